What follows belongs to an exercise in optimizing a design on an open flow for a short achievable clock period; a production flow would make more cautious choices. RTL that was checked went through simulation tests only; none was proved equivalent to the original. The runs stand in the order in which they began. Some may have run side by side, so a run need not build on the results above it, and the first need not be the original design. Some runs may be left out. An edit can pass the tests and still lose a function that they never use. Only the layout flow was run in runs 3, 5 to 9, 11 and 12; the RTL was not checked for function there. Power and IR drop assume default switching activity.

===== design/flow/config.mk =====
export PLATFORM = sky130hd
export DESIGN_NAME = ALU_TOP
export DESIGN_NICKNAME = ALU_TOP
export VERILOG_FILES = /design/flow/design.v
export SDC_FILE = /design/flow/constraint.sdc
export NUM_CORES = 4
export LEC_CHECK = 0
export CAP_MARGIN = 20
export CORE_MARGIN = 2
export CORE_UTILIZATION = 40
export SLEW_MARGIN = 20

===== design/flow/constraint.sdc =====
create_clock -name core_clock -period 34.0 [get_ports {CLK}]
set_input_delay 6.8000 -clock core_clock [delete_from_list [all_inputs] [get_ports {CLK}]]
set_output_delay 6.8000 -clock core_clock [all_outputs]
set_load 0.01 [all_outputs]

===== design/flow/design.v =====
module decoder (
input       wire      [1:0]   alu_fun_d,
output      reg       [3:0]   EN_Signals
);
always @(*) begin
 case (alu_fun_d)
    2'b00:  EN_Signals = 4'b1000;
    2'b01:  EN_Signals = 4'b0100;
    2'b10:  EN_Signals = 4'b0010;
    2'b11:  EN_Signals = 4'b0001;
endcase
end
endmodule
module arithmetic_u # (
    parameter   WIDTH =16)
(
  input    wire                  CLK,
  input    wire                  A_EN,
  input    wire   [1:0]          ALU_fun_AU,
  input    wire   [WIDTH-1 :0]   IN1, 
  input    wire   [WIDTH-1 :0]   IN2, 
  output   reg    [WIDTH-1 :0]   Arith_Out, 
  output   reg                   Carry_Out,                 
  output   reg                   Arith_flag
);
always @(*) 
begin
    if (A_EN)
      begin
        Arith_flag = 1 ;
        Carry_Out  = 0 ;
        case (ALU_fun_AU)
          2'b00: {Carry_Out,Arith_Out}  = IN1 + IN2 ;
          2'b01:  Arith_Out             = IN1 - IN2 ;
          2'b10:  Arith_Out             = IN1 * IN2 ;
          2'b11:  Arith_Out             = (IN2 == 0) ? {WIDTH{1'b1}} : IN1 / IN2 ;
        endcase  
      end
    else
      begin
      Arith_Out  = 0; 
      Carry_Out  = 0;
      Arith_flag = 0;
      end
end
endmodule
module logic_u # (
    parameter WIDTH=16)
(
  input    wire                  CLK,
  input    wire                  L_EN,
  input    wire   [1:0]          ALU_fun_LU,
  input    wire   [WIDTH-1 :0]   IN1, 
  input    wire   [WIDTH-1 :0]   IN2, 
  output   reg    [WIDTH-1 :0]   Logic_Out,                 
  output   reg                   Logic_flag
);
always @(*) 
begin
    if (L_EN)
      begin
        Logic_flag = 1 ;
        case (ALU_fun_LU)
          2'b00:  Logic_Out             =   IN1 & IN2;
          2'b01:  Logic_Out             =   IN1 | IN2;
          2'b10:  Logic_Out             = ~(IN1 & IN2);
          2'b11:  Logic_Out             = ~(IN1 | IN2);
        endcase  
      end
    else
      begin
      Logic_Out  = 0; 
      Logic_flag = 0;
      end
end
endmodule
module cmp_u # (
    parameter   WIDTH =16)
(
  input    wire                  CLK,
  input    wire                  C_EN,
  input    wire   [1:0]          ALU_fun_CU,
  input    wire   [WIDTH-1 :0]   IN1, 
  input    wire   [WIDTH-1 :0]   IN2, 
  output   reg    [WIDTH-1 :0]   CMP_Out,                  
  output   reg                   CMP_flag
);
always @(*) 
begin
    if (C_EN)
      begin
     CMP_flag = 1 ;
        case (ALU_fun_CU)
          2'b00:  CMP_Out       = 0;
          2'b01:  CMP_Out       =(IN1==IN2)? 'd1:0;
          2'b10:  CMP_Out       =(IN1>IN2)?  'd2:0;
          2'b11:  CMP_Out       =(IN1<IN2)?  'd3:0;
        endcase  
      end
    else
      begin
     CMP_Out  = 0; 
     CMP_flag = 0;
      end
end
endmodule
module shift_u# (
    parameter   WIDTH =16)
(
  input    wire                  CLK,
  input    wire                  S_EN,
  input    wire   [1:0]          ALU_fun_SU,
  input    wire   [WIDTH-1 :0]   IN1, 
  input    wire   [WIDTH-1 :0]   IN2, 
  output   reg    [WIDTH-1 :0]   SHIFT_Out,                  
  output   reg                   SHIFT_Flag
);
always @(*) 
begin
    if (S_EN)
      begin
     SHIFT_Flag = 1 ;
        case (ALU_fun_SU)
          2'b00:  SHIFT_Out       = IN1 >>1;
          2'b01:  SHIFT_Out       = IN1 <<1;
          2'b10:  SHIFT_Out       = IN2 >>1;
          2'b11:  SHIFT_Out       = IN2 <<1;
        endcase  
      end
    else
      begin
     SHIFT_Out   = 0; 
     SHIFT_Flag = 0;
      end
end
endmodule
module ALU_TOP #(
parameter WIDTH =16)
(
  input    wire                       CLK,RST,
  input    wire       [3:0]           ALU_FUN,
  input    wire       [WIDTH-1:0]     A,B,      
  output   reg        [WIDTH-1:0]     Arith_Out,
  output   reg        [WIDTH-1:0]     Logic_Out,
  output   reg        [WIDTH-1:0]     CMP_Out,
  output   reg        [WIDTH-1:0]     SHIFT_Out,
  output   reg                        Carry_Out,
  output   reg        [3:0]           flags_reg
);
wire    [3:0] EN_D_out ;   
wire   [WIDTH-1:0]  Arith_Out_c,Logic_Out_c;
wire   [WIDTH-1:0]  CMP_Out_c,SHIFT_Out_c;
wire                Arith_F_c,Logic_F_c,Carry_Out_c;
wire                CMP_F_c,SHIFT_F_c; 
wire   [3:0]        flags_c;
assign  flags_c = {SHIFT_F_c,CMP_F_c,Logic_F_c,Arith_F_c} ;
always @(posedge CLK or negedge RST ) 
begin
    if (!RST) 
     begin
        Arith_Out <= 0;
        Carry_Out <= 0; 
        Logic_Out <= 0;
        CMP_Out   <= 0;
        SHIFT_Out <= 0;
        flags_reg <= 0;
     end
    else
     begin
        Arith_Out <= Arith_Out_c;
        Carry_Out <= Carry_Out_c; 
        Logic_Out <= Logic_Out_c;
        CMP_Out   <= CMP_Out_c;
        SHIFT_Out <= SHIFT_Out_c;
        flags_reg <= flags_c;
     end
end
decoder d_U (
.alu_fun_d(ALU_FUN[3:2]),
.EN_Signals(EN_D_out)
);
arithmetic_u A_U (
.IN1(A),
.IN2(B),
.CLK(CLK),
.A_EN(EN_D_out[3]),
.ALU_fun_AU(ALU_FUN[1:0]),
.Arith_Out(Arith_Out_c),
.Carry_Out(Carry_Out_c),
.Arith_flag(Arith_F_c)
);
logic_u L_U (
.IN1(A),
.IN2(B),
.CLK(CLK),
.L_EN(EN_D_out[2]),
.ALU_fun_LU(ALU_FUN[1:0]),
.Logic_Out(Logic_Out_c),
.Logic_flag(Logic_F_c)
);
cmp_u C_U (
.IN1(A),
.IN2(B),
.CLK(CLK),
.C_EN(EN_D_out[1]),
.ALU_fun_CU(ALU_FUN[1:0]),
.CMP_Out(CMP_Out_c),
.CMP_flag(CMP_F_c)
);
shift_u S_U (
.IN1(A),
.IN2(B),
.CLK(CLK),
.S_EN(EN_D_out[0]),
.ALU_fun_SU(ALU_FUN[1:0]),
.SHIFT_Out(SHIFT_Out_c),
.SHIFT_Flag(SHIFT_F_c)
);
endmodule

===== design/flow/run.sh =====
#!/bin/bash
# synth_recipe.tcl (not shown) runs the flow's synth.tcl, then flattens the netlist and writes it again
# the make line also repeats each setting of config.mk as NAME=value (left out here)
make -C /OpenROAD-flow-scripts/flow DESIGN_CONFIG=/design/flow/config.mk WORK_HOME=/design/flow/orfs CLKGATE_MAP_FILE= SYNTH_SCRIPT=/design/flow/synth_recipe.tcl finish

==> metrics.cfg, run 1 <==
[outcome]
status = timing/DRC/antenna clean

[sta]
layout_min_cycle_time_ns = 32.49
hold_viol = 0
finalCritPeriodShare = 0.956
fin_setup_tns_ns = 0
worst_pin_slew_ns = 1.00
finalSetupViolCount = 0
whs_ns = 6.62
layout_setup_ws_ns = 1.51
slew_headroom = 0.330
slew_violations = 0
fmax_ghz = 0.0308

[yosys]
yosysWarningCount = 6
synth-compound-area-share = 0.222
ys_seq_area_frac = 0.0915
synth_xor_area_frac = 0.0804
netlist_area_mm2 = 0.0150
synth_area_per_cell_um2 = 7.83
ys_async_sr_fraction = 1.00
synth_edf_count = 0
synth_cells = 1921
synth_flop_cell = dfrtp_1
synth_fa_ha_area_frac = 0.305
synth.distinct_cells = 90
synth_top_family_by_area = adder cells
synthSimpleGateAreaFrac = 0.181
muxShareOfSynthArea = 0.0449
ys_ff_latch = 55

[global_route]
grt_usage = 0.281
grt_pass1_wl_mm = 84.0
grt_max_degree = 79
busiest_layer = met2
antenna_found_initial = 1
grt_pass1_vias = 14400
grtUsageMet2 = 0.464
globalRouteMet1Util = 0.368
grt-ovfl-total = 0
grt_util_met3 = 0.0390

[detailed_routing]
wl_per_cell_um = 21.9
drc_errors = 0
drtIter0Drc = 1302
drtAntennaViolNets = 0
dr.pass1.iters = 6
wl_mm = 54.9
vias_per_cell = 5.87
detailroute.via_count = 14700

[cts]
cts_buffer_depth = 2
tritoncts = done
cts-hold-fix-buffers = 0
root_buffer = clkbuf_16
clk_pin_slew_worst_paths_ns = 0.08
cts_buffers = 5
htreeDepth = 2
cts.sinks = 55

[finish]
final_cell_mix = 235 x ha_1, 187 x nor2_1, 180 x inv_1
fin_util = 0.463
reg_top3 = Arith_Out: 16 flops, Logic_Out: 16 flops, SHIFT_Out: 16 flops
antenna-diode-count = 0
areaGrowthSynthToFinish_pct = 14.8
final_common_cell = ha_1
stdcell_count = 2510
drive_gt1_frac = 0.115
finalNetCount = 2391

[floorplan]
die_area_mm2 = 0.0392
core_area_mm2 = 0.0373
fp-row-count = 71
io_pins = 107
start_util = 0.403
die_h_um = 198
fp.dieW_um = 198

[critical_path]
required_ns = 34.14
slowest_stage = or4b_4
crit_fanout = 11
cp_slowest_stage_delay_ns = 0.53
arrival_ns = 32.64
start_kind = input port
cpMostUsedCell = ha_1
end_kind = flip-flop
path_class = in -> reg
crit_buf_inv = 14
cp_top_family = compound AO/OA/AOI/OAI gates

[power_and_ir_drop]
vdd_drop_max_uv = 50.3
p_per_area_mw_per_mm2 = 40.3
cellLeakagePower_nw = 8.08

[place]
dp_cells = 2496
post-place-ws_ns = -0.424
gp_congestion = 0.956
hpwl_mm = 43.3
port_buffers = 92

[hold_path]
hold_class = in -> async

[run]
cap_violations = 0

-- cells by family (layout without fill, tap and decap cells) --
group	Yosys count	count (layout)
compound gates	492	492
xor+xnor	138	138
fa+ha+maj	318	318
buf+inv	282	384
flops	55	55
mux	50	50
other cells	1	14
simple gates	585	585
-- where the power goes --
part           total (mW)  switching, mW  internal, mW
logic               0.569          0.326         0.243
registers          0.0725        0.00180        0.0707
clock network      0.0547         0.0263        0.0284
-- synthesized netlist by cell type (15+ instances only) --
master    instances  area [um2]
mux2i_1          17         170
nor2_1          188         706
or3_1            19         119
nand2b_1         15        93.8
and2_1           20         125
dfrtp_1          55        1380
ha_1            236        2950
a21oi_1         135         676
and3_1           15        93.8
nand3_1          28         140
nand2_1         175         657
clkbuf_1         67         251
a31oi_1          18         113
or2_2            16         100
xor2_1           42         368
fa_1             82        1640
o21ai_0          70         350
nor3_1           55         275
xnor2_1          96         841
o21a_1           44         330
nand4_1          15        93.8
mux2_2           19         214
a211oi_1         24         180
a21o_1           35         263
inv_1           180         676
buf_4            15         113
o211ai_1         19         143
-- stage by stage --
stage | power [mW] | cell area [um2]
after floorplan | 0.478 | 15100
after global placement | 0.622 | 16900
after detailed placement | 0.627 | 16900
after CTS | 0.687 | 17000
after global routing | 0.759 | 17300
final | 0.696 | 17300
-- final timing paths --
| path | start | to | slack [ns] | depth (start not counted) |
|---|---|---|---|---|
| worst max-delay path | B[13] | Arith_Out[0] | 1.51 | 122 |
| worst min-delay path | RST | Arith_Out[0] | 6.62 | 2 |
| max in group asynchronous | RST | Arith_Out[13] | 26.90 | 2 |
| min in group core_clock | ALU_FUN[0] | Arith_Out[15] | 7.07 | 3 |
-- cell type report --
cell class,instances,area (um2)
clock buffer,5,125
sequential,55,1380
inverter,187,702
fill,3718,20000
clock inverter,3,33.8
timing repair buffer,189,1640
tap,474,593
multi-input combinational,1597,12800
-- timing repair --
action                                  4_1_cts  5_1_grt
setup buffers                                 0        6
endpoints found under the setup margin        1        2
pin swaps                                     0        6
resized for setup                             1       54
cloned                                        0        0
-- metal layers --
metal,vias up,wire length [um]
met1,7022,23400
met5,-,16
met4,2,2660
met3,136,4260
met2,652,24600
li1,6927,-
==> inputs of run 2 (changes only) <==
--- a/design/flow/design.v
+++ b/design/flow/design.v
@@ -11,38 +11,542 @@
 endcase
 end
 endmodule
-module arithmetic_u # (
-    parameter   WIDTH =16)
+module arithmetic_u #(
+    parameter WIDTH = 16)
 (
-  input    wire                  CLK,
-  input    wire                  A_EN,
-  input    wire   [1:0]          ALU_fun_AU,
-  input    wire   [WIDTH-1 :0]   IN1, 
-  input    wire   [WIDTH-1 :0]   IN2, 
-  output   reg    [WIDTH-1 :0]   Arith_Out, 
-  output   reg                   Carry_Out,                 
-  output   reg                   Arith_flag
+  input  wire               A_EN,
+  input  wire [1:0]         ALU_fun_AU,
+  input  wire [WIDTH-1:0]   IN1,
+  input  wire [WIDTH-1:0]   IN2,
+  output reg  [WIDTH-1:0]   Arith_Out,    
+  output reg                Carry_Out,
+  output wire               Arith_flag,
+  output wire               Div_sel
 );
-always @(*) 
+assign Arith_flag = A_EN;
+assign Div_sel    = A_EN & (ALU_fun_AU == 2'b11);
+always @(*)
 begin
+    Arith_Out = 0;
+    Carry_Out = 0;
     if (A_EN)
+      case (ALU_fun_AU)
+        2'b00: {Carry_Out, Arith_Out} = IN1 + IN2;
+        2'b01: Arith_Out = IN1 - IN2;
+        2'b10: Arith_Out = IN1 * IN2;
+        default: Arith_Out = 0;
+      endcase
+end
+endmodule
+module div_u (
+  input  wire          CLK,
+  input  wire          RST,
+  input  wire          EN,
+  input  wire [15:0]   A,
+  input  wire [15:0]   B,
+  output wire [15:0]   Q
+);
+wire [19:0] M0 = 20'd0;
+wire [19:0] M1 = {{4{1'b0}}, B};
+wire [19:0] M2 = {M1[18:0], 1'b0};
+wire [19:0] M3 = (M1 << 2) - M1;
+wire [19:0] M4 = {M2[18:0], 1'b0};
+wire [19:0] M5 = (M1 << 2) + M1;
+wire [19:0] M6 = {M3[18:0], 1'b0};
+wire [19:0] M7 = (M1 << 3) - M1;
+wire [19:0] M8 = {M4[18:0], 1'b0};
+wire [19:0] M9 = (M1 << 3) + M1;
+wire [19:0] M10 = {M5[18:0], 1'b0};
+wire [19:0] M11 = (M1 << 3) + M3;
+wire [19:0] M12 = {M6[18:0], 1'b0};
+wire [19:0] M13 = (M1 << 3) + M5;
+wire [19:0] M14 = {M7[18:0], 1'b0};
+wire [19:0] M15 = (M1 << 4) - M1;
+wire [3:0] A_s0;
+wire [3:0] A_s1;
+wire [3:0] A_s2;
+wire [3:0] A_s3;
+wire H0_1_c = (B <= 16'd15);
+wire H0_2_c = (B <= 16'd7);
+wire H0_3_c = (B <= 16'd5);
+wire H0_4_c = (B <= 16'd3);
+wire H0_5_c = (B <= 16'd3);
+wire H0_6_c = (B <= 16'd2);
+wire H0_7_c = (B <= 16'd2);
+wire H0_8_c = (B <= 16'd1);
+wire H0_9_c = (B <= 16'd1);
+wire H0_10_c = (B <= 16'd1);
+wire H0_11_c = (B <= 16'd1);
+wire H0_12_c = (B <= 16'd1);
+wire H0_13_c = (B <= 16'd1);
+wire H0_14_c = (B <= 16'd1);
+wire H0_15_c = (B <= 16'd1);
+wire H1_1_c = (B <= 16'd255);
+wire H1_2_c = (B <= 16'd127);
+wire H1_3_c = (B <= 16'd85);
+wire H1_4_c = (B <= 16'd63);
+wire H1_5_c = (B <= 16'd51);
+wire H1_6_c = (B <= 16'd42);
+wire H1_7_c = (B <= 16'd36);
+wire H1_8_c = (B <= 16'd31);
+wire H1_9_c = (B <= 16'd28);
+wire H1_10_c = (B <= 16'd25);
+wire H1_11_c = (B <= 16'd23);
+wire H1_12_c = (B <= 16'd21);
+wire H1_13_c = (B <= 16'd19);
+wire H1_14_c = (B <= 16'd18);
+wire H1_15_c = (B <= 16'd17);
+wire H2_1_c = (B <= 16'd4095);
+wire H2_2_c = (B <= 16'd2047);
+wire H2_3_c = (B <= 16'd1365);
+wire H2_4_c = (B <= 16'd1023);
+wire H2_5_c = (B <= 16'd819);
+wire H2_6_c = (B <= 16'd682);
+wire H2_7_c = (B <= 16'd585);
+wire H2_8_c = (B <= 16'd511);
+wire H2_9_c = (B <= 16'd455);
+wire H2_10_c = (B <= 16'd409);
+wire H2_11_c = (B <= 16'd372);
+wire H2_12_c = (B <= 16'd341);
+wire H2_13_c = (B <= 16'd315);
+wire H2_14_c = (B <= 16'd292);
+wire H2_15_c = (B <= 16'd273);
+wire H3_2_c = (B <= 16'd32767);
+wire H3_3_c = (B <= 16'd21845);
+wire H3_4_c = (B <= 16'd16383);
+wire H3_5_c = (B <= 16'd13107);
+wire H3_6_c = (B <= 16'd10922);
+wire H3_7_c = (B <= 16'd9362);
+wire H3_8_c = (B <= 16'd8191);
+wire H3_9_c = (B <= 16'd7281);
+wire H3_10_c = (B <= 16'd6553);
+wire H3_11_c = (B <= 16'd5957);
+wire H3_12_c = (B <= 16'd5461);
+wire H3_13_c = (B <= 16'd5041);
+wire H3_14_c = (B <= 16'd4681);
+wire H3_15_c = (B <= 16'd4369);
+assign A_s0 = A[15:12];
+assign A_s1 = A[11:8];
+wire [3:0] X0 = A_s0;
+wire [4:0] D0_1 = {1'b0, X0} - {1'b0, M1[3:0]};
+wire T0_1 = H0_1_c & ~D0_1[4];
+wire [4:0] D0_2 = {1'b0, X0} - {1'b0, M2[3:0]};
+wire T0_2 = H0_2_c & ~D0_2[4];
+wire [4:0] D0_3 = {1'b0, X0} - {1'b0, M3[3:0]};
+wire T0_3 = H0_3_c & ~D0_3[4];
+wire [4:0] D0_4 = {1'b0, X0} - {1'b0, M4[3:0]};
+wire T0_4 = H0_4_c & ~D0_4[4];
+wire [4:0] D0_5 = {1'b0, X0} - {1'b0, M5[3:0]};
+wire T0_5 = H0_5_c & ~D0_5[4];
+wire [4:0] D0_6 = {1'b0, X0} - {1'b0, M6[3:0]};
+wire T0_6 = H0_6_c & ~D0_6[4];
+wire [4:0] D0_7 = {1'b0, X0} - {1'b0, M7[3:0]};
+wire T0_7 = H0_7_c & ~D0_7[4];
+wire [4:0] D0_8 = {1'b0, X0} - {1'b0, M8[3:0]};
+wire T0_8 = H0_8_c & ~D0_8[4];
+wire [4:0] D0_9 = {1'b0, X0} - {1'b0, M9[3:0]};
+wire T0_9 = H0_9_c & ~D0_9[4];
+wire [4:0] D0_10 = {1'b0, X0} - {1'b0, M10[3:0]};
+wire T0_10 = H0_10_c & ~D0_10[4];
+wire [4:0] D0_11 = {1'b0, X0} - {1'b0, M11[3:0]};
+wire T0_11 = H0_11_c & ~D0_11[4];
+wire [4:0] D0_12 = {1'b0, X0} - {1'b0, M12[3:0]};
+wire T0_12 = H0_12_c & ~D0_12[4];
+wire [4:0] D0_13 = {1'b0, X0} - {1'b0, M13[3:0]};
+wire T0_13 = H0_13_c & ~D0_13[4];
+wire [4:0] D0_14 = {1'b0, X0} - {1'b0, M14[3:0]};
+wire T0_14 = H0_14_c & ~D0_14[4];
+wire [4:0] D0_15 = {1'b0, X0} - {1'b0, M15[3:0]};
+wire T0_15 = H0_15_c & ~D0_15[4];
+wire T0_0 = 1'b1;
+wire T0_16 = 1'b0;
+wire S0_0 = T0_0 & ~T0_1;
+wire S0_1 = T0_1 & ~T0_2;
+wire S0_2 = T0_2 & ~T0_3;
+wire S0_3 = T0_3 & ~T0_4;
+wire S0_4 = T0_4 & ~T0_5;
+wire S0_5 = T0_5 & ~T0_6;
+wire S0_6 = T0_6 & ~T0_7;
+wire S0_7 = T0_7 & ~T0_8;
+wire S0_8 = T0_8 & ~T0_9;
+wire S0_9 = T0_9 & ~T0_10;
+wire S0_10 = T0_10 & ~T0_11;
+wire S0_11 = T0_11 & ~T0_12;
+wire S0_12 = T0_12 & ~T0_13;
+wire S0_13 = T0_13 & ~T0_14;
+wire S0_14 = T0_14 & ~T0_15;
+wire S0_15 = T0_15 & ~T0_16;
+wire Qd0_0 = S0_1 | S0_3 | S0_5 | S0_7 | S0_9 | S0_11 | S0_13 | S0_15;
+wire Qd0_1 = S0_2 | S0_3 | S0_6 | S0_7 | S0_10 | S0_11 | S0_14 | S0_15;
+wire Qd0_2 = S0_4 | S0_5 | S0_6 | S0_7 | S0_12 | S0_13 | S0_14 | S0_15;
+wire Qd0_3 = S0_8 | S0_9 | S0_10 | S0_11 | S0_12 | S0_13 | S0_14 | S0_15;
+wire [3:0] Qd0 = {Qd0_3, Qd0_2, Qd0_1, Qd0_0};
+wire [3:0] R1 = ({4{S0_0}} & X0[3:0])
+    | ({4{S0_1}} & D0_1[3:0])
+    | ({4{S0_2}} & D0_2[3:0])
+    | ({4{S0_3}} & D0_3[3:0])
+    | ({4{S0_4}} & D0_4[3:0])
+    | ({4{S0_5}} & D0_5[3:0])
+    | ({4{S0_6}} & D0_6[3:0])
+    | ({4{S0_7}} & D0_7[3:0])
+    | ({4{S0_8}} & D0_8[3:0])
+    | ({4{S0_9}} & D0_9[3:0])
+    | ({4{S0_10}} & D0_10[3:0])
+    | ({4{S0_11}} & D0_11[3:0])
+    | ({4{S0_12}} & D0_12[3:0])
+    | ({4{S0_13}} & D0_13[3:0])
+    | ({4{S0_14}} & D0_14[3:0])
+    | ({4{S0_15}} & D0_15[3:0]);
+wire [7:0] X1 = {R1, A_s1};
+wire [8:0] D1_1 = {1'b0, X1} - {1'b0, M1[7:0]};
+wire T1_1 = H1_1_c & ~D1_1[8];
+wire [8:0] D1_2 = {1'b0, X1} - {1'b0, M2[7:0]};
+wire T1_2 = H1_2_c & ~D1_2[8];
+wire [8:0] D1_3 = {1'b0, X1} - {1'b0, M3[7:0]};
+wire T1_3 = H1_3_c & ~D1_3[8];
+wire [8:0] D1_4 = {1'b0, X1} - {1'b0, M4[7:0]};
+wire T1_4 = H1_4_c & ~D1_4[8];
+wire [8:0] D1_5 = {1'b0, X1} - {1'b0, M5[7:0]};
+wire T1_5 = H1_5_c & ~D1_5[8];
+wire [8:0] D1_6 = {1'b0, X1} - {1'b0, M6[7:0]};
+wire T1_6 = H1_6_c & ~D1_6[8];
+wire [8:0] D1_7 = {1'b0, X1} - {1'b0, M7[7:0]};
+wire T1_7 = H1_7_c & ~D1_7[8];
+wire [8:0] D1_8 = {1'b0, X1} - {1'b0, M8[7:0]};
+wire T1_8 = H1_8_c & ~D1_8[8];
+wire [8:0] D1_9 = {1'b0, X1} - {1'b0, M9[7:0]};
+wire T1_9 = H1_9_c & ~D1_9[8];
+wire [8:0] D1_10 = {1'b0, X1} - {1'b0, M10[7:0]};
+wire T1_10 = H1_10_c & ~D1_10[8];
+wire [8:0] D1_11 = {1'b0, X1} - {1'b0, M11[7:0]};
+wire T1_11 = H1_11_c & ~D1_11[8];
+wire [8:0] D1_12 = {1'b0, X1} - {1'b0, M12[7:0]};
+wire T1_12 = H1_12_c & ~D1_12[8];
+wire [8:0] D1_13 = {1'b0, X1} - {1'b0, M13[7:0]};
+wire T1_13 = H1_13_c & ~D1_13[8];
+wire [8:0] D1_14 = {1'b0, X1} - {1'b0, M14[7:0]};
+wire T1_14 = H1_14_c & ~D1_14[8];
+wire [8:0] D1_15 = {1'b0, X1} - {1'b0, M15[7:0]};
+wire T1_15 = H1_15_c & ~D1_15[8];
+wire T1_0 = 1'b1;
+wire T1_16 = 1'b0;
+wire S1_0 = T1_0 & ~T1_1;
+wire S1_1 = T1_1 & ~T1_2;
+wire S1_2 = T1_2 & ~T1_3;
+wire S1_3 = T1_3 & ~T1_4;
+wire S1_4 = T1_4 & ~T1_5;
+wire S1_5 = T1_5 & ~T1_6;
+wire S1_6 = T1_6 & ~T1_7;
+wire S1_7 = T1_7 & ~T1_8;
+wire S1_8 = T1_8 & ~T1_9;
+wire S1_9 = T1_9 & ~T1_10;
+wire S1_10 = T1_10 & ~T1_11;
+wire S1_11 = T1_11 & ~T1_12;
+wire S1_12 = T1_12 & ~T1_13;
+wire S1_13 = T1_13 & ~T1_14;
+wire S1_14 = T1_14 & ~T1_15;
+wire S1_15 = T1_15 & ~T1_16;
+wire Qd1_0 = S1_1 | S1_3 | S1_5 | S1_7 | S1_9 | S1_11 | S1_13 | S1_15;
+wire Qd1_1 = S1_2 | S1_3 | S1_6 | S1_7 | S1_10 | S1_11 | S1_14 | S1_15;
+wire Qd1_2 = S1_4 | S1_5 | S1_6 | S1_7 | S1_12 | S1_13 | S1_14 | S1_15;
+wire Qd1_3 = S1_8 | S1_9 | S1_10 | S1_11 | S1_12 | S1_13 | S1_14 | S1_15;
+wire [3:0] Qd1 = {Qd1_3, Qd1_2, Qd1_1, Qd1_0};
+wire [7:0] R2 = ({8{S1_0}} & X1[7:0])
+    | ({8{S1_1}} & D1_1[7:0])
+    | ({8{S1_2}} & D1_2[7:0])
+    | ({8{S1_3}} & D1_3[7:0])
+    | ({8{S1_4}} & D1_4[7:0])
+    | ({8{S1_5}} & D1_5[7:0])
+    | ({8{S1_6}} & D1_6[7:0])
+    | ({8{S1_7}} & D1_7[7:0])
+    | ({8{S1_8}} & D1_8[7:0])
+    | ({8{S1_9}} & D1_9[7:0])
+    | ({8{S1_10}} & D1_10[7:0])
+    | ({8{S1_11}} & D1_11[7:0])
+    | ({8{S1_12}} & D1_12[7:0])
+    | ({8{S1_13}} & D1_13[7:0])
+    | ({8{S1_14}} & D1_14[7:0])
+    | ({8{S1_15}} & D1_15[7:0]);
+reg [7:0] r_R;
+reg [7:0] r_Q;
+reg [7:0] r_A;
+reg [15:0] r_M1;
+reg [15:0] r_M2;
+reg [15:0] r_M3;
+reg [15:0] r_M4;
+reg [15:0] r_M5;
+reg [15:0] r_M6;
+reg [15:0] r_M7;
+reg [15:0] r_M8;
+reg [15:0] r_M9;
+reg [15:0] r_M10;
+reg [15:0] r_M11;
+reg [15:0] r_M12;
+reg [15:0] r_M13;
+reg [15:0] r_M14;
+reg [15:0] r_M15;
+reg [0:0] r_H2_1;
+reg [0:0] r_H2_2;
+reg [0:0] r_H2_3;
+reg [0:0] r_H2_4;
+reg [0:0] r_H2_5;
+reg [0:0] r_H2_6;
+reg [0:0] r_H2_7;
+reg [0:0] r_H2_8;
+reg [0:0] r_H2_9;
+reg [0:0] r_H2_10;
+reg [0:0] r_H2_11;
+reg [0:0] r_H2_12;
+reg [0:0] r_H2_13;
+reg [0:0] r_H2_14;
+reg [0:0] r_H2_15;
+reg [0:0] r_H3_2;
+reg [0:0] r_H3_3;
+reg [0:0] r_H3_4;
+reg [0:0] r_H3_5;
+reg [0:0] r_H3_6;
+reg [0:0] r_H3_7;
+reg [0:0] r_H3_8;
+reg [0:0] r_H3_9;
+reg [0:0] r_H3_10;
+reg [0:0] r_H3_11;
+reg [0:0] r_H3_12;
+reg [0:0] r_H3_13;
+reg [0:0] r_H3_14;
+reg [0:0] r_H3_15;
+reg [0:0] r_EN;
+always @(posedge CLK or negedge RST)
+begin
+    if (!RST)
       begin
-        Arith_flag = 1 ;
-        Carry_Out  = 0 ;
-        case (ALU_fun_AU)
-          2'b00: {Carry_Out,Arith_Out}  = IN1 + IN2 ;
-          2'b01:  Arith_Out             = IN1 - IN2 ;
-          2'b10:  Arith_Out             = IN1 * IN2 ;
-          2'b11:  Arith_Out             = (IN2 == 0) ? {WIDTH{1'b1}} : IN1 / IN2 ;
-        endcase  
+        r_R <= 8'd0;
+        r_Q <= 8'd0;
+        r_A <= 8'd0;
+        r_M1 <= 16'd0;
+        r_M2 <= 16'd0;
+        r_M3 <= 16'd0;
+        r_M4 <= 16'd0;
+        r_M5 <= 16'd0;
+        r_M6 <= 16'd0;
+        r_M7 <= 16'd0;
+        r_M8 <= 16'd0;
+        r_M9 <= 16'd0;
+        r_M10 <= 16'd0;
+        r_M11 <= 16'd0;
+        r_M12 <= 16'd0;
+        r_M13 <= 16'd0;
+        r_M14 <= 16'd0;
+        r_M15 <= 16'd0;
+        r_H2_1 <= 1'd0;
+        r_H2_2 <= 1'd0;
+        r_H2_3 <= 1'd0;
+        r_H2_4 <= 1'd0;
+        r_H2_5 <= 1'd0;
+        r_H2_6 <= 1'd0;
+        r_H2_7 <= 1'd0;
+        r_H2_8 <= 1'd0;
+        r_H2_9 <= 1'd0;
+        r_H2_10 <= 1'd0;
+        r_H2_11 <= 1'd0;
+        r_H2_12 <= 1'd0;
+        r_H2_13 <= 1'd0;
+        r_H2_14 <= 1'd0;
+        r_H2_15 <= 1'd0;
+        r_H3_2 <= 1'd0;
+        r_H3_3 <= 1'd0;
+        r_H3_4 <= 1'd0;
+        r_H3_5 <= 1'd0;
+        r_H3_6 <= 1'd0;
+        r_H3_7 <= 1'd0;
+        r_H3_8 <= 1'd0;
+        r_H3_9 <= 1'd0;
+        r_H3_10 <= 1'd0;
+        r_H3_11 <= 1'd0;
+        r_H3_12 <= 1'd0;
+        r_H3_13 <= 1'd0;
+        r_H3_14 <= 1'd0;
+        r_H3_15 <= 1'd0;
+        r_EN <= 1'd0;
       end
     else
       begin
-      Arith_Out  = 0; 
-      Carry_Out  = 0;
-      Arith_flag = 0;
+        r_R <= R2;
+        r_Q <= {Qd0, Qd1};
+        r_A <= A[7:0];
+        r_M1 <= M1[15:0];
+        r_M2 <= M2[15:0];
+        r_M3 <= M3[15:0];
+        r_M4 <= M4[15:0];
+        r_M5 <= M5[15:0];
+        r_M6 <= M6[15:0];
+        r_M7 <= M7[15:0];
+        r_M8 <= M8[15:0];
+        r_M9 <= M9[15:0];
+        r_M10 <= M10[15:0];
+        r_M11 <= M11[15:0];
+        r_M12 <= M12[15:0];
+        r_M13 <= M13[15:0];
+        r_M14 <= M14[15:0];
+        r_M15 <= M15[15:0];
+        r_H2_1 <= H2_1_c;
+        r_H2_2 <= H2_2_c;
+        r_H2_3 <= H2_3_c;
+        r_H2_4 <= H2_4_c;
+        r_H2_5 <= H2_5_c;
+        r_H2_6 <= H2_6_c;
+        r_H2_7 <= H2_7_c;
+        r_H2_8 <= H2_8_c;
+        r_H2_9 <= H2_9_c;
+        r_H2_10 <= H2_10_c;
+        r_H2_11 <= H2_11_c;
+        r_H2_12 <= H2_12_c;
+        r_H2_13 <= H2_13_c;
+        r_H2_14 <= H2_14_c;
+        r_H2_15 <= H2_15_c;
+        r_H3_2 <= H3_2_c;
+        r_H3_3 <= H3_3_c;
+        r_H3_4 <= H3_4_c;
+        r_H3_5 <= H3_5_c;
+        r_H3_6 <= H3_6_c;
+        r_H3_7 <= H3_7_c;
+        r_H3_8 <= H3_8_c;
+        r_H3_9 <= H3_9_c;
+        r_H3_10 <= H3_10_c;
+        r_H3_11 <= H3_11_c;
+        r_H3_12 <= H3_12_c;
+        r_H3_13 <= H3_13_c;
+        r_H3_14 <= H3_14_c;
+        r_H3_15 <= H3_15_c;
+        r_EN <= EN;
       end
 end
+assign A_s2 = r_A[7:4];
+assign A_s3 = r_A[3:0];
+wire [11:0] X2 = {r_R, A_s2};
+wire [12:0] D2_1 = {1'b0, X2} - {1'b0, r_M1[11:0]};
+wire T2_1 = r_H2_1 & ~D2_1[12];
+wire [12:0] D2_2 = {1'b0, X2} - {1'b0, r_M2[11:0]};
+wire T2_2 = r_H2_2 & ~D2_2[12];
+wire [12:0] D2_3 = {1'b0, X2} - {1'b0, r_M3[11:0]};
+wire T2_3 = r_H2_3 & ~D2_3[12];
+wire [12:0] D2_4 = {1'b0, X2} - {1'b0, r_M4[11:0]};
+wire T2_4 = r_H2_4 & ~D2_4[12];
+wire [12:0] D2_5 = {1'b0, X2} - {1'b0, r_M5[11:0]};
+wire T2_5 = r_H2_5 & ~D2_5[12];
+wire [12:0] D2_6 = {1'b0, X2} - {1'b0, r_M6[11:0]};
+wire T2_6 = r_H2_6 & ~D2_6[12];
+wire [12:0] D2_7 = {1'b0, X2} - {1'b0, r_M7[11:0]};
+wire T2_7 = r_H2_7 & ~D2_7[12];
+wire [12:0] D2_8 = {1'b0, X2} - {1'b0, r_M8[11:0]};
+wire T2_8 = r_H2_8 & ~D2_8[12];
+wire [12:0] D2_9 = {1'b0, X2} - {1'b0, r_M9[11:0]};
+wire T2_9 = r_H2_9 & ~D2_9[12];
+wire [12:0] D2_10 = {1'b0, X2} - {1'b0, r_M10[11:0]};
+wire T2_10 = r_H2_10 & ~D2_10[12];
+wire [12:0] D2_11 = {1'b0, X2} - {1'b0, r_M11[11:0]};
+wire T2_11 = r_H2_11 & ~D2_11[12];
+wire [12:0] D2_12 = {1'b0, X2} - {1'b0, r_M12[11:0]};
+wire T2_12 = r_H2_12 & ~D2_12[12];
+wire [12:0] D2_13 = {1'b0, X2} - {1'b0, r_M13[11:0]};
+wire T2_13 = r_H2_13 & ~D2_13[12];
+wire [12:0] D2_14 = {1'b0, X2} - {1'b0, r_M14[11:0]};
+wire T2_14 = r_H2_14 & ~D2_14[12];
+wire [12:0] D2_15 = {1'b0, X2} - {1'b0, r_M15[11:0]};
+wire T2_15 = r_H2_15 & ~D2_15[12];
+wire T2_0 = 1'b1;
+wire T2_16 = 1'b0;
+wire S2_0 = T2_0 & ~T2_1;
+wire S2_1 = T2_1 & ~T2_2;
+wire S2_2 = T2_2 & ~T2_3;
+wire S2_3 = T2_3 & ~T2_4;
+wire S2_4 = T2_4 & ~T2_5;
+wire S2_5 = T2_5 & ~T2_6;
+wire S2_6 = T2_6 & ~T2_7;
+wire S2_7 = T2_7 & ~T2_8;
+wire S2_8 = T2_8 & ~T2_9;
+wire S2_9 = T2_9 & ~T2_10;
+wire S2_10 = T2_10 & ~T2_11;
+wire S2_11 = T2_11 & ~T2_12;
+wire S2_12 = T2_12 & ~T2_13;
+wire S2_13 = T2_13 & ~T2_14;
+wire S2_14 = T2_14 & ~T2_15;
+wire S2_15 = T2_15 & ~T2_16;
+wire Qd2_0 = S2_1 | S2_3 | S2_5 | S2_7 | S2_9 | S2_11 | S2_13 | S2_15;
+wire Qd2_1 = S2_2 | S2_3 | S2_6 | S2_7 | S2_10 | S2_11 | S2_14 | S2_15;
+wire Qd2_2 = S2_4 | S2_5 | S2_6 | S2_7 | S2_12 | S2_13 | S2_14 | S2_15;
+wire Qd2_3 = S2_8 | S2_9 | S2_10 | S2_11 | S2_12 | S2_13 | S2_14 | S2_15;
+wire [3:0] Qd2 = {Qd2_3, Qd2_2, Qd2_1, Qd2_0};
+wire [11:0] R3 = ({12{S2_0}} & X2[11:0])
+    | ({12{S2_1}} & D2_1[11:0])
+    | ({12{S2_2}} & D2_2[11:0])
+    | ({12{S2_3}} & D2_3[11:0])
+    | ({12{S2_4}} & D2_4[11:0])
+    | ({12{S2_5}} & D2_5[11:0])
+    | ({12{S2_6}} & D2_6[11:0])
+    | ({12{S2_7}} & D2_7[11:0])
+    | ({12{S2_8}} & D2_8[11:0])
+    | ({12{S2_9}} & D2_9[11:0])
+    | ({12{S2_10}} & D2_10[11:0])
+    | ({12{S2_11}} & D2_11[11:0])
+    | ({12{S2_12}} & D2_12[11:0])
+    | ({12{S2_13}} & D2_13[11:0])
+    | ({12{S2_14}} & D2_14[11:0])
+    | ({12{S2_15}} & D2_15[11:0]);
+wire [15:0] X3 = {R3, A_s3};
+wire [16:0] D3_1 = {1'b0, X3} - {1'b0, r_M1[15:0]};
+wire T3_1 = ~D3_1[16];
+wire [16:0] D3_2 = {1'b0, X3} - {1'b0, r_M2[15:0]};
+wire T3_2 = r_H3_2 & ~D3_2[16];
+wire [16:0] D3_3 = {1'b0, X3} - {1'b0, r_M3[15:0]};
+wire T3_3 = r_H3_3 & ~D3_3[16];
+wire [16:0] D3_4 = {1'b0, X3} - {1'b0, r_M4[15:0]};
+wire T3_4 = r_H3_4 & ~D3_4[16];
+wire [16:0] D3_5 = {1'b0, X3} - {1'b0, r_M5[15:0]};
+wire T3_5 = r_H3_5 & ~D3_5[16];
+wire [16:0] D3_6 = {1'b0, X3} - {1'b0, r_M6[15:0]};
+wire T3_6 = r_H3_6 & ~D3_6[16];
+wire [16:0] D3_7 = {1'b0, X3} - {1'b0, r_M7[15:0]};
+wire T3_7 = r_H3_7 & ~D3_7[16];
+wire [16:0] D3_8 = {1'b0, X3} - {1'b0, r_M8[15:0]};
+wire T3_8 = r_H3_8 & ~D3_8[16];
+wire [16:0] D3_9 = {1'b0, X3} - {1'b0, r_M9[15:0]};
+wire T3_9 = r_H3_9 & ~D3_9[16];
+wire [16:0] D3_10 = {1'b0, X3} - {1'b0, r_M10[15:0]};
+wire T3_10 = r_H3_10 & ~D3_10[16];
+wire [16:0] D3_11 = {1'b0, X3} - {1'b0, r_M11[15:0]};
+wire T3_11 = r_H3_11 & ~D3_11[16];
+wire [16:0] D3_12 = {1'b0, X3} - {1'b0, r_M12[15:0]};
+wire T3_12 = r_H3_12 & ~D3_12[16];
+wire [16:0] D3_13 = {1'b0, X3} - {1'b0, r_M13[15:0]};
+wire T3_13 = r_H3_13 & ~D3_13[16];
+wire [16:0] D3_14 = {1'b0, X3} - {1'b0, r_M14[15:0]};
+wire T3_14 = r_H3_14 & ~D3_14[16];
+wire [16:0] D3_15 = {1'b0, X3} - {1'b0, r_M15[15:0]};
+wire T3_15 = r_H3_15 & ~D3_15[16];
+wire T3_0 = 1'b1;
+wire T3_16 = 1'b0;
+wire S3_0 = T3_0 & ~T3_1;
+wire S3_1 = T3_1 & ~T3_2;
+wire S3_2 = T3_2 & ~T3_3;
+wire S3_3 = T3_3 & ~T3_4;
+wire S3_4 = T3_4 & ~T3_5;
+wire S3_5 = T3_5 & ~T3_6;
+wire S3_6 = T3_6 & ~T3_7;
+wire S3_7 = T3_7 & ~T3_8;
+wire S3_8 = T3_8 & ~T3_9;
+wire S3_9 = T3_9 & ~T3_10;
+wire S3_10 = T3_10 & ~T3_11;
+wire S3_11 = T3_11 & ~T3_12;
+wire S3_12 = T3_12 & ~T3_13;
+wire S3_13 = T3_13 & ~T3_14;
+wire S3_14 = T3_14 & ~T3_15;
+wire S3_15 = T3_15 & ~T3_16;
+wire Qd3_0 = S3_1 | S3_3 | S3_5 | S3_7 | S3_9 | S3_11 | S3_13 | S3_15;
+wire Qd3_1 = S3_2 | S3_3 | S3_6 | S3_7 | S3_10 | S3_11 | S3_14 | S3_15;
+wire Qd3_2 = S3_4 | S3_5 | S3_6 | S3_7 | S3_12 | S3_13 | S3_14 | S3_15;
+wire Qd3_3 = S3_8 | S3_9 | S3_10 | S3_11 | S3_12 | S3_13 | S3_14 | S3_15;
+wire [3:0] Qd3 = {Qd3_3, Qd3_2, Qd3_1, Qd3_0};
+assign Q = {16{r_EN}} & {r_Q, Qd2, Qd3};
 endmodule
 module logic_u # (
     parameter WIDTH=16)
@@ -139,8 +643,8 @@
 (
   input    wire                       CLK,RST,
   input    wire       [3:0]           ALU_FUN,
-  input    wire       [WIDTH-1:0]     A,B,      
-  output   reg        [WIDTH-1:0]     Arith_Out,
+  input    wire       [WIDTH-1:0]     A,B,
+  output   wire       [WIDTH-1:0]     Arith_Out,
   output   reg        [WIDTH-1:0]     Logic_Out,
   output   reg        [WIDTH-1:0]     CMP_Out,
   output   reg        [WIDTH-1:0]     SHIFT_Out,
@@ -151,15 +655,19 @@
 wire   [WIDTH-1:0]  Arith_Out_c,Logic_Out_c;
 wire   [WIDTH-1:0]  CMP_Out_c,SHIFT_Out_c;
 wire                Arith_F_c,Logic_F_c,Carry_Out_c;
-wire                CMP_F_c,SHIFT_F_c; 
+wire                CMP_F_c,SHIFT_F_c;
 wire   [3:0]        flags_c;
+wire                Div_sel_c;
+wire   [WIDTH-1:0]  Div_Q;
+reg    [WIDTH-1:0]  Arith_r;    
 assign  flags_c = {SHIFT_F_c,CMP_F_c,Logic_F_c,Arith_F_c} ;
-always @(posedge CLK or negedge RST ) 
+assign  Arith_Out = Arith_r | Div_Q ;
+always @(posedge CLK or negedge RST )
 begin
-    if (!RST) 
+    if (!RST)
      begin
-        Arith_Out <= 0;
-        Carry_Out <= 0; 
+        Arith_r   <= 0;
+        Carry_Out <= 0;
         Logic_Out <= 0;
         CMP_Out   <= 0;
         SHIFT_Out <= 0;
@@ -167,8 +675,8 @@
      end
     else
      begin
-        Arith_Out <= Arith_Out_c;
-        Carry_Out <= Carry_Out_c; 
+        Arith_r   <= Arith_Out_c;
+        Carry_Out <= Carry_Out_c;
         Logic_Out <= Logic_Out_c;
         CMP_Out   <= CMP_Out_c;
         SHIFT_Out <= SHIFT_Out_c;
@@ -182,12 +690,20 @@
 arithmetic_u A_U (
 .IN1(A),
 .IN2(B),
-.CLK(CLK),
 .A_EN(EN_D_out[3]),
 .ALU_fun_AU(ALU_FUN[1:0]),
 .Arith_Out(Arith_Out_c),
 .Carry_Out(Carry_Out_c),
-.Arith_flag(Arith_F_c)
+.Arith_flag(Arith_F_c),
+.Div_sel(Div_sel_c)
+);
+div_u D_U (
+.CLK(CLK),
+.RST(RST),
+.EN(Div_sel_c),
+.A(A),
+.B(B),
+.Q(Div_Q)
 );
 logic_u L_U (
 .IN1(A),
==> run 2 against run 1 <==
Still clean; sequential share of layout area rose by 6.4 points; global-route usage rose by 2.5 points; routed wire length rose to 2.6 times the previous value; clock power rose to 5.8 times the previous value; critical path type is now reg -> out; highest routed layer unchanged.
==> metrics.cfg, run 2 <==
[outcome]
status = timing/DRC/antenna clean

[power_and_ir_drop]
vdd_drop_max_uv = 43.4
cellLeakagePower_nw = 18.1
p_per_area_mw_per_mm2 = 51.6

[cts]
cts_buffer_depth = 3
htreeDepth = 1
cts-hold-fix-buffers = 0
postCtsSetupBuffers = 0
clk_pin_slew_worst_paths_ns = 0.07
cts.sinks = 220
cts_buffers = 28
root_buffer = clkbuf_16
tritoncts = done
cts_resized = 0

[detailed_routing]
drtIter0Drc = 3206
wl_per_cell_um = 25.7
vias_per_cell = 6.08
dr.pass1.iters = 8
wl_mm = 140
drtAntennaViolNets = 0
detailroute.via_count = 33100
drc_errors = 0

[global_route]
grt_pass1_vias = 32400
grt_usage = 0.306
grt_max_degree = 100
antenna_found_initial = 3
grt-ovfl-total = 0
grt_pass1_wl_mm = 207

[floorplan]
die_h_um = 299
die_area_mm2 = 0.0893
fp-row-count = 108
core_area_mm2 = 0.0865
io_pins = 107
fp.dieW_um = 299
start_util = 0.402

[sta]
fmax_ghz = 0.0653
layout_min_cycle_time_ns = 15.30
layout_setup_ws_ns = 18.70
finalSetupViolCount = 0
slew_headroom = 0.206
hold_viol = 0
slew_violations = 0
worst_pin_slew_ns = 1.19
fin_setup_tns_ns = 0
rsz0062_at_grt = no
finalCritPeriodShare = 0.450

[yosys]
synth_cells = 4176
yosysWarningCount = 7
netlist_area_mm2 = 0.0348
synth_edf_count = 0
ys_ff_latch = 220
yosys.area.top_type = ha_1
synth.distinct_cells = 98
synth_area_per_cell_um2 = 8.32
ys_seq_area_frac = 0.158
yosys.area.top_type_share = 0.238
synth_area_leaders = ha_1 24%, dfrtp_1 16%, fa_1 6.1%
netlist_top_cells_count = 660 x ha_1, 406 x inv_1, 332 x nor2_1
yosysMostFrequentCell = ha_1
synth_flop_cell = dfrtp_1
ys_async_sr_fraction = 1.00

[finish]
multiInputGateArea_mm2 = 0.0273
finalNetCount = 5076
fin_area_mm2 = 0.0382
seqCellArea_mm2 = 0.00551
final_common_cell = ha_1
stdcell_count = 5448
final_cell_mix = 660 x ha_1, 406 x inv_1, 332 x nor2_1
areaGrowthSynthToFinish_pct = 9.87
drive_gt1_frac = 0.0513
fill_cells = 8696

[place]
gp_congestion = 1.04
placed_cell_area_mm2 = 0.0372
hpwl_mm = 110
post-place-ws_ns = 19.24
dp_cells = 5396
port_buffers = 92

[run]
cap_violations = 0

[hold_path]
hold_class = in -> async

[critical_path]
end_kind = output port
start_kind = flip-flop
path_class = reg -> out
arrival_ns = 8.50
crit_fanout = 15
required_ns = 27.20

## run 2: worst max path at each step
stage | start | to | slack, ns
3_5_place_dp | B[2] | D_U.r_R[5] | 19.24
4_1_cts | D_U.r_M1[0] | Arith_Out[1] | 18.89
5_1_grt | D_U.r_M1[0] | Arith_Out[1] | 18.39
6_report | D_U.r_M1[0] | Arith_Out[1] | 18.70
2_1_floorplan | B[2] | D_U.r_R[2] | 21.04
3_3_place_gp | B[2] | D_U.r_R[5] | 19.44
## run 2: layer usage
layer	wire length, um	track usage
met1	57200	0.394
met2	62800	0.498
met3	10900	0.0392
met4	9280	0.170
met5	21	0
## run 2: area by class of cell
cell class	count	area share
clock inverters	13	0.00373
well taps	1155	0.0378
multi-input cells	3439	0.714
repair buffers	166	0.0379
diodes	1	0.0000655
inverters	417	0.0410
clock buffers	37	0.0216
flip-flops and latches	220	0.144
## run 2: cell families after synthesis
kind of cell | count (synthesis) | synth area share
AO/OA/AOI/OAI | 1178 | 0.227
XOR/XNOR | 336 | 0.0854
adder cells (fa/ha/maj) | 766 | 0.299
buffers and inverters | 530 | 0.0597
flip-flops | 220 | 0.158
multiplexers | 28 | 0.0131
other | 1 | 0.000108
AND/OR/NAND/NOR | 1117 | 0.158
## run 2: per-stage QoR
stage               total power [mW]  utilization  hold WS, ns
floorplan                       1.23            -         6.50
global placement                1.61        0.430         6.88
detailed placement              1.62        0.430         6.88
CTS                             1.95        0.441         6.29
global route                    2.11        0.442         6.31
finish                          1.97        0.442         6.23
## run 2: critical path, stage by stage (launching register included)
cell,delay [ns]
dfrtp_1,0.55
ha_1,0.34
inv_1,0.09
fa_1,0.63
a211oi_1,0.38
o21ai_1,0.21
a41o_1,0.33
a41oi_1,0.25
nor2b_1,0.08
buf_4,0.21
a22oi_1,0.18
o2111ai_1,0.17
a2111oi_0,0.39
nand4b_1,0.89
ha_1,0.68
a21o_1,0.19
a21oi_1,0.13
o21ai_0,0.28
a211o_1,0.39
a22oi_1,0.33
a2111oi_0,0.17
o21a_1,0.15
a31oi_1,0.26
clkdlybuf4s50_1,0.60
## run 2: where the power goes
| group | switching, mW | internal [mW] | total, mW | leakage (nW) |
|---|---|---|---|---|
| clock network | 0.131 | 0.186 | 0.317 | 0.480 |
| logic | 0.806 | 0.532 | 1.34 | 14.9 |
| registers | 0.0148 | 0.302 | 0.316 | 2.74 |
| total | 0.951 | 1.02 | 1.97 | 18.1 |
==> inputs of run 3 (changes only) <==
--- a/design/flow/design.v
+++ b/design/flow/design.v
@@ -158,9 +158,9 @@
 wire T0_14 = H0_14_c & ~D0_14[4];
 wire [4:0] D0_15 = {1'b0, X0} - {1'b0, M15[3:0]};
 wire T0_15 = H0_15_c & ~D0_15[4];
-wire T0_0 = 1'b1;
-wire T0_16 = 1'b0;
-wire S0_0 = T0_0 & ~T0_1;
+wire S0_t0 = 1'b1;
+wire S0_t16 = 1'b0;
+wire S0_0 = S0_t0 & ~T0_1;
 wire S0_1 = T0_1 & ~T0_2;
 wire S0_2 = T0_2 & ~T0_3;
 wire S0_3 = T0_3 & ~T0_4;
@@ -175,7 +175,7 @@
 wire S0_12 = T0_12 & ~T0_13;
 wire S0_13 = T0_13 & ~T0_14;
 wire S0_14 = T0_14 & ~T0_15;
-wire S0_15 = T0_15 & ~T0_16;
+wire S0_15 = T0_15 & ~S0_t16;
 wire Qd0_0 = S0_1 | S0_3 | S0_5 | S0_7 | S0_9 | S0_11 | S0_13 | S0_15;
 wire Qd0_1 = S0_2 | S0_3 | S0_6 | S0_7 | S0_10 | S0_11 | S0_14 | S0_15;
 wire Qd0_2 = S0_4 | S0_5 | S0_6 | S0_7 | S0_12 | S0_13 | S0_14 | S0_15;
@@ -228,9 +228,9 @@
 wire T1_14 = H1_14_c & ~D1_14[8];
 wire [8:0] D1_15 = {1'b0, X1} - {1'b0, M15[7:0]};
 wire T1_15 = H1_15_c & ~D1_15[8];
-wire T1_0 = 1'b1;
-wire T1_16 = 1'b0;
-wire S1_0 = T1_0 & ~T1_1;
+wire S1_t0 = 1'b1;
+wire S1_t16 = 1'b0;
+wire S1_0 = S1_t0 & ~T1_1;
 wire S1_1 = T1_1 & ~T1_2;
 wire S1_2 = T1_2 & ~T1_3;
 wire S1_3 = T1_3 & ~T1_4;
@@ -245,7 +245,7 @@
 wire S1_12 = T1_12 & ~T1_13;
 wire S1_13 = T1_13 & ~T1_14;
 wire S1_14 = T1_14 & ~T1_15;
-wire S1_15 = T1_15 & ~T1_16;
+wire S1_15 = T1_15 & ~S1_t16;
 wire Qd1_0 = S1_1 | S1_3 | S1_5 | S1_7 | S1_9 | S1_11 | S1_13 | S1_15;
 wire Qd1_1 = S1_2 | S1_3 | S1_6 | S1_7 | S1_10 | S1_11 | S1_14 | S1_15;
 wire Qd1_2 = S1_4 | S1_5 | S1_6 | S1_7 | S1_12 | S1_13 | S1_14 | S1_15;
@@ -453,9 +453,9 @@
 wire T2_14 = r_H2_14 & ~D2_14[12];
 wire [12:0] D2_15 = {1'b0, X2} - {1'b0, r_M15[11:0]};
 wire T2_15 = r_H2_15 & ~D2_15[12];
-wire T2_0 = 1'b1;
-wire T2_16 = 1'b0;
-wire S2_0 = T2_0 & ~T2_1;
+wire S2_t0 = 1'b1;
+wire S2_t16 = 1'b0;
+wire S2_0 = S2_t0 & ~T2_1;
 wire S2_1 = T2_1 & ~T2_2;
 wire S2_2 = T2_2 & ~T2_3;
 wire S2_3 = T2_3 & ~T2_4;
@@ -470,7 +470,7 @@
 wire S2_12 = T2_12 & ~T2_13;
 wire S2_13 = T2_13 & ~T2_14;
 wire S2_14 = T2_14 & ~T2_15;
-wire S2_15 = T2_15 & ~T2_16;
+wire S2_15 = T2_15 & ~S2_t16;
 wire Qd2_0 = S2_1 | S2_3 | S2_5 | S2_7 | S2_9 | S2_11 | S2_13 | S2_15;
 wire Qd2_1 = S2_2 | S2_3 | S2_6 | S2_7 | S2_10 | S2_11 | S2_14 | S2_15;
 wire Qd2_2 = S2_4 | S2_5 | S2_6 | S2_7 | S2_12 | S2_13 | S2_14 | S2_15;
@@ -523,9 +523,9 @@
 wire T3_14 = r_H3_14 & ~D3_14[16];
 wire [16:0] D3_15 = {1'b0, X3} - {1'b0, r_M15[15:0]};
 wire T3_15 = r_H3_15 & ~D3_15[16];
-wire T3_0 = 1'b1;
-wire T3_16 = 1'b0;
-wire S3_0 = T3_0 & ~T3_1;
+wire S3_t0 = 1'b1;
+wire S3_t16 = 1'b0;
+wire S3_0 = S3_t0 & ~T3_1;
 wire S3_1 = T3_1 & ~T3_2;
 wire S3_2 = T3_2 & ~T3_3;
 wire S3_3 = T3_3 & ~T3_4;
@@ -540,7 +540,7 @@
 wire S3_12 = T3_12 & ~T3_13;
 wire S3_13 = T3_13 & ~T3_14;
 wire S3_14 = T3_14 & ~T3_15;
-wire S3_15 = T3_15 & ~T3_16;
+wire S3_15 = T3_15 & ~S3_t16;
 wire Qd3_0 = S3_1 | S3_3 | S3_5 | S3_7 | S3_9 | S3_11 | S3_13 | S3_15;
 wire Qd3_1 = S3_2 | S3_3 | S3_6 | S3_7 | S3_10 | S3_11 | S3_14 | S3_15;
 wire Qd3_2 = S3_4 | S3_5 | S3_6 | S3_7 | S3_12 | S3_13 | S3_14 | S3_15;
==> design/flow/flow/run.sh (new file) <==
#!/bin/bash
# The standard layout (standard.sh: ORFS with the design's SDC and
# settings), with two changes:
#  - ADDER_MAP_FILE is empty, so Yosys does not hard-map adders to the slow
#    fa/ha cells and ABC maps all of the arithmetic for delay;
#  - repair_timing gets a large setup margin, so the resizer keeps shortening
#    the critical paths well past the 34 ns that the SDC asks for.
set -euo pipefail
bash standard.sh ADDER_MAP_FILE= SETUP_SLACK_MARGIN=25  finish > standard_flow.log 2>&1
==> design/flow/standard.sh (new file) <==
#!/bin/bash
# synth_recipe.tcl (not shown) runs the flow's synth.tcl, then flattens the netlist and writes it again
# the make line also repeats each setting of config.mk as NAME=value (left out here)
make -C /OpenROAD-flow-scripts/flow DESIGN_CONFIG=/design/flow/config.mk WORK_HOME=/design/flow/orfs CLKGATE_MAP_FILE= SYNTH_SCRIPT=/design/flow/synth_recipe.tcl "${@:-finish}"
removed: design/flow/run.sh
==> run 3 against run 2 <==
Sequential power is 15% higher; first-iteration DRC count up 41%; via count is 15% higher; final area up 18%; combinational power barely moved; die area is 7.5% lower; sequential share of layout area is 2.1 points lower; utilization increased by 13 points; critical path depth is 5 higher; flip-flop and latch count unchanged; global-route usage grew 9.6 points; largest cell class unchanged.
==> metrics.cfg, run 3 <==
[cts]
htreeDepth = 1
tritoncts = done
clk_pin_slew_worst_paths_ns = 0.06
root_buffer = clkbuf_16
cts_buffers = 25
cts_buffer_depth = 3
cts.sinks = 220
cts-hold-fix-buffers = 0

[floorplan]
die_h_um = 287
fp-row-count = 103
core_area_mm2 = 0.0793
die_area_mm2 = 0.0826
fp.dieW_um = 287
start_util = 0.405
io_pins = 107

[power_and_ir_drop]
seq_power_share = 0.182
total_power_mw = 2.00
internal_power_mw = 1.07
vdd_drop_max_uv = 58.4
p_per_area_mw_per_mm2 = 44.2
netSwitchingPower_mw = 0.932
cellLeakagePower_nw = 17.8
pwr-share-comb = 0.669
p_sw_frac = 0.467
power_frac_clock = 0.148

[critical_path]
end_kind = output port
start_kind = flip-flop
cp_top_family = compound AO/OA/AOI/OAI gates
cp_slowest_stage_delay_ns = 0.48
arrival_ns = 6.28
required_ns = 27.20
crit_buf_inv = 10
endpoint = Arith_Out[1]
cp-startpoint = D_U.r_R[4]
crit_fanout = 7
cp.depth = 28
slowest_stage = dfrtp_2
path_class = reg -> out

[place]
port_buffers = 92
gp_congestion = 1.05
hpwl_mm = 111
dp_cells = 5161

[detailed_routing]
wl_per_cell_um = 29.7
dr.pass1.iters = 8
drtIter0Drc = 4527
drtAntennaViolNets = 0
wl_mm = 172
vias_per_cell = 6.57
detailroute.via_count = 38100
drc_errors = 0

[hold_path]
hold_class = in -> async

[finish]
drive_gt1_frac = 0.327
seqCellArea_mm2 = 0.00555
finalNetCount = 4762
final_cell_mix = 491 x buf_4, 450 x xnor2_1, 394 x nand2_1
stdcell_count = 5800
final_common_cell = buf_4
fill_cells = 7006
areaGrowthSynthToFinish_pct = 40.6
fin_util = 0.570
multiInputGateArea_mm2 = 0.0285

[global_route]
grt_usage = 0.402
grt_pass1_wl_mm = 246
grtUsageMet2 = 0.637
busiest_layer = met2
globalRouteMet1Util = 0.477
grt_pass1_vias = 36000
grt_util_met3 = 0.0753
antenna_found_initial = 7
grt-ovfl-total = 0
grt_max_degree = 89

[yosys]
synth_flop_cell = dfrtp_1
netlist_top_cells_count = 501 x xnor2_1, 428 x nand2_1, 348 x nor2_1
synth_edf_count = 0
synth_cells = 4254
ys_ff_latch = 220
ys_seq_area_frac = 0.171
synth.distinct_cells = 119
synth_area_leaders = dfrtp_1 17%, xnor2_1 14%, maj3_1 9.0%
yosys.area.top_type = dfrtp_1
yosys.area.top_type_share = 0.171
synth_area_per_cell_um2 = 7.55
yosysWarningCount = 7
netlist_area_mm2 = 0.0321
yosysMostFrequentCell = xnor2_1
ys_async_sr_fraction = 1.00

[sta]
finalCritPeriodShare = 0.385
finalSetupViolCount = 0
fin_setup_tns_ns = 0
rsz0062_at_grt = yes
layout_min_cycle_time_ns = 13.08
hold_viol = 0
slew_headroom = 0.143
slew_violations = 0
fmax_ghz = 0.0765
worst_pin_slew_ns = 1.27

[outcome]
status = timing/DRC/antenna clean

[run]
cap_violations = 0

-- run 3: changes by cell type after synthesis, moves of 42 or more --
| cell | before | now |
|---|---|---|
| a21oi_1 | 293 | 248 |
| fa_1 | 106 | 0 |
| xnor2_1 | 219 | 501 |
| nand2_1 | 239 | 428 |
| a21o_1 | 119 | 48 |
| buf_1 | 12 | 54 |
| buf_2 | 8 | 75 |
| maj3_1 | 0 | 288 |
| ha_1 | 660 | 0 |
| o21a_1 | 84 | 22 |
| clkbuf_1 | 75 | 174 |
| maj3_2 | 0 | 45 |
| inv_1 | 406 | 151 |
-- run 3: layout make-up --
class,instances,share of cell area
timing repair buffer,766,0.181
tap,1050,0.0291
timing repair inverter,2,0.000332
multi-input combinational,3540,0.630
clock inverter,15,0.00427
antenna,7,0.000388
inverter,169,0.0161
clock buffer,31,0.0150
sequential,220,0.123
-- run 3: per-layer routing --
metal  part of all wire  wire (um)  vias up
li1                   -          -    16200
met1               0.36      61400    18300
met2               0.44      75700     2670
met3              0.099      17000      928
met4               0.11      18200        4
met5            0.00019         32        -
-- run 3: logic make-up after synthesis --
kind of cell    Yosys count  share of synthesized area
simple gates           1369                      0.205
compound gates         1136                      0.244
xor+xnor                657                      0.192
buf+inv                 512                     0.0683
fa+ha+maj               333                      0.105
flops                   220                      0.171
mux                      26                     0.0136
other cells               1                   0.000117
-- run 3: how the worst min path moves through the flow --
stage                     start       endpoint  slack (ns)  cells after the start
after global routing        RST  Logic_Out[11]        6.28                      1
after detailed placement    RST     CMP_Out[1]        6.85                      1
final                       RST   SHIFT_Out[7]        6.21                      1
after CTS                   RST     CMP_Out[1]        6.23                      1
after floorplan             RST     Arith_r[0]        6.50                      0
after global placement      RST     CMP_Out[1]        6.86                      1
-- run 3: power by group through the flow --
stage	registers [mW]	clock network (mW)	logic, mW
floorplan	0.325	0	0.767
global placement	0.363	0	0.986
detailed placement	0.363	0	0.988
CTS	0.361	0.297	1.23
global route	0.367	0.306	1.41
finish	0.364	0.296	1.34
-- run 3: what timing repair did --
item	CTS	global route
endpoints found under the setup margin	118	86
pin swaps	334	209
buffers inserted	419	113
gates cloned	52	2
resized for setup	932	179
-- run 3: metrics by stage --
step	area (um2)	setup slack, ns	hold WS [ns]
global route	45200	20.78	6.28
detailed placement	34200	19.71	6.85
finish	45200	20.92	6.21
CTS	43400	21.05	6.23
global placement	34200	19.66	6.86
floorplan	33100	22.41	6.50
==> inputs of run 4 (changes only) <==
==> design/flow/design.v: back to that of run 2 <==
==> design/flow/flow/run.sh (replaced) <==
#!/bin/bash
# The standard layout (standard.sh, i.e. ORFS with the design's SDC),
# with a larger setup margin for repair_timing so that the resizer keeps
# shortening the critical paths well past the 34 ns the SDC asks for.
set -euo pipefail
bash standard.sh SETUP_SLACK_MARGIN=25 finish > standard_flow.log 2>&1
==> run 4 against run 3 <==
Utilization fell by 1.0 points; area after synthesis rose by 8.2%; routed wire length fell by 4.3%; worst setup slack improved by 0.10 ns.
==> metrics.cfg, run 4 <==
[outcome]
status = timing/DRC/antenna clean

[global_route]
grt_pass1_wl_mm = 235
grt_max_degree = 87
antenna_found_initial = 11
grt_pass1_vias = 35800
grt_usage = 0.353
grt-ovfl-total = 0

[yosys]
yosys.area.top_type_share = 0.238
yosysWarningCount = 7
synth_edf_count = 0
ys_async_sr_fraction = 1.00
synth_cells = 4176
synth_area_leaders = ha_1 24%, dfrtp_1 16%, fa_1 6.1%
synth_flop_cell = dfrtp_1
netlist_area_mm2 = 0.0348
ys_ff_latch = 220
ys_seq_area_frac = 0.158
synth_area_per_cell_um2 = 8.32
synth.distinct_cells = 98
netlist_top_cells_count = 660 x ha_1, 406 x inv_1, 332 x nor2_1
yosysMostFrequentCell = ha_1
yosys.area.top_type = ha_1

[critical_path]
start_kind = flip-flop
end_kind = output port
path_class = reg -> out
required_ns = 27.20
crit_fanout = 5
arrival_ns = 6.17

[sta]
worst_pin_slew_ns = 1.12
layout_min_cycle_time_ns = 12.97
fmax_ghz = 0.0771
finalSetupViolCount = 0
hold_viol = 0
finalCritPeriodShare = 0.381
fin_setup_tns_ns = 0
rsz0062_at_grt = yes
slew_violations = 0
slew_headroom = 0.244

[finish]
fill_cells = 7644
fin_util = 0.560
drive_gt1_frac = 0.297
final_common_cell = ha_1
multiInputGateArea_mm2 = 0.0320
final_cell_mix = 538 x ha_1, 405 x buf_4, 329 x inv_1
finalNetCount = 5571
seqCellArea_mm2 = 0.00553
areaGrowthSynthToFinish_pct = 39.3

[power_and_ir_drop]
seq_power_share = 0.131
p_sw_frac = 0.473
pwr-share-comb = 0.742
cellLeakagePower_nw = 21.7
power_frac_clock = 0.127
netSwitchingPower_mw = 1.15
vdd_drop_max_uv = 86.1
internal_power_mw = 1.28
p_per_area_mw_per_mm2 = 50.3

[floorplan]
fp.dieW_um = 299
fp-row-count = 108
die_area_mm2 = 0.0893
io_pins = 107
die_h_um = 299
core_area_mm2 = 0.0865
start_util = 0.402

[hold_path]
hold_class = in -> async

[cts]
cts.sinks = 220
clk_pin_slew_worst_paths_ns = 0.07
root_buffer = clkbuf_16
cts_buffer_depth = 3
tritoncts = done
cts_buffers = 27
htreeDepth = 1

[detailed_routing]
vias_per_cell = 6.24
drtAntennaViolNets = 0
drc_errors = 0
wl_per_cell_um = 27.7
detailroute.via_count = 37100
drtIter0Drc = 4126
wl_mm = 165
dr.pass1.iters = 7

[place]
port_buffers = 92
hpwl_mm = 112
gp_congestion = 1.05

[run]
cap_violations = 0

[run 4: changes by cell type after synthesis, moves of 99 or more]
cell | before | now
clkbuf_1 | 174 | 75
fa_1 | 0 | 106
ha_1 | 0 | 660
inv_1 | 151 | 406
maj3_1 | 288 | 0
nand2_1 | 428 | 239
xnor2_1 | 501 | 219
[run 4: through the flow]
stage	power, mW	hold slack (ns)	instances	cell area (um2)	worst slack [ns]
after floorplan	1.33	6.50	4189	36300	22.25
after global routing	2.57	6.25	5943	48400	20.95
after global placement	1.72	6.86	5381	38200	20.00
after detailed placement	1.71	6.87	5382	38200	19.94
final	2.44	6.22	5950	48400	21.03
after CTS	2.28	6.26	5846	46500	21.13
[run 4: area by class of cell]
| cell class | instances | share of cell area |
|---|---|---|
| clock inverter | 15 | 0.00390 |
| multi-input combinational | 3442 | 0.661 |
| inverter | 417 | 0.0373 |
| antenna | 7 | 0.000362 |
| timing repair buffer | 659 | 0.138 |
| clock buffer | 35 | 0.0154 |
| sequential | 220 | 0.114 |
| tap | 1155 | 0.0299 |
[run 4: metal layers]
| layer | vias to the layer above | GRT usage | routed length [um] |
|---|---|---|---|
| li1 | 16200 | - | - |
| met1 | 17800 | 0.438 | 63500 |
| met2 | 2352 | 0.550 | 71500 |
| met3 | 727 | 0.0694 | 15800 |
| met4 | 6 | 0.251 | 14200 |
| met5 | - | 0 | 34 |
[run 4: worst paths after layout]
path	slack (ns)	cells after the start	to	start
worst min-delay path	6.22	1	D_U.r_M3[8]	RST
worst max-delay path	21.03	25	Arith_Out[3]	D_U.r_A[4]
max in group asynchronous	26.23	2	D_U.r_R[2]	RST
min in group core_clock	6.45	1	D_U.r_A[2]	A[2]
[run 4: worst max-delay path, stage by stage (launching register included)]
cell and delay (ns):
dfrtp_1 0.37, inv_2 0.08, ha_4 0.16, inv_2 0.04, fa_2 0.44, buf_4 0.18, a211oi_2 0.24, o21bai_1 0.14
a21oi_1 0.25, o21ai_0 0.21, xor2_1 0.21, nand2_4 0.13, o21ai_0 0.08, a211o_1 0.30, buf_4 0.16, or4_4 0.64
buf_12 0.18, ha_1 0.26, and4_1 0.17, o2111ai_1 0.12, a21o_1 0.15, a31oi_4 0.16, nor4_4 0.34, o2111ai_4 0.20
a21o_1 0.24, buf_2 0.14
[run 4: cells by family (layout without fill, tap and decap cells)]
| family | count (synthesis) | in the layout | share of synthesized area |
|---|---|---|---|
| other | 1 | 21 | 0.000108 |
| multiplexers | 28 | 28 | 0.0131 |
| flip-flops | 220 | 220 | 0.158 |
| AO/OA/AOI/OAI | 1178 | 1180 | 0.227 |
| AND/OR/NAND/NOR | 1117 | 1118 | 0.158 |
| adder cells (fa/ha/maj) | 766 | 766 | 0.299 |
| buffers and inverters | 530 | 1126 | 0.0597 |
| XOR/XNOR | 336 | 336 | 0.0854 |
[run 4: power by group through the flow]
| stage | clock network [mW] | registers [mW] | logic, mW |
|---|---|---|---|
| final | 0.310 | 0.319 | 1.81 |
| after global routing | 0.323 | 0.322 | 1.92 |
| after floorplan | 0 | 0.319 | 1.01 |
| after CTS | 0.311 | 0.318 | 1.65 |
| after global placement | 0 | 0.325 | 1.39 |
| after detailed placement | 0 | 0.325 | 1.39 |
[run 4: timing repair]
action	in CTS	in global routing
resized for setup	834	236
hold buffers	0	0
pin swaps	301	210
setup endpoints to repair	117	74
buffers inserted	396	97
gates cloned	18	0
==> inputs of run 5 (changes only) <==
--- a/design/flow/design.v
+++ b/design/flow/design.v
@@ -48,20 +48,34 @@
 );
 wire [19:0] M0 = 20'd0;
 wire [19:0] M1 = {{4{1'b0}}, B};
-wire [19:0] M2 = {M1[18:0], 1'b0};
-wire [19:0] M3 = (M1 << 2) - M1;
-wire [19:0] M4 = {M2[18:0], 1'b0};
-wire [19:0] M5 = (M1 << 2) + M1;
-wire [19:0] M6 = {M3[18:0], 1'b0};
-wire [19:0] M7 = (M1 << 3) - M1;
-wire [19:0] M8 = {M4[18:0], 1'b0};
-wire [19:0] M9 = (M1 << 3) + M1;
-wire [19:0] M10 = {M5[18:0], 1'b0};
-wire [19:0] M11 = (M1 << 3) + M3;
-wire [19:0] M12 = {M6[18:0], 1'b0};
-wire [19:0] M13 = (M1 << 3) + M5;
-wire [19:0] M14 = {M7[18:0], 1'b0};
-wire [19:0] M15 = (M1 << 4) - M1;
+wire [19:0] M2;
+wire [19:0] M3;
+wire [19:0] M4;
+wire [19:0] M5;
+wire [19:0] M6;
+wire [19:0] M7;
+wire [19:0] M8;
+wire [19:0] M9;
+wire [19:0] M10;
+wire [19:0] M11;
+wire [19:0] M12;
+wire [19:0] M13;
+wire [19:0] M14;
+wire [19:0] M15;
+assign M2 = {M1[18:0], 1'b0};
+assign M3 = (M1 << 2) - M1;
+assign M4 = {M2[18:0], 1'b0};
+assign M5 = M1 + (M1 << 2);
+assign M6 = {M3[18:0], 1'b0};
+assign M7 = (M1 << 3) - M1;
+assign M8 = {M4[18:0], 1'b0};
+assign M9 = M1 + (M1 << 3);
+assign M10 = {M5[18:0], 1'b0};
+assign M11 = (M3 << 2) - M1;
+assign M12 = {M6[18:0], 1'b0};
+assign M13 = M1 + (M3 << 2);
+assign M14 = {M7[18:0], 1'b0};
+assign M15 = (M1 << 4) - M1;
 wire [3:0] A_s0;
 wire [3:0] A_s1;
 wire [3:0] A_s2;
@@ -158,9 +172,9 @@
 wire T0_14 = H0_14_c & ~D0_14[4];
 wire [4:0] D0_15 = {1'b0, X0} - {1'b0, M15[3:0]};
 wire T0_15 = H0_15_c & ~D0_15[4];
-wire T0_0 = 1'b1;
-wire T0_16 = 1'b0;
-wire S0_0 = T0_0 & ~T0_1;
+wire S0_t0 = 1'b1;
+wire S0_t16 = 1'b0;
+wire S0_0 = S0_t0 & ~T0_1;
 wire S0_1 = T0_1 & ~T0_2;
 wire S0_2 = T0_2 & ~T0_3;
 wire S0_3 = T0_3 & ~T0_4;
@@ -175,7 +189,7 @@
 wire S0_12 = T0_12 & ~T0_13;
 wire S0_13 = T0_13 & ~T0_14;
 wire S0_14 = T0_14 & ~T0_15;
-wire S0_15 = T0_15 & ~T0_16;
+wire S0_15 = T0_15 & ~S0_t16;
 wire Qd0_0 = S0_1 | S0_3 | S0_5 | S0_7 | S0_9 | S0_11 | S0_13 | S0_15;
 wire Qd0_1 = S0_2 | S0_3 | S0_6 | S0_7 | S0_10 | S0_11 | S0_14 | S0_15;
 wire Qd0_2 = S0_4 | S0_5 | S0_6 | S0_7 | S0_12 | S0_13 | S0_14 | S0_15;
@@ -228,9 +242,9 @@
 wire T1_14 = H1_14_c & ~D1_14[8];
 wire [8:0] D1_15 = {1'b0, X1} - {1'b0, M15[7:0]};
 wire T1_15 = H1_15_c & ~D1_15[8];
-wire T1_0 = 1'b1;
-wire T1_16 = 1'b0;
-wire S1_0 = T1_0 & ~T1_1;
+wire S1_t0 = 1'b1;
+wire S1_t16 = 1'b0;
+wire S1_0 = S1_t0 & ~T1_1;
 wire S1_1 = T1_1 & ~T1_2;
 wire S1_2 = T1_2 & ~T1_3;
 wire S1_3 = T1_3 & ~T1_4;
@@ -245,7 +259,7 @@
 wire S1_12 = T1_12 & ~T1_13;
 wire S1_13 = T1_13 & ~T1_14;
 wire S1_14 = T1_14 & ~T1_15;
-wire S1_15 = T1_15 & ~T1_16;
+wire S1_15 = T1_15 & ~S1_t16;
 wire Qd1_0 = S1_1 | S1_3 | S1_5 | S1_7 | S1_9 | S1_11 | S1_13 | S1_15;
 wire Qd1_1 = S1_2 | S1_3 | S1_6 | S1_7 | S1_10 | S1_11 | S1_14 | S1_15;
 wire Qd1_2 = S1_4 | S1_5 | S1_6 | S1_7 | S1_12 | S1_13 | S1_14 | S1_15;
@@ -271,19 +285,12 @@
 reg [7:0] r_Q;
 reg [7:0] r_A;
 reg [15:0] r_M1;
-reg [15:0] r_M2;
 reg [15:0] r_M3;
-reg [15:0] r_M4;
 reg [15:0] r_M5;
-reg [15:0] r_M6;
 reg [15:0] r_M7;
-reg [15:0] r_M8;
 reg [15:0] r_M9;
-reg [15:0] r_M10;
 reg [15:0] r_M11;
-reg [15:0] r_M12;
 reg [15:0] r_M13;
-reg [15:0] r_M14;
 reg [15:0] r_M15;
 reg [0:0] r_H2_1;
 reg [0:0] r_H2_2;
@@ -323,19 +330,12 @@
         r_Q <= 8'd0;
         r_A <= 8'd0;
         r_M1 <= 16'd0;
-        r_M2 <= 16'd0;
         r_M3 <= 16'd0;
-        r_M4 <= 16'd0;
         r_M5 <= 16'd0;
-        r_M6 <= 16'd0;
         r_M7 <= 16'd0;
-        r_M8 <= 16'd0;
         r_M9 <= 16'd0;
-        r_M10 <= 16'd0;
         r_M11 <= 16'd0;
-        r_M12 <= 16'd0;
         r_M13 <= 16'd0;
-        r_M14 <= 16'd0;
         r_M15 <= 16'd0;
         r_H2_1 <= 1'd0;
         r_H2_2 <= 1'd0;
@@ -374,19 +374,12 @@
         r_Q <= {Qd0, Qd1};
         r_A <= A[7:0];
         r_M1 <= M1[15:0];
-        r_M2 <= M2[15:0];
         r_M3 <= M3[15:0];
-        r_M4 <= M4[15:0];
         r_M5 <= M5[15:0];
-        r_M6 <= M6[15:0];
         r_M7 <= M7[15:0];
-        r_M8 <= M8[15:0];
         r_M9 <= M9[15:0];
-        r_M10 <= M10[15:0];
         r_M11 <= M11[15:0];
-        r_M12 <= M12[15:0];
         r_M13 <= M13[15:0];
-        r_M14 <= M14[15:0];
         r_M15 <= M15[15:0];
         r_H2_1 <= H2_1_c;
         r_H2_2 <= H2_2_c;
@@ -420,6 +413,13 @@
         r_EN <= EN;
       end
 end
+wire [15:0] r_M2 = {r_M1, 1'd0};
+wire [15:0] r_M4 = {r_M1, 2'd0};
+wire [15:0] r_M6 = {r_M3, 1'd0};
+wire [15:0] r_M8 = {r_M1, 3'd0};
+wire [15:0] r_M10 = {r_M5, 1'd0};
+wire [15:0] r_M12 = {r_M3, 2'd0};
+wire [15:0] r_M14 = {r_M7, 1'd0};
 assign A_s2 = r_A[7:4];
 assign A_s3 = r_A[3:0];
 wire [11:0] X2 = {r_R, A_s2};
@@ -453,9 +453,9 @@
 wire T2_14 = r_H2_14 & ~D2_14[12];
 wire [12:0] D2_15 = {1'b0, X2} - {1'b0, r_M15[11:0]};
 wire T2_15 = r_H2_15 & ~D2_15[12];
-wire T2_0 = 1'b1;
-wire T2_16 = 1'b0;
-wire S2_0 = T2_0 & ~T2_1;
+wire S2_t0 = 1'b1;
+wire S2_t16 = 1'b0;
+wire S2_0 = S2_t0 & ~T2_1;
 wire S2_1 = T2_1 & ~T2_2;
 wire S2_2 = T2_2 & ~T2_3;
 wire S2_3 = T2_3 & ~T2_4;
@@ -470,7 +470,7 @@
 wire S2_12 = T2_12 & ~T2_13;
 wire S2_13 = T2_13 & ~T2_14;
 wire S2_14 = T2_14 & ~T2_15;
-wire S2_15 = T2_15 & ~T2_16;
+wire S2_15 = T2_15 & ~S2_t16;
 wire Qd2_0 = S2_1 | S2_3 | S2_5 | S2_7 | S2_9 | S2_11 | S2_13 | S2_15;
 wire Qd2_1 = S2_2 | S2_3 | S2_6 | S2_7 | S2_10 | S2_11 | S2_14 | S2_15;
 wire Qd2_2 = S2_4 | S2_5 | S2_6 | S2_7 | S2_12 | S2_13 | S2_14 | S2_15;
@@ -523,9 +523,9 @@
 wire T3_14 = r_H3_14 & ~D3_14[16];
 wire [16:0] D3_15 = {1'b0, X3} - {1'b0, r_M15[15:0]};
 wire T3_15 = r_H3_15 & ~D3_15[16];
-wire T3_0 = 1'b1;
-wire T3_16 = 1'b0;
-wire S3_0 = T3_0 & ~T3_1;
+wire S3_t0 = 1'b1;
+wire S3_t16 = 1'b0;
+wire S3_0 = S3_t0 & ~T3_1;
 wire S3_1 = T3_1 & ~T3_2;
 wire S3_2 = T3_2 & ~T3_3;
 wire S3_3 = T3_3 & ~T3_4;
@@ -540,7 +540,7 @@
 wire S3_12 = T3_12 & ~T3_13;
 wire S3_13 = T3_13 & ~T3_14;
 wire S3_14 = T3_14 & ~T3_15;
-wire S3_15 = T3_15 & ~T3_16;
+wire S3_15 = T3_15 & ~S3_t16;
 wire Qd3_0 = S3_1 | S3_3 | S3_5 | S3_7 | S3_9 | S3_11 | S3_13 | S3_15;
 wire Qd3_1 = S3_2 | S3_3 | S3_6 | S3_7 | S3_10 | S3_11 | S3_14 | S3_15;
 wire Qd3_2 = S3_4 | S3_5 | S3_6 | S3_7 | S3_12 | S3_13 | S3_14 | S3_15;
==> design/flow/flow/run.sh (replaced) <==
#!/bin/bash
# The standard layout (standard.sh: ORFS with the design's SDC and
# settings), with two changes:
#  - (adders mapped as usual)
#    fa/ha cells and ABC maps all of the arithmetic for delay;
#  - repair_timing gets a large setup margin, so the resizer keeps shortening
#    the critical paths well past the 34 ns that the SDC asks for.
set -euo pipefail
bash standard.sh SETUP_SLACK_MARGIN=22 finish > standard_flow.log 2>&1
--- a/design/flow/config.mk
+++ b/design/flow/config.mk
@@ -8,4 +8,5 @@
 export CAP_MARGIN = 20
 export CORE_MARGIN = 2
 export CORE_UTILIZATION = 40
+export PLACE_DENSITY = 0.8
 export SLEW_MARGIN = 20
==> run 5 against run 4 <==
Routed wire length decreased by 2.8%; via count decreased by 2.3%; critical path depth decreased by 5; global-route usage decreased by 1.0 points; worst hold slack got worse by 0.0041 ns; die area increased by 0.16%; first-iteration DRC count increased by 9.5%; flip-flop and latch count unchanged; utilization decreased by 7.2 points; non-clock buffer count decreased by 279; critical endpoint is now Arith_Out[0].
==> metrics.cfg, run 5 <==
[detailed_routing]
vias_per_cell = 6.36
dr.pass1.iters = 9
detailroute.via_count = 36300
drc_errors = 0
wl_mm = 160
wl_per_cell_um = 28.1
drtAntennaViolNets = 0
drtIter0Drc = 4518

[sta]
finalSetupViolCount = 0
slew_headroom = 0.272
fin_setup_tns_ns = 0
rsz0062_at_grt = yes
layout_setup_ws_ns = 20.82
finalCritPeriodShare = 0.388
worst_pin_slew_ns = 1.08
whs_ns = 6.21
layout_min_cycle_time_ns = 13.18
fmax_ghz = 0.0758
slew_violations = 0
hold_viol = 0

[place]
gp_congestion = 1.05
post-place-ws_ns = 19.08
port_buffers = 92
placed_cell_area_mm2 = 0.0373
hpwl_mm = 116

[yosys]
ys_seq_area_frac = 0.158
synth_flop_cell = dfrtp_1
synth_cells = 4215
yosys.area.top_type_share = 0.236
ys_ff_latch = 220
yosys.area.top_type = ha_1
synth_area_per_cell_um2 = 8.26
yosysMostFrequentCell = ha_1
netlist_top_cells_count = 658 x ha_1, 420 x inv_1, 351 x nor2_1
synth_area_leaders = ha_1 24%, dfrtp_1 16%, fa_1 6.0%
ys_async_sr_fraction = 1.00
synth_edf_count = 0
synth.distinct_cells = 108
netlist_area_mm2 = 0.0348
yosysWarningCount = 7

[critical_path]
crit_fanout = 5
arrival_ns = 6.39
cp_top_family = compound AO/OA/AOI/OAI gates
slowest_stage = o41ai_1
end_kind = output port
required_ns = 27.20
start_kind = flip-flop
crit_buf_inv = 2
path_class = reg -> out
cp_slowest_stage_delay_ns = 0.53
path_cells = clkinvlp_4, ha_1, nor2b_2, o311a_1, o41ai_1, o21ai_0, nor4_1, nor3_1, xor2_1, a22oi_2, nand3_4, ha_1, nand4_1, nor3_1, o311ai_0, a21oi_1, or3_4, a211oi_2, a21oi_2, buf_4
cp-startpoint = D_U.r_M1[1]

[floorplan]
start_util = 0.403
die_h_um = 299
core_area_mm2 = 0.0865
fp.dieW_um = 299
io_pins = 107
die_area_mm2 = 0.0894
fp-row-count = 108

[finish]
areaGrowthSynthToFinish_pct = 21.1
fin_area_mm2 = 0.0422
final_common_cell = ha_1
finalNetCount = 5318
drive_gt1_frac = 0.158
final_cell_mix = 625 x ha_1, 384 x inv_1, 334 x nor2_1

[global_route]
antenna_found_initial = 8
grt-ovfl-total = 0
grt_pass1_vias = 34700
grt_pass1_wl_mm = 229
grt_max_degree = 87
grt_usage = 0.343

[power_and_ir_drop]
seq_power_share = 0.148
pwr-share-comb = 0.724
p_sw_frac = 0.503
p_per_area_mw_per_mm2 = 51.0
power_frac_clock = 0.127
cellLeakagePower_nw = 19.4
vdd_drop_max_uv = 73.4
internal_power_mw = 1.07
netSwitchingPower_mw = 1.08

[cts]
cts_buffers = 24
htreeDepth = 1
tritoncts = done
cts-hold-fix-buffers = 0
root_buffer = clkbuf_16
cts.sinks = 220
clk_pin_slew_worst_paths_ns = 0.07
cts_buffer_depth = 3

[run]
cap_violations = 0

[outcome]
status = timing/DRC/antenna clean

[hold_path]
hold_class = in -> async

run 5: changes by cell type in the layout (fill, tap and decap cells not counted), sizes merged, moves of 14 or more:
cell           change
o21ai             +24
o21bai            -20
nand3             +14
or3               +14
o21a              -22
nand2             +15
clkdlybuf4s50     +14
a21oi             +31
inv               +17
nor3              -23
buf              -294
xor2              -26
a21o              -14
nor2              +22
run 5: timing repair:
action                                  CTS  global route
gates cloned                              8             5
gates resized for setup                 370           150
pin swaps                                85            65
hold endpoints to repair                  0             0
setup buffers                           145            56
endpoints found under the setup margin   24            21
run 5: cells by family (layout without fill, tap and decap cells):
family / after synthesis / after routing / share of synthesized area
muxes: 26 / 26 / 0.0125
buffers and inverters: 548 / 853 / 0.0621
adders and majority gates: 763 / 763 / 0.297
xor gates and xnor gates: 319 / 319 / 0.0802
DFF: 220 / 220 / 0.158
and+or+nand+nor: 1129 / 1130 / 0.158
AOI/OAI and AO/OA: 1209 / 1209 / 0.232
other: 1 / 26 / 0.000108
run 5: stage by stage:
stage / util / power, mW / instances
floorplan: - / 1.22 / 4228
global placement: 0.431 / 1.61 / 5432
detailed placement: 0.431 / 1.62 / 5432
CTS: 0.474 / 2.00 / 5628
global route: 0.487 / 2.26 / 5690
finish: 0.487 / 2.15 / 5701
run 5: layout make-up:
| class | instances | area, um2 |
|---|---|---|
| Fill cell | 8118 | 44300 |
| Multi-Input combinational cell | 3461 | 28900 |
| Sequential cell | 220 | 5520 |
| Timing Repair Buffer | 380 | 3790 |
| Inverter | 430 | 1740 |
| Tap cell | 1155 | 1450 |
| Clock buffer | 34 | 689 |
| Clock inverter | 9 | 96.3 |
| Antenna cell | 12 | 30.0 |
run 5: final timing paths:
path / end / slack [ns] / depth (start not counted)
max in group asynchronous: D_U.r_M1[8] / 26.17 / 2
setup / recovery: Arith_Out[0] / 20.82 / 20
min in group core_clock: D_U.r_A[3] / 6.63 / 1
hold / removal: D_U.r_Q[4] / 6.21 / 1
run 5: metal layers:
| layer | wire length (um) | part of all wire | GRT usage |
|---|---|---|---|
| met1 | 60800 | 0.38 | 0.426 |
| met2 | 68000 | 0.42 | 0.527 |
| met3 | 16200 | 0.10 | 0.0726 |
| met4 | 15300 | 0.095 | 0.251 |
| met5 | 58 | 0.00036 | 0 |
run 5: power groups by stage:
stage	Sequential, mW	Combinational (mW)	Clock [mW]
floorplan	0.318	0.900	0
global route	0.322	1.65	0.282
detailed placement	0.321	1.30	0
finish	0.318	1.56	0.274
global placement	0.319	1.29	0
CTS	0.318	1.41	0.272
## Run 6: large edit since run 5, in outline
design/flow/design.v: 735 -> 4364 lines; modules unchanged: 6
  div_u: edited, 510 -> 4139 lines, shown in part
==> module div_u, changes in run 6, first 97 of 4537 lines <==
@@ -6,134 +6,1541 @@
   input  wire [15:0]   B,
   output wire [15:0]   Q
 );
-wire [19:0] M0 = 20'd0;
-wire [19:0] M1 = {{4{1'b0}}, B};
-wire [19:0] M2;
-wire [19:0] M3;
-wire [19:0] M4;
-wire [19:0] M5;
-wire [19:0] M6;
-wire [19:0] M7;
-wire [19:0] M8;
-wire [19:0] M9;
-wire [19:0] M10;
-wire [19:0] M11;
-wire [19:0] M12;
-wire [19:0] M13;
-wire [19:0] M14;
-wire [19:0] M15;
-assign M2 = {M1[18:0], 1'b0};
+wire [23:0] M0 = 24'd0;
+wire [23:0] M1 = {{8{1'b0}}, B};
+wire [23:0] M2;
+wire [23:0] M3;
+wire [23:0] M4;
+wire [23:0] M5;
+wire [23:0] M6;
+wire [23:0] M7;
+wire [23:0] M8;
+wire [23:0] M9;
+wire [23:0] M10;
+wire [23:0] M11;
+wire [23:0] M12;
+wire [23:0] M13;
+wire [23:0] M14;
+wire [23:0] M15;
+wire [23:0] M16;
+wire [23:0] M17;
+wire [23:0] M18;
+wire [23:0] M19;
+wire [23:0] M20;
+wire [23:0] M21;
+wire [23:0] M22;
+wire [23:0] M23;
+wire [23:0] M24;
+wire [23:0] M25;
+wire [23:0] M26;
+wire [23:0] M27;
+wire [23:0] M28;
+wire [23:0] M29;
+wire [23:0] M30;
+wire [23:0] M31;
+wire [23:0] M32;
+wire [23:0] M33;
+wire [23:0] M34;
+wire [23:0] M35;
+wire [23:0] M36;
+wire [23:0] M37;
+wire [23:0] M38;
+wire [23:0] M39;
+wire [23:0] M40;
+wire [23:0] M41;
+wire [23:0] M42;
+wire [23:0] M43;
+wire [23:0] M44;
+wire [23:0] M45;
+wire [23:0] M46;
+wire [23:0] M47;
+wire [23:0] M48;
+wire [23:0] M49;
+wire [23:0] M50;
+wire [23:0] M51;
+wire [23:0] M52;
+wire [23:0] M53;
+wire [23:0] M54;
+wire [23:0] M55;
+wire [23:0] M56;
+wire [23:0] M57;
+wire [23:0] M58;
+wire [23:0] M59;
+wire [23:0] M60;
+wire [23:0] M61;
+wire [23:0] M62;
+wire [23:0] M63;
+wire [23:0] M64;
+wire [23:0] M65;
+wire [23:0] M66;
+wire [23:0] M67;
+wire [23:0] M68;
+wire [23:0] M69;
+wire [23:0] M70;
+wire [23:0] M71;
+wire [23:0] M72;
+wire [23:0] M73;
+wire [23:0] M74;
+wire [23:0] M75;
==> design/flow/flow/run.sh (replaced) <==
#!/bin/bash
# The standard layout (standard.sh: ORFS with the design's SDC and
# settings), except that repair_timing gets a large setup margin, so the
# resizer keeps shortening the critical paths well past the 34 ns that the
# SDC asks for.
set -euo pipefail
bash standard.sh SETUP_SLACK_MARGIN=23 finish > standard_flow.log 2>&1
--- a/design/flow/config.mk
+++ b/design/flow/config.mk
@@ -8,5 +8,4 @@
 export CAP_MARGIN = 20
 export CORE_MARGIN = 2
 export CORE_UTILIZATION = 40
-export PLACE_DENSITY = 0.8
 export SLEW_MARGIN = 20
==> run 6 against run 5 <==
Synthesized cell count increased to 5.6 times the previous value; area after synthesis increased to 5.8 times the previous value; the run now fails in global routing.
==> metrics.cfg, run 6 <==
[outcome]
status = did not finish
failing_step = global routing
error_line = [ERROR GRT-0116] Global routing finished with congestion. Check the congestion regions in the DRC Viewer.

[yosys]
synth_area_per_cell_um2 = 8.49
yosysWarningCount = 7
netlist_area_mm2 = 0.201
yosysMostFrequentCell = ha_1
ys_seq_area_frac = 0.208
yosys.area.top_type_share = 0.282
ys_async_sr_fraction = 1.00
yosys.area.top_type = ha_1
netlist_top_cells_count = 4536 x ha_1, 2582 x inv_1, 2125 x a21oi_1
synth_edf_count = 0
ys_ff_latch = 1671
synth.distinct_cells = 107
synth_flop_cell = dfrtp_1
synth_area_leaders = ha_1 28%, dfrtp_1 21%, xnor2_1 5.8%
synth_cells = 23700

[floorplan]
io_pins = 107
die_h_um = 713
fp.dieW_um = 713
start_util = 0.402
fp-row-count = 260

[cts]
root_buffer = clkbuf_16
cts.sinks = 1671
cts_buffers = 207
cts-hold-fix-buffers = 0
cts_buffer_depth = 4
htreeDepth = 4

[place]
port_buffers = 92
hpwl_mm = 1350
gp_congestion = 1.30

[global_route]
grt_max_degree = 144

[run 6: changes by cell type after synthesis, sizes merged, moves of 846 or more]
cell and change:
ha +3878, inv +2159, a21oi +1801, dfrtp +1451, nor2 +1273, xnor2 +1109, o21ai +1040, nand2 +846
[run 6: worst min path at each step]
stage,startpoint,end,slack (ns),cells after the start
2_1_floorplan,RST,Arith_r[0],6.50,0
3_3_place_gp,RST,D_U.r_R[4],6.77,1
3_5_place_dp,RST,D_U.r_R[4],6.78,1
4_1_cts,RST,D_U.r_R[4],5.76,1
[run 6: cells by family after synthesis]
logic type,synth area share
AOI/OAI and AO/OA,0.223
and+or+nand+nor,0.133
adders and majority gates,0.295
buffers and inverters,0.0572
xor gates and xnor gates,0.0816
DFF,0.208
muxes,0.00342
other,0.0000186
[run 6: power by group through the flow]
stage / Combinational (mW) / Sequential (mW) / Clock (mW)
CTS: 13.2 / 3.03 / 2.40
detailed placement: 12.1 / 3.08 / 0
global placement: 11.8 / 3.07 / 0
floorplan: 6.76 / 2.94 / 0
[run 6: timing repair]
action	4_1_cts
gates cloned	69
setup buffers	768
hold endpoints to repair	0
pin swaps	497
gates resized for setup	2523
setup endpoints to repair	685
[run 6: metrics by stage]
stage,utilization,instances,area (um2),setup WS [ns]
after floorplan,-,23700,204000,21.47
after detailed placement,0.445,31100,223000,17.66
after CTS,0.501,32400,251000,21.40
after global placement,0.443,31100,222000,17.33
--- run 7: outline of the changes from run 6 ---
design/flow/design.v: 4364 -> 3275 lines; modules unchanged: 4
  arithmetic_u: edited, 27 -> 28 lines
  mul_u: new, 18 lines
  div_u: edited, 4139 -> 3022 lines, shown in part
  ALU_TOP: edited, 95 -> 104 lines
==> module arithmetic_u as of run 7 <==
module arithmetic_u #(
    parameter WIDTH = 16)
(
  input  wire               A_EN,
  input  wire [1:0]         ALU_fun_AU,
  input  wire [WIDTH-1:0]   IN1,
  input  wire [WIDTH-1:0]   IN2,
  output reg  [WIDTH-1:0]   Arith_Out,    
  output reg                Carry_Out,
  output wire               Arith_flag,
  output wire               Div_sel,
  output wire               Mul_sel
);
assign Arith_flag = A_EN;
assign Div_sel    = A_EN & (ALU_fun_AU == 2'b11);
assign Mul_sel    = A_EN & (ALU_fun_AU == 2'b10);
always @(*)
begin
    Arith_Out = 0;
    Carry_Out = 0;
    if (A_EN)
      case (ALU_fun_AU)
        2'b00: {Carry_Out, Arith_Out} = IN1 + IN2;
        2'b01: Arith_Out = IN1 - IN2;
        default: Arith_Out = 0;
      endcase
end
endmodule
==> module mul_u as of run 7 <==
module mul_u (
  input  wire          CLK,
  input  wire          RST,
  input  wire          EN,
  input  wire [15:0]   A,
  input  wire [15:0]   B,
  output wire [15:0]   P
);
reg [15:0] r_P;
always @(posedge CLK or negedge RST)
begin
    if (!RST)
        r_P <= 16'd0;
    else
        r_P <= EN ? A * B : 16'd0;
end
assign P = r_P;
endmodule
==> module div_u as of run 7, first 102 of 3022 lines <==
module div_u (
  input  wire          CLK,
  input  wire          RST,
  input  wire          EN,
  input  wire [15:0]   A,
  input  wire [15:0]   B,
  output wire [15:0]   Q
);
wire [23:0] M0 = 24'd0;
wire [23:0] M1 = {{8{1'b0}}, B};
wire [23:0] M2;
wire [23:0] M3;
wire [23:0] M4;
wire [23:0] M5;
wire [23:0] M6;
wire [23:0] M7;
wire [23:0] M8;
wire [23:0] M9;
wire [23:0] M10;
wire [23:0] M11;
wire [23:0] M12;
wire [23:0] M13;
wire [23:0] M14;
wire [23:0] M15;
wire [23:0] M16;
wire [23:0] M17;
wire [23:0] M18;
wire [23:0] M19;
wire [23:0] M20;
wire [23:0] M21;
wire [23:0] M22;
wire [23:0] M23;
wire [23:0] M24;
wire [23:0] M25;
wire [23:0] M26;
wire [23:0] M27;
wire [23:0] M28;
wire [23:0] M29;
wire [23:0] M30;
wire [23:0] M31;
wire [23:0] M32;
wire [23:0] M33;
wire [23:0] M34;
wire [23:0] M35;
wire [23:0] M36;
wire [23:0] M37;
wire [23:0] M38;
wire [23:0] M39;
wire [23:0] M40;
wire [23:0] M41;
wire [23:0] M42;
wire [23:0] M43;
wire [23:0] M44;
wire [23:0] M45;
wire [23:0] M46;
wire [23:0] M47;
wire [23:0] M48;
wire [23:0] M49;
wire [23:0] M50;
wire [23:0] M51;
wire [23:0] M52;
wire [23:0] M53;
wire [23:0] M54;
wire [23:0] M55;
wire [23:0] M56;
wire [23:0] M57;
wire [23:0] M58;
wire [23:0] M59;
wire [23:0] M60;
wire [23:0] M61;
wire [23:0] M62;
wire [23:0] M63;
wire [23:0] M64;
wire [23:0] M65;
wire [23:0] M66;
wire [23:0] M67;
wire [23:0] M68;
wire [23:0] M69;
wire [23:0] M70;
wire [23:0] M71;
wire [23:0] M72;
wire [23:0] M73;
wire [23:0] M74;
wire [23:0] M75;
wire [23:0] M76;
wire [23:0] M77;
wire [23:0] M78;
wire [23:0] M79;
wire [23:0] M80;
wire [23:0] M81;
wire [23:0] M82;
wire [23:0] M83;
wire [23:0] M84;
wire [23:0] M85;
wire [23:0] M86;
wire [23:0] M87;
wire [23:0] M88;
wire [23:0] M89;
wire [23:0] M90;
wire [23:0] M91;
wire [23:0] M92;
wire [23:0] M93;
==> module ALU_TOP, changes in run 7 <==
@@ -17,11 +17,11 @@
 wire                Arith_F_c,Logic_F_c,Carry_Out_c;
 wire                CMP_F_c,SHIFT_F_c;
 wire   [3:0]        flags_c;
-wire                Div_sel_c;
-wire   [WIDTH-1:0]  Div_Q;
+wire                Div_sel_c,Mul_sel_c;
+wire   [WIDTH-1:0]  Div_Q,Mul_P;
 reg    [WIDTH-1:0]  Arith_r;    
 assign  flags_c = {SHIFT_F_c,CMP_F_c,Logic_F_c,Arith_F_c} ;
-assign  Arith_Out = Arith_r | Div_Q ;
+assign  Arith_Out = Arith_r | Div_Q | Mul_P ;
 always @(posedge CLK or negedge RST )
 begin
     if (!RST)
@@ -55,7 +55,16 @@
 .Arith_Out(Arith_Out_c),
 .Carry_Out(Carry_Out_c),
 .Arith_flag(Arith_F_c),
-.Div_sel(Div_sel_c)
+.Div_sel(Div_sel_c),
+.Mul_sel(Mul_sel_c)
+);
+mul_u M_U (
+.CLK(CLK),
+.RST(RST),
+.EN(Mul_sel_c),
+.A(A),
+.B(B),
+.P(Mul_P)
 );
 div_u D_U (
 .CLK(CLK),
--- a/design/flow/config.mk
+++ b/design/flow/config.mk
@@ -7,5 +7,6 @@
 export LEC_CHECK = 0
 export CAP_MARGIN = 20
 export CORE_MARGIN = 2
-export CORE_UTILIZATION = 40
+export CORE_UTILIZATION = 35
+export PLACE_DENSITY = 0.5
 export SLEW_MARGIN = 20
==> run 7 against run 6 <==
The layout now fails its checks (max-capacitance violations, max-slew violations); area after synthesis is 14% lower; synthesized cell count is 18% lower.
==> metrics.cfg, run 7 <==
[sta]
slew_violations = 1
fmax_ghz = 0.0769
slew_headroom = -0.00460
whs_ns = 5.67
finalSetupViolCount = 0
layout_min_cycle_time_ns = 13.00
hold_viol = 0
fin_setup_tns_ns = 0
worst_pin_slew_ns = 1.50
rsz0062_at_grt = yes
finalCritPeriodShare = 0.382

[cts]
htreeDepth = 4
cts-hold-fix-buffers = 0
root_buffer = clkbuf_16
clk_pin_slew_worst_paths_ns = 0.06
cts.sinks = 1690
cts_buffers = 233
tritoncts = done
cts_buffer_depth = 4

[critical_path]
crit_fanout = 12
arrival_ns = 6.20
path_class = reg -> out
required_ns = 27.20
end_kind = output port
cp-startpoint = D_U.r_A[2]
slowest_stage = ha_2
path_cells = buf_12, ha_2, nand2_1, o21ai_1, buf_4, a31oi_1, o21ai_1, o41ai_4, nand2_1, o21ai_2, or4_4, nor4_2, nor4b_4, a31oi_4, buf_6
cp_slowest_stage_delay_ns = 0.58
start_kind = flip-flop

[yosys]
ys_ff_latch = 1690
ys_seq_area_frac = 0.245
netlist_top_cells_count = 4040 x ha_1, 2303 x inv_1, 1752 x a21oi_1
synth_flop_cell = dfrtp_1
yosys.area.top_type_share = 0.292
synth_edf_count = 0
synth.distinct_cells = 106
netlist_area_mm2 = 0.173
yosys.area.top_type = ha_1
yosysMostFrequentCell = ha_1
ys_async_sr_fraction = 1.00
synth_area_leaders = ha_1 29%, dfrtp_1 24%, xnor2_1 5.4%
synth_cells = 19500
yosysWarningCount = 8
synth_area_per_cell_um2 = 8.89

[power_and_ir_drop]
total_power_mw = 14.7
netSwitchingPower_mw = 6.93
seq_power_share = 0.201
power_frac_clock = 0.194
vdd_drop_max_uv = 152
p_sw_frac = 0.471
p_per_area_mw_per_mm2 = 69.0
cellLeakagePower_nw = 104
pwr-share-comb = 0.606
internal_power_mw = 7.80

[detailed_routing]
wl_mm = 1140
drtAntennaViolNets = 0
detailroute.via_count = 169000
wl_per_cell_um = 41.2
drc_errors = 0
vias_per_cell = 6.10
dr.pass1.iters = 7
drtIter0Drc = 20300

[outcome]
status = failed layout checks
violations = max-capacitance violations, max-slew violations

[place]
gp_congestion = 1.12
hpwl_mm = 847
port_buffers = 92

[global_route]
antenna_found_initial = 238
grt_usage = 0.442
grt_max_degree = 151
grt-ovfl-total = 0
grt_pass1_wl_mm = 1480
grt_pass1_vias = 158000

[floorplan]
die_area_mm2 = 0.500
fp.dieW_um = 707
io_pins = 107
start_util = 0.351
fp-row-count = 258
die_h_um = 707
core_area_mm2 = 0.493

[run]
cap_violations = 1

[hold_path]
hold_class = in -> async

[finish]
final_cell_mix = 3918 x ha_1, 2229 x inv_1, 1673 x dfrtp_1
drive_gt1_frac = 0.145
areaGrowthSynthToFinish_pct = 23.5
finalNetCount = 25000
final_common_cell = ha_1

run 7: cell count changes after synthesis, sizes merged, moves of 88 or more:
cell	change
nor3	-206
ha	-496
o21ai	-272
xnor2	-281
nor2	-367
nand3	-145
a21oi	-372
nand2	-255
inv	-277
xor2	-208
o21bai	-88
run 7: final cells by class:
cell class                      instances  area, um2
Sequential cell                      1690      42300
Inverter                             2311       8970
Clock inverter                        115       1930
Antenna cell                          209        523
Clock buffer                          316       6670
Fill cell                           48300     279000
Multi-Input combinational cell      15100     128000
Timing Repair inverter                  1       8.76
Timing Repair Buffer                 1417      16700
Tap cell                             6500       8130
run 7: critical path, delay by kind of cell (launching register included):
kind	cells	cell delay, ns
compound gates	6	1.68
simple gates	5	1.67
buf+inv	3	0.67
fa+ha+maj	1	0.58
flops	1	0.42
run 7: worst max path at each step:
stage	to	slack, ns	cells past startpoint
floorplan	D_U.r_R[0]	21.32	21
global placement	Arith_Out[0]	19.37	17
detailed placement	Arith_Out[0]	19.34	17
CTS	Arith_Out[3]	21.29	18
global route	Arith_Out[0]	21.18	15
finish	Arith_Out[0]	21.00	15
run 7: metrics by stage:
stage                     utilization  area, um2  std cells  worst slack, ns
after floorplan                     -     175000      19500            21.32
after global placement          0.383     189000      26400            19.37
after detailed placement        0.384     189000      26400            19.34
after CTS                       0.426     210000      27300            21.29
after global routing            0.433     213000      27500            21.18
final                           0.433     214000      27700            21.00
run 7: cell families after synthesis:
| family | Yosys count | synth area share |
|---|---|---|
| xor gates and xnor gates | 1385 | 0.0702 |
| AOI/OAI and AO/OA | 5501 | 0.205 |
| DFF | 1690 | 0.245 |
| and+or+nand+nor | 4007 | 0.112 |
| adders and majority gates | 4164 | 0.307 |
| buffers and inverters | 2654 | 0.0580 |
| muxes | 53 | 0.00416 |
| other | 1 | 0.0000217 |
run 7: power groups by stage:
stage / Sequential (mW) / Combinational (mW) / Clock (mW)
final: 2.95 / 8.93 / 2.85
after detailed placement: 3.00 / 8.10 / 0
after global routing: 3.02 / 9.66 / 2.94
after floorplan: 2.94 / 5.30 / 0
after global placement: 2.99 / 8.07 / 0
after CTS: 2.95 / 8.57 / 2.87
run 7: timing repair:
item	4_1_cts	5_1_grt
pin swaps	231	154
setup endpoints to repair	876	175
gates cloned	78	3
endpoints found under the hold margin	0	0
setup buffers	416	161
gates resized for setup	1328	345
run 7: metal layers:
| metal | up-vias | wire length [um] | global-route usage | share of wire |
|---|---|---|---|---|
| met4 | 88 | 101000 | 0.325 | 0.088 |
| met1 | 84200 | 459000 | 0.561 | 0.40 |
| met2 | 9529 | 454000 | 0.621 | 0.40 |
| met5 | - | 606 | 0 | 0.00053 |
| li1 | 72500 | - | - | - |
| met3 | 2618 | 126000 | 0.147 | 0.11 |
==> inputs of run 8 (changes only) <==
==> design/flow/design.v (replaced) <==
module decoder (
input       wire      [1:0]   alu_fun_d,
output      reg       [3:0]   EN_Signals
);
always @(*) begin
 case (alu_fun_d)
    2'b00:  EN_Signals = 4'b1000;
    2'b01:  EN_Signals = 4'b0100;
    2'b10:  EN_Signals = 4'b0010;
    2'b11:  EN_Signals = 4'b0001;
endcase
end
endmodule
module arithmetic_u #(
    parameter WIDTH = 16)
(
  input  wire               A_EN,
  input  wire [1:0]         ALU_fun_AU,
  input  wire [WIDTH-1:0]   IN1,
  input  wire [WIDTH-1:0]   IN2,
  output reg  [WIDTH-1:0]   Arith_Out,    
  output reg                Carry_Out,
  output wire               Arith_flag,
  output wire               Div_sel,
  output wire               Mul_sel
);
assign Arith_flag = A_EN;
assign Div_sel    = A_EN & (ALU_fun_AU == 2'b11);
assign Mul_sel    = A_EN & (ALU_fun_AU == 2'b10);
always @(*)
begin
    Arith_Out = 0;
    Carry_Out = 0;
    if (A_EN)
      case (ALU_fun_AU)
        2'b00: {Carry_Out, Arith_Out} = IN1 + IN2;
        2'b01: Arith_Out = IN1 - IN2;
        default: Arith_Out = 0;
      endcase
end
endmodule
module mul_u (
  input  wire          CLK,
  input  wire          RST,
  input  wire          EN,
  input  wire [15:0]   A,
  input  wire [15:0]   B,
  output wire [15:0]   P
);
reg [15:0] r_P;
always @(posedge CLK or negedge RST)
begin
    if (!RST)
        r_P <= 16'd0;
    else
        r_P <= EN ? A * B : 16'd0;
end
assign P = r_P;
endmodule
module div_u (
  input  wire          CLK,
  input  wire          RST,
  input  wire          EN,
  input  wire [15:0]   A,
  input  wire [15:0]   B,
  output wire [15:0]   Q
);
wire [20:0] M0 = 21'd0;
wire [20:0] M1 = {{5{1'b0}}, B};
wire [20:0] M2;
wire [20:0] M3;
wire [20:0] M4;
wire [20:0] M5;
wire [20:0] M6;
wire [20:0] M7;
wire [20:0] M8;
wire [20:0] M9;
wire [20:0] M10;
wire [20:0] M11;
wire [20:0] M12;
wire [20:0] M13;
wire [20:0] M14;
wire [20:0] M15;
wire [20:0] M16;
wire [20:0] M17;
wire [20:0] M18;
wire [20:0] M19;
wire [20:0] M20;
wire [20:0] M21;
wire [20:0] M22;
wire [20:0] M23;
wire [20:0] M24;
wire [20:0] M25;
wire [20:0] M26;
wire [20:0] M27;
wire [20:0] M28;
wire [20:0] M29;
wire [20:0] M30;
wire [20:0] M31;
assign M2 = {M1[19:0], 1'b0};
assign M3 = (M1 << 2) - M1;
assign M4 = {M2[19:0], 1'b0};
assign M5 = M1 + (M1 << 2);
assign M6 = {M3[19:0], 1'b0};
assign M7 = (M1 << 3) - M1;
assign M8 = {M4[19:0], 1'b0};
assign M9 = M1 + (M1 << 3);
assign M10 = {M5[19:0], 1'b0};
assign M11 = (M3 << 2) - M1;
assign M12 = {M6[19:0], 1'b0};
assign M13 = M1 + (M3 << 2);
assign M14 = {M7[19:0], 1'b0};
assign M15 = (M1 << 4) - M1;
assign M16 = {M8[19:0], 1'b0};
assign M17 = M1 + (M1 << 4);
assign M18 = {M9[19:0], 1'b0};
assign M19 = (M5 << 2) - M1;
assign M20 = {M10[19:0], 1'b0};
assign M21 = M1 + (M5 << 2);
assign M22 = {M11[19:0], 1'b0};
assign M23 = (M3 << 3) - M1;
assign M24 = {M12[19:0], 1'b0};
assign M25 = M1 + (M3 << 3);
assign M26 = {M13[19:0], 1'b0};
assign M27 = (M7 << 2) - M1;
assign M28 = {M14[19:0], 1'b0};
assign M29 = M1 + (M7 << 2);
assign M30 = {M15[19:0], 1'b0};
assign M31 = (M1 << 5) - M1;
wire [4:0] A_s0;
wire [3:0] A_s1;
wire [3:0] A_s2;
wire [2:0] A_s3;
wire H0_1_c = (B <= 16'd31);
wire H0_2_c = (B <= 16'd15);
wire H0_3_c = (B <= 16'd10);
wire H0_4_c = (B <= 16'd7);
wire H0_5_c = (B <= 16'd6);
wire H0_6_c = (B <= 16'd5);
wire H0_7_c = (B <= 16'd4);
wire H0_8_c = (B <= 16'd3);
wire H0_9_c = (B <= 16'd3);
wire H0_10_c = (B <= 16'd3);
wire H0_11_c = (B <= 16'd2);
wire H0_12_c = (B <= 16'd2);
wire H0_13_c = (B <= 16'd2);
wire H0_14_c = (B <= 16'd2);
wire H0_15_c = (B <= 16'd2);
wire H0_16_c = (B <= 16'd1);
wire H0_17_c = (B <= 16'd1);
wire H0_18_c = (B <= 16'd1);
wire H0_19_c = (B <= 16'd1);
wire H0_20_c = (B <= 16'd1);
wire H0_21_c = (B <= 16'd1);
wire H0_22_c = (B <= 16'd1);
wire H0_23_c = (B <= 16'd1);
wire H0_24_c = (B <= 16'd1);
wire H0_25_c = (B <= 16'd1);
wire H0_26_c = (B <= 16'd1);
wire H0_27_c = (B <= 16'd1);
wire H0_28_c = (B <= 16'd1);
wire H0_29_c = (B <= 16'd1);
wire H0_30_c = (B <= 16'd1);
wire H0_31_c = (B <= 16'd1);
wire H1_1_c = (B <= 16'd511);
wire H1_2_c = (B <= 16'd255);
wire H1_3_c = (B <= 16'd170);
wire H1_4_c = (B <= 16'd127);
wire H1_5_c = (B <= 16'd102);
wire H1_6_c = (B <= 16'd85);
wire H1_7_c = (B <= 16'd73);
wire H1_8_c = (B <= 16'd63);
wire H1_9_c = (B <= 16'd56);
wire H1_10_c = (B <= 16'd51);
wire H1_11_c = (B <= 16'd46);
wire H1_12_c = (B <= 16'd42);
wire H1_13_c = (B <= 16'd39);
wire H1_14_c = (B <= 16'd36);
wire H1_15_c = (B <= 16'd34);
wire H2_1_c = (B <= 16'd8191);
wire H2_2_c = (B <= 16'd4095);
wire H2_3_c = (B <= 16'd2730);
wire H2_4_c = (B <= 16'd2047);
wire H2_5_c = (B <= 16'd1638);
wire H2_6_c = (B <= 16'd1365);
wire H2_7_c = (B <= 16'd1170);
wire H2_8_c = (B <= 16'd1023);
wire H2_9_c = (B <= 16'd910);
wire H2_10_c = (B <= 16'd819);
wire H2_11_c = (B <= 16'd744);
wire H2_12_c = (B <= 16'd682);
wire H2_13_c = (B <= 16'd630);
wire H2_14_c = (B <= 16'd585);
wire H2_15_c = (B <= 16'd546);
wire H3_2_c = (B <= 16'd32767);
wire H3_3_c = (B <= 16'd21845);
wire H3_4_c = (B <= 16'd16383);
wire H3_5_c = (B <= 16'd13107);
wire H3_6_c = (B <= 16'd10922);
wire H3_7_c = (B <= 16'd9362);
assign A_s0 = A[15:11];
assign A_s1 = A[10:7];
wire [4:0] X0 = A_s0;
wire [5:0] D0_1 = {1'b0, X0} - {1'b0, M1[4:0]};
wire T0_1 = H0_1_c & ~D0_1[5];
wire [5:0] D0_2 = {1'b0, X0} - {1'b0, M2[4:0]};
wire T0_2 = H0_2_c & ~D0_2[5];
wire [5:0] D0_3 = {1'b0, X0} - {1'b0, M3[4:0]};
wire T0_3 = H0_3_c & ~D0_3[5];
wire [5:0] D0_4 = {1'b0, X0} - {1'b0, M4[4:0]};
wire T0_4 = H0_4_c & ~D0_4[5];
wire [5:0] D0_5 = {1'b0, X0} - {1'b0, M5[4:0]};
wire T0_5 = H0_5_c & ~D0_5[5];
wire [5:0] D0_6 = {1'b0, X0} - {1'b0, M6[4:0]};
wire T0_6 = H0_6_c & ~D0_6[5];
wire [5:0] D0_7 = {1'b0, X0} - {1'b0, M7[4:0]};
wire T0_7 = H0_7_c & ~D0_7[5];
wire [5:0] D0_8 = {1'b0, X0} - {1'b0, M8[4:0]};
wire T0_8 = H0_8_c & ~D0_8[5];
wire [5:0] D0_9 = {1'b0, X0} - {1'b0, M9[4:0]};
wire T0_9 = H0_9_c & ~D0_9[5];
wire [5:0] D0_10 = {1'b0, X0} - {1'b0, M10[4:0]};
wire T0_10 = H0_10_c & ~D0_10[5];
wire [5:0] D0_11 = {1'b0, X0} - {1'b0, M11[4:0]};
wire T0_11 = H0_11_c & ~D0_11[5];
wire [5:0] D0_12 = {1'b0, X0} - {1'b0, M12[4:0]};
wire T0_12 = H0_12_c & ~D0_12[5];
wire [5:0] D0_13 = {1'b0, X0} - {1'b0, M13[4:0]};
wire T0_13 = H0_13_c & ~D0_13[5];
wire [5:0] D0_14 = {1'b0, X0} - {1'b0, M14[4:0]};
wire T0_14 = H0_14_c & ~D0_14[5];
wire [5:0] D0_15 = {1'b0, X0} - {1'b0, M15[4:0]};
wire T0_15 = H0_15_c & ~D0_15[5];
wire [5:0] D0_16 = {1'b0, X0} - {1'b0, M16[4:0]};
wire T0_16 = H0_16_c & ~D0_16[5];
wire [5:0] D0_17 = {1'b0, X0} - {1'b0, M17[4:0]};
wire T0_17 = H0_17_c & ~D0_17[5];
wire [5:0] D0_18 = {1'b0, X0} - {1'b0, M18[4:0]};
wire T0_18 = H0_18_c & ~D0_18[5];
wire [5:0] D0_19 = {1'b0, X0} - {1'b0, M19[4:0]};
wire T0_19 = H0_19_c & ~D0_19[5];
wire [5:0] D0_20 = {1'b0, X0} - {1'b0, M20[4:0]};
wire T0_20 = H0_20_c & ~D0_20[5];
wire [5:0] D0_21 = {1'b0, X0} - {1'b0, M21[4:0]};
wire T0_21 = H0_21_c & ~D0_21[5];
wire [5:0] D0_22 = {1'b0, X0} - {1'b0, M22[4:0]};
wire T0_22 = H0_22_c & ~D0_22[5];
wire [5:0] D0_23 = {1'b0, X0} - {1'b0, M23[4:0]};
wire T0_23 = H0_23_c & ~D0_23[5];
wire [5:0] D0_24 = {1'b0, X0} - {1'b0, M24[4:0]};
wire T0_24 = H0_24_c & ~D0_24[5];
wire [5:0] D0_25 = {1'b0, X0} - {1'b0, M25[4:0]};
wire T0_25 = H0_25_c & ~D0_25[5];
wire [5:0] D0_26 = {1'b0, X0} - {1'b0, M26[4:0]};
wire T0_26 = H0_26_c & ~D0_26[5];
wire [5:0] D0_27 = {1'b0, X0} - {1'b0, M27[4:0]};
wire T0_27 = H0_27_c & ~D0_27[5];
wire [5:0] D0_28 = {1'b0, X0} - {1'b0, M28[4:0]};
wire T0_28 = H0_28_c & ~D0_28[5];
wire [5:0] D0_29 = {1'b0, X0} - {1'b0, M29[4:0]};
wire T0_29 = H0_29_c & ~D0_29[5];
wire [5:0] D0_30 = {1'b0, X0} - {1'b0, M30[4:0]};
wire T0_30 = H0_30_c & ~D0_30[5];
wire [5:0] D0_31 = {1'b0, X0} - {1'b0, M31[4:0]};
wire T0_31 = H0_31_c & ~D0_31[5];
wire S0_t0 = 1'b1;
wire S0_t32 = 1'b0;
wire S0_0 = S0_t0 & ~T0_1;
wire S0_1 = T0_1 & ~T0_2;
wire S0_2 = T0_2 & ~T0_3;
wire S0_3 = T0_3 & ~T0_4;
wire S0_4 = T0_4 & ~T0_5;
wire S0_5 = T0_5 & ~T0_6;
wire S0_6 = T0_6 & ~T0_7;
wire S0_7 = T0_7 & ~T0_8;
wire S0_8 = T0_8 & ~T0_9;
wire S0_9 = T0_9 & ~T0_10;
wire S0_10 = T0_10 & ~T0_11;
wire S0_11 = T0_11 & ~T0_12;
wire S0_12 = T0_12 & ~T0_13;
wire S0_13 = T0_13 & ~T0_14;
wire S0_14 = T0_14 & ~T0_15;
wire S0_15 = T0_15 & ~T0_16;
wire S0_16 = T0_16 & ~T0_17;
wire S0_17 = T0_17 & ~T0_18;
wire S0_18 = T0_18 & ~T0_19;
wire S0_19 = T0_19 & ~T0_20;
wire S0_20 = T0_20 & ~T0_21;
wire S0_21 = T0_21 & ~T0_22;
wire S0_22 = T0_22 & ~T0_23;
wire S0_23 = T0_23 & ~T0_24;
wire S0_24 = T0_24 & ~T0_25;
wire S0_25 = T0_25 & ~T0_26;
wire S0_26 = T0_26 & ~T0_27;
wire S0_27 = T0_27 & ~T0_28;
wire S0_28 = T0_28 & ~T0_29;
wire S0_29 = T0_29 & ~T0_30;
wire S0_30 = T0_30 & ~T0_31;
wire S0_31 = T0_31 & ~S0_t32;
wire Qd0_0 = S0_1 | S0_3 | S0_5 | S0_7 | S0_9 | S0_11 | S0_13 | S0_15 | S0_17 | S0_19 | S0_21 | S0_23 | S0_25 | S0_27 | S0_29 | S0_31;
wire Qd0_1 = S0_2 | S0_3 | S0_6 | S0_7 | S0_10 | S0_11 | S0_14 | S0_15 | S0_18 | S0_19 | S0_22 | S0_23 | S0_26 | S0_27 | S0_30 | S0_31;
wire Qd0_2 = S0_4 | S0_5 | S0_6 | S0_7 | S0_12 | S0_13 | S0_14 | S0_15 | S0_20 | S0_21 | S0_22 | S0_23 | S0_28 | S0_29 | S0_30 | S0_31;
wire Qd0_3 = S0_8 | S0_9 | S0_10 | S0_11 | S0_12 | S0_13 | S0_14 | S0_15 | S0_24 | S0_25 | S0_26 | S0_27 | S0_28 | S0_29 | S0_30 | S0_31;
wire Qd0_4 = S0_16 | S0_17 | S0_18 | S0_19 | S0_20 | S0_21 | S0_22 | S0_23 | S0_24 | S0_25 | S0_26 | S0_27 | S0_28 | S0_29 | S0_30 | S0_31;
wire [4:0] Qd0 = {Qd0_4, Qd0_3, Qd0_2, Qd0_1, Qd0_0};
wire [4:0] R1 = ({5{S0_0}} & X0[4:0])
    | ({5{S0_1}} & D0_1[4:0])
    | ({5{S0_2}} & D0_2[4:0])
    | ({5{S0_3}} & D0_3[4:0])
    | ({5{S0_4}} & D0_4[4:0])
    | ({5{S0_5}} & D0_5[4:0])
    | ({5{S0_6}} & D0_6[4:0])
    | ({5{S0_7}} & D0_7[4:0])
    | ({5{S0_8}} & D0_8[4:0])
    | ({5{S0_9}} & D0_9[4:0])
    | ({5{S0_10}} & D0_10[4:0])
    | ({5{S0_11}} & D0_11[4:0])
    | ({5{S0_12}} & D0_12[4:0])
    | ({5{S0_13}} & D0_13[4:0])
    | ({5{S0_14}} & D0_14[4:0])
    | ({5{S0_15}} & D0_15[4:0])
    | ({5{S0_16}} & D0_16[4:0])
    | ({5{S0_17}} & D0_17[4:0])
    | ({5{S0_18}} & D0_18[4:0])
    | ({5{S0_19}} & D0_19[4:0])
    | ({5{S0_20}} & D0_20[4:0])
    | ({5{S0_21}} & D0_21[4:0])
    | ({5{S0_22}} & D0_22[4:0])
    | ({5{S0_23}} & D0_23[4:0])
    | ({5{S0_24}} & D0_24[4:0])
    | ({5{S0_25}} & D0_25[4:0])
    | ({5{S0_26}} & D0_26[4:0])
    | ({5{S0_27}} & D0_27[4:0])
    | ({5{S0_28}} & D0_28[4:0])
    | ({5{S0_29}} & D0_29[4:0])
    | ({5{S0_30}} & D0_30[4:0])
    | ({5{S0_31}} & D0_31[4:0]);
wire [8:0] X1 = {R1, A_s1};
wire [9:0] D1_1 = {1'b0, X1} - {1'b0, M1[8:0]};
wire T1_1 = H1_1_c & ~D1_1[9];
wire [9:0] D1_2 = {1'b0, X1} - {1'b0, M2[8:0]};
wire T1_2 = H1_2_c & ~D1_2[9];
wire [9:0] D1_3 = {1'b0, X1} - {1'b0, M3[8:0]};
wire T1_3 = H1_3_c & ~D1_3[9];
wire [9:0] D1_4 = {1'b0, X1} - {1'b0, M4[8:0]};
wire T1_4 = H1_4_c & ~D1_4[9];
wire [9:0] D1_5 = {1'b0, X1} - {1'b0, M5[8:0]};
wire T1_5 = H1_5_c & ~D1_5[9];
wire [9:0] D1_6 = {1'b0, X1} - {1'b0, M6[8:0]};
wire T1_6 = H1_6_c & ~D1_6[9];
wire [9:0] D1_7 = {1'b0, X1} - {1'b0, M7[8:0]};
wire T1_7 = H1_7_c & ~D1_7[9];
wire [9:0] D1_8 = {1'b0, X1} - {1'b0, M8[8:0]};
wire T1_8 = H1_8_c & ~D1_8[9];
wire [9:0] D1_9 = {1'b0, X1} - {1'b0, M9[8:0]};
wire T1_9 = H1_9_c & ~D1_9[9];
wire [9:0] D1_10 = {1'b0, X1} - {1'b0, M10[8:0]};
wire T1_10 = H1_10_c & ~D1_10[9];
wire [9:0] D1_11 = {1'b0, X1} - {1'b0, M11[8:0]};
wire T1_11 = H1_11_c & ~D1_11[9];
wire [9:0] D1_12 = {1'b0, X1} - {1'b0, M12[8:0]};
wire T1_12 = H1_12_c & ~D1_12[9];
wire [9:0] D1_13 = {1'b0, X1} - {1'b0, M13[8:0]};
wire T1_13 = H1_13_c & ~D1_13[9];
wire [9:0] D1_14 = {1'b0, X1} - {1'b0, M14[8:0]};
wire T1_14 = H1_14_c & ~D1_14[9];
wire [9:0] D1_15 = {1'b0, X1} - {1'b0, M15[8:0]};
wire T1_15 = H1_15_c & ~D1_15[9];
wire S1_t0 = 1'b1;
wire S1_t16 = 1'b0;
wire S1_0 = S1_t0 & ~T1_1;
wire S1_1 = T1_1 & ~T1_2;
wire S1_2 = T1_2 & ~T1_3;
wire S1_3 = T1_3 & ~T1_4;
wire S1_4 = T1_4 & ~T1_5;
wire S1_5 = T1_5 & ~T1_6;
wire S1_6 = T1_6 & ~T1_7;
wire S1_7 = T1_7 & ~T1_8;
wire S1_8 = T1_8 & ~T1_9;
wire S1_9 = T1_9 & ~T1_10;
wire S1_10 = T1_10 & ~T1_11;
wire S1_11 = T1_11 & ~T1_12;
wire S1_12 = T1_12 & ~T1_13;
wire S1_13 = T1_13 & ~T1_14;
wire S1_14 = T1_14 & ~T1_15;
wire S1_15 = T1_15 & ~S1_t16;
wire Qd1_0 = S1_1 | S1_3 | S1_5 | S1_7 | S1_9 | S1_11 | S1_13 | S1_15;
wire Qd1_1 = S1_2 | S1_3 | S1_6 | S1_7 | S1_10 | S1_11 | S1_14 | S1_15;
wire Qd1_2 = S1_4 | S1_5 | S1_6 | S1_7 | S1_12 | S1_13 | S1_14 | S1_15;
wire Qd1_3 = S1_8 | S1_9 | S1_10 | S1_11 | S1_12 | S1_13 | S1_14 | S1_15;
wire [3:0] Qd1 = {Qd1_3, Qd1_2, Qd1_1, Qd1_0};
wire [8:0] R2 = ({9{S1_0}} & X1[8:0])
    | ({9{S1_1}} & D1_1[8:0])
    | ({9{S1_2}} & D1_2[8:0])
    | ({9{S1_3}} & D1_3[8:0])
    | ({9{S1_4}} & D1_4[8:0])
    | ({9{S1_5}} & D1_5[8:0])
    | ({9{S1_6}} & D1_6[8:0])
    | ({9{S1_7}} & D1_7[8:0])
    | ({9{S1_8}} & D1_8[8:0])
    | ({9{S1_9}} & D1_9[8:0])
    | ({9{S1_10}} & D1_10[8:0])
    | ({9{S1_11}} & D1_11[8:0])
    | ({9{S1_12}} & D1_12[8:0])
    | ({9{S1_13}} & D1_13[8:0])
    | ({9{S1_14}} & D1_14[8:0])
    | ({9{S1_15}} & D1_15[8:0]);
reg [8:0] r_R;
reg [8:0] r_Q;
reg [6:0] r_A;
reg [15:0] r_M1;
reg [15:0] r_M3;
reg [15:0] r_M5;
reg [15:0] r_M7;
reg [15:0] r_M9;
reg [15:0] r_M11;
reg [15:0] r_M13;
reg [15:0] r_M15;
reg [0:0] r_H2_1;
reg [0:0] r_H2_2;
reg [0:0] r_H2_3;
reg [0:0] r_H2_4;
reg [0:0] r_H2_5;
reg [0:0] r_H2_6;
reg [0:0] r_H2_7;
reg [0:0] r_H2_8;
reg [0:0] r_H2_9;
reg [0:0] r_H2_10;
reg [0:0] r_H2_11;
reg [0:0] r_H2_12;
reg [0:0] r_H2_13;
reg [0:0] r_H2_14;
reg [0:0] r_H2_15;
reg [0:0] r_H3_2;
reg [0:0] r_H3_3;
reg [0:0] r_H3_4;
reg [0:0] r_H3_5;
reg [0:0] r_H3_6;
reg [0:0] r_H3_7;
reg [0:0] r_EN;
always @(posedge CLK or negedge RST)
begin
    if (!RST)
      begin
        r_R <= 9'd0;
        r_Q <= 9'd0;
        r_A <= 7'd0;
        r_M1 <= 16'd0;
        r_M3 <= 16'd0;
        r_M5 <= 16'd0;
        r_M7 <= 16'd0;
        r_M9 <= 16'd0;
        r_M11 <= 16'd0;
        r_M13 <= 16'd0;
        r_M15 <= 16'd0;
        r_H2_1 <= 1'd0;
        r_H2_2 <= 1'd0;
        r_H2_3 <= 1'd0;
        r_H2_4 <= 1'd0;
        r_H2_5 <= 1'd0;
        r_H2_6 <= 1'd0;
        r_H2_7 <= 1'd0;
        r_H2_8 <= 1'd0;
        r_H2_9 <= 1'd0;
        r_H2_10 <= 1'd0;
        r_H2_11 <= 1'd0;
        r_H2_12 <= 1'd0;
        r_H2_13 <= 1'd0;
        r_H2_14 <= 1'd0;
        r_H2_15 <= 1'd0;
        r_H3_2 <= 1'd0;
        r_H3_3 <= 1'd0;
        r_H3_4 <= 1'd0;
        r_H3_5 <= 1'd0;
        r_H3_6 <= 1'd0;
        r_H3_7 <= 1'd0;
        r_EN <= 1'd0;
      end
    else
      begin
        r_R <= R2;
        r_Q <= {Qd0, Qd1};
        r_A <= A[6:0];
        r_M1 <= M1[15:0];
        r_M3 <= M3[15:0];
        r_M5 <= M5[15:0];
        r_M7 <= M7[15:0];
        r_M9 <= M9[15:0];
        r_M11 <= M11[15:0];
        r_M13 <= M13[15:0];
        r_M15 <= M15[15:0];
        r_H2_1 <= H2_1_c;
        r_H2_2 <= H2_2_c;
        r_H2_3 <= H2_3_c;
        r_H2_4 <= H2_4_c;
        r_H2_5 <= H2_5_c;
        r_H2_6 <= H2_6_c;
        r_H2_7 <= H2_7_c;
        r_H2_8 <= H2_8_c;
        r_H2_9 <= H2_9_c;
        r_H2_10 <= H2_10_c;
        r_H2_11 <= H2_11_c;
        r_H2_12 <= H2_12_c;
        r_H2_13 <= H2_13_c;
        r_H2_14 <= H2_14_c;
        r_H2_15 <= H2_15_c;
        r_H3_2 <= H3_2_c;
        r_H3_3 <= H3_3_c;
        r_H3_4 <= H3_4_c;
        r_H3_5 <= H3_5_c;
        r_H3_6 <= H3_6_c;
        r_H3_7 <= H3_7_c;
        r_EN <= EN;
      end
end
wire [15:0] r_M2 = {r_M1, 1'd0};
wire [15:0] r_M4 = {r_M1, 2'd0};
wire [15:0] r_M6 = {r_M3, 1'd0};
wire [15:0] r_M8 = {r_M1, 3'd0};
wire [15:0] r_M10 = {r_M5, 1'd0};
wire [15:0] r_M12 = {r_M3, 2'd0};
wire [15:0] r_M14 = {r_M7, 1'd0};
assign A_s2 = r_A[6:3];
assign A_s3 = r_A[2:0];
wire [12:0] X2 = {r_R, A_s2};
wire [13:0] D2_1 = {1'b0, X2} - {1'b0, r_M1[12:0]};
wire T2_1 = r_H2_1 & ~D2_1[13];
wire [13:0] D2_2 = {1'b0, X2} - {1'b0, r_M2[12:0]};
wire T2_2 = r_H2_2 & ~D2_2[13];
wire [13:0] D2_3 = {1'b0, X2} - {1'b0, r_M3[12:0]};
wire T2_3 = r_H2_3 & ~D2_3[13];
wire [13:0] D2_4 = {1'b0, X2} - {1'b0, r_M4[12:0]};
wire T2_4 = r_H2_4 & ~D2_4[13];
wire [13:0] D2_5 = {1'b0, X2} - {1'b0, r_M5[12:0]};
wire T2_5 = r_H2_5 & ~D2_5[13];
wire [13:0] D2_6 = {1'b0, X2} - {1'b0, r_M6[12:0]};
wire T2_6 = r_H2_6 & ~D2_6[13];
wire [13:0] D2_7 = {1'b0, X2} - {1'b0, r_M7[12:0]};
wire T2_7 = r_H2_7 & ~D2_7[13];
wire [13:0] D2_8 = {1'b0, X2} - {1'b0, r_M8[12:0]};
wire T2_8 = r_H2_8 & ~D2_8[13];
wire [13:0] D2_9 = {1'b0, X2} - {1'b0, r_M9[12:0]};
wire T2_9 = r_H2_9 & ~D2_9[13];
wire [13:0] D2_10 = {1'b0, X2} - {1'b0, r_M10[12:0]};
wire T2_10 = r_H2_10 & ~D2_10[13];
wire [13:0] D2_11 = {1'b0, X2} - {1'b0, r_M11[12:0]};
wire T2_11 = r_H2_11 & ~D2_11[13];
wire [13:0] D2_12 = {1'b0, X2} - {1'b0, r_M12[12:0]};
wire T2_12 = r_H2_12 & ~D2_12[13];
wire [13:0] D2_13 = {1'b0, X2} - {1'b0, r_M13[12:0]};
wire T2_13 = r_H2_13 & ~D2_13[13];
wire [13:0] D2_14 = {1'b0, X2} - {1'b0, r_M14[12:0]};
wire T2_14 = r_H2_14 & ~D2_14[13];
wire [13:0] D2_15 = {1'b0, X2} - {1'b0, r_M15[12:0]};
wire T2_15 = r_H2_15 & ~D2_15[13];
wire S2_t0 = 1'b1;
wire S2_t16 = 1'b0;
wire S2_0 = S2_t0 & ~T2_1;
wire S2_1 = T2_1 & ~T2_2;
wire S2_2 = T2_2 & ~T2_3;
wire S2_3 = T2_3 & ~T2_4;
wire S2_4 = T2_4 & ~T2_5;
wire S2_5 = T2_5 & ~T2_6;
wire S2_6 = T2_6 & ~T2_7;
wire S2_7 = T2_7 & ~T2_8;
wire S2_8 = T2_8 & ~T2_9;
wire S2_9 = T2_9 & ~T2_10;
wire S2_10 = T2_10 & ~T2_11;
wire S2_11 = T2_11 & ~T2_12;
wire S2_12 = T2_12 & ~T2_13;
wire S2_13 = T2_13 & ~T2_14;
wire S2_14 = T2_14 & ~T2_15;
wire S2_15 = T2_15 & ~S2_t16;
wire Qd2_0 = S2_1 | S2_3 | S2_5 | S2_7 | S2_9 | S2_11 | S2_13 | S2_15;
wire Qd2_1 = S2_2 | S2_3 | S2_6 | S2_7 | S2_10 | S2_11 | S2_14 | S2_15;
wire Qd2_2 = S2_4 | S2_5 | S2_6 | S2_7 | S2_12 | S2_13 | S2_14 | S2_15;
wire Qd2_3 = S2_8 | S2_9 | S2_10 | S2_11 | S2_12 | S2_13 | S2_14 | S2_15;
wire [3:0] Qd2 = {Qd2_3, Qd2_2, Qd2_1, Qd2_0};
wire [12:0] R3 = ({13{S2_0}} & X2[12:0])
    | ({13{S2_1}} & D2_1[12:0])
    | ({13{S2_2}} & D2_2[12:0])
    | ({13{S2_3}} & D2_3[12:0])
    | ({13{S2_4}} & D2_4[12:0])
    | ({13{S2_5}} & D2_5[12:0])
    | ({13{S2_6}} & D2_6[12:0])
    | ({13{S2_7}} & D2_7[12:0])
    | ({13{S2_8}} & D2_8[12:0])
    | ({13{S2_9}} & D2_9[12:0])
    | ({13{S2_10}} & D2_10[12:0])
    | ({13{S2_11}} & D2_11[12:0])
    | ({13{S2_12}} & D2_12[12:0])
    | ({13{S2_13}} & D2_13[12:0])
    | ({13{S2_14}} & D2_14[12:0])
    | ({13{S2_15}} & D2_15[12:0]);
wire [15:0] X3 = {R3, A_s3};
wire [16:0] D3_1 = {1'b0, X3} - {1'b0, r_M1[15:0]};
wire T3_1 = ~D3_1[16];
wire [16:0] D3_2 = {1'b0, X3} - {1'b0, r_M2[15:0]};
wire T3_2 = r_H3_2 & ~D3_2[16];
wire [16:0] D3_3 = {1'b0, X3} - {1'b0, r_M3[15:0]};
wire T3_3 = r_H3_3 & ~D3_3[16];
wire [16:0] D3_4 = {1'b0, X3} - {1'b0, r_M4[15:0]};
wire T3_4 = r_H3_4 & ~D3_4[16];
wire [16:0] D3_5 = {1'b0, X3} - {1'b0, r_M5[15:0]};
wire T3_5 = r_H3_5 & ~D3_5[16];
wire [16:0] D3_6 = {1'b0, X3} - {1'b0, r_M6[15:0]};
wire T3_6 = r_H3_6 & ~D3_6[16];
wire [16:0] D3_7 = {1'b0, X3} - {1'b0, r_M7[15:0]};
wire T3_7 = r_H3_7 & ~D3_7[16];
wire S3_t0 = 1'b1;
wire S3_t8 = 1'b0;
wire S3_0 = S3_t0 & ~T3_1;
wire S3_1 = T3_1 & ~T3_2;
wire S3_2 = T3_2 & ~T3_3;
wire S3_3 = T3_3 & ~T3_4;
wire S3_4 = T3_4 & ~T3_5;
wire S3_5 = T3_5 & ~T3_6;
wire S3_6 = T3_6 & ~T3_7;
wire S3_7 = T3_7 & ~S3_t8;
wire Qd3_0 = S3_1 | S3_3 | S3_5 | S3_7;
wire Qd3_1 = S3_2 | S3_3 | S3_6 | S3_7;
wire Qd3_2 = S3_4 | S3_5 | S3_6 | S3_7;
wire [2:0] Qd3 = {Qd3_2, Qd3_1, Qd3_0};
assign Q = {16{r_EN}} & {r_Q, Qd2, Qd3};
endmodule
module logic_u # (
    parameter WIDTH=16)
(
  input    wire                  CLK,
  input    wire                  L_EN,
  input    wire   [1:0]          ALU_fun_LU,
  input    wire   [WIDTH-1 :0]   IN1, 
  input    wire   [WIDTH-1 :0]   IN2, 
  output   reg    [WIDTH-1 :0]   Logic_Out,                 
  output   reg                   Logic_flag
);
always @(*) 
begin
    if (L_EN)
      begin
        Logic_flag = 1 ;
        case (ALU_fun_LU)
          2'b00:  Logic_Out             =   IN1 & IN2;
          2'b01:  Logic_Out             =   IN1 | IN2;
          2'b10:  Logic_Out             = ~(IN1 & IN2);
          2'b11:  Logic_Out             = ~(IN1 | IN2);
        endcase  
      end
    else
      begin
      Logic_Out  = 0; 
      Logic_flag = 0;
      end
end
endmodule
module cmp_u # (
    parameter   WIDTH =16)
(
  input    wire                  CLK,
  input    wire                  C_EN,
  input    wire   [1:0]          ALU_fun_CU,
  input    wire   [WIDTH-1 :0]   IN1, 
  input    wire   [WIDTH-1 :0]   IN2, 
  output   reg    [WIDTH-1 :0]   CMP_Out,                  
  output   reg                   CMP_flag
);
always @(*) 
begin
    if (C_EN)
      begin
     CMP_flag = 1 ;
        case (ALU_fun_CU)
          2'b00:  CMP_Out       = 0;
          2'b01:  CMP_Out       =(IN1==IN2)? 'd1:0;
          2'b10:  CMP_Out       =(IN1>IN2)?  'd2:0;
          2'b11:  CMP_Out       =(IN1<IN2)?  'd3:0;
        endcase  
      end
    else
      begin
     CMP_Out  = 0; 
     CMP_flag = 0;
      end
end
endmodule
module shift_u# (
    parameter   WIDTH =16)
(
  input    wire                  CLK,
  input    wire                  S_EN,
  input    wire   [1:0]          ALU_fun_SU,
  input    wire   [WIDTH-1 :0]   IN1, 
  input    wire   [WIDTH-1 :0]   IN2, 
  output   reg    [WIDTH-1 :0]   SHIFT_Out,                  
  output   reg                   SHIFT_Flag
);
always @(*) 
begin
    if (S_EN)
      begin
     SHIFT_Flag = 1 ;
        case (ALU_fun_SU)
          2'b00:  SHIFT_Out       = IN1 >>1;
          2'b01:  SHIFT_Out       = IN1 <<1;
          2'b10:  SHIFT_Out       = IN2 >>1;
          2'b11:  SHIFT_Out       = IN2 <<1;
        endcase  
      end
    else
      begin
     SHIFT_Out   = 0; 
     SHIFT_Flag = 0;
      end
end
endmodule
module ALU_TOP #(
parameter WIDTH =16)
(
  input    wire                       CLK,RST,
  input    wire       [3:0]           ALU_FUN,
  input    wire       [WIDTH-1:0]     A,B,
  output   wire       [WIDTH-1:0]     Arith_Out,
  output   reg        [WIDTH-1:0]     Logic_Out,
  output   reg        [WIDTH-1:0]     CMP_Out,
  output   reg        [WIDTH-1:0]     SHIFT_Out,
  output   reg                        Carry_Out,
  output   reg        [3:0]           flags_reg
);
wire    [3:0] EN_D_out ;   
wire   [WIDTH-1:0]  Arith_Out_c,Logic_Out_c;
wire   [WIDTH-1:0]  CMP_Out_c,SHIFT_Out_c;
wire                Arith_F_c,Logic_F_c,Carry_Out_c;
wire                CMP_F_c,SHIFT_F_c;
wire   [3:0]        flags_c;
wire                Div_sel_c,Mul_sel_c;
wire   [WIDTH-1:0]  Div_Q,Mul_P;
reg    [WIDTH-1:0]  Arith_r;    
assign  flags_c = {SHIFT_F_c,CMP_F_c,Logic_F_c,Arith_F_c} ;
assign  Arith_Out = Arith_r | Div_Q | Mul_P ;
always @(posedge CLK or negedge RST )
begin
    if (!RST)
     begin
        Arith_r   <= 0;
        Carry_Out <= 0;
        Logic_Out <= 0;
        CMP_Out   <= 0;
        SHIFT_Out <= 0;
        flags_reg <= 0;
     end
    else
     begin
        Arith_r   <= Arith_Out_c;
        Carry_Out <= Carry_Out_c;
        Logic_Out <= Logic_Out_c;
        CMP_Out   <= CMP_Out_c;
        SHIFT_Out <= SHIFT_Out_c;
        flags_reg <= flags_c;
     end
end
decoder d_U (
.alu_fun_d(ALU_FUN[3:2]),
.EN_Signals(EN_D_out)
);
arithmetic_u A_U (
.IN1(A),
.IN2(B),
.A_EN(EN_D_out[3]),
.ALU_fun_AU(ALU_FUN[1:0]),
.Arith_Out(Arith_Out_c),
.Carry_Out(Carry_Out_c),
.Arith_flag(Arith_F_c),
.Div_sel(Div_sel_c),
.Mul_sel(Mul_sel_c)
);
mul_u M_U (
.CLK(CLK),
.RST(RST),
.EN(Mul_sel_c),
.A(A),
.B(B),
.P(Mul_P)
);
div_u D_U (
.CLK(CLK),
.RST(RST),
.EN(Div_sel_c),
.A(A),
.B(B),
.Q(Div_Q)
);
logic_u L_U (
.IN1(A),
.IN2(B),
.CLK(CLK),
.L_EN(EN_D_out[2]),
.ALU_fun_LU(ALU_FUN[1:0]),
.Logic_Out(Logic_Out_c),
.Logic_flag(Logic_F_c)
);
cmp_u C_U (
.IN1(A),
.IN2(B),
.CLK(CLK),
.C_EN(EN_D_out[1]),
.ALU_fun_CU(ALU_FUN[1:0]),
.CMP_Out(CMP_Out_c),
.CMP_flag(CMP_F_c)
);
shift_u S_U (
.IN1(A),
.IN2(B),
.CLK(CLK),
.S_EN(EN_D_out[0]),
.ALU_fun_SU(ALU_FUN[1:0]),
.SHIFT_Out(SHIFT_Out_c),
.SHIFT_Flag(SHIFT_F_c)
);
endmodule
==> design/flow/flow/run.sh (replaced) <==
#!/bin/bash
# The standard layout (standard.sh: ORFS with the design's SDC and
# settings), except that repair_timing gets a large setup margin, so the
# resizer keeps shortening the critical paths well past the 34 ns that the
# SDC asks for.
set -euo pipefail
bash standard.sh SETUP_SLACK_MARGIN=25 finish > standard_flow.log 2>&1
--- a/design/flow/config.mk
+++ b/design/flow/config.mk
@@ -7,6 +7,5 @@
 export LEC_CHECK = 0
 export CAP_MARGIN = 20
 export CORE_MARGIN = 2
-export CORE_UTILIZATION = 35
-export PLACE_DENSITY = 0.5
+export CORE_UTILIZATION = 40
 export SLEW_MARGIN = 20
==> run 8 against run 7 <==
Critical path depth up 22; clock power decreased by 88%; global-route usage decreased by 6.1 points; count of clock-buffer cells in the layout decreased by 278; power is 83% lower; synthesized cell count fell by 77%; now clean on timing, DRC and antenna; final cell count shrank 78%; highest routed layer unchanged; sequential power shrank 89%; first-iteration DRC count is 78% lower; non-clock buffer count shrank 787.
==> metrics.cfg, run 8 <==
[yosys]
synth_xor_area_frac = 0.0938
ys_async_sr_fraction = 1.00
synth_flop_cell = dfrtp_1
netlist_area_mm2 = 0.0359
synth_top_family_by_area = adder cells
yosysMostFrequentCell = ha_1
synth_area_leaders = ha_1 21%, dfrtp_1 15%, xnor2_1 6.6%
muxShareOfSynthArea = 0.0128
ys_seq_area_frac = 0.151
synth_fa_ha_area_frac = 0.271
netlist_top_cells_count = 605 x ha_1, 409 x inv_1, 399 x nor2_1
synth_edf_count = 0
synth.distinct_cells = 108
synthSimpleGateAreaFrac = 0.173
ys_ff_latch = 217
synth_cells = 4391
yosys.area.top_type = ha_1
yosysWarningCount = 8
yosys.area.top_type_share = 0.211
synth-compound-area-share = 0.239
synth_area_per_cell_um2 = 8.17

[run]
cap_violations = 0

[detailed_routing]
detailroute.via_count = 38800
drc_errors = 0
wl_per_cell_um = 29.7
vias_per_cell = 6.32
dr.pass1.iters = 6
drtIter0Drc = 4474
drtAntennaViolNets = 0
wl_mm = 182

[global_route]
grt_pass1_vias = 37500
antenna_found_initial = 11
grt_pass1_wl_mm = 256
grt-ovfl-total = 0
grt_usage = 0.382
grt_max_degree = 104

[power_and_ir_drop]
vdd_drop_max_uv = 116
seq_power_share = 0.127
internal_power_mw = 1.28
total_power_mw = 2.44
p_sw_frac = 0.475
cellLeakagePower_nw = 21.9
p_per_area_mw_per_mm2 = 49.3
netSwitchingPower_mw = 1.16
power_frac_clock = 0.139
pwr-share-comb = 0.734

[sta]
rsz0062_at_grt = yes
slew_violations = 0
finalSetupViolCount = 0
worst_pin_slew_ns = 1.15
layout_min_cycle_time_ns = 13.29
slew_headroom = 0.235
fin_setup_tns_ns = 0
fmax_ghz = 0.0752
hold_viol = 0
whs_ns = 6.21
finalCritPeriodShare = 0.391

[floorplan]
die_h_um = 304
io_pins = 107
fp-row-count = 109
die_area_mm2 = 0.0921
core_area_mm2 = 0.0886
start_util = 0.405
fp.dieW_um = 304

[cts]
cts-hold-fix-buffers = 0
cts_buffer_depth = 3
cts_buffers = 28
root_buffer = clkbuf_16
htreeDepth = 1
clk_pin_slew_worst_paths_ns = 0.06
tritoncts = done
cts.sinks = 217

[finish]
areaGrowthSynthToFinish_pct = 37.9
drive_gt1_frac = 0.287
finalNetCount = 5695
fin_util = 0.558
final_common_cell = ha_1
final_cell_mix = 466 x ha_1, 391 x buf_4, 353 x nor2_1

[place]
hpwl_mm = 128
port_buffers = 92
gp_congestion = 1.01

[critical_path]
end_kind = output port
path_class = reg -> out
crit_fanout = 4
start_kind = flip-flop
slowest_stage = dfrtp_4
required_ns = 27.20
cpMostUsedCell = buf_4
cp_slowest_stage_delay_ns = 0.57
arrival_ns = 6.49

[hold_path]
hold_class = in -> async

[outcome]
status = timing/DRC/antenna clean

[run 8: cell count changes in the layout (fill, tap and decap cells not counted), moves of 681 or more]
cell / delta
xnor2_1: -756
inv_1: -1886
ha_1: -3452
a21oi_1: -1403
dfrtp_1: -1469
o21ai_0: -681
nor2_1: -840
[run 8: cell families after synthesis]
logic type	Yosys count
xor gates and xnor gates	383
buffers and inverters	541
DFF	217
muxes	28
other	1
AOI/OAI and AO/OA	1248
adders and majority gates	713
and+or+nand+nor	1260
[run 8: power groups by stage]
stage / logic, mW / clock network (mW) / registers, mW
finish: 1.79 / 0.338 / 0.310
global route: 1.90 / 0.348 / 0.313
CTS: 1.64 / 0.337 / 0.310
detailed placement: 1.42 / 0 / 0.315
global placement: 1.42 / 0 / 0.315
floorplan: 1.01 / 0 / 0.309
[run 8: worst max-delay path by stage]
| stage | startpoint | end | slack, ns |
|---|---|---|---|
| 3_3_place_gp | B[0] | D_U.r_R[4] | 19.43 |
| 4_1_cts | D_U.r_A[6] | Arith_Out[1] | 20.90 |
| 6_report | D_U.r_M1[0] | Arith_Out[1] | 20.71 |
| 2_1_floorplan | B[0] | D_U.r_R[5] | 21.98 |
| 5_1_grt | D_U.r_A[6] | Arith_Out[1] | 20.64 |
| 3_5_place_dp | B[0] | D_U.r_R[5] | 19.57 |
[run 8: cell type report]
class	count	area [um2]
fillers	7953	39200
multi-input cells	3648	33400
repair buffers	630	6310
flip-flops and latches	217	5460
inverters	417	1810
well taps	1165	1460
clock buffers	38	808
clock inverters	13	215
repair inverters	3	28.8
diodes	2	5.00
[run 8: layer usage]
layer | GRT usage | share of wire | wire length [um]
met1 | 0.477 | 0.38 | 69500
met2 | 0.584 | 0.42 | 77300
met3 | 0.0750 | 0.096 | 17500
met4 | 0.284 | 0.096 | 17500
met5 | 0 | 0.00037 | 67
[run 8: what timing repair did]
| item | CTS | global route |
|---|---|---|
| pin swaps | 246 | 200 |
| gates cloned | 16 | 1 |
| resized for setup | 758 | 302 |
| setup endpoints to repair | 109 | 71 |
| hold endpoints to repair | 0 | 0 |
| setup buffers | 340 | 114 |
[run 8: stage by stage]
| stage | setup WS (ns) | instances | area [um2] |
|---|---|---|---|
| floorplan | 21.98 | 4404 | 37500 |
| global placement | 19.43 | 5609 | 39500 |
| detailed placement | 19.57 | 5609 | 39500 |
| CTS | 20.90 | 6016 | 46900 |
| global route | 20.64 | 6131 | 49500 |
| finish | 20.71 | 6133 | 49500 |
[run 8: worst max-delay path, delay by kind of cell, from the launching register on]
kind,cells,cell delay [ns]
flip-flops,1,0.57
AO/OA/AOI/OAI,8,1.63
buffers and inverters,28,3.58
AND/OR/NAND/NOR,1,0.07
==> inputs of run 9 (changes only) <==
--- a/design/flow/design.v
+++ b/design/flow/design.v
@@ -128,8 +128,8 @@
 assign M30 = {M15[19:0], 1'b0};
 assign M31 = (M1 << 5) - M1;
 wire [4:0] A_s0;
-wire [3:0] A_s1;
-wire [3:0] A_s2;
+wire [4:0] A_s1;
+wire [2:0] A_s2;
 wire [2:0] A_s3;
 wire H0_1_c = (B <= 16'd31);
 wire H0_2_c = (B <= 16'd15);
@@ -162,21 +162,37 @@
 wire H0_29_c = (B <= 16'd1);
 wire H0_30_c = (B <= 16'd1);
 wire H0_31_c = (B <= 16'd1);
-wire H1_1_c = (B <= 16'd511);
-wire H1_2_c = (B <= 16'd255);
-wire H1_3_c = (B <= 16'd170);
-wire H1_4_c = (B <= 16'd127);
-wire H1_5_c = (B <= 16'd102);
-wire H1_6_c = (B <= 16'd85);
-wire H1_7_c = (B <= 16'd73);
-wire H1_8_c = (B <= 16'd63);
-wire H1_9_c = (B <= 16'd56);
-wire H1_10_c = (B <= 16'd51);
-wire H1_11_c = (B <= 16'd46);
-wire H1_12_c = (B <= 16'd42);
-wire H1_13_c = (B <= 16'd39);
-wire H1_14_c = (B <= 16'd36);
-wire H1_15_c = (B <= 16'd34);
+wire H1_1_c = (B <= 16'd1023);
+wire H1_2_c = (B <= 16'd511);
+wire H1_3_c = (B <= 16'd341);
+wire H1_4_c = (B <= 16'd255);
+wire H1_5_c = (B <= 16'd204);
+wire H1_6_c = (B <= 16'd170);
+wire H1_7_c = (B <= 16'd146);
+wire H1_8_c = (B <= 16'd127);
+wire H1_9_c = (B <= 16'd113);
+wire H1_10_c = (B <= 16'd102);
+wire H1_11_c = (B <= 16'd93);
+wire H1_12_c = (B <= 16'd85);
+wire H1_13_c = (B <= 16'd78);
+wire H1_14_c = (B <= 16'd73);
+wire H1_15_c = (B <= 16'd68);
+wire H1_16_c = (B <= 16'd63);
+wire H1_17_c = (B <= 16'd60);
+wire H1_18_c = (B <= 16'd56);
+wire H1_19_c = (B <= 16'd53);
+wire H1_20_c = (B <= 16'd51);
+wire H1_21_c = (B <= 16'd48);
+wire H1_22_c = (B <= 16'd46);
+wire H1_23_c = (B <= 16'd44);
+wire H1_24_c = (B <= 16'd42);
+wire H1_25_c = (B <= 16'd40);
+wire H1_26_c = (B <= 16'd39);
+wire H1_27_c = (B <= 16'd37);
+wire H1_28_c = (B <= 16'd36);
+wire H1_29_c = (B <= 16'd35);
+wire H1_30_c = (B <= 16'd34);
+wire H1_31_c = (B <= 16'd33);
 wire H2_1_c = (B <= 16'd8191);
 wire H2_2_c = (B <= 16'd4095);
 wire H2_3_c = (B <= 16'd2730);
@@ -184,14 +200,6 @@
 wire H2_5_c = (B <= 16'd1638);
 wire H2_6_c = (B <= 16'd1365);
 wire H2_7_c = (B <= 16'd1170);
-wire H2_8_c = (B <= 16'd1023);
-wire H2_9_c = (B <= 16'd910);
-wire H2_10_c = (B <= 16'd819);
-wire H2_11_c = (B <= 16'd744);
-wire H2_12_c = (B <= 16'd682);
-wire H2_13_c = (B <= 16'd630);
-wire H2_14_c = (B <= 16'd585);
-wire H2_15_c = (B <= 16'd546);
 wire H3_2_c = (B <= 16'd32767);
 wire H3_3_c = (B <= 16'd21845);
 wire H3_4_c = (B <= 16'd16383);
@@ -199,7 +207,7 @@
 wire H3_6_c = (B <= 16'd10922);
 wire H3_7_c = (B <= 16'd9362);
 assign A_s0 = A[15:11];
-assign A_s1 = A[10:7];
+assign A_s1 = A[10:6];
 wire [4:0] X0 = A_s0;
 wire [5:0] D0_1 = {1'b0, X0} - {1'b0, M1[4:0]};
 wire T0_1 = H0_1_c & ~D0_1[5];
@@ -335,39 +343,71 @@
     | ({5{S0_29}} & D0_29[4:0])
     | ({5{S0_30}} & D0_30[4:0])
     | ({5{S0_31}} & D0_31[4:0]);
-wire [8:0] X1 = {R1, A_s1};
-wire [9:0] D1_1 = {1'b0, X1} - {1'b0, M1[8:0]};
-wire T1_1 = H1_1_c & ~D1_1[9];
-wire [9:0] D1_2 = {1'b0, X1} - {1'b0, M2[8:0]};
-wire T1_2 = H1_2_c & ~D1_2[9];
-wire [9:0] D1_3 = {1'b0, X1} - {1'b0, M3[8:0]};
-wire T1_3 = H1_3_c & ~D1_3[9];
-wire [9:0] D1_4 = {1'b0, X1} - {1'b0, M4[8:0]};
-wire T1_4 = H1_4_c & ~D1_4[9];
-wire [9:0] D1_5 = {1'b0, X1} - {1'b0, M5[8:0]};
-wire T1_5 = H1_5_c & ~D1_5[9];
-wire [9:0] D1_6 = {1'b0, X1} - {1'b0, M6[8:0]};
-wire T1_6 = H1_6_c & ~D1_6[9];
-wire [9:0] D1_7 = {1'b0, X1} - {1'b0, M7[8:0]};
-wire T1_7 = H1_7_c & ~D1_7[9];
-wire [9:0] D1_8 = {1'b0, X1} - {1'b0, M8[8:0]};
-wire T1_8 = H1_8_c & ~D1_8[9];
-wire [9:0] D1_9 = {1'b0, X1} - {1'b0, M9[8:0]};
-wire T1_9 = H1_9_c & ~D1_9[9];
-wire [9:0] D1_10 = {1'b0, X1} - {1'b0, M10[8:0]};
-wire T1_10 = H1_10_c & ~D1_10[9];
-wire [9:0] D1_11 = {1'b0, X1} - {1'b0, M11[8:0]};
-wire T1_11 = H1_11_c & ~D1_11[9];
-wire [9:0] D1_12 = {1'b0, X1} - {1'b0, M12[8:0]};
-wire T1_12 = H1_12_c & ~D1_12[9];
-wire [9:0] D1_13 = {1'b0, X1} - {1'b0, M13[8:0]};
-wire T1_13 = H1_13_c & ~D1_13[9];
-wire [9:0] D1_14 = {1'b0, X1} - {1'b0, M14[8:0]};
-wire T1_14 = H1_14_c & ~D1_14[9];
-wire [9:0] D1_15 = {1'b0, X1} - {1'b0, M15[8:0]};
-wire T1_15 = H1_15_c & ~D1_15[9];
+wire [9:0] X1 = {R1, A_s1};
+wire [10:0] D1_1 = {1'b0, X1} - {1'b0, M1[9:0]};
+wire T1_1 = H1_1_c & ~D1_1[10];
+wire [10:0] D1_2 = {1'b0, X1} - {1'b0, M2[9:0]};
+wire T1_2 = H1_2_c & ~D1_2[10];
+wire [10:0] D1_3 = {1'b0, X1} - {1'b0, M3[9:0]};
+wire T1_3 = H1_3_c & ~D1_3[10];
+wire [10:0] D1_4 = {1'b0, X1} - {1'b0, M4[9:0]};
+wire T1_4 = H1_4_c & ~D1_4[10];
+wire [10:0] D1_5 = {1'b0, X1} - {1'b0, M5[9:0]};
+wire T1_5 = H1_5_c & ~D1_5[10];
+wire [10:0] D1_6 = {1'b0, X1} - {1'b0, M6[9:0]};
+wire T1_6 = H1_6_c & ~D1_6[10];
+wire [10:0] D1_7 = {1'b0, X1} - {1'b0, M7[9:0]};
+wire T1_7 = H1_7_c & ~D1_7[10];
+wire [10:0] D1_8 = {1'b0, X1} - {1'b0, M8[9:0]};
+wire T1_8 = H1_8_c & ~D1_8[10];
+wire [10:0] D1_9 = {1'b0, X1} - {1'b0, M9[9:0]};
+wire T1_9 = H1_9_c & ~D1_9[10];
+wire [10:0] D1_10 = {1'b0, X1} - {1'b0, M10[9:0]};
+wire T1_10 = H1_10_c & ~D1_10[10];
+wire [10:0] D1_11 = {1'b0, X1} - {1'b0, M11[9:0]};
+wire T1_11 = H1_11_c & ~D1_11[10];
+wire [10:0] D1_12 = {1'b0, X1} - {1'b0, M12[9:0]};
+wire T1_12 = H1_12_c & ~D1_12[10];
+wire [10:0] D1_13 = {1'b0, X1} - {1'b0, M13[9:0]};
+wire T1_13 = H1_13_c & ~D1_13[10];
+wire [10:0] D1_14 = {1'b0, X1} - {1'b0, M14[9:0]};
+wire T1_14 = H1_14_c & ~D1_14[10];
+wire [10:0] D1_15 = {1'b0, X1} - {1'b0, M15[9:0]};
+wire T1_15 = H1_15_c & ~D1_15[10];
+wire [10:0] D1_16 = {1'b0, X1} - {1'b0, M16[9:0]};
+wire T1_16 = H1_16_c & ~D1_16[10];
+wire [10:0] D1_17 = {1'b0, X1} - {1'b0, M17[9:0]};
+wire T1_17 = H1_17_c & ~D1_17[10];
+wire [10:0] D1_18 = {1'b0, X1} - {1'b0, M18[9:0]};
+wire T1_18 = H1_18_c & ~D1_18[10];
+wire [10:0] D1_19 = {1'b0, X1} - {1'b0, M19[9:0]};
+wire T1_19 = H1_19_c & ~D1_19[10];
+wire [10:0] D1_20 = {1'b0, X1} - {1'b0, M20[9:0]};
+wire T1_20 = H1_20_c & ~D1_20[10];
+wire [10:0] D1_21 = {1'b0, X1} - {1'b0, M21[9:0]};
+wire T1_21 = H1_21_c & ~D1_21[10];
+wire [10:0] D1_22 = {1'b0, X1} - {1'b0, M22[9:0]};
+wire T1_22 = H1_22_c & ~D1_22[10];
+wire [10:0] D1_23 = {1'b0, X1} - {1'b0, M23[9:0]};
+wire T1_23 = H1_23_c & ~D1_23[10];
+wire [10:0] D1_24 = {1'b0, X1} - {1'b0, M24[9:0]};
+wire T1_24 = H1_24_c & ~D1_24[10];
+wire [10:0] D1_25 = {1'b0, X1} - {1'b0, M25[9:0]};
+wire T1_25 = H1_25_c & ~D1_25[10];
+wire [10:0] D1_26 = {1'b0, X1} - {1'b0, M26[9:0]};
+wire T1_26 = H1_26_c & ~D1_26[10];
+wire [10:0] D1_27 = {1'b0, X1} - {1'b0, M27[9:0]};
+wire T1_27 = H1_27_c & ~D1_27[10];
+wire [10:0] D1_28 = {1'b0, X1} - {1'b0, M28[9:0]};
+wire T1_28 = H1_28_c & ~D1_28[10];
+wire [10:0] D1_29 = {1'b0, X1} - {1'b0, M29[9:0]};
+wire T1_29 = H1_29_c & ~D1_29[10];
+wire [10:0] D1_30 = {1'b0, X1} - {1'b0, M30[9:0]};
+wire T1_30 = H1_30_c & ~D1_30[10];
+wire [10:0] D1_31 = {1'b0, X1} - {1'b0, M31[9:0]};
+wire T1_31 = H1_31_c & ~D1_31[10];
 wire S1_t0 = 1'b1;
-wire S1_t16 = 1'b0;
+wire S1_t32 = 1'b0;
 wire S1_0 = S1_t0 & ~T1_1;
 wire S1_1 = T1_1 & ~T1_2;
 wire S1_2 = T1_2 & ~T1_3;
@@ -383,39 +423,68 @@
 wire S1_12 = T1_12 & ~T1_13;
 wire S1_13 = T1_13 & ~T1_14;
 wire S1_14 = T1_14 & ~T1_15;
-wire S1_15 = T1_15 & ~S1_t16;
-wire Qd1_0 = S1_1 | S1_3 | S1_5 | S1_7 | S1_9 | S1_11 | S1_13 | S1_15;
-wire Qd1_1 = S1_2 | S1_3 | S1_6 | S1_7 | S1_10 | S1_11 | S1_14 | S1_15;
-wire Qd1_2 = S1_4 | S1_5 | S1_6 | S1_7 | S1_12 | S1_13 | S1_14 | S1_15;
-wire Qd1_3 = S1_8 | S1_9 | S1_10 | S1_11 | S1_12 | S1_13 | S1_14 | S1_15;
-wire [3:0] Qd1 = {Qd1_3, Qd1_2, Qd1_1, Qd1_0};
-wire [8:0] R2 = ({9{S1_0}} & X1[8:0])
-    | ({9{S1_1}} & D1_1[8:0])
-    | ({9{S1_2}} & D1_2[8:0])
-    | ({9{S1_3}} & D1_3[8:0])
-    | ({9{S1_4}} & D1_4[8:0])
-    | ({9{S1_5}} & D1_5[8:0])
-    | ({9{S1_6}} & D1_6[8:0])
-    | ({9{S1_7}} & D1_7[8:0])
-    | ({9{S1_8}} & D1_8[8:0])
-    | ({9{S1_9}} & D1_9[8:0])
-    | ({9{S1_10}} & D1_10[8:0])
-    | ({9{S1_11}} & D1_11[8:0])
-    | ({9{S1_12}} & D1_12[8:0])
-    | ({9{S1_13}} & D1_13[8:0])
-    | ({9{S1_14}} & D1_14[8:0])
-    | ({9{S1_15}} & D1_15[8:0]);
-reg [8:0] r_R;
-reg [8:0] r_Q;
-reg [6:0] r_A;
+wire S1_15 = T1_15 & ~T1_16;
+wire S1_16 = T1_16 & ~T1_17;
+wire S1_17 = T1_17 & ~T1_18;
+wire S1_18 = T1_18 & ~T1_19;
+wire S1_19 = T1_19 & ~T1_20;
+wire S1_20 = T1_20 & ~T1_21;
+wire S1_21 = T1_21 & ~T1_22;
+wire S1_22 = T1_22 & ~T1_23;
+wire S1_23 = T1_23 & ~T1_24;
+wire S1_24 = T1_24 & ~T1_25;
+wire S1_25 = T1_25 & ~T1_26;
+wire S1_26 = T1_26 & ~T1_27;
+wire S1_27 = T1_27 & ~T1_28;
+wire S1_28 = T1_28 & ~T1_29;
+wire S1_29 = T1_29 & ~T1_30;
+wire S1_30 = T1_30 & ~T1_31;
+wire S1_31 = T1_31 & ~S1_t32;
+wire Qd1_0 = S1_1 | S1_3 | S1_5 | S1_7 | S1_9 | S1_11 | S1_13 | S1_15 | S1_17 | S1_19 | S1_21 | S1_23 | S1_25 | S1_27 | S1_29 | S1_31;
+wire Qd1_1 = S1_2 | S1_3 | S1_6 | S1_7 | S1_10 | S1_11 | S1_14 | S1_15 | S1_18 | S1_19 | S1_22 | S1_23 | S1_26 | S1_27 | S1_30 | S1_31;
+wire Qd1_2 = S1_4 | S1_5 | S1_6 | S1_7 | S1_12 | S1_13 | S1_14 | S1_15 | S1_20 | S1_21 | S1_22 | S1_23 | S1_28 | S1_29 | S1_30 | S1_31;
+wire Qd1_3 = S1_8 | S1_9 | S1_10 | S1_11 | S1_12 | S1_13 | S1_14 | S1_15 | S1_24 | S1_25 | S1_26 | S1_27 | S1_28 | S1_29 | S1_30 | S1_31;
+wire Qd1_4 = S1_16 | S1_17 | S1_18 | S1_19 | S1_20 | S1_21 | S1_22 | S1_23 | S1_24 | S1_25 | S1_26 | S1_27 | S1_28 | S1_29 | S1_30 | S1_31;
+wire [4:0] Qd1 = {Qd1_4, Qd1_3, Qd1_2, Qd1_1, Qd1_0};
+wire [9:0] R2 = ({10{S1_0}} & X1[9:0])
+    | ({10{S1_1}} & D1_1[9:0])
+    | ({10{S1_2}} & D1_2[9:0])
+    | ({10{S1_3}} & D1_3[9:0])
+    | ({10{S1_4}} & D1_4[9:0])
+    | ({10{S1_5}} & D1_5[9:0])
+    | ({10{S1_6}} & D1_6[9:0])
+    | ({10{S1_7}} & D1_7[9:0])
+    | ({10{S1_8}} & D1_8[9:0])
+    | ({10{S1_9}} & D1_9[9:0])
+    | ({10{S1_10}} & D1_10[9:0])
+    | ({10{S1_11}} & D1_11[9:0])
+    | ({10{S1_12}} & D1_12[9:0])
+    | ({10{S1_13}} & D1_13[9:0])
+    | ({10{S1_14}} & D1_14[9:0])
+    | ({10{S1_15}} & D1_15[9:0])
+    | ({10{S1_16}} & D1_16[9:0])
+    | ({10{S1_17}} & D1_17[9:0])
+    | ({10{S1_18}} & D1_18[9:0])
+    | ({10{S1_19}} & D1_19[9:0])
+    | ({10{S1_20}} & D1_20[9:0])
+    | ({10{S1_21}} & D1_21[9:0])
+    | ({10{S1_22}} & D1_22[9:0])
+    | ({10{S1_23}} & D1_23[9:0])
+    | ({10{S1_24}} & D1_24[9:0])
+    | ({10{S1_25}} & D1_25[9:0])
+    | ({10{S1_26}} & D1_26[9:0])
+    | ({10{S1_27}} & D1_27[9:0])
+    | ({10{S1_28}} & D1_28[9:0])
+    | ({10{S1_29}} & D1_29[9:0])
+    | ({10{S1_30}} & D1_30[9:0])
+    | ({10{S1_31}} & D1_31[9:0]);
+reg [9:0] r_R;
+reg [9:0] r_Q;
+reg [5:0] r_A;
 reg [15:0] r_M1;
 reg [15:0] r_M3;
 reg [15:0] r_M5;
 reg [15:0] r_M7;
-reg [15:0] r_M9;
-reg [15:0] r_M11;
-reg [15:0] r_M13;
-reg [15:0] r_M15;
 reg [0:0] r_H2_1;
 reg [0:0] r_H2_2;
 reg [0:0] r_H2_3;
@@ -423,14 +492,6 @@
 reg [0:0] r_H2_5;
 reg [0:0] r_H2_6;
 reg [0:0] r_H2_7;
-reg [0:0] r_H2_8;
-reg [0:0] r_H2_9;
-reg [0:0] r_H2_10;
-reg [0:0] r_H2_11;
-reg [0:0] r_H2_12;
-reg [0:0] r_H2_13;
-reg [0:0] r_H2_14;
-reg [0:0] r_H2_15;
 reg [0:0] r_H3_2;
 reg [0:0] r_H3_3;
 reg [0:0] r_H3_4;
@@ -442,17 +503,13 @@
 begin
     if (!RST)
       begin
-        r_R <= 9'd0;
-        r_Q <= 9'd0;
-        r_A <= 7'd0;
+        r_R <= 10'd0;
+        r_Q <= 10'd0;
+        r_A <= 6'd0;
         r_M1 <= 16'd0;
         r_M3 <= 16'd0;
         r_M5 <= 16'd0;
         r_M7 <= 16'd0;
-        r_M9 <= 16'd0;
-        r_M11 <= 16'd0;
-        r_M13 <= 16'd0;
-        r_M15 <= 16'd0;
         r_H2_1 <= 1'd0;
         r_H2_2 <= 1'd0;
         r_H2_3 <= 1'd0;
@@ -460,14 +517,6 @@
         r_H2_5 <= 1'd0;
         r_H2_6 <= 1'd0;
         r_H2_7 <= 1'd0;
-        r_H2_8 <= 1'd0;
-        r_H2_9 <= 1'd0;
-        r_H2_10 <= 1'd0;
-        r_H2_11 <= 1'd0;
-        r_H2_12 <= 1'd0;
-        r_H2_13 <= 1'd0;
-        r_H2_14 <= 1'd0;
-        r_H2_15 <= 1'd0;
         r_H3_2 <= 1'd0;
         r_H3_3 <= 1'd0;
         r_H3_4 <= 1'd0;
@@ -480,15 +529,11 @@
       begin
         r_R <= R2;
         r_Q <= {Qd0, Qd1};
-        r_A <= A[6:0];
+        r_A <= A[5:0];
         r_M1 <= M1[15:0];
         r_M3 <= M3[15:0];
         r_M5 <= M5[15:0];
         r_M7 <= M7[15:0];
-        r_M9 <= M9[15:0];
-        r_M11 <= M11[15:0];
-        r_M13 <= M13[15:0];
-        r_M15 <= M15[15:0];
         r_H2_1 <= H2_1_c;
         r_H2_2 <= H2_2_c;
         r_H2_3 <= H2_3_c;
@@ -496,14 +541,6 @@
         r_H2_5 <= H2_5_c;
         r_H2_6 <= H2_6_c;
         r_H2_7 <= H2_7_c;
-        r_H2_8 <= H2_8_c;
-        r_H2_9 <= H2_9_c;
-        r_H2_10 <= H2_10_c;
-        r_H2_11 <= H2_11_c;
-        r_H2_12 <= H2_12_c;
-        r_H2_13 <= H2_13_c;
-        r_H2_14 <= H2_14_c;
-        r_H2_15 <= H2_15_c;
         r_H3_2 <= H3_2_c;
         r_H3_3 <= H3_3_c;
         r_H3_4 <= H3_4_c;
@@ -516,11 +553,7 @@
 wire [15:0] r_M2 = {r_M1, 1'd0};
 wire [15:0] r_M4 = {r_M1, 2'd0};
 wire [15:0] r_M6 = {r_M3, 1'd0};
-wire [15:0] r_M8 = {r_M1, 3'd0};
-wire [15:0] r_M10 = {r_M5, 1'd0};
-wire [15:0] r_M12 = {r_M3, 2'd0};
-wire [15:0] r_M14 = {r_M7, 1'd0};
-assign A_s2 = r_A[6:3];
+assign A_s2 = r_A[5:3];
 assign A_s3 = r_A[2:0];
 wire [12:0] X2 = {r_R, A_s2};
 wire [13:0] D2_1 = {1'b0, X2} - {1'b0, r_M1[12:0]};
@@ -537,24 +570,8 @@
 wire T2_6 = r_H2_6 & ~D2_6[13];
 wire [13:0] D2_7 = {1'b0, X2} - {1'b0, r_M7[12:0]};
 wire T2_7 = r_H2_7 & ~D2_7[13];
-wire [13:0] D2_8 = {1'b0, X2} - {1'b0, r_M8[12:0]};
-wire T2_8 = r_H2_8 & ~D2_8[13];
-wire [13:0] D2_9 = {1'b0, X2} - {1'b0, r_M9[12:0]};
-wire T2_9 = r_H2_9 & ~D2_9[13];
-wire [13:0] D2_10 = {1'b0, X2} - {1'b0, r_M10[12:0]};
-wire T2_10 = r_H2_10 & ~D2_10[13];
-wire [13:0] D2_11 = {1'b0, X2} - {1'b0, r_M11[12:0]};
-wire T2_11 = r_H2_11 & ~D2_11[13];
-wire [13:0] D2_12 = {1'b0, X2} - {1'b0, r_M12[12:0]};
-wire T2_12 = r_H2_12 & ~D2_12[13];
-wire [13:0] D2_13 = {1'b0, X2} - {1'b0, r_M13[12:0]};
-wire T2_13 = r_H2_13 & ~D2_13[13];
-wire [13:0] D2_14 = {1'b0, X2} - {1'b0, r_M14[12:0]};
-wire T2_14 = r_H2_14 & ~D2_14[13];
-wire [13:0] D2_15 = {1'b0, X2} - {1'b0, r_M15[12:0]};
-wire T2_15 = r_H2_15 & ~D2_15[13];
 wire S2_t0 = 1'b1;
-wire S2_t16 = 1'b0;
+wire S2_t8 = 1'b0;
 wire S2_0 = S2_t0 & ~T2_1;
 wire S2_1 = T2_1 & ~T2_2;
 wire S2_2 = T2_2 & ~T2_3;
@@ -562,20 +579,11 @@
 wire S2_4 = T2_4 & ~T2_5;
 wire S2_5 = T2_5 & ~T2_6;
 wire S2_6 = T2_6 & ~T2_7;
-wire S2_7 = T2_7 & ~T2_8;
-wire S2_8 = T2_8 & ~T2_9;
-wire S2_9 = T2_9 & ~T2_10;
-wire S2_10 = T2_10 & ~T2_11;
-wire S2_11 = T2_11 & ~T2_12;
-wire S2_12 = T2_12 & ~T2_13;
-wire S2_13 = T2_13 & ~T2_14;
-wire S2_14 = T2_14 & ~T2_15;
-wire S2_15 = T2_15 & ~S2_t16;
-wire Qd2_0 = S2_1 | S2_3 | S2_5 | S2_7 | S2_9 | S2_11 | S2_13 | S2_15;
-wire Qd2_1 = S2_2 | S2_3 | S2_6 | S2_7 | S2_10 | S2_11 | S2_14 | S2_15;
-wire Qd2_2 = S2_4 | S2_5 | S2_6 | S2_7 | S2_12 | S2_13 | S2_14 | S2_15;
-wire Qd2_3 = S2_8 | S2_9 | S2_10 | S2_11 | S2_12 | S2_13 | S2_14 | S2_15;
-wire [3:0] Qd2 = {Qd2_3, Qd2_2, Qd2_1, Qd2_0};
+wire S2_7 = T2_7 & ~S2_t8;
+wire Qd2_0 = S2_1 | S2_3 | S2_5 | S2_7;
+wire Qd2_1 = S2_2 | S2_3 | S2_6 | S2_7;
+wire Qd2_2 = S2_4 | S2_5 | S2_6 | S2_7;
+wire [2:0] Qd2 = {Qd2_2, Qd2_1, Qd2_0};
 wire [12:0] R3 = ({13{S2_0}} & X2[12:0])
     | ({13{S2_1}} & D2_1[12:0])
     | ({13{S2_2}} & D2_2[12:0])
@@ -583,15 +591,7 @@
     | ({13{S2_4}} & D2_4[12:0])
     | ({13{S2_5}} & D2_5[12:0])
     | ({13{S2_6}} & D2_6[12:0])
-    | ({13{S2_7}} & D2_7[12:0])
-    | ({13{S2_8}} & D2_8[12:0])
-    | ({13{S2_9}} & D2_9[12:0])
-    | ({13{S2_10}} & D2_10[12:0])
-    | ({13{S2_11}} & D2_11[12:0])
-    | ({13{S2_12}} & D2_12[12:0])
-    | ({13{S2_13}} & D2_13[12:0])
-    | ({13{S2_14}} & D2_14[12:0])
-    | ({13{S2_15}} & D2_15[12:0]);
+    | ({13{S2_7}} & D2_7[12:0]);
 wire [15:0] X3 = {R3, A_s3};
 wire [16:0] D3_1 = {1'b0, X3} - {1'b0, r_M1[15:0]};
 wire T3_1 = ~D3_1[16];
==> run 9 against run 8 <==
Still clean; routed wire length rose by 12%; critical path type is now in -> reg; first-iteration DRC count increased by 2.9%; final area down 1.1%; utilization decreased by 2.4 points; largest cell class unchanged; fmax grew 2.6%; non-clock buffer count is 44 lower; synthesized cell count grew 4.9%; largest power group unchanged; sequential share of layout area fell by 2.3 points; area after synthesis rose by 2.7%; global-route usage increased by 3.6 points; worst setup slack better by 0.34 ns.
==> metrics.cfg, run 9 <==
[floorplan]
start_util = 0.403
die_area_mm2 = 0.0946
fp-row-count = 111
die_h_um = 308
fp.dieW_um = 308
io_pins = 107
core_area_mm2 = 0.0915

[yosys]
yosysMostFrequentCell = ha_1
muxShareOfSynthArea = 0.0126
synthSimpleGateAreaFrac = 0.182
synth.distinct_cells = 100
netlist_area_mm2 = 0.0369
yosysWarningCount = 8
synth_area_leaders = ha_1 23%, dfrtp_1 12%, xnor2_1 7.1%
synth_xor_area_frac = 0.106
synth_flop_cell = dfrtp_1
ys_ff_latch = 170
synth_fa_ha_area_frac = 0.287
synth-compound-area-share = 0.241
ys_async_sr_fraction = 1.00
synth_cells = 4608
ys_seq_area_frac = 0.115
yosys.area.top_type = ha_1
synth_edf_count = 0
yosys.area.top_type_share = 0.227
synth_top_family_by_area = adder cells
synth_area_per_cell_um2 = 8.00
netlist_top_cells_count = 669 x ha_1, 450 x nor2_1, 387 x inv_1

[cts]
root_buffer = clkbuf_16
tritoncts = done
cts_buffers = 17
cts_buffer_depth = 2
cts.sinks = 170
cts-hold-fix-buffers = 0
clk_pin_slew_worst_paths_ns = 0.10
htreeDepth = 4

[global_route]
grt_pass1_vias = 39000
grt_max_degree = 64
antenna_found_initial = 9
grt-ovfl-total = 0
grt_pass1_wl_mm = 282
grt_usage = 0.417

[finish]
final_common_cell = ha_1
drive_gt1_frac = 0.252
areaGrowthSynthToFinish_pct = 32.8
final_cell_mix = 556 x ha_1, 412 x nor2_1, 383 x buf_4
fin_area_mm2 = 0.0489
finalNetCount = 5918

[sta]
fin_setup_tns_ns = 0
fmax_ghz = 0.0772
slew_headroom = 0.0519
worst_pin_slew_ns = 1.41
slew_violations = 0
layout_min_cycle_time_ns = 12.96
hold_viol = 0
finalSetupViolCount = 0
finalCritPeriodShare = 0.381
rsz0062_at_grt = yes

[detailed_routing]
wl_mm = 204
drtIter0Drc = 4604
drtAntennaViolNets = 0
vias_per_cell = 6.45
dr.pass1.iters = 8
drc_errors = 0
detailroute.via_count = 40700
wl_per_cell_um = 32.4

[place]
placed_cell_area_mm2 = 0.0398
hpwl_mm = 147
gp_congestion = 1.09
port_buffers = 92

[critical_path]
crit_fanout = 16
arrival_ns = 13.30
required_ns = 34.35
end_kind = flip-flop
path_class = in -> reg
start_kind = input port

[hold_path]
hold_class = in -> async

[run]
cap_violations = 0

[outcome]
status = timing/DRC/antenna clean

[power_and_ir_drop]
vdd_drop_max_uv = 59.3
cellLeakagePower_nw = 21.8
p_per_area_mw_per_mm2 = 47.8

run 9: cell types whose count changed in the layout (fill, tap and decap cells not counted), sizes merged, moves of 20 or more:
| cell | change |
|---|---|
| ha | +64 |
| nor2 | +51 |
| dfrtp | -47 |
| a21oi | +44 |
| buf | -39 |
| xor2 | +35 |
| xnor2 | +30 |
| a21o | +23 |
| o21a | -20 |
run 9: cell type report:
type / instances / area [um2]
clock buffer: 17 / 425
multi-input combinational: 3931 / 35100
timing repair buffer: 586 / 5810
timing repair inverter: 1 / 11.3
fill: 8496 / 42600
clock inverter: 14 / 175
inverter: 395 / 1670
sequential: 170 / 4270
tap: 1186 / 1480
antenna: 2 / 5.00
run 9: stage by stage:
stage                     hold slack, ns   util  instances  total power, mW  setup slack [ns]
after floorplan                     6.50      -       4621             1.26             19.91
after global placement              6.82  0.435       5842             1.73             18.17
after detailed placement            6.82  0.435       5843             1.73             18.05
after CTS                           6.27  0.513       6208             2.20             21.19
after global routing                6.28  0.535       6300             2.46             21.00
final                               6.27  0.535       6302             2.34             21.04
run 9: critical path, cell delays in order:
cell	delay, ns
buf_6	0.08
buf_12	0.12
clkinvlp_4	0.22
ha_4	0.29
xor2_4	0.24
clkinvlp_4	0.20
ha_4	0.32
nor2_4	0.04
a21oi_4	0.23
o31ai_4	0.09
a311oi_2	0.42
nor2_1	0.09
or3_4	0.42
nor3_4	0.32
o221ai_4	0.25
bufbuf_16	0.40
ha_1	0.26
or3_1	0.36
or3_1	0.33
a311o_1	0.41
and2_4	0.21
o21ai_4	0.13
o2111ai_2	0.20
or4_4	0.57
nor3_4	0.15
o2111ai_2	0.11
run 9: where the power goes:
| part | internal, mW | switching (mW) |
|---|---|---|
| clock network | 0.105 | 0.111 |
| logic | 0.778 | 1.11 |
| registers | 0.221 | 0.0146 |
| total | 1.10 | 1.24 |
run 9: worst max-delay path by stage:
stage | from | to
after global routing | B[1] | D_U.r_R[4]
final | B[1] | D_U.r_R[6]
after detailed placement | B[0] | D_U.r_R[2]
after CTS | B[2] | D_U.r_R[6]
after floorplan | B[1] | D_U.r_R[1]
after global placement | B[0] | D_U.r_R[2]
run 9: logic make-up (layout without fill, tap and decap cells):
| logic type | Yosys count | count (layout) |
|---|---|---|
| xor+xnor | 447 | 447 |
| buf+inv | 522 | 1013 |
| mux | 29 | 29 |
| flops | 170 | 170 |
| fa+ha+maj | 782 | 782 |
| compound gates | 1305 | 1305 |
| simple gates | 1352 | 1354 |
| other cells | 1 | 16 |
run 9: metal layers:
| metal | track usage | share of wire |
|---|---|---|
| met5 | 0 | 0.00019 |
| met4 | 0.341 | 0.10 |
| met3 | 0.120 | 0.11 |
| met2 | 0.616 | 0.41 |
| met1 | 0.504 | 0.37 |
run 9: repair_timing:
action | in CTS | in global routing
gates resized for setup | 813 | 233
setup endpoints to repair | 93 | 64
setup buffers | 317 | 90
pin swaps | 214 | 153
gates cloned | 17 | 2
==> inputs of run 10 (changes only) <==
==> design/flow/design.v: back to that of run 2 <==
==> design/flow/flow/run.sh (replaced) <==
#!/bin/bash
# The standard layout (standard.sh: ORFS with the design's SDC and
# settings), with two changes:
#  - repair_timing gets a large setup margin, so the resizer keeps shortening
#    the critical paths well past the 34 ns that the SDC asks for;
#  - the port buffers that buffer_ports inserts are buf_4 cells rather than
#    the slow delay cells it picks by default.
set -euo pipefail
bash standard.sh SETUP_SLACK_MARGIN=25 'BUFFER_PORTS_ARGS=-buffer_cell sky130_fd_sc_hd__buf_4' finish > standard_flow.log 2>&1
==> run 10 against run 9 <==
Sequential power rose by 36%; area after synthesis fell by 5.7%; die area fell by 5.6%.
==> metrics.cfg, run 10 <==
[critical_path]
crit_buf_inv = 5
slowest_stage = o221ai_1
path_cells = clkinvlp_4, ha_1, or2_2, o221ai_1, a21oi_1, nand4_1, a31oi_1, xnor2_1, o22ai_1, a211oi_1, nand3_4, buf_6, ha_1, nand4_1, nor3_1, a21oi_2, buf_4, buf_4, a21oi_2, o2111ai_4, a21o_1, buf_6
start_kind = flip-flop
cp_top_family = compound AO/OA/AOI/OAI gates
path_class = reg -> out
end_kind = output port
crit_fanout = 6
cp_slowest_stage_delay_ns = 0.47
arrival_ns = 6.15
required_ns = 27.20

[sta]
slew_violations = 0
worst_pin_slew_ns = 0.954
finalCritPeriodShare = 0.381
fmax_ghz = 0.0772
layout_min_cycle_time_ns = 12.95
finalSetupViolCount = 0
hold_viol = 0
fin_setup_tns_ns = 0
rsz0062_at_grt = yes
slew_headroom = 0.364

[yosys]
synth.distinct_cells = 98
ys_ff_latch = 220
synth_flop_cell = dfrtp_1
synth_area_per_cell_um2 = 8.32
yosysWarningCount = 7
yosysMostFrequentCell = ha_1
synth_area_leaders = ha_1 24%, dfrtp_1 16%, fa_1 6.1%
ys_seq_area_frac = 0.158
yosys.area.top_type = ha_1
yosys.area.top_type_share = 0.238
synth_cells = 4176
netlist_area_mm2 = 0.0348
ys_async_sr_fraction = 1.00
netlist_top_cells_count = 660 x ha_1, 406 x inv_1, 332 x nor2_1
synth_edf_count = 0

[detailed_routing]
drtIter0Drc = 3761
vias_per_cell = 6.18
detailroute.via_count = 36000
drtAntennaViolNets = 0
wl_mm = 161
drc_errors = 0
dr.pass1.iters = 6
wl_per_cell_um = 27.7

[cts]
root_buffer = clkbuf_16
tritoncts = done
clk_pin_slew_worst_paths_ns = 0.06
cts.sinks = 220
cts_buffers = 28
htreeDepth = 1
cts_buffer_depth = 3

[place]
port_buffers = 92
dp_cells = 5356
hpwl_mm = 115
gp_congestion = 1.01

[finish]
stdcell_count = 5825
seqCellArea_mm2 = 0.00553
final_cell_mix = 558 x ha_1, 399 x buf_4, 343 x inv_1
final_common_cell = ha_1
antenna-diode-count = 0
areaGrowthSynthToFinish_pct = 34.4
drive_gt1_frac = 0.284
fill_cells = 7847
finalNetCount = 5452
multiInputGateArea_mm2 = 0.0316

[outcome]
status = timing/DRC/antenna clean

[floorplan]
die_area_mm2 = 0.0893
fp-row-count = 108
core_area_mm2 = 0.0865
start_util = 0.402
io_pins = 107
die_h_um = 299
fp.dieW_um = 299

[global_route]
grt_usage = 0.348
antenna_found_initial = 5
grt_max_degree = 105
grt-ovfl-total = 0
grt_pass1_vias = 35000
grt_pass1_wl_mm = 231

[run]
cap_violations = 0

[power_and_ir_drop]
vdd_drop_max_uv = 110
cellLeakagePower_nw = 21.2
p_per_area_mw_per_mm2 = 51.1

[hold_path]
hold_class = in -> async

==> run 10: where the power goes <==
part	switching (mW)	internal (mW)	total (mW)
sequential	0.0205	0.302	0.322
clock	0.136	0.180	0.316
combinational	0.981	0.766	1.75
==> run 10: worst max path at each step <==
stage | from | end | slack [ns] | cells past startpoint
4_1_cts | D_U.r_M1[0] | Arith_Out[3] | 21.17 | 23
3_5_place_dp | D_U.r_M1[0] | Arith_Out[3] | 19.73 | 21
5_1_grt | D_U.r_M3[3] | Arith_Out[0] | 20.97 | 27
6_report | D_U.r_M1[2] | Arith_Out[3] | 21.05 | 22
3_3_place_gp | D_U.r_M1[0] | Arith_Out[3] | 19.78 | 21
2_1_floorplan | D_U.r_M1[0] | Arith_Out[0] | 22.25 | 23
==> run 10: kinds of logic (layout without fill, tap and decap cells) <==
group,Yosys count,count (layout),synth area share
compound gates,1178,1178,0.227
simple gates,1117,1118,0.158
fa+ha+maj,766,766,0.299
buf+inv,530,1010,0.0597
xor+xnor,336,336,0.0854
flops,220,220,0.158
mux,28,28,0.0131
other cells,1,14,0.000108
==> run 10: cell type report <==
type / count / area share
Clock buffer: 32 / 0.0157
Clock inverter: 20 / 0.00479
Inverter: 417 / 0.0385
Multi-Input combinational cell: 3440 / 0.676
Sequential cell: 220 / 0.118
Tap cell: 1155 / 0.0309
Timing Repair Buffer: 540 / 0.116
Timing Repair inverter: 1 / 0.000187
==> run 10: per-layer routing <==
layer / wire length, um / GRT usage / vias to the layer above
li1: - / - / 15900
met3: 13500 / 0.0567 / 634
met5: 23 / 0 / -
met2: 70800 / 0.551 / 2049
met4: 14100 / 0.240 / 4
met1: 63000 / 0.433 / 17400
==> run 10: per-stage QoR <==
| step | total power, mW | util | hold slack (ns) | setup slack (ns) | cell area, um2 |
|---|---|---|---|---|---|
| 6_report | 2.39 | 0.540 | 6.20 | 21.05 | 46700 |
| 5_1_grt | 2.52 | 0.540 | 6.30 | 20.97 | 46700 |
| 4_1_cts | 2.24 | 0.517 | 6.27 | 21.17 | 44700 |
| 3_5_place_dp | 1.72 | 0.438 | 6.90 | 19.73 | 37900 |
| 3_3_place_gp | 1.71 | 0.438 | 6.89 | 19.78 | 37900 |
| 2_1_floorplan | 1.33 | - | 6.50 | 22.25 | 36300 |
==> run 10: timing repair <==
item / 4_1_cts / 5_1_grt
buffers inserted: 295 / 107
pin swaps: 271 / 227
hold buffers: 0 / 0
cloned: 13 / 1
gates resized for setup: 642 / 235
setup endpoints to repair: 86 / 60
==> inputs of run 11 (changes only) <==
==> design/flow/design.v: back to that of run 9 <==
==> run 11 against run 10 <==
Worst hold slack better by 0.030 ns; largest power group unchanged; final cell count is 7.4% higher; area after synthesis is 6.1% higher; via count is 12% higher; worst setup slack worse by 0.018 ns.
==> metrics.cfg, run 11 <==
[outcome]
status = timing/DRC/antenna clean

[finish]
final_cell_mix = 548 x ha_1, 414 x buf_4, 412 x nor2_1
fill_cells = 8494
areaGrowthSynthToFinish_pct = 31.2
finalNetCount = 5862
final_common_cell = ha_1
drive_gt1_frac = 0.258

[place]
hpwl_mm = 146
gp_congestion = 1.11
post-place-ws_ns = 17.78
port_buffers = 92

[yosys]
synth_area_per_cell_um2 = 8.00
netlist_area_mm2 = 0.0369
ys_seq_area_frac = 0.115
synth_cells = 4608
yosysWarningCount = 8
ys_async_sr_fraction = 1.00
yosys.area.top_type = ha_1
ys_ff_latch = 170
yosysMostFrequentCell = ha_1
synth_area_leaders = ha_1 23%, dfrtp_1 12%, xnor2_1 7.1%
synth_edf_count = 0
synth_flop_cell = dfrtp_1
netlist_top_cells_count = 669 x ha_1, 450 x nor2_1, 387 x inv_1
synth.distinct_cells = 100
yosys.area.top_type_share = 0.227

[critical_path]
end_kind = flip-flop
crit_fanout = 8
start_kind = input port
cp-startpoint = B[0]
path_class = in -> reg
required_ns = 34.39
arrival_ns = 13.36

[global_route]
grt_usage = 0.402
grt-ovfl-total = 0
antenna_found_initial = 23
grt_pass1_wl_mm = 274
grt_pass1_vias = 38000
grt_max_degree = 68

[detailed_routing]
drc_errors = 0
drtAntennaViolNets = 0
drtIter0Drc = 4884
wl_per_cell_um = 31.5
wl_mm = 197
vias_per_cell = 6.47
detailroute.via_count = 40500
dr.pass1.iters = 9

[sta]
whs_ns = 6.23
hold_viol = 0
layout_setup_ws_ns = 21.03
layout_min_cycle_time_ns = 12.97
slew_headroom = 0.0872
finalCritPeriodShare = 0.382
rsz0062_at_grt = yes
fin_setup_tns_ns = 0
slew_violations = 0
fmax_ghz = 0.0771
finalSetupViolCount = 0
worst_pin_slew_ns = 1.36

[power_and_ir_drop]
total_power_mw = 2.32
cellLeakagePower_nw = 21.5
vdd_drop_max_uv = 60.5
p_per_area_mw_per_mm2 = 47.9

[run]
cap_violations = 0

[floorplan]
die_h_um = 308
fp.dieW_um = 308
start_util = 0.403
fp-row-count = 111
io_pins = 107
core_area_mm2 = 0.0915
die_area_mm2 = 0.0946

[cts]
cts_buffer_depth = 2
cts.sinks = 170
htreeDepth = 4
root_buffer = clkbuf_16
cts_buffers = 17
tritoncts = done
clk_pin_slew_worst_paths_ns = 0.10
cts-hold-fix-buffers = 0

[hold_path]
hold_class = in -> async

[run 11: logic make-up after synthesis]
family | synth area share
buffers and inverters | 0.0556
other | 0.000102
AOI/OAI and AO/OA | 0.241
adders and majority gates | 0.287
and+or+nand+nor | 0.182
DFF | 0.115
xor gates and xnor gates | 0.106
muxes | 0.0126
[run 11: routing by layer]
layer | track usage | wire, um | vias up
li1 | - | - | 17600
met1 | 0.485 | 74700 | 19500
met2 | 0.610 | 83400 | 2561
met3 | 0.112 | 21100 | 779
met4 | 0.298 | 17900 | 12
met5 | 0.00465 | 77 | -
[run 11: final cells by class]
cell class,instances,area [um2],area share
repair inverters,1,11.3,0.000233
diodes,12,30.0,0.000621
well taps,1186,1480,0.0307
repair buffers,530,5130,0.106
clock inverters,13,153,0.00316
multi-input cells,3931,35200,0.728
flip-flops and latches,170,4270,0.0883
inverters,395,1660,0.0342
clock buffers,19,443,0.00916
[run 11: worst paths after layout]
path / to / slack [ns] / depth (start not counted)
worst max-delay path: D_U.r_R[4] / 21.03 / 25
worst min-delay path: M_U.r_P[11] / 6.23 / 1
max in group asynchronous: D_U.r_M1[10] / 25.96 / 3
min in group core_clock: flags_reg[0] / 6.51 / 2
[run 11: critical path: stages]
cell and delay [ns]:
buf_16 0.13, buf_16 0.14, ha_4 0.34, buf_4 0.18, nor4bb_1 0.46, or2_4 0.26
or2_1 0.11, buf_4 0.24, clkinv_1 0.45, xnor2_1 0.33, a32o_1 0.23, nor4_1 0.35
nand4_1 0.25, buf_12 0.24, ha_4 0.28, o21ai_1 0.08, a211oi_2 0.27, a21oi_2 0.08
or3_4 0.40, and2_4 0.18, a222oi_1 0.53, nand2_1 0.13, a221oi_2 0.21, o2111ai_1 0.18
or4_1 0.49
[run 11: what timing repair did]
action,CTS,global route
pin swaps,295,226
setup buffers,277,96
gates resized for setup,703,253
endpoints found under the setup margin,87,64
gates cloned,14,2
[run 11: stage by stage]
stage | std cells | cell area (um2) | util
after global routing | 6246 | 48400 | 0.528
after detailed placement | 5824 | 39500 | 0.432
final | 6257 | 48400 | 0.529
after floorplan | 4621 | 37700 | -
after global placement | 5824 | 39500 | 0.432
after CTS | 6147 | 46300 | 0.506
[run 11: report_power, final]
group	leakage [nW]	total (mW)	internal, mW	switching (mW)
Clock	0.281	0.216	0.101	0.116
Combinational	19.1	1.86	0.770	1.10
Sequential	2.15	0.237	0.221	0.0151
==> inputs of run 12 (changes only) <==
==> design/flow/design.v: back to that of run 8 <==
==> run 12 against run 11 <==
Count of clock-buffer cells in the layout up 12; combinational power down 5%; fmax fell by 1.8%; worst hold slack better by 0.027 ns; critical path type is now reg -> out; largest power group unchanged; highest routed layer unchanged.
==> metrics.cfg, run 12 <==
[global_route]
grt_pass1_vias = 36700
grt-ovfl-total = 0
grt_max_degree = 102
grt_pass1_wl_mm = 247
antenna_found_initial = 6
grt_usage = 0.366

[sta]
finalCritPeriodShare = 0.389
worst_pin_slew_ns = 1.31
whs_ns = 6.26
hold_viol = 0
finalSetupViolCount = 0
fin_setup_tns_ns = 0
layout_min_cycle_time_ns = 13.21
slew_headroom = 0.123
rsz0062_at_grt = yes
fmax_ghz = 0.0757
slew_violations = 0

[floorplan]
core_area_mm2 = 0.0886
start_util = 0.405
die_area_mm2 = 0.0921
die_h_um = 304
io_pins = 107
fp-row-count = 109
fp.dieW_um = 304

[critical_path]
cp.depth = 25
crit_fanout = 12
end_kind = output port
path_class = reg -> out
start_kind = flip-flop
arrival_ns = 6.41
cpMostUsedCell = buf_4
crit_buf_inv = 6
cp_top_family = compound AO/OA/AOI/OAI gates
required_ns = 27.20
cp-startpoint = D_U.r_M1[3]
slowest_stage = or4b_4
cp_slowest_stage_delay_ns = 0.65

[power_and_ir_drop]
seq_power_share = 0.129
pwr-share-comb = 0.733
vdd_drop_max_uv = 169
netSwitchingPower_mw = 1.15
p_sw_frac = 0.479
internal_power_mw = 1.25
cellLeakagePower_nw = 21.2
p_per_area_mw_per_mm2 = 50.5
power_frac_clock = 0.138

[hold_path]
hold_class = in -> async

[detailed_routing]
vias_per_cell = 6.30
drc_errors = 0
drtIter0Drc = 4194
wl_per_cell_um = 28.8
wl_mm = 173
detailroute.via_count = 38000
dr.pass1.iters = 9
drtAntennaViolNets = 0

[place]
hpwl_mm = 127
gp_congestion = 1.07
port_buffers = 92

[cts]
root_buffer = clkbuf_16
cts.sinks = 217
tritoncts = done
cts_buffer_depth = 3
cts_buffers = 28
clk_pin_slew_worst_paths_ns = 0.06
htreeDepth = 1

[yosys]
netlist_top_cells_count = 605 x ha_1, 409 x inv_1, 399 x nor2_1
ys_seq_area_frac = 0.151
yosys.area.top_type_share = 0.211
netlist_area_mm2 = 0.0359
synth_flop_cell = dfrtp_1
synth.distinct_cells = 108
yosysMostFrequentCell = ha_1
yosysWarningCount = 8
yosys.area.top_type = ha_1
synth_area_per_cell_um2 = 8.17
synth_cells = 4391
ys_async_sr_fraction = 1.00
synth_area_leaders = ha_1 21%, dfrtp_1 15%, xnor2_1 6.6%
synth_edf_count = 0
ys_ff_latch = 217

[finish]
fill_cells = 8083
finalNetCount = 5594
fin_util = 0.537
final_cell_mix = 485 x ha_1, 396 x buf_4, 368 x nor2_1
final_common_cell = ha_1
seqCellArea_mm2 = 0.00547
drive_gt1_frac = 0.274
areaGrowthSynthToFinish_pct = 32.5
multiInputGateArea_mm2 = 0.0328

[run]
cap_violations = 0

[outcome]
status = timing/DRC/antenna clean

## run 12: cell types whose count changed in the layout (fill, tap and decap cells not counted), moves of 26 or more
| cell | previous run | this run |
|---|---|---|
| dfrtp_1 | 157 | 205 |
| ha_1 | 548 | 485 |
| a21oi_1 | 253 | 227 |
| xnor2_1 | 284 | 245 |
| nor2_1 | 412 | 368 |
| xor2_1 | 139 | 110 |
| buf_6 | 52 | 79 |
## run 12: what timing repair did
action                     in CTS  in global routing
setup buffers                 319                 74
pin swaps                     197                151
setup endpoints to repair      82                 65
hold buffers                    0                  0
resized for setup             589                253
cloned                          8                  0
## run 12: worst paths after layout
check,endpoint,slack (ns)
min,D_U.r_H3_2,6.26
max,Arith_Out[1],20.79
max in group asynchronous,D_U.r_R[3],26.21
min in group core_clock,D_U.r_A[3],6.41
## run 12: stage by stage
stage	cells	setup WS, ns	power (mW)	cell area [um2]
after floorplan	4404	21.98	1.32	37500
after global placement	5575	18.94	1.72	39100
after detailed placement	5578	19.96	1.72	39100
after CTS	5957	20.85	2.28	45700
after global routing	6031	20.74	2.54	47600
final	6032	20.79	2.40	47600
## run 12: final cells by class
class / instances / share of cell area
repair buffers: 532 / 0.106
well taps: 1165 / 0.0306
repair inverters: 2 / 0.000526
diodes: 1 / 0.0000526
multi-input cells: 3646 / 0.690
clock buffers: 31 / 0.0150
clock inverters: 21 / 0.00592
inverters: 417 / 0.0372
flip-flops and latches: 217 / 0.115
## run 12: cell families after synthesis
| logic type | after synthesis | synth area share |
|---|---|---|
| AOI/OAI and AO/OA | 1248 | 0.239 |
| xor gates and xnor gates | 383 | 0.0938 |
| adders and majority gates | 713 | 0.271 |
| buffers and inverters | 541 | 0.0592 |
| DFF | 217 | 0.151 |
| muxes | 28 | 0.0128 |
| other | 1 | 0.000104 |
| and+or+nand+nor | 1260 | 0.173 |
## run 12: power groups by stage
stage	logic [mW]	clock network, mW	registers, mW
final	1.76	0.331	0.310
after global routing	1.88	0.342	0.312
after CTS	1.64	0.331	0.309
after detailed placement	1.41	0	0.316
after global placement	1.41	0	0.316
after floorplan	1.01	0	0.309
## run 12: metal layers
metal  global-route usage  vias to the layer above  share of wire
li1                     -                    16800              -
met1                0.468                    18400           0.39
met2                0.550                     2267           0.42
met3               0.0610                      635          0.093
met4                0.284                        2          0.096
met5                    0                        -       0.000046
==> inputs of run 13 (changes only) <==
==> design/flow/design.v (replaced) <==
module decoder (
input       wire      [1:0]   alu_fun_d,
output      reg       [3:0]   EN_Signals
);
always @(*) begin
 case (alu_fun_d)
    2'b00:  EN_Signals = 4'b1000;
    2'b01:  EN_Signals = 4'b0100;
    2'b10:  EN_Signals = 4'b0010;
    2'b11:  EN_Signals = 4'b0001;
endcase
end
endmodule
module arithmetic_u #(
    parameter WIDTH = 16)
(
  input  wire               A_EN,
  input  wire [1:0]         ALU_fun_AU,
  input  wire [WIDTH-1:0]   IN1,
  input  wire [WIDTH-1:0]   IN2,
  output reg  [WIDTH-1:0]   Arith_Out,    
  output reg                Carry_Out,
  output wire               Arith_flag,
  output wire               Div_sel,
  output wire               Mul_sel
);
assign Arith_flag = A_EN;
assign Div_sel    = A_EN & (ALU_fun_AU == 2'b11);
assign Mul_sel    = A_EN & (ALU_fun_AU == 2'b10);
always @(*)
begin
    Arith_Out = 0;
    Carry_Out = 0;
    if (A_EN)
      case (ALU_fun_AU)
        2'b00: {Carry_Out, Arith_Out} = IN1 + IN2;
        2'b01: Arith_Out = IN1 - IN2;
        default: Arith_Out = 0;
      endcase
end
endmodule
module mul_u (
  input  wire          CLK,
  input  wire          RST,
  input  wire          EN,
  input  wire [15:0]   A,
  input  wire [15:0]   B,
  output wire [15:0]   P
);
reg [15:0] r_P;
always @(posedge CLK or negedge RST)
begin
    if (!RST)
        r_P <= 16'd0;
    else
        r_P <= EN ? A * B : 16'd0;
end
assign P = r_P;
endmodule
module div_u (
  input  wire          CLK,
  input  wire          RST,
  input  wire          EN,
  input  wire [15:0]   A,
  input  wire [15:0]   B,
  output wire [15:0]   Q
);
wire [22:0] M0 = 23'd0;
wire [22:0] M1 = {{7{1'b0}}, B};
wire [22:0] M2;
wire [22:0] M3;
wire [22:0] M4;
wire [22:0] M5;
wire [22:0] M6;
wire [22:0] M7;
wire [22:0] M8;
wire [22:0] M9;
wire [22:0] M10;
wire [22:0] M11;
wire [22:0] M12;
wire [22:0] M13;
wire [22:0] M14;
wire [22:0] M15;
wire [22:0] M16;
wire [22:0] M17;
wire [22:0] M18;
wire [22:0] M19;
wire [22:0] M20;
wire [22:0] M21;
wire [22:0] M22;
wire [22:0] M23;
wire [22:0] M24;
wire [22:0] M25;
wire [22:0] M26;
wire [22:0] M27;
wire [22:0] M28;
wire [22:0] M29;
wire [22:0] M30;
wire [22:0] M31;
wire [22:0] M32;
wire [22:0] M33;
wire [22:0] M34;
wire [22:0] M35;
wire [22:0] M36;
wire [22:0] M37;
wire [22:0] M38;
wire [22:0] M39;
wire [22:0] M40;
wire [22:0] M41;
wire [22:0] M42;
wire [22:0] M43;
wire [22:0] M44;
wire [22:0] M45;
wire [22:0] M46;
wire [22:0] M47;
wire [22:0] M48;
wire [22:0] M49;
wire [22:0] M50;
wire [22:0] M51;
wire [22:0] M52;
wire [22:0] M53;
wire [22:0] M54;
wire [22:0] M55;
wire [22:0] M56;
wire [22:0] M57;
wire [22:0] M58;
wire [22:0] M59;
wire [22:0] M60;
wire [22:0] M61;
wire [22:0] M62;
wire [22:0] M63;
wire [22:0] M64;
wire [22:0] M65;
wire [22:0] M66;
wire [22:0] M67;
wire [22:0] M68;
wire [22:0] M69;
wire [22:0] M70;
wire [22:0] M71;
wire [22:0] M72;
wire [22:0] M73;
wire [22:0] M74;
wire [22:0] M75;
wire [22:0] M76;
wire [22:0] M77;
wire [22:0] M78;
wire [22:0] M79;
wire [22:0] M80;
wire [22:0] M81;
wire [22:0] M82;
wire [22:0] M83;
wire [22:0] M84;
wire [22:0] M85;
wire [22:0] M86;
wire [22:0] M87;
wire [22:0] M88;
wire [22:0] M89;
wire [22:0] M90;
wire [22:0] M91;
wire [22:0] M92;
wire [22:0] M93;
wire [22:0] M94;
wire [22:0] M95;
wire [22:0] M96;
wire [22:0] M97;
wire [22:0] M98;
wire [22:0] M99;
wire [22:0] M100;
wire [22:0] M101;
wire [22:0] M102;
wire [22:0] M103;
wire [22:0] M104;
wire [22:0] M105;
wire [22:0] M106;
wire [22:0] M107;
wire [22:0] M108;
wire [22:0] M109;
wire [22:0] M110;
wire [22:0] M111;
wire [22:0] M112;
wire [22:0] M113;
wire [22:0] M114;
wire [22:0] M115;
wire [22:0] M116;
wire [22:0] M117;
wire [22:0] M118;
wire [22:0] M119;
wire [22:0] M120;
wire [22:0] M121;
wire [22:0] M122;
wire [22:0] M123;
wire [22:0] M124;
wire [22:0] M125;
wire [22:0] M126;
wire [22:0] M127;
assign M2 = {M1[21:0], 1'b0};
assign M3 = (M1 << 2) - M1;
assign M4 = {M2[21:0], 1'b0};
assign M5 = M1 + (M1 << 2);
assign M6 = {M3[21:0], 1'b0};
assign M7 = (M1 << 3) - M1;
assign M8 = {M4[21:0], 1'b0};
assign M9 = M1 + (M1 << 3);
assign M10 = {M5[21:0], 1'b0};
assign M11 = (M3 << 2) - M1;
assign M12 = {M6[21:0], 1'b0};
assign M13 = M1 + (M3 << 2);
assign M14 = {M7[21:0], 1'b0};
assign M15 = (M1 << 4) - M1;
assign M16 = {M8[21:0], 1'b0};
assign M17 = M1 + (M1 << 4);
assign M18 = {M9[21:0], 1'b0};
assign M19 = (M5 << 2) - M1;
assign M20 = {M10[21:0], 1'b0};
assign M21 = M1 + (M5 << 2);
assign M22 = {M11[21:0], 1'b0};
assign M23 = (M3 << 3) - M1;
assign M24 = {M12[21:0], 1'b0};
assign M25 = M1 + (M3 << 3);
assign M26 = {M13[21:0], 1'b0};
assign M27 = (M7 << 2) - M1;
assign M28 = {M14[21:0], 1'b0};
assign M29 = M1 + (M7 << 2);
assign M30 = {M15[21:0], 1'b0};
assign M31 = (M1 << 5) - M1;
assign M32 = {M16[21:0], 1'b0};
assign M33 = M1 + (M1 << 5);
assign M34 = {M17[21:0], 1'b0};
assign M35 = (M9 << 2) - M1;
assign M36 = {M18[21:0], 1'b0};
assign M37 = M1 + (M9 << 2);
assign M38 = {M19[21:0], 1'b0};
assign M39 = (M5 << 3) - M1;
assign M40 = {M20[21:0], 1'b0};
assign M41 = M1 + (M5 << 3);
assign M42 = {M21[21:0], 1'b0};
assign M43 = (M3 << 4) - M5;
assign M44 = {M22[21:0], 1'b0};
assign M45 = (M3 << 4) - M3;
assign M46 = {M23[21:0], 1'b0};
assign M47 = (M3 << 4) - M1;
assign M48 = {M24[21:0], 1'b0};
assign M49 = M1 + (M3 << 4);
assign M50 = {M25[21:0], 1'b0};
assign M51 = M3 + (M3 << 4);
assign M52 = {M26[21:0], 1'b0};
assign M53 = M5 + (M3 << 4);
assign M54 = {M27[21:0], 1'b0};
assign M55 = (M7 << 3) - M1;
assign M56 = {M28[21:0], 1'b0};
assign M57 = M1 + (M7 << 3);
assign M58 = {M29[21:0], 1'b0};
assign M59 = (M15 << 2) - M1;
assign M60 = {M30[21:0], 1'b0};
assign M61 = M1 + (M15 << 2);
assign M62 = {M31[21:0], 1'b0};
assign M63 = (M1 << 6) - M1;
assign M64 = {M32[21:0], 1'b0};
assign M65 = M1 + (M1 << 6);
assign M66 = {M33[21:0], 1'b0};
assign M67 = (M17 << 2) - M1;
assign M68 = {M34[21:0], 1'b0};
assign M69 = M1 + (M17 << 2);
assign M70 = {M35[21:0], 1'b0};
assign M71 = (M9 << 3) - M1;
assign M72 = {M36[21:0], 1'b0};
assign M73 = M1 + (M9 << 3);
assign M74 = {M37[21:0], 1'b0};
assign M75 = (M5 << 4) - M5;
assign M76 = {M38[21:0], 1'b0};
assign M77 = (M5 << 4) - M3;
assign M78 = {M39[21:0], 1'b0};
assign M79 = (M5 << 4) - M1;
assign M80 = {M40[21:0], 1'b0};
assign M81 = M1 + (M5 << 4);
assign M82 = {M41[21:0], 1'b0};
assign M83 = M3 + (M5 << 4);
assign M84 = {M42[21:0], 1'b0};
assign M85 = M5 + (M5 << 4);
assign M86 = {M43[21:0], 1'b0};
assign M87 = (M3 << 5) - M9;
assign M88 = {M44[21:0], 1'b0};
assign M89 = (M3 << 5) - M7;
assign M90 = {M45[21:0], 1'b0};
assign M91 = (M3 << 5) - M5;
assign M92 = {M46[21:0], 1'b0};
assign M93 = (M3 << 5) - M3;
assign M94 = {M47[21:0], 1'b0};
assign M95 = (M3 << 5) - M1;
assign M96 = {M48[21:0], 1'b0};
assign M97 = M1 + (M3 << 5);
assign M98 = {M49[21:0], 1'b0};
assign M99 = M3 + (M3 << 5);
assign M100 = {M50[21:0], 1'b0};
assign M101 = M5 + (M3 << 5);
assign M102 = {M51[21:0], 1'b0};
assign M103 = M7 + (M3 << 5);
assign M104 = {M52[21:0], 1'b0};
assign M105 = M9 + (M3 << 5);
assign M106 = {M53[21:0], 1'b0};
assign M107 = (M7 << 4) - M5;
assign M108 = {M54[21:0], 1'b0};
assign M109 = (M7 << 4) - M3;
assign M110 = {M55[21:0], 1'b0};
assign M111 = (M7 << 4) - M1;
assign M112 = {M56[21:0], 1'b0};
assign M113 = M1 + (M7 << 4);
assign M114 = {M57[21:0], 1'b0};
assign M115 = M3 + (M7 << 4);
assign M116 = {M58[21:0], 1'b0};
assign M117 = M5 + (M7 << 4);
assign M118 = {M59[21:0], 1'b0};
assign M119 = (M15 << 3) - M1;
assign M120 = {M60[21:0], 1'b0};
assign M121 = M1 + (M15 << 3);
assign M122 = {M61[21:0], 1'b0};
assign M123 = (M31 << 2) - M1;
assign M124 = {M62[21:0], 1'b0};
assign M125 = M1 + (M31 << 2);
assign M126 = {M63[21:0], 1'b0};
assign M127 = (M1 << 7) - M1;
wire [3:0] A_s0;
wire [4:0] A_s1;
wire [6:0] A_s2;
wire H0_1_c = (B <= 16'd15);
wire H0_2_c = (B <= 16'd7);
wire H0_3_c = (B <= 16'd5);
wire H0_4_c = (B <= 16'd3);
wire H0_5_c = (B <= 16'd3);
wire H0_6_c = (B <= 16'd2);
wire H0_7_c = (B <= 16'd2);
wire H0_8_c = (B <= 16'd1);
wire H0_9_c = (B <= 16'd1);
wire H0_10_c = (B <= 16'd1);
wire H0_11_c = (B <= 16'd1);
wire H0_12_c = (B <= 16'd1);
wire H0_13_c = (B <= 16'd1);
wire H0_14_c = (B <= 16'd1);
wire H0_15_c = (B <= 16'd1);
wire H1_1_c = (B <= 16'd511);
wire H1_2_c = (B <= 16'd255);
wire H1_3_c = (B <= 16'd170);
wire H1_4_c = (B <= 16'd127);
wire H1_5_c = (B <= 16'd102);
wire H1_6_c = (B <= 16'd85);
wire H1_7_c = (B <= 16'd73);
wire H1_8_c = (B <= 16'd63);
wire H1_9_c = (B <= 16'd56);
wire H1_10_c = (B <= 16'd51);
wire H1_11_c = (B <= 16'd46);
wire H1_12_c = (B <= 16'd42);
wire H1_13_c = (B <= 16'd39);
wire H1_14_c = (B <= 16'd36);
wire H1_15_c = (B <= 16'd34);
wire H1_16_c = (B <= 16'd31);
wire H1_17_c = (B <= 16'd30);
wire H1_18_c = (B <= 16'd28);
wire H1_19_c = (B <= 16'd26);
wire H1_20_c = (B <= 16'd25);
wire H1_21_c = (B <= 16'd24);
wire H1_22_c = (B <= 16'd23);
wire H1_23_c = (B <= 16'd22);
wire H1_24_c = (B <= 16'd21);
wire H1_25_c = (B <= 16'd20);
wire H1_26_c = (B <= 16'd19);
wire H1_27_c = (B <= 16'd18);
wire H1_28_c = (B <= 16'd18);
wire H1_29_c = (B <= 16'd17);
wire H1_30_c = (B <= 16'd17);
wire H1_31_c = (B <= 16'd16);
wire H2_2_c = (B <= 16'd32767);
wire H2_3_c = (B <= 16'd21845);
wire H2_4_c = (B <= 16'd16383);
wire H2_5_c = (B <= 16'd13107);
wire H2_6_c = (B <= 16'd10922);
wire H2_7_c = (B <= 16'd9362);
wire H2_8_c = (B <= 16'd8191);
wire H2_9_c = (B <= 16'd7281);
wire H2_10_c = (B <= 16'd6553);
wire H2_11_c = (B <= 16'd5957);
wire H2_12_c = (B <= 16'd5461);
wire H2_13_c = (B <= 16'd5041);
wire H2_14_c = (B <= 16'd4681);
wire H2_15_c = (B <= 16'd4369);
wire H2_16_c = (B <= 16'd4095);
wire H2_17_c = (B <= 16'd3855);
wire H2_18_c = (B <= 16'd3640);
wire H2_19_c = (B <= 16'd3449);
wire H2_20_c = (B <= 16'd3276);
wire H2_21_c = (B <= 16'd3120);
wire H2_22_c = (B <= 16'd2978);
wire H2_23_c = (B <= 16'd2849);
wire H2_24_c = (B <= 16'd2730);
wire H2_25_c = (B <= 16'd2621);
wire H2_26_c = (B <= 16'd2520);
wire H2_27_c = (B <= 16'd2427);
wire H2_28_c = (B <= 16'd2340);
wire H2_29_c = (B <= 16'd2259);
wire H2_30_c = (B <= 16'd2184);
wire H2_31_c = (B <= 16'd2114);
wire H2_32_c = (B <= 16'd2047);
wire H2_33_c = (B <= 16'd1985);
wire H2_34_c = (B <= 16'd1927);
wire H2_35_c = (B <= 16'd1872);
wire H2_36_c = (B <= 16'd1820);
wire H2_37_c = (B <= 16'd1771);
wire H2_38_c = (B <= 16'd1724);
wire H2_39_c = (B <= 16'd1680);
wire H2_40_c = (B <= 16'd1638);
wire H2_41_c = (B <= 16'd1598);
wire H2_42_c = (B <= 16'd1560);
wire H2_43_c = (B <= 16'd1524);
wire H2_44_c = (B <= 16'd1489);
wire H2_45_c = (B <= 16'd1456);
wire H2_46_c = (B <= 16'd1424);
wire H2_47_c = (B <= 16'd1394);
wire H2_48_c = (B <= 16'd1365);
wire H2_49_c = (B <= 16'd1337);
wire H2_50_c = (B <= 16'd1310);
wire H2_51_c = (B <= 16'd1285);
wire H2_52_c = (B <= 16'd1260);
wire H2_53_c = (B <= 16'd1236);
wire H2_54_c = (B <= 16'd1213);
wire H2_55_c = (B <= 16'd1191);
wire H2_56_c = (B <= 16'd1170);
wire H2_57_c = (B <= 16'd1149);
wire H2_58_c = (B <= 16'd1129);
wire H2_59_c = (B <= 16'd1110);
wire H2_60_c = (B <= 16'd1092);
wire H2_61_c = (B <= 16'd1074);
wire H2_62_c = (B <= 16'd1057);
wire H2_63_c = (B <= 16'd1040);
wire H2_64_c = (B <= 16'd1023);
wire H2_65_c = (B <= 16'd1008);
wire H2_66_c = (B <= 16'd992);
wire H2_67_c = (B <= 16'd978);
wire H2_68_c = (B <= 16'd963);
wire H2_69_c = (B <= 16'd949);
wire H2_70_c = (B <= 16'd936);
wire H2_71_c = (B <= 16'd923);
wire H2_72_c = (B <= 16'd910);
wire H2_73_c = (B <= 16'd897);
wire H2_74_c = (B <= 16'd885);
wire H2_75_c = (B <= 16'd873);
wire H2_76_c = (B <= 16'd862);
wire H2_77_c = (B <= 16'd851);
wire H2_78_c = (B <= 16'd840);
wire H2_79_c = (B <= 16'd829);
wire H2_80_c = (B <= 16'd819);
wire H2_81_c = (B <= 16'd809);
wire H2_82_c = (B <= 16'd799);
wire H2_83_c = (B <= 16'd789);
wire H2_84_c = (B <= 16'd780);
wire H2_85_c = (B <= 16'd771);
wire H2_86_c = (B <= 16'd762);
wire H2_87_c = (B <= 16'd753);
wire H2_88_c = (B <= 16'd744);
wire H2_89_c = (B <= 16'd736);
wire H2_90_c = (B <= 16'd728);
wire H2_91_c = (B <= 16'd720);
wire H2_92_c = (B <= 16'd712);
wire H2_93_c = (B <= 16'd704);
wire H2_94_c = (B <= 16'd697);
wire H2_95_c = (B <= 16'd689);
wire H2_96_c = (B <= 16'd682);
wire H2_97_c = (B <= 16'd675);
wire H2_98_c = (B <= 16'd668);
wire H2_99_c = (B <= 16'd661);
wire H2_100_c = (B <= 16'd655);
wire H2_101_c = (B <= 16'd648);
wire H2_102_c = (B <= 16'd642);
wire H2_103_c = (B <= 16'd636);
wire H2_104_c = (B <= 16'd630);
wire H2_105_c = (B <= 16'd624);
wire H2_106_c = (B <= 16'd618);
wire H2_107_c = (B <= 16'd612);
wire H2_108_c = (B <= 16'd606);
wire H2_109_c = (B <= 16'd601);
wire H2_110_c = (B <= 16'd595);
wire H2_111_c = (B <= 16'd590);
wire H2_112_c = (B <= 16'd585);
wire H2_113_c = (B <= 16'd579);
wire H2_114_c = (B <= 16'd574);
wire H2_115_c = (B <= 16'd569);
wire H2_116_c = (B <= 16'd564);
wire H2_117_c = (B <= 16'd560);
wire H2_118_c = (B <= 16'd555);
wire H2_119_c = (B <= 16'd550);
wire H2_120_c = (B <= 16'd546);
wire H2_121_c = (B <= 16'd541);
wire H2_122_c = (B <= 16'd537);
wire H2_123_c = (B <= 16'd532);
wire H2_124_c = (B <= 16'd528);
wire H2_125_c = (B <= 16'd524);
wire H2_126_c = (B <= 16'd520);
wire H2_127_c = (B <= 16'd516);
assign A_s0 = A[15:12];
assign A_s1 = A[11:7];
wire [3:0] X0 = A_s0;
wire [4:0] D0_1 = {1'b0, X0} - {1'b0, M1[3:0]};
wire T0_1 = H0_1_c & ~D0_1[4];
wire [4:0] D0_2 = {1'b0, X0} - {1'b0, M2[3:0]};
wire T0_2 = H0_2_c & ~D0_2[4];
wire [4:0] D0_3 = {1'b0, X0} - {1'b0, M3[3:0]};
wire T0_3 = H0_3_c & ~D0_3[4];
wire [4:0] D0_4 = {1'b0, X0} - {1'b0, M4[3:0]};
wire T0_4 = H0_4_c & ~D0_4[4];
wire [4:0] D0_5 = {1'b0, X0} - {1'b0, M5[3:0]};
wire T0_5 = H0_5_c & ~D0_5[4];
wire [4:0] D0_6 = {1'b0, X0} - {1'b0, M6[3:0]};
wire T0_6 = H0_6_c & ~D0_6[4];
wire [4:0] D0_7 = {1'b0, X0} - {1'b0, M7[3:0]};
wire T0_7 = H0_7_c & ~D0_7[4];
wire [4:0] D0_8 = {1'b0, X0} - {1'b0, M8[3:0]};
wire T0_8 = H0_8_c & ~D0_8[4];
wire [4:0] D0_9 = {1'b0, X0} - {1'b0, M9[3:0]};
wire T0_9 = H0_9_c & ~D0_9[4];
wire [4:0] D0_10 = {1'b0, X0} - {1'b0, M10[3:0]};
wire T0_10 = H0_10_c & ~D0_10[4];
wire [4:0] D0_11 = {1'b0, X0} - {1'b0, M11[3:0]};
wire T0_11 = H0_11_c & ~D0_11[4];
wire [4:0] D0_12 = {1'b0, X0} - {1'b0, M12[3:0]};
wire T0_12 = H0_12_c & ~D0_12[4];
wire [4:0] D0_13 = {1'b0, X0} - {1'b0, M13[3:0]};
wire T0_13 = H0_13_c & ~D0_13[4];
wire [4:0] D0_14 = {1'b0, X0} - {1'b0, M14[3:0]};
wire T0_14 = H0_14_c & ~D0_14[4];
wire [4:0] D0_15 = {1'b0, X0} - {1'b0, M15[3:0]};
wire T0_15 = H0_15_c & ~D0_15[4];
wire S0_t0 = 1'b1;
wire S0_t16 = 1'b0;
wire S0_0 = S0_t0 & ~T0_1;
wire S0_1 = T0_1 & ~T0_2;
wire S0_2 = T0_2 & ~T0_3;
wire S0_3 = T0_3 & ~T0_4;
wire S0_4 = T0_4 & ~T0_5;
wire S0_5 = T0_5 & ~T0_6;
wire S0_6 = T0_6 & ~T0_7;
wire S0_7 = T0_7 & ~T0_8;
wire S0_8 = T0_8 & ~T0_9;
wire S0_9 = T0_9 & ~T0_10;
wire S0_10 = T0_10 & ~T0_11;
wire S0_11 = T0_11 & ~T0_12;
wire S0_12 = T0_12 & ~T0_13;
wire S0_13 = T0_13 & ~T0_14;
wire S0_14 = T0_14 & ~T0_15;
wire S0_15 = T0_15 & ~S0_t16;
wire Qd0_0 = S0_1 | S0_3 | S0_5 | S0_7 | S0_9 | S0_11 | S0_13 | S0_15;
wire Qd0_1 = S0_2 | S0_3 | S0_6 | S0_7 | S0_10 | S0_11 | S0_14 | S0_15;
wire Qd0_2 = S0_4 | S0_5 | S0_6 | S0_7 | S0_12 | S0_13 | S0_14 | S0_15;
wire Qd0_3 = S0_8 | S0_9 | S0_10 | S0_11 | S0_12 | S0_13 | S0_14 | S0_15;
wire [3:0] Qd0 = {Qd0_3, Qd0_2, Qd0_1, Qd0_0};
wire [3:0] R1 = ({4{S0_0}} & X0[3:0])
    | ({4{S0_1}} & D0_1[3:0])
    | ({4{S0_2}} & D0_2[3:0])
    | ({4{S0_3}} & D0_3[3:0])
    | ({4{S0_4}} & D0_4[3:0])
    | ({4{S0_5}} & D0_5[3:0])
    | ({4{S0_6}} & D0_6[3:0])
    | ({4{S0_7}} & D0_7[3:0])
    | ({4{S0_8}} & D0_8[3:0])
    | ({4{S0_9}} & D0_9[3:0])
    | ({4{S0_10}} & D0_10[3:0])
    | ({4{S0_11}} & D0_11[3:0])
    | ({4{S0_12}} & D0_12[3:0])
    | ({4{S0_13}} & D0_13[3:0])
    | ({4{S0_14}} & D0_14[3:0])
    | ({4{S0_15}} & D0_15[3:0]);
wire [8:0] X1 = {R1, A_s1};
wire [9:0] D1_1 = {1'b0, X1} - {1'b0, M1[8:0]};
wire T1_1 = H1_1_c & ~D1_1[9];
wire [9:0] D1_2 = {1'b0, X1} - {1'b0, M2[8:0]};
wire T1_2 = H1_2_c & ~D1_2[9];
wire [9:0] D1_3 = {1'b0, X1} - {1'b0, M3[8:0]};
wire T1_3 = H1_3_c & ~D1_3[9];
wire [9:0] D1_4 = {1'b0, X1} - {1'b0, M4[8:0]};
wire T1_4 = H1_4_c & ~D1_4[9];
wire [9:0] D1_5 = {1'b0, X1} - {1'b0, M5[8:0]};
wire T1_5 = H1_5_c & ~D1_5[9];
wire [9:0] D1_6 = {1'b0, X1} - {1'b0, M6[8:0]};
wire T1_6 = H1_6_c & ~D1_6[9];
wire [9:0] D1_7 = {1'b0, X1} - {1'b0, M7[8:0]};
wire T1_7 = H1_7_c & ~D1_7[9];
wire [9:0] D1_8 = {1'b0, X1} - {1'b0, M8[8:0]};
wire T1_8 = H1_8_c & ~D1_8[9];
wire [9:0] D1_9 = {1'b0, X1} - {1'b0, M9[8:0]};
wire T1_9 = H1_9_c & ~D1_9[9];
wire [9:0] D1_10 = {1'b0, X1} - {1'b0, M10[8:0]};
wire T1_10 = H1_10_c & ~D1_10[9];
wire [9:0] D1_11 = {1'b0, X1} - {1'b0, M11[8:0]};
wire T1_11 = H1_11_c & ~D1_11[9];
wire [9:0] D1_12 = {1'b0, X1} - {1'b0, M12[8:0]};
wire T1_12 = H1_12_c & ~D1_12[9];
wire [9:0] D1_13 = {1'b0, X1} - {1'b0, M13[8:0]};
wire T1_13 = H1_13_c & ~D1_13[9];
wire [9:0] D1_14 = {1'b0, X1} - {1'b0, M14[8:0]};
wire T1_14 = H1_14_c & ~D1_14[9];
wire [9:0] D1_15 = {1'b0, X1} - {1'b0, M15[8:0]};
wire T1_15 = H1_15_c & ~D1_15[9];
wire [9:0] D1_16 = {1'b0, X1} - {1'b0, M16[8:0]};
wire T1_16 = H1_16_c & ~D1_16[9];
wire [9:0] D1_17 = {1'b0, X1} - {1'b0, M17[8:0]};
wire T1_17 = H1_17_c & ~D1_17[9];
wire [9:0] D1_18 = {1'b0, X1} - {1'b0, M18[8:0]};
wire T1_18 = H1_18_c & ~D1_18[9];
wire [9:0] D1_19 = {1'b0, X1} - {1'b0, M19[8:0]};
wire T1_19 = H1_19_c & ~D1_19[9];
wire [9:0] D1_20 = {1'b0, X1} - {1'b0, M20[8:0]};
wire T1_20 = H1_20_c & ~D1_20[9];
wire [9:0] D1_21 = {1'b0, X1} - {1'b0, M21[8:0]};
wire T1_21 = H1_21_c & ~D1_21[9];
wire [9:0] D1_22 = {1'b0, X1} - {1'b0, M22[8:0]};
wire T1_22 = H1_22_c & ~D1_22[9];
wire [9:0] D1_23 = {1'b0, X1} - {1'b0, M23[8:0]};
wire T1_23 = H1_23_c & ~D1_23[9];
wire [9:0] D1_24 = {1'b0, X1} - {1'b0, M24[8:0]};
wire T1_24 = H1_24_c & ~D1_24[9];
wire [9:0] D1_25 = {1'b0, X1} - {1'b0, M25[8:0]};
wire T1_25 = H1_25_c & ~D1_25[9];
wire [9:0] D1_26 = {1'b0, X1} - {1'b0, M26[8:0]};
wire T1_26 = H1_26_c & ~D1_26[9];
wire [9:0] D1_27 = {1'b0, X1} - {1'b0, M27[8:0]};
wire T1_27 = H1_27_c & ~D1_27[9];
wire [9:0] D1_28 = {1'b0, X1} - {1'b0, M28[8:0]};
wire T1_28 = H1_28_c & ~D1_28[9];
wire [9:0] D1_29 = {1'b0, X1} - {1'b0, M29[8:0]};
wire T1_29 = H1_29_c & ~D1_29[9];
wire [9:0] D1_30 = {1'b0, X1} - {1'b0, M30[8:0]};
wire T1_30 = H1_30_c & ~D1_30[9];
wire [9:0] D1_31 = {1'b0, X1} - {1'b0, M31[8:0]};
wire T1_31 = H1_31_c & ~D1_31[9];
wire S1_t0 = 1'b1;
wire S1_t32 = 1'b0;
wire S1_0 = S1_t0 & ~T1_1;
wire S1_1 = T1_1 & ~T1_2;
wire S1_2 = T1_2 & ~T1_3;
wire S1_3 = T1_3 & ~T1_4;
wire S1_4 = T1_4 & ~T1_5;
wire S1_5 = T1_5 & ~T1_6;
wire S1_6 = T1_6 & ~T1_7;
wire S1_7 = T1_7 & ~T1_8;
wire S1_8 = T1_8 & ~T1_9;
wire S1_9 = T1_9 & ~T1_10;
wire S1_10 = T1_10 & ~T1_11;
wire S1_11 = T1_11 & ~T1_12;
wire S1_12 = T1_12 & ~T1_13;
wire S1_13 = T1_13 & ~T1_14;
wire S1_14 = T1_14 & ~T1_15;
wire S1_15 = T1_15 & ~T1_16;
wire S1_16 = T1_16 & ~T1_17;
wire S1_17 = T1_17 & ~T1_18;
wire S1_18 = T1_18 & ~T1_19;
wire S1_19 = T1_19 & ~T1_20;
wire S1_20 = T1_20 & ~T1_21;
wire S1_21 = T1_21 & ~T1_22;
wire S1_22 = T1_22 & ~T1_23;
wire S1_23 = T1_23 & ~T1_24;
wire S1_24 = T1_24 & ~T1_25;
wire S1_25 = T1_25 & ~T1_26;
wire S1_26 = T1_26 & ~T1_27;
wire S1_27 = T1_27 & ~T1_28;
wire S1_28 = T1_28 & ~T1_29;
wire S1_29 = T1_29 & ~T1_30;
wire S1_30 = T1_30 & ~T1_31;
wire S1_31 = T1_31 & ~S1_t32;
wire Qd1_0 = S1_1 | S1_3 | S1_5 | S1_7 | S1_9 | S1_11 | S1_13 | S1_15 | S1_17 | S1_19 | S1_21 | S1_23 | S1_25 | S1_27 | S1_29 | S1_31;
wire Qd1_1 = S1_2 | S1_3 | S1_6 | S1_7 | S1_10 | S1_11 | S1_14 | S1_15 | S1_18 | S1_19 | S1_22 | S1_23 | S1_26 | S1_27 | S1_30 | S1_31;
wire Qd1_2 = S1_4 | S1_5 | S1_6 | S1_7 | S1_12 | S1_13 | S1_14 | S1_15 | S1_20 | S1_21 | S1_22 | S1_23 | S1_28 | S1_29 | S1_30 | S1_31;
wire Qd1_3 = S1_8 | S1_9 | S1_10 | S1_11 | S1_12 | S1_13 | S1_14 | S1_15 | S1_24 | S1_25 | S1_26 | S1_27 | S1_28 | S1_29 | S1_30 | S1_31;
wire Qd1_4 = S1_16 | S1_17 | S1_18 | S1_19 | S1_20 | S1_21 | S1_22 | S1_23 | S1_24 | S1_25 | S1_26 | S1_27 | S1_28 | S1_29 | S1_30 | S1_31;
wire [4:0] Qd1 = {Qd1_4, Qd1_3, Qd1_2, Qd1_1, Qd1_0};
wire [8:0] R2 = ({9{S1_0}} & X1[8:0])
    | ({9{S1_1}} & D1_1[8:0])
    | ({9{S1_2}} & D1_2[8:0])
    | ({9{S1_3}} & D1_3[8:0])
    | ({9{S1_4}} & D1_4[8:0])
    | ({9{S1_5}} & D1_5[8:0])
    | ({9{S1_6}} & D1_6[8:0])
    | ({9{S1_7}} & D1_7[8:0])
    | ({9{S1_8}} & D1_8[8:0])
    | ({9{S1_9}} & D1_9[8:0])
    | ({9{S1_10}} & D1_10[8:0])
    | ({9{S1_11}} & D1_11[8:0])
    | ({9{S1_12}} & D1_12[8:0])
    | ({9{S1_13}} & D1_13[8:0])
    | ({9{S1_14}} & D1_14[8:0])
    | ({9{S1_15}} & D1_15[8:0])
    | ({9{S1_16}} & D1_16[8:0])
    | ({9{S1_17}} & D1_17[8:0])
    | ({9{S1_18}} & D1_18[8:0])
    | ({9{S1_19}} & D1_19[8:0])
    | ({9{S1_20}} & D1_20[8:0])
    | ({9{S1_21}} & D1_21[8:0])
    | ({9{S1_22}} & D1_22[8:0])
    | ({9{S1_23}} & D1_23[8:0])
    | ({9{S1_24}} & D1_24[8:0])
    | ({9{S1_25}} & D1_25[8:0])
    | ({9{S1_26}} & D1_26[8:0])
    | ({9{S1_27}} & D1_27[8:0])
    | ({9{S1_28}} & D1_28[8:0])
    | ({9{S1_29}} & D1_29[8:0])
    | ({9{S1_30}} & D1_30[8:0])
    | ({9{S1_31}} & D1_31[8:0]);
reg [8:0] r_R;
reg [8:0] r_Q;
reg [6:0] r_A;
reg [15:0] r_M1;
reg [15:0] r_M3;
reg [15:0] r_M5;
reg [15:0] r_M7;
reg [15:0] r_M9;
reg [15:0] r_M11;
reg [15:0] r_M13;
reg [15:0] r_M15;
reg [15:0] r_M17;
reg [15:0] r_M19;
reg [15:0] r_M21;
reg [15:0] r_M23;
reg [15:0] r_M25;
reg [15:0] r_M27;
reg [15:0] r_M29;
reg [15:0] r_M31;
reg [15:0] r_M33;
reg [15:0] r_M35;
reg [15:0] r_M37;
reg [15:0] r_M39;
reg [15:0] r_M41;
reg [15:0] r_M43;
reg [15:0] r_M45;
reg [15:0] r_M47;
reg [15:0] r_M49;
reg [15:0] r_M51;
reg [15:0] r_M53;
reg [15:0] r_M55;
reg [15:0] r_M57;
reg [15:0] r_M59;
reg [15:0] r_M61;
reg [15:0] r_M63;
reg [15:0] r_M65;
reg [15:0] r_M67;
reg [15:0] r_M69;
reg [15:0] r_M71;
reg [15:0] r_M73;
reg [15:0] r_M75;
reg [15:0] r_M77;
reg [15:0] r_M79;
reg [15:0] r_M81;
reg [15:0] r_M83;
reg [15:0] r_M85;
reg [15:0] r_M87;
reg [15:0] r_M89;
reg [15:0] r_M91;
reg [15:0] r_M93;
reg [15:0] r_M95;
reg [15:0] r_M97;
reg [15:0] r_M99;
reg [15:0] r_M101;
reg [15:0] r_M103;
reg [15:0] r_M105;
reg [15:0] r_M107;
reg [15:0] r_M109;
reg [15:0] r_M111;
reg [15:0] r_M113;
reg [15:0] r_M115;
reg [15:0] r_M117;
reg [15:0] r_M119;
reg [15:0] r_M121;
reg [15:0] r_M123;
reg [15:0] r_M125;
reg [15:0] r_M127;
reg [0:0] r_H2_2;
reg [0:0] r_H2_3;
reg [0:0] r_H2_4;
reg [0:0] r_H2_5;
reg [0:0] r_H2_6;
reg [0:0] r_H2_7;
reg [0:0] r_H2_8;
reg [0:0] r_H2_9;
reg [0:0] r_H2_10;
reg [0:0] r_H2_11;
reg [0:0] r_H2_12;
reg [0:0] r_H2_13;
reg [0:0] r_H2_14;
reg [0:0] r_H2_15;
reg [0:0] r_H2_16;
reg [0:0] r_H2_17;
reg [0:0] r_H2_18;
reg [0:0] r_H2_19;
reg [0:0] r_H2_20;
reg [0:0] r_H2_21;
reg [0:0] r_H2_22;
reg [0:0] r_H2_23;
reg [0:0] r_H2_24;
reg [0:0] r_H2_25;
reg [0:0] r_H2_26;
reg [0:0] r_H2_27;
reg [0:0] r_H2_28;
reg [0:0] r_H2_29;
reg [0:0] r_H2_30;
reg [0:0] r_H2_31;
reg [0:0] r_H2_32;
reg [0:0] r_H2_33;
reg [0:0] r_H2_34;
reg [0:0] r_H2_35;
reg [0:0] r_H2_36;
reg [0:0] r_H2_37;
reg [0:0] r_H2_38;
reg [0:0] r_H2_39;
reg [0:0] r_H2_40;
reg [0:0] r_H2_41;
reg [0:0] r_H2_42;
reg [0:0] r_H2_43;
reg [0:0] r_H2_44;
reg [0:0] r_H2_45;
reg [0:0] r_H2_46;
reg [0:0] r_H2_47;
reg [0:0] r_H2_48;
reg [0:0] r_H2_49;
reg [0:0] r_H2_50;
reg [0:0] r_H2_51;
reg [0:0] r_H2_52;
reg [0:0] r_H2_53;
reg [0:0] r_H2_54;
reg [0:0] r_H2_55;
reg [0:0] r_H2_56;
reg [0:0] r_H2_57;
reg [0:0] r_H2_58;
reg [0:0] r_H2_59;
reg [0:0] r_H2_60;
reg [0:0] r_H2_61;
reg [0:0] r_H2_62;
reg [0:0] r_H2_63;
reg [0:0] r_H2_64;
reg [0:0] r_H2_65;
reg [0:0] r_H2_66;
reg [0:0] r_H2_67;
reg [0:0] r_H2_68;
reg [0:0] r_H2_69;
reg [0:0] r_H2_70;
reg [0:0] r_H2_71;
reg [0:0] r_H2_72;
reg [0:0] r_H2_73;
reg [0:0] r_H2_74;
reg [0:0] r_H2_75;
reg [0:0] r_H2_76;
reg [0:0] r_H2_77;
reg [0:0] r_H2_78;
reg [0:0] r_H2_79;
reg [0:0] r_H2_80;
reg [0:0] r_H2_81;
reg [0:0] r_H2_82;
reg [0:0] r_H2_83;
reg [0:0] r_H2_84;
reg [0:0] r_H2_85;
reg [0:0] r_H2_86;
reg [0:0] r_H2_87;
reg [0:0] r_H2_88;
reg [0:0] r_H2_89;
reg [0:0] r_H2_90;
reg [0:0] r_H2_91;
reg [0:0] r_H2_92;
reg [0:0] r_H2_93;
reg [0:0] r_H2_94;
reg [0:0] r_H2_95;
reg [0:0] r_H2_96;
reg [0:0] r_H2_97;
reg [0:0] r_H2_98;
reg [0:0] r_H2_99;
reg [0:0] r_H2_100;
reg [0:0] r_H2_101;
reg [0:0] r_H2_102;
reg [0:0] r_H2_103;
reg [0:0] r_H2_104;
reg [0:0] r_H2_105;
reg [0:0] r_H2_106;
reg [0:0] r_H2_107;
reg [0:0] r_H2_108;
reg [0:0] r_H2_109;
reg [0:0] r_H2_110;
reg [0:0] r_H2_111;
reg [0:0] r_H2_112;
reg [0:0] r_H2_113;
reg [0:0] r_H2_114;
reg [0:0] r_H2_115;
reg [0:0] r_H2_116;
reg [0:0] r_H2_117;
reg [0:0] r_H2_118;
reg [0:0] r_H2_119;
reg [0:0] r_H2_120;
reg [0:0] r_H2_121;
reg [0:0] r_H2_122;
reg [0:0] r_H2_123;
reg [0:0] r_H2_124;
reg [0:0] r_H2_125;
reg [0:0] r_H2_126;
reg [0:0] r_H2_127;
reg [0:0] r_EN;
always @(posedge CLK or negedge RST)
begin
    if (!RST)
      begin
        r_R <= 9'd0;
        r_Q <= 9'd0;
        r_A <= 7'd0;
        r_M1 <= 16'd0;
        r_M3 <= 16'd0;
        r_M5 <= 16'd0;
        r_M7 <= 16'd0;
        r_M9 <= 16'd0;
        r_M11 <= 16'd0;
        r_M13 <= 16'd0;
        r_M15 <= 16'd0;
        r_M17 <= 16'd0;
        r_M19 <= 16'd0;
        r_M21 <= 16'd0;
        r_M23 <= 16'd0;
        r_M25 <= 16'd0;
        r_M27 <= 16'd0;
        r_M29 <= 16'd0;
        r_M31 <= 16'd0;
        r_M33 <= 16'd0;
        r_M35 <= 16'd0;
        r_M37 <= 16'd0;
        r_M39 <= 16'd0;
        r_M41 <= 16'd0;
        r_M43 <= 16'd0;
        r_M45 <= 16'd0;
        r_M47 <= 16'd0;
        r_M49 <= 16'd0;
        r_M51 <= 16'd0;
        r_M53 <= 16'd0;
        r_M55 <= 16'd0;
        r_M57 <= 16'd0;
        r_M59 <= 16'd0;
        r_M61 <= 16'd0;
        r_M63 <= 16'd0;
        r_M65 <= 16'd0;
        r_M67 <= 16'd0;
        r_M69 <= 16'd0;
        r_M71 <= 16'd0;
        r_M73 <= 16'd0;
        r_M75 <= 16'd0;
        r_M77 <= 16'd0;
        r_M79 <= 16'd0;
        r_M81 <= 16'd0;
        r_M83 <= 16'd0;
        r_M85 <= 16'd0;
        r_M87 <= 16'd0;
        r_M89 <= 16'd0;
        r_M91 <= 16'd0;
        r_M93 <= 16'd0;
        r_M95 <= 16'd0;
        r_M97 <= 16'd0;
        r_M99 <= 16'd0;
        r_M101 <= 16'd0;
        r_M103 <= 16'd0;
        r_M105 <= 16'd0;
        r_M107 <= 16'd0;
        r_M109 <= 16'd0;
        r_M111 <= 16'd0;
        r_M113 <= 16'd0;
        r_M115 <= 16'd0;
        r_M117 <= 16'd0;
        r_M119 <= 16'd0;
        r_M121 <= 16'd0;
        r_M123 <= 16'd0;
        r_M125 <= 16'd0;
        r_M127 <= 16'd0;
        r_H2_2 <= 1'd0;
        r_H2_3 <= 1'd0;
        r_H2_4 <= 1'd0;
        r_H2_5 <= 1'd0;
        r_H2_6 <= 1'd0;
        r_H2_7 <= 1'd0;
        r_H2_8 <= 1'd0;
        r_H2_9 <= 1'd0;
        r_H2_10 <= 1'd0;
        r_H2_11 <= 1'd0;
        r_H2_12 <= 1'd0;
        r_H2_13 <= 1'd0;
        r_H2_14 <= 1'd0;
        r_H2_15 <= 1'd0;
        r_H2_16 <= 1'd0;
        r_H2_17 <= 1'd0;
        r_H2_18 <= 1'd0;
        r_H2_19 <= 1'd0;
        r_H2_20 <= 1'd0;
        r_H2_21 <= 1'd0;
        r_H2_22 <= 1'd0;
        r_H2_23 <= 1'd0;
        r_H2_24 <= 1'd0;
        r_H2_25 <= 1'd0;
        r_H2_26 <= 1'd0;
        r_H2_27 <= 1'd0;
        r_H2_28 <= 1'd0;
        r_H2_29 <= 1'd0;
        r_H2_30 <= 1'd0;
        r_H2_31 <= 1'd0;
        r_H2_32 <= 1'd0;
        r_H2_33 <= 1'd0;
        r_H2_34 <= 1'd0;
        r_H2_35 <= 1'd0;
        r_H2_36 <= 1'd0;
        r_H2_37 <= 1'd0;
        r_H2_38 <= 1'd0;
        r_H2_39 <= 1'd0;
        r_H2_40 <= 1'd0;
        r_H2_41 <= 1'd0;
        r_H2_42 <= 1'd0;
        r_H2_43 <= 1'd0;
        r_H2_44 <= 1'd0;
        r_H2_45 <= 1'd0;
        r_H2_46 <= 1'd0;
        r_H2_47 <= 1'd0;
        r_H2_48 <= 1'd0;
        r_H2_49 <= 1'd0;
        r_H2_50 <= 1'd0;
        r_H2_51 <= 1'd0;
        r_H2_52 <= 1'd0;
        r_H2_53 <= 1'd0;
        r_H2_54 <= 1'd0;
        r_H2_55 <= 1'd0;
        r_H2_56 <= 1'd0;
        r_H2_57 <= 1'd0;
        r_H2_58 <= 1'd0;
        r_H2_59 <= 1'd0;
        r_H2_60 <= 1'd0;
        r_H2_61 <= 1'd0;
        r_H2_62 <= 1'd0;
        r_H2_63 <= 1'd0;
        r_H2_64 <= 1'd0;
        r_H2_65 <= 1'd0;
        r_H2_66 <= 1'd0;
        r_H2_67 <= 1'd0;
        r_H2_68 <= 1'd0;
        r_H2_69 <= 1'd0;
        r_H2_70 <= 1'd0;
        r_H2_71 <= 1'd0;
        r_H2_72 <= 1'd0;
        r_H2_73 <= 1'd0;
        r_H2_74 <= 1'd0;
        r_H2_75 <= 1'd0;
        r_H2_76 <= 1'd0;
        r_H2_77 <= 1'd0;
        r_H2_78 <= 1'd0;
        r_H2_79 <= 1'd0;
        r_H2_80 <= 1'd0;
        r_H2_81 <= 1'd0;
        r_H2_82 <= 1'd0;
        r_H2_83 <= 1'd0;
        r_H2_84 <= 1'd0;
        r_H2_85 <= 1'd0;
        r_H2_86 <= 1'd0;
        r_H2_87 <= 1'd0;
        r_H2_88 <= 1'd0;
        r_H2_89 <= 1'd0;
        r_H2_90 <= 1'd0;
        r_H2_91 <= 1'd0;
        r_H2_92 <= 1'd0;
        r_H2_93 <= 1'd0;
        r_H2_94 <= 1'd0;
        r_H2_95 <= 1'd0;
        r_H2_96 <= 1'd0;
        r_H2_97 <= 1'd0;
        r_H2_98 <= 1'd0;
        r_H2_99 <= 1'd0;
        r_H2_100 <= 1'd0;
        r_H2_101 <= 1'd0;
        r_H2_102 <= 1'd0;
        r_H2_103 <= 1'd0;
        r_H2_104 <= 1'd0;
        r_H2_105 <= 1'd0;
        r_H2_106 <= 1'd0;
        r_H2_107 <= 1'd0;
        r_H2_108 <= 1'd0;
        r_H2_109 <= 1'd0;
        r_H2_110 <= 1'd0;
        r_H2_111 <= 1'd0;
        r_H2_112 <= 1'd0;
        r_H2_113 <= 1'd0;
        r_H2_114 <= 1'd0;
        r_H2_115 <= 1'd0;
        r_H2_116 <= 1'd0;
        r_H2_117 <= 1'd0;
        r_H2_118 <= 1'd0;
        r_H2_119 <= 1'd0;
        r_H2_120 <= 1'd0;
        r_H2_121 <= 1'd0;
        r_H2_122 <= 1'd0;
        r_H2_123 <= 1'd0;
        r_H2_124 <= 1'd0;
        r_H2_125 <= 1'd0;
        r_H2_126 <= 1'd0;
        r_H2_127 <= 1'd0;
        r_EN <= 1'd0;
      end
    else
      begin
        r_R <= R2;
        r_Q <= {Qd0, Qd1};
        r_A <= A[6:0];
        r_M1 <= M1[15:0];
        r_M3 <= M3[15:0];
        r_M5 <= M5[15:0];
        r_M7 <= M7[15:0];
        r_M9 <= M9[15:0];
        r_M11 <= M11[15:0];
        r_M13 <= M13[15:0];
        r_M15 <= M15[15:0];
        r_M17 <= M17[15:0];
        r_M19 <= M19[15:0];
        r_M21 <= M21[15:0];
        r_M23 <= M23[15:0];
        r_M25 <= M25[15:0];
        r_M27 <= M27[15:0];
        r_M29 <= M29[15:0];
        r_M31 <= M31[15:0];
        r_M33 <= M33[15:0];
        r_M35 <= M35[15:0];
        r_M37 <= M37[15:0];
        r_M39 <= M39[15:0];
        r_M41 <= M41[15:0];
        r_M43 <= M43[15:0];
        r_M45 <= M45[15:0];
        r_M47 <= M47[15:0];
        r_M49 <= M49[15:0];
        r_M51 <= M51[15:0];
        r_M53 <= M53[15:0];
        r_M55 <= M55[15:0];
        r_M57 <= M57[15:0];
        r_M59 <= M59[15:0];
        r_M61 <= M61[15:0];
        r_M63 <= M63[15:0];
        r_M65 <= M65[15:0];
        r_M67 <= M67[15:0];
        r_M69 <= M69[15:0];
        r_M71 <= M71[15:0];
        r_M73 <= M73[15:0];
        r_M75 <= M75[15:0];
        r_M77 <= M77[15:0];
        r_M79 <= M79[15:0];
        r_M81 <= M81[15:0];
        r_M83 <= M83[15:0];
        r_M85 <= M85[15:0];
        r_M87 <= M87[15:0];
        r_M89 <= M89[15:0];
        r_M91 <= M91[15:0];
        r_M93 <= M93[15:0];
        r_M95 <= M95[15:0];
        r_M97 <= M97[15:0];
        r_M99 <= M99[15:0];
        r_M101 <= M101[15:0];
        r_M103 <= M103[15:0];
        r_M105 <= M105[15:0];
        r_M107 <= M107[15:0];
        r_M109 <= M109[15:0];
        r_M111 <= M111[15:0];
        r_M113 <= M113[15:0];
        r_M115 <= M115[15:0];
        r_M117 <= M117[15:0];
        r_M119 <= M119[15:0];
        r_M121 <= M121[15:0];
        r_M123 <= M123[15:0];
        r_M125 <= M125[15:0];
        r_M127 <= M127[15:0];
        r_H2_2 <= H2_2_c;
        r_H2_3 <= H2_3_c;
        r_H2_4 <= H2_4_c;
        r_H2_5 <= H2_5_c;
        r_H2_6 <= H2_6_c;
        r_H2_7 <= H2_7_c;
        r_H2_8 <= H2_8_c;
        r_H2_9 <= H2_9_c;
        r_H2_10 <= H2_10_c;
        r_H2_11 <= H2_11_c;
        r_H2_12 <= H2_12_c;
        r_H2_13 <= H2_13_c;
        r_H2_14 <= H2_14_c;
        r_H2_15 <= H2_15_c;
        r_H2_16 <= H2_16_c;
        r_H2_17 <= H2_17_c;
        r_H2_18 <= H2_18_c;
        r_H2_19 <= H2_19_c;
        r_H2_20 <= H2_20_c;
        r_H2_21 <= H2_21_c;
        r_H2_22 <= H2_22_c;
        r_H2_23 <= H2_23_c;
        r_H2_24 <= H2_24_c;
        r_H2_25 <= H2_25_c;
        r_H2_26 <= H2_26_c;
        r_H2_27 <= H2_27_c;
        r_H2_28 <= H2_28_c;
        r_H2_29 <= H2_29_c;
        r_H2_30 <= H2_30_c;
        r_H2_31 <= H2_31_c;
        r_H2_32 <= H2_32_c;
        r_H2_33 <= H2_33_c;
        r_H2_34 <= H2_34_c;
        r_H2_35 <= H2_35_c;
        r_H2_36 <= H2_36_c;
        r_H2_37 <= H2_37_c;
        r_H2_38 <= H2_38_c;
        r_H2_39 <= H2_39_c;
        r_H2_40 <= H2_40_c;
        r_H2_41 <= H2_41_c;
        r_H2_42 <= H2_42_c;
        r_H2_43 <= H2_43_c;
        r_H2_44 <= H2_44_c;
        r_H2_45 <= H2_45_c;
        r_H2_46 <= H2_46_c;
        r_H2_47 <= H2_47_c;
        r_H2_48 <= H2_48_c;
        r_H2_49 <= H2_49_c;
        r_H2_50 <= H2_50_c;
        r_H2_51 <= H2_51_c;
        r_H2_52 <= H2_52_c;
        r_H2_53 <= H2_53_c;
        r_H2_54 <= H2_54_c;
        r_H2_55 <= H2_55_c;
        r_H2_56 <= H2_56_c;
        r_H2_57 <= H2_57_c;
        r_H2_58 <= H2_58_c;
        r_H2_59 <= H2_59_c;
        r_H2_60 <= H2_60_c;
        r_H2_61 <= H2_61_c;
        r_H2_62 <= H2_62_c;
        r_H2_63 <= H2_63_c;
        r_H2_64 <= H2_64_c;
        r_H2_65 <= H2_65_c;
        r_H2_66 <= H2_66_c;
        r_H2_67 <= H2_67_c;
        r_H2_68 <= H2_68_c;
        r_H2_69 <= H2_69_c;
        r_H2_70 <= H2_70_c;
        r_H2_71 <= H2_71_c;
        r_H2_72 <= H2_72_c;
        r_H2_73 <= H2_73_c;
        r_H2_74 <= H2_74_c;
        r_H2_75 <= H2_75_c;
        r_H2_76 <= H2_76_c;
        r_H2_77 <= H2_77_c;
        r_H2_78 <= H2_78_c;
        r_H2_79 <= H2_79_c;
        r_H2_80 <= H2_80_c;
        r_H2_81 <= H2_81_c;
        r_H2_82 <= H2_82_c;
        r_H2_83 <= H2_83_c;
        r_H2_84 <= H2_84_c;
        r_H2_85 <= H2_85_c;
        r_H2_86 <= H2_86_c;
        r_H2_87 <= H2_87_c;
        r_H2_88 <= H2_88_c;
        r_H2_89 <= H2_89_c;
        r_H2_90 <= H2_90_c;
        r_H2_91 <= H2_91_c;
        r_H2_92 <= H2_92_c;
        r_H2_93 <= H2_93_c;
        r_H2_94 <= H2_94_c;
        r_H2_95 <= H2_95_c;
        r_H2_96 <= H2_96_c;
        r_H2_97 <= H2_97_c;
        r_H2_98 <= H2_98_c;
        r_H2_99 <= H2_99_c;
        r_H2_100 <= H2_100_c;
        r_H2_101 <= H2_101_c;
        r_H2_102 <= H2_102_c;
        r_H2_103 <= H2_103_c;
        r_H2_104 <= H2_104_c;
        r_H2_105 <= H2_105_c;
        r_H2_106 <= H2_106_c;
        r_H2_107 <= H2_107_c;
        r_H2_108 <= H2_108_c;
        r_H2_109 <= H2_109_c;
        r_H2_110 <= H2_110_c;
        r_H2_111 <= H2_111_c;
        r_H2_112 <= H2_112_c;
        r_H2_113 <= H2_113_c;
        r_H2_114 <= H2_114_c;
        r_H2_115 <= H2_115_c;
        r_H2_116 <= H2_116_c;
        r_H2_117 <= H2_117_c;
        r_H2_118 <= H2_118_c;
        r_H2_119 <= H2_119_c;
        r_H2_120 <= H2_120_c;
        r_H2_121 <= H2_121_c;
        r_H2_122 <= H2_122_c;
        r_H2_123 <= H2_123_c;
        r_H2_124 <= H2_124_c;
        r_H2_125 <= H2_125_c;
        r_H2_126 <= H2_126_c;
        r_H2_127 <= H2_127_c;
        r_EN <= EN;
      end
end
wire [15:0] r_M2 = {r_M1, 1'd0};
wire [15:0] r_M4 = {r_M1, 2'd0};
wire [15:0] r_M6 = {r_M3, 1'd0};
wire [15:0] r_M8 = {r_M1, 3'd0};
wire [15:0] r_M10 = {r_M5, 1'd0};
wire [15:0] r_M12 = {r_M3, 2'd0};
wire [15:0] r_M14 = {r_M7, 1'd0};
wire [15:0] r_M16 = {r_M1, 4'd0};
wire [15:0] r_M18 = {r_M9, 1'd0};
wire [15:0] r_M20 = {r_M5, 2'd0};
wire [15:0] r_M22 = {r_M11, 1'd0};
wire [15:0] r_M24 = {r_M3, 3'd0};
wire [15:0] r_M26 = {r_M13, 1'd0};
wire [15:0] r_M28 = {r_M7, 2'd0};
wire [15:0] r_M30 = {r_M15, 1'd0};
wire [15:0] r_M32 = {r_M1, 5'd0};
wire [15:0] r_M34 = {r_M17, 1'd0};
wire [15:0] r_M36 = {r_M9, 2'd0};
wire [15:0] r_M38 = {r_M19, 1'd0};
wire [15:0] r_M40 = {r_M5, 3'd0};
wire [15:0] r_M42 = {r_M21, 1'd0};
wire [15:0] r_M44 = {r_M11, 2'd0};
wire [15:0] r_M46 = {r_M23, 1'd0};
wire [15:0] r_M48 = {r_M3, 4'd0};
wire [15:0] r_M50 = {r_M25, 1'd0};
wire [15:0] r_M52 = {r_M13, 2'd0};
wire [15:0] r_M54 = {r_M27, 1'd0};
wire [15:0] r_M56 = {r_M7, 3'd0};
wire [15:0] r_M58 = {r_M29, 1'd0};
wire [15:0] r_M60 = {r_M15, 2'd0};
wire [15:0] r_M62 = {r_M31, 1'd0};
wire [15:0] r_M64 = {r_M1, 6'd0};
wire [15:0] r_M66 = {r_M33, 1'd0};
wire [15:0] r_M68 = {r_M17, 2'd0};
wire [15:0] r_M70 = {r_M35, 1'd0};
wire [15:0] r_M72 = {r_M9, 3'd0};
wire [15:0] r_M74 = {r_M37, 1'd0};
wire [15:0] r_M76 = {r_M19, 2'd0};
wire [15:0] r_M78 = {r_M39, 1'd0};
wire [15:0] r_M80 = {r_M5, 4'd0};
wire [15:0] r_M82 = {r_M41, 1'd0};
wire [15:0] r_M84 = {r_M21, 2'd0};
wire [15:0] r_M86 = {r_M43, 1'd0};
wire [15:0] r_M88 = {r_M11, 3'd0};
wire [15:0] r_M90 = {r_M45, 1'd0};
wire [15:0] r_M92 = {r_M23, 2'd0};
wire [15:0] r_M94 = {r_M47, 1'd0};
wire [15:0] r_M96 = {r_M3, 5'd0};
wire [15:0] r_M98 = {r_M49, 1'd0};
wire [15:0] r_M100 = {r_M25, 2'd0};
wire [15:0] r_M102 = {r_M51, 1'd0};
wire [15:0] r_M104 = {r_M13, 3'd0};
wire [15:0] r_M106 = {r_M53, 1'd0};
wire [15:0] r_M108 = {r_M27, 2'd0};
wire [15:0] r_M110 = {r_M55, 1'd0};
wire [15:0] r_M112 = {r_M7, 4'd0};
wire [15:0] r_M114 = {r_M57, 1'd0};
wire [15:0] r_M116 = {r_M29, 2'd0};
wire [15:0] r_M118 = {r_M59, 1'd0};
wire [15:0] r_M120 = {r_M15, 3'd0};
wire [15:0] r_M122 = {r_M61, 1'd0};
wire [15:0] r_M124 = {r_M31, 2'd0};
wire [15:0] r_M126 = {r_M63, 1'd0};
assign A_s2 = r_A[6:0];
wire [15:0] X2 = {r_R, A_s2};
wire [16:0] D2_1 = {1'b0, X2} - {1'b0, r_M1[15:0]};
wire T2_1 = ~D2_1[16];
wire [16:0] D2_2 = {1'b0, X2} - {1'b0, r_M2[15:0]};
wire T2_2 = r_H2_2 & ~D2_2[16];
wire [16:0] D2_3 = {1'b0, X2} - {1'b0, r_M3[15:0]};
wire T2_3 = r_H2_3 & ~D2_3[16];
wire [16:0] D2_4 = {1'b0, X2} - {1'b0, r_M4[15:0]};
wire T2_4 = r_H2_4 & ~D2_4[16];
wire [16:0] D2_5 = {1'b0, X2} - {1'b0, r_M5[15:0]};
wire T2_5 = r_H2_5 & ~D2_5[16];
wire [16:0] D2_6 = {1'b0, X2} - {1'b0, r_M6[15:0]};
wire T2_6 = r_H2_6 & ~D2_6[16];
wire [16:0] D2_7 = {1'b0, X2} - {1'b0, r_M7[15:0]};
wire T2_7 = r_H2_7 & ~D2_7[16];
wire [16:0] D2_8 = {1'b0, X2} - {1'b0, r_M8[15:0]};
wire T2_8 = r_H2_8 & ~D2_8[16];
wire [16:0] D2_9 = {1'b0, X2} - {1'b0, r_M9[15:0]};
wire T2_9 = r_H2_9 & ~D2_9[16];
wire [16:0] D2_10 = {1'b0, X2} - {1'b0, r_M10[15:0]};
wire T2_10 = r_H2_10 & ~D2_10[16];
wire [16:0] D2_11 = {1'b0, X2} - {1'b0, r_M11[15:0]};
wire T2_11 = r_H2_11 & ~D2_11[16];
wire [16:0] D2_12 = {1'b0, X2} - {1'b0, r_M12[15:0]};
wire T2_12 = r_H2_12 & ~D2_12[16];
wire [16:0] D2_13 = {1'b0, X2} - {1'b0, r_M13[15:0]};
wire T2_13 = r_H2_13 & ~D2_13[16];
wire [16:0] D2_14 = {1'b0, X2} - {1'b0, r_M14[15:0]};
wire T2_14 = r_H2_14 & ~D2_14[16];
wire [16:0] D2_15 = {1'b0, X2} - {1'b0, r_M15[15:0]};
wire T2_15 = r_H2_15 & ~D2_15[16];
wire [16:0] D2_16 = {1'b0, X2} - {1'b0, r_M16[15:0]};
wire T2_16 = r_H2_16 & ~D2_16[16];
wire [16:0] D2_17 = {1'b0, X2} - {1'b0, r_M17[15:0]};
wire T2_17 = r_H2_17 & ~D2_17[16];
wire [16:0] D2_18 = {1'b0, X2} - {1'b0, r_M18[15:0]};
wire T2_18 = r_H2_18 & ~D2_18[16];
wire [16:0] D2_19 = {1'b0, X2} - {1'b0, r_M19[15:0]};
wire T2_19 = r_H2_19 & ~D2_19[16];
wire [16:0] D2_20 = {1'b0, X2} - {1'b0, r_M20[15:0]};
wire T2_20 = r_H2_20 & ~D2_20[16];
wire [16:0] D2_21 = {1'b0, X2} - {1'b0, r_M21[15:0]};
wire T2_21 = r_H2_21 & ~D2_21[16];
wire [16:0] D2_22 = {1'b0, X2} - {1'b0, r_M22[15:0]};
wire T2_22 = r_H2_22 & ~D2_22[16];
wire [16:0] D2_23 = {1'b0, X2} - {1'b0, r_M23[15:0]};
wire T2_23 = r_H2_23 & ~D2_23[16];
wire [16:0] D2_24 = {1'b0, X2} - {1'b0, r_M24[15:0]};
wire T2_24 = r_H2_24 & ~D2_24[16];
wire [16:0] D2_25 = {1'b0, X2} - {1'b0, r_M25[15:0]};
wire T2_25 = r_H2_25 & ~D2_25[16];
wire [16:0] D2_26 = {1'b0, X2} - {1'b0, r_M26[15:0]};
wire T2_26 = r_H2_26 & ~D2_26[16];
wire [16:0] D2_27 = {1'b0, X2} - {1'b0, r_M27[15:0]};
wire T2_27 = r_H2_27 & ~D2_27[16];
wire [16:0] D2_28 = {1'b0, X2} - {1'b0, r_M28[15:0]};
wire T2_28 = r_H2_28 & ~D2_28[16];
wire [16:0] D2_29 = {1'b0, X2} - {1'b0, r_M29[15:0]};
wire T2_29 = r_H2_29 & ~D2_29[16];
wire [16:0] D2_30 = {1'b0, X2} - {1'b0, r_M30[15:0]};
wire T2_30 = r_H2_30 & ~D2_30[16];
wire [16:0] D2_31 = {1'b0, X2} - {1'b0, r_M31[15:0]};
wire T2_31 = r_H2_31 & ~D2_31[16];
wire [16:0] D2_32 = {1'b0, X2} - {1'b0, r_M32[15:0]};
wire T2_32 = r_H2_32 & ~D2_32[16];
wire [16:0] D2_33 = {1'b0, X2} - {1'b0, r_M33[15:0]};
wire T2_33 = r_H2_33 & ~D2_33[16];
wire [16:0] D2_34 = {1'b0, X2} - {1'b0, r_M34[15:0]};
wire T2_34 = r_H2_34 & ~D2_34[16];
wire [16:0] D2_35 = {1'b0, X2} - {1'b0, r_M35[15:0]};
wire T2_35 = r_H2_35 & ~D2_35[16];
wire [16:0] D2_36 = {1'b0, X2} - {1'b0, r_M36[15:0]};
wire T2_36 = r_H2_36 & ~D2_36[16];
wire [16:0] D2_37 = {1'b0, X2} - {1'b0, r_M37[15:0]};
wire T2_37 = r_H2_37 & ~D2_37[16];
wire [16:0] D2_38 = {1'b0, X2} - {1'b0, r_M38[15:0]};
wire T2_38 = r_H2_38 & ~D2_38[16];
wire [16:0] D2_39 = {1'b0, X2} - {1'b0, r_M39[15:0]};
wire T2_39 = r_H2_39 & ~D2_39[16];
wire [16:0] D2_40 = {1'b0, X2} - {1'b0, r_M40[15:0]};
wire T2_40 = r_H2_40 & ~D2_40[16];
wire [16:0] D2_41 = {1'b0, X2} - {1'b0, r_M41[15:0]};
wire T2_41 = r_H2_41 & ~D2_41[16];
wire [16:0] D2_42 = {1'b0, X2} - {1'b0, r_M42[15:0]};
wire T2_42 = r_H2_42 & ~D2_42[16];
wire [16:0] D2_43 = {1'b0, X2} - {1'b0, r_M43[15:0]};
wire T2_43 = r_H2_43 & ~D2_43[16];
wire [16:0] D2_44 = {1'b0, X2} - {1'b0, r_M44[15:0]};
wire T2_44 = r_H2_44 & ~D2_44[16];
wire [16:0] D2_45 = {1'b0, X2} - {1'b0, r_M45[15:0]};
wire T2_45 = r_H2_45 & ~D2_45[16];
wire [16:0] D2_46 = {1'b0, X2} - {1'b0, r_M46[15:0]};
wire T2_46 = r_H2_46 & ~D2_46[16];
wire [16:0] D2_47 = {1'b0, X2} - {1'b0, r_M47[15:0]};
wire T2_47 = r_H2_47 & ~D2_47[16];
wire [16:0] D2_48 = {1'b0, X2} - {1'b0, r_M48[15:0]};
wire T2_48 = r_H2_48 & ~D2_48[16];
wire [16:0] D2_49 = {1'b0, X2} - {1'b0, r_M49[15:0]};
wire T2_49 = r_H2_49 & ~D2_49[16];
wire [16:0] D2_50 = {1'b0, X2} - {1'b0, r_M50[15:0]};
wire T2_50 = r_H2_50 & ~D2_50[16];
wire [16:0] D2_51 = {1'b0, X2} - {1'b0, r_M51[15:0]};
wire T2_51 = r_H2_51 & ~D2_51[16];
wire [16:0] D2_52 = {1'b0, X2} - {1'b0, r_M52[15:0]};
wire T2_52 = r_H2_52 & ~D2_52[16];
wire [16:0] D2_53 = {1'b0, X2} - {1'b0, r_M53[15:0]};
wire T2_53 = r_H2_53 & ~D2_53[16];
wire [16:0] D2_54 = {1'b0, X2} - {1'b0, r_M54[15:0]};
wire T2_54 = r_H2_54 & ~D2_54[16];
wire [16:0] D2_55 = {1'b0, X2} - {1'b0, r_M55[15:0]};
wire T2_55 = r_H2_55 & ~D2_55[16];
wire [16:0] D2_56 = {1'b0, X2} - {1'b0, r_M56[15:0]};
wire T2_56 = r_H2_56 & ~D2_56[16];
wire [16:0] D2_57 = {1'b0, X2} - {1'b0, r_M57[15:0]};
wire T2_57 = r_H2_57 & ~D2_57[16];
wire [16:0] D2_58 = {1'b0, X2} - {1'b0, r_M58[15:0]};
wire T2_58 = r_H2_58 & ~D2_58[16];
wire [16:0] D2_59 = {1'b0, X2} - {1'b0, r_M59[15:0]};
wire T2_59 = r_H2_59 & ~D2_59[16];
wire [16:0] D2_60 = {1'b0, X2} - {1'b0, r_M60[15:0]};
wire T2_60 = r_H2_60 & ~D2_60[16];
wire [16:0] D2_61 = {1'b0, X2} - {1'b0, r_M61[15:0]};
wire T2_61 = r_H2_61 & ~D2_61[16];
wire [16:0] D2_62 = {1'b0, X2} - {1'b0, r_M62[15:0]};
wire T2_62 = r_H2_62 & ~D2_62[16];
wire [16:0] D2_63 = {1'b0, X2} - {1'b0, r_M63[15:0]};
wire T2_63 = r_H2_63 & ~D2_63[16];
wire [16:0] D2_64 = {1'b0, X2} - {1'b0, r_M64[15:0]};
wire T2_64 = r_H2_64 & ~D2_64[16];
wire [16:0] D2_65 = {1'b0, X2} - {1'b0, r_M65[15:0]};
wire T2_65 = r_H2_65 & ~D2_65[16];
wire [16:0] D2_66 = {1'b0, X2} - {1'b0, r_M66[15:0]};
wire T2_66 = r_H2_66 & ~D2_66[16];
wire [16:0] D2_67 = {1'b0, X2} - {1'b0, r_M67[15:0]};
wire T2_67 = r_H2_67 & ~D2_67[16];
wire [16:0] D2_68 = {1'b0, X2} - {1'b0, r_M68[15:0]};
wire T2_68 = r_H2_68 & ~D2_68[16];
wire [16:0] D2_69 = {1'b0, X2} - {1'b0, r_M69[15:0]};
wire T2_69 = r_H2_69 & ~D2_69[16];
wire [16:0] D2_70 = {1'b0, X2} - {1'b0, r_M70[15:0]};
wire T2_70 = r_H2_70 & ~D2_70[16];
wire [16:0] D2_71 = {1'b0, X2} - {1'b0, r_M71[15:0]};
wire T2_71 = r_H2_71 & ~D2_71[16];
wire [16:0] D2_72 = {1'b0, X2} - {1'b0, r_M72[15:0]};
wire T2_72 = r_H2_72 & ~D2_72[16];
wire [16:0] D2_73 = {1'b0, X2} - {1'b0, r_M73[15:0]};
wire T2_73 = r_H2_73 & ~D2_73[16];
wire [16:0] D2_74 = {1'b0, X2} - {1'b0, r_M74[15:0]};
wire T2_74 = r_H2_74 & ~D2_74[16];
wire [16:0] D2_75 = {1'b0, X2} - {1'b0, r_M75[15:0]};
wire T2_75 = r_H2_75 & ~D2_75[16];
wire [16:0] D2_76 = {1'b0, X2} - {1'b0, r_M76[15:0]};
wire T2_76 = r_H2_76 & ~D2_76[16];
wire [16:0] D2_77 = {1'b0, X2} - {1'b0, r_M77[15:0]};
wire T2_77 = r_H2_77 & ~D2_77[16];
wire [16:0] D2_78 = {1'b0, X2} - {1'b0, r_M78[15:0]};
wire T2_78 = r_H2_78 & ~D2_78[16];
wire [16:0] D2_79 = {1'b0, X2} - {1'b0, r_M79[15:0]};
wire T2_79 = r_H2_79 & ~D2_79[16];
wire [16:0] D2_80 = {1'b0, X2} - {1'b0, r_M80[15:0]};
wire T2_80 = r_H2_80 & ~D2_80[16];
wire [16:0] D2_81 = {1'b0, X2} - {1'b0, r_M81[15:0]};
wire T2_81 = r_H2_81 & ~D2_81[16];
wire [16:0] D2_82 = {1'b0, X2} - {1'b0, r_M82[15:0]};
wire T2_82 = r_H2_82 & ~D2_82[16];
wire [16:0] D2_83 = {1'b0, X2} - {1'b0, r_M83[15:0]};
wire T2_83 = r_H2_83 & ~D2_83[16];
wire [16:0] D2_84 = {1'b0, X2} - {1'b0, r_M84[15:0]};
wire T2_84 = r_H2_84 & ~D2_84[16];
wire [16:0] D2_85 = {1'b0, X2} - {1'b0, r_M85[15:0]};
wire T2_85 = r_H2_85 & ~D2_85[16];
wire [16:0] D2_86 = {1'b0, X2} - {1'b0, r_M86[15:0]};
wire T2_86 = r_H2_86 & ~D2_86[16];
wire [16:0] D2_87 = {1'b0, X2} - {1'b0, r_M87[15:0]};
wire T2_87 = r_H2_87 & ~D2_87[16];
wire [16:0] D2_88 = {1'b0, X2} - {1'b0, r_M88[15:0]};
wire T2_88 = r_H2_88 & ~D2_88[16];
wire [16:0] D2_89 = {1'b0, X2} - {1'b0, r_M89[15:0]};
wire T2_89 = r_H2_89 & ~D2_89[16];
wire [16:0] D2_90 = {1'b0, X2} - {1'b0, r_M90[15:0]};
wire T2_90 = r_H2_90 & ~D2_90[16];
wire [16:0] D2_91 = {1'b0, X2} - {1'b0, r_M91[15:0]};
wire T2_91 = r_H2_91 & ~D2_91[16];
wire [16:0] D2_92 = {1'b0, X2} - {1'b0, r_M92[15:0]};
wire T2_92 = r_H2_92 & ~D2_92[16];
wire [16:0] D2_93 = {1'b0, X2} - {1'b0, r_M93[15:0]};
wire T2_93 = r_H2_93 & ~D2_93[16];
wire [16:0] D2_94 = {1'b0, X2} - {1'b0, r_M94[15:0]};
wire T2_94 = r_H2_94 & ~D2_94[16];
wire [16:0] D2_95 = {1'b0, X2} - {1'b0, r_M95[15:0]};
wire T2_95 = r_H2_95 & ~D2_95[16];
wire [16:0] D2_96 = {1'b0, X2} - {1'b0, r_M96[15:0]};
wire T2_96 = r_H2_96 & ~D2_96[16];
wire [16:0] D2_97 = {1'b0, X2} - {1'b0, r_M97[15:0]};
wire T2_97 = r_H2_97 & ~D2_97[16];
wire [16:0] D2_98 = {1'b0, X2} - {1'b0, r_M98[15:0]};
wire T2_98 = r_H2_98 & ~D2_98[16];
wire [16:0] D2_99 = {1'b0, X2} - {1'b0, r_M99[15:0]};
wire T2_99 = r_H2_99 & ~D2_99[16];
wire [16:0] D2_100 = {1'b0, X2} - {1'b0, r_M100[15:0]};
wire T2_100 = r_H2_100 & ~D2_100[16];
wire [16:0] D2_101 = {1'b0, X2} - {1'b0, r_M101[15:0]};
wire T2_101 = r_H2_101 & ~D2_101[16];
wire [16:0] D2_102 = {1'b0, X2} - {1'b0, r_M102[15:0]};
wire T2_102 = r_H2_102 & ~D2_102[16];
wire [16:0] D2_103 = {1'b0, X2} - {1'b0, r_M103[15:0]};
wire T2_103 = r_H2_103 & ~D2_103[16];
wire [16:0] D2_104 = {1'b0, X2} - {1'b0, r_M104[15:0]};
wire T2_104 = r_H2_104 & ~D2_104[16];
wire [16:0] D2_105 = {1'b0, X2} - {1'b0, r_M105[15:0]};
wire T2_105 = r_H2_105 & ~D2_105[16];
wire [16:0] D2_106 = {1'b0, X2} - {1'b0, r_M106[15:0]};
wire T2_106 = r_H2_106 & ~D2_106[16];
wire [16:0] D2_107 = {1'b0, X2} - {1'b0, r_M107[15:0]};
wire T2_107 = r_H2_107 & ~D2_107[16];
wire [16:0] D2_108 = {1'b0, X2} - {1'b0, r_M108[15:0]};
wire T2_108 = r_H2_108 & ~D2_108[16];
wire [16:0] D2_109 = {1'b0, X2} - {1'b0, r_M109[15:0]};
wire T2_109 = r_H2_109 & ~D2_109[16];
wire [16:0] D2_110 = {1'b0, X2} - {1'b0, r_M110[15:0]};
wire T2_110 = r_H2_110 & ~D2_110[16];
wire [16:0] D2_111 = {1'b0, X2} - {1'b0, r_M111[15:0]};
wire T2_111 = r_H2_111 & ~D2_111[16];
wire [16:0] D2_112 = {1'b0, X2} - {1'b0, r_M112[15:0]};
wire T2_112 = r_H2_112 & ~D2_112[16];
wire [16:0] D2_113 = {1'b0, X2} - {1'b0, r_M113[15:0]};
wire T2_113 = r_H2_113 & ~D2_113[16];
wire [16:0] D2_114 = {1'b0, X2} - {1'b0, r_M114[15:0]};
wire T2_114 = r_H2_114 & ~D2_114[16];
wire [16:0] D2_115 = {1'b0, X2} - {1'b0, r_M115[15:0]};
wire T2_115 = r_H2_115 & ~D2_115[16];
wire [16:0] D2_116 = {1'b0, X2} - {1'b0, r_M116[15:0]};
wire T2_116 = r_H2_116 & ~D2_116[16];
wire [16:0] D2_117 = {1'b0, X2} - {1'b0, r_M117[15:0]};
wire T2_117 = r_H2_117 & ~D2_117[16];
wire [16:0] D2_118 = {1'b0, X2} - {1'b0, r_M118[15:0]};
wire T2_118 = r_H2_118 & ~D2_118[16];
wire [16:0] D2_119 = {1'b0, X2} - {1'b0, r_M119[15:0]};
wire T2_119 = r_H2_119 & ~D2_119[16];
wire [16:0] D2_120 = {1'b0, X2} - {1'b0, r_M120[15:0]};
wire T2_120 = r_H2_120 & ~D2_120[16];
wire [16:0] D2_121 = {1'b0, X2} - {1'b0, r_M121[15:0]};
wire T2_121 = r_H2_121 & ~D2_121[16];
wire [16:0] D2_122 = {1'b0, X2} - {1'b0, r_M122[15:0]};
wire T2_122 = r_H2_122 & ~D2_122[16];
wire [16:0] D2_123 = {1'b0, X2} - {1'b0, r_M123[15:0]};
wire T2_123 = r_H2_123 & ~D2_123[16];
wire [16:0] D2_124 = {1'b0, X2} - {1'b0, r_M124[15:0]};
wire T2_124 = r_H2_124 & ~D2_124[16];
wire [16:0] D2_125 = {1'b0, X2} - {1'b0, r_M125[15:0]};
wire T2_125 = r_H2_125 & ~D2_125[16];
wire [16:0] D2_126 = {1'b0, X2} - {1'b0, r_M126[15:0]};
wire T2_126 = r_H2_126 & ~D2_126[16];
wire [16:0] D2_127 = {1'b0, X2} - {1'b0, r_M127[15:0]};
wire T2_127 = r_H2_127 & ~D2_127[16];
wire S2_t0 = 1'b1;
wire S2_t128 = 1'b0;
wire S2_0 = S2_t0 & ~T2_1;
wire S2_1 = T2_1 & ~T2_2;
wire S2_2 = T2_2 & ~T2_3;
wire S2_3 = T2_3 & ~T2_4;
wire S2_4 = T2_4 & ~T2_5;
wire S2_5 = T2_5 & ~T2_6;
wire S2_6 = T2_6 & ~T2_7;
wire S2_7 = T2_7 & ~T2_8;
wire S2_8 = T2_8 & ~T2_9;
wire S2_9 = T2_9 & ~T2_10;
wire S2_10 = T2_10 & ~T2_11;
wire S2_11 = T2_11 & ~T2_12;
wire S2_12 = T2_12 & ~T2_13;
wire S2_13 = T2_13 & ~T2_14;
wire S2_14 = T2_14 & ~T2_15;
wire S2_15 = T2_15 & ~T2_16;
wire S2_16 = T2_16 & ~T2_17;
wire S2_17 = T2_17 & ~T2_18;
wire S2_18 = T2_18 & ~T2_19;
wire S2_19 = T2_19 & ~T2_20;
wire S2_20 = T2_20 & ~T2_21;
wire S2_21 = T2_21 & ~T2_22;
wire S2_22 = T2_22 & ~T2_23;
wire S2_23 = T2_23 & ~T2_24;
wire S2_24 = T2_24 & ~T2_25;
wire S2_25 = T2_25 & ~T2_26;
wire S2_26 = T2_26 & ~T2_27;
wire S2_27 = T2_27 & ~T2_28;
wire S2_28 = T2_28 & ~T2_29;
wire S2_29 = T2_29 & ~T2_30;
wire S2_30 = T2_30 & ~T2_31;
wire S2_31 = T2_31 & ~T2_32;
wire S2_32 = T2_32 & ~T2_33;
wire S2_33 = T2_33 & ~T2_34;
wire S2_34 = T2_34 & ~T2_35;
wire S2_35 = T2_35 & ~T2_36;
wire S2_36 = T2_36 & ~T2_37;
wire S2_37 = T2_37 & ~T2_38;
wire S2_38 = T2_38 & ~T2_39;
wire S2_39 = T2_39 & ~T2_40;
wire S2_40 = T2_40 & ~T2_41;
wire S2_41 = T2_41 & ~T2_42;
wire S2_42 = T2_42 & ~T2_43;
wire S2_43 = T2_43 & ~T2_44;
wire S2_44 = T2_44 & ~T2_45;
wire S2_45 = T2_45 & ~T2_46;
wire S2_46 = T2_46 & ~T2_47;
wire S2_47 = T2_47 & ~T2_48;
wire S2_48 = T2_48 & ~T2_49;
wire S2_49 = T2_49 & ~T2_50;
wire S2_50 = T2_50 & ~T2_51;
wire S2_51 = T2_51 & ~T2_52;
wire S2_52 = T2_52 & ~T2_53;
wire S2_53 = T2_53 & ~T2_54;
wire S2_54 = T2_54 & ~T2_55;
wire S2_55 = T2_55 & ~T2_56;
wire S2_56 = T2_56 & ~T2_57;
wire S2_57 = T2_57 & ~T2_58;
wire S2_58 = T2_58 & ~T2_59;
wire S2_59 = T2_59 & ~T2_60;
wire S2_60 = T2_60 & ~T2_61;
wire S2_61 = T2_61 & ~T2_62;
wire S2_62 = T2_62 & ~T2_63;
wire S2_63 = T2_63 & ~T2_64;
wire S2_64 = T2_64 & ~T2_65;
wire S2_65 = T2_65 & ~T2_66;
wire S2_66 = T2_66 & ~T2_67;
wire S2_67 = T2_67 & ~T2_68;
wire S2_68 = T2_68 & ~T2_69;
wire S2_69 = T2_69 & ~T2_70;
wire S2_70 = T2_70 & ~T2_71;
wire S2_71 = T2_71 & ~T2_72;
wire S2_72 = T2_72 & ~T2_73;
wire S2_73 = T2_73 & ~T2_74;
wire S2_74 = T2_74 & ~T2_75;
wire S2_75 = T2_75 & ~T2_76;
wire S2_76 = T2_76 & ~T2_77;
wire S2_77 = T2_77 & ~T2_78;
wire S2_78 = T2_78 & ~T2_79;
wire S2_79 = T2_79 & ~T2_80;
wire S2_80 = T2_80 & ~T2_81;
wire S2_81 = T2_81 & ~T2_82;
wire S2_82 = T2_82 & ~T2_83;
wire S2_83 = T2_83 & ~T2_84;
wire S2_84 = T2_84 & ~T2_85;
wire S2_85 = T2_85 & ~T2_86;
wire S2_86 = T2_86 & ~T2_87;
wire S2_87 = T2_87 & ~T2_88;
wire S2_88 = T2_88 & ~T2_89;
wire S2_89 = T2_89 & ~T2_90;
wire S2_90 = T2_90 & ~T2_91;
wire S2_91 = T2_91 & ~T2_92;
wire S2_92 = T2_92 & ~T2_93;
wire S2_93 = T2_93 & ~T2_94;
wire S2_94 = T2_94 & ~T2_95;
wire S2_95 = T2_95 & ~T2_96;
wire S2_96 = T2_96 & ~T2_97;
wire S2_97 = T2_97 & ~T2_98;
wire S2_98 = T2_98 & ~T2_99;
wire S2_99 = T2_99 & ~T2_100;
wire S2_100 = T2_100 & ~T2_101;
wire S2_101 = T2_101 & ~T2_102;
wire S2_102 = T2_102 & ~T2_103;
wire S2_103 = T2_103 & ~T2_104;
wire S2_104 = T2_104 & ~T2_105;
wire S2_105 = T2_105 & ~T2_106;
wire S2_106 = T2_106 & ~T2_107;
wire S2_107 = T2_107 & ~T2_108;
wire S2_108 = T2_108 & ~T2_109;
wire S2_109 = T2_109 & ~T2_110;
wire S2_110 = T2_110 & ~T2_111;
wire S2_111 = T2_111 & ~T2_112;
wire S2_112 = T2_112 & ~T2_113;
wire S2_113 = T2_113 & ~T2_114;
wire S2_114 = T2_114 & ~T2_115;
wire S2_115 = T2_115 & ~T2_116;
wire S2_116 = T2_116 & ~T2_117;
wire S2_117 = T2_117 & ~T2_118;
wire S2_118 = T2_118 & ~T2_119;
wire S2_119 = T2_119 & ~T2_120;
wire S2_120 = T2_120 & ~T2_121;
wire S2_121 = T2_121 & ~T2_122;
wire S2_122 = T2_122 & ~T2_123;
wire S2_123 = T2_123 & ~T2_124;
wire S2_124 = T2_124 & ~T2_125;
wire S2_125 = T2_125 & ~T2_126;
wire S2_126 = T2_126 & ~T2_127;
wire S2_127 = T2_127 & ~S2_t128;
wire Qd2_0 = S2_1 | S2_3 | S2_5 | S2_7 | S2_9 | S2_11 | S2_13 | S2_15 | S2_17 | S2_19 | S2_21 | S2_23 | S2_25 | S2_27 | S2_29 | S2_31 | S2_33 | S2_35 | S2_37 | S2_39 | S2_41 | S2_43 | S2_45 | S2_47 | S2_49 | S2_51 | S2_53 | S2_55 | S2_57 | S2_59 | S2_61 | S2_63 | S2_65 | S2_67 | S2_69 | S2_71 | S2_73 | S2_75 | S2_77 | S2_79 | S2_81 | S2_83 | S2_85 | S2_87 | S2_89 | S2_91 | S2_93 | S2_95 | S2_97 | S2_99 | S2_101 | S2_103 | S2_105 | S2_107 | S2_109 | S2_111 | S2_113 | S2_115 | S2_117 | S2_119 | S2_121 | S2_123 | S2_125 | S2_127;
wire Qd2_1 = S2_2 | S2_3 | S2_6 | S2_7 | S2_10 | S2_11 | S2_14 | S2_15 | S2_18 | S2_19 | S2_22 | S2_23 | S2_26 | S2_27 | S2_30 | S2_31 | S2_34 | S2_35 | S2_38 | S2_39 | S2_42 | S2_43 | S2_46 | S2_47 | S2_50 | S2_51 | S2_54 | S2_55 | S2_58 | S2_59 | S2_62 | S2_63 | S2_66 | S2_67 | S2_70 | S2_71 | S2_74 | S2_75 | S2_78 | S2_79 | S2_82 | S2_83 | S2_86 | S2_87 | S2_90 | S2_91 | S2_94 | S2_95 | S2_98 | S2_99 | S2_102 | S2_103 | S2_106 | S2_107 | S2_110 | S2_111 | S2_114 | S2_115 | S2_118 | S2_119 | S2_122 | S2_123 | S2_126 | S2_127;
wire Qd2_2 = S2_4 | S2_5 | S2_6 | S2_7 | S2_12 | S2_13 | S2_14 | S2_15 | S2_20 | S2_21 | S2_22 | S2_23 | S2_28 | S2_29 | S2_30 | S2_31 | S2_36 | S2_37 | S2_38 | S2_39 | S2_44 | S2_45 | S2_46 | S2_47 | S2_52 | S2_53 | S2_54 | S2_55 | S2_60 | S2_61 | S2_62 | S2_63 | S2_68 | S2_69 | S2_70 | S2_71 | S2_76 | S2_77 | S2_78 | S2_79 | S2_84 | S2_85 | S2_86 | S2_87 | S2_92 | S2_93 | S2_94 | S2_95 | S2_100 | S2_101 | S2_102 | S2_103 | S2_108 | S2_109 | S2_110 | S2_111 | S2_116 | S2_117 | S2_118 | S2_119 | S2_124 | S2_125 | S2_126 | S2_127;
wire Qd2_3 = S2_8 | S2_9 | S2_10 | S2_11 | S2_12 | S2_13 | S2_14 | S2_15 | S2_24 | S2_25 | S2_26 | S2_27 | S2_28 | S2_29 | S2_30 | S2_31 | S2_40 | S2_41 | S2_42 | S2_43 | S2_44 | S2_45 | S2_46 | S2_47 | S2_56 | S2_57 | S2_58 | S2_59 | S2_60 | S2_61 | S2_62 | S2_63 | S2_72 | S2_73 | S2_74 | S2_75 | S2_76 | S2_77 | S2_78 | S2_79 | S2_88 | S2_89 | S2_90 | S2_91 | S2_92 | S2_93 | S2_94 | S2_95 | S2_104 | S2_105 | S2_106 | S2_107 | S2_108 | S2_109 | S2_110 | S2_111 | S2_120 | S2_121 | S2_122 | S2_123 | S2_124 | S2_125 | S2_126 | S2_127;
wire Qd2_4 = S2_16 | S2_17 | S2_18 | S2_19 | S2_20 | S2_21 | S2_22 | S2_23 | S2_24 | S2_25 | S2_26 | S2_27 | S2_28 | S2_29 | S2_30 | S2_31 | S2_48 | S2_49 | S2_50 | S2_51 | S2_52 | S2_53 | S2_54 | S2_55 | S2_56 | S2_57 | S2_58 | S2_59 | S2_60 | S2_61 | S2_62 | S2_63 | S2_80 | S2_81 | S2_82 | S2_83 | S2_84 | S2_85 | S2_86 | S2_87 | S2_88 | S2_89 | S2_90 | S2_91 | S2_92 | S2_93 | S2_94 | S2_95 | S2_112 | S2_113 | S2_114 | S2_115 | S2_116 | S2_117 | S2_118 | S2_119 | S2_120 | S2_121 | S2_122 | S2_123 | S2_124 | S2_125 | S2_126 | S2_127;
wire Qd2_5 = S2_32 | S2_33 | S2_34 | S2_35 | S2_36 | S2_37 | S2_38 | S2_39 | S2_40 | S2_41 | S2_42 | S2_43 | S2_44 | S2_45 | S2_46 | S2_47 | S2_48 | S2_49 | S2_50 | S2_51 | S2_52 | S2_53 | S2_54 | S2_55 | S2_56 | S2_57 | S2_58 | S2_59 | S2_60 | S2_61 | S2_62 | S2_63 | S2_96 | S2_97 | S2_98 | S2_99 | S2_100 | S2_101 | S2_102 | S2_103 | S2_104 | S2_105 | S2_106 | S2_107 | S2_108 | S2_109 | S2_110 | S2_111 | S2_112 | S2_113 | S2_114 | S2_115 | S2_116 | S2_117 | S2_118 | S2_119 | S2_120 | S2_121 | S2_122 | S2_123 | S2_124 | S2_125 | S2_126 | S2_127;
wire Qd2_6 = S2_64 | S2_65 | S2_66 | S2_67 | S2_68 | S2_69 | S2_70 | S2_71 | S2_72 | S2_73 | S2_74 | S2_75 | S2_76 | S2_77 | S2_78 | S2_79 | S2_80 | S2_81 | S2_82 | S2_83 | S2_84 | S2_85 | S2_86 | S2_87 | S2_88 | S2_89 | S2_90 | S2_91 | S2_92 | S2_93 | S2_94 | S2_95 | S2_96 | S2_97 | S2_98 | S2_99 | S2_100 | S2_101 | S2_102 | S2_103 | S2_104 | S2_105 | S2_106 | S2_107 | S2_108 | S2_109 | S2_110 | S2_111 | S2_112 | S2_113 | S2_114 | S2_115 | S2_116 | S2_117 | S2_118 | S2_119 | S2_120 | S2_121 | S2_122 | S2_123 | S2_124 | S2_125 | S2_126 | S2_127;
wire [6:0] Qd2 = {Qd2_6, Qd2_5, Qd2_4, Qd2_3, Qd2_2, Qd2_1, Qd2_0};
assign Q = {16{r_EN}} & {r_Q, Qd2};
endmodule
module logic_u # (
    parameter WIDTH=16)
(
  input    wire                  CLK,
  input    wire                  L_EN,
  input    wire   [1:0]          ALU_fun_LU,
  input    wire   [WIDTH-1 :0]   IN1, 
  input    wire   [WIDTH-1 :0]   IN2, 
  output   reg    [WIDTH-1 :0]   Logic_Out,                 
  output   reg                   Logic_flag
);
always @(*) 
begin
    if (L_EN)
      begin
        Logic_flag = 1 ;
        case (ALU_fun_LU)
          2'b00:  Logic_Out             =   IN1 & IN2;
          2'b01:  Logic_Out             =   IN1 | IN2;
          2'b10:  Logic_Out             = ~(IN1 & IN2);
          2'b11:  Logic_Out             = ~(IN1 | IN2);
        endcase  
      end
    else
      begin
      Logic_Out  = 0; 
      Logic_flag = 0;
      end
end
endmodule
module cmp_u # (
    parameter   WIDTH =16)
(
  input    wire                  CLK,
  input    wire                  C_EN,
  input    wire   [1:0]          ALU_fun_CU,
  input    wire   [WIDTH-1 :0]   IN1, 
  input    wire   [WIDTH-1 :0]   IN2, 
  output   reg    [WIDTH-1 :0]   CMP_Out,                  
  output   reg                   CMP_flag
);
always @(*) 
begin
    if (C_EN)
      begin
     CMP_flag = 1 ;
        case (ALU_fun_CU)
          2'b00:  CMP_Out       = 0;
          2'b01:  CMP_Out       =(IN1==IN2)? 'd1:0;
          2'b10:  CMP_Out       =(IN1>IN2)?  'd2:0;
          2'b11:  CMP_Out       =(IN1<IN2)?  'd3:0;
        endcase  
      end
    else
      begin
     CMP_Out  = 0; 
     CMP_flag = 0;
      end
end
endmodule
module shift_u# (
    parameter   WIDTH =16)
(
  input    wire                  CLK,
  input    wire                  S_EN,
  input    wire   [1:0]          ALU_fun_SU,
  input    wire   [WIDTH-1 :0]   IN1, 
  input    wire   [WIDTH-1 :0]   IN2, 
  output   reg    [WIDTH-1 :0]   SHIFT_Out,                  
  output   reg                   SHIFT_Flag
);
always @(*) 
begin
    if (S_EN)
      begin
     SHIFT_Flag = 1 ;
        case (ALU_fun_SU)
          2'b00:  SHIFT_Out       = IN1 >>1;
          2'b01:  SHIFT_Out       = IN1 <<1;
          2'b10:  SHIFT_Out       = IN2 >>1;
          2'b11:  SHIFT_Out       = IN2 <<1;
        endcase  
      end
    else
      begin
     SHIFT_Out   = 0; 
     SHIFT_Flag = 0;
      end
end
endmodule
module ALU_TOP #(
parameter WIDTH =16)
(
  input    wire                       CLK,RST,
  input    wire       [3:0]           ALU_FUN,
  input    wire       [WIDTH-1:0]     A,B,
  output   wire       [WIDTH-1:0]     Arith_Out,
  output   reg        [WIDTH-1:0]     Logic_Out,
  output   reg        [WIDTH-1:0]     CMP_Out,
  output   reg        [WIDTH-1:0]     SHIFT_Out,
  output   reg                        Carry_Out,
  output   reg        [3:0]           flags_reg
);
wire    [3:0] EN_D_out ;   
wire   [WIDTH-1:0]  Arith_Out_c,Logic_Out_c;
wire   [WIDTH-1:0]  CMP_Out_c,SHIFT_Out_c;
wire                Arith_F_c,Logic_F_c,Carry_Out_c;
wire                CMP_F_c,SHIFT_F_c;
wire   [3:0]        flags_c;
wire                Div_sel_c,Mul_sel_c;
wire   [WIDTH-1:0]  Div_Q,Mul_P;
reg    [WIDTH-1:0]  Arith_r;    
assign  flags_c = {SHIFT_F_c,CMP_F_c,Logic_F_c,Arith_F_c} ;
assign  Arith_Out = Arith_r | Div_Q | Mul_P ;
always @(posedge CLK or negedge RST )
begin
    if (!RST)
     begin
        Arith_r   <= 0;
        Carry_Out <= 0;
        Logic_Out <= 0;
        CMP_Out   <= 0;
        SHIFT_Out <= 0;
        flags_reg <= 0;
     end
    else
     begin
        Arith_r   <= Arith_Out_c;
        Carry_Out <= Carry_Out_c;
        Logic_Out <= Logic_Out_c;
        CMP_Out   <= CMP_Out_c;
        SHIFT_Out <= SHIFT_Out_c;
        flags_reg <= flags_c;
     end
end
decoder d_U (
.alu_fun_d(ALU_FUN[3:2]),
.EN_Signals(EN_D_out)
);
arithmetic_u A_U (
.IN1(A),
.IN2(B),
.A_EN(EN_D_out[3]),
.ALU_fun_AU(ALU_FUN[1:0]),
.Arith_Out(Arith_Out_c),
.Carry_Out(Carry_Out_c),
.Arith_flag(Arith_F_c),
.Div_sel(Div_sel_c),
.Mul_sel(Mul_sel_c)
);
mul_u M_U (
.CLK(CLK),
.RST(RST),
.EN(Mul_sel_c),
.A(A),
.B(B),
.P(Mul_P)
);
div_u D_U (
.CLK(CLK),
.RST(RST),
.EN(Div_sel_c),
.A(A),
.B(B),
.Q(Div_Q)
);
logic_u L_U (
.IN1(A),
.IN2(B),
.CLK(CLK),
.L_EN(EN_D_out[2]),
.ALU_fun_LU(ALU_FUN[1:0]),
.Logic_Out(Logic_Out_c),
.Logic_flag(Logic_F_c)
);
cmp_u C_U (
.IN1(A),
.IN2(B),
.CLK(CLK),
.C_EN(EN_D_out[1]),
.ALU_fun_CU(ALU_FUN[1:0]),
.CMP_Out(CMP_Out_c),
.CMP_flag(CMP_F_c)
);
shift_u S_U (
.IN1(A),
.IN2(B),
.CLK(CLK),
.S_EN(EN_D_out[0]),
.ALU_fun_SU(ALU_FUN[1:0]),
.SHIFT_Out(SHIFT_Out_c),
.SHIFT_Flag(SHIFT_F_c)
);
endmodule
==> run 13 against run 12 <==
Utilization up 3.0 points; worst hold slack worse by 0.39 ns; count of clock-buffer cells in the layout grew 159; fmax increased by 8.8%; non-clock buffer count up 1088; worst setup slack gained 1.1 ns; routed wire length increased to 4.0 times the previous value; global-route usage is 13 points higher; clock power rose to 4.7 times the previous value; area after synthesis grew to 3.0 times the previous value; largest cell class unchanged.
==> metrics.cfg, run 13 <==
[finish]
drive_gt1_frac = 0.297
stdcell_count = 17500
final_cell_mix = 1975 x ha_1, 1250 x inv_1, 975 x buf_4
fin_util = 0.566
areaGrowthSynthToFinish_pct = 40.8
final_common_cell = ha_1
finalNetCount = 16400

[sta]
rsz0062_at_grt = yes
finalSetupViolCount = 0
finalCritPeriodShare = 0.357
worst_pin_slew_ns = 1.23
fin_setup_tns_ns = 0
layout_min_cycle_time_ns = 12.14
fmax_ghz = 0.0823
slew_violations = 0
slew_headroom = 0.175
hold_viol = 0

[cts]
clk_pin_slew_worst_paths_ns = 0.06
cts.sinks = 954
tritoncts = done
cts_buffers = 137
cts-hold-fix-buffers = 0
root_buffer = clkbuf_16
cts_buffer_depth = 4
htreeDepth = 4

[critical_path]
end_kind = output port
path_class = reg -> out
required_ns = 27.20
start_kind = flip-flop
crit_fanout = 6
cp-startpoint = D_U.r_A[6]
arrival_ns = 5.34
endpoint = Arith_Out[1]

[global_route]
grt_usage = 0.492
grt_pass1_wl_mm = 915
antenna_found_initial = 96
grt-ovfl-total = 0
grt_pass1_vias = 108000
grt_max_degree = 120

[power_and_ir_drop]
cellLeakagePower_nw = 69.1
seq_power_share = 0.168
netSwitchingPower_mw = 4.60
p_sw_frac = 0.472
vdd_drop_max_uv = 230
power_frac_clock = 0.159
internal_power_mw = 5.14
p_per_area_mw_per_mm2 = 64.8
pwr-share-comb = 0.673

[floorplan]
core_area_mm2 = 0.265
die_area_mm2 = 0.271
die_h_um = 521
fp-row-count = 189
io_pins = 107
fp.dieW_um = 521
start_util = 0.402

[hold_path]
hold_class = in -> async

[yosys]
ys_ff_latch = 954
synth-compound-area-share = 0.204
netlist_area_mm2 = 0.107
synthSimpleGateAreaFrac = 0.130
synth_fa_ha_area_frac = 0.301
yosys.area.top_type = ha_1
synth_area_per_cell_um2 = 8.66
yosysMostFrequentCell = ha_1
muxShareOfSynthArea = 0.00635
synth_area_leaders = ha_1 28%, dfrtp_1 22%, xnor2_1 5.5%
ys_seq_area_frac = 0.224
synth_flop_cell = dfrtp_1
synth.distinct_cells = 100
synth_xor_area_frac = 0.0744
yosysWarningCount = 8
netlist_top_cells_count = 2386 x ha_1, 1405 x inv_1, 1065 x a21oi_1
synth_cells = 12300
synth_top_family_by_area = adder cells
yosys.area.top_type_share = 0.280
ys_async_sr_fraction = 1.00
synth_edf_count = 0

[detailed_routing]
wl_mm = 698
dr.pass1.iters = 7
vias_per_cell = 6.46
routed.top_layer = met5
wl_per_cell_um = 39.8
detailroute.via_count = 113000
drtIter0Drc = 13200
drc_errors = 0
drtAntennaViolNets = 0
wl_met3_mm = 84.9
met1_length_mm = 259
route.met2.wl_mm = 277

[place]
port_buffers = 92
hpwl_mm = 497
gp_congestion = 1.11
dp_cells = 16000

[run]
cap_violations = 0

[outcome]
status = timing/DRC/antenna clean

[run 13: worst min path at each step]
stage / to / startpoint / cells after the start
floorplan: Arith_r[0] / RST / 0
global placement: D_U.r_M65[14] / RST / 1
detailed placement: D_U.r_M65[14] / RST / 1
CTS: D_U.r_M65[12] / RST / 1
global route: D_U.r_M65[14] / RST / 1
finish: D_U.r_M65[14] / RST / 1
[run 13: logic make-up (layout without fill, tap and decap cells)]
logic type | Yosys count | in the layout
DFF | 954 | 954
AOI/OAI and AO/OA | 3379 | 3379
xor gates and xnor gates | 901 | 901
muxes | 49 | 49
and+or+nand+nor | 2847 | 2847
adders and majority gates | 2500 | 2500
other | 1 | 75
buffers and inverters | 1696 | 3271
[run 13: stage by stage]
step | total power, mW | cell area, um2 | hold slack, ns | setup WS, ns
floorplan | 4.95 | 114000 | 6.50 | 21.07
global placement | 6.49 | 119000 | 6.85 | 19.04
detailed placement | 6.61 | 119000 | 6.86 | 18.97
CTS | 9.01 | 142000 | 5.97 | 22.03
global route | 10.2 | 150000 | 5.91 | 21.99
finish | 9.73 | 150000 | 5.86 | 21.86
[run 13: power by group through the flow]
stage,logic (mW),registers (mW),clock network (mW)
global route,6.92,1.67,1.59
global placement,4.84,1.66,0
finish,6.55,1.63,1.55
CTS,5.84,1.63,1.54
floorplan,3.33,1.62,0
detailed placement,4.95,1.66,0
[run 13: routing by layer]
metal,GRT usage,vias to the layer above
met3,0.165,2452
met4,0.427,38
li1,-,47200
met1,0.598,56000
met5,0,-
met2,0.694,7520
[run 13: what timing repair did]
item                       4_1_cts  5_1_grt
gates cloned                    43        7
pin swaps                      619      596
gates resized for setup       2139      963
setup endpoints to repair     1015      702
buffers inserted               813      360
[run 13: cell type report]
type	count	area (um2)
clock buffer	190	3950
antenna	61	153
sequential	954	23900
timing repair inverter	3	33.8
clock inverter	47	636
fill	22700	115000
multi-input combinational	9690	93000
tap	3533	4420
inverter	1411	5790
timing repair buffer	1620	18400
[run 13: worst max-delay path, cell delays in order (launching register included)]
cell and delay (ns):
dfrtp_4 0.60, buf_16 0.21, buf_16 0.15, ha_1 0.32, clkinvlp_4 0.30, nor4_4 0.85, o22ai_4 0.28, a311oi_4 0.31
buf_12 0.19, a211o_1 0.16, nor3_4 0.06, nor3b_1 0.16, and4b_1 0.30, a31oi_4 0.33, buf_6 0.17
==> inputs of run 14 (changes only) <==
--- a/design/flow/design.v
+++ b/design/flow/design.v
@@ -319,24 +319,40 @@
 assign M125 = M1 + (M31 << 2);
 assign M126 = {M63[21:0], 1'b0};
 assign M127 = (M1 << 7) - M1;
-wire [3:0] A_s0;
-wire [4:0] A_s1;
+wire [4:0] A_s0;
+wire [3:0] A_s1;
 wire [6:0] A_s2;
-wire H0_1_c = (B <= 16'd15);
-wire H0_2_c = (B <= 16'd7);
-wire H0_3_c = (B <= 16'd5);
-wire H0_4_c = (B <= 16'd3);
-wire H0_5_c = (B <= 16'd3);
-wire H0_6_c = (B <= 16'd2);
-wire H0_7_c = (B <= 16'd2);
-wire H0_8_c = (B <= 16'd1);
-wire H0_9_c = (B <= 16'd1);
-wire H0_10_c = (B <= 16'd1);
-wire H0_11_c = (B <= 16'd1);
-wire H0_12_c = (B <= 16'd1);
-wire H0_13_c = (B <= 16'd1);
-wire H0_14_c = (B <= 16'd1);
-wire H0_15_c = (B <= 16'd1);
+wire H0_1_c = (B <= 16'd31);
+wire H0_2_c = (B <= 16'd15);
+wire H0_3_c = (B <= 16'd10);
+wire H0_4_c = (B <= 16'd7);
+wire H0_5_c = (B <= 16'd6);
+wire H0_6_c = (B <= 16'd5);
+wire H0_7_c = (B <= 16'd4);
+wire H0_8_c = (B <= 16'd3);
+wire H0_9_c = (B <= 16'd3);
+wire H0_10_c = (B <= 16'd3);
+wire H0_11_c = (B <= 16'd2);
+wire H0_12_c = (B <= 16'd2);
+wire H0_13_c = (B <= 16'd2);
+wire H0_14_c = (B <= 16'd2);
+wire H0_15_c = (B <= 16'd2);
+wire H0_16_c = (B <= 16'd1);
+wire H0_17_c = (B <= 16'd1);
+wire H0_18_c = (B <= 16'd1);
+wire H0_19_c = (B <= 16'd1);
+wire H0_20_c = (B <= 16'd1);
+wire H0_21_c = (B <= 16'd1);
+wire H0_22_c = (B <= 16'd1);
+wire H0_23_c = (B <= 16'd1);
+wire H0_24_c = (B <= 16'd1);
+wire H0_25_c = (B <= 16'd1);
+wire H0_26_c = (B <= 16'd1);
+wire H0_27_c = (B <= 16'd1);
+wire H0_28_c = (B <= 16'd1);
+wire H0_29_c = (B <= 16'd1);
+wire H0_30_c = (B <= 16'd1);
+wire H0_31_c = (B <= 16'd1);
 wire H1_1_c = (B <= 16'd511);
 wire H1_2_c = (B <= 16'd255);
 wire H1_3_c = (B <= 16'd170);
@@ -352,22 +368,6 @@
 wire H1_13_c = (B <= 16'd39);
 wire H1_14_c = (B <= 16'd36);
 wire H1_15_c = (B <= 16'd34);
-wire H1_16_c = (B <= 16'd31);
-wire H1_17_c = (B <= 16'd30);
-wire H1_18_c = (B <= 16'd28);
-wire H1_19_c = (B <= 16'd26);
-wire H1_20_c = (B <= 16'd25);
-wire H1_21_c = (B <= 16'd24);
-wire H1_22_c = (B <= 16'd23);
-wire H1_23_c = (B <= 16'd22);
-wire H1_24_c = (B <= 16'd21);
-wire H1_25_c = (B <= 16'd20);
-wire H1_26_c = (B <= 16'd19);
-wire H1_27_c = (B <= 16'd18);
-wire H1_28_c = (B <= 16'd18);
-wire H1_29_c = (B <= 16'd17);
-wire H1_30_c = (B <= 16'd17);
-wire H1_31_c = (B <= 16'd16);
 wire H2_2_c = (B <= 16'd32767);
 wire H2_3_c = (B <= 16'd21845);
 wire H2_4_c = (B <= 16'd16383);
@@ -494,41 +494,73 @@
 wire H2_125_c = (B <= 16'd524);
 wire H2_126_c = (B <= 16'd520);
 wire H2_127_c = (B <= 16'd516);
-assign A_s0 = A[15:12];
-assign A_s1 = A[11:7];
-wire [3:0] X0 = A_s0;
-wire [4:0] D0_1 = {1'b0, X0} - {1'b0, M1[3:0]};
-wire T0_1 = H0_1_c & ~D0_1[4];
-wire [4:0] D0_2 = {1'b0, X0} - {1'b0, M2[3:0]};
-wire T0_2 = H0_2_c & ~D0_2[4];
-wire [4:0] D0_3 = {1'b0, X0} - {1'b0, M3[3:0]};
-wire T0_3 = H0_3_c & ~D0_3[4];
-wire [4:0] D0_4 = {1'b0, X0} - {1'b0, M4[3:0]};
-wire T0_4 = H0_4_c & ~D0_4[4];
-wire [4:0] D0_5 = {1'b0, X0} - {1'b0, M5[3:0]};
-wire T0_5 = H0_5_c & ~D0_5[4];
-wire [4:0] D0_6 = {1'b0, X0} - {1'b0, M6[3:0]};
-wire T0_6 = H0_6_c & ~D0_6[4];
-wire [4:0] D0_7 = {1'b0, X0} - {1'b0, M7[3:0]};
-wire T0_7 = H0_7_c & ~D0_7[4];
-wire [4:0] D0_8 = {1'b0, X0} - {1'b0, M8[3:0]};
-wire T0_8 = H0_8_c & ~D0_8[4];
-wire [4:0] D0_9 = {1'b0, X0} - {1'b0, M9[3:0]};
-wire T0_9 = H0_9_c & ~D0_9[4];
-wire [4:0] D0_10 = {1'b0, X0} - {1'b0, M10[3:0]};
-wire T0_10 = H0_10_c & ~D0_10[4];
-wire [4:0] D0_11 = {1'b0, X0} - {1'b0, M11[3:0]};
-wire T0_11 = H0_11_c & ~D0_11[4];
-wire [4:0] D0_12 = {1'b0, X0} - {1'b0, M12[3:0]};
-wire T0_12 = H0_12_c & ~D0_12[4];
-wire [4:0] D0_13 = {1'b0, X0} - {1'b0, M13[3:0]};
-wire T0_13 = H0_13_c & ~D0_13[4];
-wire [4:0] D0_14 = {1'b0, X0} - {1'b0, M14[3:0]};
-wire T0_14 = H0_14_c & ~D0_14[4];
-wire [4:0] D0_15 = {1'b0, X0} - {1'b0, M15[3:0]};
-wire T0_15 = H0_15_c & ~D0_15[4];
+assign A_s0 = A[15:11];
+assign A_s1 = A[10:7];
+wire [4:0] X0 = A_s0;
+wire [5:0] D0_1 = {1'b0, X0} - {1'b0, M1[4:0]};
+wire T0_1 = H0_1_c & ~D0_1[5];
+wire [5:0] D0_2 = {1'b0, X0} - {1'b0, M2[4:0]};
+wire T0_2 = H0_2_c & ~D0_2[5];
+wire [5:0] D0_3 = {1'b0, X0} - {1'b0, M3[4:0]};
+wire T0_3 = H0_3_c & ~D0_3[5];
+wire [5:0] D0_4 = {1'b0, X0} - {1'b0, M4[4:0]};
+wire T0_4 = H0_4_c & ~D0_4[5];
+wire [5:0] D0_5 = {1'b0, X0} - {1'b0, M5[4:0]};
+wire T0_5 = H0_5_c & ~D0_5[5];
+wire [5:0] D0_6 = {1'b0, X0} - {1'b0, M6[4:0]};
+wire T0_6 = H0_6_c & ~D0_6[5];
+wire [5:0] D0_7 = {1'b0, X0} - {1'b0, M7[4:0]};
+wire T0_7 = H0_7_c & ~D0_7[5];
+wire [5:0] D0_8 = {1'b0, X0} - {1'b0, M8[4:0]};
+wire T0_8 = H0_8_c & ~D0_8[5];
+wire [5:0] D0_9 = {1'b0, X0} - {1'b0, M9[4:0]};
+wire T0_9 = H0_9_c & ~D0_9[5];
+wire [5:0] D0_10 = {1'b0, X0} - {1'b0, M10[4:0]};
+wire T0_10 = H0_10_c & ~D0_10[5];
+wire [5:0] D0_11 = {1'b0, X0} - {1'b0, M11[4:0]};
+wire T0_11 = H0_11_c & ~D0_11[5];
+wire [5:0] D0_12 = {1'b0, X0} - {1'b0, M12[4:0]};
+wire T0_12 = H0_12_c & ~D0_12[5];
+wire [5:0] D0_13 = {1'b0, X0} - {1'b0, M13[4:0]};
+wire T0_13 = H0_13_c & ~D0_13[5];
+wire [5:0] D0_14 = {1'b0, X0} - {1'b0, M14[4:0]};
+wire T0_14 = H0_14_c & ~D0_14[5];
+wire [5:0] D0_15 = {1'b0, X0} - {1'b0, M15[4:0]};
+wire T0_15 = H0_15_c & ~D0_15[5];
+wire [5:0] D0_16 = {1'b0, X0} - {1'b0, M16[4:0]};
+wire T0_16 = H0_16_c & ~D0_16[5];
+wire [5:0] D0_17 = {1'b0, X0} - {1'b0, M17[4:0]};
+wire T0_17 = H0_17_c & ~D0_17[5];
+wire [5:0] D0_18 = {1'b0, X0} - {1'b0, M18[4:0]};
+wire T0_18 = H0_18_c & ~D0_18[5];
+wire [5:0] D0_19 = {1'b0, X0} - {1'b0, M19[4:0]};
+wire T0_19 = H0_19_c & ~D0_19[5];
+wire [5:0] D0_20 = {1'b0, X0} - {1'b0, M20[4:0]};
+wire T0_20 = H0_20_c & ~D0_20[5];
+wire [5:0] D0_21 = {1'b0, X0} - {1'b0, M21[4:0]};
+wire T0_21 = H0_21_c & ~D0_21[5];
+wire [5:0] D0_22 = {1'b0, X0} - {1'b0, M22[4:0]};
+wire T0_22 = H0_22_c & ~D0_22[5];
+wire [5:0] D0_23 = {1'b0, X0} - {1'b0, M23[4:0]};
+wire T0_23 = H0_23_c & ~D0_23[5];
+wire [5:0] D0_24 = {1'b0, X0} - {1'b0, M24[4:0]};
+wire T0_24 = H0_24_c & ~D0_24[5];
+wire [5:0] D0_25 = {1'b0, X0} - {1'b0, M25[4:0]};
+wire T0_25 = H0_25_c & ~D0_25[5];
+wire [5:0] D0_26 = {1'b0, X0} - {1'b0, M26[4:0]};
+wire T0_26 = H0_26_c & ~D0_26[5];
+wire [5:0] D0_27 = {1'b0, X0} - {1'b0, M27[4:0]};
+wire T0_27 = H0_27_c & ~D0_27[5];
+wire [5:0] D0_28 = {1'b0, X0} - {1'b0, M28[4:0]};
+wire T0_28 = H0_28_c & ~D0_28[5];
+wire [5:0] D0_29 = {1'b0, X0} - {1'b0, M29[4:0]};
+wire T0_29 = H0_29_c & ~D0_29[5];
+wire [5:0] D0_30 = {1'b0, X0} - {1'b0, M30[4:0]};
+wire T0_30 = H0_30_c & ~D0_30[5];
+wire [5:0] D0_31 = {1'b0, X0} - {1'b0, M31[4:0]};
+wire T0_31 = H0_31_c & ~D0_31[5];
 wire S0_t0 = 1'b1;
-wire S0_t16 = 1'b0;
+wire S0_t32 = 1'b0;
 wire S0_0 = S0_t0 & ~T0_1;
 wire S0_1 = T0_1 & ~T0_2;
 wire S0_2 = T0_2 & ~T0_3;
@@ -544,28 +576,61 @@
 wire S0_12 = T0_12 & ~T0_13;
 wire S0_13 = T0_13 & ~T0_14;
 wire S0_14 = T0_14 & ~T0_15;
-wire S0_15 = T0_15 & ~S0_t16;
-wire Qd0_0 = S0_1 | S0_3 | S0_5 | S0_7 | S0_9 | S0_11 | S0_13 | S0_15;
-wire Qd0_1 = S0_2 | S0_3 | S0_6 | S0_7 | S0_10 | S0_11 | S0_14 | S0_15;
-wire Qd0_2 = S0_4 | S0_5 | S0_6 | S0_7 | S0_12 | S0_13 | S0_14 | S0_15;
-wire Qd0_3 = S0_8 | S0_9 | S0_10 | S0_11 | S0_12 | S0_13 | S0_14 | S0_15;
-wire [3:0] Qd0 = {Qd0_3, Qd0_2, Qd0_1, Qd0_0};
-wire [3:0] R1 = ({4{S0_0}} & X0[3:0])
-    | ({4{S0_1}} & D0_1[3:0])
-    | ({4{S0_2}} & D0_2[3:0])
-    | ({4{S0_3}} & D0_3[3:0])
-    | ({4{S0_4}} & D0_4[3:0])
-    | ({4{S0_5}} & D0_5[3:0])
-    | ({4{S0_6}} & D0_6[3:0])
-    | ({4{S0_7}} & D0_7[3:0])
-    | ({4{S0_8}} & D0_8[3:0])
-    | ({4{S0_9}} & D0_9[3:0])
-    | ({4{S0_10}} & D0_10[3:0])
-    | ({4{S0_11}} & D0_11[3:0])
-    | ({4{S0_12}} & D0_12[3:0])
-    | ({4{S0_13}} & D0_13[3:0])
-    | ({4{S0_14}} & D0_14[3:0])
-    | ({4{S0_15}} & D0_15[3:0]);
+wire S0_15 = T0_15 & ~T0_16;
+wire S0_16 = T0_16 & ~T0_17;
+wire S0_17 = T0_17 & ~T0_18;
+wire S0_18 = T0_18 & ~T0_19;
+wire S0_19 = T0_19 & ~T0_20;
+wire S0_20 = T0_20 & ~T0_21;
+wire S0_21 = T0_21 & ~T0_22;
+wire S0_22 = T0_22 & ~T0_23;
+wire S0_23 = T0_23 & ~T0_24;
+wire S0_24 = T0_24 & ~T0_25;
+wire S0_25 = T0_25 & ~T0_26;
+wire S0_26 = T0_26 & ~T0_27;
+wire S0_27 = T0_27 & ~T0_28;
+wire S0_28 = T0_28 & ~T0_29;
+wire S0_29 = T0_29 & ~T0_30;
+wire S0_30 = T0_30 & ~T0_31;
+wire S0_31 = T0_31 & ~S0_t32;
+wire Qd0_0 = S0_1 | S0_3 | S0_5 | S0_7 | S0_9 | S0_11 | S0_13 | S0_15 | S0_17 | S0_19 | S0_21 | S0_23 | S0_25 | S0_27 | S0_29 | S0_31;
+wire Qd0_1 = S0_2 | S0_3 | S0_6 | S0_7 | S0_10 | S0_11 | S0_14 | S0_15 | S0_18 | S0_19 | S0_22 | S0_23 | S0_26 | S0_27 | S0_30 | S0_31;
+wire Qd0_2 = S0_4 | S0_5 | S0_6 | S0_7 | S0_12 | S0_13 | S0_14 | S0_15 | S0_20 | S0_21 | S0_22 | S0_23 | S0_28 | S0_29 | S0_30 | S0_31;
+wire Qd0_3 = S0_8 | S0_9 | S0_10 | S0_11 | S0_12 | S0_13 | S0_14 | S0_15 | S0_24 | S0_25 | S0_26 | S0_27 | S0_28 | S0_29 | S0_30 | S0_31;
+wire Qd0_4 = S0_16 | S0_17 | S0_18 | S0_19 | S0_20 | S0_21 | S0_22 | S0_23 | S0_24 | S0_25 | S0_26 | S0_27 | S0_28 | S0_29 | S0_30 | S0_31;
+wire [4:0] Qd0 = {Qd0_4, Qd0_3, Qd0_2, Qd0_1, Qd0_0};
+wire [4:0] R1 = ({5{S0_0}} & X0[4:0])
+    | ({5{S0_1}} & D0_1[4:0])
+    | ({5{S0_2}} & D0_2[4:0])
+    | ({5{S0_3}} & D0_3[4:0])
+    | ({5{S0_4}} & D0_4[4:0])
+    | ({5{S0_5}} & D0_5[4:0])
+    | ({5{S0_6}} & D0_6[4:0])
+    | ({5{S0_7}} & D0_7[4:0])
+    | ({5{S0_8}} & D0_8[4:0])
+    | ({5{S0_9}} & D0_9[4:0])
+    | ({5{S0_10}} & D0_10[4:0])
+    | ({5{S0_11}} & D0_11[4:0])
+    | ({5{S0_12}} & D0_12[4:0])
+    | ({5{S0_13}} & D0_13[4:0])
+    | ({5{S0_14}} & D0_14[4:0])
+    | ({5{S0_15}} & D0_15[4:0])
+    | ({5{S0_16}} & D0_16[4:0])
+    | ({5{S0_17}} & D0_17[4:0])
+    | ({5{S0_18}} & D0_18[4:0])
+    | ({5{S0_19}} & D0_19[4:0])
+    | ({5{S0_20}} & D0_20[4:0])
+    | ({5{S0_21}} & D0_21[4:0])
+    | ({5{S0_22}} & D0_22[4:0])
+    | ({5{S0_23}} & D0_23[4:0])
+    | ({5{S0_24}} & D0_24[4:0])
+    | ({5{S0_25}} & D0_25[4:0])
+    | ({5{S0_26}} & D0_26[4:0])
+    | ({5{S0_27}} & D0_27[4:0])
+    | ({5{S0_28}} & D0_28[4:0])
+    | ({5{S0_29}} & D0_29[4:0])
+    | ({5{S0_30}} & D0_30[4:0])
+    | ({5{S0_31}} & D0_31[4:0]);
 wire [8:0] X1 = {R1, A_s1};
 wire [9:0] D1_1 = {1'b0, X1} - {1'b0, M1[8:0]};
 wire T1_1 = H1_1_c & ~D1_1[9];
@@ -597,40 +662,8 @@
 wire T1_14 = H1_14_c & ~D1_14[9];
 wire [9:0] D1_15 = {1'b0, X1} - {1'b0, M15[8:0]};
 wire T1_15 = H1_15_c & ~D1_15[9];
-wire [9:0] D1_16 = {1'b0, X1} - {1'b0, M16[8:0]};
-wire T1_16 = H1_16_c & ~D1_16[9];
-wire [9:0] D1_17 = {1'b0, X1} - {1'b0, M17[8:0]};
-wire T1_17 = H1_17_c & ~D1_17[9];
-wire [9:0] D1_18 = {1'b0, X1} - {1'b0, M18[8:0]};
-wire T1_18 = H1_18_c & ~D1_18[9];
-wire [9:0] D1_19 = {1'b0, X1} - {1'b0, M19[8:0]};
-wire T1_19 = H1_19_c & ~D1_19[9];
-wire [9:0] D1_20 = {1'b0, X1} - {1'b0, M20[8:0]};
-wire T1_20 = H1_20_c & ~D1_20[9];
-wire [9:0] D1_21 = {1'b0, X1} - {1'b0, M21[8:0]};
-wire T1_21 = H1_21_c & ~D1_21[9];
-wire [9:0] D1_22 = {1'b0, X1} - {1'b0, M22[8:0]};
-wire T1_22 = H1_22_c & ~D1_22[9];
-wire [9:0] D1_23 = {1'b0, X1} - {1'b0, M23[8:0]};
-wire T1_23 = H1_23_c & ~D1_23[9];
-wire [9:0] D1_24 = {1'b0, X1} - {1'b0, M24[8:0]};
-wire T1_24 = H1_24_c & ~D1_24[9];
-wire [9:0] D1_25 = {1'b0, X1} - {1'b0, M25[8:0]};
-wire T1_25 = H1_25_c & ~D1_25[9];
-wire [9:0] D1_26 = {1'b0, X1} - {1'b0, M26[8:0]};
-wire T1_26 = H1_26_c & ~D1_26[9];
-wire [9:0] D1_27 = {1'b0, X1} - {1'b0, M27[8:0]};
-wire T1_27 = H1_27_c & ~D1_27[9];
-wire [9:0] D1_28 = {1'b0, X1} - {1'b0, M28[8:0]};
-wire T1_28 = H1_28_c & ~D1_28[9];
-wire [9:0] D1_29 = {1'b0, X1} - {1'b0, M29[8:0]};
-wire T1_29 = H1_29_c & ~D1_29[9];
-wire [9:0] D1_30 = {1'b0, X1} - {1'b0, M30[8:0]};
-wire T1_30 = H1_30_c & ~D1_30[9];
-wire [9:0] D1_31 = {1'b0, X1} - {1'b0, M31[8:0]};
-wire T1_31 = H1_31_c & ~D1_31[9];
 wire S1_t0 = 1'b1;
-wire S1_t32 = 1'b0;
+wire S1_t16 = 1'b0;
 wire S1_0 = S1_t0 & ~T1_1;
 wire S1_1 = T1_1 & ~T1_2;
 wire S1_2 = T1_2 & ~T1_3;
@@ -646,29 +679,12 @@
 wire S1_12 = T1_12 & ~T1_13;
 wire S1_13 = T1_13 & ~T1_14;
 wire S1_14 = T1_14 & ~T1_15;
-wire S1_15 = T1_15 & ~T1_16;
-wire S1_16 = T1_16 & ~T1_17;
-wire S1_17 = T1_17 & ~T1_18;
-wire S1_18 = T1_18 & ~T1_19;
-wire S1_19 = T1_19 & ~T1_20;
-wire S1_20 = T1_20 & ~T1_21;
-wire S1_21 = T1_21 & ~T1_22;
-wire S1_22 = T1_22 & ~T1_23;
-wire S1_23 = T1_23 & ~T1_24;
-wire S1_24 = T1_24 & ~T1_25;
-wire S1_25 = T1_25 & ~T1_26;
-wire S1_26 = T1_26 & ~T1_27;
-wire S1_27 = T1_27 & ~T1_28;
-wire S1_28 = T1_28 & ~T1_29;
-wire S1_29 = T1_29 & ~T1_30;
-wire S1_30 = T1_30 & ~T1_31;
-wire S1_31 = T1_31 & ~S1_t32;
-wire Qd1_0 = S1_1 | S1_3 | S1_5 | S1_7 | S1_9 | S1_11 | S1_13 | S1_15 | S1_17 | S1_19 | S1_21 | S1_23 | S1_25 | S1_27 | S1_29 | S1_31;
-wire Qd1_1 = S1_2 | S1_3 | S1_6 | S1_7 | S1_10 | S1_11 | S1_14 | S1_15 | S1_18 | S1_19 | S1_22 | S1_23 | S1_26 | S1_27 | S1_30 | S1_31;
-wire Qd1_2 = S1_4 | S1_5 | S1_6 | S1_7 | S1_12 | S1_13 | S1_14 | S1_15 | S1_20 | S1_21 | S1_22 | S1_23 | S1_28 | S1_29 | S1_30 | S1_31;
-wire Qd1_3 = S1_8 | S1_9 | S1_10 | S1_11 | S1_12 | S1_13 | S1_14 | S1_15 | S1_24 | S1_25 | S1_26 | S1_27 | S1_28 | S1_29 | S1_30 | S1_31;
-wire Qd1_4 = S1_16 | S1_17 | S1_18 | S1_19 | S1_20 | S1_21 | S1_22 | S1_23 | S1_24 | S1_25 | S1_26 | S1_27 | S1_28 | S1_29 | S1_30 | S1_31;
-wire [4:0] Qd1 = {Qd1_4, Qd1_3, Qd1_2, Qd1_1, Qd1_0};
+wire S1_15 = T1_15 & ~S1_t16;
+wire Qd1_0 = S1_1 | S1_3 | S1_5 | S1_7 | S1_9 | S1_11 | S1_13 | S1_15;
+wire Qd1_1 = S1_2 | S1_3 | S1_6 | S1_7 | S1_10 | S1_11 | S1_14 | S1_15;
+wire Qd1_2 = S1_4 | S1_5 | S1_6 | S1_7 | S1_12 | S1_13 | S1_14 | S1_15;
+wire Qd1_3 = S1_8 | S1_9 | S1_10 | S1_11 | S1_12 | S1_13 | S1_14 | S1_15;
+wire [3:0] Qd1 = {Qd1_3, Qd1_2, Qd1_1, Qd1_0};
 wire [8:0] R2 = ({9{S1_0}} & X1[8:0])
     | ({9{S1_1}} & D1_1[8:0])
     | ({9{S1_2}} & D1_2[8:0])
@@ -684,23 +700,7 @@
     | ({9{S1_12}} & D1_12[8:0])
     | ({9{S1_13}} & D1_13[8:0])
     | ({9{S1_14}} & D1_14[8:0])
-    | ({9{S1_15}} & D1_15[8:0])
-    | ({9{S1_16}} & D1_16[8:0])
-    | ({9{S1_17}} & D1_17[8:0])
-    | ({9{S1_18}} & D1_18[8:0])
-    | ({9{S1_19}} & D1_19[8:0])
-    | ({9{S1_20}} & D1_20[8:0])
-    | ({9{S1_21}} & D1_21[8:0])
-    | ({9{S1_22}} & D1_22[8:0])
-    | ({9{S1_23}} & D1_23[8:0])
-    | ({9{S1_24}} & D1_24[8:0])
-    | ({9{S1_25}} & D1_25[8:0])
-    | ({9{S1_26}} & D1_26[8:0])
-    | ({9{S1_27}} & D1_27[8:0])
-    | ({9{S1_28}} & D1_28[8:0])
-    | ({9{S1_29}} & D1_29[8:0])
-    | ({9{S1_30}} & D1_30[8:0])
-    | ({9{S1_31}} & D1_31[8:0]);
+    | ({9{S1_15}} & D1_15[8:0]);
 reg [8:0] r_R;
 reg [8:0] r_Q;
 reg [6:0] r_A;
==> run 14 against run 13 <==
Still clean; critical path type unchanged; utilization shrank 1.0 points; clock power shrank 9%; final cell count shrank 4.0%.
==> metrics.cfg, run 14 <==
[place]
port_buffers = 92
gp_congestion = 1.11
hpwl_mm = 427

[sta]
finalSetupViolCount = 0
rsz0062_at_grt = yes
finalCritPeriodShare = 0.360
fin_setup_tns_ns = 0
whs_ns = 5.86
layout_min_cycle_time_ns = 12.24
slew_violations = 0
fmax_ghz = 0.0817
hold_viol = 0
slew_headroom = 0.0577
worst_pin_slew_ns = 1.41

[critical_path]
cp-startpoint = D_U.r_A[5]
required_ns = 27.20
start_kind = flip-flop
endpoint = Arith_Out[0]
path_class = reg -> out
arrival_ns = 5.44
end_kind = output port
crit_fanout = 12

[detailed_routing]
drtIter0Drc = 13200
wl_per_cell_um = 36.9
wl_mm = 620
drtAntennaViolNets = 0
detailroute.via_count = 108000
dr.pass1.iters = 9
drc_errors = 0
vias_per_cell = 6.43

[finish]
drive_gt1_frac = 0.287
areaGrowthSynthToFinish_pct = 38.4
final_common_cell = ha_1
finalNetCount = 15800
fill_cells = 22300
final_cell_mix = 1956 x ha_1, 1220 x inv_1, 972 x buf_4
fin_util = 0.556

[yosys]
ys_seq_area_frac = 0.229
yosys.area.top_type_share = 0.281
synth_area_leaders = ha_1 28%, dfrtp_1 23%, xnor2_1 5.1%
yosysMostFrequentCell = ha_1
synth_flop_cell = dfrtp_1
yosys.area.top_type = ha_1
netlist_top_cells_count = 2337 x ha_1, 1358 x inv_1, 1021 x a21oi_1
synth_area_per_cell_um2 = 8.77
synth_cells = 11900
ys_ff_latch = 954
synth_edf_count = 0
yosysWarningCount = 8
ys_async_sr_fraction = 1.00
netlist_area_mm2 = 0.104
synth.distinct_cells = 107

[run]
cap_violations = 0

[global_route]
grt_max_degree = 117
antenna_found_initial = 88
grt_pass1_vias = 103000
grt_pass1_wl_mm = 827
grt_usage = 0.448
grt-ovfl-total = 0

[cts]
htreeDepth = 3
root_buffer = clkbuf_16
cts_buffer_depth = 3
cts_buffers = 121
clk_pin_slew_worst_paths_ns = 0.06
tritoncts = done
cts.sinks = 954

[floorplan]
io_pins = 107
core_area_mm2 = 0.259
die_h_um = 514
fp-row-count = 187
fp.dieW_um = 514
die_area_mm2 = 0.264
start_util = 0.402

[power_and_ir_drop]
pwr-share-comb = 0.669
power_frac_clock = 0.153
cellLeakagePower_nw = 67.0
internal_power_mw = 4.88
p_sw_frac = 0.467
seq_power_share = 0.178
netSwitchingPower_mw = 4.29
p_per_area_mw_per_mm2 = 63.6
vdd_drop_max_uv = 116

[hold_path]
hold_class = in -> async

[outcome]
status = timing/DRC/antenna clean

==> run 14: worst min path at each step <==
stage / to / slack (ns) / depth (start not counted)
after global routing: Logic_Out[8] / 5.92 / 1
after floorplan: Arith_r[0] / 6.50 / 0
after global placement: Logic_Out[8] / 6.92 / 1
final: Logic_Out[8] / 5.86 / 1
after detailed placement: Logic_Out[8] / 6.92 / 1
after CTS: Logic_Out[8] / 6.04 / 1
==> run 14: layer usage <==
layer  vias up  global-route usage  share of wire  wire length, um
li1      45500                   -              -                -
met1     53300               0.552           0.37           233000
met2      6883               0.629           0.40           247000
met3      2282               0.148           0.12            76500
met4        53               0.374           0.10            64100
met5         -                   0        0.00080              496
==> run 14: kinds of logic (layout without fill, tap and decap cells) <==
kind of cell,after synthesis,count (layout),share of synthesized area
simple gates,2657,2659,0.124
compound gates,3315,3315,0.207
xor+xnor,842,842,0.0716
other cells,1,49,0.0000360
flops,954,954,0.229
fa+ha+maj,2451,2451,0.303
mux,40,40,0.00568
buf+inv,1609,3092,0.0593
==> run 14: repair_timing <==
action	CTS	global route
resized for setup	2055	956
gates cloned	37	7
endpoints found under the setup margin	857	641
pin swaps	539	645
hold buffers	0	0
buffers inserted	731	387
==> run 14: per-stage QoR <==
step           setup WS, ns  area [um2]  total power, mW  std cells
2_1_floorplan         21.18      109000             4.76      11900
3_3_place_gp          18.34      114000             6.09      15400
3_5_place_dp          18.25      114000             6.22      15400
4_1_cts               21.96      136000             8.44      16400
5_1_grt               21.85      144000             9.64      16800
6_report              21.76      144000             9.17      16800
==> run 14: power groups by stage <==
stage          clock network [mW]  logic (mW)  registers [mW]
2_1_floorplan                   0        3.14            1.62
3_5_place_dp                    0        4.56            1.66
5_1_grt                      1.45        6.53            1.66
4_1_cts                      1.40        5.42            1.63
6_report                     1.41        6.13            1.63
3_3_place_gp                    0        4.43            1.65
==> run 14: layout make-up <==
cell class | instances | area [um2] | share of cell area
tap | 3402 | 4260 | 0.0295
timing repair inverter | 5 | 58.8 | 0.000408
sequential | 954 | 23900 | 0.166
clock buffer | 158 | 3400 | 0.0236
antenna | 35 | 87.6 | 0.000608
timing repair buffer | 1508 | 16800 | 0.116
inverter | 1367 | 5540 | 0.0384
clock inverter | 54 | 701 | 0.00486
multi-input combinational | 9321 | 89400 | 0.620
==> run 14: worst max-delay path: stages, from the launching register on <==
cell and delay, ns:
dfrtp_4 0.58, buf_16 0.21, buf_16 0.17, ha_4 0.28
a31oi_2 0.25, o21ai_1 0.28, a31oi_2 0.14, o22ai_4 0.49
a311oi_4 0.10, buf_12 0.20, buf_4 0.15, nor4_4 0.25
nand4b_1 0.48, nor4_4 0.51, a41oi_4 0.26, buf_6 0.20

[port drivers added, routing unchanged]
The results above use ideal ports. As a check the final layouts listed here were re-extracted and re-timed, cells and wires unchanged. Step 1 sets driving cells, clkbuf_16 on the clock port and buf_2 on the other inputs (assumed; they add their load-dependent delay and slew). Step 2 also shifts input and output timing later by t, the mid clock arrival at the registers, as if the neighbouring blocks saw the same clock. Three values: ideal, step 1, step 2; two values: the first two.
| run | t (ns) | setup WS [ns] | clock arrival spread, ns | worst slew at a driven data input, ns |
|---|---|---|---|---|
| run 1 | 0.337 | 1.509 / 1.519 / 1.183 | 0.011 / 0.011 | 0.07 |
| run 2 | 0.641 | 18.696 / 18.632 / 18.932 | 0.035 / 0.035 | 0.05 |
| run 3 | 0.619 | 20.925 / 20.872 / 21.491 | 0.032 / 0.032 | 0.24 |
| run 4 | 0.641 | 21.029 / 20.965 / 21.606 | 0.019 / 0.018 | 0.08 |
| run 5 | 0.609 | 20.815 / 20.753 / 21.362 | 0.031 / 0.032 | 0.05 |
| run 7 | 1.164 | 21.001 / 20.857 / 21.433 | 0.090 / 0.090 | 0.60 |
| run 8 | 0.662 | 20.706 / 20.642 / 21.074 | 0.020 / 0.020 | 0.06 |
| run 9 | 0.548 | 21.042 / 21.028 / 20.480 | 0.033 / 0.033 | 0.25 |
| run 10 | 0.651 | 21.046 / 20.986 / 21.637 | 0.033 / 0.033 | 0.27 |
| run 11 | 0.551 | 21.028 / 20.877 / 20.326 | 0.028 / 0.027 | 0.25 |
| run 12 | 0.647 | 20.788 / 20.731 / 21.013 | 0.021 / 0.021 | 0.26 |
| run 13 | 0.962 | 21.855 / 21.758 / 21.094 | 0.054 / 0.054 | 0.18 |
| run 14 | 0.968 | 21.755 / 21.648 / 20.851 | 0.059 / 0.059 | 0.33 |
For run 14, which loses most, drivers alone change the setup slack by -0.107 ns; drivers and shift together by -0.904 ns.
